Background: an optimization exercise with open tools, aiming at small area. Do not read the settings as production practice.
Where RTL was checked, it was by simulation tests only, not by an equivalence proof against the original.
The runs stand in the order in which they began. Some may have run side by side, so a run need not build on the results above it, and the first need not be the original design.
The series may have gaps, and a smaller design here may also do less where the tests do not look.
No functional check of the RTL was part of runs 2 to 7, 14 to 16, 21, 25 and 26.
Power and IR drop assume default switching activity.

`config.mk`:
```
export PLATFORM = sky130hd
export DESIGN_NAME = systolic_array_3x3
export DESIGN_NICKNAME = systolic_array_3x3
export VERILOG_FILES = /design/flow/design.v
export SDC_FILE = /design/flow/constraint.sdc
export NUM_CORES = 4
export LEC_CHECK = 0
export CAP_MARGIN = 20
export CORE_MARGIN = 2
export CORE_UTILIZATION = 40
export PLACE_DENSITY = 0.6
export SLEW_MARGIN = 20
```
`constraint.sdc`:
```
create_clock -name core_clock -period 8.0 [get_ports {clk}]
set_input_delay 1.6000 -clock core_clock [delete_from_list [all_inputs] [get_ports {clk}]]
set_output_delay 1.6000 -clock core_clock [all_outputs]
set_load 0.01 [all_outputs]
```
`run.sh`:
```
#!/bin/bash
# synth_recipe.tcl (not shown) runs the flow's synth.tcl, then flattens the netlist and writes it again
# the make line also repeats each setting of config.mk as NAME=value (left out here)
make -C /OpenROAD-flow-scripts/flow DESIGN_CONFIG=/design/flow/config.mk WORK_HOME=/design/flow/orfs CLKGATE_MAP_FILE= SYNTH_SCRIPT=/design/flow/synth_recipe.tcl finish
```
`design.v`:
```
module systolic_array_3x3(
    input clk,          
    input rst,          
    input [71:0] a,     
    input [71:0] b,     
    output [143:0] c    
);
wire [7:0] a_wire[0:2][0:2];
wire [7:0] b_wire[0:2][0:2];
wire [15:0] c_wire[0:2][0:2];
genvar i, j;
generate
    for (i = 0; i < 3; i = i + 1) begin: row
        for (j = 0; j < 3; j = j + 1) begin: col
            processing_element PE (
                .clk(clk),
                .rst(rst),
                .a_in((i == 0) ? a[(i*3+j)*8 +: 8] : a_wire[(i>0)?i-1:0][j]),   
                .b_in((j == 0) ? b[(i*3+j)*8 +: 8] : b_wire[i][(j>0)?j-1:0]),   
                .a_out(a_wire[i][j]),                         
                .b_out(b_wire[i][j]),                         
                .c_in((i == 0 || j == 0) ? 16'd0 : c_wire[(i>0)?i-1:0][(j>0)?j-1:0]),  
                .c_out(c_wire[i][j])                          
            );
            assign c[(i*3+j)*16 +: 16] = c_wire[i][j];
        end
    end
endgenerate
endmodule
module processing_element(
    input clk,              
    input rst,              
    input [7:0] a_in,       
    input [7:0] b_in,       
    output [7:0] a_out,     
    output [7:0] b_out,     
    input [15:0] c_in,      
    output reg [15:0] c_out  
);
reg [7:0] a_reg, b_reg;
always @(posedge clk or posedge rst) begin
    if (rst) begin
        a_reg <= 8'd0;
        b_reg <= 8'd0;
        c_out <= 16'd0;
    end else begin
        a_reg <= a_in;
        b_reg <= b_in;
        c_out <= c_in + (a_in * b_in);
    end
end
assign a_out = a_reg;
assign b_out = b_reg;
endmodule
```
==> reports/qor.yml, run 1 <==
status:
  outcome: "complete, no violations"
pwr:
  finalPower_mw: 11.33
  leakagePower_nw: 15.63
  p_per_area_nw_per_um2: 369.3
  ir_drop_v: 0.0002518
floorplan:
  die_area_sq_um: 68150
  start_util: 0.4027
  fp.dieW_microns: 261.1
  num_rows: 94
  pin_count: 290
  core_area_sq_um: 65630
  die_height_microns: 261.1
clock_network:
  clkSinkCount: 240
  clock_latency_ps: 540
  post_cts_resize_count: 0
  cts_tree: "built"
  post_cts_buffers: 0
  cts_root_buf: "clkbuf_16"
  cts_buffers: 34
  clkTransAtPathRegs_ps: 60
  ctsHtreeMaxLevel: 2
  cts.path.max_buffers: 3
  cts_hold_buf: 0
placement:
  dp_hpwl_microns: 48570
  dp_slack_ps: 1646
  place_area_sq_um: 29460
  place_congestion: 0.8776
  place_inst: 3715
  io_buffers: 193
synth:
  async_reset_ff_frac: 1.000
  synth_top_cell_by_area: "fa_1"
  synth_warnings: 2
  synth.avg_cell_area_sq_um: 9.933
  synthTopCellsByCount: "inv_1, and2_1, fa_1, ha_1, dfrtp_1"
  synth_edf_count: 0
  yosysUniqueCellTypes: 58
  synth_fp_nets: 3507
  synthCells: 2661
  ys_seq_area_frac: 0.2272
  post-synth-top-count-cell: "inv_1"
  synth_top_cell_area_share: 0.2878
  ys_ff_latch: 240
  synthTopCellsByArea: "fa_1, dfrtp_1, ha_1"
  dominantRegCellSynth: "dfrtp_1"
  netlist_area_sq_um: 26430
timing:
  skew_ps: 17.09
  timing.setup.tns_ps: 0
  slew_viol_final: 0
  setup_viol: 0
  fmax_mhz: 172.1
  period_needed_ps: 5809
  worstMarginPinSlew_ps: 842.1
  finalCritPeriodShare: 0.7261
  relSlewSlack: 0.4386
  hold_ws_ps: 540.0
  hold_viol_final: 0
  rsz0062_at_grt: "false"
  setup_ws_ps: 2191
routing:
  antenna_left: 0
  dr_total_vias: 18170
  wl_per_cell_microns: 15.79
  drcViolationCount: 0
  routed_wl_microns: 59650
  vias_per_cell: 4.809
  drt_first_pass_iters: 5
  drt-initial-drc-count: 800
grt:
  grt_pass1_wl_microns: 101100
  grt_max_degree: 105
  overflow: 0
  grt_util_all_layers: 0.1851
  grt_pass1_vias: 20010
  antenna_found_initial: 1
cells_and_area:
  final_nets: 3733
  fillers: 6181
  finalInstanceArea_sq_um: 30680
  ff_latch_area_sq_um: 6006
  largest_reg_flops: 144
  instances_no_fill: 3777
  utilization: 0.4674
  multi_input_area_sq_um: 18030
  syn2layout_area_growth_pct: 16.06
  layout-drive-gt1-share: 0.02645
worst_setup_path:
  endpoint_kind: "register"
  cp_max_fo: 9
  path_class: "input port to register"
  start_kind: "input port"
  critPathArrivalTime_ps: 6230
  required_ps: 8420
job:
  cap_violations: 0
worst_hold_path:
  min_path_type: "register to register"
metal layers:
metal | vias up | GRT usage | routed length, microns
li1 | 8571 | - | -
met1 | 9159 | 0.2418 | 26420
met2 | 341 | 0.3224 | 29360
met3 | 94 | 0.02391 | 2318
met4 | 0 | 0.05335 | 1551
met5 | - | 0 | 0
final timing paths:
path | startpoint | end | slack, ps | cells after the start
max reg2reg | row[0].col[0].PE.b_reg[2]$_DFF_PP0_ | row[0].col[1].PE.c_out[13]$_DFF_PP0_ | 3430 | 15
min | row[1].col[0].PE.c_out[0]$_DFF_PP0_ | row[2].col[1].PE.c_out[0]$_DFF_PP0_ | 540 | 1
min in group asynchronous | rst | row[2].col[1].PE.c_out[9]$_DFF_PP0_ | 1360 | 2
max in group asynchronous | rst | row[1].col[0].PE.c_out[9]$_DFF_PP0_ | 4730 | 4
max | b[50] | row[2].col[0].PE.c_out[13]$_DFF_PP0_ | 2190 | 16
min reg2reg | row[1].col[0].PE.c_out[0]$_DFF_PP0_ | row[2].col[1].PE.c_out[0]$_DFF_PP0_ | 540 | 1
logic make-up after synthesis:
kind of cell / after synthesis / share of synthesized area
and+or+nand+nor: 741 / 0.1497
xor gates and xnor gates: 98 / 0.03247
muxes: 1 / 0.0003787
AOI/OAI and AO/OA: 243 / 0.06036
DFF: 240 / 0.2272
adders and majority gates: 700 / 0.4393
buffers and inverters: 638 / 0.09060
power by group:
part / switching [mW] / total, mW / internal (mW)
combinational: 4.13 / 7.73 / 3.59
sequential: 0.294 / 1.96 / 1.67
clock: 0.591 / 1.64 / 1.05
total: 5.02 / 11.3 / 6.31
cell usage in the layout (no fill, tap or decap), types with 3 or more instances in the layout:
| master | instances |
|---|---|
| a21oi_1 | 62 |
| nor2_1 | 57 |
| o21ai_1 | 7 |
| xnor2_1 | 76 |
| o211ai_1 | 6 |
| o311a_1 | 4 |
| o31ai_1 | 6 |
| dfrtp_1 | 240 |
| fa_1 | 380 |
| o31a_1 | 3 |
| and3_1 | 5 |
| o311ai_0 | 3 |
| xor2_1 | 22 |
| and2_1 | 403 |
| clkbuf_16 | 37 |
| nor4_1 | 7 |
| a211oi_1 | 12 |
| a31o_2 | 5 |
| nand2_1 | 217 |
| o21a_1 | 10 |
| o21bai_1 | 8 |
| nand4_1 | 4 |
| nor2b_1 | 17 |
| clkbuf_1 | 5 |
| a21o_1 | 27 |
| bufinv_16 | 6 |
| ha_1 | 320 |
| nand3_1 | 3 |
| clkinvlp_4 | 3 |
| clkdlybuf4s50_1 | 193 |
| nor3_1 | 9 |
| inv_1 | 631 |
| a2111oi_2 | 3 |
| a31oi_1 | 10 |
| nand2b_1 | 5 |
| clkinv_2 | 7 |
| a21oi_2 | 3 |
| o21ai_0 | 54 |
worst max-delay path, stage by stage:
cell and delay [ps]:
clkdlybuf4s50_1 620, and2_1 290, fa_1 530, inv_1 50, fa_1 530, inv_1 50, fa_1 500, inv_1 60
fa_1 480, inv_1 40, ha_1 310, o21ai_0 310, a211oi_1 100, a2111oi_2 460, a21oi_1 130, xor2_1 160
layout make-up:
type,instances,area share
timing repair buffer,196,0.06412
antenna,2,0.0001631
tap,864,0.03524
multi-input combinational,1783,0.5878
clock buffer,44,0.03169
inverter,632,0.07745
sequential,240,0.1958
clock inverter,16,0.007790
## Run 2: large edit since run 1, in outline
design.v: 54 -> 3067 lines; modules unchanged: 0
  systolic_array_3x3: edited, 29 -> 3053 lines, shown in part
  pp: new, 3 lines
  fa: new, 4 lines
  ha: new, 4 lines
  xr: new, 3 lines
  removed: processing_element
==> module systolic_array_3x3, changes in run 2, first 50 of 3079 lines <==
@@ -1,29 +1,3053 @@
 module systolic_array_3x3(
-    input clk,          
-    input rst,          
-    input [71:0] a,     
-    input [71:0] b,     
-    output [143:0] c    
+    input clk,
+    input rst,
+    input [71:0] a,
+    input [71:0] b,
+    output [143:0] c
 );
-wire [7:0] a_wire[0:2][0:2];
-wire [7:0] b_wire[0:2][0:2];
-wire [15:0] c_wire[0:2][0:2];
-genvar i, j;
-generate
-    for (i = 0; i < 3; i = i + 1) begin: row
-        for (j = 0; j < 3; j = j + 1) begin: col
-            processing_element PE (
-                .clk(clk),
-                .rst(rst),
-                .a_in((i == 0) ? a[(i*3+j)*8 +: 8] : a_wire[(i>0)?i-1:0][j]),   
-                .b_in((j == 0) ? b[(i*3+j)*8 +: 8] : b_wire[i][(j>0)?j-1:0]),   
-                .a_out(a_wire[i][j]),                         
-                .b_out(b_wire[i][j]),                         
-                .c_in((i == 0 || j == 0) ? 16'd0 : c_wire[(i>0)?i-1:0][(j>0)?j-1:0]),  
-                .c_out(c_wire[i][j])                          
-            );
-            assign c[(i*3+j)*16 +: 16] = c_wire[i][j];
-        end
+reg [7:0] a00, a01, a02, a10, a11, a12, a20, b00, b10, b20, b01, b11, b21, b02;
+wire [7:0] a00n = ~a00, a01n = ~a01, a02n = ~a02, a10n = ~a10, a11n = ~a11, a12n = ~a12, a20n = ~a20, b00n = ~b00, b10n = ~b10, b20n = ~b20, b01n = ~b01, b11n = ~b11, b21n = ~b21, b02n = ~b02;
+reg [15:0] c11, c12, c21, c22;
+wire [15:0] c00, c01, c02, c10, c20;
+wire [15:0] n11, n12, n21, n22;
+always @(posedge clk or posedge rst) begin
+    if (rst) begin
+        a00 <= 8'd0;
+        a01 <= 8'd0;
+        a02 <= 8'd0;
+        a10 <= 8'd0;
+        a11 <= 8'd0;
+        a12 <= 8'd0;
+        a20 <= 8'd0;
+        b00 <= 8'd0;
+        b10 <= 8'd0;
+        b20 <= 8'd0;
+        b01 <= 8'd0;
==> module pp as of run 2 <==
module pp(input an, input bn, output p);
    assign p = ~(an | bn);
endmodule
==> module fa as of run 2 <==
module fa(input a, input b, input ci, output s, output co);
    assign s = a ^ b ^ ci;
    assign co = (a & b) | (a & ci) | (b & ci);
endmodule
==> module ha as of run 2 <==
module ha(input a, input b, output s, output co);
    assign s = a ^ b;
    assign co = a & b;
endmodule
==> module xr as of run 2 <==
module xr(input a, input b, output y);
    assign y = a ^ b;
endmodule
--- a/config.mk
+++ b/config.mk
@@ -10,3 +10,4 @@
 export CORE_UTILIZATION = 40
 export PLACE_DENSITY = 0.6
 export SLEW_MARGIN = 20
+export SYNTH_HIERARCHICAL = 1
==> run 2 against run 1 <==
Now fails the layout checks on negative setup slack. Critical path depth rose by 1. Via count fell by 35%. Global-route usage rose by 2.0 points. Register-to-register slack got worse by 2900 ps. Worst setup slack got worse by 2200 ps. Critical endpoint is now c[30].
==> reports/qor.yml, run 2 <==
synth:
  synth_top_cell_by_area: "fa_1"
  synth_fp_nets: 2227
  ys_ff_latch: 176
  post-synth-top-count-cell: "nor2_1"
  synthTopCellsByCount: "nor2_1, fa_1, dfrtp_1, inv_1, buf_4"
  dominantRegCellSynth: "dfrtp_1"
  synth_top_cell_area_share: 0.5315
  yosysUniqueCellTypes: 7
  ys_seq_area_frac: 0.2396
  netlist_area_sq_um: 18380
  synth_edf_count: 0
  synthCells: 1517
  synthTopCellsByArea: "fa_1, dfrtp_1, nor2_1"
  synth.avg_cell_area_sq_um: 12.12
  async_reset_ff_frac: 1.000
  synth_warnings: 7
routing:
  vias_per_cell: 4.879
  routed_wl_microns: 44610
  antenna_left: 0
  drt-initial-drc-count: 824
  drt_first_pass_iters: 5
  wl_per_cell_microns: 18.56
  drcViolationCount: 0
  dr_total_vias: 11730
clock_network:
  cts_buffers: 17
  cts_tree: "built"
  cts_hold_buf: 0
  ctsHtreeMaxLevel: 4
  cts_root_buf: "clkbuf_16"
  cts.path.max_buffers: 2
  clock_latency_ps: 460
  clkSinkCount: 176
  clkTransAtPathRegs_ps: 80
timing:
  hold_viol_final: 0
  rsz0062_at_grt: "true"
  setup_viol: 1
  period_needed_ps: 8056
  skew_ps: 9.607
  worstMarginPinSlew_ps: 886.4
  fmax_mhz: 124.1
  hold_ws_ps: 374.7
  finalCritPeriodShare: 1.007
  timing.setup.tns_ps: -55.72
  slew_viol_final: 0
  relSlewSlack: 0.4091
  setup_ws_ps: -55.72
worst_setup_path:
  cp_num_buf_inv: 2
  r2r-end: "c21[15]$_DFF_PP0_"
  cp_max_fo: 4
  path_class: "register to primary output"
  required_ps: 6400
  rr_worst_depth: 21
  cp_cell_sequence: "inv_2 > nor2_2 > fa_2 > fa_1 > fa_2 > fa_2 > fa_2 > fa_2 > fa_1 > ha_2 > fa_2 > fa_2 > fa_2 > fa_2 > fa_2 > fa_2 > buf_6"
  r2r_start: "b20[3]$_DFF_PP0_"
  critical_path.max_stage_delay_ps: 570
  endpoint_kind: "primary output"
  cp_common_cell: "fa_2"
  start_kind: "register"
  crit_slowest_cell: "fa_2"
  r2r_slack_ps: 490
  critPathArrivalTime_ps: 6460
  critPathTopFamily: "adder cells"
floorplan:
  die_area_sq_um: 47680
  die_height_microns: 218.4
  num_rows: 78
  pin_count: 290
  core_area_sq_um: 45380
  fp.dieW_microns: 218.4
  start_util: 0.4050
job:
  cap_violations: 0
pwr:
  p_per_area_nw_per_um2: 320.4
  finalPower_mw: 7.199
  seqPwrFrac: 0.176
  p_sw_mw: 2.984
  switching_share: 0.4146
  ir_drop_v: 0.0002581
  pwr-share-clk: 0.119
  leakagePower_nw: 10.54
  internal-power_mw: 4.214
  p_comb_frac: 0.705
placement:
  dp_hpwl_microns: 37080
  io_buffers: 193
  place_congestion: 0.8935
cells_and_area:
  antenna_cells: 0
  final_nets: 2501
  utilization: 0.4951
  syn2layout_area_growth_pct: 22.24
  layout_commonest_cell: "nor2_1"
  layout_common_cells: "nor2_1, fa_1, clkdlybuf4s50_1, dfrtp_1, buf_4"
  layout-drive-gt1-share: 0.1729
worst_hold_path:
  hp-start: "b01[4]$_DFF_PP0_"
  whs_endpoint: "b02[4]$_DFF_PP0_"
  min_path_cells: 0
  min_path_type: "register to register"
grt:
  grt_max_degree: 113
  grt_util_all_layers: 0.2050
  grt_pass1_vias: 13630
  overflow: 0
  grt_pass1_wl_microns: 73630
  antenna_found_initial: 0
status:
  outcome: "finished with violations"
  check-failures: "negative setup slack"
==> run 2: changes by cell type in the layout (fill, tap and decap cells not counted), moves of 54 or more <==
cell     before  now
buf_4         2  123
fa_2          0   70
o21ai_0      54    0
ha_1        320   71
inv_1       631   87
a21oi_1      62    0
xnor2_1      76    0
and2_1      403    0
dfrtp_1     240  174
nand2_1     217    0
nor2_1       57  551
==> run 2: worst max path at each step <==
stage	startpoint	to	slack [ps]	cells past startpoint
2_1_floorplan	b10[3]$_DFF_PP0_	c[62]	80	17
3_3_place_gp	a01[0]$_DFF_PP0_	c[30]	-430	17
3_5_place_dp	a02[1]$_DFF_PP0_	c[46]	-480	17
4_1_cts	a02[1]$_DFF_PP0_	c[46]	-110	17
5_1_grt	a01[0]$_DFF_PP0_	c[30]	-200	17
6_report	a01[0]$_DFF_PP0_	c[30]	-60	17
==> run 2: routing by layer <==
layer,global-route usage,wire (microns)
met5,0,0
met4,0.06848,1168
met3,0.03104,2234
met2,0.3345,22460
met1,0.2822,18750
==> run 2: power groups by stage <==
stage / Clock (mW) / Sequential [mW] / Combinational [mW]
2_1_floorplan: 0 / 1.34 / 3.35
3_3_place_gp: 0 / 1.29 / 5.13
3_5_place_dp: 0 / 1.29 / 5.17
4_1_cts: 0.888 / 1.28 / 5.28
5_1_grt: 0.931 / 1.29 / 5.89
6_report: 0.857 / 1.27 / 5.07
==> run 2: cell type report <==
cell class                      instances  area (sq um)
Multi-Input combinational cell       1148         13220
Fill cell                            4114         22910
Clock buffer                           18         429.2
Sequential cell                       176          4407
Timing Repair Buffer                  335          3083
Inverter                              113         434.2
Clock inverter                         14         147.6
Tap cell                              600         750.7
==> run 2: cells by family (layout without fill, tap and decap cells) <==
kind of cell / Yosys count / in the layout / share of synthesized area
xor+xnor: 8 / 8 / 0.003812
fa+ha+maj: 564 / 564 / 0.5832
buf+inv: 193 / 480 / 0.05575
flops: 176 / 176 / 0.2396
simple gates: 576 / 576 / 0.1176
==> run 2: what timing repair did <==
action | CTS | global route
resized for setup | 166 | 47
pin swaps | 12 | 13
endpoints found under the setup margin | 20 | 13
setup buffers | 13 | 5
==> run 2: stage by stage <==
stage	instances	area [sq um]	setup WS (ps)
global route	2404	22470	-200.3
finish	2404	22470	-55.72
detailed placement	2354	21400	-483.5
CTS	2399	22340	-106.8
global placement	2354	21400	-432.7
floorplan	1517	18380	84.46
==> run 2: modules after synthesis (local to each module, per instance) <==
module / cells / cell area (sq um) / flops+latches / times used
pp: 1 / 3.754 / 0 / 576
systolic_array_3x3: 369 / 5429 / 176 / 1
ha: 1 / 12.51 / 0 / 76
xr: 1 / 8.758 / 0 / 8
fa: 1 / 20.02 / 0 / 488
==> inputs of run 3 (changes only) <==
--- a/config.mk
+++ b/config.mk
@@ -5,6 +5,7 @@
 export SDC_FILE = /design/flow/constraint.sdc
 export NUM_CORES = 4
 export LEC_CHECK = 0
+export ABC_AREA = 1
 export CAP_MARGIN = 20
 export CORE_MARGIN = 2
 export CORE_UTILIZATION = 40
==> run 3 against run 2 <==
Still fails the layout checks on negative setup slack. Utilization is 0.16 points higher. Cell area increased by 0.53%. Maximum frequency rose by 0.45%. Flip-flop and latch count stayed put. Combinational power up 0.8%. Via count rose by 2.1%. Non-clock buffer count increased by 6. Sequential power about the same. Clock skew rose by 4.5 ps. Critical path depth unchanged. Area after synthesis rose by 0.44%. Power grew 0.26%. Critical endpoint unchanged. Largest cell class unchanged. Highest routed layer unchanged.
==> reports/qor.yml, run 3 <==
status:
  outcome: "finished with violations"
  check-failures: "negative setup slack"
routing:
  antenna_left: 0
  drcViolationCount: 0
  drt_first_pass_iters: 5
  routed_wl_microns: 44910
  wl_per_cell_microns: 18.39
  vias_per_cell: 4.902
  dr_total_vias: 11970
  drt-initial-drc-count: 797
grt:
  antenna_found_initial: 1
  grt_util_all_layers: 0.2024
  grt_max_degree: 131
  grt_pass1_wl_microns: 72280
  overflow: 0
  grt_pass1_vias: 13340
timing:
  skew_ps: 14.09
  worstMarginPinSlew_ps: 946.3
  rsz0062_at_grt: "true"
  slew_viol_final: 0
  setup_ws_ps: -19.98
  period_needed_ps: 8020
  relSlewSlack: 0.3691
  fmax_mhz: 124.7
  finalCritPeriodShare: 1.002
  setup_viol: 2
  hold_viol_final: 0
placement:
  place_area_sq_um: 21510
  place_congestion: 0.9137
  io_buffers: 193
  dp_hpwl_microns: 37210
worst_setup_path:
  crit_slowest_cell: "fa_2"
  path_class: "register to primary output"
  critPathArrivalTime_ps: 6420
  endpoint_kind: "primary output"
  critPathTopFamily: "adder cells"
  cp_max_fo: 4
  start_kind: "register"
  r2r_start: "a01[2]$_DFF_PP0_"
  crit_start: "a01[0]$_DFF_PP0_"
  critical_path.max_stage_delay_ps: 590
  required_ps: 6400
  cp_num_buf_inv: 2
  cp_common_cell: "fa_2"
  cp_cell_sequence: "inv_2 > nor2_2 > fa_2 > fa_1 > fa_2 > fa_2 > fa_2 > fa_2 > fa_1 > ha_2 > fa_2 > fa_2 > fa_2 > fa_2 > fa_2 > fa_2 > buf_6"
synth:
  synth_edf_count: 0
  synth-adder-area-share: 0.5807
  synth_compound_area_frac: 0
  synthTopCellsByCount: "nor2_1, fa_1, dfrtp_1, inv_1, buf_4"
  synth_top_cell_area_share: 0.5292
  yosysUniqueCellTypes: 7
  synthTopCellsByArea: "fa_1, dfrtp_1, nor2_1"
  synth_simple_gate_area_frac: 0.1220
  ys_seq_area_frac: 0.2386
  synth_top_cell_by_area: "fa_1"
  synthMuxAreaShare: 0
  synth-xor-area-share: 0
  synth_fp_nets: 2259
  synth_warnings: 7
  dominantRegCellSynth: "dfrtp_1"
  synthCells: 1549
  synth.avg_cell_area_sq_um: 11.92
  netlist_area_sq_um: 18460
  synth_top_family_by_area: "adder cells"
  ys_ff_latch: 176
  async_reset_ff_frac: 1.000
  post-synth-top-count-cell: "nor2_1"
clock_network:
  cts.path.max_buffers: 2
  cts_buffers: 17
  cts_root_buf: "clkbuf_16"
  clock_latency_ps: 490
  clkSinkCount: 176
  ctsHtreeMaxLevel: 4
  clkTransAtPathRegs_ps: 80
  cts_tree: "built"
  cts_hold_buf: 0
worst_hold_path:
  hp-start: "b01[5]$_DFF_PP0_"
  min_path_type: "register to register"
cells_and_area:
  layout-drive-gt1-share: 0.1748
  final_nets: 2539
  utilization: 0.4967
  syn2layout_area_growth_pct: 22.35
  antenna_cells: 0
  layout_common_cells: "nor2_1, fa_1, clkdlybuf4s50_1, dfrtp_1, buf_4"
  finalInstanceArea_sq_um: 22590
  layout_commonest_cell: "nor2_1"
floorplan:
  num_rows: 78
  die_height_microns: 218.8
  pin_count: 290
  fp.dieW_microns: 218.8
  start_util: 0.4059
  die_area_sq_um: 47890
  core_area_sq_um: 45480
job:
  cap_violations: 0
pwr:
  ir_drop_v: 0.0002104
  leakagePower_nw: 10.62
  finalPower_mw: 7.218
  p_per_area_nw_per_um2: 319.5
-- run 3: cell count changes after synthesis --
cell and delta:
nand2_1 +24, xor2_1 -8, inv_1 +16
-- run 3: kinds of logic (layout without fill, tap and decap cells) --
group / Yosys count / after routing
and+or+nand+nor: 600 / 600
adders and majority gates: 564 / 564
buffers and inverters: 209 / 502
DFF: 176 / 176
-- run 3: power by group --
group	leakage [nW]	total, mW	switching, mW	internal [mW]
sequential	2.06	1.27	0.0930	1.17
clock	0.275	0.841	0.429	0.412
combinational	8.29	5.11	2.50	2.61
total	10.6	7.22	3.02	4.19
-- run 3: final cells by class --
class                           count  area (sq um)
Multi-Input combinational cell   1164         13250
Inverter                          129         491.7
Timing Repair Buffer              341          3132
Tap cell                          600         750.7
Clock buffer                       17         425.4
Fill cell                        4124         22890
Clock inverter                     15         137.6
Sequential cell                   176          4405
-- run 3: metrics by stage --
stage	setup slack, ps	TNS, ps	hold WS, ps	std cells
after floorplan	84.46	0	353.7	1549
after global placement	-433.9	-2865	360.3	2388
after detailed placement	-530.4	-3761	360.9	2388
after CTS	-133.9	-339.5	368.8	2431
after global routing	-211.7	-747.8	384.0	2442
final	-19.98	-30.79	366.3	2442
-- run 3: per-module statistics from Yosys, one instance, submodules excluded --
module	cells inside	area, sq um	times used	flip-flops and latches
ha	1	12.51	76	0
systolic_array_3x3	369	5429	1	176
fa	1	20.02	488	0
xr	5	18.77	8	0
pp	1	3.754	576	0
-- run 3: layer usage --
metal  global-route usage  part of all wire
met1               0.2638              0.40
met2               0.3327              0.50
met3              0.05530             0.072
met4              0.05968             0.026
met5                    0                 0
-- run 3: path summary, 6_finish.rpt --
| kind | depth (start not counted) | slack (ps) | to |
|---|---|---|---|
| min in group asynchronous | 2 | 1700 | c22[4]$_DFF_PP0_ |
| worst min-delay path | 0 | 370 | b02[5]$_DFF_PP0_ |
| worst min register to register | 0 | 370 | b02[5]$_DFF_PP0_ |
| worst max-delay path | 17 | -20 | c[30] |
| max in group asynchronous | 3 | 5060 | b11[2]$_DFF_PP0_ |
| worst max register to register | 21 | 520 | c11[15]$_DFF_PP0_ |
-- run 3: worst reg2reg max path: cells and delay by family (launching register included) --
| family | cells | cell delay (ps) |
|---|---|---|
| flip-flops | 1 | 410 |
| buffers and inverters | 3 | 410 |
| AND/OR/NAND/NOR | 3 | 300 |
| adder cells (fa/ha/maj) | 15 | 6230 |
-- run 3: timing repair --
action                     CTS  global route
setup endpoints to repair   20            15
resized for setup          166            46
pin swaps                   15            21
buffers inserted            11            11
==> inputs of run 4 (changes only) <==
--- a/design.v
+++ b/design.v
@@ -5,43 +5,42 @@
     input [71:0] b,
     output [143:0] c
 );
-reg [7:0] a00, a01, a02, a10, a11, a12, a20, b00, b10, b20, b01, b11, b21, b02;
-wire [7:0] a00n = ~a00, a01n = ~a01, a02n = ~a02, a10n = ~a10, a11n = ~a11, a12n = ~a12, a20n = ~a20, b00n = ~b00, b10n = ~b10, b20n = ~b20, b01n = ~b01, b11n = ~b11, b21n = ~b21, b02n = ~b02;
+reg [7:0] a00n, a01n, a02n, a10n, a11n, a12n, a20n, b00n, b10n, b20n, b01n, b11n, b21n, b02n;
 reg [15:0] c11, c12, c21, c22;
 wire [15:0] c00, c01, c02, c10, c20;
 wire [15:0] n11, n12, n21, n22;
 always @(posedge clk or posedge rst) begin
     if (rst) begin
-        a00 <= 8'd0;
-        a01 <= 8'd0;
-        a02 <= 8'd0;
-        a10 <= 8'd0;
-        a11 <= 8'd0;
-        a12 <= 8'd0;
-        a20 <= 8'd0;
-        b00 <= 8'd0;
-        b10 <= 8'd0;
-        b20 <= 8'd0;
-        b01 <= 8'd0;
-        b11 <= 8'd0;
-        b21 <= 8'd0;
-        b02 <= 8'd0;
+        a00n <= 8'hff;
+        a01n <= 8'hff;
+        a02n <= 8'hff;
+        a10n <= 8'hff;
+        a11n <= 8'hff;
+        a12n <= 8'hff;
+        a20n <= 8'hff;
+        b00n <= 8'hff;
+        b10n <= 8'hff;
+        b20n <= 8'hff;
+        b01n <= 8'hff;
+        b11n <= 8'hff;
+        b21n <= 8'hff;
+        b02n <= 8'hff;
         c11 <= 16'd0; c12 <= 16'd0; c21 <= 16'd0; c22 <= 16'd0;
     end else begin
-        a00 <= a[7:0];
-        a01 <= a[15:8];
-        a02 <= a[23:16];
-        a10 <= a00;
-        a11 <= a01;
-        a12 <= a02;
-        a20 <= a10;
-        b00 <= b[7:0];
-        b10 <= b[31:24];
-        b20 <= b[55:48];
-        b01 <= b00;
-        b11 <= b10;
-        b21 <= b20;
-        b02 <= b01;
+        a00n <= ~a[7:0];
+        a01n <= ~a[15:8];
+        a02n <= ~a[23:16];
+        a10n <= a00n;
+        a11n <= a01n;
+        a12n <= a02n;
+        a20n <= a10n;
+        b00n <= ~b[7:0];
+        b10n <= ~b[31:24];
+        b20n <= ~b[55:48];
+        b01n <= b00n;
+        b11n <= b10n;
+        b21n <= b20n;
+        b02n <= b01n;
         c11 <= n11; c12 <= n12; c21 <= n21; c22 <= n22;
     end
 end
--- a/config.mk
+++ b/config.mk
@@ -5,7 +5,6 @@
 export SDC_FILE = /design/flow/constraint.sdc
 export NUM_CORES = 4
 export LEC_CHECK = 0
-export ABC_AREA = 1
 export CAP_MARGIN = 20
 export CORE_MARGIN = 2
 export CORE_UTILIZATION = 40
==> run 4 against run 3 <==
The layout still fails its checks (negative setup slack). Combinational power about the same. Flip-flop and latch count unchanged. Clock skew down 3.9 ps. Power up 1.6%. Area after synthesis down 0.98%. Register-to-register slack worse by 200 ps. Sequential power up 6%. Clock power up 4.3%. Worst hold slack better by 37 ps. Cell area down 1.4%. Critical path depth down 1. Global-route usage up 0.76 points. Critical path type unchanged. Critical endpoint is now c[14]. Largest cell class unchanged. Largest power group unchanged.
==> reports/qor.yml, run 4 <==
worst_setup_path:
  critPathArrivalTime_ps: 6420
  path_class: "register to primary output"
  cp_max_fo: 6
  start_kind: "register"
  crit_start: "a00n[1]$_DFF_PP1_"
  r2r_start: "b10n[3]$_DFF_PP1_"
  endpoint_kind: "primary output"
  required_ps: 6400
placement:
  place_congestion: 0.8806
  dp_slack_ps: -451.4
  io_buffers: 193
  dp_hpwl_microns: 37130
cells_and_area:
  final_nets: 2425
  layout_commonest_cell: "nor2_1"
  utilization: 0.4920
  antenna_cells: 0
  multi_input_area_sq_um: 13170
  syn2layout_area_growth_pct: 21.88
  layout_common_cells: "nor2_1, fa_1, clkdlybuf4s50_1, buf_4, dfstp_2"
  ff_latch_area_sq_um: 4544
  fillers: 4003
  layout-drive-gt1-share: 0.2130
synth:
  yosysUniqueCellTypes: 8
  synth_top_cell_area_share: 0.5344
  ys_seq_area_frac: 0.2486
  post-synth-top-count-cell: "nor2_1"
  synth_warnings: 7
  synth_fp_nets: 2163
  dominantRegCellSynth: "dfstp_2"
  synth_edf_count: 0
  synthTopCellsByCount: "nor2_1, fa_1, dfstp_2, buf_4, ha_1"
  netlist_area_sq_um: 18280
  synth.avg_cell_area_sq_um: 12.58
  async_reset_ff_frac: 1.000
  synthTopCellsByArea: "fa_1, dfstp_2, nor2_1"
  synthCells: 1453
  ys_ff_latch: 176
  synth_top_cell_by_area: "fa_1"
worst_hold_path:
  min_path_type: "register to register"
  hp-start: "b01n[6]$_DFF_PP1_"
floorplan:
  die_height_microns: 217.8
  fp.dieW_microns: 217.8
  pin_count: 290
  die_area_sq_um: 47430
  start_util: 0.4037
  num_rows: 78
  core_area_sq_um: 45280
routing:
  drt-initial-drc-count: 811
  vias_per_cell: 5.023
  drcViolationCount: 0
  wl_per_cell_microns: 19.68
  antenna_left: 0
  routed_wl_microns: 45810
  drt_first_pass_iters: 7
  dr_total_vias: 11690
grt:
  antenna_found_initial: 0
  grt_util_all_layers: 0.2100
  grt_pass1_wl_microns: 74220
  grt_max_degree: 68
  grt_pass1_vias: 13580
  overflow: 0
pwr:
  seqPwrFrac: 0.183
  p_per_area_nw_per_um2: 329.0
  leakagePower_nw: 10.06
  pwr-share-clk: 0.120
  p_comb_frac: 0.697
  ir_drop_v: 0.0002515
  p_sw_mw: 3.048
  switching_share: 0.4158
  finalPower_mw: 7.331
  internal-power_mw: 4.283
timing:
  slew_viol_final: 0
  relSlewSlack: 0.4995
  hold_ws_ps: 402.9
  timing.setup.tns_ps: -46.61
  setup_ws_ps: -22.22
  setup_viol: 3
  hold_viol_final: 0
  period_needed_ps: 8022
  finalCritPeriodShare: 1.003
  fmax_mhz: 124.7
  rsz0062_at_grt: "true"
  skew_ps: 10.23
  worstMarginPinSlew_ps: 750.8
job:
  cap_violations: 0
clock_network:
  cts_buffers: 17
  ctsHtreeMaxLevel: 4
  cts_tree: "built"
  clkSinkCount: 176
  cts_root_buf: "clkbuf_16"
  clkTransAtPathRegs_ps: 80
  cts.path.max_buffers: 2
  clock_latency_ps: 490
status:
  outcome: "finished with violations"
  check-failures: "negative setup slack"
## run 4: cell types whose count changed after synthesis
cell     before  now
xor2_1        0    8
dfstp_2       0  112
nand2_1      24    0
dfrtp_1     176   64
inv_1       129   49
## run 4: repair_timing
action                     in CTS  in global routing
hold buffers                    0                  0
pin swaps                       9                 24
setup endpoints to repair      20                 18
resized for setup             134                 36
buffers inserted                8                 12
## run 4: routing by layer
layer	vias to the layer above	share of wire	global-route usage
met2	492	0.51	0.3413
met4	0	0.038	0.09683
met5	-	0	0
met3	83	0.060	0.04268
met1	6259	0.40	0.2726
li1	4859	-	-
## run 4: area by class of cell
cell class / instances / area share
sequential: 176 / 0.2040
tap: 600 / 0.03369
inverter: 49 / 0.008479
timing repair buffer: 323 / 0.1361
multi-input combinational: 1148 / 0.5911
clock buffer: 18 / 0.02022
clock inverter: 14 / 0.006514
## run 4: final timing paths
check / endpoint / slack [ps] / depth (start not counted)
setup / recovery: c[14] / -20 / 16
setup reg to reg: c11[15]$_DFF_PP0_ / 320 / 20
hold / removal: b02n[6]$_DFF_PP1_ / 400 / 0
max in group asynchronous: c11[7]$_DFF_PP0_ / 5250 / 3
hold reg to reg: b02n[6]$_DFF_PP1_ / 400 / 0
min in group asynchronous: c22[7]$_DFF_PP0_ / 1570 / 2
## run 4: kinds of logic (layout without fill, tap and decap cells)
| family | after synthesis | in the layout | share of synthesized area |
|---|---|---|---|
| adders and majority gates | 564 | 564 | 0.5864 |
| and+or+nand+nor | 576 | 576 | 0.1183 |
| xor gates and xnor gates | 8 | 8 | 0.003833 |
| buffers and inverters | 129 | 404 | 0.04291 |
| DFF | 176 | 176 | 0.2486 |
## run 4: power by group through the flow
stage / Clock, mW / Combinational, mW / Sequential, mW
3_5_place_dp: 0 / 5.16 / 1.36
4_1_cts: 0.913 / 5.27 / 1.35
3_3_place_gp: 0 / 5.08 / 1.36
2_1_floorplan: 0 / 3.29 / 1.42
5_1_grt: 0.952 / 5.88 / 1.37
6_report: 0.877 / 5.11 / 1.34
## run 4: modules after synthesis (local to each module, per instance)
module	cells	area [sq um]	flops+latches	copies in the design
fa	1	20.02	0	488
pp	1	3.754	0	576
systolic_array_3x3	305	5329	176	1
ha	1	12.51	0	76
xr	1	8.758	0	8
## run 4: metrics by stage
stage,area (sq um),cells
global placement,21190,2276
global route,22280,2328
finish,22280,2328
detailed placement,21190,2276
CTS,22060,2316
floorplan,18280,1453
## run 4: critical path, stage by stage, from the launching register on
cell and delay (ps):
dfstp_2 610, buf_6 160, nor2_1 60, fa_1 540, fa_2 460, fa_2 380
fa_2 350, fa_2 350, fa_1 440, ha_2 190, fa_2 350, fa_2 350
fa_2 350, fa_2 340, fa_2 350, fa_2 560, buf_6 100
==> inputs of run 5 (changes only) <==
--- a/design.v
+++ b/design.v
@@ -5,42 +5,43 @@
     input [71:0] b,
     output [143:0] c
 );
-reg [7:0] a00n, a01n, a02n, a10n, a11n, a12n, a20n, b00n, b10n, b20n, b01n, b11n, b21n, b02n;
+reg [7:0] a00, a01, a02, a10, a11, a12, a20, b00, b10, b20, b01, b11, b21, b02;
+wire [7:0] a00n = ~a00, a01n = ~a01, a02n = ~a02, a10n = ~a10, a11n = ~a11, a12n = ~a12, a20n = ~a20, b00n = ~b00, b10n = ~b10, b20n = ~b20, b01n = ~b01, b11n = ~b11, b21n = ~b21, b02n = ~b02;
 reg [15:0] c11, c12, c21, c22;
 wire [15:0] c00, c01, c02, c10, c20;
 wire [15:0] n11, n12, n21, n22;
 always @(posedge clk or posedge rst) begin
     if (rst) begin
-        a00n <= 8'hff;
-        a01n <= 8'hff;
-        a02n <= 8'hff;
-        a10n <= 8'hff;
-        a11n <= 8'hff;
-        a12n <= 8'hff;
-        a20n <= 8'hff;
-        b00n <= 8'hff;
-        b10n <= 8'hff;
-        b20n <= 8'hff;
-        b01n <= 8'hff;
-        b11n <= 8'hff;
-        b21n <= 8'hff;
-        b02n <= 8'hff;
+        a00 <= 8'd0;
+        a01 <= 8'd0;
+        a02 <= 8'd0;
+        a10 <= 8'd0;
+        a11 <= 8'd0;
+        a12 <= 8'd0;
+        a20 <= 8'd0;
+        b00 <= 8'd0;
+        b10 <= 8'd0;
+        b20 <= 8'd0;
+        b01 <= 8'd0;
+        b11 <= 8'd0;
+        b21 <= 8'd0;
+        b02 <= 8'd0;
         c11 <= 16'd0; c12 <= 16'd0; c21 <= 16'd0; c22 <= 16'd0;
     end else begin
-        a00n <= ~a[7:0];
-        a01n <= ~a[15:8];
-        a02n <= ~a[23:16];
-        a10n <= a00n;
-        a11n <= a01n;
-        a12n <= a02n;
-        a20n <= a10n;
-        b00n <= ~b[7:0];
-        b10n <= ~b[31:24];
-        b20n <= ~b[55:48];
-        b01n <= b00n;
-        b11n <= b10n;
-        b21n <= b20n;
-        b02n <= b01n;
+        a00 <= a[7:0];
+        a01 <= a[15:8];
+        a02 <= a[23:16];
+        a10 <= a00;
+        a11 <= a01;
+        a12 <= a02;
+        a20 <= a10;
+        b00 <= b[7:0];
+        b10 <= b[31:24];
+        b20 <= b[55:48];
+        b01 <= b00;
+        b11 <= b10;
+        b21 <= b20;
+        b02 <= b01;
         c11 <= n11; c12 <= n12; c21 <= n21; c22 <= n22;
     end
 end
--- a/config.mk
+++ b/config.mk
@@ -8,6 +8,7 @@
 export CAP_MARGIN = 20
 export CORE_MARGIN = 2
 export CORE_UTILIZATION = 40
+export GPL_TIMING_DRIVEN = 1
 export PLACE_DENSITY = 0.6
 export SLEW_MARGIN = 20
 export SYNTH_HIERARCHICAL = 1
==> run 5 against run 4 <==
Still fails the layout checks on negative setup slack. Global-route usage fell by 0.51 points. Cell area rose by 0.84%. Area after synthesis rose by 0.55%. Power fell by 1.8%. Flip-flop and latch count did not move. Via count rose by 0.31%. Worst hold slack got worse by 28 ps. Combinational power fell by 0.8%. Critical path type unchanged. Largest power group unchanged.
==> reports/qor.yml, run 5 <==
synth:
  dominantRegCellSynth: "dfrtp_1"
  synth_top_cell_area_share: 0.5315
  synth-xor-area-share: 0.003812
  synth_top_cell_by_area: "fa_1"
  async_reset_ff_frac: 1.000
  synth_simple_gate_area_frac: 0.1176
  yosysUniqueCellTypes: 7
  synth_compound_area_frac: 0
  synthMuxAreaShare: 0
  netlist_area_sq_um: 18380
  synthTopCellsByArea: "fa_1, dfrtp_1, nor2_1"
  synthCells: 1517
  synth-adder-area-share: 0.5832
  post-synth-top-count-cell: "nor2_1"
  ys_seq_area_frac: 0.2396
  synth.avg_cell_area_sq_um: 12.12
  ys_ff_latch: 176
  synth_edf_count: 0
  synth_fp_nets: 2227
  synthTopCellsByCount: "nor2_1, fa_1, dfrtp_1, inv_1, buf_4"
  synth_warnings: 7
  synth_top_family_by_area: "adder cells"
clock_network:
  clkSinkCount: 176
  cts_root_buf: "clkbuf_16"
  cts.path.max_buffers: 2
  cts_tree: "built"
  clkTransAtPathRegs_ps: 80
  ctsHtreeMaxLevel: 4
  clock_latency_ps: 460
  cts_buffers: 17
timing:
  worstMarginPinSlew_ps: 886.4
  fmax_mhz: 124.1
  setup_viol: 1
  period_needed_ps: 8056
  slew_viol_final: 0
  timing.setup.tns_ps: -55.72
  finalCritPeriodShare: 1.007
  setup_ws_ps: -55.72
  skew_ps: 9.607
  hold_viol_final: 0
  rsz0062_at_grt: "true"
  relSlewSlack: 0.4091
worst_setup_path:
  start_kind: "register"
  cp_max_fo: 4
  crit_slowest_cell: "fa_2"
  cp_cell_sequence: "inv_2 > nor2_2 > fa_2 > fa_1 > fa_2 > fa_2 > fa_2 > fa_2 > fa_1 > ha_2 > fa_2 > fa_2 > fa_2 > fa_2 > fa_2 > fa_2 > buf_6"
  path_class: "register to primary output"
  critical_path.max_stage_delay_ps: 570
  cp_common_cell: "fa_2"
  critPathArrivalTime_ps: 6460
  required_ps: 6400
  endpoint_kind: "primary output"
routing:
  vias_per_cell: 4.879
  drt_first_pass_iters: 5
  dr_total_vias: 11730
  antenna_left: 0
  drt-initial-drc-count: 824
  wl_per_cell_microns: 18.56
  drcViolationCount: 0
  routed_wl_microns: 44610
grt:
  antenna_found_initial: 0
  grt_max_degree: 113
  grt_util_all_layers: 0.2050
  overflow: 0
  grt_pass1_vias: 13630
  grt_pass1_wl_microns: 73630
cells_and_area:
  multi_input_area_sq_um: 13220
  layout_commonest_cell: "nor2_1"
  ff_latch_area_sq_um: 4407
  final_nets: 2501
  syn2layout_area_growth_pct: 22.24
  layout-drive-gt1-share: 0.1729
  layout_common_cells: "nor2_1, fa_1, clkdlybuf4s50_1, dfrtp_1, buf_4"
  antenna_cells: 0
  fillers: 4114
  finalInstanceArea_sq_um: 22470
  instances_no_fill: 2404
floorplan:
  num_rows: 78
  die_area_sq_um: 47680
  start_util: 0.4050
  die_height_microns: 218.4
  pin_count: 290
  fp.dieW_microns: 218.4
  core_area_sq_um: 45380
pwr:
  finalPower_mw: 7.199
  ir_drop_v: 0.0002581
  leakagePower_nw: 10.54
  p_per_area_nw_per_um2: 320.4
job:
  cap_violations: 0
placement:
  io_buffers: 193
  place_inst: 2354
  place_congestion: 0.8935
  dp_hpwl_microns: 37080
  place_area_sq_um: 21400
status:
  check-failures: "negative setup slack"
  outcome: "finished with violations"
worst_hold_path:
  min_path_type: "register to register"
run 5: per-layer routing:
layer	vias up	track usage	share of wire
met5	-	0	0
met4	0	0.06848	0.026
met3	55	0.03104	0.050
met2	363	0.3345	0.50
met1	6302	0.2822	0.42
li1	5009	-	-
run 5: timing repair:
item                                    4_1_cts  5_1_grt
endpoints found under the hold margin         0        0
pin swaps                                    12       13
endpoints found under the setup margin       20       13
gates resized for setup                     166       47
hold buffers                                  0        0
buffers inserted                             13        5
run 5: per-module statistics from Yosys (local to each module, per instance):
module | area [sq um] | flops+latches
ha | 12.51 | 0
systolic_array_3x3 | 5429 | 176
xr | 8.758 | 0
pp | 3.754 | 0
fa | 20.02 | 0
run 5: through the flow:
step           worst slack, ps    util  hold WS (ps)
6_report                -55.72  0.4951         374.7
5_1_grt                 -200.3  0.4951         390.2
4_1_cts                 -106.8  0.4922         376.5
3_5_place_dp            -483.5  0.4716         360.5
3_3_place_gp            -432.7  0.4716         361.5
2_1_floorplan            84.46       -         353.7
run 5: cell families after synthesis:
kind of cell,after synthesis
XOR/XNOR,8
AND/OR/NAND/NOR,576
buffers and inverters,193
adder cells (fa/ha/maj),564
flip-flops,176
run 5: worst max-delay path: cells and delay by family, from the launching register on:
family,cells,cell delay [ps]
adders and majority gates,14,5230
buffers and inverters,2,250
DFF,1,430
and+or+nand+nor,1,70
run 5: worst paths after layout:
path,end,slack [ps],startpoint,depth (start not counted)
worst max-delay path,c[30],-60,a01[0]$_DFF_PP0_,17
worst min-delay path,b02[4]$_DFF_PP0_,370,b01[4]$_DFF_PP0_,0
worst max register to register,c21[15]$_DFF_PP0_,490,b20[3]$_DFF_PP0_,21
worst min register to register,b02[4]$_DFF_PP0_,370,b01[4]$_DFF_PP0_,0
max in group asynchronous,b20[0]$_DFF_PP0_,4840,rst,3
min in group asynchronous,a02[1]$_DFF_PP0_,1680,rst,2
run 5: power breakdown:
group | switching, mW | total, mW | internal (mW)
logic | 2.48 | 5.07 | 2.60
registers | 0.0924 | 1.27 | 1.18
clock network | 0.416 | 0.857 | 0.441
total | 2.98 | 7.20 | 4.21
run 5: area by class of cell:
type                            count  share of cell area
Sequential cell                   176              0.1961
Timing Repair Buffer              335              0.1372
Inverter                          113             0.01932
Clock buffer                       18             0.01910
Tap cell                          600             0.03341
Multi-Input combinational cell   1148              0.5883
Clock inverter                     14            0.006571
==> inputs of run 6 (changes only) <==
--- a/design.v
+++ b/design.v
@@ -5,43 +5,42 @@
     input [71:0] b,
     output [143:0] c
 );
-reg [7:0] a00, a01, a02, a10, a11, a12, a20, b00, b10, b20, b01, b11, b21, b02;
-wire [7:0] a00n = ~a00, a01n = ~a01, a02n = ~a02, a10n = ~a10, a11n = ~a11, a12n = ~a12, a20n = ~a20, b00n = ~b00, b10n = ~b10, b20n = ~b20, b01n = ~b01, b11n = ~b11, b21n = ~b21, b02n = ~b02;
+reg [7:0] a00n, a01n, a02n, a10n, a11n, a12n, a20n, b00n, b10n, b20n, b01n, b11n, b21n, b02n;
 reg [15:0] c11, c12, c21, c22;
 wire [15:0] c00, c01, c02, c10, c20;
 wire [15:0] n11, n12, n21, n22;
 always @(posedge clk or posedge rst) begin
     if (rst) begin
-        a00 <= 8'd0;
-        a01 <= 8'd0;
-        a02 <= 8'd0;
-        a10 <= 8'd0;
-        a11 <= 8'd0;
-        a12 <= 8'd0;
-        a20 <= 8'd0;
-        b00 <= 8'd0;
-        b10 <= 8'd0;
-        b20 <= 8'd0;
-        b01 <= 8'd0;
-        b11 <= 8'd0;
-        b21 <= 8'd0;
-        b02 <= 8'd0;
+        a00n <= 8'hff;
+        a01n <= 8'hff;
+        a02n <= 8'hff;
+        a10n <= 8'hff;
+        a11n <= 8'hff;
+        a12n <= 8'hff;
+        a20n <= 8'hff;
+        b00n <= 8'hff;
+        b10n <= 8'hff;
+        b20n <= 8'hff;
+        b01n <= 8'hff;
+        b11n <= 8'hff;
+        b21n <= 8'hff;
+        b02n <= 8'hff;
         c11 <= 16'd0; c12 <= 16'd0; c21 <= 16'd0; c22 <= 16'd0;
     end else begin
-        a00 <= a[7:0];
-        a01 <= a[15:8];
-        a02 <= a[23:16];
-        a10 <= a00;
-        a11 <= a01;
-        a12 <= a02;
-        a20 <= a10;
-        b00 <= b[7:0];
-        b10 <= b[31:24];
-        b20 <= b[55:48];
-        b01 <= b00;
-        b11 <= b10;
-        b21 <= b20;
-        b02 <= b01;
+        a00n <= ~a[7:0];
+        a01n <= ~a[15:8];
+        a02n <= ~a[23:16];
+        a10n <= a00n;
+        a11n <= a01n;
+        a12n <= a02n;
+        a20n <= a10n;
+        b00n <= ~b[7:0];
+        b10n <= ~b[31:24];
+        b20n <= ~b[55:48];
+        b01n <= b00n;
+        b11n <= b10n;
+        b21n <= b20n;
+        b02n <= b01n;
         c11 <= n11; c12 <= n12; c21 <= n21; c22 <= n22;
     end
 end
@@ -1876,13 +1875,13 @@
 fa us147 (.a(p32), .b(p39), .ci(p46), .s(s147), .co(k148));
 fa us149 (.a(p53), .b(p60), .ci(k136), .s(s149), .co(k150));
 fa us151 (.a(k138), .b(s147), .ci(k140), .s(s151), .co(k152));
-fa us153 (.a(s149), .b(s151), .ci(k142), .s(s153), .co(k154));
+fa us153 (.a(s149), .b(k142), .ci(s151), .s(s153), .co(k154));
 fa us155 (.a(s153), .b(k144), .ci(k146), .s(s155), .co(k156));
 assign c00[10] = s155;
 fa us157 (.a(p40), .b(p47), .ci(p54), .s(s157), .co(k158));
 fa us159 (.a(p61), .b(k148), .ci(s157), .s(s159), .co(k160));
 fa us161 (.a(k150), .b(s159), .ci(k152), .s(s161), .co(k162));
-fa us163 (.a(k154), .b(s161), .ci(k156), .s(s163), .co(k164));
+fa us163 (.a(s161), .b(k154), .ci(k156), .s(s163), .co(k164));
 assign c00[11] = s163;
 fa us165 (.a(p48), .b(p55), .ci(p62), .s(s165), .co(k166));
 fa us167 (.a(k158), .b(s165), .ci(k160), .s(s167), .co(k168));
@@ -2012,13 +2011,13 @@
 fa us323 (.a(p208), .b(p215), .ci(p222), .s(s323), .co(k324));
 fa us325 (.a(p229), .b(p236), .ci(k312), .s(s325), .co(k326));
 fa us327 (.a(k314), .b(s323), .ci(k316), .s(s327), .co(k328));
-fa us329 (.a(s325), .b(s327), .ci(k318), .s(s329), .co(k330));
+fa us329 (.a(s325), .b(k318), .ci(s327), .s(s329), .co(k330));
 fa us331 (.a(s329), .b(k320), .ci(k322), .s(s331), .co(k332));
 assign c01[10] = s331;
 fa us333 (.a(p216), .b(p223), .ci(p230), .s(s333), .co(k334));
 fa us335 (.a(p237), .b(k324), .ci(s333), .s(s335), .co(k336));
 fa us337 (.a(k326), .b(s335), .ci(k328), .s(s337), .co(k338));
-fa us339 (.a(k330), .b(s337), .ci(k332), .s(s339), .co(k340));
+fa us339 (.a(s337), .b(k330), .ci(k332), .s(s339), .co(k340));
 assign c01[11] = s339;
 fa us341 (.a(p224), .b(p231), .ci(p238), .s(s341), .co(k342));
 fa us343 (.a(k334), .b(s341), .ci(k336), .s(s343), .co(k344));
@@ -2148,13 +2147,13 @@
 fa us499 (.a(p384), .b(p391), .ci(p398), .s(s499), .co(k500));
 fa us501 (.a(p405), .b(p412), .ci(k488), .s(s501), .co(k502));
 fa us503 (.a(k490), .b(s499), .ci(k492), .s(s503), .co(k504));
-fa us505 (.a(s501), .b(s503), .ci(k494), .s(s505), .co(k506));
+fa us505 (.a(s501), .b(k494), .ci(s503), .s(s505), .co(k506));
 fa us507 (.a(s505), .b(k496), .ci(k498), .s(s507), .co(k508));
 assign c02[10] = s507;
 fa us509 (.a(p392), .b(p399), .ci(p406), .s(s509), .co(k510));
 fa us511 (.a(p413), .b(k500), .ci(s509), .s(s511), .co(k512));
 fa us513 (.a(k502), .b(s511), .ci(k504), .s(s513), .co(k514));
-fa us515 (.a(k506), .b(s513), .ci(k508), .s(s515), .co(k516));
+fa us515 (.a(s513), .b(k506), .ci(k508), .s(s515), .co(k516));
 assign c02[11] = s515;
 fa us517 (.a(p400), .b(p407), .ci(p414), .s(s517), .co(k518));
 fa us519 (.a(k510), .b(s517), .ci(k512), .s(s519), .co(k520));
@@ -2284,13 +2283,13 @@
 fa us675 (.a(p560), .b(p567), .ci(p574), .s(s675), .co(k676));
 fa us677 (.a(p581), .b(p588), .ci(k664), .s(s677), .co(k678));
 fa us679 (.a(k666), .b(s675), .ci(k668), .s(s679), .co(k680));
-fa us681 (.a(s677), .b(s679), .ci(k670), .s(s681), .co(k682));
+fa us681 (.a(s677), .b(k670), .ci(s679), .s(s681), .co(k682));
 fa us683 (.a(s681), .b(k672), .ci(k674), .s(s683), .co(k684));
 assign c10[10] = s683;
 fa us685 (.a(p568), .b(p575), .ci(p582), .s(s685), .co(k686));
 fa us687 (.a(p589), .b(k676), .ci(s685), .s(s687), .co(k688));
 fa us689 (.a(k678), .b(s687), .ci(k680), .s(s689), .co(k690));
-fa us691 (.a(k682), .b(s689), .ci(k684), .s(s691), .co(k692));
+fa us691 (.a(s689), .b(k682), .ci(k684), .s(s691), .co(k692));
 assign c10[11] = s691;
 fa us693 (.a(p576), .b(p583), .ci(p590), .s(s693), .co(k694));
 fa us695 (.a(k686), .b(s693), .ci(k688), .s(s695), .co(k696));
@@ -2420,13 +2419,13 @@
 fa us851 (.a(p736), .b(p743), .ci(p750), .s(s851), .co(k852));
 fa us853 (.a(p757), .b(p764), .ci(k840), .s(s853), .co(k854));
 fa us855 (.a(k842), .b(s851), .ci(k844), .s(s855), .co(k856));
-fa us857 (.a(s853), .b(s855), .ci(k846), .s(s857), .co(k858));
+fa us857 (.a(s853), .b(k846), .ci(s855), .s(s857), .co(k858));
 fa us859 (.a(s857), .b(k848), .ci(k850), .s(s859), .co(k860));
 assign c20[10] = s859;
 fa us861 (.a(p744), .b(p751), .ci(p758), .s(s861), .co(k862));
 fa us863 (.a(p765), .b(k852), .ci(s861), .s(s863), .co(k864));
 fa us865 (.a(k854), .b(s863), .ci(k856), .s(s865), .co(k866));
-fa us867 (.a(k858), .b(s865), .ci(k860), .s(s867), .co(k868));
+fa us867 (.a(s865), .b(k858), .ci(k860), .s(s867), .co(k868));
 assign c20[11] = s867;
 fa us869 (.a(p752), .b(p759), .ci(p766), .s(s869), .co(k870));
 fa us871 (.a(k862), .b(s869), .ci(k864), .s(s871), .co(k872));
@@ -2519,7 +2518,7 @@
 fa us965 (.a(p885), .b(p892), .ci(p899), .s(s965), .co(k966));
 fa us967 (.a(p906), .b(p913), .ci(k958), .s(s967), .co(k968));
 fa us969 (.a(s965), .b(k960), .ci(s967), .s(s969), .co(k970));
-fa us971 (.a(s969), .b(c00[4]), .ci(k962), .s(s971), .co(k972));
+fa us971 (.a(s969), .b(k962), .ci(c00[4]), .s(s971), .co(k972));
 ha us973 (.a(k964), .b(s971), .s(s973), .co(k974));
 assign n11[4] = s973;
 fa us975 (.a(p886), .b(p893), .ci(p900), .s(s975), .co(k976));
@@ -2566,27 +2565,27 @@
 fa us1047 (.a(p912), .b(p919), .ci(p926), .s(s1047), .co(k1048));
 fa us1049 (.a(p933), .b(p940), .ci(k1034), .s(s1049), .co(k1050));
 fa us1051 (.a(k1036), .b(s1047), .ci(k1038), .s(s1051), .co(k1052));
-fa us1053 (.a(s1049), .b(s1051), .ci(k1040), .s(s1053), .co(k1054));
+fa us1053 (.a(s1049), .b(k1040), .ci(s1051), .s(s1053), .co(k1054));
 fa us1055 (.a(s1053), .b(k1042), .ci(c00[10]), .s(s1055), .co(k1056));
 fa us1057 (.a(k1044), .b(k1046), .ci(s1055), .s(s1057), .co(k1058));
 assign n11[10] = s1057;
 fa us1059 (.a(p920), .b(p927), .ci(p934), .s(s1059), .co(k1060));
 fa us1061 (.a(p941), .b(k1048), .ci(s1059), .s(s1061), .co(k1062));
 fa us1063 (.a(k1050), .b(s1061), .ci(k1052), .s(s1063), .co(k1064));
-fa us1065 (.a(k1054), .b(s1063), .ci(c00[11]), .s(s1065), .co(k1066));
-fa us1067 (.a(k1056), .b(k1058), .ci(s1065), .s(s1067), .co(k1068));
+fa us1065 (.a(s1063), .b(k1054), .ci(k1056), .s(s1065), .co(k1066));
+fa us1067 (.a(c00[11]), .b(s1065), .ci(k1058), .s(s1067), .co(k1068));
 assign n11[11] = s1067;
 fa us1069 (.a(p928), .b(p935), .ci(p942), .s(s1069), .co(k1070));
 fa us1071 (.a(k1060), .b(s1069), .ci(k1062), .s(s1071), .co(k1072));
-fa us1073 (.a(s1071), .b(k1064), .ci(c00[12]), .s(s1073), .co(k1074));
-fa us1075 (.a(k1066), .b(k1068), .ci(s1073), .s(s1075), .co(k1076));
+fa us1073 (.a(s1071), .b(k1064), .ci(k1066), .s(s1073), .co(k1074));
+fa us1075 (.a(c00[12]), .b(s1073), .ci(k1068), .s(s1075), .co(k1076));
 assign n11[12] = s1075;
 fa us1077 (.a(p936), .b(p943), .ci(k1070), .s(s1077), .co(k1078));
-fa us1079 (.a(s1077), .b(k1072), .ci(c00[13]), .s(s1079), .co(k1080));
-fa us1081 (.a(k1074), .b(k1076), .ci(s1079), .s(s1081), .co(k1082));
+fa us1079 (.a(s1077), .b(k1072), .ci(k1074), .s(s1079), .co(k1080));
+fa us1081 (.a(c00[13]), .b(s1079), .ci(k1076), .s(s1081), .co(k1082));
 assign n11[13] = s1081;
-fa us1083 (.a(p944), .b(k1078), .ci(c00[14]), .s(s1083), .co(k1084));
-fa us1085 (.a(k1080), .b(k1082), .ci(s1083), .s(s1085), .co(k1086));
+fa us1083 (.a(p944), .b(k1078), .ci(k1080), .s(s1083), .co(k1084));
+fa us1085 (.a(c00[14]), .b(s1083), .ci(k1082), .s(s1085), .co(k1086));
 assign n11[14] = s1085;
 xr us1087 (.a(c00[15]), .b(k1084), .y(s1087));
 xr us1088 (.a(s1087), .b(k1086), .y(s1088));
@@ -2672,7 +2671,7 @@
 fa us1173 (.a(p1093), .b(p1100), .ci(p1107), .s(s1173), .co(k1174));
 fa us1175 (.a(p1114), .b(p1121), .ci(k1166), .s(s1175), .co(k1176));
 fa us1177 (.a(s1173), .b(k1168), .ci(s1175), .s(s1177), .co(k1178));
-fa us1179 (.a(s1177), .b(c01[4]), .ci(k1170), .s(s1179), .co(k1180));
+fa us1179 (.a(s1177), .b(k1170), .ci(c01[4]), .s(s1179), .co(k1180));
 ha us1181 (.a(k1172), .b(s1179), .s(s1181), .co(k1182));
 assign n12[4] = s1181;
 fa us1183 (.a(p1094), .b(p1101), .ci(p1108), .s(s1183), .co(k1184));
@@ -2719,27 +2718,27 @@
 fa us1255 (.a(p1120), .b(p1127), .ci(p1134), .s(s1255), .co(k1256));
 fa us1257 (.a(p1141), .b(p1148), .ci(k1242), .s(s1257), .co(k1258));
 fa us1259 (.a(k1244), .b(s1255), .ci(k1246), .s(s1259), .co(k1260));
-fa us1261 (.a(s1257), .b(s1259), .ci(k1248), .s(s1261), .co(k1262));
+fa us1261 (.a(s1257), .b(k1248), .ci(s1259), .s(s1261), .co(k1262));
 fa us1263 (.a(s1261), .b(k1250), .ci(c01[10]), .s(s1263), .co(k1264));
 fa us1265 (.a(k1252), .b(k1254), .ci(s1263), .s(s1265), .co(k1266));
 assign n12[10] = s1265;
 fa us1267 (.a(p1128), .b(p1135), .ci(p1142), .s(s1267), .co(k1268));
 fa us1269 (.a(p1149), .b(k1256), .ci(s1267), .s(s1269), .co(k1270));
 fa us1271 (.a(k1258), .b(s1269), .ci(k1260), .s(s1271), .co(k1272));
-fa us1273 (.a(k1262), .b(s1271), .ci(c01[11]), .s(s1273), .co(k1274));
-fa us1275 (.a(k1264), .b(k1266), .ci(s1273), .s(s1275), .co(k1276));
+fa us1273 (.a(s1271), .b(k1262), .ci(k1264), .s(s1273), .co(k1274));
+fa us1275 (.a(c01[11]), .b(s1273), .ci(k1266), .s(s1275), .co(k1276));
 assign n12[11] = s1275;
 fa us1277 (.a(p1136), .b(p1143), .ci(p1150), .s(s1277), .co(k1278));
 fa us1279 (.a(k1268), .b(s1277), .ci(k1270), .s(s1279), .co(k1280));
-fa us1281 (.a(s1279), .b(k1272), .ci(c01[12]), .s(s1281), .co(k1282));
-fa us1283 (.a(k1274), .b(k1276), .ci(s1281), .s(s1283), .co(k1284));
+fa us1281 (.a(s1279), .b(k1272), .ci(k1274), .s(s1281), .co(k1282));
+fa us1283 (.a(c01[12]), .b(s1281), .ci(k1276), .s(s1283), .co(k1284));
 assign n12[12] = s1283;
 fa us1285 (.a(p1144), .b(p1151), .ci(k1278), .s(s1285), .co(k1286));
-fa us1287 (.a(s1285), .b(k1280), .ci(c01[13]), .s(s1287), .co(k1288));
-fa us1289 (.a(k1282), .b(k1284), .ci(s1287), .s(s1289), .co(k1290));
+fa us1287 (.a(s1285), .b(k1280), .ci(k1282), .s(s1287), .co(k1288));
+fa us1289 (.a(c01[13]), .b(s1287), .ci(k1284), .s(s1289), .co(k1290));
 assign n12[13] = s1289;
-fa us1291 (.a(p1152), .b(k1286), .ci(c01[14]), .s(s1291), .co(k1292));
-fa us1293 (.a(k1288), .b(k1290), .ci(s1291), .s(s1293), .co(k1294));
+fa us1291 (.a(p1152), .b(k1286), .ci(k1288), .s(s1291), .co(k1292));
+fa us1293 (.a(c01[14]), .b(s1291), .ci(k1290), .s(s1293), .co(k1294));
 assign n12[14] = s1293;
 xr us1295 (.a(c01[15]), .b(k1292), .y(s1295));
 xr us1296 (.a(s1295), .b(k1294), .y(s1296));
@@ -2825,7 +2824,7 @@
 fa us1381 (.a(p1301), .b(p1308), .ci(p1315), .s(s1381), .co(k1382));
 fa us1383 (.a(p1322), .b(p1329), .ci(k1374), .s(s1383), .co(k1384));
 fa us1385 (.a(s1381), .b(k1376), .ci(s1383), .s(s1385), .co(k1386));
-fa us1387 (.a(s1385), .b(c10[4]), .ci(k1378), .s(s1387), .co(k1388));
+fa us1387 (.a(s1385), .b(k1378), .ci(c10[4]), .s(s1387), .co(k1388));
 ha us1389 (.a(k1380), .b(s1387), .s(s1389), .co(k1390));
 assign n21[4] = s1389;
 fa us1391 (.a(p1302), .b(p1309), .ci(p1316), .s(s1391), .co(k1392));
@@ -2872,27 +2871,27 @@
 fa us1463 (.a(p1328), .b(p1335), .ci(p1342), .s(s1463), .co(k1464));
 fa us1465 (.a(p1349), .b(p1356), .ci(k1450), .s(s1465), .co(k1466));
 fa us1467 (.a(k1452), .b(s1463), .ci(k1454), .s(s1467), .co(k1468));
-fa us1469 (.a(s1465), .b(s1467), .ci(k1456), .s(s1469), .co(k1470));
+fa us1469 (.a(s1465), .b(k1456), .ci(s1467), .s(s1469), .co(k1470));
 fa us1471 (.a(s1469), .b(k1458), .ci(c10[10]), .s(s1471), .co(k1472));
 fa us1473 (.a(k1460), .b(k1462), .ci(s1471), .s(s1473), .co(k1474));
 assign n21[10] = s1473;
 fa us1475 (.a(p1336), .b(p1343), .ci(p1350), .s(s1475), .co(k1476));
 fa us1477 (.a(p1357), .b(k1464), .ci(s1475), .s(s1477), .co(k1478));
 fa us1479 (.a(k1466), .b(s1477), .ci(k1468), .s(s1479), .co(k1480));
-fa us1481 (.a(k1470), .b(s1479), .ci(c10[11]), .s(s1481), .co(k1482));
-fa us1483 (.a(k1472), .b(k1474), .ci(s1481), .s(s1483), .co(k1484));
+fa us1481 (.a(s1479), .b(k1470), .ci(k1472), .s(s1481), .co(k1482));
+fa us1483 (.a(c10[11]), .b(s1481), .ci(k1474), .s(s1483), .co(k1484));
 assign n21[11] = s1483;
 fa us1485 (.a(p1344), .b(p1351), .ci(p1358), .s(s1485), .co(k1486));
 fa us1487 (.a(k1476), .b(s1485), .ci(k1478), .s(s1487), .co(k1488));
-fa us1489 (.a(s1487), .b(k1480), .ci(c10[12]), .s(s1489), .co(k1490));
-fa us1491 (.a(k1482), .b(k1484), .ci(s1489), .s(s1491), .co(k1492));
+fa us1489 (.a(s1487), .b(k1480), .ci(k1482), .s(s1489), .co(k1490));
+fa us1491 (.a(c10[12]), .b(s1489), .ci(k1484), .s(s1491), .co(k1492));
 assign n21[12] = s1491;
 fa us1493 (.a(p1352), .b(p1359), .ci(k1486), .s(s1493), .co(k1494));
-fa us1495 (.a(s1493), .b(k1488), .ci(c10[13]), .s(s1495), .co(k1496));
-fa us1497 (.a(k1490), .b(k1492), .ci(s1495), .s(s1497), .co(k1498));
+fa us1495 (.a(s1493), .b(k1488), .ci(k1490), .s(s1495), .co(k1496));
+fa us1497 (.a(c10[13]), .b(s1495), .ci(k1492), .s(s1497), .co(k1498));
 assign n21[13] = s1497;
-fa us1499 (.a(p1360), .b(k1494), .ci(c10[14]), .s(s1499), .co(k1500));
-fa us1501 (.a(k1496), .b(k1498), .ci(s1499), .s(s1501), .co(k1502));
+fa us1499 (.a(p1360), .b(k1494), .ci(k1496), .s(s1499), .co(k1500));
+fa us1501 (.a(c10[14]), .b(s1499), .ci(k1498), .s(s1501), .co(k1502));
 assign n21[14] = s1501;
 xr us1503 (.a(c10[15]), .b(k1500), .y(s1503));
 xr us1504 (.a(s1503), .b(k1502), .y(s1504));
@@ -3018,8 +3017,8 @@
 fa us1659 (.a(p1542), .b(p1549), .ci(p1556), .s(s1659), .co(k1660));
 fa us1661 (.a(p1563), .b(k1642), .ci(k1644), .s(s1661), .co(k1662));
 fa us1663 (.a(s1657), .b(s1659), .ci(k1646), .s(s1663), .co(k1664));
-fa us1665 (.a(k1648), .b(s1661), .ci(k1650), .s(s1665), .co(k1666));
-fa us1667 (.a(s1663), .b(k1652), .ci(s1665), .s(s1667), .co(k1668));
+fa us1665 (.a(k1648), .b(s1661), .ci(s1663), .s(s1665), .co(k1666));
+fa us1667 (.a(k1650), .b(s1665), .ci(k1652), .s(s1667), .co(k1668));
 fa us1669 (.a(s1667), .b(k1654), .ci(k1656), .s(s1669), .co(k1670));
 assign n22[9] = s1669;
 fa us1671 (.a(c11[10]), .b(p1536), .ci(p1543), .s(s1671), .co(k1672));
@@ -3027,18 +3026,18 @@
 fa us1675 (.a(k1658), .b(k1660), .ci(s1671), .s(s1675), .co(k1676));
 fa us1677 (.a(s1673), .b(k1662), .ci(s1675), .s(s1677), .co(k1678));
 fa us1679 (.a(k1664), .b(s1677), .ci(k1666), .s(s1679), .co(k1680));
-fa us1681 (.a(k1668), .b(s1679), .ci(k1670), .s(s1681), .co(k1682));
+fa us1681 (.a(s1679), .b(k1668), .ci(k1670), .s(s1681), .co(k1682));
 assign n22[10] = s1681;
 fa us1683 (.a(c11[11]), .b(p1544), .ci(p1551), .s(s1683), .co(k1684));
 fa us1685 (.a(p1558), .b(p1565), .ci(k1672), .s(s1685), .co(k1686));
 fa us1687 (.a(k1674), .b(s1683), .ci(k1676), .s(s1687), .co(k1688));
-fa us1689 (.a(s1685), .b(s1687), .ci(k1678), .s(s1689), .co(k1690));
+fa us1689 (.a(s1685), .b(k1678), .ci(s1687), .s(s1689), .co(k1690));
 fa us1691 (.a(s1689), .b(k1680), .ci(k1682), .s(s1691), .co(k1692));
 assign n22[11] = s1691;
 fa us1693 (.a(c11[12]), .b(p1552), .ci(p1559), .s(s1693), .co(k1694));
 fa us1695 (.a(p1566), .b(k1684), .ci(s1693), .s(s1695), .co(k1696));
 fa us1697 (.a(k1686), .b(s1695), .ci(k1688), .s(s1697), .co(k1698));
-fa us1699 (.a(k1690), .b(s1697), .ci(k1692), .s(s1699), .co(k1700));
+fa us1699 (.a(s1697), .b(k1690), .ci(k1692), .s(s1699), .co(k1700));
 assign n22[12] = s1699;
 fa us1701 (.a(c11[13]), .b(p1560), .ci(p1567), .s(s1701), .co(k1702));
 fa us1703 (.a(k1694), .b(s1701), .ci(k1696), .s(s1703), .co(k1704));
--- a/config.mk
+++ b/config.mk
@@ -8,7 +8,6 @@
 export CAP_MARGIN = 20
 export CORE_MARGIN = 2
 export CORE_UTILIZATION = 40
-export GPL_TIMING_DRIVEN = 1
 export PLACE_DENSITY = 0.6
 export SLEW_MARGIN = 20
 export SYNTH_HIERARCHICAL = 1
==> run 6 against run 5 <==
Still fails the layout checks on negative setup slack. Via count decreased by 2.7%. First-iteration DRC count fell by 4.5%. Cell area is 1.7% lower. Sequential power rose by 6%. Area after synthesis decreased by 0.54%. Clock power up 5.7%. Worst setup slack improved by 43 ps. Flip-flop and latch count is the same. Worst hold slack better by 41 ps. Wire length shrank 0.63%. Global-route usage is essentially flat. Register-to-register slack improved by 80 ps.
==> reports/qor.yml, run 6 <==
synth:
  ys_seq_area_frac: 0.2486
  yosysUniqueCellTypes: 8
  synth_edf_count: 0
  synth_fp_nets: 2163
  netlist_area_sq_um: 18280
  synthCells: 1453
  synthTopCellsByArea: "fa_1, dfstp_2, nor2_1"
  synth_warnings: 7
  synth_top_cell_by_area: "fa_1"
  synth_top_cell_area_share: 0.5344
  async_reset_ff_frac: 1.000
  synth.avg_cell_area_sq_um: 12.58
  post-synth-top-count-cell: "nor2_1"
  dominantRegCellSynth: "dfstp_2"
  ys_ff_latch: 176
  synthTopCellsByCount: "nor2_1, fa_1, dfstp_2, buf_4, ha_1"
floorplan:
  pin_count: 290
  die_area_sq_um: 47430
  num_rows: 78
  core_area_sq_um: 45280
  die_height_microns: 217.8
  fp.dieW_microns: 217.8
  start_util: 0.4037
worst_setup_path:
  cp_cell_sequence: "nor2_2 > fa_2 > fa_2 > fa_2 > fa_2 > fa_2 > fa_2 > fa_1 > ha_2 > fa_2 > fa_2 > fa_2 > fa_2 > fa_2 > fa_2 > buf_6"
  r2r_start: "a02n[0]$_DFF_PP1_"
  required_ps: 6400
  start_kind: "register"
  critPathArrivalTime_ps: 6410
  cp_common_cell: "fa_2"
  path_class: "register to primary output"
  critical_path.max_stage_delay_ps: 600
  cp_max_fo: 3
  r2r-end: "c12[15]$_DFF_PP0_"
  rr_worst_depth: 20
  r2r_slack_ps: 570
  endpoint_kind: "primary output"
  crit_slowest_cell: "dfstp_2"
cells_and_area:
  fillers: 4071
  layout-drive-gt1-share: 0.2051
  utilization: 0.4875
  layout_commonest_cell: "nor2_1"
  finalInstanceArea_sq_um: 22080
  final_nets: 2413
  antenna_cells: 0
  syn2layout_area_growth_pct: 20.77
  layout_common_cells: "nor2_1, fa_1, clkdlybuf4s50_1, dfstp_2, buf_4"
clock_network:
  clock_latency_ps: 490
  cts_buffers: 17
  cts_tree: "built"
  ctsHtreeMaxLevel: 4
  cts_root_buf: "clkbuf_16"
  clkTransAtPathRegs_ps: 70
  clkSinkCount: 176
  cts.path.max_buffers: 2
pwr:
  seqPwrFrac: 0.186
  pwr-share-clk: 0.125
  p_sw_mw: 2.979
  p_comb_frac: 0.689
  leakagePower_nw: 9.983
  finalPower_mw: 7.259
  internal-power_mw: 4.280
  p_per_area_nw_per_um2: 328.8
  ir_drop_v: 0.0003281
  switching_share: 0.4104
timing:
  period_needed_ps: 8013
  worstMarginPinSlew_ps: 805.1
  setup_ws_ps: -13.03
  hold_viol_final: 0
  relSlewSlack: 0.4633
  fmax_mhz: 124.8
  timing.setup.tns_ps: -13.03
  finalCritPeriodShare: 1.002
  slew_viol_final: 0
  skew_ps: 16.89
  hold_ws_ps: 415.4
  setup_viol: 1
  rsz0062_at_grt: "true"
routing:
  routed_wl_microns: 44330
  dr_total_vias: 11410
  drcViolationCount: 0
  antenna_left: 0
  vias_per_cell: 4.928
  drt_first_pass_iters: 5
  drt-initial-drc-count: 787
  wl_per_cell_microns: 19.14
worst_hold_path:
  whs_endpoint: "a12n[6]$_DFF_PP1_"
  min_path_cells: 0
  hp-start: "a02n[6]$_DFF_PP1_"
  min_path_type: "register to register"
placement:
  place_area_sq_um: 21230
  dp_hpwl_microns: 36160
  io_buffers: 193
  place_congestion: 0.8728
status:
  outcome: "finished with violations"
  check-failures: "negative setup slack"
grt:
  overflow: 0
  grt_pass1_vias: 13220
  grt_pass1_wl_microns: 72480
  antenna_found_initial: 0
  grt_max_degree: 135
  grt_util_all_layers: 0.2050
job:
  cap_violations: 0
## run 6: cell types whose count changed in the layout (fill, tap and decap cells not counted), moves of 3 or more
cell / before / now
buf_6: 18 / 10
nor2_2: 22 / 7
nor2_4: 3 / 0
inv_1: 87 / 48
dfstp_2: 0 / 112
inv_8: 5 / 1
fa_1: 418 / 421
dfrtp_1: 174 / 64
nor2_1: 551 / 569
buf_8: 5 / 2
fa_2: 70 / 67
buf_4: 123 / 110
inv_2: 24 / 0
## run 6: what timing repair did
| action | CTS | global route |
|---|---|---|
| buffers inserted | 3 | 2 |
| pin swaps | 6 | 11 |
| hold buffers | 0 | 0 |
| endpoints found under the setup margin | 20 | 13 |
| resized for setup | 125 | 19 |
## run 6: how the worst max path moves through the flow
| stage | slack, ps | startpoint | cells after the start | endpoint |
|---|---|---|---|---|
| 4_1_cts | -130 | b01n[1]$_DFF_PP1_ | 16 | c[30] |
| 3_3_place_gp | -440 | b00n[2]$_DFF_PP1_ | 16 | c[14] |
| 2_1_floorplan | 60 | b10n[3]$_DFF_PP1_ | 16 | c[62] |
| 3_5_place_dp | -470 | b00n[2]$_DFF_PP1_ | 16 | c[14] |
| 6_report | -10 | b01n[2]$_DFF_PP1_ | 16 | c[30] |
| 5_1_grt | -200 | b01n[2]$_DFF_PP1_ | 16 | c[30] |
## run 6: cells by family after synthesis
family	after synthesis	share of synthesized area
AND/OR/NAND/NOR	576	0.1183
adder cells (fa/ha/maj)	564	0.5864
flip-flops	176	0.2486
buffers and inverters	129	0.04291
XOR/XNOR	8	0.003833
## run 6: power by group through the flow
stage | Sequential, mW | Combinational [mW] | Clock, mW
floorplan | 1.42 | 3.27 | 0
global placement | 1.37 | 4.92 | 0
detailed placement | 1.37 | 5.04 | 0
CTS | 1.36 | 5.15 | 0.942
global route | 1.37 | 5.71 | 0.974
finish | 1.35 | 5.00 | 0.906
## run 6: routing by layer
metal  global-route usage  wire length [microns]
met5                    0                      0
met4              0.07438                   1308
met3              0.03473                   2440
met2               0.3394                  22210
met1               0.2735                  18370
## run 6: metrics by stage
stage	worst slack [ps]	instances
4_1_cts	-128.7	2314
2_1_floorplan	60.54	1453
3_5_place_dp	-471.1	2279
6_report	-13.03	2316
5_1_grt	-196.2	2316
3_3_place_gp	-443.0	2279
## run 6: layout make-up
cell class	count	area, sq um	share of cell area
Clock inverter	14	177.7	0.008048
Clock buffer	18	429.2	0.01944
Sequential cell	176	4544	0.2058
Tap cell	600	750.7	0.03400
Timing Repair Buffer	311	2836	0.1285
Inverter	49	188.9	0.008558
Multi-Input combinational cell	1148	13150	0.5956
## run 6: Yosys stat by module, one instance, submodules excluded
module	copies in the design	cells	cell area, sq um	flops+latches
ha	76	1	12.51	0
systolic_array_3x3	1	305	5329	176
pp	576	1	3.754	0
xr	8	1	8.758	0
fa	488	1	20.02	0
## run 6: critical path, delay by kind of cell (launching register included)
| family | cells | cell delay (ps) |
|---|---|---|
| buffers and inverters | 1 | 110 |
| adders and majority gates | 14 | 5160 |
| DFF | 1 | 600 |
| and+or+nand+nor | 1 | 70 |
==> inputs of run 7 (changes only) <==
--- a/design.v
+++ b/design.v
@@ -5,42 +5,43 @@
     input [71:0] b,
     output [143:0] c
 );
-reg [7:0] a00n, a01n, a02n, a10n, a11n, a12n, a20n, b00n, b10n, b20n, b01n, b11n, b21n, b02n;
+reg [7:0] a00, a01, a02, a10, a11, a12, a20, b00, b10, b20, b01, b11, b21, b02;
+wire [7:0] a00n = ~a00, a01n = ~a01, a02n = ~a02, a10n = ~a10, a11n = ~a11, a12n = ~a12, a20n = ~a20, b00n = ~b00, b10n = ~b10, b20n = ~b20, b01n = ~b01, b11n = ~b11, b21n = ~b21, b02n = ~b02;
 reg [15:0] c11, c12, c21, c22;
 wire [15:0] c00, c01, c02, c10, c20;
 wire [15:0] n11, n12, n21, n22;
 always @(posedge clk or posedge rst) begin
     if (rst) begin
-        a00n <= 8'hff;
-        a01n <= 8'hff;
-        a02n <= 8'hff;
-        a10n <= 8'hff;
-        a11n <= 8'hff;
-        a12n <= 8'hff;
-        a20n <= 8'hff;
-        b00n <= 8'hff;
-        b10n <= 8'hff;
-        b20n <= 8'hff;
-        b01n <= 8'hff;
-        b11n <= 8'hff;
-        b21n <= 8'hff;
-        b02n <= 8'hff;
+        a00 <= 8'd0;
+        a01 <= 8'd0;
+        a02 <= 8'd0;
+        a10 <= 8'd0;
+        a11 <= 8'd0;
+        a12 <= 8'd0;
+        a20 <= 8'd0;
+        b00 <= 8'd0;
+        b10 <= 8'd0;
+        b20 <= 8'd0;
+        b01 <= 8'd0;
+        b11 <= 8'd0;
+        b21 <= 8'd0;
+        b02 <= 8'd0;
         c11 <= 16'd0; c12 <= 16'd0; c21 <= 16'd0; c22 <= 16'd0;
     end else begin
-        a00n <= ~a[7:0];
-        a01n <= ~a[15:8];
-        a02n <= ~a[23:16];
-        a10n <= a00n;
-        a11n <= a01n;
-        a12n <= a02n;
-        a20n <= a10n;
-        b00n <= ~b[7:0];
-        b10n <= ~b[31:24];
-        b20n <= ~b[55:48];
-        b01n <= b00n;
-        b11n <= b10n;
-        b21n <= b20n;
-        b02n <= b01n;
+        a00 <= a[7:0];
+        a01 <= a[15:8];
+        a02 <= a[23:16];
+        a10 <= a00;
+        a11 <= a01;
+        a12 <= a02;
+        a20 <= a10;
+        b00 <= b[7:0];
+        b10 <= b[31:24];
+        b20 <= b[55:48];
+        b01 <= b00;
+        b11 <= b10;
+        b21 <= b20;
+        b02 <= b01;
         c11 <= n11; c12 <= n12; c21 <= n21; c22 <= n22;
     end
 end
@@ -1824,64 +1825,64 @@
 assign c00[0] = p1;
 ha us65 (.a(p2), .b(p9), .s(s65), .co(k66));
 assign c00[1] = s65;
-fa us67 (.a(p3), .b(p10), .ci(p17), .s(s67), .co(k68));
-ha us69 (.a(k66), .b(s67), .s(s69), .co(k70));
+ha us67 (.a(p3), .b(p10), .s(s67), .co(k68));
+fa us69 (.a(p17), .b(k66), .ci(s67), .s(s69), .co(k70));
 assign c00[2] = s69;
-fa us71 (.a(p4), .b(p11), .ci(p18), .s(s71), .co(k72));
-fa us73 (.a(p25), .b(k68), .ci(s71), .s(s73), .co(k74));
-ha us75 (.a(k70), .b(s73), .s(s75), .co(k76));
+ha us71 (.a(p4), .b(p11), .s(s71), .co(k72));
+fa us73 (.a(p18), .b(p25), .ci(k68), .s(s73), .co(k74));
+fa us75 (.a(s71), .b(k70), .ci(s73), .s(s75), .co(k76));
 assign c00[3] = s75;
-fa us77 (.a(p5), .b(p12), .ci(p19), .s(s77), .co(k78));
-fa us79 (.a(p26), .b(p33), .ci(k72), .s(s79), .co(k80));
-fa us81 (.a(s77), .b(k74), .ci(s79), .s(s81), .co(k82));
-ha us83 (.a(k76), .b(s81), .s(s83), .co(k84));
+ha us77 (.a(p5), .b(p12), .s(s77), .co(k78));
+fa us79 (.a(p19), .b(p26), .ci(p33), .s(s79), .co(k80));
+fa us81 (.a(k72), .b(s77), .ci(s79), .s(s81), .co(k82));
+fa us83 (.a(k74), .b(s81), .ci(k76), .s(s83), .co(k84));
 assign c00[4] = s83;
-fa us85 (.a(p6), .b(p13), .ci(p20), .s(s85), .co(k86));
-fa us87 (.a(p27), .b(p34), .ci(p41), .s(s87), .co(k88));
-fa us89 (.a(k78), .b(s85), .ci(s87), .s(s89), .co(k90));
-fa us91 (.a(k80), .b(s89), .ci(k82), .s(s91), .co(k92));
-ha us93 (.a(k84), .b(s91), .s(s93), .co(k94));
+ha us85 (.a(p6), .b(p13), .s(s85), .co(k86));
+fa us87 (.a(p20), .b(p27), .ci(p34), .s(s87), .co(k88));
+fa us89 (.a(p41), .b(k78), .ci(s85), .s(s89), .co(k90));
+fa us91 (.a(k80), .b(s87), .ci(s89), .s(s91), .co(k92));
+fa us93 (.a(k82), .b(s91), .ci(k84), .s(s93), .co(k94));
 assign c00[5] = s93;
-fa us95 (.a(p7), .b(p14), .ci(p21), .s(s95), .co(k96));
-fa us97 (.a(p28), .b(p35), .ci(p42), .s(s97), .co(k98));
-fa us99 (.a(p49), .b(k86), .ci(k88), .s(s99), .co(k100));
-fa us101 (.a(s95), .b(s97), .ci(k90), .s(s101), .co(k102));
-fa us103 (.a(s99), .b(s101), .ci(k92), .s(s103), .co(k104));
-ha us105 (.a(k94), .b(s103), .s(s105), .co(k106));
+ha us95 (.a(p7), .b(p14), .s(s95), .co(k96));
+fa us97 (.a(p21), .b(p28), .ci(p35), .s(s97), .co(k98));
+fa us99 (.a(p42), .b(p49), .ci(k86), .s(s99), .co(k100));
+fa us101 (.a(s95), .b(k88), .ci(s97), .s(s101), .co(k102));
+fa us103 (.a(k90), .b(s99), .ci(s101), .s(s103), .co(k104));
+fa us105 (.a(k92), .b(s103), .ci(k94), .s(s105), .co(k106));
 assign c00[6] = s105;
-fa us107 (.a(p8), .b(p15), .ci(p22), .s(s107), .co(k108));
-fa us109 (.a(p29), .b(p36), .ci(p43), .s(s109), .co(k110));
-fa us111 (.a(p50), .b(p57), .ci(k96), .s(s111), .co(k112));
-fa us113 (.a(k98), .b(s107), .ci(s109), .s(s113), .co(k114));
-fa us115 (.a(k100), .b(s111), .ci(s113), .s(s115), .co(k116));
-fa us117 (.a(k102), .b(s115), .ci(k104), .s(s117), .co(k118));
-ha us119 (.a(k106), .b(s117), .s(s119), .co(k120));
+ha us107 (.a(p8), .b(p15), .s(s107), .co(k108));
+fa us109 (.a(p22), .b(p29), .ci(p36), .s(s109), .co(k110));
+fa us111 (.a(p43), .b(p50), .ci(p57), .s(s111), .co(k112));
+fa us113 (.a(k96), .b(s107), .ci(k98), .s(s113), .co(k114));
+fa us115 (.a(s109), .b(s111), .ci(k100), .s(s115), .co(k116));
+fa us117 (.a(k102), .b(s113), .ci(s115), .s(s117), .co(k118));
+fa us119 (.a(k104), .b(s117), .ci(k106), .s(s119), .co(k120));
 assign c00[7] = s119;
-fa us121 (.a(p16), .b(p23), .ci(p30), .s(s121), .co(k122));
-fa us123 (.a(p37), .b(p44), .ci(p51), .s(s123), .co(k124));
-fa us125 (.a(p58), .b(k108), .ci(k110), .s(s125), .co(k126));
-fa us127 (.a(s121), .b(s123), .ci(k112), .s(s127), .co(k128));
-fa us129 (.a(k114), .b(s125), .ci(s127), .s(s129), .co(k130));
-fa us131 (.a(k116), .b(s129), .ci(k118), .s(s131), .co(k132));
-ha us133 (.a(k120), .b(s131), .s(s133), .co(k134));
+ha us121 (.a(p16), .b(p23), .s(s121), .co(k122));
+fa us123 (.a(p30), .b(p37), .ci(p44), .s(s123), .co(k124));
+fa us125 (.a(p51), .b(p58), .ci(k108), .s(s125), .co(k126));
+fa us127 (.a(s121), .b(k110), .ci(k112), .s(s127), .co(k128));
+fa us129 (.a(s123), .b(s125), .ci(k114), .s(s129), .co(k130));
+fa us131 (.a(s127), .b(k116), .ci(s129), .s(s131), .co(k132));
+fa us133 (.a(k118), .b(s131), .ci(k120), .s(s133), .co(k134));
 assign c00[8] = s133;
 fa us135 (.a(p24), .b(p31), .ci(p38), .s(s135), .co(k136));
 fa us137 (.a(p45), .b(p52), .ci(p59), .s(s137), .co(k138));
 fa us139 (.a(k122), .b(k124), .ci(s135), .s(s139), .co(k140));
-fa us141 (.a(s137), .b(k126), .ci(s139), .s(s141), .co(k142));
-fa us143 (.a(k128), .b(s141), .ci(k130), .s(s143), .co(k144));
-fa us145 (.a(s143), .b(k132), .ci(k134), .s(s145), .co(k146));
+fa us141 (.a(s137), .b(k126), .ci(k128), .s(s141), .co(k142));
+fa us143 (.a(s139), .b(k130), .ci(s141), .s(s143), .co(k144));
+fa us145 (.a(k132), .b(s143), .ci(k134), .s(s145), .co(k146));
 assign c00[9] = s145;
 fa us147 (.a(p32), .b(p39), .ci(p46), .s(s147), .co(k148));
 fa us149 (.a(p53), .b(p60), .ci(k136), .s(s149), .co(k150));
 fa us151 (.a(k138), .b(s147), .ci(k140), .s(s151), .co(k152));
 fa us153 (.a(s149), .b(k142), .ci(s151), .s(s153), .co(k154));
-fa us155 (.a(s153), .b(k144), .ci(k146), .s(s155), .co(k156));
+fa us155 (.a(k144), .b(s153), .ci(k146), .s(s155), .co(k156));
 assign c00[10] = s155;
 fa us157 (.a(p40), .b(p47), .ci(p54), .s(s157), .co(k158));
 fa us159 (.a(p61), .b(k148), .ci(s157), .s(s159), .co(k160));
 fa us161 (.a(k150), .b(s159), .ci(k152), .s(s161), .co(k162));
-fa us163 (.a(s161), .b(k154), .ci(k156), .s(s163), .co(k164));
+fa us163 (.a(k154), .b(s161), .ci(k156), .s(s163), .co(k164));
 assign c00[11] = s163;
 fa us165 (.a(p48), .b(p55), .ci(p62), .s(s165), .co(k166));
 fa us167 (.a(k158), .b(s165), .ci(k160), .s(s167), .co(k168));
@@ -1960,64 +1961,64 @@
 assign c01[0] = p177;
 ha us241 (.a(p178), .b(p185), .s(s241), .co(k242));
 assign c01[1] = s241;
-fa us243 (.a(p179), .b(p186), .ci(p193), .s(s243), .co(k244));
-ha us245 (.a(k242), .b(s243), .s(s245), .co(k246));
+ha us243 (.a(p179), .b(p186), .s(s243), .co(k244));
+fa us245 (.a(p193), .b(k242), .ci(s243), .s(s245), .co(k246));
 assign c01[2] = s245;
-fa us247 (.a(p180), .b(p187), .ci(p194), .s(s247), .co(k248));
-fa us249 (.a(p201), .b(k244), .ci(s247), .s(s249), .co(k250));
-ha us251 (.a(k246), .b(s249), .s(s251), .co(k252));
+ha us247 (.a(p180), .b(p187), .s(s247), .co(k248));
+fa us249 (.a(p194), .b(p201), .ci(k244), .s(s249), .co(k250));
+fa us251 (.a(s247), .b(k246), .ci(s249), .s(s251), .co(k252));
 assign c01[3] = s251;
-fa us253 (.a(p181), .b(p188), .ci(p195), .s(s253), .co(k254));
-fa us255 (.a(p202), .b(p209), .ci(k248), .s(s255), .co(k256));
-fa us257 (.a(s253), .b(k250), .ci(s255), .s(s257), .co(k258));
-ha us259 (.a(k252), .b(s257), .s(s259), .co(k260));
+ha us253 (.a(p181), .b(p188), .s(s253), .co(k254));
+fa us255 (.a(p195), .b(p202), .ci(p209), .s(s255), .co(k256));
+fa us257 (.a(k248), .b(s253), .ci(s255), .s(s257), .co(k258));
+fa us259 (.a(k250), .b(s257), .ci(k252), .s(s259), .co(k260));
 assign c01[4] = s259;
-fa us261 (.a(p182), .b(p189), .ci(p196), .s(s261), .co(k262));
-fa us263 (.a(p203), .b(p210), .ci(p217), .s(s263), .co(k264));
-fa us265 (.a(k254), .b(s261), .ci(s263), .s(s265), .co(k266));
-fa us267 (.a(k256), .b(s265), .ci(k258), .s(s267), .co(k268));
-ha us269 (.a(k260), .b(s267), .s(s269), .co(k270));
+ha us261 (.a(p182), .b(p189), .s(s261), .co(k262));
+fa us263 (.a(p196), .b(p203), .ci(p210), .s(s263), .co(k264));
+fa us265 (.a(p217), .b(k254), .ci(s261), .s(s265), .co(k266));
+fa us267 (.a(k256), .b(s263), .ci(s265), .s(s267), .co(k268));
+fa us269 (.a(k258), .b(s267), .ci(k260), .s(s269), .co(k270));
 assign c01[5] = s269;
-fa us271 (.a(p183), .b(p190), .ci(p197), .s(s271), .co(k272));
-fa us273 (.a(p204), .b(p211), .ci(p218), .s(s273), .co(k274));
-fa us275 (.a(p225), .b(k262), .ci(k264), .s(s275), .co(k276));
-fa us277 (.a(s271), .b(s273), .ci(k266), .s(s277), .co(k278));
-fa us279 (.a(s275), .b(s277), .ci(k268), .s(s279), .co(k280));
-ha us281 (.a(k270), .b(s279), .s(s281), .co(k282));
+ha us271 (.a(p183), .b(p190), .s(s271), .co(k272));
+fa us273 (.a(p197), .b(p204), .ci(p211), .s(s273), .co(k274));
+fa us275 (.a(p218), .b(p225), .ci(k262), .s(s275), .co(k276));
+fa us277 (.a(s271), .b(k264), .ci(s273), .s(s277), .co(k278));
+fa us279 (.a(k266), .b(s275), .ci(s277), .s(s279), .co(k280));
+fa us281 (.a(k268), .b(s279), .ci(k270), .s(s281), .co(k282));
 assign c01[6] = s281;
-fa us283 (.a(p184), .b(p191), .ci(p198), .s(s283), .co(k284));
-fa us285 (.a(p205), .b(p212), .ci(p219), .s(s285), .co(k286));
-fa us287 (.a(p226), .b(p233), .ci(k272), .s(s287), .co(k288));
-fa us289 (.a(k274), .b(s283), .ci(s285), .s(s289), .co(k290));
-fa us291 (.a(k276), .b(s287), .ci(s289), .s(s291), .co(k292));
-fa us293 (.a(k278), .b(s291), .ci(k280), .s(s293), .co(k294));
-ha us295 (.a(k282), .b(s293), .s(s295), .co(k296));
+ha us283 (.a(p184), .b(p191), .s(s283), .co(k284));
+fa us285 (.a(p198), .b(p205), .ci(p212), .s(s285), .co(k286));
+fa us287 (.a(p219), .b(p226), .ci(p233), .s(s287), .co(k288));
+fa us289 (.a(k272), .b(s283), .ci(k274), .s(s289), .co(k290));
+fa us291 (.a(s285), .b(s287), .ci(k276), .s(s291), .co(k292));
+fa us293 (.a(k278), .b(s289), .ci(s291), .s(s293), .co(k294));
+fa us295 (.a(k280), .b(s293), .ci(k282), .s(s295), .co(k296));
 assign c01[7] = s295;
-fa us297 (.a(p192), .b(p199), .ci(p206), .s(s297), .co(k298));
-fa us299 (.a(p213), .b(p220), .ci(p227), .s(s299), .co(k300));
-fa us301 (.a(p234), .b(k284), .ci(k286), .s(s301), .co(k302));
-fa us303 (.a(s297), .b(s299), .ci(k288), .s(s303), .co(k304));
-fa us305 (.a(k290), .b(s301), .ci(s303), .s(s305), .co(k306));
-fa us307 (.a(k292), .b(s305), .ci(k294), .s(s307), .co(k308));
-ha us309 (.a(k296), .b(s307), .s(s309), .co(k310));
+ha us297 (.a(p192), .b(p199), .s(s297), .co(k298));
+fa us299 (.a(p206), .b(p213), .ci(p220), .s(s299), .co(k300));
+fa us301 (.a(p227), .b(p234), .ci(k284), .s(s301), .co(k302));
+fa us303 (.a(s297), .b(k286), .ci(k288), .s(s303), .co(k304));
+fa us305 (.a(s299), .b(s301), .ci(k290), .s(s305), .co(k306));
+fa us307 (.a(s303), .b(k292), .ci(s305), .s(s307), .co(k308));
+fa us309 (.a(k294), .b(s307), .ci(k296), .s(s309), .co(k310));
 assign c01[8] = s309;
 fa us311 (.a(p200), .b(p207), .ci(p214), .s(s311), .co(k312));
 fa us313 (.a(p221), .b(p228), .ci(p235), .s(s313), .co(k314));
 fa us315 (.a(k298), .b(k300), .ci(s311), .s(s315), .co(k316));
-fa us317 (.a(s313), .b(k302), .ci(s315), .s(s317), .co(k318));
-fa us319 (.a(k304), .b(s317), .ci(k306), .s(s319), .co(k320));
-fa us321 (.a(s319), .b(k308), .ci(k310), .s(s321), .co(k322));
+fa us317 (.a(s313), .b(k302), .ci(k304), .s(s317), .co(k318));
+fa us319 (.a(s315), .b(k306), .ci(s317), .s(s319), .co(k320));
+fa us321 (.a(k308), .b(s319), .ci(k310), .s(s321), .co(k322));
 assign c01[9] = s321;
 fa us323 (.a(p208), .b(p215), .ci(p222), .s(s323), .co(k324));
 fa us325 (.a(p229), .b(p236), .ci(k312), .s(s325), .co(k326));
 fa us327 (.a(k314), .b(s323), .ci(k316), .s(s327), .co(k328));
 fa us329 (.a(s325), .b(k318), .ci(s327), .s(s329), .co(k330));
-fa us331 (.a(s329), .b(k320), .ci(k322), .s(s331), .co(k332));
+fa us331 (.a(k320), .b(s329), .ci(k322), .s(s331), .co(k332));
 assign c01[10] = s331;
 fa us333 (.a(p216), .b(p223), .ci(p230), .s(s333), .co(k334));
 fa us335 (.a(p237), .b(k324), .ci(s333), .s(s335), .co(k336));
 fa us337 (.a(k326), .b(s335), .ci(k328), .s(s337), .co(k338));
-fa us339 (.a(s337), .b(k330), .ci(k332), .s(s339), .co(k340));
+fa us339 (.a(k330), .b(s337), .ci(k332), .s(s339), .co(k340));
 assign c01[11] = s339;
 fa us341 (.a(p224), .b(p231), .ci(p238), .s(s341), .co(k342));
 fa us343 (.a(k334), .b(s341), .ci(k336), .s(s343), .co(k344));
@@ -2096,64 +2097,64 @@
 assign c02[0] = p353;
 ha us417 (.a(p354), .b(p361), .s(s417), .co(k418));
 assign c02[1] = s417;
-fa us419 (.a(p355), .b(p362), .ci(p369), .s(s419), .co(k420));
-ha us421 (.a(k418), .b(s419), .s(s421), .co(k422));
+ha us419 (.a(p355), .b(p362), .s(s419), .co(k420));
+fa us421 (.a(p369), .b(k418), .ci(s419), .s(s421), .co(k422));
 assign c02[2] = s421;
-fa us423 (.a(p356), .b(p363), .ci(p370), .s(s423), .co(k424));
-fa us425 (.a(p377), .b(k420), .ci(s423), .s(s425), .co(k426));
-ha us427 (.a(k422), .b(s425), .s(s427), .co(k428));
+ha us423 (.a(p356), .b(p363), .s(s423), .co(k424));
+fa us425 (.a(p370), .b(p377), .ci(k420), .s(s425), .co(k426));
+fa us427 (.a(s423), .b(k422), .ci(s425), .s(s427), .co(k428));
 assign c02[3] = s427;
-fa us429 (.a(p357), .b(p364), .ci(p371), .s(s429), .co(k430));
-fa us431 (.a(p378), .b(p385), .ci(k424), .s(s431), .co(k432));
-fa us433 (.a(s429), .b(k426), .ci(s431), .s(s433), .co(k434));
-ha us435 (.a(k428), .b(s433), .s(s435), .co(k436));
+ha us429 (.a(p357), .b(p364), .s(s429), .co(k430));
+fa us431 (.a(p371), .b(p378), .ci(p385), .s(s431), .co(k432));
+fa us433 (.a(k424), .b(s429), .ci(s431), .s(s433), .co(k434));
+fa us435 (.a(k426), .b(s433), .ci(k428), .s(s435), .co(k436));
 assign c02[4] = s435;
-fa us437 (.a(p358), .b(p365), .ci(p372), .s(s437), .co(k438));
-fa us439 (.a(p379), .b(p386), .ci(p393), .s(s439), .co(k440));
-fa us441 (.a(k430), .b(s437), .ci(s439), .s(s441), .co(k442));
-fa us443 (.a(k432), .b(s441), .ci(k434), .s(s443), .co(k444));
-ha us445 (.a(k436), .b(s443), .s(s445), .co(k446));
+ha us437 (.a(p358), .b(p365), .s(s437), .co(k438));
+fa us439 (.a(p372), .b(p379), .ci(p386), .s(s439), .co(k440));
+fa us441 (.a(p393), .b(k430), .ci(s437), .s(s441), .co(k442));
+fa us443 (.a(k432), .b(s439), .ci(s441), .s(s443), .co(k444));
+fa us445 (.a(k434), .b(s443), .ci(k436), .s(s445), .co(k446));
 assign c02[5] = s445;
-fa us447 (.a(p359), .b(p366), .ci(p373), .s(s447), .co(k448));
-fa us449 (.a(p380), .b(p387), .ci(p394), .s(s449), .co(k450));
-fa us451 (.a(p401), .b(k438), .ci(k440), .s(s451), .co(k452));
-fa us453 (.a(s447), .b(s449), .ci(k442), .s(s453), .co(k454));
-fa us455 (.a(s451), .b(s453), .ci(k444), .s(s455), .co(k456));
-ha us457 (.a(k446), .b(s455), .s(s457), .co(k458));
+ha us447 (.a(p359), .b(p366), .s(s447), .co(k448));
+fa us449 (.a(p373), .b(p380), .ci(p387), .s(s449), .co(k450));
+fa us451 (.a(p394), .b(p401), .ci(k438), .s(s451), .co(k452));
+fa us453 (.a(s447), .b(k440), .ci(s449), .s(s453), .co(k454));
+fa us455 (.a(k442), .b(s451), .ci(s453), .s(s455), .co(k456));
+fa us457 (.a(k444), .b(s455), .ci(k446), .s(s457), .co(k458));
 assign c02[6] = s457;
-fa us459 (.a(p360), .b(p367), .ci(p374), .s(s459), .co(k460));
-fa us461 (.a(p381), .b(p388), .ci(p395), .s(s461), .co(k462));
-fa us463 (.a(p402), .b(p409), .ci(k448), .s(s463), .co(k464));
-fa us465 (.a(k450), .b(s459), .ci(s461), .s(s465), .co(k466));
-fa us467 (.a(k452), .b(s463), .ci(s465), .s(s467), .co(k468));
-fa us469 (.a(k454), .b(s467), .ci(k456), .s(s469), .co(k470));
-ha us471 (.a(k458), .b(s469), .s(s471), .co(k472));
+ha us459 (.a(p360), .b(p367), .s(s459), .co(k460));
+fa us461 (.a(p374), .b(p381), .ci(p388), .s(s461), .co(k462));
+fa us463 (.a(p395), .b(p402), .ci(p409), .s(s463), .co(k464));
+fa us465 (.a(k448), .b(s459), .ci(k450), .s(s465), .co(k466));
+fa us467 (.a(s461), .b(s463), .ci(k452), .s(s467), .co(k468));
+fa us469 (.a(k454), .b(s465), .ci(s467), .s(s469), .co(k470));
+fa us471 (.a(k456), .b(s469), .ci(k458), .s(s471), .co(k472));
 assign c02[7] = s471;
-fa us473 (.a(p368), .b(p375), .ci(p382), .s(s473), .co(k474));
-fa us475 (.a(p389), .b(p396), .ci(p403), .s(s475), .co(k476));
-fa us477 (.a(p410), .b(k460), .ci(k462), .s(s477), .co(k478));
-fa us479 (.a(s473), .b(s475), .ci(k464), .s(s479), .co(k480));
-fa us481 (.a(k466), .b(s477), .ci(s479), .s(s481), .co(k482));
-fa us483 (.a(k468), .b(s481), .ci(k470), .s(s483), .co(k484));
-ha us485 (.a(k472), .b(s483), .s(s485), .co(k486));
+ha us473 (.a(p368), .b(p375), .s(s473), .co(k474));
+fa us475 (.a(p382), .b(p389), .ci(p396), .s(s475), .co(k476));
+fa us477 (.a(p403), .b(p410), .ci(k460), .s(s477), .co(k478));
+fa us479 (.a(s473), .b(k462), .ci(k464), .s(s479), .co(k480));
+fa us481 (.a(s475), .b(s477), .ci(k466), .s(s481), .co(k482));
+fa us483 (.a(s479), .b(k468), .ci(s481), .s(s483), .co(k484));
+fa us485 (.a(k470), .b(s483), .ci(k472), .s(s485), .co(k486));
 assign c02[8] = s485;
 fa us487 (.a(p376), .b(p383), .ci(p390), .s(s487), .co(k488));
 fa us489 (.a(p397), .b(p404), .ci(p411), .s(s489), .co(k490));
 fa us491 (.a(k474), .b(k476), .ci(s487), .s(s491), .co(k492));
-fa us493 (.a(s489), .b(k478), .ci(s491), .s(s493), .co(k494));
-fa us495 (.a(k480), .b(s493), .ci(k482), .s(s495), .co(k496));
-fa us497 (.a(s495), .b(k484), .ci(k486), .s(s497), .co(k498));
+fa us493 (.a(s489), .b(k478), .ci(k480), .s(s493), .co(k494));
+fa us495 (.a(s491), .b(k482), .ci(s493), .s(s495), .co(k496));
+fa us497 (.a(k484), .b(s495), .ci(k486), .s(s497), .co(k498));
 assign c02[9] = s497;
 fa us499 (.a(p384), .b(p391), .ci(p398), .s(s499), .co(k500));
 fa us501 (.a(p405), .b(p412), .ci(k488), .s(s501), .co(k502));
 fa us503 (.a(k490), .b(s499), .ci(k492), .s(s503), .co(k504));
 fa us505 (.a(s501), .b(k494), .ci(s503), .s(s505), .co(k506));
-fa us507 (.a(s505), .b(k496), .ci(k498), .s(s507), .co(k508));
+fa us507 (.a(k496), .b(s505), .ci(k498), .s(s507), .co(k508));
 assign c02[10] = s507;
 fa us509 (.a(p392), .b(p399), .ci(p406), .s(s509), .co(k510));
 fa us511 (.a(p413), .b(k500), .ci(s509), .s(s511), .co(k512));
 fa us513 (.a(k502), .b(s511), .ci(k504), .s(s513), .co(k514));
-fa us515 (.a(s513), .b(k506), .ci(k508), .s(s515), .co(k516));
+fa us515 (.a(k506), .b(s513), .ci(k508), .s(s515), .co(k516));
 assign c02[11] = s515;
 fa us517 (.a(p400), .b(p407), .ci(p414), .s(s517), .co(k518));
 fa us519 (.a(k510), .b(s517), .ci(k512), .s(s519), .co(k520));
@@ -2232,64 +2233,64 @@
 assign c10[0] = p529;
 ha us593 (.a(p530), .b(p537), .s(s593), .co(k594));
 assign c10[1] = s593;
-fa us595 (.a(p531), .b(p538), .ci(p545), .s(s595), .co(k596));
-ha us597 (.a(k594), .b(s595), .s(s597), .co(k598));
+ha us595 (.a(p531), .b(p538), .s(s595), .co(k596));
+fa us597 (.a(p545), .b(k594), .ci(s595), .s(s597), .co(k598));
 assign c10[2] = s597;
-fa us599 (.a(p532), .b(p539), .ci(p546), .s(s599), .co(k600));
-fa us601 (.a(p553), .b(k596), .ci(s599), .s(s601), .co(k602));
-ha us603 (.a(k598), .b(s601), .s(s603), .co(k604));
+ha us599 (.a(p532), .b(p539), .s(s599), .co(k600));
+fa us601 (.a(p546), .b(p553), .ci(k596), .s(s601), .co(k602));
+fa us603 (.a(s599), .b(k598), .ci(s601), .s(s603), .co(k604));
 assign c10[3] = s603;
-fa us605 (.a(p533), .b(p540), .ci(p547), .s(s605), .co(k606));
-fa us607 (.a(p554), .b(p561), .ci(k600), .s(s607), .co(k608));
-fa us609 (.a(s605), .b(k602), .ci(s607), .s(s609), .co(k610));
-ha us611 (.a(k604), .b(s609), .s(s611), .co(k612));
+ha us605 (.a(p533), .b(p540), .s(s605), .co(k606));
+fa us607 (.a(p547), .b(p554), .ci(p561), .s(s607), .co(k608));
+fa us609 (.a(k600), .b(s605), .ci(s607), .s(s609), .co(k610));
+fa us611 (.a(k602), .b(s609), .ci(k604), .s(s611), .co(k612));
 assign c10[4] = s611;
-fa us613 (.a(p534), .b(p541), .ci(p548), .s(s613), .co(k614));
-fa us615 (.a(p555), .b(p562), .ci(p569), .s(s615), .co(k616));
-fa us617 (.a(k606), .b(s613), .ci(s615), .s(s617), .co(k618));
-fa us619 (.a(k608), .b(s617), .ci(k610), .s(s619), .co(k620));
-ha us621 (.a(k612), .b(s619), .s(s621), .co(k622));
+ha us613 (.a(p534), .b(p541), .s(s613), .co(k614));
+fa us615 (.a(p548), .b(p555), .ci(p562), .s(s615), .co(k616));
+fa us617 (.a(p569), .b(k606), .ci(s613), .s(s617), .co(k618));
+fa us619 (.a(k608), .b(s615), .ci(s617), .s(s619), .co(k620));
+fa us621 (.a(k610), .b(s619), .ci(k612), .s(s621), .co(k622));
 assign c10[5] = s621;
-fa us623 (.a(p535), .b(p542), .ci(p549), .s(s623), .co(k624));
-fa us625 (.a(p556), .b(p563), .ci(p570), .s(s625), .co(k626));
-fa us627 (.a(p577), .b(k614), .ci(k616), .s(s627), .co(k628));
-fa us629 (.a(s623), .b(s625), .ci(k618), .s(s629), .co(k630));
-fa us631 (.a(s627), .b(s629), .ci(k620), .s(s631), .co(k632));
-ha us633 (.a(k622), .b(s631), .s(s633), .co(k634));
+ha us623 (.a(p535), .b(p542), .s(s623), .co(k624));
+fa us625 (.a(p549), .b(p556), .ci(p563), .s(s625), .co(k626));
+fa us627 (.a(p570), .b(p577), .ci(k614), .s(s627), .co(k628));
+fa us629 (.a(s623), .b(k616), .ci(s625), .s(s629), .co(k630));
+fa us631 (.a(k618), .b(s627), .ci(s629), .s(s631), .co(k632));
+fa us633 (.a(k620), .b(s631), .ci(k622), .s(s633), .co(k634));
 assign c10[6] = s633;
-fa us635 (.a(p536), .b(p543), .ci(p550), .s(s635), .co(k636));
-fa us637 (.a(p557), .b(p564), .ci(p571), .s(s637), .co(k638));
-fa us639 (.a(p578), .b(p585), .ci(k624), .s(s639), .co(k640));
-fa us641 (.a(k626), .b(s635), .ci(s637), .s(s641), .co(k642));
-fa us643 (.a(k628), .b(s639), .ci(s641), .s(s643), .co(k644));
-fa us645 (.a(k630), .b(s643), .ci(k632), .s(s645), .co(k646));
-ha us647 (.a(k634), .b(s645), .s(s647), .co(k648));
+ha us635 (.a(p536), .b(p543), .s(s635), .co(k636));
+fa us637 (.a(p550), .b(p557), .ci(p564), .s(s637), .co(k638));
+fa us639 (.a(p571), .b(p578), .ci(p585), .s(s639), .co(k640));
+fa us641 (.a(k624), .b(s635), .ci(k626), .s(s641), .co(k642));
+fa us643 (.a(s637), .b(s639), .ci(k628), .s(s643), .co(k644));
+fa us645 (.a(k630), .b(s641), .ci(s643), .s(s645), .co(k646));
+fa us647 (.a(k632), .b(s645), .ci(k634), .s(s647), .co(k648));
 assign c10[7] = s647;
-fa us649 (.a(p544), .b(p551), .ci(p558), .s(s649), .co(k650));
-fa us651 (.a(p565), .b(p572), .ci(p579), .s(s651), .co(k652));
-fa us653 (.a(p586), .b(k636), .ci(k638), .s(s653), .co(k654));
-fa us655 (.a(s649), .b(s651), .ci(k640), .s(s655), .co(k656));
-fa us657 (.a(k642), .b(s653), .ci(s655), .s(s657), .co(k658));
-fa us659 (.a(k644), .b(s657), .ci(k646), .s(s659), .co(k660));
-ha us661 (.a(k648), .b(s659), .s(s661), .co(k662));
+ha us649 (.a(p544), .b(p551), .s(s649), .co(k650));
+fa us651 (.a(p558), .b(p565), .ci(p572), .s(s651), .co(k652));
+fa us653 (.a(p579), .b(p586), .ci(k636), .s(s653), .co(k654));
+fa us655 (.a(s649), .b(k638), .ci(k640), .s(s655), .co(k656));
+fa us657 (.a(s651), .b(s653), .ci(k642), .s(s657), .co(k658));
+fa us659 (.a(s655), .b(k644), .ci(s657), .s(s659), .co(k660));
+fa us661 (.a(k646), .b(s659), .ci(k648), .s(s661), .co(k662));
 assign c10[8] = s661;
 fa us663 (.a(p552), .b(p559), .ci(p566), .s(s663), .co(k664));
 fa us665 (.a(p573), .b(p580), .ci(p587), .s(s665), .co(k666));
 fa us667 (.a(k650), .b(k652), .ci(s663), .s(s667), .co(k668));
-fa us669 (.a(s665), .b(k654), .ci(s667), .s(s669), .co(k670));
-fa us671 (.a(k656), .b(s669), .ci(k658), .s(s671), .co(k672));
-fa us673 (.a(s671), .b(k660), .ci(k662), .s(s673), .co(k674));
+fa us669 (.a(s665), .b(k654), .ci(k656), .s(s669), .co(k670));
+fa us671 (.a(s667), .b(k658), .ci(s669), .s(s671), .co(k672));
+fa us673 (.a(k660), .b(s671), .ci(k662), .s(s673), .co(k674));
 assign c10[9] = s673;
 fa us675 (.a(p560), .b(p567), .ci(p574), .s(s675), .co(k676));
 fa us677 (.a(p581), .b(p588), .ci(k664), .s(s677), .co(k678));
 fa us679 (.a(k666), .b(s675), .ci(k668), .s(s679), .co(k680));
 fa us681 (.a(s677), .b(k670), .ci(s679), .s(s681), .co(k682));
-fa us683 (.a(s681), .b(k672), .ci(k674), .s(s683), .co(k684));
+fa us683 (.a(k672), .b(s681), .ci(k674), .s(s683), .co(k684));
 assign c10[10] = s683;
 fa us685 (.a(p568), .b(p575), .ci(p582), .s(s685), .co(k686));
 fa us687 (.a(p589), .b(k676), .ci(s685), .s(s687), .co(k688));
 fa us689 (.a(k678), .b(s687), .ci(k680), .s(s689), .co(k690));
-fa us691 (.a(s689), .b(k682), .ci(k684), .s(s691), .co(k692));
+fa us691 (.a(k682), .b(s689), .ci(k684), .s(s691), .co(k692));
 assign c10[11] = s691;
 fa us693 (.a(p576), .b(p583), .ci(p590), .s(s693), .co(k694));
 fa us695 (.a(k686), .b(s693), .ci(k688), .s(s695), .co(k696));
@@ -2368,64 +2369,64 @@
 assign c20[0] = p705;
 ha us769 (.a(p706), .b(p713), .s(s769), .co(k770));
 assign c20[1] = s769;
-fa us771 (.a(p707), .b(p714), .ci(p721), .s(s771), .co(k772));
-ha us773 (.a(k770), .b(s771), .s(s773), .co(k774));
+ha us771 (.a(p707), .b(p714), .s(s771), .co(k772));
+fa us773 (.a(p721), .b(k770), .ci(s771), .s(s773), .co(k774));
 assign c20[2] = s773;
-fa us775 (.a(p708), .b(p715), .ci(p722), .s(s775), .co(k776));
-fa us777 (.a(p729), .b(k772), .ci(s775), .s(s777), .co(k778));
-ha us779 (.a(k774), .b(s777), .s(s779), .co(k780));
+ha us775 (.a(p708), .b(p715), .s(s775), .co(k776));
+fa us777 (.a(p722), .b(p729), .ci(k772), .s(s777), .co(k778));
+fa us779 (.a(s775), .b(k774), .ci(s777), .s(s779), .co(k780));
 assign c20[3] = s779;
-fa us781 (.a(p709), .b(p716), .ci(p723), .s(s781), .co(k782));
-fa us783 (.a(p730), .b(p737), .ci(k776), .s(s783), .co(k784));
-fa us785 (.a(s781), .b(k778), .ci(s783), .s(s785), .co(k786));
-ha us787 (.a(k780), .b(s785), .s(s787), .co(k788));
+ha us781 (.a(p709), .b(p716), .s(s781), .co(k782));
+fa us783 (.a(p723), .b(p730), .ci(p737), .s(s783), .co(k784));
+fa us785 (.a(k776), .b(s781), .ci(s783), .s(s785), .co(k786));
+fa us787 (.a(k778), .b(s785), .ci(k780), .s(s787), .co(k788));
 assign c20[4] = s787;
-fa us789 (.a(p710), .b(p717), .ci(p724), .s(s789), .co(k790));
-fa us791 (.a(p731), .b(p738), .ci(p745), .s(s791), .co(k792));
-fa us793 (.a(k782), .b(s789), .ci(s791), .s(s793), .co(k794));
-fa us795 (.a(k784), .b(s793), .ci(k786), .s(s795), .co(k796));
-ha us797 (.a(k788), .b(s795), .s(s797), .co(k798));
+ha us789 (.a(p710), .b(p717), .s(s789), .co(k790));
+fa us791 (.a(p724), .b(p731), .ci(p738), .s(s791), .co(k792));
+fa us793 (.a(p745), .b(k782), .ci(s789), .s(s793), .co(k794));
+fa us795 (.a(k784), .b(s791), .ci(s793), .s(s795), .co(k796));
+fa us797 (.a(k786), .b(s795), .ci(k788), .s(s797), .co(k798));
 assign c20[5] = s797;
-fa us799 (.a(p711), .b(p718), .ci(p725), .s(s799), .co(k800));
-fa us801 (.a(p732), .b(p739), .ci(p746), .s(s801), .co(k802));
-fa us803 (.a(p753), .b(k790), .ci(k792), .s(s803), .co(k804));
-fa us805 (.a(s799), .b(s801), .ci(k794), .s(s805), .co(k806));
-fa us807 (.a(s803), .b(s805), .ci(k796), .s(s807), .co(k808));
-ha us809 (.a(k798), .b(s807), .s(s809), .co(k810));
+ha us799 (.a(p711), .b(p718), .s(s799), .co(k800));
+fa us801 (.a(p725), .b(p732), .ci(p739), .s(s801), .co(k802));
+fa us803 (.a(p746), .b(p753), .ci(k790), .s(s803), .co(k804));
+fa us805 (.a(s799), .b(k792), .ci(s801), .s(s805), .co(k806));
+fa us807 (.a(k794), .b(s803), .ci(s805), .s(s807), .co(k808));
+fa us809 (.a(k796), .b(s807), .ci(k798), .s(s809), .co(k810));
 assign c20[6] = s809;
-fa us811 (.a(p712), .b(p719), .ci(p726), .s(s811), .co(k812));
-fa us813 (.a(p733), .b(p740), .ci(p747), .s(s813), .co(k814));
-fa us815 (.a(p754), .b(p761), .ci(k800), .s(s815), .co(k816));
-fa us817 (.a(k802), .b(s811), .ci(s813), .s(s817), .co(k818));
-fa us819 (.a(k804), .b(s815), .ci(s817), .s(s819), .co(k820));
-fa us821 (.a(k806), .b(s819), .ci(k808), .s(s821), .co(k822));
-ha us823 (.a(k810), .b(s821), .s(s823), .co(k824));
+ha us811 (.a(p712), .b(p719), .s(s811), .co(k812));
+fa us813 (.a(p726), .b(p733), .ci(p740), .s(s813), .co(k814));
+fa us815 (.a(p747), .b(p754), .ci(p761), .s(s815), .co(k816));
+fa us817 (.a(k800), .b(s811), .ci(k802), .s(s817), .co(k818));
+fa us819 (.a(s813), .b(s815), .ci(k804), .s(s819), .co(k820));
+fa us821 (.a(k806), .b(s817), .ci(s819), .s(s821), .co(k822));
+fa us823 (.a(k808), .b(s821), .ci(k810), .s(s823), .co(k824));
 assign c20[7] = s823;
-fa us825 (.a(p720), .b(p727), .ci(p734), .s(s825), .co(k826));
-fa us827 (.a(p741), .b(p748), .ci(p755), .s(s827), .co(k828));
-fa us829 (.a(p762), .b(k812), .ci(k814), .s(s829), .co(k830));
-fa us831 (.a(s825), .b(s827), .ci(k816), .s(s831), .co(k832));
-fa us833 (.a(k818), .b(s829), .ci(s831), .s(s833), .co(k834));
-fa us835 (.a(k820), .b(s833), .ci(k822), .s(s835), .co(k836));
-ha us837 (.a(k824), .b(s835), .s(s837), .co(k838));
+ha us825 (.a(p720), .b(p727), .s(s825), .co(k826));
+fa us827 (.a(p734), .b(p741), .ci(p748), .s(s827), .co(k828));
+fa us829 (.a(p755), .b(p762), .ci(k812), .s(s829), .co(k830));
+fa us831 (.a(s825), .b(k814), .ci(k816), .s(s831), .co(k832));
+fa us833 (.a(s827), .b(s829), .ci(k818), .s(s833), .co(k834));
+fa us835 (.a(s831), .b(k820), .ci(s833), .s(s835), .co(k836));
+fa us837 (.a(k822), .b(s835), .ci(k824), .s(s837), .co(k838));
 assign c20[8] = s837;
 fa us839 (.a(p728), .b(p735), .ci(p742), .s(s839), .co(k840));
 fa us841 (.a(p749), .b(p756), .ci(p763), .s(s841), .co(k842));
 fa us843 (.a(k826), .b(k828), .ci(s839), .s(s843), .co(k844));
-fa us845 (.a(s841), .b(k830), .ci(s843), .s(s845), .co(k846));
-fa us847 (.a(k832), .b(s845), .ci(k834), .s(s847), .co(k848));
-fa us849 (.a(s847), .b(k836), .ci(k838), .s(s849), .co(k850));
+fa us845 (.a(s841), .b(k830), .ci(k832), .s(s845), .co(k846));
+fa us847 (.a(s843), .b(k834), .ci(s845), .s(s847), .co(k848));
+fa us849 (.a(k836), .b(s847), .ci(k838), .s(s849), .co(k850));
 assign c20[9] = s849;
 fa us851 (.a(p736), .b(p743), .ci(p750), .s(s851), .co(k852));
 fa us853 (.a(p757), .b(p764), .ci(k840), .s(s853), .co(k854));
 fa us855 (.a(k842), .b(s851), .ci(k844), .s(s855), .co(k856));
 fa us857 (.a(s853), .b(k846), .ci(s855), .s(s857), .co(k858));
-fa us859 (.a(s857), .b(k848), .ci(k850), .s(s859), .co(k860));
+fa us859 (.a(k848), .b(s857), .ci(k850), .s(s859), .co(k860));
 assign c20[10] = s859;
 fa us861 (.a(p744), .b(p751), .ci(p758), .s(s861), .co(k862));
 fa us863 (.a(p765), .b(k852), .ci(s861), .s(s863), .co(k864));
 fa us865 (.a(k854), .b(s863), .ci(k856), .s(s865), .co(k866));
-fa us867 (.a(s865), .b(k858), .ci(k860), .s(s867), .co(k868));
+fa us867 (.a(k858), .b(s865), .ci(k860), .s(s867), .co(k868));
 assign c20[11] = s867;
 fa us869 (.a(p752), .b(p759), .ci(p766), .s(s869), .co(k870));
 fa us871 (.a(k862), .b(s869), .ci(k864), .s(s871), .co(k872));
@@ -2503,76 +2504,76 @@
 pp up944 (.an(a01n[7]), .bn(b10n[7]), .p(p944));
 ha us945 (.a(p881), .b(c00[0]), .s(s945), .co(k946));
 assign n11[0] = s945;
-fa us947 (.a(p882), .b(p889), .ci(k946), .s(s947), .co(k948));
-ha us949 (.a(c00[1]), .b(s947), .s(s949), .co(k950));
+ha us947 (.a(p882), .b(p889), .s(s947), .co(k948));
+fa us949 (.a(k946), .b(c00[1]), .ci(s947), .s(s949), .co(k950));
 assign n11[1] = s949;
-fa us951 (.a(p883), .b(p890), .ci(p897), .s(s951), .co(k952));
-fa us953 (.a(s951), .b(k948), .ci(c00[2]), .s(s953), .co(k954));
-ha us955 (.a(k950), .b(s953), .s(s955), .co(k956));
+ha us951 (.a(p883), .b(p890), .s(s951), .co(k952));
+fa us953 (.a(p897), .b(k948), .ci(s951), .s(s953), .co(k954));
+fa us955 (.a(k950), .b(c00[2]), .ci(s953), .s(s955), .co(k956));
 assign n11[2] = s955;
-fa us957 (.a(p884), .b(p891), .ci(p898), .s(s957), .co(k958));
-fa us959 (.a(p905), .b(k952), .ci(s957), .s(s959), .co(k960));
-fa us961 (.a(s959), .b(k954), .ci(c00[3]), .s(s961), .co(k962));
-ha us963 (.a(k956), .b(s961), .s(s963), .co(k964));
+ha us957 (.a(p884), .b(p891), .s(s957), .co(k958));
+fa us959 (.a(p898), .b(p905), .ci(k952), .s(s959), .co(k960));
+fa us961 (.a(s957), .b(k954), .ci(s959), .s(s961), .co(k962));
+fa us963 (.a(c00[3]), .b(s961), .ci(k956), .s(s963), .co(k964));
 assign n11[3] = s963;
-fa us965 (.a(p885), .b(p892), .ci(p899), .s(s965), .co(k966));
-fa us967 (.a(p906), .b(p913), .ci(k958), .s(s967), .co(k968));
-fa us969 (.a(s965), .b(k960), .ci(s967), .s(s969), .co(k970));
-fa us971 (.a(s969), .b(k962), .ci(c00[4]), .s(s971), .co(k972));
-ha us973 (.a(k964), .b(s971), .s(s973), .co(k974));
+ha us965 (.a(p885), .b(p892), .s(s965), .co(k966));
+fa us967 (.a(p899), .b(p906), .ci(p913), .s(s967), .co(k968));
+fa us969 (.a(k958), .b(s965), .ci(s967), .s(s969), .co(k970));
+fa us971 (.a(k960), .b(s969), .ci(k962), .s(s971), .co(k972));
+fa us973 (.a(c00[4]), .b(s971), .ci(k964), .s(s973), .co(k974));
 assign n11[4] = s973;
-fa us975 (.a(p886), .b(p893), .ci(p900), .s(s975), .co(k976));
-fa us977 (.a(p907), .b(p914), .ci(p921), .s(s977), .co(k978));
-fa us979 (.a(k966), .b(s975), .ci(s977), .s(s979), .co(k980));
-fa us981 (.a(k968), .b(s979), .ci(k970), .s(s981), .co(k982));
-fa us983 (.a(s981), .b(c00[5]), .ci(k972), .s(s983), .co(k984));
-ha us985 (.a(k974), .b(s983), .s(s985), .co(k986));
+ha us975 (.a(p886), .b(p893), .s(s975), .co(k976));
+fa us977 (.a(p900), .b(p907), .ci(p914), .s(s977), .co(k978));
+fa us979 (.a(p921), .b(k966), .ci(s975), .s(s979), .co(k980));
+fa us981 (.a(k968), .b(s977), .ci(s979), .s(s981), .co(k982));
+fa us983 (.a(k970), .b(s981), .ci(k972), .s(s983), .co(k984));
+fa us985 (.a(c00[5]), .b(s983), .ci(k974), .s(s985), .co(k986));
 assign n11[5] = s985;
-fa us987 (.a(p887), .b(p894), .ci(p901), .s(s987), .co(k988));
-fa us989 (.a(p908), .b(p915), .ci(p922), .s(s989), .co(k990));
-fa us991 (.a(p929), .b(k976), .ci(k978), .s(s991), .co(k992));
-fa us993 (.a(s987), .b(s989), .ci(k980), .s(s993), .co(k994));
-fa us995 (.a(s991), .b(s993), .ci(k982), .s(s995), .co(k996));
-fa us997 (.a(s995), .b(c00[6]), .ci(k984), .s(s997), .co(k998));
-ha us999 (.a(k986), .b(s997), .s(s999), .co(k1000));
+ha us987 (.a(p887), .b(p894), .s(s987), .co(k988));
+fa us989 (.a(p901), .b(p908), .ci(p915), .s(s989), .co(k990));
+fa us991 (.a(p922), .b(p929), .ci(k976), .s(s991), .co(k992));
+fa us993 (.a(s987), .b(k978), .ci(s989), .s(s993), .co(k994));
+fa us995 (.a(k980), .b(s991), .ci(s993), .s(s995), .co(k996));
+fa us997 (.a(k982), .b(s995), .ci(k984), .s(s997), .co(k998));
+fa us999 (.a(c00[6]), .b(s997), .ci(k986), .s(s999), .co(k1000));
 assign n11[6] = s999;
-fa us1001 (.a(p888), .b(p895), .ci(p902), .s(s1001), .co(k1002));
-fa us1003 (.a(p909), .b(p916), .ci(p923), .s(s1003), .co(k1004));
-fa us1005 (.a(p930), .b(p937), .ci(k988), .s(s1005), .co(k1006));
-fa us1007 (.a(k990), .b(s1001), .ci(s1003), .s(s1007), .co(k1008));
-fa us1009 (.a(k992), .b(s1005), .ci(s1007), .s(s1009), .co(k1010));
-fa us1011 (.a(k994), .b(s1009), .ci(k996), .s(s1011), .co(k1012));
-fa us1013 (.a(s1011), .b(c00[7]), .ci(k998), .s(s1013), .co(k1014));
-ha us1015 (.a(k1000), .b(s1013), .s(s1015), .co(k1016));
+ha us1001 (.a(p888), .b(p895), .s(s1001), .co(k1002));
+fa us1003 (.a(p902), .b(p909), .ci(p916), .s(s1003), .co(k1004));
+fa us1005 (.a(p923), .b(p930), .ci(p937), .s(s1005), .co(k1006));
+fa us1007 (.a(k988), .b(s1001), .ci(k990), .s(s1007), .co(k1008));
+fa us1009 (.a(s1003), .b(s1005), .ci(k992), .s(s1009), .co(k1010));
+fa us1011 (.a(k994), .b(s1007), .ci(s1009), .s(s1011), .co(k1012));
+fa us1013 (.a(k996), .b(s1011), .ci(k998), .s(s1013), .co(k1014));
+fa us1015 (.a(c00[7]), .b(s1013), .ci(k1000), .s(s1015), .co(k1016));
 assign n11[7] = s1015;
-fa us1017 (.a(p896), .b(p903), .ci(p910), .s(s1017), .co(k1018));
-fa us1019 (.a(p917), .b(p924), .ci(p931), .s(s1019), .co(k1020));
-fa us1021 (.a(p938), .b(k1002), .ci(k1004), .s(s1021), .co(k1022));
-fa us1023 (.a(s1017), .b(s1019), .ci(k1006), .s(s1023), .co(k1024));
-fa us1025 (.a(k1008), .b(s1021), .ci(s1023), .s(s1025), .co(k1026));
-fa us1027 (.a(k1010), .b(s1025), .ci(k1012), .s(s1027), .co(k1028));
-fa us1029 (.a(s1027), .b(c00[8]), .ci(k1014), .s(s1029), .co(k1030));
-ha us1031 (.a(k1016), .b(s1029), .s(s1031), .co(k1032));
+ha us1017 (.a(p896), .b(p903), .s(s1017), .co(k1018));
+fa us1019 (.a(p910), .b(p917), .ci(p924), .s(s1019), .co(k1020));
+fa us1021 (.a(p931), .b(p938), .ci(k1002), .s(s1021), .co(k1022));
+fa us1023 (.a(s1017), .b(k1004), .ci(k1006), .s(s1023), .co(k1024));
+fa us1025 (.a(s1019), .b(s1021), .ci(k1008), .s(s1025), .co(k1026));
+fa us1027 (.a(s1023), .b(k1010), .ci(s1025), .s(s1027), .co(k1028));
+fa us1029 (.a(k1012), .b(s1027), .ci(k1014), .s(s1029), .co(k1030));
+fa us1031 (.a(c00[8]), .b(s1029), .ci(k1016), .s(s1031), .co(k1032));
 assign n11[8] = s1031;
 fa us1033 (.a(p904), .b(p911), .ci(p918), .s(s1033), .co(k1034));
 fa us1035 (.a(p925), .b(p932), .ci(p939), .s(s1035), .co(k1036));
 fa us1037 (.a(k1018), .b(k1020), .ci(s1033), .s(s1037), .co(k1038));
-fa us1039 (.a(s1035), .b(k1022), .ci(s1037), .s(s1039), .co(k1040));
-fa us1041 (.a(k1024), .b(s1039), .ci(k1026), .s(s1041), .co(k1042));
-fa us1043 (.a(s1041), .b(k1028), .ci(c00[9]), .s(s1043), .co(k1044));
-fa us1045 (.a(k1030), .b(k1032), .ci(s1043), .s(s1045), .co(k1046));
+fa us1039 (.a(s1035), .b(k1022), .ci(k1024), .s(s1039), .co(k1040));
+fa us1041 (.a(s1037), .b(k1026), .ci(s1039), .s(s1041), .co(k1042));
+fa us1043 (.a(k1028), .b(s1041), .ci(k1030), .s(s1043), .co(k1044));
+fa us1045 (.a(c00[9]), .b(s1043), .ci(k1032), .s(s1045), .co(k1046));
 assign n11[9] = s1045;
 fa us1047 (.a(p912), .b(p919), .ci(p926), .s(s1047), .co(k1048));
 fa us1049 (.a(p933), .b(p940), .ci(k1034), .s(s1049), .co(k1050));
 fa us1051 (.a(k1036), .b(s1047), .ci(k1038), .s(s1051), .co(k1052));
 fa us1053 (.a(s1049), .b(k1040), .ci(s1051), .s(s1053), .co(k1054));
-fa us1055 (.a(s1053), .b(k1042), .ci(c00[10]), .s(s1055), .co(k1056));
-fa us1057 (.a(k1044), .b(k1046), .ci(s1055), .s(s1057), .co(k1058));
+fa us1055 (.a(k1042), .b(s1053), .ci(k1044), .s(s1055), .co(k1056));
+fa us1057 (.a(c00[10]), .b(s1055), .ci(k1046), .s(s1057), .co(k1058));
 assign n11[10] = s1057;
 fa us1059 (.a(p920), .b(p927), .ci(p934), .s(s1059), .co(k1060));
 fa us1061 (.a(p941), .b(k1048), .ci(s1059), .s(s1061), .co(k1062));
 fa us1063 (.a(k1050), .b(s1061), .ci(k1052), .s(s1063), .co(k1064));
-fa us1065 (.a(s1063), .b(k1054), .ci(k1056), .s(s1065), .co(k1066));
+fa us1065 (.a(k1054), .b(s1063), .ci(k1056), .s(s1065), .co(k1066));
 fa us1067 (.a(c00[11]), .b(s1065), .ci(k1058), .s(s1067), .co(k1068));
 assign n11[11] = s1067;
 fa us1069 (.a(p928), .b(p935), .ci(p942), .s(s1069), .co(k1070));
@@ -2656,76 +2657,76 @@
 pp up1152 (.an(a02n[7]), .bn(b11n[7]), .p(p1152));
 ha us1153 (.a(p1089), .b(c01[0]), .s(s1153), .co(k1154));
 assign n12[0] = s1153;
-fa us1155 (.a(p1090), .b(p1097), .ci(k1154), .s(s1155), .co(k1156));
-ha us1157 (.a(c01[1]), .b(s1155), .s(s1157), .co(k1158));
+ha us1155 (.a(p1090), .b(p1097), .s(s1155), .co(k1156));
+fa us1157 (.a(k1154), .b(c01[1]), .ci(s1155), .s(s1157), .co(k1158));
 assign n12[1] = s1157;
-fa us1159 (.a(p1091), .b(p1098), .ci(p1105), .s(s1159), .co(k1160));
-fa us1161 (.a(s1159), .b(k1156), .ci(c01[2]), .s(s1161), .co(k1162));
-ha us1163 (.a(k1158), .b(s1161), .s(s1163), .co(k1164));
+ha us1159 (.a(p1091), .b(p1098), .s(s1159), .co(k1160));
+fa us1161 (.a(p1105), .b(k1156), .ci(s1159), .s(s1161), .co(k1162));
+fa us1163 (.a(k1158), .b(c01[2]), .ci(s1161), .s(s1163), .co(k1164));
 assign n12[2] = s1163;
-fa us1165 (.a(p1092), .b(p1099), .ci(p1106), .s(s1165), .co(k1166));
-fa us1167 (.a(p1113), .b(k1160), .ci(s1165), .s(s1167), .co(k1168));
-fa us1169 (.a(s1167), .b(k1162), .ci(c01[3]), .s(s1169), .co(k1170));
-ha us1171 (.a(k1164), .b(s1169), .s(s1171), .co(k1172));
+ha us1165 (.a(p1092), .b(p1099), .s(s1165), .co(k1166));
+fa us1167 (.a(p1106), .b(p1113), .ci(k1160), .s(s1167), .co(k1168));
+fa us1169 (.a(s1165), .b(k1162), .ci(s1167), .s(s1169), .co(k1170));
+fa us1171 (.a(c01[3]), .b(s1169), .ci(k1164), .s(s1171), .co(k1172));
 assign n12[3] = s1171;
-fa us1173 (.a(p1093), .b(p1100), .ci(p1107), .s(s1173), .co(k1174));
-fa us1175 (.a(p1114), .b(p1121), .ci(k1166), .s(s1175), .co(k1176));
-fa us1177 (.a(s1173), .b(k1168), .ci(s1175), .s(s1177), .co(k1178));
-fa us1179 (.a(s1177), .b(k1170), .ci(c01[4]), .s(s1179), .co(k1180));
-ha us1181 (.a(k1172), .b(s1179), .s(s1181), .co(k1182));
+ha us1173 (.a(p1093), .b(p1100), .s(s1173), .co(k1174));
+fa us1175 (.a(p1107), .b(p1114), .ci(p1121), .s(s1175), .co(k1176));
+fa us1177 (.a(k1166), .b(s1173), .ci(s1175), .s(s1177), .co(k1178));
+fa us1179 (.a(k1168), .b(s1177), .ci(k1170), .s(s1179), .co(k1180));
+fa us1181 (.a(c01[4]), .b(s1179), .ci(k1172), .s(s1181), .co(k1182));
 assign n12[4] = s1181;
-fa us1183 (.a(p1094), .b(p1101), .ci(p1108), .s(s1183), .co(k1184));
-fa us1185 (.a(p1115), .b(p1122), .ci(p1129), .s(s1185), .co(k1186));
-fa us1187 (.a(k1174), .b(s1183), .ci(s1185), .s(s1187), .co(k1188));
-fa us1189 (.a(k1176), .b(s1187), .ci(k1178), .s(s1189), .co(k1190));
-fa us1191 (.a(s1189), .b(c01[5]), .ci(k1180), .s(s1191), .co(k1192));
-ha us1193 (.a(k1182), .b(s1191), .s(s1193), .co(k1194));
+ha us1183 (.a(p1094), .b(p1101), .s(s1183), .co(k1184));
+fa us1185 (.a(p1108), .b(p1115), .ci(p1122), .s(s1185), .co(k1186));
+fa us1187 (.a(p1129), .b(k1174), .ci(s1183), .s(s1187), .co(k1188));
+fa us1189 (.a(k1176), .b(s1185), .ci(s1187), .s(s1189), .co(k1190));
+fa us1191 (.a(k1178), .b(s1189), .ci(k1180), .s(s1191), .co(k1192));
+fa us1193 (.a(c01[5]), .b(s1191), .ci(k1182), .s(s1193), .co(k1194));
 assign n12[5] = s1193;
-fa us1195 (.a(p1095), .b(p1102), .ci(p1109), .s(s1195), .co(k1196));
-fa us1197 (.a(p1116), .b(p1123), .ci(p1130), .s(s1197), .co(k1198));
-fa us1199 (.a(p1137), .b(k1184), .ci(k1186), .s(s1199), .co(k1200));
-fa us1201 (.a(s1195), .b(s1197), .ci(k1188), .s(s1201), .co(k1202));
-fa us1203 (.a(s1199), .b(s1201), .ci(k1190), .s(s1203), .co(k1204));
-fa us1205 (.a(s1203), .b(c01[6]), .ci(k1192), .s(s1205), .co(k1206));
-ha us1207 (.a(k1194), .b(s1205), .s(s1207), .co(k1208));
+ha us1195 (.a(p1095), .b(p1102), .s(s1195), .co(k1196));
+fa us1197 (.a(p1109), .b(p1116), .ci(p1123), .s(s1197), .co(k1198));
+fa us1199 (.a(p1130), .b(p1137), .ci(k1184), .s(s1199), .co(k1200));
+fa us1201 (.a(s1195), .b(k1186), .ci(s1197), .s(s1201), .co(k1202));
+fa us1203 (.a(k1188), .b(s1199), .ci(s1201), .s(s1203), .co(k1204));
+fa us1205 (.a(k1190), .b(s1203), .ci(k1192), .s(s1205), .co(k1206));
+fa us1207 (.a(c01[6]), .b(s1205), .ci(k1194), .s(s1207), .co(k1208));
 assign n12[6] = s1207;
-fa us1209 (.a(p1096), .b(p1103), .ci(p1110), .s(s1209), .co(k1210));
-fa us1211 (.a(p1117), .b(p1124), .ci(p1131), .s(s1211), .co(k1212));
-fa us1213 (.a(p1138), .b(p1145), .ci(k1196), .s(s1213), .co(k1214));
-fa us1215 (.a(k1198), .b(s1209), .ci(s1211), .s(s1215), .co(k1216));
-fa us1217 (.a(k1200), .b(s1213), .ci(s1215), .s(s1217), .co(k1218));
-fa us1219 (.a(k1202), .b(s1217), .ci(k1204), .s(s1219), .co(k1220));
-fa us1221 (.a(s1219), .b(c01[7]), .ci(k1206), .s(s1221), .co(k1222));
-ha us1223 (.a(k1208), .b(s1221), .s(s1223), .co(k1224));
+ha us1209 (.a(p1096), .b(p1103), .s(s1209), .co(k1210));
+fa us1211 (.a(p1110), .b(p1117), .ci(p1124), .s(s1211), .co(k1212));
+fa us1213 (.a(p1131), .b(p1138), .ci(p1145), .s(s1213), .co(k1214));
+fa us1215 (.a(k1196), .b(s1209), .ci(k1198), .s(s1215), .co(k1216));
+fa us1217 (.a(s1211), .b(s1213), .ci(k1200), .s(s1217), .co(k1218));
+fa us1219 (.a(k1202), .b(s1215), .ci(s1217), .s(s1219), .co(k1220));
+fa us1221 (.a(k1204), .b(s1219), .ci(k1206), .s(s1221), .co(k1222));
+fa us1223 (.a(c01[7]), .b(s1221), .ci(k1208), .s(s1223), .co(k1224));
 assign n12[7] = s1223;
-fa us1225 (.a(p1104), .b(p1111), .ci(p1118), .s(s1225), .co(k1226));
-fa us1227 (.a(p1125), .b(p1132), .ci(p1139), .s(s1227), .co(k1228));
-fa us1229 (.a(p1146), .b(k1210), .ci(k1212), .s(s1229), .co(k1230));
-fa us1231 (.a(s1225), .b(s1227), .ci(k1214), .s(s1231), .co(k1232));
-fa us1233 (.a(k1216), .b(s1229), .ci(s1231), .s(s1233), .co(k1234));
-fa us1235 (.a(k1218), .b(s1233), .ci(k1220), .s(s1235), .co(k1236));
-fa us1237 (.a(s1235), .b(c01[8]), .ci(k1222), .s(s1237), .co(k1238));
-ha us1239 (.a(k1224), .b(s1237), .s(s1239), .co(k1240));
+ha us1225 (.a(p1104), .b(p1111), .s(s1225), .co(k1226));
+fa us1227 (.a(p1118), .b(p1125), .ci(p1132), .s(s1227), .co(k1228));
+fa us1229 (.a(p1139), .b(p1146), .ci(k1210), .s(s1229), .co(k1230));
+fa us1231 (.a(s1225), .b(k1212), .ci(k1214), .s(s1231), .co(k1232));
+fa us1233 (.a(s1227), .b(s1229), .ci(k1216), .s(s1233), .co(k1234));
+fa us1235 (.a(s1231), .b(k1218), .ci(s1233), .s(s1235), .co(k1236));
+fa us1237 (.a(k1220), .b(s1235), .ci(k1222), .s(s1237), .co(k1238));
+fa us1239 (.a(c01[8]), .b(s1237), .ci(k1224), .s(s1239), .co(k1240));
 assign n12[8] = s1239;
 fa us1241 (.a(p1112), .b(p1119), .ci(p1126), .s(s1241), .co(k1242));
 fa us1243 (.a(p1133), .b(p1140), .ci(p1147), .s(s1243), .co(k1244));
 fa us1245 (.a(k1226), .b(k1228), .ci(s1241), .s(s1245), .co(k1246));
-fa us1247 (.a(s1243), .b(k1230), .ci(s1245), .s(s1247), .co(k1248));
-fa us1249 (.a(k1232), .b(s1247), .ci(k1234), .s(s1249), .co(k1250));
-fa us1251 (.a(s1249), .b(k1236), .ci(c01[9]), .s(s1251), .co(k1252));
-fa us1253 (.a(k1238), .b(k1240), .ci(s1251), .s(s1253), .co(k1254));
+fa us1247 (.a(s1243), .b(k1230), .ci(k1232), .s(s1247), .co(k1248));
+fa us1249 (.a(s1245), .b(k1234), .ci(s1247), .s(s1249), .co(k1250));
+fa us1251 (.a(k1236), .b(s1249), .ci(k1238), .s(s1251), .co(k1252));
+fa us1253 (.a(c01[9]), .b(s1251), .ci(k1240), .s(s1253), .co(k1254));
 assign n12[9] = s1253;
 fa us1255 (.a(p1120), .b(p1127), .ci(p1134), .s(s1255), .co(k1256));
 fa us1257 (.a(p1141), .b(p1148), .ci(k1242), .s(s1257), .co(k1258));
 fa us1259 (.a(k1244), .b(s1255), .ci(k1246), .s(s1259), .co(k1260));
 fa us1261 (.a(s1257), .b(k1248), .ci(s1259), .s(s1261), .co(k1262));
-fa us1263 (.a(s1261), .b(k1250), .ci(c01[10]), .s(s1263), .co(k1264));
-fa us1265 (.a(k1252), .b(k1254), .ci(s1263), .s(s1265), .co(k1266));
+fa us1263 (.a(k1250), .b(s1261), .ci(k1252), .s(s1263), .co(k1264));
+fa us1265 (.a(c01[10]), .b(s1263), .ci(k1254), .s(s1265), .co(k1266));
 assign n12[10] = s1265;
 fa us1267 (.a(p1128), .b(p1135), .ci(p1142), .s(s1267), .co(k1268));
 fa us1269 (.a(p1149), .b(k1256), .ci(s1267), .s(s1269), .co(k1270));
 fa us1271 (.a(k1258), .b(s1269), .ci(k1260), .s(s1271), .co(k1272));
-fa us1273 (.a(s1271), .b(k1262), .ci(k1264), .s(s1273), .co(k1274));
+fa us1273 (.a(k1262), .b(s1271), .ci(k1264), .s(s1273), .co(k1274));
 fa us1275 (.a(c01[11]), .b(s1273), .ci(k1266), .s(s1275), .co(k1276));
 assign n12[11] = s1275;
 fa us1277 (.a(p1136), .b(p1143), .ci(p1150), .s(s1277), .co(k1278));
@@ -2809,76 +2810,76 @@
 pp up1360 (.an(a11n[7]), .bn(b20n[7]), .p(p1360));
 ha us1361 (.a(p1297), .b(c10[0]), .s(s1361), .co(k1362));
 assign n21[0] = s1361;
-fa us1363 (.a(p1298), .b(p1305), .ci(k1362), .s(s1363), .co(k1364));
-ha us1365 (.a(c10[1]), .b(s1363), .s(s1365), .co(k1366));
+ha us1363 (.a(p1298), .b(p1305), .s(s1363), .co(k1364));
+fa us1365 (.a(k1362), .b(c10[1]), .ci(s1363), .s(s1365), .co(k1366));
 assign n21[1] = s1365;
-fa us1367 (.a(p1299), .b(p1306), .ci(p1313), .s(s1367), .co(k1368));
-fa us1369 (.a(s1367), .b(k1364), .ci(c10[2]), .s(s1369), .co(k1370));
-ha us1371 (.a(k1366), .b(s1369), .s(s1371), .co(k1372));
+ha us1367 (.a(p1299), .b(p1306), .s(s1367), .co(k1368));
+fa us1369 (.a(p1313), .b(k1364), .ci(s1367), .s(s1369), .co(k1370));
+fa us1371 (.a(k1366), .b(c10[2]), .ci(s1369), .s(s1371), .co(k1372));
 assign n21[2] = s1371;
-fa us1373 (.a(p1300), .b(p1307), .ci(p1314), .s(s1373), .co(k1374));
-fa us1375 (.a(p1321), .b(k1368), .ci(s1373), .s(s1375), .co(k1376));
-fa us1377 (.a(s1375), .b(k1370), .ci(c10[3]), .s(s1377), .co(k1378));
-ha us1379 (.a(k1372), .b(s1377), .s(s1379), .co(k1380));
+ha us1373 (.a(p1300), .b(p1307), .s(s1373), .co(k1374));
+fa us1375 (.a(p1314), .b(p1321), .ci(k1368), .s(s1375), .co(k1376));
+fa us1377 (.a(s1373), .b(k1370), .ci(s1375), .s(s1377), .co(k1378));
+fa us1379 (.a(c10[3]), .b(s1377), .ci(k1372), .s(s1379), .co(k1380));
 assign n21[3] = s1379;
-fa us1381 (.a(p1301), .b(p1308), .ci(p1315), .s(s1381), .co(k1382));
-fa us1383 (.a(p1322), .b(p1329), .ci(k1374), .s(s1383), .co(k1384));
-fa us1385 (.a(s1381), .b(k1376), .ci(s1383), .s(s1385), .co(k1386));
-fa us1387 (.a(s1385), .b(k1378), .ci(c10[4]), .s(s1387), .co(k1388));
-ha us1389 (.a(k1380), .b(s1387), .s(s1389), .co(k1390));
+ha us1381 (.a(p1301), .b(p1308), .s(s1381), .co(k1382));
+fa us1383 (.a(p1315), .b(p1322), .ci(p1329), .s(s1383), .co(k1384));
+fa us1385 (.a(k1374), .b(s1381), .ci(s1383), .s(s1385), .co(k1386));
+fa us1387 (.a(k1376), .b(s1385), .ci(k1378), .s(s1387), .co(k1388));
+fa us1389 (.a(c10[4]), .b(s1387), .ci(k1380), .s(s1389), .co(k1390));
 assign n21[4] = s1389;
-fa us1391 (.a(p1302), .b(p1309), .ci(p1316), .s(s1391), .co(k1392));
-fa us1393 (.a(p1323), .b(p1330), .ci(p1337), .s(s1393), .co(k1394));
-fa us1395 (.a(k1382), .b(s1391), .ci(s1393), .s(s1395), .co(k1396));
-fa us1397 (.a(k1384), .b(s1395), .ci(k1386), .s(s1397), .co(k1398));
-fa us1399 (.a(s1397), .b(c10[5]), .ci(k1388), .s(s1399), .co(k1400));
-ha us1401 (.a(k1390), .b(s1399), .s(s1401), .co(k1402));
+ha us1391 (.a(p1302), .b(p1309), .s(s1391), .co(k1392));
+fa us1393 (.a(p1316), .b(p1323), .ci(p1330), .s(s1393), .co(k1394));
+fa us1395 (.a(p1337), .b(k1382), .ci(s1391), .s(s1395), .co(k1396));
+fa us1397 (.a(k1384), .b(s1393), .ci(s1395), .s(s1397), .co(k1398));
+fa us1399 (.a(k1386), .b(s1397), .ci(k1388), .s(s1399), .co(k1400));
+fa us1401 (.a(c10[5]), .b(s1399), .ci(k1390), .s(s1401), .co(k1402));
 assign n21[5] = s1401;
-fa us1403 (.a(p1303), .b(p1310), .ci(p1317), .s(s1403), .co(k1404));
-fa us1405 (.a(p1324), .b(p1331), .ci(p1338), .s(s1405), .co(k1406));
-fa us1407 (.a(p1345), .b(k1392), .ci(k1394), .s(s1407), .co(k1408));
-fa us1409 (.a(s1403), .b(s1405), .ci(k1396), .s(s1409), .co(k1410));
-fa us1411 (.a(s1407), .b(s1409), .ci(k1398), .s(s1411), .co(k1412));
-fa us1413 (.a(s1411), .b(c10[6]), .ci(k1400), .s(s1413), .co(k1414));
-ha us1415 (.a(k1402), .b(s1413), .s(s1415), .co(k1416));
+ha us1403 (.a(p1303), .b(p1310), .s(s1403), .co(k1404));
+fa us1405 (.a(p1317), .b(p1324), .ci(p1331), .s(s1405), .co(k1406));
+fa us1407 (.a(p1338), .b(p1345), .ci(k1392), .s(s1407), .co(k1408));
+fa us1409 (.a(s1403), .b(k1394), .ci(s1405), .s(s1409), .co(k1410));
+fa us1411 (.a(k1396), .b(s1407), .ci(s1409), .s(s1411), .co(k1412));
+fa us1413 (.a(k1398), .b(s1411), .ci(k1400), .s(s1413), .co(k1414));
+fa us1415 (.a(c10[6]), .b(s1413), .ci(k1402), .s(s1415), .co(k1416));
 assign n21[6] = s1415;
-fa us1417 (.a(p1304), .b(p1311), .ci(p1318), .s(s1417), .co(k1418));
-fa us1419 (.a(p1325), .b(p1332), .ci(p1339), .s(s1419), .co(k1420));
-fa us1421 (.a(p1346), .b(p1353), .ci(k1404), .s(s1421), .co(k1422));
-fa us1423 (.a(k1406), .b(s1417), .ci(s1419), .s(s1423), .co(k1424));
-fa us1425 (.a(k1408), .b(s1421), .ci(s1423), .s(s1425), .co(k1426));
-fa us1427 (.a(k1410), .b(s1425), .ci(k1412), .s(s1427), .co(k1428));
-fa us1429 (.a(s1427), .b(c10[7]), .ci(k1414), .s(s1429), .co(k1430));
-ha us1431 (.a(k1416), .b(s1429), .s(s1431), .co(k1432));
+ha us1417 (.a(p1304), .b(p1311), .s(s1417), .co(k1418));
+fa us1419 (.a(p1318), .b(p1325), .ci(p1332), .s(s1419), .co(k1420));
+fa us1421 (.a(p1339), .b(p1346), .ci(p1353), .s(s1421), .co(k1422));
+fa us1423 (.a(k1404), .b(s1417), .ci(k1406), .s(s1423), .co(k1424));
+fa us1425 (.a(s1419), .b(s1421), .ci(k1408), .s(s1425), .co(k1426));
+fa us1427 (.a(k1410), .b(s1423), .ci(s1425), .s(s1427), .co(k1428));
+fa us1429 (.a(k1412), .b(s1427), .ci(k1414), .s(s1429), .co(k1430));
+fa us1431 (.a(c10[7]), .b(s1429), .ci(k1416), .s(s1431), .co(k1432));
 assign n21[7] = s1431;
-fa us1433 (.a(p1312), .b(p1319), .ci(p1326), .s(s1433), .co(k1434));
-fa us1435 (.a(p1333), .b(p1340), .ci(p1347), .s(s1435), .co(k1436));
-fa us1437 (.a(p1354), .b(k1418), .ci(k1420), .s(s1437), .co(k1438));
-fa us1439 (.a(s1433), .b(s1435), .ci(k1422), .s(s1439), .co(k1440));
-fa us1441 (.a(k1424), .b(s1437), .ci(s1439), .s(s1441), .co(k1442));
-fa us1443 (.a(k1426), .b(s1441), .ci(k1428), .s(s1443), .co(k1444));
-fa us1445 (.a(s1443), .b(c10[8]), .ci(k1430), .s(s1445), .co(k1446));
-ha us1447 (.a(k1432), .b(s1445), .s(s1447), .co(k1448));
+ha us1433 (.a(p1312), .b(p1319), .s(s1433), .co(k1434));
+fa us1435 (.a(p1326), .b(p1333), .ci(p1340), .s(s1435), .co(k1436));
+fa us1437 (.a(p1347), .b(p1354), .ci(k1418), .s(s1437), .co(k1438));
+fa us1439 (.a(s1433), .b(k1420), .ci(k1422), .s(s1439), .co(k1440));
+fa us1441 (.a(s1435), .b(s1437), .ci(k1424), .s(s1441), .co(k1442));
+fa us1443 (.a(s1439), .b(k1426), .ci(s1441), .s(s1443), .co(k1444));
+fa us1445 (.a(k1428), .b(s1443), .ci(k1430), .s(s1445), .co(k1446));
+fa us1447 (.a(c10[8]), .b(s1445), .ci(k1432), .s(s1447), .co(k1448));
 assign n21[8] = s1447;
 fa us1449 (.a(p1320), .b(p1327), .ci(p1334), .s(s1449), .co(k1450));
 fa us1451 (.a(p1341), .b(p1348), .ci(p1355), .s(s1451), .co(k1452));
 fa us1453 (.a(k1434), .b(k1436), .ci(s1449), .s(s1453), .co(k1454));
-fa us1455 (.a(s1451), .b(k1438), .ci(s1453), .s(s1455), .co(k1456));
-fa us1457 (.a(k1440), .b(s1455), .ci(k1442), .s(s1457), .co(k1458));
-fa us1459 (.a(s1457), .b(k1444), .ci(c10[9]), .s(s1459), .co(k1460));
-fa us1461 (.a(k1446), .b(k1448), .ci(s1459), .s(s1461), .co(k1462));
+fa us1455 (.a(s1451), .b(k1438), .ci(k1440), .s(s1455), .co(k1456));
+fa us1457 (.a(s1453), .b(k1442), .ci(s1455), .s(s1457), .co(k1458));
+fa us1459 (.a(k1444), .b(s1457), .ci(k1446), .s(s1459), .co(k1460));
+fa us1461 (.a(c10[9]), .b(s1459), .ci(k1448), .s(s1461), .co(k1462));
 assign n21[9] = s1461;
 fa us1463 (.a(p1328), .b(p1335), .ci(p1342), .s(s1463), .co(k1464));
 fa us1465 (.a(p1349), .b(p1356), .ci(k1450), .s(s1465), .co(k1466));
 fa us1467 (.a(k1452), .b(s1463), .ci(k1454), .s(s1467), .co(k1468));
 fa us1469 (.a(s1465), .b(k1456), .ci(s1467), .s(s1469), .co(k1470));
-fa us1471 (.a(s1469), .b(k1458), .ci(c10[10]), .s(s1471), .co(k1472));
-fa us1473 (.a(k1460), .b(k1462), .ci(s1471), .s(s1473), .co(k1474));
+fa us1471 (.a(k1458), .b(s1469), .ci(k1460), .s(s1471), .co(k1472));
+fa us1473 (.a(c10[10]), .b(s1471), .ci(k1462), .s(s1473), .co(k1474));
 assign n21[10] = s1473;
 fa us1475 (.a(p1336), .b(p1343), .ci(p1350), .s(s1475), .co(k1476));
 fa us1477 (.a(p1357), .b(k1464), .ci(s1475), .s(s1477), .co(k1478));
 fa us1479 (.a(k1466), .b(s1477), .ci(k1468), .s(s1479), .co(k1480));
-fa us1481 (.a(s1479), .b(k1470), .ci(k1472), .s(s1481), .co(k1482));
+fa us1481 (.a(k1470), .b(s1479), .ci(k1472), .s(s1481), .co(k1482));
 fa us1483 (.a(c10[11]), .b(s1481), .ci(k1474), .s(s1483), .co(k1484));
 assign n21[11] = s1483;
 fa us1485 (.a(p1344), .b(p1351), .ci(p1358), .s(s1485), .co(k1486));
@@ -2962,82 +2963,82 @@
 pp up1568 (.an(a12n[7]), .bn(b21n[7]), .p(p1568));
 ha us1569 (.a(c11[0]), .b(p1505), .s(s1569), .co(k1570));
 assign n22[0] = s1569;
-fa us1571 (.a(c11[1]), .b(p1506), .ci(p1513), .s(s1571), .co(k1572));
-ha us1573 (.a(k1570), .b(s1571), .s(s1573), .co(k1574));
+ha us1571 (.a(c11[1]), .b(p1506), .s(s1571), .co(k1572));
+fa us1573 (.a(p1513), .b(k1570), .ci(s1571), .s(s1573), .co(k1574));
 assign n22[1] = s1573;
-fa us1575 (.a(c11[2]), .b(p1507), .ci(p1514), .s(s1575), .co(k1576));
-fa us1577 (.a(p1521), .b(k1572), .ci(s1575), .s(s1577), .co(k1578));
-ha us1579 (.a(k1574), .b(s1577), .s(s1579), .co(k1580));
+ha us1575 (.a(c11[2]), .b(p1507), .s(s1575), .co(k1576));
+fa us1577 (.a(p1514), .b(p1521), .ci(k1572), .s(s1577), .co(k1578));
+fa us1579 (.a(s1575), .b(k1574), .ci(s1577), .s(s1579), .co(k1580));
 assign n22[2] = s1579;
-fa us1581 (.a(c11[3]), .b(p1508), .ci(p1515), .s(s1581), .co(k1582));
-fa us1583 (.a(p1522), .b(p1529), .ci(k1576), .s(s1583), .co(k1584));
-fa us1585 (.a(s1581), .b(k1578), .ci(s1583), .s(s1585), .co(k1586));
-ha us1587 (.a(k1580), .b(s1585), .s(s1587), .co(k1588));
+ha us1581 (.a(c11[3]), .b(p1508), .s(s1581), .co(k1582));
+fa us1583 (.a(p1515), .b(p1522), .ci(p1529), .s(s1583), .co(k1584));
+fa us1585 (.a(k1576), .b(s1581), .ci(s1583), .s(s1585), .co(k1586));
+fa us1587 (.a(k1578), .b(s1585), .ci(k1580), .s(s1587), .co(k1588));
 assign n22[3] = s1587;
-fa us1589 (.a(c11[4]), .b(p1509), .ci(p1516), .s(s1589), .co(k1590));
-fa us1591 (.a(p1523), .b(p1530), .ci(p1537), .s(s1591), .co(k1592));
-fa us1593 (.a(k1582), .b(s1589), .ci(s1591), .s(s1593), .co(k1594));
-fa us1595 (.a(k1584), .b(s1593), .ci(k1586), .s(s1595), .co(k1596));
-ha us1597 (.a(k1588), .b(s1595), .s(s1597), .co(k1598));
+ha us1589 (.a(c11[4]), .b(p1509), .s(s1589), .co(k1590));
+fa us1591 (.a(p1516), .b(p1523), .ci(p1530), .s(s1591), .co(k1592));
+fa us1593 (.a(p1537), .b(k1582), .ci(s1589), .s(s1593), .co(k1594));
+fa us1595 (.a(k1584), .b(s1591), .ci(s1593), .s(s1595), .co(k1596));
+fa us1597 (.a(k1586), .b(s1595), .ci(k1588), .s(s1597), .co(k1598));
 assign n22[4] = s1597;
-fa us1599 (.a(c11[5]), .b(p1510), .ci(p1517), .s(s1599), .co(k1600));
-fa us1601 (.a(p1524), .b(p1531), .ci(p1538), .s(s1601), .co(k1602));
-fa us1603 (.a(p1545), .b(k1590), .ci(k1592), .s(s1603), .co(k1604));
-fa us1605 (.a(s1599), .b(s1601), .ci(k1594), .s(s1605), .co(k1606));
-fa us1607 (.a(s1603), .b(s1605), .ci(k1596), .s(s1607), .co(k1608));
-ha us1609 (.a(k1598), .b(s1607), .s(s1609), .co(k1610));
+ha us1599 (.a(c11[5]), .b(p1510), .s(s1599), .co(k1600));
+fa us1601 (.a(p1517), .b(p1524), .ci(p1531), .s(s1601), .co(k1602));
+fa us1603 (.a(p1538), .b(p1545), .ci(k1590), .s(s1603), .co(k1604));
+fa us1605 (.a(s1599), .b(k1592), .ci(s1601), .s(s1605), .co(k1606));
+fa us1607 (.a(k1594), .b(s1603), .ci(s1605), .s(s1607), .co(k1608));
+fa us1609 (.a(k1596), .b(s1607), .ci(k1598), .s(s1609), .co(k1610));
 assign n22[5] = s1609;
-fa us1611 (.a(c11[6]), .b(p1511), .ci(p1518), .s(s1611), .co(k1612));
-fa us1613 (.a(p1525), .b(p1532), .ci(p1539), .s(s1613), .co(k1614));
-fa us1615 (.a(p1546), .b(p1553), .ci(k1600), .s(s1615), .co(k1616));
-fa us1617 (.a(k1602), .b(s1611), .ci(s1613), .s(s1617), .co(k1618));
-fa us1619 (.a(k1604), .b(s1615), .ci(s1617), .s(s1619), .co(k1620));
-fa us1621 (.a(k1606), .b(s1619), .ci(k1608), .s(s1621), .co(k1622));
-ha us1623 (.a(k1610), .b(s1621), .s(s1623), .co(k1624));
+ha us1611 (.a(c11[6]), .b(p1511), .s(s1611), .co(k1612));
+fa us1613 (.a(p1518), .b(p1525), .ci(p1532), .s(s1613), .co(k1614));
+fa us1615 (.a(p1539), .b(p1546), .ci(p1553), .s(s1615), .co(k1616));
+fa us1617 (.a(k1600), .b(s1611), .ci(k1602), .s(s1617), .co(k1618));
+fa us1619 (.a(s1613), .b(s1615), .ci(k1604), .s(s1619), .co(k1620));
+fa us1621 (.a(k1606), .b(s1617), .ci(s1619), .s(s1621), .co(k1622));
+fa us1623 (.a(k1608), .b(s1621), .ci(k1610), .s(s1623), .co(k1624));
 assign n22[6] = s1623;
-fa us1625 (.a(c11[7]), .b(p1512), .ci(p1519), .s(s1625), .co(k1626));
-fa us1627 (.a(p1526), .b(p1533), .ci(p1540), .s(s1627), .co(k1628));
-fa us1629 (.a(p1547), .b(p1554), .ci(p1561), .s(s1629), .co(k1630));
-fa us1631 (.a(k1612), .b(k1614), .ci(s1625), .s(s1631), .co(k1632));
-fa us1633 (.a(s1627), .b(s1629), .ci(k1616), .s(s1633), .co(k1634));
-fa us1635 (.a(k1618), .b(s1631), .ci(s1633), .s(s1635), .co(k1636));
-fa us1637 (.a(k1620), .b(s1635), .ci(k1622), .s(s1637), .co(k1638));
-ha us1639 (.a(k1624), .b(s1637), .s(s1639), .co(k1640));
+ha us1625 (.a(c11[7]), .b(p1512), .s(s1625), .co(k1626));
+fa us1627 (.a(p1519), .b(p1526), .ci(p1533), .s(s1627), .co(k1628));
+fa us1629 (.a(p1540), .b(p1547), .ci(p1554), .s(s1629), .co(k1630));
+fa us1631 (.a(p1561), .b(k1612), .ci(s1625), .s(s1631), .co(k1632));
+fa us1633 (.a(k1614), .b(k1616), .ci(s1627), .s(s1633), .co(k1634));
+fa us1635 (.a(s1629), .b(s1631), .ci(k1618), .s(s1635), .co(k1636));
+fa us1637 (.a(k1620), .b(s1633), .ci(s1635), .s(s1637), .co(k1638));
+fa us1639 (.a(k1622), .b(s1637), .ci(k1624), .s(s1639), .co(k1640));
 assign n22[7] = s1639;
-fa us1641 (.a(c11[8]), .b(p1520), .ci(p1527), .s(s1641), .co(k1642));
-fa us1643 (.a(p1534), .b(p1541), .ci(p1548), .s(s1643), .co(k1644));
-fa us1645 (.a(p1555), .b(p1562), .ci(k1626), .s(s1645), .co(k1646));
-fa us1647 (.a(k1628), .b(k1630), .ci(s1641), .s(s1647), .co(k1648));
-fa us1649 (.a(s1643), .b(k1632), .ci(s1645), .s(s1649), .co(k1650));
-fa us1651 (.a(s1647), .b(k1634), .ci(s1649), .s(s1651), .co(k1652));
-fa us1653 (.a(k1636), .b(s1651), .ci(k1638), .s(s1653), .co(k1654));
-ha us1655 (.a(k1640), .b(s1653), .s(s1655), .co(k1656));
+ha us1641 (.a(c11[8]), .b(p1520), .s(s1641), .co(k1642));
+fa us1643 (.a(p1527), .b(p1534), .ci(p1541), .s(s1643), .co(k1644));
+fa us1645 (.a(p1548), .b(p1555), .ci(p1562), .s(s1645), .co(k1646));
+fa us1647 (.a(k1626), .b(s1641), .ci(k1628), .s(s1647), .co(k1648));
+fa us1649 (.a(k1630), .b(s1643), .ci(s1645), .s(s1649), .co(k1650));
+fa us1651 (.a(k1632), .b(k1634), .ci(s1647), .s(s1651), .co(k1652));
+fa us1653 (.a(s1649), .b(k1636), .ci(s1651), .s(s1653), .co(k1654));
+fa us1655 (.a(k1638), .b(s1653), .ci(k1640), .s(s1655), .co(k1656));
 assign n22[8] = s1655;
 fa us1657 (.a(c11[9]), .b(p1528), .ci(p1535), .s(s1657), .co(k1658));
 fa us1659 (.a(p1542), .b(p1549), .ci(p1556), .s(s1659), .co(k1660));
 fa us1661 (.a(p1563), .b(k1642), .ci(k1644), .s(s1661), .co(k1662));
-fa us1663 (.a(s1657), .b(s1659), .ci(k1646), .s(s1663), .co(k1664));
-fa us1665 (.a(k1648), .b(s1661), .ci(s1663), .s(s1665), .co(k1666));
-fa us1667 (.a(k1650), .b(s1665), .ci(k1652), .s(s1667), .co(k1668));
-fa us1669 (.a(s1667), .b(k1654), .ci(k1656), .s(s1669), .co(k1670));
+fa us1663 (.a(k1646), .b(s1657), .ci(s1659), .s(s1663), .co(k1664));
+fa us1665 (.a(k1648), .b(s1661), .ci(k1650), .s(s1665), .co(k1666));
+fa us1667 (.a(s1663), .b(k1652), .ci(s1665), .s(s1667), .co(k1668));
+fa us1669 (.a(k1654), .b(s1667), .ci(k1656), .s(s1669), .co(k1670));
 assign n22[9] = s1669;
 fa us1671 (.a(c11[10]), .b(p1536), .ci(p1543), .s(s1671), .co(k1672));
 fa us1673 (.a(p1550), .b(p1557), .ci(p1564), .s(s1673), .co(k1674));
 fa us1675 (.a(k1658), .b(k1660), .ci(s1671), .s(s1675), .co(k1676));
-fa us1677 (.a(s1673), .b(k1662), .ci(s1675), .s(s1677), .co(k1678));
-fa us1679 (.a(k1664), .b(s1677), .ci(k1666), .s(s1679), .co(k1680));
-fa us1681 (.a(s1679), .b(k1668), .ci(k1670), .s(s1681), .co(k1682));
+fa us1677 (.a(s1673), .b(k1662), .ci(k1664), .s(s1677), .co(k1678));
+fa us1679 (.a(s1675), .b(k1666), .ci(s1677), .s(s1679), .co(k1680));
+fa us1681 (.a(k1668), .b(s1679), .ci(k1670), .s(s1681), .co(k1682));
 assign n22[10] = s1681;
 fa us1683 (.a(c11[11]), .b(p1544), .ci(p1551), .s(s1683), .co(k1684));
 fa us1685 (.a(p1558), .b(p1565), .ci(k1672), .s(s1685), .co(k1686));
 fa us1687 (.a(k1674), .b(s1683), .ci(k1676), .s(s1687), .co(k1688));
 fa us1689 (.a(s1685), .b(k1678), .ci(s1687), .s(s1689), .co(k1690));
-fa us1691 (.a(s1689), .b(k1680), .ci(k1682), .s(s1691), .co(k1692));
+fa us1691 (.a(k1680), .b(s1689), .ci(k1682), .s(s1691), .co(k1692));
 assign n22[11] = s1691;
 fa us1693 (.a(c11[12]), .b(p1552), .ci(p1559), .s(s1693), .co(k1694));
 fa us1695 (.a(p1566), .b(k1684), .ci(s1693), .s(s1695), .co(k1696));
 fa us1697 (.a(k1686), .b(s1695), .ci(k1688), .s(s1697), .co(k1698));
-fa us1699 (.a(s1697), .b(k1690), .ci(k1692), .s(s1699), .co(k1700));
+fa us1699 (.a(k1690), .b(s1697), .ci(k1692), .s(s1699), .co(k1700));
 assign n22[12] = s1699;
 fa us1701 (.a(c11[13]), .b(p1560), .ci(p1567), .s(s1701), .co(k1702));
 fa us1703 (.a(k1694), .b(s1701), .ci(k1696), .s(s1703), .co(k1704));
==> run 7 against run 6 <==
The run now finishes clean. Final cell count is 4.7% higher. Sequential share of layout area is 1.0 points lower. Maximum frequency is 0.74% higher. Clock-buffer cell count is 1 lower. Die area is 0.53% higher. Synthesized cell count is 4.4% higher. Critical path depth is 2 higher. Register-to-register slack better by 180 ps. Worst hold slack worse by 42 ps. Clock power is 6.0% higher. Cell area is 2.0% higher. Non-clock buffer count is 44 higher.
==> reports/qor.yml, run 7 <==
synth:
  synth.avg_cell_area_sq_um: 12.12
  ys_ff_latch: 176
  async_reset_ff_frac: 1.000
  synth_top_cell_area_share: 0.5315
  synthTopCellsByCount: "nor2_1, fa_1, dfrtp_1, inv_1, buf_4"
  netlist_area_sq_um: 18380
  synthTopCellsByArea: "fa_1, dfrtp_1, nor2_1"
  synth_fp_nets: 2227
  synth_edf_count: 0
  ys_seq_area_frac: 0.2396
  yosysUniqueCellTypes: 7
  dominantRegCellSynth: "dfrtp_1"
  synth_warnings: 7
  synth_top_cell_by_area: "fa_1"
  synthCells: 1517
  post-synth-top-count-cell: "nor2_1"
worst_setup_path:
  crit_slowest_cell: "fa_2"
  r2r_slack_ps: 750
  required_ps: 6400
  rr_worst_depth: 21
  critPathArrivalTime_ps: 6350
  cp_cell_sequence: "inv_2 > buf_4 > buf_4 > nor2_2 > ha_1 > fa_1 > fa_1 > fa_2 > fa_2 > fa_2 > fa_2 > fa_2 > fa_2 > fa_2 > fa_2 > fa_2 > fa_2 > buf_6"
  path_class: "register to primary output"
  r2r_start: "a01[0]$_DFF_PP0_"
  r2r-end: "c11[15]$_DFF_PP0_"
  cp_common_cell: "fa_2"
  endpoint_kind: "primary output"
  start_kind: "register"
  critical_path.max_stage_delay_ps: 580
  cp_max_fo: 5
timing:
  rsz0062_at_grt: "true"
  timing.setup.tns_ps: 0
  skew_ps: 12.42
  hold_viol_final: 0
  fmax_mhz: 125.7
  worstMarginPinSlew_ps: 868.2
  slew_viol_final: 0
  setup_viol: 0
  finalCritPeriodShare: 0.9943
  relSlewSlack: 0.4212
  period_needed_ps: 7954
  setup_ws_ps: 45.59
worst_hold_path:
  hp-start: "b01[1]$_DFF_PP0_"
  min_path_type: "register to register"
  whs_endpoint: "b02[1]$_DFF_PP0_"
  min_path_cells: 0
placement:
  place_congestion: 0.9136
  dp_slack_ps: -454.8
  io_buffers: 193
  dp_hpwl_microns: 37620
status:
  outcome: "complete, no violations"
pwr:
  switching_share: 0.3953
  p_per_area_nw_per_um2: 296.9
  seqPwrFrac: 0.189
  ir_drop_v: 0.0001870
  p_sw_mw: 2.644
  leakagePower_nw: 10.71
  internal-power_mw: 4.045
  p_comb_frac: 0.668
  finalPower_mw: 6.688
  pwr-share-clk: 0.143
routing:
  wl_per_cell_microns: 18.45
  antenna_left: 0
  vias_per_cell: 4.849
  drcViolationCount: 0
  drt_first_pass_iters: 5
  dr_total_vias: 11760
  drt-initial-drc-count: 774
  routed_wl_microns: 44720
floorplan:
  num_rows: 78
  fp.dieW_microns: 218.4
  die_area_sq_um: 47680
  core_area_sq_um: 45380
  die_height_microns: 218.4
  start_util: 0.4050
  pin_count: 290
grt:
  grt_pass1_wl_microns: 74800
  grt_pass1_vias: 13880
  grt_max_degree: 119
  antenna_found_initial: 2
  grt_util_all_layers: 0.2074
  overflow: 0
job:
  cap_violations: 0
cells_and_area:
  layout_commonest_cell: "nor2_1"
  layout-drive-gt1-share: 0.1612
  antenna_cells: 0
  syn2layout_area_growth_pct: 22.54
  final_nets: 2521
  fillers: 4099
  layout_common_cells: "nor2_1, fa_1, clkdlybuf4s50_1, dfrtp_1, buf_4"
clock_network:
  cts_buffers: 17
  clkSinkCount: 176
  clkTransAtPathRegs_ps: 70
  ctsHtreeMaxLevel: 4
  cts_tree: "built"
  cts.path.max_buffers: 2
  cts_root_buf: "clkbuf_16"
  clock_latency_ps: 460
[run 7: cell count changes after synthesis, sizes merged]
cell	delta
inv	+64
dfstp	-112
dfrtp	+112
[run 7: how the worst max path moves through the flow]
stage / slack (ps) / endpoint / cells past startpoint / startpoint
finish: 50 / c[30] / 18 / a01[0]$_DFF_PP0_
global placement: -370 / c[30] / 17 / a01[0]$_DFF_PP0_
floorplan: 140 / c[62] / 17 / b10[2]$_DFF_PP0_
global route: -130 / c[30] / 18 / a01[0]$_DFF_PP0_
detailed placement: -450 / c[30] / 17 / a01[0]$_DFF_PP0_
CTS: -30 / c[30] / 18 / a01[0]$_DFF_PP0_
[run 7: stage by stage]
stage | hold slack, ps | std cells | cell area, sq um | utilization
finish | 373.5 | 2424 | 22520 | 0.4963
global route | 387.6 | 2424 | 22520 | 0.4963
CTS | 371.9 | 2415 | 22430 | 0.4943
detailed placement | 363.7 | 2368 | 21520 | 0.4742
global placement | 362.1 | 2368 | 21520 | 0.4742
floorplan | 353.7 | 1517 | 18380 | -
[run 7: critical path: cells and delay by family (launching register included)]
| family | cells | cell delay, ps |
|---|---|---|
| and+or+nand+nor | 1 | 30 |
| DFF | 1 | 420 |
| buffers and inverters | 4 | 480 |
| adders and majority gates | 13 | 4940 |
[run 7: power groups by stage]
stage / sequential [mW] / clock [mW] / combinational (mW)
2_1_floorplan: 1.33 / 0 / 2.98
6_report: 1.26 / 0.960 / 4.47
4_1_cts: 1.27 / 0.989 / 4.65
5_1_grt: 1.28 / 1.02 / 5.13
3_3_place_gp: 1.29 / 0 / 4.49
3_5_place_dp: 1.29 / 0 / 4.54
[run 7: area by class of cell]
type	instances	area [sq um]	area share
flip-flops and latches	176	4405	0.1956
repair buffers	355	3153	0.1400
clock inverters	15	230.2	0.01022
inverters	113	436.7	0.01939
well taps	600	750.7	0.03333
clock buffers	17	425.4	0.01889
multi-input cells	1148	13120	0.5826
[run 7: repair_timing]
item	CTS	global route
endpoints found under the setup margin	20	12
setup buffers	15	9
gates resized for setup	114	23
hold buffers	0	0
hold endpoints to repair	0	0
pin swaps	10	20
[run 7: modules after synthesis, one instance, submodules excluded]
module,flops+latches,cell area [sq um]
fa,0,20.02
ha,0,12.51
pp,0,3.754
systolic_array_3x3,176,5429
xr,0,8.758
[run 7: routing by layer]
layer  GRT usage  wire length (microns)
met5           0                      0
met4     0.05306                    880
met3     0.03438                   2367
met2      0.3436                  22630
met1      0.2855                  18830
[run 7: cells by family after synthesis]
| group | after synthesis | synth area share |
|---|---|---|
| flip-flops | 176 | 0.2396 |
| XOR/XNOR | 8 | 0.003812 |
| AND/OR/NAND/NOR | 576 | 0.1176 |
| buffers and inverters | 193 | 0.05575 |
| adder cells (fa/ha/maj) | 564 | 0.5832 |
==> inputs of run 8 (changes only) <==
--- a/design.v
+++ b/design.v
@@ -5,43 +5,42 @@
     input [71:0] b,
     output [143:0] c
 );
-reg [7:0] a00, a01, a02, a10, a11, a12, a20, b00, b10, b20, b01, b11, b21, b02;
-wire [7:0] a00n = ~a00, a01n = ~a01, a02n = ~a02, a10n = ~a10, a11n = ~a11, a12n = ~a12, a20n = ~a20, b00n = ~b00, b10n = ~b10, b20n = ~b20, b01n = ~b01, b11n = ~b11, b21n = ~b21, b02n = ~b02;
+reg [7:0] a00n, a01n, a02n, a10n, a11n, a12n, a20n, b00n, b10n, b20n, b01n, b11n, b21n, b02n;
 reg [15:0] c11, c12, c21, c22;
 wire [15:0] c00, c01, c02, c10, c20;
 wire [15:0] n11, n12, n21, n22;
 always @(posedge clk or posedge rst) begin
     if (rst) begin
-        a00 <= 8'd0;
-        a01 <= 8'd0;
-        a02 <= 8'd0;
-        a10 <= 8'd0;
-        a11 <= 8'd0;
-        a12 <= 8'd0;
-        a20 <= 8'd0;
-        b00 <= 8'd0;
-        b10 <= 8'd0;
-        b20 <= 8'd0;
-        b01 <= 8'd0;
-        b11 <= 8'd0;
-        b21 <= 8'd0;
-        b02 <= 8'd0;
+        a00n <= 8'hff;
+        a01n <= 8'hff;
+        a02n <= 8'hff;
+        a10n <= 8'hff;
+        a11n <= 8'hff;
+        a12n <= 8'hff;
+        a20n <= 8'hff;
+        b00n <= 8'hff;
+        b10n <= 8'hff;
+        b20n <= 8'hff;
+        b01n <= 8'hff;
+        b11n <= 8'hff;
+        b21n <= 8'hff;
+        b02n <= 8'hff;
         c11 <= 16'd0; c12 <= 16'd0; c21 <= 16'd0; c22 <= 16'd0;
     end else begin
-        a00 <= a[7:0];
-        a01 <= a[15:8];
-        a02 <= a[23:16];
-        a10 <= a00;
-        a11 <= a01;
-        a12 <= a02;
-        a20 <= a10;
-        b00 <= b[7:0];
-        b10 <= b[31:24];
-        b20 <= b[55:48];
-        b01 <= b00;
-        b11 <= b10;
-        b21 <= b20;
-        b02 <= b01;
+        a00n <= ~a[7:0];
+        a01n <= ~a[15:8];
+        a02n <= ~a[23:16];
+        a10n <= a00n;
+        a11n <= a01n;
+        a12n <= a02n;
+        a20n <= a10n;
+        b00n <= ~b[7:0];
+        b10n <= ~b[31:24];
+        b20n <= ~b[55:48];
+        b01n <= b00n;
+        b11n <= b10n;
+        b21n <= b20n;
+        b02n <= b01n;
         c11 <= n11; c12 <= n12; c21 <= n21; c22 <= n22;
     end
 end
==> run 8 against run 7 <==
Register-to-register slack improved by 30 ps. Still clean. Critical path depth decreased by 3. Clock skew rose by 0.55 ps. Sequential power increased by 6%. Synthesized cell count down 4.2%. First-iteration DRC count is 5.4% higher. Critical path type unchanged. Utilization fell by 0.79 points. Largest cell class unchanged. Global-route usage up 0.059 points. Worst setup slack worse by 3.6 ps. Largest power group unchanged. Worst hold slack better by 29 ps.
==> reports/qor.yml, run 8 <==
timing:
  hold_viol_final: 0
  rsz0062_at_grt: "true"
  slew_viol_final: 0
  skew_ps: 12.97
  fmax_mhz: 125.7
  setup_viol: 0
  worstMarginPinSlew_ps: 710.4
  period_needed_ps: 7958
  finalCritPeriodShare: 0.9947
  relSlewSlack: 0.5264
floorplan:
  num_rows: 78
  start_util: 0.4037
  pin_count: 290
  core_area_sq_um: 45280
  fp.dieW_microns: 217.8
  die_height_microns: 217.8
  die_area_sq_um: 47430
placement:
  io_buffers: 193
  dp_hpwl_microns: 37110
  place_area_sq_um: 21280
  place_congestion: 0.8765
  place_inst: 2287
worst_hold_path:
  min_path_type: "register to register"
grt:
  overflow: 0
  grt_max_degree: 76
  grt_pass1_vias: 13410
  grt_pass1_wl_microns: 73560
  grt_busiest_layer: "met2"
  grt_use_met3: 0.04198
  grt_util_all_layers: 0.2080
  met1_usage: 0.2761
  grt_use_met2: 0.3358
  antenna_found_initial: 0
clock_network:
  cts_root_buf: "clkbuf_16"
  cts_buffers: 17
  cts.path.max_buffers: 2
  clock_latency_ps: 490
  clkTransAtPathRegs_ps: 70
  ctsHtreeMaxLevel: 4
  cts_tree: "built"
  cts_hold_buf: 0
  clkSinkCount: 176
cells_and_area:
  final_nets: 2428
  finalInstanceArea_sq_um: 22120
  layout_common_cells: "nor2_1, fa_1, clkdlybuf4s50_1, buf_4, dfstp_2"
  instances_no_fill: 2331
  multi_input_area_sq_um: 13120
  layout-drive-gt1-share: 0.2045
  syn2layout_area_growth_pct: 20.99
  ff_latch_area_sq_um: 4544
  fillers: 4098
  antenna_cells: 0
  layout_commonest_cell: "nor2_1"
routing:
  routed_wl_microns: 45520
  drt-initial-drc-count: 816
  wl_per_cell_microns: 19.53
  dr_total_vias: 11600
  drt_first_pass_iters: 6
  drcViolationCount: 0
  antenna_left: 0
  vias_per_cell: 4.978
job:
  cap_violations: 0
status:
  outcome: "complete, no violations"
worst_setup_path:
  crit_slowest_cell: "dfstp_2"
  required_ps: 6400
  r2r_slack_ps: 780
  endpoint_kind: "primary output"
  path_class: "register to primary output"
  critical_path.max_stage_delay_ps: 590
  cp_common_cell: "fa_2"
  critPathArrivalTime_ps: 6360
  start_kind: "register"
  cp_max_fo: 4
  cp_cell_sequence: "nor2_1 > fa_1 > fa_1 > fa_2 > fa_2 > fa_2 > fa_2 > fa_2 > fa_2 > fa_2 > fa_2 > fa_2 > fa_2 > fa_1 > buf_2"
synth:
  netlist_area_sq_um: 18280
  synth_edf_count: 0
  synthTopCellsByArea: "fa_1, dfstp_2, nor2_1"
  async_reset_ff_frac: 1.000
  ys_seq_area_frac: 0.2486
  synthMuxAreaShare: 0
  synthTopCellsByCount: "nor2_1, fa_1, dfstp_2, buf_4, ha_1"
  ys_ff_latch: 176
  yosysUniqueCellTypes: 8
  synth_top_cell_by_area: "fa_1"
  synth_simple_gate_area_frac: 0.1183
  synth-xor-area-share: 0.003833
  post-synth-top-count-cell: "nor2_1"
  synth_warnings: 7
  synth_fp_nets: 2163
  dominantRegCellSynth: "dfstp_2"
  synth-adder-area-share: 0.5864
  synth_top_cell_area_share: 0.5344
  synthCells: 1453
  synth_compound_area_frac: 0
  synth_top_family_by_area: "adder cells"
  synth.avg_cell_area_sq_um: 12.58
pwr:
  ir_drop_v: 0.0003368
  p_per_area_nw_per_um2: 304.2
  leakagePower_nw: 10.10
-- run 8: cell count changes after synthesis, sizes merged --
cell and change:
inv -64, dfstp +112, dfrtp -112
-- run 8: what timing repair did --
| action | 4_1_cts | 5_1_grt |
|---|---|---|
| setup endpoints to repair | 20 | 10 |
| pin swaps | 15 | 13 |
| buffers inserted | 8 | 4 |
| hold endpoints to repair | 0 | 0 |
| resized for setup | 104 | 14 |
-- run 8: modules after synthesis (local to each module, per instance) --
module	cells inside	flops+latches	area (sq um)	copies in the design
fa	1	0	20.02	488
xr	1	0	8.758	8
ha	1	0	12.51	76
pp	1	0	3.754	576
systolic_array_3x3	305	176	5329	1
-- run 8: area by class of cell --
class,instances,area share
clock buffers,18,0.02036
inverters,49,0.008542
multi-input cells,1148,0.5931
repair buffers,326,0.1320
flip-flops and latches,176,0.2055
well taps,600,0.03394
clock inverters,14,0.006675
-- run 8: worst paths after layout --
| path | start | endpoint | cells after the start |
|---|---|---|---|
| min reg2reg | b01n[4]$_DFF_PP1_ | b02n[4]$_DFF_PP1_ | 0 |
| max reg2reg | a02n[0]$_DFF_PP1_ | c12[15]$_DFF_PP0_ | 19 |
| max | b02n[1]$_DFF_PP1_ | c[46] | 15 |
| min in group asynchronous | rst | c22[2]$_DFF_PP0_ | 2 |
| min | b01n[4]$_DFF_PP1_ | b02n[4]$_DFF_PP1_ | 0 |
| max in group asynchronous | rst | c21[8]$_DFF_PP0_ | 3 |
-- run 8: kinds of logic (layout without fill, tap and decap cells) --
| logic type | Yosys count | after routing |
|---|---|---|
| adder cells (fa/ha/maj) | 564 | 564 |
| AND/OR/NAND/NOR | 576 | 576 |
| XOR/XNOR | 8 | 8 |
| flip-flops | 176 | 176 |
| buffers and inverters | 129 | 407 |
-- run 8: layer usage --
metal / wire, microns / share of wire
met1: 18170 / 0.40
met2: 22900 / 0.50
met3: 3014 / 0.066
met4: 1441 / 0.032
met5: 0 / 0
-- run 8: worst max-delay path: cells and delay by family, from the launching register on --
kind | cells | cell delay (ps)
flip-flops | 1 | 590
adder cells (fa/ha/maj) | 13 | 5070
AND/OR/NAND/NOR | 1 | 80
buffers and inverters | 1 | 130
-- run 8: per-stage QoR --
stage | worst slack [ps] | util | total power [mW] | setup TNS (ps) | hold WS, ps
finish | 42.01 | 0.4885 | 6.729 | 0 | 402.9
global route | -125.9 | 0.4885 | 7.487 | -463.1 | 410.5
CTS | -73.15 | 0.4881 | 6.965 | -73.15 | 402.3
detailed placement | -393.0 | 0.4699 | 5.936 | -2615 | 390.9
global placement | -361.7 | 0.4699 | 5.883 | -2273 | 393.5
floorplan | 138.5 | - | 4.331 | 0 | 395.8
-- run 8: where the power goes --
part | switching (mW) | leakage (nW) | internal [mW] | total (mW)
combinational | 2.17 | 7.86 | 2.34 | 4.51
sequential | 0.135 | 1.93 | 1.19 | 1.33
clock | 0.407 | 0.303 | 0.481 | 0.888
total | 2.71 | 10.1 | 4.02 | 6.73
==> inputs of run 9 (changes only) <==
==> flow/run.sh (new file) <==
#!/bin/bash
# Own layout flow: the standard ORFS flow (standard.sh, unchanged synthesis),
# with the port buffers made from the smallest buffer cell instead of the
# default, and the clock tree built without dummy loads. Each tool's output goes
# to a log file in this work folder (ORFS also keeps its per-step logs under
# orfs/logs/).
set -euo pipefail
cat >> config.mk <<'EOM'
export BUFFER_PORTS_ARGS = -buffer_cell sky130_fd_sc_hd__buf_1
EOM
bash standard.sh > standard_flow.log 2>&1
==> standard.sh (new file) <==
#!/bin/bash
# synth_recipe.tcl (not shown) runs the flow's synth.tcl, then flattens the netlist and writes it again
# the make line also repeats each setting of config.mk as NAME=value (left out here)
make -C /OpenROAD-flow-scripts/flow DESIGN_CONFIG=/design/flow/config.mk WORK_HOME=/design/flow/orfs CLKGATE_MAP_FILE= SYNTH_SCRIPT=/design/flow/synth_recipe.tcl "${@:-finish}"
--- a/config.mk
+++ b/config.mk
@@ -11,3 +11,4 @@
 export PLACE_DENSITY = 0.6
 export SLEW_MARGIN = 20
 export SYNTH_HIERARCHICAL = 1
+export BUFFER_PORTS_ARGS = -buffer_cell sky130_fd_sc_hd__buf_1
removed: run.sh
==> run 9 against run 8 <==
The layout now fails its checks (negative setup slack). Worst setup slack worse by 66 ps. Clock-buffer cell count grew 1. Die area did not move. Power decreased by 7.8%. Sequential power about the same. Worst hold slack better by 12 ps. Critical path depth increased by 1. Synthesized cell count unchanged. Area after synthesis stayed put. Highest routed layer unchanged. Utilization is 3.2 points lower. First-iteration DRC count down 9.4%. Non-clock buffer count down 45.
==> reports/qor.yml, run 9 <==
placement:
  dp_slack_ps: -73.78
  place_congestion: 0.8605
  dp_hpwl_microns: 36390
  io_buffers: 193
  place_area_sq_um: 19740
clock_network:
  cts_tree: "built"
  clkSinkCount: 176
  clock_latency_ps: 500
  cts_hold_buf: 0
  clkTransAtPathRegs_ps: 70
  cts.path.max_buffers: 2
  cts_buffers: 17
  cts_root_buf: "clkbuf_16"
  ctsHtreeMaxLevel: 4
pwr:
  p_per_area_nw_per_um2: 299.8
  ir_drop_v: 0.0002521
  leakagePower_nw: 9.372
  finalPower_mw: 6.201
routing:
  vias_per_cell: 5.031
  drt_first_pass_iters: 5
  routed_wl_microns: 44950
  drcViolationCount: 0
  antenna_left: 0
  drt-initial-drc-count: 739
  dr_total_vias: 11500
  wl_per_cell_microns: 19.66
cells_and_area:
  layout_common_cells: "nor2_1, fa_1, buf_1, dfstp_2, ha_1"
  ff_latch_area_sq_um: 4544
  layout-drive-gt1-share: 0.1803
  multi_input_area_sq_um: 13120
  syn2layout_area_growth_pct: 13.15
  fillers: 4211
  final_nets: 2383
  finalInstanceArea_sq_um: 20690
  antenna_cells: 0
  layout_commonest_cell: "nor2_1"
worst_setup_path:
  critical_path.max_stage_delay_ps: 590
  cp_cell_sequence: "nor2_1 > ha_1 > fa_2 > fa_2 > fa_2 > fa_2 > fa_2 > fa_2 > fa_2 > fa_2 > fa_2 > fa_2 > fa_2 > fa_2 > fa_2 > buf_6"
  critPathTopFamily: "adder cells"
  cp_max_fo: 4
  cp_num_buf_inv: 1
  critPathArrivalTime_ps: 6420
  path_class: "register to primary output"
  endpoint_kind: "primary output"
  required_ps: 6400
  crit_slowest_cell: "fa_2"
  r2r_slack_ps: 820
  cp_common_cell: "fa_2"
  start_kind: "register"
status:
  outcome: "finished with violations"
  check-failures: "negative setup slack"
synth:
  netlist_area_sq_um: 18280
  synth_edf_count: 0
  ys_ff_latch: 176
  synth_top_cell_by_area: "fa_1"
  async_reset_ff_frac: 1.000
  ys_seq_area_frac: 0.2486
  synth_warnings: 7
  synthTopCellsByCount: "nor2_1, fa_1, dfstp_2, buf_4, ha_1"
  synth.avg_cell_area_sq_um: 12.58
  synth_top_cell_area_share: 0.5344
  synthCells: 1453
  post-synth-top-count-cell: "nor2_1"
  synth_fp_nets: 2163
  dominantRegCellSynth: "dfstp_2"
  yosysUniqueCellTypes: 8
  synthTopCellsByArea: "fa_1, dfstp_2, nor2_1"
floorplan:
  fp.dieW_microns: 217.8
  start_util: 0.4037
  die_height_microns: 217.8
  die_area_sq_um: 47430
  pin_count: 290
  core_area_sq_um: 45280
  num_rows: 78
timing:
  setup_ws_ps: -24.23
  skew_ps: 21.79
  fmax_mhz: 124.6
  period_needed_ps: 8024
  worstMarginPinSlew_ps: 836.9
  relSlewSlack: 0.4421
  slew_viol_final: 0
  rsz0062_at_grt: "true"
  finalCritPeriodShare: 1.003
  timing.setup.tns_ps: -24.23
  setup_viol: 1
  hold_viol_final: 0
grt:
  antenna_found_initial: 0
  grt_max_degree: 119
  grt_pass1_wl_microns: 72440
  grt_util_all_layers: 0.2055
  grt_pass1_vias: 13160
  overflow: 0
worst_hold_path:
  min_path_type: "register to register"
job:
  cap_violations: 0
-- run 9: logic make-up (layout without fill, tap and decap cells) --
group | count (synthesis) | count (layout) | share of synthesized area
and+or+nand+nor | 576 | 576 | 0.1183
adders and majority gates | 564 | 564 | 0.5864
DFF | 176 | 176 | 0.2486
buffers and inverters | 129 | 362 | 0.04291
xor gates and xnor gates | 8 | 8 | 0.003833
-- run 9: final timing paths --
check                                  startpoint                end  cells past startpoint
worst max-delay path            a01n[0]$_DFF_PP1_              c[30]                     16
worst min-delay path            b01n[0]$_DFF_PP1_  b02n[0]$_DFF_PP1_                      0
worst max register to register  a01n[0]$_DFF_PP1_  c11[15]$_DFF_PP0_                     19
worst min register to register  b01n[0]$_DFF_PP1_  b02n[0]$_DFF_PP1_                      0
max in group asynchronous                     rst  c12[10]$_DFF_PP0_                      3
min in group asynchronous                     rst   c22[3]$_DFF_PP0_                      2
-- run 9: power by group --
part / switching (mW) / leakage, nW / internal [mW]
Sequential: 0.145 / 1.93 / 1.19
Clock: 0.419 / 0.299 / 0.475
Combinational: 2.20 / 7.14 / 1.77
Total: 2.76 / 9.37 / 3.44
-- run 9: per-stage QoR --
stage | util | cells | hold slack [ps]
6_report | 0.4568 | 2286 | 414.5
2_1_floorplan | - | 1453 | 395.8
4_1_cts | 0.4549 | 2283 | 417.9
3_3_place_gp | 0.4360 | 2243 | 401.2
3_5_place_dp | 0.4360 | 2243 | 404.5
5_1_grt | 0.4568 | 2286 | 424.0
-- run 9: cell type report --
type	instances	share of cell area
clock buffer	19	0.02298
sequential	176	0.2197
multi-input combinational	1148	0.6340
clock inverter	13	0.006472
inverter	49	0.009254
timing repair buffer	281	0.07131
tap	600	0.03629
-- run 9: Yosys stat by module, one instance, submodules excluded --
| module | flops+latches | area [sq um] |
|---|---|---|
| systolic_array_3x3 | 176 | 5329 |
| xr | 0 | 8.758 |
| fa | 0 | 20.02 |
| ha | 0 | 12.51 |
| pp | 0 | 3.754 |
-- run 9: per-layer routing --
| metal | vias to the layer above | global-route usage | part of all wire |
|---|---|---|---|
| met5 | - | 0 | 0 |
| met4 | 0 | 0.07823 | 0.031 |
| met3 | 65 | 0.04142 | 0.059 |
| met2 | 401 | 0.3332 | 0.50 |
| met1 | 6264 | 0.2746 | 0.41 |
| li1 | 4772 | - | - |
-- run 9: repair_timing --
| item | CTS | global route |
|---|---|---|
| pin swaps | 14 | 17 |
| endpoints found under the setup margin | 15 | 9 |
| setup buffers | 8 | 3 |
| gates resized for setup | 71 | 21 |
==> inputs of run 10 (changes only) <==
--- a/config.mk
+++ b/config.mk
@@ -8,6 +8,8 @@
 export CAP_MARGIN = 20
 export CORE_MARGIN = 2
 export CORE_UTILIZATION = 40
+export CTS_CLUSTER_DIAMETER = 300
+export CTS_CLUSTER_SIZE = 50
 export PLACE_DENSITY = 0.6
 export SLEW_MARGIN = 20
 export SYNTH_HIERARCHICAL = 1
==> run 10 against run 9 <==
Still fails the layout checks on negative setup slack. Die area unchanged. Global-route usage did not move. Area after synthesis did not move. Cell area is the same. Worst hold slack unchanged. Flip-flop and latch count unchanged. Clock skew stayed put. Clock power about the same. Critical path depth is the same. Power unchanged. Synthesized cell count unchanged. Register-to-register slack is essentially flat. Critical path type unchanged. Largest cell class unchanged. Largest power group unchanged.
==> reports/qor.yml, run 10 <==
status:
  outcome: "finished with violations"
  check-failures: "negative setup slack"
routing:
  routed_wl_microns: 44950
  drt-initial-drc-count: 739
  vias_per_cell: 5.031
  dr_total_vias: 11500
  drcViolationCount: 0
  wl_per_cell_microns: 19.66
  antenna_left: 0
  drt_first_pass_iters: 5
worst_setup_path:
  cp.depth: 16
  cp_common_cell: "fa_2"
  required_ps: 6400
  r2r-end: "c11[15]$_DFF_PP0_"
  endpoint_kind: "primary output"
  critical_path.max_stage_delay_ps: 590
  cp_max_fo: 4
  r2r_slack_ps: 820
  start_kind: "register"
  crit_slowest_cell: "fa_2"
  r2r_start: "a01n[0]$_DFF_PP1_"
  rr_worst_depth: 19
  critPathCapture: "c[30]"
  path_class: "register to primary output"
  cp_num_buf_inv: 1
  cp_cell_sequence: "nor2_1 > ha_1 > fa_2 > fa_2 > fa_2 > fa_2 > fa_2 > fa_2 > fa_2 > fa_2 > fa_2 > fa_2 > fa_2 > fa_2 > fa_2 > buf_6"
  critPathTopFamily: "adder cells"
  critPathArrivalTime_ps: 6420
  crit_start: "a01n[0]$_DFF_PP1_"
clock_network:
  cts_buffers: 17
  ctsHtreeMaxLevel: 4
  clock_latency_ps: 500
  cts_root_buf: "clkbuf_16"
  cts.path.max_buffers: 2
  clkSinkCount: 176
  cts_hold_buf: 0
  cts_tree: "built"
  clkTransAtPathRegs_ps: 70
timing:
  slew_viol_final: 0
  period_needed_ps: 8024
  setup_viol: 1
  hold_ws_ps: 414.5
  fmax_mhz: 124.6
  worstMarginPinSlew_ps: 836.9
  relSlewSlack: 0.4421
  finalCritPeriodShare: 1.003
  hold_viol_final: 0
  setup_ws_ps: -24.23
  skew_ps: 21.79
  rsz0062_at_grt: "true"
  timing.setup.tns_ps: -24.23
cells_and_area:
  instances_no_fill: 2286
  final_nets: 2383
  utilization: 0.4568
  layout-drive-gt1-share: 0.1803
  finalInstanceArea_sq_um: 20690
  antenna_cells: 0
  fillers: 4211
  layout_commonest_cell: "nor2_1"
  multi_input_area_sq_um: 13120
  syn2layout_area_growth_pct: 13.15
  ff_latch_area_sq_um: 4544
  layout_common_cells: "nor2_1, fa_1, buf_1, dfstp_2, ha_1"
placement:
  place_inst: 2243
  place_congestion: 0.8605
  dp_slack_ps: -73.78
  io_buffers: 193
  dp_hpwl_microns: 36390
  place_area_sq_um: 19740
synth:
  yosysUniqueCellTypes: 8
  netlist_area_sq_um: 18280
  synth_top_cell_by_area: "fa_1"
  synthCells: 1453
  synthTopCellsByArea: "fa_1, dfstp_2, nor2_1"
  synth_edf_count: 0
  synthTopCellsByCount: "nor2_1, fa_1, dfstp_2, buf_4, ha_1"
  ys_ff_latch: 176
  synth.avg_cell_area_sq_um: 12.58
  synth_fp_nets: 2163
  post-synth-top-count-cell: "nor2_1"
  async_reset_ff_frac: 1.000
  synth_top_cell_area_share: 0.5344
  synth_warnings: 7
  dominantRegCellSynth: "dfstp_2"
  ys_seq_area_frac: 0.2486
floorplan:
  pin_count: 290
  num_rows: 78
  fp.dieW_microns: 217.8
  start_util: 0.4037
  die_area_sq_um: 47430
  die_height_microns: 217.8
  core_area_sq_um: 45280
worst_hold_path:
  min_path_cells: 0
  min_path_type: "register to register"
  hp-start: "b01n[0]$_DFF_PP1_"
pwr:
  ir_drop_v: 0.0002521
  internal-power_mw: 3.438
  p_sw_mw: 2.763
  finalPower_mw: 6.201
  p_comb_frac: 0.640
  leakagePower_nw: 9.372
  pwr-share-clk: 0.144
  p_per_area_nw_per_um2: 299.8
  switching_share: 0.4456
  seqPwrFrac: 0.216
job:
  cap_violations: 0
grt:
  grt_pass1_vias: 13160
  antenna_found_initial: 0
  overflow: 0
  grt_max_degree: 119
  grt_pass1_wl_microns: 72440
  grt_util_all_layers: 0.2055
## run 10: cell counts in the layout (fill, tap and decap cells not counted)
No cell type changed its count.
## run 10: per-module statistics from Yosys, one instance, submodules excluded
module	cell area (sq um)	times used	flip-flops and latches
xr	8.758	8	0
systolic_array_3x3	5329	1	176
pp	3.754	576	0
fa	20.02	488	0
ha	12.51	76	0
## run 10: how the worst min path moves through the flow
stage / end / slack (ps)
floorplan: a10n[0]$_DFF_PP1_ / 400
global placement: b02n[4]$_DFF_PP1_ / 400
detailed placement: b02n[4]$_DFF_PP1_ / 400
CTS: b02n[0]$_DFF_PP1_ / 420
global route: b02n[4]$_DFF_PP1_ / 420
finish: b02n[0]$_DFF_PP1_ / 410
## run 10: cell type report
class	instances	share of cell area
multi-input cells	1148	0.6340
flip-flops and latches	176	0.2197
repair buffers	281	0.07131
well taps	600	0.03629
clock buffers	19	0.02298
inverters	49	0.009254
clock inverters	13	0.006472
## run 10: routing by layer
layer	vias up	GRT usage	routed length (microns)
li1	4772	-	-
met1	6264	0.2746	18220
met2	401	0.3332	22670
met3	65	0.04142	2643
met4	0	0.07823	1413
met5	-	0	0
## run 10: cell families (layout without fill, tap and decap cells)
group         after synthesis  after routing  share of synthesized area
xor+xnor                    8              8                   0.003833
fa+ha+maj                 564            564                     0.5864
buf+inv                   129            362                    0.04291
flops                     176            176                     0.2486
simple gates              576            576                     0.1183
## run 10: repair_timing
action                     CTS  global route
setup endpoints to repair   15             9
pin swaps                   14            17
gates resized for setup     71            21
setup buffers                8             3
gates cloned                 0             0
## run 10: power groups by stage
stage          sequential (mW)  clock [mW]  combinational, mW
2_1_floorplan             1.41           0               2.92
3_3_place_gp              1.36           0               3.91
3_5_place_dp              1.36           0               3.99
4_1_cts                   1.35       0.928               4.14
5_1_grt                   1.36       0.961               4.63
6_report                  1.34       0.894               3.97
==> inputs of run 11 (changes only) <==
--- a/config.mk
+++ b/config.mk
@@ -8,8 +8,9 @@
 export CAP_MARGIN = 20
 export CORE_MARGIN = 2
 export CORE_UTILIZATION = 40
-export CTS_CLUSTER_DIAMETER = 300
-export CTS_CLUSTER_SIZE = 50
+export CTS_BUF_LIST = sky130_fd_sc_hd__clkbuf_8
+export CTS_CLUSTER_DIAMETER = 150
+export CTS_CLUSTER_SIZE = 30
 export PLACE_DENSITY = 0.6
 export SLEW_MARGIN = 20
 export SYNTH_HIERARCHICAL = 1
==> run 11 against run 10 <==
Still fails the layout checks on negative setup slack. Sequential share of layout area grew 0.088 points. Worst setup slack got worse by 82 ps. Via count hardly changed. Final cell count increased by 0.31%. Sequential power barely moved. Wire length grew 0.47%. Highest routed layer unchanged.
==> reports/qor.yml, run 11 <==
clock_network:
  clkTransAtPathRegs_ps: 110
  cts.path.max_buffers: 2
  ctsHtreeMaxLevel: 4
  cts_root_buf: "clkbuf_8"
  cts_buffers: 17
  clkSinkCount: 176
  cts_tree: "built"
  clock_latency_ps: 580
grt:
  grt_use_met2: 0.3329
  grt_max_degree: 119
  grt_pass1_vias: 13130
  grt_pass1_wl_microns: 72440
  grt_util_all_layers: 0.2056
  overflow: 0
  grt_use_met3: 0.04393
  antenna_found_initial: 0
  grt_busiest_layer: "met2"
  met1_usage: 0.2750
worst_setup_path:
  r2r_slack_ps: 780
  r2r_start: "a02n[0]$_DFF_PP1_"
  required_ps: 6400
  critPathCapture: "c[30]"
  rr_worst_depth: 19
  r2r-end: "c12[15]$_DFF_PP0_"
  start_kind: "register"
  path_class: "register to primary output"
  cp_max_fo: 4
  critPathArrivalTime_ps: 6510
  crit_start: "a01n[1]$_DFF_PP1_"
  endpoint_kind: "primary output"
synth:
  netlist_area_sq_um: 18280
  ys_ff_latch: 176
  synth_top_cell_by_area: "fa_1"
  synth_fp_nets: 2163
  ys_seq_area_frac: 0.2486
  synthCells: 1453
  async_reset_ff_frac: 1.000
  synth_edf_count: 0
  synth_warnings: 7
  synth.avg_cell_area_sq_um: 12.58
  dominantRegCellSynth: "dfstp_2"
  synth_top_cell_area_share: 0.5344
  synthTopCellsByCount: "nor2_1, fa_1, dfstp_2, buf_4, ha_1"
  synthTopCellsByArea: "fa_1, dfstp_2, nor2_1"
  post-synth-top-count-cell: "nor2_1"
  yosysUniqueCellTypes: 8
timing:
  hold_viol_final: 0
  hold_ws_ps: 415.5
  skew_ps: 27.25
  period_needed_ps: 8107
  relSlewSlack: 0.4426
  setup_viol: 4
  finalCritPeriodShare: 1.013
  fmax_mhz: 123.4
  slew_viol_final: 0
  rsz0062_at_grt: "true"
  worstMarginPinSlew_ps: 836.2
  setup_ws_ps: -106.7
placement:
  dp_slack_ps: -73.78
  dp_hpwl_microns: 36390
  place_inst: 2243
  place_congestion: 0.8605
  io_buffers: 193
floorplan:
  die_height_microns: 217.8
  start_util: 0.4037
  num_rows: 78
  fp.dieW_microns: 217.8
  core_area_sq_um: 45280
  pin_count: 290
  die_area_sq_um: 47430
job:
  cap_violations: 0
routing:
  drt-initial-drc-count: 723
  antenna_left: 0
  drt_first_pass_iters: 5
  wl_per_cell_microns: 19.69
  vias_per_cell: 5.019
  drcViolationCount: 0
  dr_total_vias: 11510
  routed_wl_microns: 45160
status:
  check-failures: "negative setup slack"
  outcome: "finished with violations"
cells_and_area:
  layout_common_cells: "nor2_1, fa_1, buf_1, dfstp_2, buf_4"
  layout-drive-gt1-share: 0.1914
  final_nets: 2390
  antenna_cells: 0
  instances_no_fill: 2293
  layout_commonest_cell: "nor2_1"
  syn2layout_area_growth_pct: 12.70
pwr:
  ir_drop_v: 0.0002512
  leakagePower_nw: 9.333
  p_per_area_nw_per_um2: 292.9
worst_hold_path:
  min_path_type: "register to register"
==> run 11: layout make-up <==
class,count,area (sq um)
fillers,4205,24680
clock inverters,15,193.9
repair buffers,288,1546
inverters,49,191.4
multi-input cells,1148,13140
flip-flops and latches,176,4544
clock buffers,17,234.0
well taps,600,750.7
==> run 11: per-layer routing <==
metal / part of all wire / wire, microns
met5: 0 / 0
met2: 0.50 / 22590
met4: 0.033 / 1484
met1: 0.40 / 18230
met3: 0.063 / 2856
==> run 11: worst min-delay path by stage <==
stage | startpoint | to | slack, ps | cells past startpoint
finish | b00n[4]$_DFF_PP1_ | b01n[4]$_DFF_PP1_ | 420 | 0
global route | b00n[4]$_DFF_PP1_ | b01n[4]$_DFF_PP1_ | 430 | 0
CTS | b01n[0]$_DFF_PP1_ | b02n[0]$_DFF_PP1_ | 420 | 0
detailed placement | b01n[4]$_DFF_PP1_ | b02n[4]$_DFF_PP1_ | 400 | 0
global placement | b01n[4]$_DFF_PP1_ | b02n[4]$_DFF_PP1_ | 400 | 0
floorplan | a00n[0]$_DFF_PP1_ | a10n[0]$_DFF_PP1_ | 400 | 0
==> run 11: power breakdown <==
part | switching (mW) | leakage [nW] | internal [mW]
combinational | 2.20 | 7.19 | 1.78
sequential | 0.145 | 1.93 | 1.19
clock | 0.394 | 0.215 | 0.318
total | 2.74 | 9.33 | 3.29
==> run 11: critical path, stage by stage, from the launching register on <==
cell     delay (ps)
dfstp_2         580
buf_6           120
nor2_1           40
ha_1            320
fa_1            540
fa_1            440
fa_2            360
fa_2            350
fa_2            380
fa_2            340
fa_2            340
fa_2            350
fa_2            350
fa_2            350
fa_2            370
fa_2            590
buf_6           120
==> run 11: kinds of logic after synthesis <==
| group | after synthesis | synth area share |
|---|---|---|
| xor+xnor | 8 | 0.003833 |
| fa+ha+maj | 564 | 0.5864 |
| buf+inv | 129 | 0.04291 |
| flops | 176 | 0.2486 |
| simple gates | 576 | 0.1183 |
==> run 11: through the flow <==
step / power (mW) / util / instance area, sq um / TNS, ps
2_1_floorplan: 4.331 / - / 18280 / 0
3_3_place_gp: 5.275 / 0.4360 / 19740 / 0
3_5_place_dp: 5.350 / 0.4360 / 19740 / -73.78
4_1_cts: 6.245 / 0.4526 / 20490 / -472.7
5_1_grt: 6.778 / 0.4550 / 20600 / -1200
6_report: 6.034 / 0.4550 / 20600 / -203.0
==> run 11: modules after synthesis, one instance, submodules excluded <==
module	area (sq um)	flops+latches	cells inside
systolic_array_3x3	5329	176	305
fa	20.02	0	1
ha	12.51	0	1
xr	8.758	0	1
pp	3.754	0	1
==> run 11: what timing repair did <==
item / 4_1_cts / 5_1_grt
gates resized for setup: 82 / 26
pin swaps: 20 / 12
cloned: 0 / 0
buffers inserted: 14 / 4
hold buffers: 0 / 0
setup endpoints to repair: 15 / 10
## Run 12: large edit since run 11, in outline
design.v: 3066 -> 3139 lines; modules unchanged: 4
  systolic_array_3x3: edited, 3052 -> 3122 lines, shown in part
  an: new, 3 lines
==> module systolic_array_3x3, changes in run 12, first 148 of 4586 lines <==
@@ -221,13 +221,13 @@
 wire k174;
 wire s175;
 wire k176;
-wire p177;
-wire p178;
-wire p179;
-wire p180;
-wire p181;
-wire p182;
-wire p183;
+wire g177;
+wire g178;
+wire g179;
+wire g180;
+wire g181;
+wire g182;
+wire g183;
 wire p184;
 wire p185;
 wire p186;
@@ -285,132 +285,132 @@
 wire p238;
 wire p239;
 wire p240;
-wire s241;
-wire k242;
-wire s243;
-wire k244;
-wire s245;
-wire k246;
-wire s247;
-wire k248;
-wire s249;
-wire k250;
-wire s251;
-wire k252;
-wire s253;
-wire k254;
-wire s255;
-wire k256;
-wire s257;
-wire k258;
-wire s259;
-wire k260;
-wire s261;
-wire k262;
-wire s263;
-wire k264;
-wire s265;
-wire k266;
-wire s267;
-wire k268;
-wire s269;
-wire k270;
-wire s271;
-wire k272;
-wire s273;
-wire k274;
-wire s275;
-wire k276;
-wire s277;
-wire k278;
-wire s279;
-wire k280;
-wire s281;
-wire k282;
-wire s283;
-wire k284;
-wire s285;
-wire k286;
-wire s287;
-wire k288;
-wire s289;
-wire k290;
-wire s291;
-wire k292;
-wire s293;
-wire k294;
-wire s295;
-wire k296;
-wire s297;
-wire k298;
-wire s299;
-wire k300;
-wire s301;
-wire k302;
-wire s303;
-wire k304;
-wire s305;
-wire k306;
-wire s307;
-wire k308;
-wire s309;
-wire k310;
-wire s311;
-wire k312;
-wire s313;
-wire k314;
-wire s315;
-wire k316;
-wire s317;
-wire k318;
-wire s319;
-wire k320;
-wire s321;
-wire k322;
-wire s323;
-wire k324;
-wire s325;
-wire k326;
-wire s327;
-wire k328;
-wire s329;
-wire k330;
-wire s331;
-wire k332;
-wire s333;
-wire k334;
-wire s335;
-wire k336;
-wire s337;
-wire k338;
-wire s339;
-wire k340;
-wire s341;
-wire k342;
-wire s343;
-wire k344;
-wire s345;
-wire k346;
-wire s347;
-wire k348;
-wire s349;
-wire k350;
-wire s351;
-wire k352;
-wire p353;
-wire p354;
-wire p355;
-wire p356;
-wire p357;
-wire p358;
-wire p359;
-wire p360;
-wire p361;
-wire p362;
-wire p363;
==> module an as of run 12 <==
module an(input a, input b, output y);
    assign y = a & b;
endmodule
--- a/config.mk
+++ b/config.mk
@@ -8,9 +8,6 @@
 export CAP_MARGIN = 20
 export CORE_MARGIN = 2
 export CORE_UTILIZATION = 40
-export CTS_BUF_LIST = sky130_fd_sc_hd__clkbuf_8
-export CTS_CLUSTER_DIAMETER = 150
-export CTS_CLUSTER_SIZE = 30
 export PLACE_DENSITY = 0.6
 export SLEW_MARGIN = 20
 export SYNTH_HIERARCHICAL = 1
==> run 12 against run 11 <==
The run now finishes clean. Largest power group unchanged. Register-to-register slack better by 40 ps. Worst hold slack improved by 18 ps. Area after synthesis increased by 1.2%. Critical path type unchanged. Largest cell class unchanged. Clock power is 18% higher. Synthesized cell count increased by 2.4%.
==> reports/qor.yml, run 12 <==
grt:
  grt_pass1_vias: 13140
  grt_max_degree: 110
  grt_util_all_layers: 0.1947
  overflow: 0
  antenna_found_initial: 0
  grt_pass1_wl_microns: 70270
worst_setup_path:
  cp_max_fo: 17
  rr_worst_depth: 17
  start_kind: "register"
  critPathArrivalTime_ps: 5960
  path_class: "register to primary output"
  endpoint_kind: "primary output"
  required_ps: 6400
  r2r_start: "b10n[2]$_DFF_PP1_"
  crit_start: "a01n[0]$_DFF_PP1_"
cells_and_area:
  layout_commonest_cell: "nor2_1"
  layout_common_cells: "nor2_1, fa_1, buf_1, dfstp_2, ha_1"
  final_nets: 2364
  multi_input_area_sq_um: 13350
  antenna_cells: 0
  utilization: 0.4442
  layout-drive-gt1-share: 0.09178
  syn2layout_area_growth_pct: 9.221
  instances_no_fill: 2267
  fillers: 4285
  ff_latch_area_sq_um: 4544
clock_network:
  clock_latency_ps: 490
  cts_buffers: 17
  post_cts_resize_count: 0
  cts.path.max_buffers: 2
  cts_root_buf: "clkbuf_16"
  clkTransAtPathRegs_ps: 80
  cts_hold_buf: 0
  cts_tree: "built"
  ctsHtreeMaxLevel: 4
  clkSinkCount: 176
  post_cts_buffers: 0
synth:
  ys_ff_latch: 176
  synthCells: 1488
  async_reset_ff_frac: 1.000
  post-synth-top-count-cell: "nor2_1"
  dominantRegCellSynth: "dfstp_2"
  ys_seq_area_frac: 0.2457
  synth_top_cell_area_share: 0.5228
  synth_top_cell_by_area: "fa_1"
  synthTopCellsByArea: "fa_1, dfstp_2, nor2_1"
  synthTopCellsByCount: "nor2_1, fa_1, dfstp_2, ha_1, dfrtp_1"
  synth_warnings: 7
  synth.avg_cell_area_sq_um: 12.43
  netlist_area_sq_um: 18490
  synth_fp_nets: 2198
  synth_edf_count: 0
  yosysUniqueCellTypes: 9
routing:
  drcViolationCount: 0
  drt-initial-drc-count: 773
  dr_total_vias: 11380
  routed_wl_microns: 43120
  wl_per_cell_microns: 19.02
  vias_per_cell: 5.022
  antenna_left: 0
  drt_first_pass_iters: 5
pwr:
  leakagePower_nw: 9.286
  ir_drop_v: 0.0002221
  p_per_area_nw_per_um2: 300.1
  finalPower_mw: 6.063
timing:
  setup_viol: 0
  setup_ws_ps: 437.1
  timing.setup.tns_ps: 0
  finalCritPeriodShare: 0.9454
  skew_ps: 13.04
  relSlewSlack: 0.4338
  worstMarginPinSlew_ps: 849.2
  rsz0062_at_grt: "false"
  fmax_mhz: 132.2
  hold_viol_final: 0
  slew_viol_final: 0
  period_needed_ps: 7563
placement:
  dp_slack_ps: 727.5
  place_inst: 2235
  io_buffers: 193
  dp_hpwl_microns: 34170
  place_congestion: 0.8423
worst_hold_path:
  min_path_type: "register to register"
  hp-start: "b00n[1]$_DFF_PP1_"
  min_path_cells: 0
floorplan:
  start_util: 0.4067
  core_area_sq_um: 45480
  fp.dieW_microns: 219.0
  num_rows: 78
  die_height_microns: 219.0
  pin_count: 290
  die_area_sq_um: 47970
status:
  outcome: "complete, no violations"
job:
  cap_violations: 0
## run 12: cell types whose count changed in the layout (fill, tap and decap cells not counted), moves of 17 or more
cell,before,now
fa_2,64,0
fa_1,424,483
clkbuf_16,0,17
buf_4,81,9
xor2_1,8,33
and2_1,0,35
buf_6,21,0
## run 12: per-layer routing
layer  GRT usage  vias up  wire length, microns
met5           0        -                     0
met4     0.07410        0                  1216
met3     0.03922       62                  2447
met2      0.3269      381                 22270
met1      0.2497     6143                 17190
li1            -     4798                     -
## run 12: layout make-up
class	instances	area share
tap	600	0.03717
sequential	176	0.2250
clock buffer	19	0.02193
inverter	49	0.009477
clock inverter	13	0.006194
multi-input combinational	1208	0.6610
timing repair buffer	202	0.03921
## run 12: modules after synthesis (local to each module, per instance)
module / area [sq um] / cells inside
pp: 3.754 / 1
xr: 8.758 / 1
fa: 20.02 / 1
systolic_array_3x3: 5141 / 280
ha: 12.51 / 1
an: 6.256 / 1
## run 12: path summary, 6_finish.rpt
path                       slack, ps                end
max                              440              c[31]
min                              430  b01n[1]$_DFF_PP1_
max reg2reg                      820  c21[15]$_DFF_PP0_
min reg2reg                      430  b01n[1]$_DFF_PP1_
max in group asynchronous       5370   c21[9]$_DFF_PP0_
min in group asynchronous       1250   c22[1]$_DFF_PP0_
## run 12: power by group
part / internal [mW] / switching (mW)
Combinational: 1.68 / 2.16
Sequential: 1.20 / 0.192
Clock: 0.441 / 0.397
Total: 3.32 / 2.75
## run 12: cell families after synthesis
family | share of synthesized area
buffers and inverters | 0.03227
adders and majority gates | 0.5776
DFF | 0.2457
xor gates and xnor gates | 0.01563
and+or+nand+nor | 0.1287
## run 12: metrics by stage
stage,hold slack (ps),instance area [sq um]
after floorplan,395.8,18490
after global placement,430.2,19630
after detailed placement,428.0,19630
after CTS,424.6,20200
after global routing,433.1,20200
final,433.4,20200
## run 12: critical path, cell delays in order (launching register included)
cell	delay, ps
dfstp_2	760
nor2_1	80
ha_1	330
fa_1	400
fa_1	410
fa_1	380
fa_1	380
fa_1	380
fa_1	390
fa_1	380
fa_1	390
fa_1	450
and2_1	200
xor2_1	340
buf_1	200
==> inputs of run 13 (changes only) <==
--- a/config.mk
+++ b/config.mk
@@ -5,9 +5,11 @@
 export SDC_FILE = /design/flow/constraint.sdc
 export NUM_CORES = 4
 export LEC_CHECK = 0
+export ABC_AREA = 1
 export CAP_MARGIN = 20
 export CORE_MARGIN = 2
 export CORE_UTILIZATION = 40
+export GPL_TIMING_DRIVEN = 0
 export PLACE_DENSITY = 0.6
 export SLEW_MARGIN = 20
 export SYNTH_HIERARCHICAL = 1
==> run 13 against run 12 <==
Worst hold slack worse by 0.87 ps. Final cell count is 9.8% higher. Sequential share of layout area is 0.90 points lower. Non-clock buffer count is 48 higher. First-iteration DRC count is 12% lower. Die area is 2.0% higher. Wire length is 2.9% higher. Area after synthesis is 2.0% higher. Sequential power hardly changed. Combinational power is 9.7% higher. Critical path type unchanged.
==> reports/qor.yml, run 13 <==
clock_network:
  clkSinkCount: 176
  clkTransAtPathRegs_ps: 80
  cts.path.max_buffers: 2
  cts_hold_buf: 0
  cts_tree: "built"
  ctsHtreeMaxLevel: 4
  post_cts_resize_count: 0
  post_cts_buffers: 0
  cts_buffers: 17
  cts_root_buf: "clkbuf_16"
  clock_latency_ps: 490
placement:
  place_area_sq_um: 20410
  io_buffers: 193
  place_congestion: 0.8331
  dp_hpwl_microns: 35050
floorplan:
  fp.dieW_microns: 221.2
  die_area_sq_um: 48920
  pin_count: 290
  num_rows: 79
  core_area_sq_um: 46560
  die_height_microns: 221.2
  start_util: 0.4053
worst_setup_path:
  critPathArrivalTime_ps: 5920
  cp_cell_sequence: "nor2_1 > ha_1 > fa_1 > fa_1 > fa_1 > fa_1 > fa_1 > fa_1 > fa_1 > fa_1 > fa_1 > nand2_1 > inv_1 > inv_1 > nand2_1 > nand2_1 > buf_1"
  path_class: "register to primary output"
  critPathCapture: "c[60]"
  cp_num_buf_inv: 3
  critPathTopFamily: "adder cells"
  rr_worst_depth: 18
  cp_max_fo: 17
  crit_slowest_cell: "dfstp_2"
  endpoint_kind: "primary output"
  r2r_start: "b10n[1]$_DFF_PP1_"
  crit_start: "b10n[1]$_DFF_PP1_"
  cp.depth: 17
  r2r_slack_ps: 680
  r2r-end: "c21[15]$_DFF_PP0_"
  required_ps: 6400
  cp_common_cell: "fa_1"
  start_kind: "register"
  critical_path.max_stage_delay_ps: 830
synth:
  synth_warnings: 7
  synth_top_cell_area_share: 0.5125
  synthCells: 1655
  synthTopCellsByCount: "nor2_1, fa_1, inv_1, nand2_1, dfstp_2"
  synth.avg_cell_area_sq_um: 11.40
  synth_fp_nets: 2365
  synth_edf_count: 0
  async_reset_ff_frac: 1.000
  ys_ff_latch: 176
  synthTopCellsByArea: "fa_1, dfstp_2, nor2_1"
  synth_top_cell_by_area: "fa_1"
  ys_seq_area_frac: 0.2408
  netlist_area_sq_um: 18870
  yosysUniqueCellTypes: 8
  post-synth-top-count-cell: "nor2_1"
  dominantRegCellSynth: "dfstp_2"
timing:
  slew_viol_final: 0
  worstMarginPinSlew_ps: 525.3
  skew_ps: 17.40
  relSlewSlack: 0.6498
  hold_ws_ps: 432.5
  fmax_mhz: 133.0
  setup_viol: 0
  finalCritPeriodShare: 0.9395
  period_needed_ps: 7516
  hold_viol_final: 0
  rsz0062_at_grt: "false"
routing:
  antenna_left: 0
  drt-initial-drc-count: 678
  drcViolationCount: 0
  vias_per_cell: 4.917
  drt_first_pass_iters: 5
  dr_total_vias: 12240
  wl_per_cell_microns: 17.83
  routed_wl_microns: 44390
grt:
  grt_pass1_vias: 13790
  grt_pass1_wl_microns: 73010
  grt_use_met2: 0.3268
  grt_use_met3: 0.03784
  grt_util_all_layers: 0.1939
  met1_usage: 0.2519
  grt_max_degree: 98
  grt_busiest_layer: "met2"
  antenna_found_initial: 0
  overflow: 0
cells_and_area:
  utilization: 0.4519
  finalInstanceArea_sq_um: 21040
  ff_latch_area_sq_um: 4544
  syn2layout_area_growth_pct: 11.51
  fillers: 4337
  layout-drive-gt1-share: 0.1073
  layout_commonest_cell: "nor2_1"
  antenna_cells: 0
  multi_input_area_sq_um: 13350
  final_nets: 2579
  layout_common_cells: "nor2_1, fa_1, buf_1, inv_1, nand2_1"
worst_hold_path:
  min_path_type: "register to register"
pwr:
  p_per_area_nw_per_um2: 309.6
  leakagePower_nw: 10.06
  ir_drop_v: 0.0003691
status:
  outcome: "complete, no violations"
job:
  cap_violations: 0
run 13: worst min-delay path by stage:
stage	to	cells after the start	start	slack, ps
floorplan	a10n[0]$_DFF_PP1_	0	a00n[0]$_DFF_PP1_	400
global placement	a10n[6]$_DFF_PP1_	0	a00n[6]$_DFF_PP1_	430
detailed placement	b01n[6]$_DFF_PP1_	0	b00n[6]$_DFF_PP1_	430
CTS	a10n[6]$_DFF_PP1_	0	a00n[6]$_DFF_PP1_	420
global route	b01n[6]$_DFF_PP1_	0	b00n[6]$_DFF_PP1_	430
finish	a10n[6]$_DFF_PP1_	0	a00n[6]$_DFF_PP1_	430
run 13: logic make-up (layout without fill, tap and decap cells):
logic type / Yosys count / after routing / share of synthesized area
simple gates: 710 / 710 / 0.1412
fa+ha+maj: 564 / 564 / 0.5662
buf+inv: 205 / 432 / 0.05172
flops: 176 / 176 / 0.2408
run 13: power breakdown:
part	leakage, nW	switching, mW	total [mW]	internal [mW]
registers	1.93	0.200	1.39	1.19
logic	7.82	2.26	4.20	1.94
clock network	0.311	0.422	0.921	0.499
run 13: routing by layer:
layer	share of wire	wire (microns)
met1	0.41	18160
met5	0	0
met3	0.052	2299
met4	0.024	1044
met2	0.52	22880
run 13: final cells by class:
cell class | instances | share of cell area
clock inverters | 13 | 0.007671
repair buffers | 195 | 0.03705
well taps | 607 | 0.03610
inverters | 150 | 0.02712
flip-flops and latches | 176 | 0.2160
multi-input cells | 1274 | 0.6344
plain buffers | 55 | 0.01962
clock buffers | 19 | 0.02206
run 13: per-module statistics from Yosys (local to each module, per instance):
module	flip-flops and latches	times used	cells inside
fa	0	483	1
pp	0	576	1
systolic_array_3x3	176	1	280
ha	0	81	1
xr	0	33	5
an	0	35	2
run 13: per-stage QoR:
stage | setup TNS (ps) | power, mW | setup WS (ps) | cells
2_1_floorplan | 0 | 4.364 | 1246 | 1655
3_3_place_gp | -42690 | 5.718 | -717.8 | 2455
4_1_cts | 0 | 6.749 | 424.2 | 2489
5_1_grt | 0 | 7.340 | 203.4 | 2489
3_5_place_dp | 0 | 5.758 | 564.9 | 2457
6_report | 0 | 6.514 | 483.8 | 2489
==> run 14: too many edits to list; what changed since run 13 <==
design.v: 3139 -> 3099 lines; modules unchanged: 5
  systolic_array_3x3: edited, 3122 -> 3082 lines, shown in part
==> module systolic_array_3x3, changes in run 14, first 144 of 3043 lines <==
@@ -224,10 +224,10 @@
 wire g177;
 wire g178;
 wire g179;
-wire g180;
-wire g181;
-wire g182;
-wire g183;
+wire p180;
+wire p181;
+wire p182;
+wire p183;
 wire p184;
 wire p185;
 wire p186;
@@ -288,10 +288,10 @@
 wire p241;
 wire p242;
 wire p243;
-wire p244;
-wire p245;
-wire p246;
-wire p247;
+wire s244;
+wire k245;
+wire s246;
+wire k247;
 wire s248;
 wire k249;
 wire s250;
@@ -400,17 +400,17 @@
 wire k353;
 wire s354;
 wire k355;
-wire s356;
-wire k357;
-wire s358;
-wire k359;
-wire g360;
-wire g361;
-wire g362;
-wire g363;
-wire g364;
-wire g365;
-wire g366;
+wire g356;
+wire g357;
+wire g358;
+wire p359;
+wire p360;
+wire p361;
+wire p362;
+wire p363;
+wire p364;
+wire p365;
+wire p366;
 wire p367;
 wire p368;
 wire p369;
@@ -467,14 +467,14 @@
 wire p420;
 wire p421;
 wire p422;
-wire p423;
-wire p424;
-wire p425;
-wire p426;
-wire p427;
-wire p428;
-wire p429;
-wire p430;
+wire s423;
+wire k424;
+wire s425;
+wire k426;
+wire s427;
+wire k428;
+wire s429;
+wire k430;
 wire s431;
 wire k432;
 wire s433;
@@ -579,21 +579,21 @@
 wire k532;
 wire s533;
 wire k534;
-wire s535;
-wire k536;
-wire s537;
-wire k538;
-wire s539;
-wire k540;
-wire s541;
-wire k542;
-wire g543;
-wire g544;
-wire g545;
-wire g546;
-wire g547;
-wire g548;
-wire g549;
+wire g535;
+wire g536;
+wire g537;
+wire p538;
+wire p539;
+wire p540;
+wire p541;
+wire p542;
+wire p543;
+wire p544;
+wire p545;
+wire p546;
+wire p547;
+wire p548;
+wire p549;
 wire p550;
 wire p551;
 wire p552;
@@ -646,18 +646,18 @@
 wire p599;
 wire p600;
 wire p601;
-wire p602;
-wire p603;
-wire p604;
-wire p605;
-wire p606;
-wire p607;
-wire p608;
-wire p609;
-wire p610;
-wire p611;
-wire p612;
-wire p613;
+wire s602;
+wire k603;
+wire s604;
+wire k605;
+wire s606;
+wire k607;
+wire s608;
+wire k609;
+wire s610;
--- a/config.mk
+++ b/config.mk
@@ -5,11 +5,10 @@
 export SDC_FILE = /design/flow/constraint.sdc
 export NUM_CORES = 4
 export LEC_CHECK = 0
-export ABC_AREA = 1
 export CAP_MARGIN = 20
 export CORE_MARGIN = 2
 export CORE_UTILIZATION = 40
-export GPL_TIMING_DRIVEN = 0
+export CTS_BUF_LIST = sky130_fd_sc_hd__clkbuf_8
 export PLACE_DENSITY = 0.6
 export SLEW_MARGIN = 20
 export SYNTH_HIERARCHICAL = 1
==> run 14 against run 13 <==
First-iteration DRC count is 22% higher. Still clean on timing, DRC and antenna. Utilization is 0.31 points lower. Critical endpoint is now c[62]. Cell area is 3.2% lower. Sequential share of layout area is 0.71 points higher.
==> reports/qor.yml, run 14 <==
status:
  outcome: "complete, no violations"
pwr:
  ir_drop_v: 0.0002501
  internal-power_mw: 3.126
  seqPwrFrac: 0.232
  finalPower_mw: 5.775
  switching_share: 0.4587
  p_comb_frac: 0.665
  p_per_area_nw_per_um2: 283.5
  pwr-share-clk: 0.103
  p_sw_mw: 2.649
  leakagePower_nw: 9.358
cells_and_area:
  syn2layout_area_growth_pct: 10.97
  layout_commonest_cell: "nor2_1"
  multi_input_area_sq_um: 13260
  fillers: 4249
  finalInstanceArea_sq_um: 20370
  instances_no_fill: 2297
  final_nets: 2394
  ff_latch_area_sq_um: 4544
  utilization: 0.4489
  layout_common_cells: "nor2_1, fa_1, buf_1, dfstp_2, ha_1"
  layout-drive-gt1-share: 0.1520
  antenna_cells: 0
worst_setup_path:
  path_class: "register to primary output"
  critPathArrivalTime_ps: 6200
  endpoint_kind: "primary output"
  r2r_slack_ps: 740
  required_ps: 6400
  start_kind: "register"
  cp_max_fo: 4
routing:
  dr_total_vias: 11450
  drcViolationCount: 0
  vias_per_cell: 4.983
  drt_first_pass_iters: 5
  routed_wl_microns: 44210
  wl_per_cell_microns: 19.25
  drt-initial-drc-count: 826
  antenna_left: 0
clock_network:
  ctsHtreeMaxLevel: 4
  clock_latency_ps: 560
  cts_buffers: 17
  cts_tree: "built"
  cts_root_buf: "clkbuf_8"
  cts.path.max_buffers: 2
  clkTransAtPathRegs_ps: 110
  cts_hold_buf: 0
  clkSinkCount: 176
timing:
  setup_viol: 0
  finalCritPeriodShare: 0.9745
  relSlewSlack: 0.3536
  timing.setup.tns_ps: 0
  hold_ws_ps: 413.6
  hold_viol_final: 0
  slew_viol_final: 0
  skew_ps: 25.08
  rsz0062_at_grt: "true"
  period_needed_ps: 7796
  worstMarginPinSlew_ps: 969.6
  fmax_mhz: 128.3
  setup_ws_ps: 203.6
synth:
  netlist_area_sq_um: 18360
  yosysUniqueCellTypes: 9
  synthCells: 1468
  synth_fp_nets: 2178
  synth_top_cell_area_share: 0.5268
  synth.avg_cell_area_sq_um: 12.50
  ys_seq_area_frac: 0.2476
  async_reset_ff_frac: 1.000
  synth_warnings: 7
  synthTopCellsByCount: "nor2_1, fa_1, dfstp_2, ha_1, buf_4"
  synthTopCellsByArea: "fa_1, dfstp_2, nor2_1"
  ys_ff_latch: 176
  post-synth-top-count-cell: "nor2_1"
  synth_top_cell_by_area: "fa_1"
  synth_edf_count: 0
  dominantRegCellSynth: "dfstp_2"
floorplan:
  pin_count: 290
  die_area_sq_um: 47620
  num_rows: 78
  core_area_sq_um: 45380
  start_util: 0.4045
  die_height_microns: 218.2
  fp.dieW_microns: 218.2
grt:
  overflow: 0
  grt_pass1_wl_microns: 71650
  antenna_found_initial: 0
  grt_max_degree: 100
  grt_util_all_layers: 0.2012
  grt_pass1_vias: 13050
placement:
  dp_hpwl_microns: 35230
  dp_slack_ps: 319.8
  place_area_sq_um: 19680
  place_inst: 2240
  io_buffers: 193
  place_congestion: 0.8504
worst_hold_path:
  min_path_type: "register to register"
job:
  cap_violations: 0
[run 14: worst paths after layout]
check | startpoint | to | cells after the start
max | a10n[0]$_DFF_PP1_ | c[62] | 16
min | b00n[2]$_DFF_PP1_ | b01n[2]$_DFF_PP1_ | 0
max reg2reg | b20n[1]$_DFF_PP1_ | c21[15]$_DFF_PP0_ | 19
min reg2reg | b00n[2]$_DFF_PP1_ | b01n[2]$_DFF_PP1_ | 0
max in group asynchronous | rst | c21[12]$_DFF_PP0_ | 3
min in group asynchronous | rst | c22[1]$_DFF_PP0_ | 2
[run 14: layout make-up]
type	count	share of cell area
multi-input cells	1178	0.6507
inverters	49	0.009397
clock inverters	13	0.004422
repair buffers	262	0.06271
clock buffers	19	0.01284
flip-flops and latches	176	0.2231
well taps	600	0.03685
[run 14: Yosys stat by module (local to each module, per instance)]
| module | flops+latches | cells inside | cell area [sq um] | times used |
|---|---|---|---|---|
| an | 0 | 1 | 6.256 | 15 |
| ha | 0 | 1 | 12.51 | 81 |
| xr | 0 | 1 | 8.758 | 23 |
| fa | 0 | 1 | 20.02 | 483 |
| pp | 0 | 1 | 3.754 | 576 |
| systolic_array_3x3 | 176 | 290 | 5216 | 1 |
[run 14: power groups by stage]
stage	Combinational [mW]	Clock [mW]	Sequential, mW
finish	3.84	0.594	1.34
floorplan	2.90	0	1.41
detailed placement	3.88	0	1.36
CTS	3.98	0.627	1.35
global placement	3.81	0	1.37
global route	4.47	0.659	1.36
[run 14: what timing repair did]
action                                  CTS  global route
setup buffers                            22             3
pin swaps                                 5             5
gates cloned                              0             0
gates resized for setup                  28            24
endpoints found under the setup margin   15            13
[run 14: kinds of logic after synthesis]
logic type | after synthesis | synth area share
buffers and inverters | 114 | 0.03660
AND/OR/NAND/NOR | 591 | 0.1229
XOR/XNOR | 23 | 0.01097
flip-flops | 176 | 0.2476
adder cells (fa/ha/maj) | 564 | 0.5820
[run 14: critical path, cell delays in order (launching register included)]
cell and delay [ps]:
dfstp_2 610, nor2_1 60, ha_1 320, fa_2 350, fa_1 410, fa_1 390, fa_1 390, fa_1 380
fa_1 390, fa_1 390, fa_2 350, fa_2 350, fa_2 340, fa_2 370, and2_1 200, xor2_2 160
buf_2 160
[run 14: metal layers]
| metal | vias to the layer above | global-route usage | share of wire |
|---|---|---|---|
| li1 | 4816 | - | - |
| met1 | 6125 | 0.2611 | 0.40 |
| met2 | 427 | 0.3310 | 0.51 |
| met3 | 78 | 0.03953 | 0.061 |
| met4 | 0 | 0.08503 | 0.034 |
| met5 | - | 0 | 0 |
## Run 15: large edit since run 14, in outline
design.v: 3099 -> 3119 lines; modules unchanged: 5
  systolic_array_3x3: edited, 3082 -> 3102 lines, shown in part
==> module systolic_array_3x3, changes in run 15, first 143 of 2773 lines <==
@@ -224,8 +224,8 @@
 wire g177;
 wire g178;
 wire g179;
-wire p180;
-wire p181;
+wire g180;
+wire g181;
 wire p182;
 wire p183;
 wire p184;
@@ -288,8 +288,8 @@
 wire p241;
 wire p242;
 wire p243;
-wire s244;
-wire k245;
+wire p244;
+wire p245;
 wire s246;
 wire k247;
 wire s248;
@@ -400,13 +400,13 @@
 wire k353;
 wire s354;
 wire k355;
-wire g356;
-wire g357;
+wire s356;
+wire k357;
 wire g358;
-wire p359;
-wire p360;
-wire p361;
-wire p362;
+wire g359;
+wire g360;
+wire g361;
+wire g362;
 wire p363;
 wire p364;
 wire p365;
@@ -467,10 +467,10 @@
 wire p420;
 wire p421;
 wire p422;
-wire s423;
-wire k424;
-wire s425;
-wire k426;
+wire p423;
+wire p424;
+wire p425;
+wire p426;
 wire s427;
 wire k428;
 wire s429;
@@ -579,15 +579,15 @@
 wire k532;
 wire s533;
 wire k534;
-wire g535;
-wire g536;
-wire g537;
-wire p538;
-wire p539;
-wire p540;
-wire p541;
-wire p542;
-wire p543;
+wire s535;
+wire k536;
+wire s537;
+wire k538;
+wire g539;
+wire g540;
+wire g541;
+wire g542;
+wire g543;
 wire p544;
 wire p545;
 wire p546;
@@ -646,12 +646,12 @@
 wire p599;
 wire p600;
 wire p601;
-wire s602;
-wire k603;
-wire s604;
-wire k605;
-wire s606;
-wire k607;
+wire p602;
+wire p603;
+wire p604;
+wire p605;
+wire p606;
+wire p607;
 wire s608;
 wire k609;
 wire s610;
@@ -758,17 +758,17 @@
 wire k711;
 wire s712;
 wire k713;
-wire g714;
-wire g715;
-wire g716;
-wire p717;
-wire p718;
-wire p719;
-wire p720;
-wire p721;
-wire p722;
-wire p723;
-wire p724;
+wire s714;
+wire k715;
+wire s716;
+wire k717;
+wire s718;
+wire k719;
+wire g720;
+wire g721;
+wire g722;
+wire g723;
+wire g724;
 wire p725;
 wire p726;
 wire p727;
@@ -825,14 +825,14 @@
 wire p778;
 wire p779;
 wire p780;
-wire s781;
-wire k782;
-wire s783;
-wire k784;
-wire s785;
-wire k786;
-wire s787;
-wire k788;
+wire p781;
==> run 15 against run 14 <==
Combinational power about the same. Power up 3.0%. Global-route usage down 0.14 points. Sequential power up 3%. Critical path depth down 1. Clock skew down 3.4 ps. Maximum frequency up 0.17%. Clock-buffer cell count down 1. First-iteration DRC count down 5.0%. Critical path type unchanged.
==> reports/qor.yml, run 15 <==
cells_and_area:
  syn2layout_area_growth_pct: 10.04
  layout_commonest_cell: "nor2_1"
  final_nets: 2379
  layout_common_cells: "nor2_1, fa_1, buf_1, dfstp_2, ha_1"
  layout-drive-gt1-share: 0.1177
floorplan:
  num_rows: 78
  die_height_microns: 218.6
  fp.dieW_microns: 218.6
  die_area_sq_um: 47790
  core_area_sq_um: 45380
  pin_count: 290
  start_util: 0.4060
grt:
  grt_max_degree: 121
  grt_pass1_wl_microns: 71770
  antenna_found_initial: 1
  grt_pass1_vias: 13030
  grt_util_all_layers: 0.1998
  overflow: 0
routing:
  antenna_left: 0
  drt_first_pass_iters: 5
  dr_total_vias: 11490
  drt-initial-drc-count: 785
  drcViolationCount: 0
  routed_wl_microns: 44400
  wl_per_cell_microns: 19.45
  vias_per_cell: 5.031
worst_setup_path:
  path_class: "register to primary output"
  endpoint_kind: "primary output"
  critPathArrivalTime_ps: 6180
  required_ps: 6400
  start_kind: "register"
  cp_max_fo: 8
timing:
  setup_ws_ps: 216.9
  skew_ps: 21.65
  worstMarginPinSlew_ps: 845.7
  setup_viol: 0
  slew_viol_final: 0
  hold_viol_final: 0
  relSlewSlack: 0.4362
  fmax_mhz: 128.5
  period_needed_ps: 7783
  finalCritPeriodShare: 0.9729
placement:
  dp_hpwl_microns: 35220
  place_congestion: 0.8638
  dp_slack_ps: 441.1
  io_buffers: 193
synth:
  ys_seq_area_frac: 0.2466
  ys_ff_latch: 176
  yosysUniqueCellTypes: 9
  async_reset_ff_frac: 1.000
  synth_fp_nets: 2188
  synth_edf_count: 0
  netlist_area_sq_um: 18430
  synth_warnings: 7
  post-synth-top-count-cell: "nor2_1"
  synthTopCellsByArea: "fa_1, dfstp_2, nor2_1"
  synth_top_cell_by_area: "fa_1"
  dominantRegCellSynth: "dfstp_2"
  synth.avg_cell_area_sq_um: 12.47
  synthTopCellsByCount: "nor2_1, fa_1, dfstp_2, ha_1, dfrtp_1"
  synthCells: 1478
  synth_top_cell_area_share: 0.5248
pwr:
  finalPower_mw: 5.946
  ir_drop_v: 0.0003398
  p_per_area_nw_per_um2: 293.2
  leakagePower_nw: 9.328
worst_hold_path:
  min_path_type: "register to register"
clock_network:
  ctsHtreeMaxLevel: 4
  clock_latency_ps: 530
  cts_buffers: 17
  clkSinkCount: 176
  cts_hold_buf: 0
  clkTransAtPathRegs_ps: 100
  cts_tree: "built"
  cts_root_buf: "clkbuf_8"
  cts.path.max_buffers: 2
job:
  cap_violations: 0
status:
  outcome: "complete, no violations"
-- run 15: cell types whose count changed after synthesis, sizes merged --
cell,previous run,this run
xor2,23,28
buf,65,60
and2,15,25
-- run 15: final cells by class --
class / count / area (sq um)
antenna: 1 / 2.502
tap: 600 / 750.7
timing repair buffer: 232 / 1020
inverter: 49 / 191.4
clock buffer: 18 / 247.7
multi-input combinational: 1193 / 13310
sequential: 176 / 4556
clock inverter: 14 / 201.4
fill: 4228 / 25110
-- run 15: worst max-delay path, cell delays in order, from the launching register on --
cell and delay [ps]:
dfstp_2 670, nor2_1 70, ha_1 300, fa_1 390
fa_1 420, fa_1 380, fa_1 380, fa_1 380
fa_1 390, fa_1 390, fa_1 390, fa_1 390
fa_1 440, and2_1 190, xor2_1 270, buf_1 210
-- run 15: stage by stage --
stage | TNS [ps] | utilization | cells | cell area [sq um] | hold slack [ps]
2_1_floorplan | 0 | - | 1478 | 18430 | 395.8
3_3_place_gp | 0 | 0.4324 | 2233 | 19620 | 428.2
3_5_place_dp | 0 | 0.4324 | 2233 | 19620 | 428.0
4_1_cts | 0 | 0.4429 | 2266 | 20100 | 433.1
5_1_grt | -13.92 | 0.4467 | 2282 | 20270 | 423.2
6_report | 0 | 0.4468 | 2283 | 20280 | 418.0
-- run 15: modules after synthesis, one instance, submodules excluded --
module,area (sq um),flops+latches,times used
systolic_array_3x3,5179,176,1
fa,20.02,0,483
ha,12.51,0,81
xr,8.758,0,28
an,6.256,0,25
pp,3.754,0,576
-- run 15: final timing paths --
kind	startpoint	to	slack, ps	cells past startpoint
worst max register to register	b10n[1]$_DFF_PP1_	c11[15]$_DFF_PP0_	780	18
worst max-delay path	a00n[1]$_DFF_PP1_	c[14]	220	15
min in group asynchronous	rst	c22[1]$_DFF_PP0_	1240	2
worst min register to register	b00n[1]$_DFF_PP1_	b01n[1]$_DFF_PP1_	420	0
worst min-delay path	b00n[1]$_DFF_PP1_	b01n[1]$_DFF_PP1_	420	0
max in group asynchronous	rst	c21[12]$_DFF_PP0_	5370	3
-- run 15: routing by layer --
layer / wire length, microns / GRT usage
met3: 3070 / 0.04217
met1: 17820 / 0.2638
met5: 97 / 0.01563
met4: 1066 / 0.06984
met2: 22340 / 0.3263
-- run 15: logic make-up after synthesis --
logic type               Yosys count  share of synthesized area
adder cells (fa/ha/maj)          564                     0.5798
AND/OR/NAND/NOR                  601                     0.1258
flip-flops                       176                     0.2466
XOR/XNOR                          28                    0.01331
buffers and inverters            109                    0.03443
-- run 15: repair_timing --
item                       in CTS  in global routing
setup buffers                   1                 16
pin swaps                       0                  3
setup endpoints to repair       5                 14
gates resized for setup         3                 14
-- run 15: report_power, final --
part | internal, mW | total [mW] | leakage, nW | switching, mW
Sequential | 1.20 | 1.38 | 1.93 | 0.180
Combinational | 1.69 | 3.84 | 7.17 | 2.15
Clock | 0.354 | 0.726 | 0.229 | 0.372
## Run 16: large edit since run 15, in outline
design.v: 3119 -> 3159 lines; modules unchanged: 5
  systolic_array_3x3: edited, 3102 -> 3142 lines, shown in part
==> module systolic_array_3x3, changes in run 16, first 144 of 3090 lines <==
@@ -226,10 +226,10 @@
 wire g179;
 wire g180;
 wire g181;
-wire p182;
-wire p183;
-wire p184;
-wire p185;
+wire g182;
+wire g183;
+wire g184;
+wire g185;
 wire p186;
 wire p187;
 wire p188;
@@ -290,10 +290,10 @@
 wire p243;
 wire p244;
 wire p245;
-wire s246;
-wire k247;
-wire s248;
-wire k249;
+wire p246;
+wire p247;
+wire p248;
+wire p249;
 wire s250;
 wire k251;
 wire s252;
@@ -402,19 +402,19 @@
 wire k355;
 wire s356;
 wire k357;
-wire g358;
-wire g359;
-wire g360;
-wire g361;
+wire s358;
+wire k359;
+wire s360;
+wire k361;
 wire g362;
-wire p363;
-wire p364;
-wire p365;
-wire p366;
-wire p367;
-wire p368;
-wire p369;
-wire p370;
+wire g363;
+wire g364;
+wire g365;
+wire g366;
+wire g367;
+wire g368;
+wire g369;
+wire g370;
 wire p371;
 wire p372;
 wire p373;
@@ -471,14 +471,14 @@
 wire p424;
 wire p425;
 wire p426;
-wire s427;
-wire k428;
-wire s429;
-wire k430;
-wire s431;
-wire k432;
-wire s433;
-wire k434;
+wire p427;
+wire p428;
+wire p429;
+wire p430;
+wire p431;
+wire p432;
+wire p433;
+wire p434;
 wire s435;
 wire k436;
 wire s437;
@@ -583,23 +583,23 @@
 wire k536;
 wire s537;
 wire k538;
-wire g539;
-wire g540;
-wire g541;
-wire g542;
-wire g543;
-wire p544;
-wire p545;
-wire p546;
-wire p547;
-wire p548;
-wire p549;
-wire p550;
-wire p551;
-wire p552;
-wire p553;
-wire p554;
-wire p555;
+wire s539;
+wire k540;
+wire s541;
+wire k542;
+wire s543;
+wire k544;
+wire s545;
+wire k546;
+wire g547;
+wire g548;
+wire g549;
+wire g550;
+wire g551;
+wire g552;
+wire g553;
+wire g554;
+wire g555;
 wire p556;
 wire p557;
 wire p558;
@@ -652,18 +652,18 @@
 wire p605;
 wire p606;
 wire p607;
-wire s608;
-wire k609;
-wire s610;
-wire k611;
-wire s612;
-wire k613;
-wire s614;
-wire k615;
-wire s616;
-wire k617;
-wire s618;
-wire k619;
+wire p608;
+wire p609;
==> run 16 against run 15 <==
Highest routed layer is now met4. Via count increased by 0.44%. Critical path type unchanged. Sequential power hardly changed. Global-route usage down 0.060 points. Still clean. Combinational power up 5.2%. Critical endpoint is now c[31]. Die area grew 0.73%. Power increased by 3.1%. Wire length down 0.43%. Largest cell class unchanged.
==> reports/qor.yml, run 16 <==
grt:
  overflow: 0
  grt_pass1_wl_microns: 71510
  grt_util_all_layers: 0.1992
  antenna_found_initial: 0
  grt_max_degree: 100
  grt_pass1_vias: 13050
worst_setup_path:
  path_class: "register to primary output"
  cp_num_buf_inv: 1
  required_ps: 6400
  crit_start: "a01n[2]$_DFF_PP1_"
  critPathArrivalTime_ps: 6020
  r2r_start: "b10n[1]$_DFF_PP1_"
  cp_cell_sequence: "nor2_1 > fa_1 > fa_1 > fa_1 > fa_1 > fa_1 > fa_1 > fa_1 > fa_1 > fa_1 > and2_1 > and2_1 > xor2_1 > buf_1"
  start_kind: "register"
  cp_common_cell: "fa_1"
  critPathTopFamily: "adder cells"
  endpoint_kind: "primary output"
  critical_path.max_stage_delay_ps: 790
  cp_max_fo: 17
  crit_slowest_cell: "dfstp_2"
pwr:
  p_sw_mw: 2.840
  p_per_area_nw_per_um2: 303.8
  seqPwrFrac: 0.226
  finalPower_mw: 6.132
  internal-power_mw: 3.292
  switching_share: 0.4632
  pwr-share-clk: 0.116
  p_comb_frac: 0.658
  leakagePower_nw: 9.298
  ir_drop_v: 0.0003141
synth:
  synthCells: 1498
  synth_top_cell_area_share: 0.5209
  synth_edf_count: 0
  netlist_area_sq_um: 18560
  synth_fp_nets: 2208
  synthTopCellsByArea: "fa_1, dfstp_2, nor2_1"
  synth_warnings: 7
  post-synth-top-count-cell: "nor2_1"
  synth_top_cell_by_area: "fa_1"
  synthTopCellsByCount: "nor2_1, fa_1, dfstp_2, ha_1, dfrtp_1"
  synth.avg_cell_area_sq_um: 12.39
  async_reset_ff_frac: 1.000
  ys_ff_latch: 176
  dominantRegCellSynth: "dfstp_2"
  yosysUniqueCellTypes: 9
  ys_seq_area_frac: 0.2448
placement:
  place_inst: 2251
  dp_slack_ps: 669.2
  dp_hpwl_microns: 35130
  place_area_sq_um: 19750
  place_congestion: 0.8324
  io_buffers: 193
cells_and_area:
  layout_common_cells: "nor2_1, fa_1, buf_1, dfstp_2, ha_1"
  finalInstanceArea_sq_um: 20180
  layout_commonest_cell: "nor2_1"
  ff_latch_area_sq_um: 4544
  final_nets: 2380
  multi_input_area_sq_um: 13460
  layout-drive-gt1-share: 0.09150
  fillers: 4233
  instances_no_fill: 2284
  utilization: 0.4429
  syn2layout_area_growth_pct: 8.736
status:
  outcome: "complete, no violations"
routing:
  drt_first_pass_iters: 7
  met2WireLength_microns: 22620
  wl_met3_microns: 2769
  antenna_left: 0
  vias_per_cell: 5.050
  drt-met1-wl_microns: 17470
  top_layer_used: "met4"
  routed_wl_microns: 44200
  dr_total_vias: 11540
  drt-initial-drc-count: 730
  wl_per_cell_microns: 19.35
  drcViolationCount: 0
timing:
  worstMarginPinSlew_ps: 996.8
  fmax_mhz: 131.2
  skew_ps: 19.37
  finalCritPeriodShare: 0.9525
  hold_ws_ps: 441.8
  slew_viol_final: 0
  relSlewSlack: 0.3354
  setup_ws_ps: 379.9
  period_needed_ps: 7620
  setup_viol: 0
  hold_viol_final: 0
  rsz0062_at_grt: "false"
  timing.setup.tns_ps: 0
job:
  cap_violations: 0
clock_network:
  cts_tree: "built"
  clkTransAtPathRegs_ps: 100
  cts_buffers: 17
  clock_latency_ps: 570
  clkSinkCount: 176
  cts.path.max_buffers: 2
  cts_root_buf: "clkbuf_8"
  post_cts_buffers: 0
  post_cts_resize_count: 0
  cts_hold_buf: 0
  ctsHtreeMaxLevel: 4
worst_hold_path:
  hp-start: "a00n[2]$_DFF_PP1_"
  min_path_type: "register to register"
floorplan:
  start_util: 0.4073
  fp.dieW_microns: 219.4
  core_area_sq_um: 45580
  die_height_microns: 219.4
  pin_count: 290
  die_area_sq_um: 48150
  num_rows: 78
[run 16: changes by cell type in the layout (fill, tap and decap cells not counted), sizes merged]
cell	delta
clkinv	-1
xor2	+10
bufinv	-1
and2	+20
clkbuf	-3
buf	-25
inv	+1
[run 16: final timing paths]
path                                     end  depth (start not counted)  slack [ps]
min                        a10n[2]$_DFF_PP1_                          0         440
min reg2reg                a10n[2]$_DFF_PP1_                          0         440
max reg2reg                c21[15]$_DFF_PP0_                         17         790
min in group asynchronous  c12[10]$_DFF_PP0_                          2        1180
max                                    c[31]                         14         380
max in group asynchronous   c11[2]$_DFF_PP0_                          3        5360
[run 16: modules after synthesis, one instance, submodules excluded]
module | cells | cell area (sq um) | flip-flops and latches
an | 1 | 6.256 | 0
fa | 1 | 20.02 | 0
ha | 1 | 12.51 | 0
pp | 1 | 3.754 | 0
systolic_array_3x3 | 275 | 5104 | 176
xr | 1 | 8.758 | 0
[run 16: logic make-up (layout without fill, tap and decap cells)]
group | after synthesis | in the layout | synth area share
buffers and inverters | 99 | 284 | 0.03013
flip-flops | 176 | 176 | 0.2448
XOR/XNOR | 38 | 38 | 0.01793
other | 0 | 1 | 0
adder cells (fa/ha/maj) | 564 | 564 | 0.5755
AND/OR/NAND/NOR | 621 | 621 | 0.1316
[run 16: power groups by stage]
stage	clock network, mW	registers (mW)	logic [mW]
after floorplan	0	1.41	2.93
after global placement	0	1.42	4.12
after detailed placement	0	1.41	4.22
after CTS	0.745	1.40	4.25
after global routing	0.777	1.42	4.72
final	0.709	1.39	4.04
[run 16: metal layers]
layer / vias up / GRT usage
met5: - / 0
met4: 0 / 0.07793
met3: 67 / 0.04019
met2: 409 / 0.3299
met1: 6216 / 0.2583
li1: 4843 / -
[run 16: area by class of cell]
cell class	count	area share
antenna	1	0.0001240
clock buffer	19	0.01296
clock inverter	13	0.008678
inverter	49	0.009484
multi-input combinational	1223	0.6668
sequential	176	0.2251
tap	600	0.03719
timing repair buffer	203	0.03961
==> inputs of run 17 (changes only) <==
==> design.v: back to that of run 12 <==
==> run 17 against run 16 <==
Sequential share of layout area rose by 0.20 points. Via count fell by 1.6%. Power fell by 4.6%. Utilization fell by 0.29 points. Clock-buffer cell count fell by 1. Flip-flop and latch count did not move. Maximum frequency fell by 0.19%. Worst setup slack got worse by 14 ps. Worst hold slack got worse by 19 ps. Clock skew fell by 0.56 ps. Cell area fell by 0.87%.
==> reports/qor.yml, run 17 <==
status:
  outcome: "complete, no violations"
synth:
  synthMuxAreaShare: 0
  ys_ff_latch: 176
  synth_warnings: 7
  synth_top_cell_by_area: "fa_1"
  post-synth-top-count-cell: "nor2_1"
  dominantRegCellSynth: "dfstp_2"
  synth_top_cell_area_share: 0.5228
  ys_seq_area_frac: 0.2457
  synth_fp_nets: 2198
  yosysUniqueCellTypes: 9
  netlist_area_sq_um: 18490
  synth-adder-area-share: 0.5776
  synth_top_family_by_area: "adder cells"
  synth-xor-area-share: 0.01563
  synthCells: 1488
  synth_edf_count: 0
  async_reset_ff_frac: 1.000
  synth_simple_gate_area_frac: 0.1287
  synth_compound_area_frac: 0
  synth.avg_cell_area_sq_um: 12.43
  synthTopCellsByCount: "nor2_1, fa_1, dfstp_2, ha_1, dfrtp_1"
  synthTopCellsByArea: "fa_1, dfstp_2, nor2_1"
pwr:
  leakagePower_nw: 9.203
  p_sw_mw: 2.719
  p_per_area_nw_per_um2: 292.4
  internal-power_mw: 3.131
  pwr-share-clk: 0.107
  ir_drop_v: 0.0002275
  finalPower_mw: 5.850
  switching_share: 0.4647
  p_comb_frac: 0.655
  seqPwrFrac: 0.237
cells_and_area:
  fillers: 4301
  instances_no_fill: 2267
  layout_common_cells: "nor2_1, fa_1, buf_1, dfstp_2, ha_1"
  finalInstanceArea_sq_um: 20010
  syn2layout_area_growth_pct: 8.186
  final_nets: 2364
  antenna_cells: 0
  layout_commonest_cell: "nor2_1"
  layout-drive-gt1-share: 0.09178
routing:
  vias_per_cell: 5.007
  drcViolationCount: 0
  wl_per_cell_microns: 18.96
  dr_total_vias: 11350
  routed_wl_microns: 42990
  antenna_left: 0
  drt_first_pass_iters: 5
  drt-initial-drc-count: 861
timing:
  period_needed_ps: 7634
  slew_viol_final: 0
  hold_ws_ps: 423.2
  worstMarginPinSlew_ps: 852.6
  timing.setup.tns_ps: 0
  relSlewSlack: 0.4316
  rsz0062_at_grt: "false"
  hold_viol_final: 0
  skew_ps: 18.81
  setup_viol: 0
  fmax_mhz: 131.0
  finalCritPeriodShare: 0.9543
grt:
  grt_pass1_vias: 13090
  antenna_found_initial: 0
  grt_util_all_layers: 0.1946
  overflow: 0
  grt_pass1_wl_microns: 70030
  grt_max_degree: 110
floorplan:
  start_util: 0.4067
  die_area_sq_um: 47970
  num_rows: 78
  core_area_sq_um: 45480
  die_height_microns: 219.0
  fp.dieW_microns: 219.0
  pin_count: 290
placement:
  place_inst: 2235
  dp_hpwl_microns: 34170
  place_area_sq_um: 19630
  place_congestion: 0.8423
  io_buffers: 193
worst_setup_path:
  required_ps: 6400
  critPathArrivalTime_ps: 6030
  start_kind: "register"
  cp_max_fo: 17
  endpoint_kind: "primary output"
  path_class: "register to primary output"
clock_network:
  post_cts_resize_count: 0
  cts_tree: "built"
  cts.path.max_buffers: 2
  cts_buffers: 17
  post_cts_buffers: 0
  clkSinkCount: 176
  cts_hold_buf: 0
  ctsHtreeMaxLevel: 4
  clkTransAtPathRegs_ps: 110
  clock_latency_ps: 560
  cts_root_buf: "clkbuf_8"
worst_hold_path:
  min_path_type: "register to register"
job:
  cap_violations: 0
run 17: cell types whose count changed in the layout (fill, tap and decap cells not counted), sizes merged:
| cell | before | now |
|---|---|---|
| and2 | 45 | 35 |
| xor2 | 38 | 33 |
| bufinv | 3 | 1 |
| inv | 55 | 57 |
| buf | 203 | 202 |
| clkbuf | 19 | 18 |
| clkinvlp | 0 | 1 |
| diode | 1 | 0 |
run 17: kinds of logic after synthesis:
logic type | count (synthesis)
xor gates and xnor gates | 33
adders and majority gates | 564
buffers and inverters | 104
DFF | 176
and+or+nand+nor | 611
run 17: worst paths after layout:
kind | start | endpoint | slack, ps | cells past startpoint
max | a01n[0]$_DFF_PP1_ | c[31] | 370 | 14
min | b00n[1]$_DFF_PP1_ | b01n[1]$_DFF_PP1_ | 420 | 0
max reg2reg | b10n[2]$_DFF_PP1_ | c21[15]$_DFF_PP0_ | 830 | 17
min reg2reg | b00n[1]$_DFF_PP1_ | b01n[1]$_DFF_PP1_ | 420 | 0
max in group asynchronous | rst | c21[9]$_DFF_PP0_ | 5430 | 3
min in group asynchronous | rst | c22[1]$_DFF_PP0_ | 1190 | 2
run 17: power groups by stage:
stage / clock network, mW / logic (mW) / registers, mW
2_1_floorplan: 0 / 2.91 / 1.41
3_3_place_gp: 0 / 3.88 / 1.41
3_5_place_dp: 0 / 3.96 / 1.41
4_1_cts: 0.667 / 4.01 / 1.40
5_1_grt: 0.701 / 4.49 / 1.41
6_report: 0.628 / 3.83 / 1.39
run 17: layout make-up:
cell class	instances	area, sq um	area share
Inverter	49	191.4	0.009568
Sequential cell	176	4544	0.2271
Timing Repair Buffer	202	792.0	0.03958
Clock inverter	14	128.9	0.006441
Clock buffer	18	247.7	0.01238
Multi-Input combinational cell	1208	13350	0.6674
Tap cell	600	750.7	0.03752
run 17: per-module statistics from Yosys (local to each module, per instance):
module,flops+latches,cells,copies in the design,area [sq um]
pp,0,1,576,3.754
fa,0,1,483,20.02
an,0,1,35,6.256
ha,0,1,81,12.51
systolic_array_3x3,176,280,1,5141
xr,0,1,33,8.758
run 17: per-stage QoR:
stage | utilization | setup slack (ps)
2_1_floorplan | - | 1192
3_3_place_gp | 0.4317 | 838.5
3_5_place_dp | 0.4317 | 727.5
4_1_cts | 0.4399 | 215.1
5_1_grt | 0.4399 | 38.34
6_report | 0.4399 | 365.7
run 17: per-layer routing:
| metal | vias up | wire length [microns] | GRT usage |
|---|---|---|---|
| met3 | 55 | 2483 | 0.04310 |
| li1 | 4792 | - | - |
| met2 | 389 | 22250 | 0.3259 |
| met5 | - | 0 | 0 |
| met1 | 6115 | 17110 | 0.2498 |
| met4 | 0 | 1146 | 0.06914 |
run 17: worst max-delay path, cell delays in order (launching register included):
cell	delay (ps)
dfstp_2	770
nor2_1	80
ha_1	330
fa_1	400
fa_1	420
fa_1	380
fa_1	380
fa_1	380
fa_1	390
fa_1	380
fa_1	390
fa_1	440
and2_1	200
xor2_1	340
buf_1	200
==> inputs of run 18 (changes only) <==
--- a/config.mk
+++ b/config.mk
@@ -7,9 +7,9 @@
 export LEC_CHECK = 0
 export CAP_MARGIN = 20
 export CORE_MARGIN = 2
-export CORE_UTILIZATION = 40
+export CORE_UTILIZATION = 55
 export CTS_BUF_LIST = sky130_fd_sc_hd__clkbuf_8
-export PLACE_DENSITY = 0.6
+export PLACE_DENSITY = 0.75
 export SLEW_MARGIN = 20
 export SYNTH_HIERARCHICAL = 1
 export BUFFER_PORTS_ARGS = -buffer_cell sky130_fd_sc_hd__buf_1
==> run 18 against run 17 <==
Global-route usage up 6.4 points. Maximum frequency down 0.91%. Power up 2.0%. Final cell count down 6.8%. Sequential power about the same. Clock skew up 6.1 ps. Flip-flop and latch count unchanged. Clock power up 9.6%. Cell area down 0.81%. Utilization up 16 points. Non-clock buffer count down 2.
==> reports/qor.yml, run 18 <==
status:
  outcome: "complete, no violations"
timing:
  setup_ws_ps: 295.4
  skew_ps: 24.88
  setup_viol: 0
  worstMarginPinSlew_ps: 943.5
  hold_ws_ps: 417.0
  finalCritPeriodShare: 0.9631
  period_needed_ps: 7705
  slew_viol_final: 0
  relSlewSlack: 0.3710
  hold_viol_final: 0
  rsz0062_at_grt: "false"
  timing.setup.tns_ps: 0
  fmax_mhz: 129.8
pwr:
  ir_drop_v: 0.0003846
  p_per_area_nw_per_um2: 300.6
  finalPower_mw: 5.967
  leakagePower_nw: 9.201
cells_and_area:
  layout_commonest_cell: "nor2_1"
  antenna_cells: 0
  multi_input_area_sq_um: 13350
  syn2layout_area_growth_pct: 7.313
  layout-drive-gt1-share: 0.09129
  fillers: 2670
  ff_latch_area_sq_um: 4548
  final_nets: 2362
  layout_common_cells: "nor2_1, fa_1, buf_1, dfstp_2, ha_1"
  finalInstanceArea_sq_um: 19850
placement:
  place_area_sq_um: 19420
  io_buffers: 193
  dp_hpwl_microns: 32100
  place_congestion: 0.9054
  dp_slack_ps: 670.3
grt:
  overflow: 0
  grt_pass1_wl_microns: 69830
  grt_use_met3: 0.05422
  met1_usage: 0.3312
  grt_busiest_layer: "met2"
  grt_max_degree: 101
  antenna_found_initial: 0
  grt_util_all_layers: 0.2588
  grt_pass1_vias: 13570
  grt_use_met2: 0.4359
routing:
  dr_total_vias: 11690
  vias_per_cell: 5.531
  drt-initial-drc-count: 717
  routed_wl_microns: 42010
  antenna_left: 0
  drt_first_pass_iters: 5
  wl_per_cell_microns: 19.88
  drcViolationCount: 0
clock_network:
  cts.path.max_buffers: 2
  cts_root_buf: "clkbuf_8"
  ctsHtreeMaxLevel: 4
  cts_hold_buf: 0
  clkSinkCount: 176
  clkTransAtPathRegs_ps: 120
  clock_latency_ps: 510
  cts_tree: "built"
  cts_buffers: 17
  post_cts_buffers: 0
floorplan:
  die_height_microns: 187.4
  num_rows: 67
  fp.dieW_microns: 187.4
  core_area_sq_um: 33280
  die_area_sq_um: 35110
  start_util: 0.5557
  pin_count: 290
synth:
  synth_top_cell_by_area: "fa_1"
  async_reset_ff_frac: 1.000
  synth.avg_cell_area_sq_um: 12.43
  synth_top_cell_area_share: 0.5228
  dominantRegCellSynth: "dfstp_2"
  synthTopCellsByCount: "nor2_1, fa_1, dfstp_2, ha_1, dfrtp_1"
  synth_warnings: 7
  synth_edf_count: 0
  synthTopCellsByArea: "fa_1, dfstp_2, nor2_1"
  ys_ff_latch: 176
  ys_seq_area_frac: 0.2457
  synth_fp_nets: 2198
  synthCells: 1488
  yosysUniqueCellTypes: 9
  netlist_area_sq_um: 18490
  post-synth-top-count-cell: "nor2_1"
worst_setup_path:
  critical_path.max_stage_delay_ps: 790
  critPathTopFamily: "adder cells"
  endpoint_kind: "primary output"
  required_ps: 6400
  crit_slowest_cell: "dfstp_2"
  cp_common_cell: "fa_1"
  path_class: "register to primary output"
  cp_max_fo: 17
  cp_num_buf_inv: 1
  start_kind: "register"
  cp_cell_sequence: "nor2_1 > ha_1 > fa_1 > fa_1 > fa_1 > fa_1 > fa_1 > fa_1 > fa_1 > fa_1 > fa_1 > and2_1 > xor2_1 > buf_1"
  critPathArrivalTime_ps: 6100
job:
  cap_violations: 0
worst_hold_path:
  min_path_type: "register to register"
## run 18: cell counts after synthesis
Identical to the previous run, type by type.
## run 18: metal layers
layer | part of all wire | up-vias
li1 | - | 4783
met5 | 0 | -
met1 | 0.37 | 6211
met2 | 0.52 | 591
met3 | 0.075 | 103
met4 | 0.033 | 0
## run 18: power by group
part	internal [mW]	switching [mW]	total, mW
sequential	1.20	0.183	1.38
clock	0.297	0.391	0.688
combinational	1.72	2.18	3.90
## run 18: cell type report
class / instances / area share
multi-input combinational: 1208 / 0.6728
sequential: 176 / 0.2292
timing repair buffer: 200 / 0.03915
tap: 448 / 0.02824
clock buffer: 18 / 0.01248
inverter: 49 / 0.009520
clock inverter: 14 / 0.008637
## run 18: cells by family after synthesis
| family | Yosys count | share of synthesized area |
|---|---|---|
| xor gates and xnor gates | 33 | 0.01563 |
| DFF | 176 | 0.2457 |
| and+or+nand+nor | 611 | 0.1287 |
| buffers and inverters | 104 | 0.03227 |
| adders and majority gates | 564 | 0.5776 |
## run 18: final timing paths
check                                        from                end  slack (ps)  cells after the start
worst min-delay path            b20n[2]$_DFF_PP1_  b21n[2]$_DFF_PP1_         420                      0
worst max register to register  b10n[1]$_DFF_PP1_  c21[15]$_DFF_PP0_         610                     17
min in group asynchronous                     rst   c22[4]$_DFF_PP0_        1300                      2
worst max-delay path            b10n[1]$_DFF_PP1_              c[60]         300                     14
worst min register to register  b20n[2]$_DFF_PP1_  b21n[2]$_DFF_PP1_         420                      0
max in group asynchronous                     rst  c21[11]$_DFF_PP0_        5210                      3
## run 18: worst register-to-register path, cell delays in order, from the launching register on
cell and delay (ps):
dfstp_2 790, nor2_1 120, ha_1 320, fa_1 420, fa_1 430, fa_1 410, fa_1 420, fa_1 400
fa_1 540, fa_1 480, fa_1 400, fa_1 400, fa_1 390, fa_1 390, fa_1 420, fa_1 400
fa_1 380, xor2_1 170
## run 18: modules after synthesis (local to each module, per instance)
module,area [sq um],flip-flops and latches,cells inside,times used
systolic_array_3x3,5141,176,280,1
fa,20.02,0,1,483
ha,12.51,0,1,81
xr,8.758,0,1,33
an,6.256,0,1,35
pp,3.754,0,1,576
## run 18: stage by stage
| step | instances | utilization |
|---|---|---|
| after detailed placement | 2081 | 0.5836 |
| after CTS | 2113 | 0.5962 |
| after floorplan | 1488 | - |
| final | 2113 | 0.5963 |
| after global placement | 2081 | 0.5836 |
| after global routing | 2113 | 0.5963 |
## run 18: timing repair
action,CTS,global route
endpoints found under the setup margin,0,1
hold endpoints to repair,0,0
gates resized for setup,0,1
==> inputs of run 19 (changes only) <==
==> flow/run.sh (replaced) <==
#!/bin/bash
# Own layout flow: the standard ORFS flow (standard.sh, unchanged synthesis),
# with the port buffers made from the smallest buffer cell instead of the
# default, and the clock tree built without dummy loads. ORFS keeps each
# step's log under orfs/logs/; make's own output goes to standard_flow.log.
set -euo pipefail
cat >> config.mk <<'EOM'
export BUFFER_PORTS_ARGS = -buffer_cell sky130_fd_sc_hd__buf_1
export CTS_ARGS = -sink_clustering_enable -repair_clock_nets -buf_list "sky130_fd_sc_hd__clkbuf_4 sky130_fd_sc_hd__clkbuf_8" -dont_use_dummy_load
EOM
bash standard.sh > standard_flow.log 2>&1
--- a/config.mk
+++ b/config.mk
@@ -7,9 +7,10 @@
 export LEC_CHECK = 0
 export CAP_MARGIN = 20
 export CORE_MARGIN = 2
-export CORE_UTILIZATION = 55
+export CORE_UTILIZATION = 40
 export CTS_BUF_LIST = sky130_fd_sc_hd__clkbuf_8
-export PLACE_DENSITY = 0.75
+export PLACE_DENSITY = 0.6
 export SLEW_MARGIN = 20
 export SYNTH_HIERARCHICAL = 1
 export BUFFER_PORTS_ARGS = -buffer_cell sky130_fd_sc_hd__buf_1
+export CTS_ARGS = -sink_clustering_enable -repair_clock_nets -buf_list "sky130_fd_sc_hd__clkbuf_4 sky130_fd_sc_hd__clkbuf_8" -dont_use_dummy_load
==> run 19 against run 18 <==
Cell area is essentially flat. Combinational power fell by 2%. Register-to-register slack gained 210 ps. Maximum frequency up 1.1%. Final cell count grew 6.6%. Critical path type unchanged. Clock-buffer cell count decreased by 1. First-iteration DRC count is 4.7% higher. Critical path depth unchanged. Clock power is 28% lower. Non-clock buffer count grew 2. Via count decreased by 3.6%. Wire length up 2.2%.
==> reports/qor.yml, run 19 <==
worst_setup_path:
  r2r_start: "b10n[2]$_DFF_PP1_"
  required_ps: 6400
  critPathArrivalTime_ps: 6020
  critPathTopFamily: "adder cells"
  r2r-end: "c21[15]$_DFF_PP0_"
  critPathCapture: "c[62]"
  rr_worst_depth: 17
  r2r_slack_ps: 820
  start_kind: "register"
  path_class: "register to primary output"
  cp.depth: 14
  endpoint_kind: "primary output"
  cp_max_fo: 13
  crit_start: "b10n[2]$_DFF_PP1_"
  crit_slowest_cell: "dfstp_2"
  cp_common_cell: "fa_1"
  cp_num_buf_inv: 1
  critical_path.max_stage_delay_ps: 760
  cp_cell_sequence: "nor2_1 > ha_1 > fa_1 > fa_1 > fa_1 > fa_1 > fa_1 > fa_1 > fa_1 > fa_1 > fa_1 > and2_1 > xor2_1 > buf_1"
grt:
  overflow: 0
  antenna_found_initial: 0
  grt_pass1_vias: 13050
  grt_util_all_layers: 0.1937
  grt_pass1_wl_microns: 69780
  grt_max_degree: 110
routing:
  drcViolationCount: 0
  routed_wl_microns: 42910
  drt-initial-drc-count: 751
  wl_per_cell_microns: 19.06
  vias_per_cell: 5.003
  dr_total_vias: 11270
  antenna_left: 0
  drt_first_pass_iters: 5
cells_and_area:
  antenna_cells: 0
  layout_common_cells: "nor2_1, fa_1, buf_1, dfstp_2, ha_1"
  syn2layout_area_growth_pct: 7.415
  layout_commonest_cell: "nor2_1"
  layout-drive-gt1-share: 0.08414
  fillers: 4314
  utilization: 0.4368
  final_nets: 2364
  multi_input_area_sq_um: 13350
  ff_latch_area_sq_um: 4544
timing:
  skew_ps: 35.23
  timing.setup.tns_ps: 0
  fmax_mhz: 131.2
  rsz0062_at_grt: "false"
  hold_viol_final: 0
  setup_viol: 0
  relSlewSlack: 0.4258
  slew_viol_final: 0
  worstMarginPinSlew_ps: 861.3
  period_needed_ps: 7623
  finalCritPeriodShare: 0.9529
clock_network:
  post_cts_resize_count: 0
  ctsHtreeMaxLevel: 4
  post_cts_buffers: 0
  cts_tree: "built"
  cts.path.max_buffers: 2
  clock_latency_ps: 550
  cts_root_buf: "clkbuf_8"
  cts_hold_buf: 0
  clkSinkCount: 176
  clkTransAtPathRegs_ps: 100
  cts_buffers: 17
synth:
  ys_seq_area_frac: 0.2457
  synth_top_cell_area_share: 0.5228
  synth_edf_count: 0
  synth_top_cell_by_area: "fa_1"
  synthTopCellsByArea: "fa_1, dfstp_2, nor2_1"
  yosysUniqueCellTypes: 9
  synthCells: 1488
  synth_fp_nets: 2198
  ys_ff_latch: 176
  dominantRegCellSynth: "dfstp_2"
  synth.avg_cell_area_sq_um: 12.43
  post-synth-top-count-cell: "nor2_1"
  synth_warnings: 7
  async_reset_ff_frac: 1.000
  synthTopCellsByCount: "nor2_1, fa_1, dfstp_2, ha_1, dfrtp_1"
  netlist_area_sq_um: 18490
floorplan:
  pin_count: 290
  start_util: 0.4067
  core_area_sq_um: 45480
  num_rows: 78
  fp.dieW_microns: 219.0
  die_area_sq_um: 47970
  die_height_microns: 219.0
status:
  outcome: "complete, no violations"
job:
  cap_violations: 0
placement:
  dp_hpwl_microns: 34170
  place_congestion: 0.8423
  io_buffers: 193
pwr:
  leakagePower_nw: 9.126
  ir_drop_v: 0.0002222
  p_per_area_nw_per_um2: 287.4
worst_hold_path:
  min_path_type: "register to register"
==> run 19: cell families after synthesis <==
group,share of synthesized area
xor+xnor,0.01563
flops,0.2457
fa+ha+maj,0.5776
simple gates,0.1287
buf+inv,0.03227
==> run 19: cell type report <==
cell class              instances  share of cell area
clock buffers                  17             0.01178
inverters                      49            0.009637
well taps                     600             0.03779
multi-input cells            1208              0.6722
flip-flops and latches        176              0.2288
repair buffers                202             0.03987
==> run 19: worst min-delay path by stage <==
| stage | from | endpoint | depth (start not counted) |
|---|---|---|---|
| after floorplan | a00n[0]$_DFF_PP1_ | a10n[0]$_DFF_PP1_ | 0 |
| after global placement | b00n[0]$_DFF_PP1_ | b01n[0]$_DFF_PP1_ | 0 |
| after detailed placement | a00n[6]$_DFF_PP1_ | a10n[6]$_DFF_PP1_ | 0 |
| after CTS | b00n[1]$_DFF_PP1_ | b01n[1]$_DFF_PP1_ | 0 |
| after global routing | b00n[1]$_DFF_PP1_ | b01n[1]$_DFF_PP1_ | 0 |
| final | b00n[1]$_DFF_PP1_ | b01n[1]$_DFF_PP1_ | 0 |
==> run 19: report_power, final <==
part           switching [mW]  leakage [nW]  internal [mW]
Clock                   0.307         0.122          0.187
Sequential              0.191          1.93           1.20
Combinational            2.15          7.08           1.67
==> run 19: through the flow <==
stage	hold slack [ps]	power [mW]	setup WS [ps]	area, sq um	std cells
5_1_grt	403.1	6.461	73.09	19870	2252
4_1_cts	398.0	5.938	237.4	19870	2252
3_5_place_dp	428.0	5.371	727.5	19630	2235
3_3_place_gp	430.2	5.289	838.5	19630	2235
2_1_floorplan	395.8	4.314	1192	18490	1488
6_report	403.8	5.709	376.6	19870	2252
==> run 19: routing by layer <==
layer / GRT usage / wire [microns]
met3: 0.03728 / 2432
met1: 0.2492 / 17270
met4: 0.07523 / 1111
met5: 0 / 0
met2: 0.3251 / 22100
==> run 19: Yosys stat by module (local to each module, per instance) <==
module | flip-flops and latches | copies in the design | cells | area (sq um)
systolic_array_3x3 | 176 | 1 | 280 | 5141
ha | 0 | 81 | 1 | 12.51
xr | 0 | 33 | 1 | 8.758
an | 0 | 35 | 1 | 6.256
fa | 0 | 483 | 1 | 20.02
pp | 0 | 576 | 1 | 3.754
==> run 19: worst register-to-register path: stages, from the launching register on <==
cell,delay [ps]
dfstp_2,760
nor2_1,110
ha_1,320
fa_1,400
fa_1,420
fa_1,380
fa_1,380
fa_1,390
fa_1,520
fa_1,480
fa_1,410
fa_1,400
fa_1,400
fa_1,390
fa_1,390
fa_1,390
fa_1,380
xor2_1,170
==> inputs of run 20 (changes only) <==
--- a/flow/run.sh
+++ b/flow/run.sh
@@ -6,6 +6,6 @@
 set -euo pipefail
 cat >> config.mk <<'EOM'
 export BUFFER_PORTS_ARGS = -buffer_cell sky130_fd_sc_hd__buf_1
-export CTS_ARGS = -sink_clustering_enable -repair_clock_nets -buf_list "sky130_fd_sc_hd__clkbuf_4 sky130_fd_sc_hd__clkbuf_8" -dont_use_dummy_load
+export CTS_ARGS = -sink_clustering_enable -repair_clock_nets -buf_list sky130_fd_sc_hd__clkbuf_8 -dont_use_dummy_load
 EOM
 bash standard.sh > standard_flow.log 2>&1
--- a/config.mk
+++ b/config.mk
@@ -13,4 +13,4 @@
 export SLEW_MARGIN = 20
 export SYNTH_HIERARCHICAL = 1
 export BUFFER_PORTS_ARGS = -buffer_cell sky130_fd_sc_hd__buf_1
-export CTS_ARGS = -sink_clustering_enable -repair_clock_nets -buf_list "sky130_fd_sc_hd__clkbuf_4 sky130_fd_sc_hd__clkbuf_8" -dont_use_dummy_load
+export CTS_ARGS = -sink_clustering_enable -repair_clock_nets -buf_list sky130_fd_sc_hd__clkbuf_8 -dont_use_dummy_load
==> run 20 against run 19 <==
Final cell count stayed put. Area after synthesis did not move. Non-clock buffer count did not move. Highest routed layer unchanged. Largest power group unchanged. Flip-flop and latch count is the same. Cell area stayed put. Still clean on timing, DRC and antenna. Critical path type unchanged. First-iteration DRC count unchanged. Clock skew did not move.
==> reports/qor.yml, run 20 <==
status:
  outcome: "complete, no violations"
worst_setup_path:
  cp_common_cell: "fa_1"
  endpoint_kind: "primary output"
  critical_path.max_stage_delay_ps: 760
  start_kind: "register"
  critPathArrivalTime_ps: 6020
  required_ps: 6400
  rr_worst_depth: 17
  cp_max_fo: 13
  crit_slowest_cell: "dfstp_2"
  path_class: "register to primary output"
  cp_cell_sequence: "nor2_1 > ha_1 > fa_1 > fa_1 > fa_1 > fa_1 > fa_1 > fa_1 > fa_1 > fa_1 > fa_1 > and2_1 > xor2_1 > buf_1"
floorplan:
  die_height_microns: 219.0
  fp.dieW_microns: 219.0
  start_util: 0.4067
  core_area_sq_um: 45480
  pin_count: 290
  die_area_sq_um: 47970
  num_rows: 78
routing:
  dr_total_vias: 11270
  drt-initial-drc-count: 751
  antenna_left: 0
  vias_per_cell: 5.003
  routed_wl_microns: 42910
  wl_per_cell_microns: 19.06
  drcViolationCount: 0
  drt_first_pass_iters: 5
placement:
  io_buffers: 193
  place_inst: 2235
  place_congestion: 0.8423
  dp_slack_ps: 727.5
  dp_hpwl_microns: 34170
  place_area_sq_um: 19630
cells_and_area:
  finalInstanceArea_sq_um: 19870
  utilization: 0.4368
  layout-drive-gt1-share: 0.08414
  layout_common_cells: "nor2_1, fa_1, buf_1, dfstp_2, ha_1"
  instances_no_fill: 2252
  layout_commonest_cell: "nor2_1"
  syn2layout_area_growth_pct: 7.415
  fillers: 4314
  antenna_cells: 0
  final_nets: 2364
synth:
  synthTopCellsByArea: "fa_1, dfstp_2, nor2_1"
  synth_edf_count: 0
  ys_ff_latch: 176
  post-synth-top-count-cell: "nor2_1"
  synthCells: 1488
  synth_top_cell_area_share: 0.5228
  synth.avg_cell_area_sq_um: 12.43
  netlist_area_sq_um: 18490
  synth_fp_nets: 2198
  async_reset_ff_frac: 1.000
  ys_seq_area_frac: 0.2457
  dominantRegCellSynth: "dfstp_2"
  synthTopCellsByCount: "nor2_1, fa_1, dfstp_2, ha_1, dfrtp_1"
  yosysUniqueCellTypes: 9
  synth_top_cell_by_area: "fa_1"
  synth_warnings: 7
timing:
  slew_viol_final: 0
  relSlewSlack: 0.4258
  hold_ws_ps: 403.8
  skew_ps: 35.23
  worstMarginPinSlew_ps: 861.3
  period_needed_ps: 7623
  timing.setup.tns_ps: 0
  rsz0062_at_grt: "false"
  finalCritPeriodShare: 0.9529
  setup_viol: 0
  hold_viol_final: 0
  fmax_mhz: 131.2
  setup_ws_ps: 376.6
grt:
  grt_pass1_vias: 13050
  grt_util_all_layers: 0.1937
  antenna_found_initial: 0
  grt_pass1_wl_microns: 69780
  grt_max_degree: 110
  overflow: 0
worst_hold_path:
  min_path_cells: 0
  min_path_type: "register to register"
clock_network:
  ctsHtreeMaxLevel: 4
  clkTransAtPathRegs_ps: 100
  clkSinkCount: 176
  cts_hold_buf: 0
  post_cts_resize_count: 0
  post_cts_buffers: 0
  clock_latency_ps: 550
  cts.path.max_buffers: 2
  cts_tree: "built"
  cts_root_buf: "clkbuf_8"
  cts_buffers: 17
pwr:
  finalPower_mw: 5.709
  leakagePower_nw: 9.126
  p_per_area_nw_per_um2: 287.4
  ir_drop_v: 0.0002222
job:
  cap_violations: 0
run 20: critical path, delay by kind of cell, from the launching register on:
family / cells / cell delay, ps
adders and majority gates: 10 / 3910
DFF: 1 / 760
buffers and inverters: 1 / 190
and+or+nand+nor: 2 / 310
xor gates and xnor gates: 1 / 300
run 20: path summary, 6_finish.rpt:
| path | start | slack [ps] | to |
|---|---|---|---|
| max in group asynchronous | rst | 5400 | c21[9]$_DFF_PP0_ |
| min in group asynchronous | rst | 1200 | c22[1]$_DFF_PP0_ |
| worst min-delay path | b00n[1]$_DFF_PP1_ | 400 | b01n[1]$_DFF_PP1_ |
| worst min register to register | b00n[1]$_DFF_PP1_ | 400 | b01n[1]$_DFF_PP1_ |
| worst max register to register | b10n[2]$_DFF_PP1_ | 820 | c21[15]$_DFF_PP0_ |
| worst max-delay path | b10n[2]$_DFF_PP1_ | 380 | c[62] |
run 20: logic make-up after synthesis:
| family | after synthesis | share of synthesized area |
|---|---|---|
| buf+inv | 104 | 0.03227 |
| simple gates | 611 | 0.1287 |
| fa+ha+maj | 564 | 0.5776 |
| flops | 176 | 0.2457 |
| xor+xnor | 33 | 0.01563 |
run 20: where the power goes:
group	internal [mW]	switching (mW)	leakage (nW)
clock network	0.187	0.307	0.122
logic	1.67	2.15	7.08
registers	1.20	0.191	1.93
run 20: metal layers:
metal | share of wire | track usage
met4 | 0.026 | 0.07523
met1 | 0.40 | 0.2492
met5 | 0 | 0
met2 | 0.52 | 0.3251
met3 | 0.057 | 0.03728
run 20: modules after synthesis, one instance, submodules excluded:
module	flip-flops and latches	times used
systolic_array_3x3	176	1
fa	0	483
xr	0	33
an	0	35
ha	0	81
pp	0	576
run 20: cell type report:
cell class | instances | area, sq um | share of cell area
multi-input cells | 1208 | 13350 | 0.6722
flip-flops and latches | 176 | 4544 | 0.2288
repair buffers | 202 | 792.0 | 0.03987
well taps | 600 | 750.7 | 0.03779
clock buffers | 17 | 234.0 | 0.01178
inverters | 49 | 191.4 | 0.009637
## Run 21: large edit since run 20, in outline
design.v: 3139 -> 3114 lines; modules unchanged: 5
  systolic_array_3x3: edited, 3122 -> 3082 lines, shown in part
  xn: new, 3 lines
  nd2: new, 3 lines
  nd3: new, 3 lines
  nd4: new, 3 lines
  an4: new, 3 lines
==> module systolic_array_3x3, changes in run 21, first 144 of 3044 lines <==
@@ -224,10 +224,10 @@
 wire g177;
 wire g178;
 wire g179;
-wire g180;
-wire g181;
-wire g182;
-wire g183;
+wire p180;
+wire p181;
+wire p182;
+wire p183;
 wire p184;
 wire p185;
 wire p186;
@@ -288,10 +288,10 @@
 wire p241;
 wire p242;
 wire p243;
-wire p244;
-wire p245;
-wire p246;
-wire p247;
+wire s244;
+wire k245;
+wire s246;
+wire k247;
 wire s248;
 wire k249;
 wire s250;
@@ -400,17 +400,17 @@
 wire k353;
 wire s354;
 wire k355;
-wire s356;
-wire k357;
-wire s358;
-wire k359;
-wire g360;
-wire g361;
-wire g362;
-wire g363;
-wire g364;
-wire g365;
-wire g366;
+wire g356;
+wire g357;
+wire g358;
+wire p359;
+wire p360;
+wire p361;
+wire p362;
+wire p363;
+wire p364;
+wire p365;
+wire p366;
 wire p367;
 wire p368;
 wire p369;
@@ -467,14 +467,14 @@
 wire p420;
 wire p421;
 wire p422;
-wire p423;
-wire p424;
-wire p425;
-wire p426;
-wire p427;
-wire p428;
-wire p429;
-wire p430;
+wire s423;
+wire k424;
+wire s425;
+wire k426;
+wire s427;
+wire k428;
+wire s429;
+wire k430;
 wire s431;
 wire k432;
 wire s433;
@@ -579,21 +579,21 @@
 wire k532;
 wire s533;
 wire k534;
-wire s535;
-wire k536;
-wire s537;
-wire k538;
-wire s539;
-wire k540;
-wire s541;
-wire k542;
-wire g543;
-wire g544;
-wire g545;
-wire g546;
-wire g547;
-wire g548;
-wire g549;
+wire g535;
+wire g536;
+wire g537;
+wire p538;
+wire p539;
+wire p540;
+wire p541;
+wire p542;
+wire p543;
+wire p544;
+wire p545;
+wire p546;
+wire p547;
+wire p548;
+wire p549;
 wire p550;
 wire p551;
 wire p552;
@@ -646,18 +646,18 @@
 wire p599;
 wire p600;
 wire p601;
-wire p602;
-wire p603;
-wire p604;
-wire p605;
-wire p606;
-wire p607;
-wire p608;
-wire p609;
-wire p610;
-wire p611;
-wire p612;
-wire p613;
+wire s602;
+wire k603;
+wire s604;
+wire k605;
+wire s606;
+wire k607;
+wire s608;
+wire k609;
+wire s610;
==> module xn as of run 21 <==
module xn(input a, input b, output y);
    assign y = ~(a ^ b);
endmodule
==> module nd2 as of run 21 <==
module nd2(input a, input b, output y);
    assign y = ~(a & b);
endmodule
==> module nd3 as of run 21 <==
module nd3(input a, input b, input c, output y);
    assign y = ~(a & b & c);
endmodule
==> module nd4 as of run 21 <==
module nd4(input a, input b, input c, input d, output y);
    assign y = ~(a & b & c & d);
endmodule
==> module an4 as of run 21 <==
module an4(input a, input b, input c, input d, output y);
    assign y = a & b & c & d;
endmodule
==> run 21 against run 20 <==
Via count increased by 1.2%. First-iteration DRC count up 0.40%. Combinational power hardly changed. Clock skew is 12 ps lower. Die area down 0.80%. Global-route usage increased by 0.73 points. Power down 0.24%. Worst hold slack improved by 26 ps. Final cell count about the same. Largest power group unchanged.
==> reports/qor.yml, run 21 <==
placement:
  place_area_sq_um: 19470
  io_buffers: 193
  place_congestion: 0.8860
  dp_hpwl_microns: 34680
  place_inst: 2214
synth:
  synth_top_family_by_area: "adder cells"
  post-synth-top-count-cell: "nor2_1"
  synth-xor-area-share: 0.01337
  synthCells: 1468
  async_reset_ff_frac: 1.000
  synth_top_cell_area_share: 0.5271
  yosysUniqueCellTypes: 12
  synth_edf_count: 0
  netlist_area_sq_um: 18340
  synth_simple_gate_area_frac: 0.1220
  ys_seq_area_frac: 0.2477
  synthTopCellsByCount: "nor2_1, fa_1, dfstp_2, ha_1, dfrtp_1"
  synth_fp_nets: 2178
  synthMuxAreaShare: 0
  dominantRegCellSynth: "dfstp_2"
  synth_compound_area_frac: 0
  synth_warnings: 7
  synth.avg_cell_area_sq_um: 12.50
  synth-adder-area-share: 0.5824
  ys_ff_latch: 176
  synthTopCellsByArea: "fa_1, dfstp_2, nor2_1"
  synth_top_cell_by_area: "fa_1"
cells_and_area:
  multi_input_area_sq_um: 13190
  finalInstanceArea_sq_um: 19950
  ff_latch_area_sq_um: 4582
  syn2layout_area_growth_pct: 8.731
  layout_commonest_cell: "nor2_1"
  layout-drive-gt1-share: 0.1046
  layout_common_cells: "nor2_1, fa_1, buf_1, dfstp_2, ha_1"
  final_nets: 2366
  instances_no_fill: 2254
  fillers: 4334
  antenna_cells: 0
worst_setup_path:
  cp_max_fo: 17
  cp_common_cell: "fa_1"
  critPathTopFamily: "adder cells"
  rr_worst_depth: 18
  r2r-end: "c12[15]$_DFF_PP0_"
  cp.depth: 15
  start_kind: "register"
  path_class: "register to primary output"
  critPathArrivalTime_ps: 6140
  crit_start: "b20n[2]$_DFF_PP1_"
  r2r_start: "a02n[0]$_DFF_PP1_"
  cp_num_buf_inv: 1
  r2r_slack_ps: 830
  required_ps: 6400
  critical_path.max_stage_delay_ps: 760
  endpoint_kind: "primary output"
  crit_slowest_cell: "dfstp_4"
  cp_cell_sequence: "nor2_1 > ha_1 > fa_1 > fa_1 > fa_1 > fa_1 > fa_1 > fa_1 > fa_1 > fa_1 > fa_1 > fa_1 > nand4_1 > xnor2_1 > buf_1"
  critPathCapture: "c[111]"
timing:
  setup_viol: 0
  timing.setup.tns_ps: 0
  hold_viol_final: 0
  skew_ps: 23.15
  hold_ws_ps: 429.5
  fmax_mhz: 129.2
  period_needed_ps: 7742
  finalCritPeriodShare: 0.9678
  rsz0062_at_grt: "false"
  relSlewSlack: 0.4506
  worstMarginPinSlew_ps: 824.1
  slew_viol_final: 0
pwr:
  seqPwrFrac: 0.241
  p_comb_frac: 0.670
  p_sw_mw: 2.637
  ir_drop_v: 0.0002723
  p_per_area_nw_per_um2: 285.5
  leakagePower_nw: 9.082
  pwr-share-clk: 0.089
  internal-power_mw: 3.059
  switching_share: 0.4630
grt:
  antenna_found_initial: 0
  grt_max_degree: 114
  overflow: 0
  grt_pass1_wl_microns: 71520
  grt_util_all_layers: 0.2010
  grt_pass1_vias: 13100
routing:
  vias_per_cell: 5.056
  routed_wl_microns: 44010
  antenna_left: 0
  drcViolationCount: 0
  drt_first_pass_iters: 5
  drt-initial-drc-count: 754
  wl_per_cell_microns: 19.52
  dr_total_vias: 11400
worst_hold_path:
  min_path_type: "register to register"
  min_path_cells: 0
  hp-start: "b00n[0]$_DFF_PP1_"
floorplan:
  num_rows: 78
  pin_count: 290
  die_height_microns: 218.2
  die_area_sq_um: 47590
  core_area_sq_um: 45280
  start_util: 0.4051
  fp.dieW_microns: 218.2
job:
  cap_violations: 0
clock_network:
  cts.path.max_buffers: 2
  clock_latency_ps: 570
  clkTransAtPathRegs_ps: 90
  cts_tree: "built"
  cts_hold_buf: 0
  clkSinkCount: 176
  ctsHtreeMaxLevel: 4
  cts_buffers: 17
  cts_root_buf: "clkbuf_8"
status:
  outcome: "complete, no violations"
run 21: Yosys stat by module, one instance, submodules excluded:
module | cells inside | flip-flops and latches | copies in the design
pp | 1 | 0 | 576
xn | 1 | 0 | 15
ha | 1 | 0 | 81
xr | 1 | 0 | 13
nd2 | 1 | 0 | 5
systolic_array_3x3 | 285 | 176 | 1
nd4 | 1 | 0 | 5
nd3 | 1 | 0 | 5
fa | 1 | 0 | 483
run 21: power groups by stage:
stage / clock, mW / sequential [mW] / combinational, mW
after floorplan: 0 / 1.41 / 2.90
after global placement: 0 / 1.41 / 3.82
after detailed placement: 0 / 1.41 / 3.90
after CTS: 0.538 / 1.39 / 3.95
after global routing: 0.572 / 1.40 / 4.46
final: 0.508 / 1.37 / 3.81
run 21: per-stage QoR:
stage               utilization  total power [mW]  setup WS [ps]
floorplan                     -             4.309           1156
global placement         0.4300             5.231          682.9
detailed placement       0.4300             5.313          619.0
CTS                      0.4353             5.885          26.46
global route             0.4405             6.433          6.378
finish                   0.4405             5.695          257.5
run 21: timing repair:
action / in CTS / in global routing
hold endpoints to repair: 0 / 0
endpoints found under the setup margin: 1 / 19
gates resized for setup: 1 / 16
buffers inserted: 0 / 23
run 21: layer usage:
metal  vias to the layer above  global-route usage  share of wire
met5                         -                   0              0
met4                         0             0.08753          0.030
met3                        70             0.03883          0.057
met2                       418              0.3315           0.51
met1                      6143              0.2598           0.40
li1                       4765                   -              -
run 21: cell families (layout without fill, tap and decap cells):
| kind of cell | Yosys count | in the layout |
|---|---|---|
| simple gates | 591 | 591 |
| fa+ha+maj | 564 | 564 |
| flops | 176 | 176 |
| buf+inv | 109 | 295 |
| xor+xnor | 28 | 28 |
run 21: worst min path at each step:
| stage | endpoint | slack (ps) |
|---|---|---|
| global route | a10n[0]$_DFF_PP1_ | 430 |
| floorplan | a10n[0]$_DFF_PP1_ | 400 |
| global placement | a10n[6]$_DFF_PP1_ | 430 |
| finish | b01n[0]$_DFF_PP1_ | 430 |
| CTS | a10n[0]$_DFF_PP1_ | 420 |
| detailed placement | a10n[6]$_DFF_PP1_ | 430 |
run 21: cell type report:
type / instances / share of cell area
Tap cell: 600 / 0.03764
Sequential cell: 176 / 0.2297
Clock buffer: 17 / 0.01173
Inverter: 49 / 0.009598
Multi-Input combinational cell: 1183 / 0.6614
Timing Repair Buffer: 229 / 0.04987
==> run 22: too many edits to list; what changed since run 21 <==
design.v: 3114 -> 3134 lines; modules unchanged: 10
  systolic_array_3x3: edited, 3082 -> 3102 lines, shown in part
==> module systolic_array_3x3, changes in run 22, first 143 of 2781 lines <==
@@ -224,8 +224,8 @@
 wire g177;
 wire g178;
 wire g179;
-wire p180;
-wire p181;
+wire g180;
+wire g181;
 wire p182;
 wire p183;
 wire p184;
@@ -288,8 +288,8 @@
 wire p241;
 wire p242;
 wire p243;
-wire s244;
-wire k245;
+wire p244;
+wire p245;
 wire s246;
 wire k247;
 wire s248;
@@ -400,13 +400,13 @@
 wire k353;
 wire s354;
 wire k355;
-wire g356;
-wire g357;
+wire s356;
+wire k357;
 wire g358;
-wire p359;
-wire p360;
-wire p361;
-wire p362;
+wire g359;
+wire g360;
+wire g361;
+wire g362;
 wire p363;
 wire p364;
 wire p365;
@@ -467,10 +467,10 @@
 wire p420;
 wire p421;
 wire p422;
-wire s423;
-wire k424;
-wire s425;
-wire k426;
+wire p423;
+wire p424;
+wire p425;
+wire p426;
 wire s427;
 wire k428;
 wire s429;
@@ -579,15 +579,15 @@
 wire k532;
 wire s533;
 wire k534;
-wire g535;
-wire g536;
-wire g537;
-wire p538;
-wire p539;
-wire p540;
-wire p541;
-wire p542;
-wire p543;
+wire s535;
+wire k536;
+wire s537;
+wire k538;
+wire g539;
+wire g540;
+wire g541;
+wire g542;
+wire g543;
 wire p544;
 wire p545;
 wire p546;
@@ -646,12 +646,12 @@
 wire p599;
 wire p600;
 wire p601;
-wire s602;
-wire k603;
-wire s604;
-wire k605;
-wire s606;
-wire k607;
+wire p602;
+wire p603;
+wire p604;
+wire p605;
+wire p606;
+wire p607;
 wire s608;
 wire k609;
 wire s610;
@@ -758,17 +758,17 @@
 wire k711;
 wire s712;
 wire k713;
-wire g714;
-wire g715;
-wire g716;
-wire p717;
-wire p718;
-wire p719;
-wire p720;
-wire p721;
-wire p722;
-wire p723;
-wire p724;
+wire s714;
+wire k715;
+wire s716;
+wire k717;
+wire s718;
+wire k719;
+wire g720;
+wire g721;
+wire g722;
+wire g723;
+wire g724;
 wire p725;
 wire p726;
 wire p727;
@@ -825,14 +825,14 @@
 wire p778;
 wire p779;
 wire p780;
-wire s781;
-wire k782;
-wire s783;
-wire k784;
-wire s785;
-wire k786;
-wire s787;
-wire k788;
+wire p781;
==> run 22 against run 21 <==
Power increased by 2.4%. Still clean on timing, DRC and antenna. Area after synthesis grew 0.38%. Final cell count decreased by 0.44%. Largest power group unchanged. Largest cell class unchanged. Cell area decreased by 0.73%. Sequential share of layout area barely moved. Register-to-register slack worse by 120 ps. Clock-buffer cell count stayed put. Non-clock buffer count is 25 lower. Combinational power increased by 3%. Clock skew up 4.9 ps. Utilization down 0.42 points.
==> reports/qor.yml, run 22 <==
placement:
  place_area_sq_um: 19570
  dp_hpwl_microns: 34620
  place_congestion: 0.8475
  io_buffers: 193
clock_network:
  ctsHtreeMaxLevel: 4
  post_cts_buffers: 0
  clkSinkCount: 176
  cts.path.max_buffers: 2
  clkTransAtPathRegs_ps: 100
  cts_tree: "built"
  cts_root_buf: "clkbuf_8"
  cts_hold_buf: 0
  cts_buffers: 17
  post_cts_resize_count: 0
  clock_latency_ps: 550
pwr:
  leakagePower_nw: 8.972
  p_comb_frac: 0.676
  finalPower_mw: 5.833
  switching_share: 0.4683
  pwr-share-clk: 0.086
  ir_drop_v: 0.0002749
  internal-power_mw: 3.101
  seqPwrFrac: 0.238
  p_sw_mw: 2.732
  p_per_area_nw_per_um2: 294.6
synth:
  post-synth-top-count-cell: "nor2_1"
  ys_seq_area_frac: 0.2468
  synth_top_cell_area_share: 0.5251
  synth_warnings: 7
  netlist_area_sq_um: 18410
  synthTopCellsByArea: "fa_1, dfstp_2, nor2_1"
  dominantRegCellSynth: "dfstp_2"
  synth_edf_count: 0
  yosysUniqueCellTypes: 13
  async_reset_ff_frac: 1.000
  ys_ff_latch: 176
  synth.avg_cell_area_sq_um: 12.46
  synth_fp_nets: 2188
  synthTopCellsByCount: "nor2_1, fa_1, dfstp_2, ha_1, dfrtp_1"
  synth_top_cell_by_area: "fa_1"
  synthCells: 1478
job:
  cap_violations: 0
timing:
  setup_viol: 0
  worstMarginPinSlew_ps: 938.3
  hold_viol_final: 0
  skew_ps: 28.02
  slew_viol_final: 0
  relSlewSlack: 0.3744
  finalCritPeriodShare: 0.9480
  period_needed_ps: 7584
  fmax_mhz: 131.9
  timing.setup.tns_ps: 0
  rsz0062_at_grt: "false"
worst_hold_path:
  min_path_type: "register to register"
cells_and_area:
  syn2layout_area_growth_pct: 7.529
  final_nets: 2356
  layout_commonest_cell: "nor2_1"
  finalInstanceArea_sq_um: 19800
  antenna_cells: 0
  layout_common_cells: "nor2_1, fa_1, buf_1, dfstp_2, ha_1"
  utilization: 0.4363
  layout-drive-gt1-share: 0.08577
floorplan:
  core_area_sq_um: 45380
  die_height_microns: 218.6
  num_rows: 78
  start_util: 0.4057
  pin_count: 290
  die_area_sq_um: 47760
  fp.dieW_microns: 218.6
worst_setup_path:
  start_kind: "register"
  path_class: "register to primary output"
  endpoint_kind: "primary output"
  cp_max_fo: 17
  critPathArrivalTime_ps: 5980
  required_ps: 6400
grt:
  grt_max_degree: 130
  grt_util_all_layers: 0.2011
  overflow: 0
  grt_pass1_vias: 13250
  grt_pass1_wl_microns: 72140
  antenna_found_initial: 0
routing:
  drt_first_pass_iters: 5
  dr_total_vias: 11400
  wl_per_cell_microns: 19.69
  drcViolationCount: 0
  routed_wl_microns: 44200
  antenna_left: 0
  drt-initial-drc-count: 724
  vias_per_cell: 5.079
status:
  outcome: "complete, no violations"
run 22: path summary, 6_finish.rpt:
| path | slack (ps) | cells past startpoint | start | endpoint |
|---|---|---|---|---|
| setup / recovery | 420 | 14 | b10n[2]$_DFF_PP1_ | c[61] |
| hold / removal | 440 | 0 | a00n[1]$_DFF_PP1_ | a10n[1]$_DFF_PP1_ |
| setup reg to reg | 710 | 17 | b10n[2]$_DFF_PP1_ | c21[15]$_DFF_PP0_ |
| hold reg to reg | 440 | 0 | a00n[1]$_DFF_PP1_ | a10n[1]$_DFF_PP1_ |
| max in group asynchronous | 5540 | 3 | rst | a20n[7]$_DFF_PP1_ |
| min in group asynchronous | 1250 | 2 | rst | c22[4]$_DFF_PP0_ |
run 22: power groups by stage:
| stage | Combinational, mW | Sequential [mW] | Clock (mW) |
|---|---|---|---|
| CTS | 4.13 | 1.39 | 0.537 |
| floorplan | 2.93 | 1.41 | 0 |
| global route | 4.61 | 1.41 | 0.563 |
| detailed placement | 4.09 | 1.41 | 0 |
| finish | 3.94 | 1.39 | 0.502 |
| global placement | 3.98 | 1.41 | 0 |
run 22: worst max-delay path, cell delays in order, from the launching register on:
cell and delay [ps]:
dfstp_2 820, nor2_1 100, ha_1 320, fa_1 400, fa_1 420, fa_1 380, fa_1 380, fa_1 380
fa_1 390, fa_1 390, fa_1 380, fa_1 480, nand3_1 160, xnor2_1 190, buf_1 200
run 22: final cells by class:
cell class	instances	area, sq um
Fill cell	4302	25580
Multi-Input combinational cell	1198	13270
Sequential cell	176	4544
Timing Repair Buffer	204	807.0
Tap cell	600	750.7
Clock buffer	17	234.0
Inverter	49	191.4
run 22: per-layer routing:
metal | routed length [microns] | part of all wire | global-route usage | vias to the layer above
met5 | 0 | 0 | 0 | -
met4 | 1122 | 0.025 | 0.07596 | 0
met3 | 2978 | 0.067 | 0.04816 | 77
met2 | 22580 | 0.51 | 0.3344 | 416
met1 | 17510 | 0.40 | 0.2553 | 6129
li1 | - | - | - | 4775
run 22: kinds of logic (layout without fill, tap and decap cells):
| kind of cell | Yosys count | count (layout) | share of synthesized area |
|---|---|---|---|
| fa+ha+maj | 564 | 564 | 0.5802 |
| xor+xnor | 33 | 33 | 0.01570 |
| flops | 176 | 176 | 0.2468 |
| buf+inv | 104 | 270 | 0.03241 |
| simple gates | 601 | 601 | 0.1249 |
run 22: Yosys stat by module (local to each module, per instance):
module | flops+latches | cells inside
xr | 0 | 1
ha | 0 | 1
nd3 | 0 | 1
xn | 0 | 1
fa | 0 | 1
nd4 | 0 | 1
nd2 | 0 | 1
an4 | 0 | 1
systolic_array_3x3 | 176 | 280
pp | 0 | 1
run 22: stage by stage:
stage / std cells / setup slack, ps / hold WS [ps]
after floorplan: 1478 / 1192 / 395.8
after global placement: 2227 / 778.0 / 432.0
after detailed placement: 2227 / 637.0 / 433.0
after CTS: 2244 / 323.2 / 436.5
after global routing: 2244 / 165.5 / 440.4
final: 2244 / 416.0 / 437.4
==> inputs of run 23 (changes only) <==
--- a/flow/run.sh
+++ b/flow/run.sh
@@ -7,5 +7,6 @@
 cat >> config.mk <<'EOM'
 export BUFFER_PORTS_ARGS = -buffer_cell sky130_fd_sc_hd__buf_1
 export CTS_ARGS = -sink_clustering_enable -repair_clock_nets -buf_list sky130_fd_sc_hd__clkbuf_8 -dont_use_dummy_load
+export GPL_KEEP_OVERFLOW = 0
 EOM
 bash standard.sh > standard_flow.log 2>&1
--- a/config.mk
+++ b/config.mk
@@ -14,3 +14,4 @@
 export SYNTH_HIERARCHICAL = 1
 export BUFFER_PORTS_ARGS = -buffer_cell sky130_fd_sc_hd__buf_1
 export CTS_ARGS = -sink_clustering_enable -repair_clock_nets -buf_list sky130_fd_sc_hd__clkbuf_8 -dont_use_dummy_load
+export GPL_KEEP_OVERFLOW = 0
==> run 23 against run 22 <==
Combinational power about the same. Worst setup slack got worse by 72 ps. Utilization fell by 0.12 points. Highest routed layer unchanged. Still clean on timing, DRC and antenna. Final cell count down 0.45%. Non-clock buffer count fell by 10. Sequential power is essentially flat. Worst hold slack got worse by 13 ps.
==> reports/qor.yml, run 23 <==
clock_network:
  cts_root_buf: "clkbuf_8"
  cts_hold_buf: 0
  clock_latency_ps: 560
  cts_buffers: 17
  post_cts_resize_count: 0
  clkSinkCount: 176
  clkTransAtPathRegs_ps: 100
  ctsHtreeMaxLevel: 4
  post_cts_buffers: 0
  cts_tree: "built"
  cts.path.max_buffers: 2
synth:
  ys_seq_area_frac: 0.2468
  synth_top_cell_by_area: "fa_1"
  synth.avg_cell_area_sq_um: 12.46
  yosysUniqueCellTypes: 13
  synth_warnings: 7
  synth_fp_nets: 2188
  netlist_area_sq_um: 18410
  synthTopCellsByArea: "fa_1, dfstp_2, nor2_1"
  dominantRegCellSynth: "dfstp_2"
  ys_ff_latch: 176
  synthCells: 1478
  post-synth-top-count-cell: "nor2_1"
  synth_top_cell_area_share: 0.5251
  synth_edf_count: 0
  synthTopCellsByCount: "nor2_1, fa_1, dfstp_2, ha_1, dfrtp_1"
  async_reset_ff_frac: 1.000
status:
  outcome: "complete, no violations"
grt:
  grt_max_degree: 104
  antenna_found_initial: 0
  overflow: 0
  grt_pass1_vias: 13090
  grt_pass1_wl_microns: 71210
  grt_util_all_layers: 0.1984
floorplan:
  die_height_microns: 218.6
  core_area_sq_um: 45380
  start_util: 0.4057
  die_area_sq_um: 47760
  num_rows: 78
  pin_count: 290
  fp.dieW_microns: 218.6
worst_setup_path:
  r2r_start: "b10n[2]$_DFF_PP1_"
  start_kind: "register"
  endpoint_kind: "primary output"
  required_ps: 6400
  r2r_slack_ps: 710
  rr_worst_depth: 17
  path_class: "register to primary output"
  r2r-end: "c21[15]$_DFF_PP0_"
  critPathArrivalTime_ps: 6060
  cp_max_fo: 17
timing:
  hold_ws_ps: 424.7
  fmax_mhz: 130.6
  worstMarginPinSlew_ps: 581.1
  period_needed_ps: 7656
  timing.setup.tns_ps: 0
  setup_ws_ps: 344.3
  setup_viol: 0
  relSlewSlack: 0.6126
  skew_ps: 31.91
  finalCritPeriodShare: 0.9570
  slew_viol_final: 0
  rsz0062_at_grt: "false"
  hold_viol_final: 0
cells_and_area:
  layout_commonest_cell: "nor2_1"
  instances_no_fill: 2234
  syn2layout_area_growth_pct: 7.230
  layout_common_cells: "nor2_1, fa_1, buf_1, dfstp_2, ha_1"
  final_nets: 2346
  layout-drive-gt1-share: 0.08017
  antenna_cells: 0
routing:
  dr_total_vias: 11290
  routed_wl_microns: 43120
  wl_per_cell_microns: 19.30
  drt_first_pass_iters: 5
  drcViolationCount: 0
  drt-initial-drc-count: 659
  vias_per_cell: 5.051
  antenna_left: 0
placement:
  dp_hpwl_microns: 34020
  dp_slack_ps: 640.7
  place_congestion: 0.8552
  place_inst: 2217
  io_buffers: 193
job:
  cap_violations: 0
worst_hold_path:
  min_path_cells: 0
  whs_endpoint: "a10n[0]$_DFF_PP1_"
  hp-start: "a00n[0]$_DFF_PP1_"
  min_path_type: "register to register"
pwr:
  p_per_area_nw_per_um2: 295.0
  leakagePower_nw: 8.931
  ir_drop_v: 0.0003041
[run 23: cells by family after synthesis]
logic type               after synthesis  synth area share
adder cells (fa/ha/maj)              564            0.5802
buffers and inverters                104           0.03241
XOR/XNOR                              33           0.01570
AND/OR/NAND/NOR                      601            0.1249
flip-flops                           176            0.2468
[run 23: worst max-delay path, cell delays in order (launching register included)]
cell and delay [ps]:
dfstp_2 820, nor2_1 100, ha_1 330, fa_1 410, fa_1 420, fa_1 400, fa_1 400, fa_1 390
fa_1 380, fa_1 400, fa_1 390, fa_1 480, xor2_1 370, buf_1 200
[run 23: worst max-delay path by stage]
| stage | end | depth (start not counted) | from | slack (ps) |
|---|---|---|---|---|
| 4_1_cts | c[59] | 13 | b10n[2]$_DFF_PP1_ | 260 |
| 3_5_place_dp | c21[15]$_DFF_PP0_ | 17 | b10n[2]$_DFF_PP1_ | 640 |
| 5_1_grt | c[59] | 13 | b10n[2]$_DFF_PP1_ | 100 |
| 2_1_floorplan | c21[15]$_DFF_PP0_ | 17 | b10n[2]$_DFF_PP1_ | 1190 |
| 6_report | c[59] | 13 | b10n[2]$_DFF_PP1_ | 340 |
| 3_3_place_gp | c21[11]$_DFF_PP0_ | 2 | rst | -520 |
[run 23: metal layers]
| metal | vias to the layer above | track usage | wire (microns) |
|---|---|---|---|
| li1 | 4754 | - | - |
| met1 | 6111 | 0.2546 | 17210 |
| met2 | 353 | 0.3327 | 22360 |
| met3 | 67 | 0.03897 | 2349 |
| met4 | 0 | 0.07596 | 1208 |
| met5 | - | 0 | 0 |
[run 23: per-stage QoR]
stage	power (mW)	util	cell area, sq um
after global placement	5.423	0.4291	19470
after global routing	6.606	0.4351	19740
after detailed placement	5.502	0.4299	19510
after floorplan	4.336	-	18410
after CTS	6.075	0.4351	19740
final	5.824	0.4351	19740
[run 23: area by class of cell]
class,count,area [sq um]
Timing Repair Buffer,194,752.0
Fill cell,4289,25640
Sequential cell,176,4544
Multi-Input combinational cell,1198,13270
Tap cell,600,750.7
Clock buffer,17,234.0
Inverter,49,191.4
[run 23: per-module statistics from Yosys (local to each module, per instance)]
module / flops+latches / cells / copies in the design
systolic_array_3x3: 176 / 280 / 1
xr: 0 / 1 / 13
pp: 0 / 1 / 576
nd3: 0 / 1 / 5
an4: 0 / 1 / 5
xn: 0 / 1 / 20
ha: 0 / 1 / 81
nd2: 0 / 1 / 10
nd4: 0 / 1 / 5
fa: 0 / 1 / 483
[run 23: where the power goes]
group	internal, mW	leakage, nW	switching, mW	total [mW]
Sequential	1.20	1.93	0.199	1.40
Combinational	1.71	6.88	2.21	3.93
Clock	0.187	0.122	0.314	0.501
Total	3.10	8.93	2.72	5.82
==> inputs of run 24 (changes only) <==
==> flow/run.sh (replaced) <==
#!/bin/bash
# Own layout flow: the standard ORFS flow (standard.sh, unchanged
# synthesis) with three placement/clock-tree settings changed:
#  - the port buffers use the smallest buffer cell instead of the default;
#  - the clock tree is built from clkbuf_8 cells without dummy loads;
#  - buffers that timing-driven global placement adds as a trial are not kept.
# ORFS keeps each step's full log under orfs/logs/; make's own output goes to
# standard_flow.log in this folder.
set -euo pipefail
cat >> config.mk <<'EOM'
export BUFFER_PORTS_ARGS = -buffer_cell sky130_fd_sc_hd__buf_1
export CTS_ARGS = -sink_clustering_enable -repair_clock_nets -buf_list sky130_fd_sc_hd__clkbuf_8 -dont_use_dummy_load
export GPL_KEEP_OVERFLOW = 0
EOM
bash standard.sh > standard_flow.log 2>&1
==> run 24 against run 23 <==
Still clean. Sequential share of layout area is the same. Cell area unchanged. Maximum frequency stayed put. Critical path depth is the same. Register-to-register slack is essentially flat.
==> reports/qor.yml, run 24 <==
worst_setup_path:
  rr_worst_depth: 17
  critPathArrivalTime_ps: 6060
  r2r-end: "c21[15]$_DFF_PP0_"
  r2r_slack_ps: 710
  required_ps: 6400
  critPathCapture: "c[59]"
  endpoint_kind: "primary output"
  r2r_start: "b10n[2]$_DFF_PP1_"
  path_class: "register to primary output"
  crit_start: "b10n[2]$_DFF_PP1_"
  start_kind: "register"
  cp_max_fo: 17
synth:
  synthTopCellsByArea: "fa_1, dfstp_2, nor2_1"
  synth_edf_count: 0
  synth_warnings: 7
  async_reset_ff_frac: 1.000
  synth_fp_nets: 2188
  dominantRegCellSynth: "dfstp_2"
  post-synth-top-count-cell: "nor2_1"
  synth.avg_cell_area_sq_um: 12.46
  netlist_area_sq_um: 18410
  synthCells: 1478
  ys_seq_area_frac: 0.2468
  yosysUniqueCellTypes: 13
  synth_top_cell_area_share: 0.5251
  synth_top_cell_by_area: "fa_1"
  ys_ff_latch: 176
  synthTopCellsByCount: "nor2_1, fa_1, dfstp_2, ha_1, dfrtp_1"
clock_network:
  clock_latency_ps: 560
  post_cts_resize_count: 0
  cts_tree: "built"
  cts.path.max_buffers: 2
  ctsHtreeMaxLevel: 4
  clkSinkCount: 176
  clkTransAtPathRegs_ps: 100
  cts_hold_buf: 0
  cts_buffers: 17
  cts_root_buf: "clkbuf_8"
  post_cts_buffers: 0
timing:
  hold_viol_final: 0
  relSlewSlack: 0.6126
  setup_viol: 0
  period_needed_ps: 7656
  worstMarginPinSlew_ps: 581.1
  slew_viol_final: 0
  rsz0062_at_grt: "false"
  skew_ps: 31.91
  fmax_mhz: 130.6
  finalCritPeriodShare: 0.9570
routing:
  dr_total_vias: 11290
  drt_first_pass_iters: 5
  wl_per_cell_microns: 19.30
  vias_per_cell: 5.051
  antenna_left: 0
  drt-initial-drc-count: 659
  drcViolationCount: 0
  routed_wl_microns: 43120
floorplan:
  pin_count: 290
  fp.dieW_microns: 218.6
  die_height_microns: 218.6
  start_util: 0.4057
  core_area_sq_um: 45380
  die_area_sq_um: 47760
  num_rows: 78
grt:
  grt_util_all_layers: 0.1984
  grt_max_degree: 104
  antenna_found_initial: 0
  grt_pass1_wl_microns: 71210
  grt_pass1_vias: 13090
  overflow: 0
cells_and_area:
  final_nets: 2346
  antenna_cells: 0
  layout-drive-gt1-share: 0.08017
  syn2layout_area_growth_pct: 7.230
  utilization: 0.4351
  layout_commonest_cell: "nor2_1"
  layout_common_cells: "nor2_1, fa_1, buf_1, dfstp_2, ha_1"
status:
  outcome: "complete, no violations"
pwr:
  p_per_area_nw_per_um2: 295.0
  finalPower_mw: 5.824
  ir_drop_v: 0.0003041
  leakagePower_nw: 8.931
worst_hold_path:
  min_path_type: "register to register"
  hp-start: "a00n[0]$_DFF_PP1_"
placement:
  dp_hpwl_microns: 34020
  place_congestion: 0.8552
  io_buffers: 193
job:
  cap_violations: 0
## run 24: worst max-delay path: stages (launching register included)
cell     delay (ps)
dfstp_2         820
nor2_1          100
ha_1            330
fa_1            410
fa_1            420
fa_1            400
fa_1            400
fa_1            390
fa_1            380
fa_1            400
fa_1            390
fa_1            480
xor2_1          370
buf_1           200
## run 24: how the worst min path moves through the flow
stage,depth (start not counted),endpoint
floorplan,0,a10n[0]$_DFF_PP1_
CTS,0,a10n[0]$_DFF_PP1_
global route,0,a10n[0]$_DFF_PP1_
global placement,0,b01n[0]$_DFF_PP1_
detailed placement,0,a10n[7]$_DFF_PP1_
finish,0,a10n[0]$_DFF_PP1_
## run 24: cells by family after synthesis
kind of cell,share of synthesized area
simple gates,0.1249
fa+ha+maj,0.5802
flops,0.2468
buf+inv,0.03241
xor+xnor,0.01570
## run 24: through the flow
step / hold WS [ps] / setup WS (ps) / TNS [ps] / std cells / area (sq um)
6_report: 424.7 / 344.3 / 0 / 2234 / 19740
4_1_cts: 424.4 / 262.9 / 0 / 2234 / 19740
5_1_grt: 424.7 / 101.1 / 0 / 2234 / 19740
3_3_place_gp: 433.1 / -515.8 / -31200 / 2216 / 19470
2_1_floorplan: 395.8 / 1192 / 0 / 1478 / 18410
3_5_place_dp: 431.9 / 640.7 / 0 / 2217 / 19510
## run 24: layout make-up
type                    instances  area [sq um]
clock buffers                  17         234.0
repair buffers                194         752.0
fillers                      4289         25640
multi-input cells            1198         13270
flip-flops and latches        176          4544
inverters                      49         191.4
well taps                     600         750.7
## run 24: power by group
group | total, mW | internal [mW] | switching (mW)
registers | 1.40 | 1.20 | 0.199
clock network | 0.501 | 0.187 | 0.314
logic | 3.93 | 1.71 | 2.21
total | 5.82 | 3.10 | 2.72
## run 24: Yosys stat by module, one instance, submodules excluded, excerpt
module  copies in the design  flip-flops and latches  cell area (sq um)  cells inside
an4                        5                       0              8.758             1
fa                       483                       0              20.02             1
ha                        81                       0              12.51             1
nd4                        5                       0              6.256             1
pp                       576                       0              3.754             1
xn                        20                       0              8.758             1
xr                        13                       0              8.758             1
## run 24: layer usage
metal,vias up,wire (microns),share of wire,global-route usage
li1,4754,-,-,-
met1,6111,17210,0.40,0.2546
met2,353,22360,0.52,0.3327
met3,67,2349,0.054,0.03897
met4,0,1208,0.028,0.07596
met5,-,0,0,0
==> inputs of run 25 (changes only) <==
==> design.v: back to that of run 21 <==
==> run 25 against run 24 <==
Still clean on timing, DRC and antenna. Non-clock buffer count is 19 higher. Sequential power hardly changed. Cell area is 0.75% higher. Area after synthesis is 0.37% lower. Synthesized cell count is 0.68% lower. Sequential share of layout area is 0.11 points higher. Largest cell class unchanged. Flip-flop and latch count stayed put. Clock skew is 1.5 ps lower. Worst setup slack worse by 100 ps. Wire length is 0.77% lower. First-iteration DRC count is 6.4% higher. Final cell count is 0.18% higher.
==> reports/qor.yml, run 25 <==
timing:
  slew_viol_final: 0
  skew_ps: 30.42
  setup_viol: 0
  hold_ws_ps: 426.9
  rsz0062_at_grt: "true"
  relSlewSlack: 0.6665
  hold_viol_final: 0
  setup_ws_ps: 243.7
  finalCritPeriodShare: 0.9695
  worstMarginPinSlew_ps: 500.3
  period_needed_ps: 7756
  fmax_mhz: 128.9
worst_hold_path:
  hp-start: "a00n[0]$_DFF_PP1_"
  min_path_type: "register to register"
worst_setup_path:
  r2r_start: "a01n[1]$_DFF_PP1_"
  start_kind: "register"
  endpoint_kind: "primary output"
  path_class: "register to primary output"
  cp_max_fo: 17
  required_ps: 6400
  crit_start: "a01n[4]$_DFF_PP1_"
  critPathArrivalTime_ps: 6160
grt:
  grt_pass1_vias: 12570
  grt_pass1_wl_microns: 69630
  grt_util_all_layers: 0.1950
  antenna_found_initial: 0
  grt_max_degree: 98
  overflow: 0
clock_network:
  cts_root_buf: "clkbuf_8"
  cts.path.max_buffers: 2
  cts_tree: "built"
  cts_hold_buf: 0
  cts_buffers: 17
  clkSinkCount: 176
  ctsHtreeMaxLevel: 4
  clock_latency_ps: 580
  clkTransAtPathRegs_ps: 90
pwr:
  finalPower_mw: 5.694
  p_per_area_nw_per_um2: 286.3
  leakagePower_nw: 9.024
  ir_drop_v: 0.0002358
floorplan:
  die_height_microns: 218.2
  fp.dieW_microns: 218.2
  start_util: 0.4051
  core_area_sq_um: 45280
  pin_count: 290
  num_rows: 78
  die_area_sq_um: 47590
synth:
  synth_compound_area_frac: 0
  synthMuxAreaShare: 0
  post-synth-top-count-cell: "nor2_1"
  ys_ff_latch: 176
  synth_warnings: 7
  dominantRegCellSynth: "dfstp_2"
  synth-adder-area-share: 0.5824
  synth_edf_count: 0
  ys_seq_area_frac: 0.2477
  synth-xor-area-share: 0.01337
  async_reset_ff_frac: 1.000
  synthCells: 1468
  synthTopCellsByArea: "fa_1, dfstp_2, nor2_1"
  synth.avg_cell_area_sq_um: 12.50
  synth_simple_gate_area_frac: 0.1220
  synth_top_family_by_area: "adder cells"
  synthTopCellsByCount: "nor2_1, fa_1, dfstp_2, ha_1, dfrtp_1"
  yosysUniqueCellTypes: 12
  synth_fp_nets: 2178
  synth_top_cell_by_area: "fa_1"
  synth_top_cell_area_share: 0.5271
  netlist_area_sq_um: 18340
placement:
  place_inst: 2203
  dp_hpwl_microns: 33680
  dp_slack_ps: 645.7
  place_congestion: 0.8630
  io_buffers: 193
status:
  outcome: "complete, no violations"
cells_and_area:
  final_nets: 2350
  fillers: 4270
  layout_commonest_cell: "nor2_1"
  instances_no_fill: 2238
  antenna_cells: 0
  layout-drive-gt1-share: 0.09646
  syn2layout_area_growth_pct: 8.437
  layout_common_cells: "nor2_1, fa_1, buf_1, dfstp_2, ha_1"
routing:
  dr_total_vias: 11270
  antenna_left: 0
  wl_per_cell_microns: 19.12
  routed_wl_microns: 42790
  vias_per_cell: 5.035
  drcViolationCount: 0
  drt_first_pass_iters: 5
  drt-initial-drc-count: 701
job:
  cap_violations: 0
-- run 25: critical path, stage by stage (launching register included) --
cell and delay, ps:
dfstp_2 780, nor2_1 120, fa_1 510, fa_1 430
fa_1 410, fa_1 390, fa_1 380, fa_1 380
fa_1 380, fa_1 390, fa_1 390, fa_1 470
nand4_1 180, xnor2_2 170, buf_1 180
-- run 25: final timing paths --
check	to	slack, ps	cells after the start
worst max-delay path	c[31]	240	14
worst min-delay path	a10n[0]$_DFF_PP1_	430	0
worst max register to register	c11[15]$_DFF_PP0_	780	19
worst min register to register	a10n[0]$_DFF_PP1_	430	0
max in group asynchronous	a20n[6]$_DFF_PP1_	5940	4
min in group asynchronous	c22[12]$_DFF_PP0_	980	2
-- run 25: routing by layer --
metal | part of all wire | global-route usage
met2 | 0.50 | 0.3174
met4 | 0.032 | 0.07370
met5 | 0 | 0
met3 | 0.066 | 0.04217
met1 | 0.40 | 0.2573
-- run 25: power breakdown --
part,internal (mW),switching [mW]
combinational,1.67,2.13
clock,0.187,0.323
sequential,1.20,0.188
-- run 25: cell families after synthesis --
logic type	count (synthesis)
fa+ha+maj	564
buf+inv	109
flops	176
xor+xnor	28
simple gates	591
-- run 25: stage by stage --
step / util / area [sq um] / setup TNS, ps
2_1_floorplan: - / 18340 / 0
3_3_place_gp: 0.4277 / 19370 / -28730
3_5_place_dp: 0.4291 / 19430 / 0
4_1_cts: 0.4344 / 19670 / 0
5_1_grt: 0.4393 / 19890 / -6.824
6_report: 0.4393 / 19890 / 0
-- run 25: final cells by class --
type                            instances  area (sq um)  share of cell area
Multi-Input combinational cell       1183         13200              0.6636
Timing Repair Buffer                  213         914.6             0.04598
Tap cell                              600         750.7             0.03774
Clock buffer                           17         234.0             0.01176
Sequential cell                       176          4601              0.2313
Inverter                               49         191.4            0.009624
-- run 25: repair_timing --
item	in CTS	in global routing
buffers inserted	0	18
resized for setup	1	22
setup endpoints to repair	3	16
pin swaps	0	0
hold endpoints to repair	0	0
-- run 25: per-module statistics from Yosys (local to each module, per instance) --
module              flops+latches  copies in the design  area [sq um]
systolic_array_3x3            176                     1          5179
fa                              0                   483         20.02
ha                              0                    81         12.51
xn                              0                    15         8.758
xr                              0                    13         8.758
nd4                             0                     5         6.256
nd3                             0                     5         5.005
nd2                             0                     5         3.754
pp                              0                   576         3.754
## Run 26: large edit since run 25, in outline
design.v: 3114 -> 3104 lines; modules unchanged: 10
  systolic_array_3x3: edited, 3082 -> 3072 lines, shown in part
==> module systolic_array_3x3, changes in run 26, first 148 of 4125 lines <==
@@ -223,7 +223,7 @@
 wire k176;
 wire g177;
 wire g178;
-wire g179;
+wire p179;
 wire p180;
 wire p181;
 wire p182;
@@ -287,122 +287,122 @@
 wire p240;
 wire p241;
 wire p242;
-wire p243;
-wire s244;
-wire k245;
-wire s246;
-wire k247;
-wire s248;
-wire k249;
-wire s250;
-wire k251;
-wire s252;
-wire k253;
-wire s254;
-wire k255;
-wire s256;
-wire k257;
-wire s258;
-wire k259;
-wire s260;
-wire k261;
-wire s262;
-wire k263;
-wire s264;
-wire k265;
-wire s266;
-wire k267;
-wire s268;
-wire k269;
-wire s270;
-wire k271;
-wire s272;
-wire k273;
-wire s274;
-wire k275;
-wire s276;
-wire k277;
-wire s278;
-wire k279;
-wire s280;
-wire k281;
-wire s282;
-wire k283;
-wire s284;
-wire k285;
-wire s286;
-wire k287;
-wire s288;
-wire k289;
-wire s290;
-wire k291;
-wire s292;
-wire k293;
-wire s294;
-wire k295;
-wire s296;
-wire k297;
-wire s298;
-wire k299;
-wire s300;
-wire k301;
-wire s302;
-wire k303;
-wire s304;
-wire k305;
-wire s306;
-wire k307;
-wire s308;
-wire k309;
-wire s310;
-wire k311;
-wire s312;
-wire k313;
-wire s314;
-wire k315;
-wire s316;
-wire k317;
-wire s318;
-wire k319;
-wire s320;
-wire k321;
-wire s322;
-wire k323;
-wire s324;
-wire k325;
-wire s326;
-wire k327;
-wire s328;
-wire k329;
-wire s330;
-wire k331;
-wire s332;
-wire k333;
-wire s334;
-wire k335;
-wire s336;
-wire k337;
-wire s338;
-wire k339;
-wire s340;
-wire k341;
-wire s342;
-wire k343;
-wire s344;
-wire k345;
-wire s346;
-wire k347;
-wire s348;
-wire k349;
-wire s350;
-wire k351;
-wire s352;
-wire k353;
-wire s354;
-wire k355;
+wire s243;
+wire k244;
+wire s245;
+wire k246;
+wire s247;
+wire k248;
+wire s249;
+wire k250;
+wire s251;
+wire k252;
+wire s253;
+wire k254;
+wire s255;
+wire k256;
+wire s257;
+wire k258;
+wire s259;
+wire k260;
+wire s261;
+wire k262;
+wire s263;
+wire k264;
==> run 26 against run 25 <==
Utilization increased by 0.84 points. Synthesized cell count decreased by 0.34%. Non-clock buffer count increased by 36. Clock power decreased by 1%. Maximum frequency decreased by 0.47%. Cell area increased by 1.9%. Global-route usage increased by 0.72 points. Register-to-register slack got worse by 120 ps. Combinational power increased by 2%. Clock-buffer cell count unchanged. Highest routed layer unchanged.
==> reports/qor.yml, run 26 <==
timing:
  hold_ws_ps: 421.1
  worstMarginPinSlew_ps: 695.4
  slew_viol_final: 0
  hold_viol_final: 0
  rsz0062_at_grt: "false"
  relSlewSlack: 0.5364
  period_needed_ps: 7793
  setup_viol: 0
  fmax_mhz: 128.3
  finalCritPeriodShare: 0.9741
  skew_ps: 33.90
job:
  cap_violations: 0
floorplan:
  fp.dieW_microns: 217.9
  start_util: 0.4043
  core_area_sq_um: 45280
  num_rows: 78
  die_area_sq_um: 47490
  pin_count: 290
  die_height_microns: 217.9
pwr:
  finalPower_mw: 5.737
  p_per_area_nw_per_um2: 283.0
  ir_drop_v: 0.0004059
  leakagePower_nw: 9.228
synth:
  synth-adder-area-share: 0.5836
  dominantRegCellSynth: "dfstp_2"
  post-synth-top-count-cell: "nor2_1"
  synth_compound_area_frac: 0
  synth_top_family_by_area: "adder cells"
  synth_top_cell_by_area: "fa_1"
  synth_top_cell_area_share: 0.5282
  synthCells: 1463
  netlist_area_sq_um: 18310
  synthTopCellsByCount: "nor2_1, fa_1, dfstp_2, ha_1, buf_4"
  synth.avg_cell_area_sq_um: 12.51
  ys_seq_area_frac: 0.2482
  yosysUniqueCellTypes: 11
  synthTopCellsByArea: "fa_1, dfstp_2, nor2_1"
  synth-xor-area-share: 0.01100
  synth_fp_nets: 2173
  synth_edf_count: 0
  synth_simple_gate_area_frac: 0.1205
  async_reset_ff_frac: 1.000
  ys_ff_latch: 176
  synthMuxAreaShare: 0
  synth_warnings: 7
worst_setup_path:
  path_class: "register to primary output"
  cp_max_fo: 4
  r2r_slack_ps: 660
  r2r_start: "a01n[2]$_DFF_PP1_"
  r2r-end: "c11[15]$_DFF_PP0_"
  critPathArrivalTime_ps: 6190
  start_kind: "register"
  rr_worst_depth: 18
  endpoint_kind: "primary output"
  required_ps: 6400
worst_hold_path:
  min_path_cells: 0
  min_path_type: "register to register"
  hp-start: "b00n[7]$_DFF_PP1_"
  whs_endpoint: "b01n[7]$_DFF_PP1_"
clock_network:
  ctsHtreeMaxLevel: 4
  cts_tree: "built"
  cts_hold_buf: 0
  cts_root_buf: "clkbuf_8"
  clkTransAtPathRegs_ps: 100
  cts_buffers: 17
  clock_latency_ps: 560
  clkSinkCount: 176
  cts.path.max_buffers: 2
grt:
  overflow: 0
  grt_pass1_vias: 13020
  grt_util_all_layers: 0.2022
  antenna_found_initial: 0
  grt_max_degree: 95
  grt_pass1_wl_microns: 71790
routing:
  dr_total_vias: 11310
  antenna_left: 0
  drt_first_pass_iters: 5
  drcViolationCount: 0
  vias_per_cell: 4.996
  drt-initial-drc-count: 749
  wl_per_cell_microns: 19.60
  routed_wl_microns: 44360
cells_and_area:
  layout-drive-gt1-share: 0.1406
  final_nets: 2376
  layout_common_cells: "nor2_1, fa_1, buf_1, dfstp_2, ha_1"
  layout_commonest_cell: "nor2_1"
  syn2layout_area_growth_pct: 10.73
  antenna_cells: 0
status:
  outcome: "complete, no violations"
placement:
  place_congestion: 0.8540
  io_buffers: 193
  dp_hpwl_microns: 33670
## run 26: changes by cell type in the layout (fill, tap and decap cells not counted), sizes merged
cell / delta
clkbuf: -1
nand4: -5
xnor2: -5
buf: +37
## run 26: where the power goes
| group | internal, mW | total [mW] | switching [mW] |
|---|---|---|---|
| logic | 1.71 | 3.86 | 2.15 |
| registers | 1.20 | 1.37 | 0.172 |
| clock network | 0.187 | 0.505 | 0.318 |
## run 26: area by class of cell
class	count	area [sq um]
Clock buffer	17	234.0
Fill cell	4189	25010
Inverter	49	191.4
Multi-Input combinational cell	1173	13280
Sequential cell	176	4619
Tap cell	600	750.7
Timing Repair Buffer	249	1191
## run 26: worst max path at each step
stage                       end  slack, ps               from
6_report                  c[47]        210  a02n[2]$_DFF_PP1_
5_1_grt                  c[111]          5  b20n[2]$_DFF_PP1_
4_1_cts                   c[62]          1  b10n[2]$_DFF_PP1_
3_5_place_dp              c[29]        250  a01n[2]$_DFF_PP1_
3_3_place_gp   c21[7]$_DFF_PP0_       -600                rst
2_1_floorplan             c[61]        790  b10n[2]$_DFF_PP1_
## run 26: worst max-delay path, stage by stage (launching register included)
cell and delay, ps:
dfstp_4 650, nor2_1 70, fa_1 570, fa_1 460, fa_1 440, fa_1 410
fa_2 360, fa_1 390, fa_2 360, fa_1 390, fa_1 390, fa_1 390
fa_2 380, nand3_1 110, xnor2_1 130, buf_2 160
## run 26: per-layer routing
| metal | global-route usage | wire, microns | part of all wire |
|---|---|---|---|
| met3 | 0.04324 | 2666 | 0.060 |
| met5 | 0 | 0 | 0 |
| met1 | 0.2559 | 17340 | 0.39 |
| met4 | 0.07642 | 1301 | 0.029 |
| met2 | 0.3415 | 23060 | 0.52 |
## run 26: Yosys stat by module (local to each module, per instance)
module	area, sq um	copies in the design	flops+latches
xn	8.758	10	0
nd3	5.005	5	0
pp	3.754	576	0
fa	20.02	483	0
nd2	3.754	5	0
systolic_array_3x3	5216	1	176
xr	8.758	13	0
ha	12.51	81	0
## run 26: through the flow
step	area [sq um]	TNS, ps	instances	setup WS (ps)	utilization
2_1_floorplan	18310	0	1463	793.9	-
3_3_place_gp	19290	-35290	2191	-602.3	0.4261
3_5_place_dp	19330	0	2192	253.9	0.4268
4_1_cts	20110	0	2255	1.210	0.4442
5_1_grt	20270	0	2264	4.596	0.4476
6_report	20270	0	2264	207.3	0.4476
## run 26: logic make-up after synthesis
kind of cell | Yosys count
xor gates and xnor gates | 23
adders and majority gates | 564
buffers and inverters | 114
DFF | 176
and+or+nand+nor | 586
## run 26: repair_timing
item	4_1_cts	5_1_grt
setup endpoints to repair	19	18
gates resized for setup	50	27
buffers inserted	46	9
pin swaps	5	6
## Run 27: large edit since run 26, in outline
design.v: 3104 -> 3131 lines; modules unchanged: 9
  systolic_array_3x3: edited, 3072 -> 3102 lines, shown in part
  removed: an
==> module systolic_array_3x3, changes in run 27, first 148 of 4297 lines <==
@@ -223,9 +223,9 @@
 wire k176;
 wire g177;
 wire g178;
-wire p179;
-wire p180;
-wire p181;
+wire g179;
+wire g180;
+wire g181;
 wire p182;
 wire p183;
 wire p184;
@@ -287,126 +287,126 @@
 wire p240;
 wire p241;
 wire p242;
-wire s243;
-wire k244;
-wire s245;
-wire k246;
-wire s247;
-wire k248;
-wire s249;
-wire k250;
-wire s251;
-wire k252;
-wire s253;
-wire k254;
-wire s255;
-wire k256;
-wire s257;
-wire k258;
-wire s259;
-wire k260;
-wire s261;
-wire k262;
-wire s263;
-wire k264;
-wire s265;
-wire k266;
-wire s267;
-wire k268;
-wire s269;
-wire k270;
-wire s271;
-wire k272;
-wire s273;
-wire k274;
-wire s275;
-wire k276;
-wire s277;
-wire k278;
-wire s279;
-wire k280;
-wire s281;
-wire k282;
-wire s283;
-wire k284;
-wire s285;
-wire k286;
-wire s287;
-wire k288;
-wire s289;
-wire k290;
-wire s291;
-wire k292;
-wire s293;
-wire k294;
-wire s295;
-wire k296;
-wire s297;
-wire k298;
-wire s299;
-wire k300;
-wire s301;
-wire k302;
-wire s303;
-wire k304;
-wire s305;
-wire k306;
-wire s307;
-wire k308;
-wire s309;
-wire k310;
-wire s311;
-wire k312;
-wire s313;
-wire k314;
-wire s315;
-wire k316;
-wire s317;
-wire k318;
-wire s319;
-wire k320;
-wire s321;
-wire k322;
-wire s323;
-wire k324;
-wire s325;
-wire k326;
-wire s327;
-wire k328;
-wire s329;
-wire k330;
-wire s331;
-wire k332;
-wire s333;
-wire k334;
-wire s335;
-wire k336;
-wire s337;
-wire k338;
-wire s339;
-wire k340;
-wire s341;
-wire k342;
-wire s343;
-wire k344;
-wire s345;
-wire k346;
-wire s347;
-wire k348;
-wire s349;
-wire k350;
-wire s351;
-wire k352;
-wire s353;
-wire k354;
-wire g355;
-wire g356;
-wire p357;
-wire p358;
-wire p359;
-wire p360;
-wire p361;
-wire p362;
+wire p243;
+wire p244;
+wire p245;
+wire s246;
+wire k247;
+wire s248;
+wire k249;
+wire s250;
+wire k251;
+wire s252;
+wire k253;
==> run 27 against run 26 <==
Still clean on timing, DRC and antenna. Non-clock buffer count is 55 lower. Clock-buffer cell count is the same. Via count shrank 0.23%. Wire length fell by 2.8%. Synthesized cell count grew 1.0%. Clock power decreased by 0.8%. Sequential share of layout area up 0.23 points. Flip-flop and latch count is the same. Global-route usage decreased by 0.38 points. Critical endpoint is now c[59]. Largest power group unchanged. Highest routed layer unchanged.
==> reports/qor.yml, run 27 <==
status:
  outcome: "complete, no violations"
cells_and_area:
  layout_commonest_cell: "nor2_1"
  instances_no_fill: 2234
  layout_common_cells: "nor2_1, fa_1, buf_1, dfstp_2, ha_1"
  finalInstanceArea_sq_um: 19740
  layout-drive-gt1-share: 0.08017
  final_nets: 2346
  utilization: 0.4351
  antenna_cells: 0
  syn2layout_area_growth_pct: 7.230
worst_setup_path:
  required_ps: 6400
  endpoint_kind: "primary output"
  cp_num_buf_inv: 1
  r2r_slack_ps: 710
  cp_common_cell: "fa_1"
  start_kind: "register"
  crit_slowest_cell: "dfstp_2"
  path_class: "register to primary output"
  cp_max_fo: 17
  cp_cell_sequence: "nor2_1 > ha_1 > fa_1 > fa_1 > fa_1 > fa_1 > fa_1 > fa_1 > fa_1 > fa_1 > fa_1 > xor2_1 > buf_1"
  critPathArrivalTime_ps: 6060
  critPathTopFamily: "adder cells"
  critical_path.max_stage_delay_ps: 820
timing:
  period_needed_ps: 7656
  setup_ws_ps: 344.3
  fmax_mhz: 130.6
  skew_ps: 31.91
  slew_viol_final: 0
  rsz0062_at_grt: "false"
  hold_viol_final: 0
  setup_viol: 0
  finalCritPeriodShare: 0.9570
  relSlewSlack: 0.6126
  worstMarginPinSlew_ps: 581.1
clock_network:
  cts_hold_buf: 0
  post_cts_resize_count: 0
  cts.path.max_buffers: 2
  clkTransAtPathRegs_ps: 100
  ctsHtreeMaxLevel: 4
  cts_root_buf: "clkbuf_8"
  clock_latency_ps: 560
  cts_buffers: 17
  post_cts_buffers: 0
  cts_tree: "built"
  clkSinkCount: 176
routing:
  drcViolationCount: 0
  drt-initial-drc-count: 659
  routed_wl_microns: 43120
  wl_per_cell_microns: 19.30
  drt_first_pass_iters: 5
  vias_per_cell: 5.051
  dr_total_vias: 11290
  antenna_left: 0
floorplan:
  pin_count: 290
  fp.dieW_microns: 218.6
  die_area_sq_um: 47760
  die_height_microns: 218.6
  core_area_sq_um: 45380
  start_util: 0.4057
  num_rows: 78
pwr:
  p_comb_frac: 0.674
  ir_drop_v: 0.0003041
  finalPower_mw: 5.824
  pwr-share-clk: 0.086
  p_per_area_nw_per_um2: 295.0
  seqPwrFrac: 0.240
  p_sw_mw: 2.724
  leakagePower_nw: 8.931
  switching_share: 0.4678
  internal-power_mw: 3.099
synth:
  post-synth-top-count-cell: "nor2_1"
  yosysUniqueCellTypes: 13
  synthTopCellsByCount: "nor2_1, fa_1, dfstp_2, ha_1, dfrtp_1"
  synth_top_cell_area_share: 0.5251
  synth.avg_cell_area_sq_um: 12.46
  async_reset_ff_frac: 1.000
  synthTopCellsByArea: "fa_1, dfstp_2, nor2_1"
  synth_edf_count: 0
  synth_top_cell_by_area: "fa_1"
  dominantRegCellSynth: "dfstp_2"
  synth_warnings: 7
  synthCells: 1478
  synth_fp_nets: 2188
  netlist_area_sq_um: 18410
  ys_seq_area_frac: 0.2468
  ys_ff_latch: 176
grt:
  grt_util_all_layers: 0.1984
  antenna_found_initial: 0
  grt_pass1_vias: 13090
  grt_max_degree: 104
  overflow: 0
  grt_pass1_wl_microns: 71210
placement:
  io_buffers: 193
  place_congestion: 0.8552
  dp_hpwl_microns: 34020
  place_area_sq_um: 19510
  dp_slack_ps: 640.7
  place_inst: 2217
worst_hold_path:
  min_path_type: "register to register"
job:
  cap_violations: 0
-- run 27: changes by cell type in the layout (fill, tap and decap cells not counted), moves of 7 or more --
cell / change
buf_4: -53
fa_1: +23
fa_2: -23
dfstp_2: +20
dfstp_4: -20
xnor2_1: +16
buf_1: +10
nand2_1: +8
buf_2: -7
-- run 27: layout make-up --
cell class                 count  area [sq um]
tap                          600         750.7
multi-input combinational   1198         13270
inverter                      49         191.4
sequential                   176          4544
clock buffer                  17         234.0
timing repair buffer         194         752.0
fill                        4289         25640
-- run 27: logic make-up (layout without fill, tap and decap cells) --
family	Yosys count	after routing	share of synthesized area
DFF	176	176	0.2468
adders and majority gates	564	564	0.5802
buffers and inverters	104	260	0.03241
xor gates and xnor gates	33	33	0.01570
and+or+nand+nor	601	601	0.1249
-- run 27: power by group through the flow --
stage / Clock [mW] / Combinational, mW / Sequential [mW]
finish: 0.501 / 3.93 / 1.40
global route: 0.566 / 4.62 / 1.42
CTS: 0.538 / 4.13 / 1.40
detailed placement: 0 / 4.08 / 1.42
global placement: 0 / 4.01 / 1.42
floorplan: 0 / 2.93 / 1.41
-- run 27: routing by layer --
metal,share of wire,track usage,wire length (microns),vias to the layer above
met4,0.028,0.07596,1208,0
met3,0.054,0.03897,2349,67
met1,0.40,0.2546,17210,6111
met2,0.52,0.3327,22360,353
met5,0,0,0,-
li1,-,-,-,4754
-- run 27: stage by stage --
stage / setup TNS (ps) / hold WS [ps]
after floorplan: 0 / 395.8
after global placement: -31200 / 433.1
after detailed placement: 0 / 431.9
after CTS: 0 / 424.4
after global routing: 0 / 424.7
final: 0 / 424.7
-- run 27: per-module statistics from Yosys, one instance, submodules excluded --
| module | cells inside | copies in the design |
|---|---|---|
| nd2 | 1 | 10 |
| ha | 1 | 81 |
| xr | 1 | 13 |
| systolic_array_3x3 | 280 | 1 |
| xn | 1 | 20 |
| fa | 1 | 483 |
| nd3 | 1 | 5 |
| pp | 1 | 576 |
| an4 | 1 | 5 |
| nd4 | 1 | 5 |
-- run 27: worst paths after layout --
kind | startpoint | endpoint | cells after the start
worst max-delay path | b10n[2]$_DFF_PP1_ | c[59] | 13
worst min-delay path | a00n[0]$_DFF_PP1_ | a10n[0]$_DFF_PP1_ | 0
worst max register to register | b10n[2]$_DFF_PP1_ | c21[15]$_DFF_PP0_ | 17
worst min register to register | a00n[0]$_DFF_PP1_ | a10n[0]$_DFF_PP1_ | 0
max in group asynchronous | rst | b21n[6]$_DFF_PP1_ | 3
min in group asynchronous | rst | c22[5]$_DFF_PP0_ | 2
-- run 27: worst reg2reg max path, stage by stage, from the launching register on --
cell and delay [ps]:
dfstp_2 820, nor2_1 110, ha_1 330, fa_1 410, fa_1 420, fa_1 400, fa_1 400, fa_1 390
fa_1 380, fa_1 400, fa_1 390, fa_1 530, fa_1 460, fa_1 390, fa_1 390, fa_1 390
fa_1 400, xor2_1 170
==> inputs of run 28 (changes only) <==
--- a/design.v
+++ b/design.v
@@ -5,38 +5,40 @@
     input [71:0] b,
     output [143:0] c
 );
-reg [7:0] a00n, a01n, a02n, a10n, a11n, a12n, a20n, b00n, b10n, b20n, b01n, b11n, b21n, b02n;
+reg [7:0] a10n, a11n, a12n, a20n, b01n, b11n, b21n, b02n;
+reg [7:0] a00, a01, a02, b00, b10, b20;
+wire [7:0] a00n = ~a00, a01n = ~a01, a02n = ~a02, b00n = ~b00, b10n = ~b10, b20n = ~b20;
 reg [15:0] c11, c12, c21, c22;
 wire [15:0] c00, c01, c02, c10, c20;
 wire [15:0] n11, n12, n21, n22;
 always @(posedge clk or posedge rst) begin
     if (rst) begin
-        a00n <= 8'hff;
-        a01n <= 8'hff;
-        a02n <= 8'hff;
+        a00 <= 8'd0;
+        a01 <= 8'd0;
+        a02 <= 8'd0;
         a10n <= 8'hff;
         a11n <= 8'hff;
         a12n <= 8'hff;
         a20n <= 8'hff;
-        b00n <= 8'hff;
-        b10n <= 8'hff;
-        b20n <= 8'hff;
+        b00 <= 8'd0;
+        b10 <= 8'd0;
+        b20 <= 8'd0;
         b01n <= 8'hff;
         b11n <= 8'hff;
         b21n <= 8'hff;
         b02n <= 8'hff;
         c11 <= 16'd0; c12 <= 16'd0; c21 <= 16'd0; c22 <= 16'd0;
     end else begin
-        a00n <= ~a[7:0];
-        a01n <= ~a[15:8];
-        a02n <= ~a[23:16];
+        a00 <= a[7:0];
+        a01 <= a[15:8];
+        a02 <= a[23:16];
         a10n <= a00n;
         a11n <= a01n;
         a12n <= a02n;
         a20n <= a10n;
-        b00n <= ~b[7:0];
-        b10n <= ~b[31:24];
-        b20n <= ~b[55:48];
+        b00 <= b[7:0];
+        b10 <= b[31:24];
+        b20 <= b[55:48];
         b01n <= b00n;
         b11n <= b10n;
         b21n <= b20n;
==> run 28 against run 27 <==
Clock power is essentially flat. Area after synthesis shrank 0.33%. Power shrank 0.85%. Critical endpoint unchanged. Largest cell class unchanged.
==> reports/qor.yml, run 28 <==
pwr:
  ir_drop_v: 0.0002346
  p_per_area_nw_per_um2: 292.8
  leakagePower_nw: 8.988
timing:
  hold_ws_ps: 435.2
  worstMarginPinSlew_ps: 810.7
  fmax_mhz: 129.7
  skew_ps: 31.56
  hold_viol_final: 0
  slew_viol_final: 0
  setup_viol: 0
  finalCritPeriodShare: 0.9636
  timing.setup.tns_ps: 0
  period_needed_ps: 7709
  relSlewSlack: 0.4590
  rsz0062_at_grt: "false"
routing:
  drt-initial-drc-count: 603
  antenna_left: 0
  vias_per_cell: 5.099
  routed_wl_microns: 43580
  drcViolationCount: 0
  drt_first_pass_iters: 8
  wl_per_cell_microns: 19.50
  dr_total_vias: 11400
cells_and_area:
  final_nets: 2347
  fillers: 4292
  layout_commonest_cell: "nor2_1"
  antenna_cells: 0
  syn2layout_area_growth_pct: 7.445
  layout_common_cells: "nor2_1, fa_1, buf_1, dfrtp_1, ha_1"
  layout-drive-gt1-share: 0.05260
worst_setup_path:
  crit_slowest_cell: "inv_1"
  path_class: "register to primary output"
  rr_worst_depth: 18
  critical_path.max_stage_delay_ps: 560
  cp_max_fo: 17
  cp_common_cell: "fa_1"
  r2r_slack_ps: 630
  cp_cell_sequence: "inv_1 > nor2_1 > ha_1 > fa_1 > fa_1 > fa_1 > fa_1 > fa_1 > fa_1 > fa_1 > fa_1 > fa_1 > xor2_1 > buf_1"
  r2r-end: "c21[15]$_DFF_PP0_"
  r2r_start: "b10[0]$_DFF_PP0_"
  critPathArrivalTime_ps: 6110
  start_kind: "register"
  endpoint_kind: "primary output"
  required_ps: 6400
synth:
  synthTopCellsByArea: "fa_1, dfrtp_1, nor2_1"
  yosysUniqueCellTypes: 13
  synth_top_cell_by_area: "fa_1"
  async_reset_ff_frac: 1.000
  synth_warnings: 7
  netlist_area_sq_um: 18350
  dominantRegCellSynth: "dfrtp_1"
  synth_top_cell_area_share: 0.5269
  ys_ff_latch: 176
  synth_edf_count: 0
  synthCells: 1478
  synthTopCellsByCount: "nor2_1, fa_1, dfrtp_1, ha_1, dfstp_2"
  post-synth-top-count-cell: "nor2_1"
  synth.avg_cell_area_sq_um: 12.42
  synth_fp_nets: 2188
  ys_seq_area_frac: 0.2443
grt:
  overflow: 0
  grt_pass1_vias: 13160
  grt_max_degree: 97
  antenna_found_initial: 0
  grt_pass1_wl_microns: 71730
  grt_util_all_layers: 0.1997
clock_network:
  cts_root_buf: "clkbuf_8"
  cts_tree: "built"
  post_cts_buffers: 0
  clkTransAtPathRegs_ps: 100
  cts_buffers: 17
  clock_latency_ps: 560
  clkSinkCount: 176
  ctsHtreeMaxLevel: 4
  cts.path.max_buffers: 2
floorplan:
  core_area_sq_um: 45380
  die_area_sq_um: 47610
  start_util: 0.4044
  num_rows: 78
  fp.dieW_microns: 218.2
  die_height_microns: 218.2
  pin_count: 290
worst_hold_path:
  min_path_type: "register to register"
  hp-start: "a10n[4]$_DFF_PP1_"
  whs_endpoint: "a20n[4]$_DFF_PP1_"
  min_path_cells: 0
job:
  cap_violations: 0
status:
  outcome: "complete, no violations"
placement:
  place_congestion: 0.8489
  dp_hpwl_microns: 34590
  io_buffers: 193
## run 28: cell count changes after synthesis, sizes merged
cell / change
dfrtp: +48
dfstp: -48
## run 28: Yosys stat by module, one instance, submodules excluded
module | area [sq um] | times used | flops+latches | cells inside
an4 | 8.758 | 5 | 0 | 1
nd3 | 5.005 | 5 | 0 | 1
pp | 3.754 | 576 | 0 | 1
nd2 | 3.754 | 10 | 0 | 1
systolic_array_3x3 | 5081 | 1 | 176 | 280
ha | 12.51 | 81 | 0 | 1
xr | 8.758 | 13 | 0 | 1
xn | 8.758 | 20 | 0 | 1
fa | 20.02 | 483 | 0 | 1
nd4 | 6.256 | 5 | 0 | 1
## run 28: worst max-delay path, delay by kind of cell (launching register included)
family / cells / cell delay, ps
adder cells (fa/ha/maj): 10 / 3940
AND/OR/NAND/NOR: 1 / 120
buffers and inverters: 2 / 760
XOR/XNOR: 1 / 360
flip-flops: 1 / 370
## run 28: final cells by class
cell class | instances | area (sq um) | share of cell area
repair buffers | 195 | 779.5 | 0.03953
well taps | 600 | 750.7 | 0.03807
flip-flops and latches | 176 | 4484 | 0.2274
inverters | 49 | 198.9 | 0.01009
multi-input cells | 1198 | 13270 | 0.6730
clock buffers | 17 | 234.0 | 0.01187
## run 28: worst max path at each step
stage,start,to,cells past startpoint
global placement,rst,b20[6]$_DFF_PP0_,2
floorplan,b10[2]$_DFF_PP0_,c21[15]$_DFF_PP0_,18
detailed placement,b10[1]$_DFF_PP0_,c21[15]$_DFF_PP0_,18
CTS,b10[1]$_DFF_PP0_,c[59],14
global route,b10[0]$_DFF_PP0_,c[59],14
finish,b10[0]$_DFF_PP0_,c[59],14
## run 28: power by group
part           switching [mW]  internal (mW)
sequential              0.129           1.19
clock                   0.311          0.187
combinational            2.26           1.70
total                    2.70           3.07
## run 28: timing repair
item                                    CTS  global route
endpoints found under the setup margin    0             5
hold buffers                              0             0
hold endpoints to repair                  0             0
gates resized for setup                   0             2
## run 28: routing by layer
layer / vias to the layer above / part of all wire / GRT usage
met4: 0 / 0.028 / 0.07211
met2: 362 / 0.52 / 0.3431
li1: 4754 / - / -
met3: 70 / 0.053 / 0.04050
met5: - / 0 / 0
met1: 6211 / 0.40 / 0.2506
## run 28: logic make-up (layout without fill, tap and decap cells)
| kind of cell | Yosys count | count (layout) | synth area share |
|---|---|---|---|
| simple gates | 601 | 601 | 0.1253 |
| fa+ha+maj | 564 | 564 | 0.5821 |
| flops | 176 | 176 | 0.2443 |
| buf+inv | 104 | 261 | 0.03252 |
| xor+xnor | 33 | 33 | 0.01575 |
## run 28: through the flow
| step | instances | utilization | power [mW] | setup slack [ps] | area [sq um] |
|---|---|---|---|---|---|
| 2_1_floorplan | 1478 | - | 4.326 | 1199 | 18350 |
| 3_3_place_gp | 2216 | 0.4278 | 5.349 | -672.8 | 19410 |
| 3_5_place_dp | 2218 | 0.4292 | 5.438 | 486.9 | 19480 |
| 4_1_cts | 2235 | 0.4344 | 5.999 | 124.3 | 19710 |
| 5_1_grt | 2235 | 0.4345 | 6.515 | 22.61 | 19720 |
| 6_report | 2235 | 0.4345 | 5.774 | 291.1 | 19720 |

[static timing again, ports no longer ideal]
The results above use ideal ports. As a check the final layouts listed here were re-extracted and re-timed, cells and wires unchanged.
Step 1, drivers: a clkbuf_16 drives clk and a buf_2 each remaining input, both assumed.
Step 2, shift: input delay + t, output delay - t, t = (earliest + latest rising clock arrival at the registers) / 2. This alone moves slack from input paths to output paths.
Three values: ideal ports, drivers, drivers and shift; two values: the first two.
run	shift t [ns]	setup slack, ns	clock arrival spread, ns
run 1	0.599	2.191 / 2.227 / 1.628	0.019 / 0.020
run 2	0.510	-0.056 / -0.109 / 0.401	0.010 / 0.010
run 3	0.540	-0.020 / -0.076 / 0.463	0.015 / 0.015
run 4	0.539	-0.022 / -0.081 / 0.319	0.014 / 0.014
run 5	0.510	-0.056 / -0.109 / 0.401	0.010 / 0.010
run 6	0.532	-0.013 / -0.066 / 0.466	0.020 / 0.021
run 7	0.512	0.046 / -0.012 / 0.501	0.013 / 0.013
run 8	0.541	0.042 / -0.012 / 0.529	0.015 / 0.016
run 9	0.541	-0.024 / -0.079 / 0.462	0.022 / 0.022
run 10	0.541	-0.024 / -0.079 / 0.462	0.022 / 0.022
run 11	0.613	-0.107 / -0.157 / 0.455	0.028 / 0.027
run 12	0.538	0.437 / 0.385 / 0.822	0.014 / 0.014
run 13	0.540	0.484 / 0.427 / 0.681	0.019 / 0.019
run 14	0.601	0.204 / 0.152 / 0.739	0.026 / 0.025
run 15	0.573	0.217 / 0.162 / 0.734	0.023 / 0.023
run 16	0.611	0.380 / 0.325 / 0.786	0.019 / 0.019
run 17	0.600	0.366 / 0.317 / 0.826	0.020 / 0.020
run 18	0.550	0.295 / 0.247 / 0.613	0.025 / 0.025
run 19	0.585	0.377 / 0.328 / 0.815	0.037 / 0.037
run 20	0.585	0.377 / 0.328 / 0.815	0.037 / 0.037
run 21	0.609	0.258 / 0.205 / 0.814	0.025 / 0.025
run 22	0.591	0.416 / 0.364 / 0.713	0.029 / 0.029
run 23	0.591	0.344 / 0.297 / 0.714	0.033 / 0.033
run 24	0.591	0.344 / 0.297 / 0.714	0.033 / 0.033
run 25	0.613	0.244 / 0.193 / 0.778	0.032 / 0.031
run 26	0.597	0.207 / 0.155 / 0.660	0.034 / 0.034
run 27	0.591	0.344 / 0.297 / 0.714	0.033 / 0.033
run 28	0.595	0.291 / 0.242 / 0.629	0.032 / 0.033
For run 1, which loses most, drivers alone change the setup slack by +0.036 ns; drivers and shift together by -0.563 ns.
